Context: an optimization exercise on an open-source flow, tuned for small area, a short achievable clock period and few clock cycles. The choices shown serve that exercise and are no tape-out recipe. At most, simulation tests tie the RTL to the original design; equivalence was not proved. Order is by start time. A run may have started before the one above it ended, and the first run may already hold edits. Some runs may be left out. An edit can pass the tests and still lose a function that they never use. Only the layout flow was run in runs 2 to 6, 10 to 16, 22, 23, 33, 34, 37, 38, 46 and 48; the RTL was not checked for function there. The clock cells of runs 28 to 56 come from the design's own scripts or RTL, not from TritonCTS. No driver is modelled on the clock port, so clock power and skew are understated where the tree is cut down; a real chip needs a root buffer or a tree.

==> flow/design.v <==
module SORT_IP #(parameter IP_WIDTH = 8) (
           IN_character, IN_weight,
           OUT_character
       );
input [IP_WIDTH*4-1:0]  IN_character;   
input [IP_WIDTH*5-1:0]  IN_weight;      
output  [IP_WIDTH*4-1:0] OUT_character;  
reg [4:0] w_temp;
reg [4:0] c_temp;
wire [3:0]  character_temp [IP_WIDTH - 1 : 0 ];   
wire [4:0]  weight_temp    [IP_WIDTH - 1 : 0 ];   
reg [3:0]  character [IP_WIDTH - 1 : 0 ];   
reg [4:0]  weight    [IP_WIDTH - 1 : 0 ];   
genvar  gen_i;
generate
    for( gen_i = 0 ; gen_i < IP_WIDTH ; gen_i =  gen_i + 1) begin
        assign weight_temp[gen_i] =    IN_weight[ (gen_i*5) + 4 : (gen_i * 5)];
        assign character_temp[gen_i] = IN_character[ (gen_i*4) + 3 : (gen_i * 4)];
    end
endgenerate
integer  i , j ;
always@(*) begin
    for( i = 0 ; i < IP_WIDTH ; i =  i + 1) begin
        weight[i] =  weight_temp[i];
        character[i] = character_temp[i];
    end
    for( i = 0 ; i < IP_WIDTH ; i =  i + 1) begin
        for( j = IP_WIDTH - 1 ; j > i  ; j =  j - 1) begin
            if(weight[j] < weight[j - 1]) begin
                c_temp = character[j];
                character[j] = character[j - 1];
                character[j - 1] =  c_temp ;
                w_temp = weight[j];
                weight[j] = weight[j - 1];
                weight[j - 1] =  w_temp ;
            end
        end
    end
end
generate
    for( gen_i = 0 ; gen_i < IP_WIDTH ; gen_i =  gen_i + 1) begin
        assign OUT_character[(gen_i*4) + 3: (gen_i*4)] =  character[gen_i];
    end
endgenerate
endmodule
module HT_TOP(
           clk,
           rst_n,
           in_valid,
           in_weight,
           out_mode,
           out_valid,
           out_code
       );
input clk, rst_n, in_valid, out_mode;
input [2:0] in_weight;
output reg out_valid, out_code;
reg  [31 : 0]sort_c_in ;
reg  [39 : 0]sort_w    ;
wire [31 : 0]sort_c_out ;
SORT_IP #(.IP_WIDTH(8)) SORT(.IN_character(sort_c_in), .IN_weight(sort_w), .OUT_character(sort_c_out));
reg [3:0]state;
reg [2:0] counter ;
reg mode;
parameter Output_I = 6,
          Output_L = 7,
          Output_O = 8,
          Output_V = 9,
          Output_E = 10,
          Output_C = 11,
          Output_A = 13,
          Output_B = 14;
reg [2:0] test_number[7:0] ;  
reg [4:0] group_weight[7:0] ;  
reg [7:0] group_member[7:0] ;  
reg [3:0] group_number      ;
reg [6:0] HC [7:0]     ;  
reg [2:0] HC_long[7:0] ;  
reg [7:0]check ;  
reg [3:0]last ;
reg [3:0]second_last;
reg [3:0]weight_last ;
reg [3:0]weight_second_last;
always@(*) begin
    case(group_number)
        default: begin
            second_last =  test_number[( 8 - group_number) ];
            last        =  test_number[( 7 - group_number) ];
            weight_second_last =  ( 8 - group_number) ;
            weight_last =   ( 7 - group_number) ;
        end
    endcase
end
wire [4:0] new_weight ;
assign new_weight = group_weight[ weight_second_last] + group_weight[ weight_last];
integer  i;
always@(posedge clk or negedge rst_n) begin
    if(!rst_n) begin
        out_valid <= 0 ;
        out_code  <= 0 ;
        state <= 0;
        counter <= 0;
    end
    else begin
        case(state)
            0: begin
                group_number <= 7;
                for( i = 7 ; i >= 0 ; i = i - 1) begin
                    HC[i] <= 1;
                    HC_long[i] <= 0;
                    group_weight[i] <= 0;  
                end
                check <= 8'b01111111;
                group_member[7] <= 8'b10000000;
                group_member[6] <= 8'b01000000;
                group_member[5] <= 8'b00100000;
                group_member[4] <= 8'b00010000;
                group_member[3] <= 8'b00001000;
                group_member[2] <= 8'b00000100;
                group_member[1] <= 8'b00000010;
                group_member[0] <= 8'b00000001;
                if(in_valid) begin
                    mode <= out_mode;
                    group_weight[7] <= in_weight;
                    test_number[7] <= 7;
                    counter <= 6;
                    state <= state + 1;
                end
            end
            1: begin
                if(in_weight > group_weight [4] || check[4] ) begin
                    if(in_weight > group_weight [6] || check[6]) begin
                        if(in_weight > group_weight [7] ) begin
                            group_weight[7] <= in_weight;
                            test_number[7] <= counter ;
                            for(i = 7 ; i > 0 ; i = i - 1) begin
                                group_weight[i - 1] <= group_weight[i];
                                test_number[i - 1] <= test_number[i];
                                check[i - 1] <= check[i] ;
                            end
                        end
                        else begin
                            group_weight[6] <= in_weight;
                            test_number[6] <= counter ;
                            check[6] <= 0;
                            for(i = 6 ; i > 0 ; i = i - 1) begin
                                group_weight[i - 1] <= group_weight[i];
                                test_number[i - 1] <= test_number[i];
                                check[i - 1] <= check[i] ;
                            end
                        end
                    end
                    else begin
                        if(in_weight > group_weight [5] || check[5]) begin
                            group_weight[5] <= in_weight;
                            test_number[5] <= counter;
                            check[5] <= 0;
                            for(i = 5 ; i > 0 ; i = i - 1) begin
                                group_weight[i - 1] <= group_weight[i];
                                test_number[i - 1] <= test_number[i];
                                check[i - 1] <= check[i] ;
                            end
                        end
                        else begin
                            group_weight[4] <= in_weight;
                            test_number[4] <= counter;
                            check[4] <= 0;
                            for(i = 4 ; i > 0 ; i = i - 1) begin
                                group_weight[i - 1] <= group_weight[i];
                                test_number[i - 1] <= test_number[i];
                                check[i - 1] <= check[i] ;
                            end
                        end
                    end
                end
                else begin
                    if(in_weight > group_weight [2] || check[2]) begin
                        if(in_weight > group_weight [3] || check[3]) begin
                            group_weight[3] <= in_weight;
                            test_number[3] <= counter;
                            check[3] <= 0;
                            for(i = 3 ; i > 0 ; i = i - 1) begin
                                group_weight[i - 1] <= group_weight[i];
                                test_number[i - 1] <= test_number[i];
                                check[i - 1] <= check[i] ;
                            end
                        end
                        else begin
                            group_weight[2] <= in_weight;
                            test_number[2] <= counter;
                            check[2] <= 0;
                            for(i = 2 ; i > 0 ; i = i - 1) begin
                                group_weight[i - 1] <= group_weight[i];
                                test_number[i - 1] <= test_number[i];
                                check[i - 1] <= check[i] ;
                            end
                        end
                    end
                    else begin
                        if(in_weight > group_weight [1] || check[1]) begin
                            group_weight[1] <= in_weight;
                            test_number[1] <= counter;
                            check[1] <= 0;
                            for(i = 1 ; i > 0 ; i = i - 1) begin
                                group_weight[i - 1] <= group_weight[i];
                                test_number[i - 1] <= test_number[i];
                                check[i - 1] <= check[i] ;
                            end
                        end
                        else begin
                            group_weight[0] <= in_weight;
                            test_number[0] <= counter;
                            check[0] <= 0;
                        end
                    end
                end
                if(counter == 0) begin
                    state <= state + 1;
                end
                else
                    counter <= counter - 1;
            end
            2: begin   
                for(i = 0 ; i < 8; i = i + 1) begin
                    if(group_member[last][i]) begin   
                        HC[i] <= {HC[i][6:0],1'b1 };
                        HC_long[i] <= HC_long[i] + 1;
                    end
                    if(group_member[second_last][i]) begin   
                        HC[i] <= {HC[i][6:0],1'b0 };
                        HC_long[i] <= HC_long[i] + 1;
                    end
                end
                group_number <= group_number - 1;
                group_member[ second_last ] <= group_member[ last] | group_member[ second_last];
                if(new_weight > group_weight [4]) begin
                    if(new_weight > group_weight [6]) begin
                        if(new_weight > group_weight [7]) begin
                            group_weight[7] <= new_weight;
                            test_number[7] <= second_last ;
                            for(i = 7 ; i > 0 ; i = i - 1) begin
                                group_weight[i - 1] <= group_weight[i];
                                test_number[i - 1] <= test_number[i];
                            end
                        end
                        else begin
                            group_weight[6] <= new_weight;
                            test_number[6] <= second_last ;
                            for(i = 6 ; i > 0 ; i = i - 1) begin
                                group_weight[i - 1] <= group_weight[i];
                                test_number[i - 1] <= test_number[i];
                            end
                        end
                    end
                    else begin
                        if(new_weight > group_weight [5]) begin
                            group_weight[5] <= new_weight;
                            test_number[5] <= second_last;
                            for(i = 5 ; i > 0 ; i = i - 1) begin
                                group_weight[i - 1] <= group_weight[i];
                                test_number[i - 1] <= test_number[i];
                            end
                        end
                        else begin
                            group_weight[4] <= new_weight;
                            test_number[4] <= second_last;
                            for(i = 4 ; i > 0 ; i = i - 1) begin
                                group_weight[i - 1] <= group_weight[i];
                                test_number[i - 1] <= test_number[i];
                            end
                        end
                    end
                end
                else begin
                    if(new_weight > group_weight [2]) begin
                        if(new_weight > group_weight [3]) begin
                            group_weight[3] <= new_weight;
                            test_number[3] <= second_last;
                            for(i = 3 ; i > 0 ; i = i - 1) begin
                                group_weight[i - 1] <= group_weight[i];
                                test_number[i - 1] <= test_number[i];
                            end
                        end
                        else begin
                            group_weight[2] <= new_weight;
                            test_number[2] <= second_last;
                            for(i = 2 ; i > 0 ; i = i - 1) begin
                                group_weight[i - 1] <= group_weight[i];
                                test_number[i - 1] <= test_number[i];
                            end
                        end
                    end
                    else begin
                        if(new_weight > group_weight [1]) begin
                            group_weight[1] <= new_weight;
                            test_number[1] <= second_last;
                            for(i = 1 ; i > 0 ; i = i - 1) begin
                                group_weight[i - 1] <= group_weight[i];
                                test_number[i - 1] <= test_number[i];
                            end
                        end
                        else begin
                            group_weight[0] <= new_weight;
                            test_number[0] <= second_last;
                        end
                    end
                end
                if(group_number == 1)
                    state <=  Output_I;
            end
            Output_I: begin  
                out_valid  <= 1 ;
                out_code <= HC[3][0];
                HC[3] <= ( HC[3] >> 1);
                if(HC_long[3] == 1) begin
                    if(mode == 0)  
                        state <=  state + 1;
                    else  
                        state <= Output_C;
                end
                else begin
                    HC_long[3] <= HC_long[3] - 1;
                end
            end
            Output_L: begin  
                out_code <= HC[2][0];
                HC[2] <= ( HC[2] >> 1);
                if(HC_long[2] == 1) begin
                    if(mode == 0)  
                        state <= state + 1;
                    else  
                        state <= Output_A;
                end
                else
                    HC_long[2] <= HC_long[2] - 1;
            end
            Output_O: begin 
                out_code <= HC[1][0];
                HC[1] <= ( HC[1] >> 1);
                if(HC_long[1] == 1)
                    state <= state + 1;
                else
                    HC_long[1] <= HC_long[1] - 1;
            end
            Output_V: begin  
                out_code <= HC[0][0];
                HC[0] <= ( HC[0] >> 1);
                if(HC_long[0] == 1)
                    state <= state + 1;
                else
                    HC_long[0] <= HC_long[0] - 1;
            end
            Output_E: begin  
                out_code <= HC[4][0];
                HC[4] <= ( HC[4] >> 1);
                if(HC_long[4] == 1)
                    state <= 15;
                else
                    HC_long[4] <= HC_long[4] - 1;
            end
            Output_C: begin  
                out_code <= HC[5][0];
                HC[5] <= ( HC[5] >> 1);
                if(HC_long[5] == 1)
                    state <= Output_L;
                else
                    HC_long[5] <= HC_long[5] - 1;
            end
            Output_A: begin  
                out_code <= HC[7][0];
                HC[7] <= ( HC[7] >> 1);
                if(HC_long[7] == 1)
                    state <= state + 1;
                else
                    HC_long[7] <= HC_long[7] - 1;
            end
            Output_B: begin  
                out_code <= HC[6][0];
                HC[6] <= ( HC[6] >> 1);
                if(HC_long[6] == 1)
                    state <= state + 1;
                else
                    HC_long[6] <= HC_long[6] - 1;
            end
            15: begin
                out_valid <= 0;
                out_code  <= 0;
                state <= 0;
            end
        endcase
    end
end
endmodule  
==> flow/run.sh <==
#!/bin/bash
# synth_recipe.tcl (not shown) runs the flow's synth.tcl, then flattens the netlist and writes it again
# the make line also repeats each setting of config.mk as NAME=value (left out here)
make -C /OpenROAD-flow-scripts/flow DESIGN_CONFIG=/design/flow/config.mk WORK_HOME=/design/flow/orfs CLKGATE_MAP_FILE= SYNTH_SCRIPT=/design/flow/synth_recipe.tcl finish
==> flow/config.mk <==
export PLATFORM = sky130hd
export DESIGN_NAME = HT_TOP
export DESIGN_NICKNAME = HT_TOP
export VERILOG_FILES = /design/flow/design.v
export SDC_FILE = /design/flow/constraint.sdc
export NUM_CORES = 4
export LEC_CHECK = 0
export CAP_MARGIN = 20
export CORE_MARGIN = 2
export CORE_UTILIZATION = 40
export SLEW_MARGIN = 20
==> flow/constraint.sdc <==
create_clock -name core_clock -period 6.0 [get_ports {clk}]
set_input_delay 1.2000 -clock core_clock [delete_from_list [all_inputs] [get_ports {clk}]]
set_output_delay 1.2000 -clock core_clock [all_outputs]
set_load 0.01 [all_outputs]
==> summary.txt, run 1 <==
Status
  • Status: timing/DRC/antenna clean

Die
  • Die Wd: 194 um
  • Initial Util: 40.7%
  • Die height: around 200 um
  • Core area: between 0.03 and 0.04 mm^2
  • Area of the die: roughly 0.038 mm^2
  • Row count: between 60 and 70
  • Top Ports: 9

Placement
  • Placed wire-length estimate: around 32000 um
  • IO Port Bufs: 8
  • GPL Wtd Cong: ~0.95

Clock tree
  • Clk pin slew, worst setup/hold paths: 0.06 ns
  • CTS root buf: clkbuf_16
  • CTS tree: yes
  • Post-CTS setup buffers: 0
  • Clk sinks: 228
  • Worst skew pair latency: 0.56 ns
  • TritonCTS Buffers: 27
  • H-tree depth: 1
  • Hold Buf Count CTS: 0
  • Max Buffers Root-to-Sink: 3

STA
  • Setup TNS Final: 0 ns
  • Max Slew Vio Count: 0
  • Final setup viols: 0
  • Slew @ Worst Pin: 0.989 ns
  • Slew margin rel.: between 30 and 40%
  • RSZ-0062 raised after global routing: false
  • Post-Route Skew: 0.0141 ns
  • Fmax: approximately 0.17 GHz
  • Hold Vio Cnt, Final: 0
  • Min Tclk post-route: approximately 5.7 ns
  • Final critical-path share of the clock period: a little over nine tenths

Logic synthesis
  • Post-synthesis async set-or-reset flop share: approximately 3.9%
  • Register area share after synthesis: 47.0%
  • #FFs+latches synth: 228
  • Netlist cell types: 70
  • Most used DFF post-synth: edfxtp_1
  • Synth Instances: 1400
  • Top cell type's share of synthesized area: roughly 45%
  • Yosys warns: 9
  • Synth area leaders: edfxtp_1 45%, ha_1 8.4%, mux2i_1 3.9%
  • Synth area leader: edfxtp_1
  • Synth Area per Inst: around 10 um^2
  • Mapped cell area: 0.0145 mm^2
  • Number of synthesized flops with an enable pin: 219

Critical path
  • Startpoint Class: flip-flop
  • Reg2reg path depth: 19
  • Crit end category: flip-flop
  • FF-to-FF End: group_weight[0][1]
  • Crit Path Category: flip-flop to flip-flop
  • R2R setup slack: ~0.27 ns
  • Worst r2r src: group_number[0]
  • Worst Path Arrival: slightly above 6 ns
  • Crit-path max FO: 9
  • Critical Path RT: 6.30 ns

Hold path
  • Hold Path Sink: HC[7][5]
  • Hold Path Origin: HC[7][6]
  • Worst hold stages: 1
  • Hold/Removal Path Class: flip-flop to flip-flop

Final layout
  • FF/Latch Area: between 0.006 and 0.007 mm^2
  • Area occupied by multi-input gates: 0.00704 mm^2
  • Layout area overhead: 11.6%
  • ANT cells: 0
  • Fill cells: approximately 3400
  • Layout cells sized above 1: 10.1%
  • Nets: roughly 1500

Global route
  • Initial antenna violation count: 1
  • First-pass GRT wire length: a little under 70000 um
  • GRT Overall Usage: 22.9%
  • Largest net degree at the start of global routing: 51
  • Number of global-route vias before repair: approximately 12000
  • GRT overflow: 0

Routing
  • Iter 0 DRT Violations: 1110
  • Antenna-violating nets left: 0
  • Vias after detailed routing: 11800
  • Routed wire length: 44300 um
  • Vias per std cell: approximately 6.3
  • Avg WL per Cell: 23.4 um
  • Drc violations: 0
  • DRT Pass-1 Iters: 5

Job
  • Maxcap violations: 0
-- cell usage after synthesis (all sizes together), types with 30 or more instances --
cell,n
nor2,101
o21ai,76
ha,97
and3,30
clkbuf,50
a22o,55
a21oi,95
o22ai,43
nand2,99
buf,35
mux2i,56
inv,82
edfxtp,219
-- critical path: stages (launching register included) --
cell and delay [ns]:
edfxtp_1 0.42, inv_1 0.11, ha_1 0.24, ha_1 0.20, or3_4 0.42, or3_1 0.50
nor2_1 0.13, a41oi_1 0.05, ha_1 0.24, fa_1 0.43, xor2_2 0.58, buf_4 0.29
ha_1 0.27, o21a_1 0.12, o21a_1 0.16, o21a_1 0.16, o22ai_1 0.14, and2_0 0.38
o22ai_1 0.22, a221o_1 0.40
-- layer usage --
metal	GRT usage [%]	part of all wire [%]	up-vias
met1	32.5	44	5814
met3	6.00	11	64
li1	-	-	5409
met4	6.03	2.0	0
met2	34.8	44	542
met5	0	0	-
-- worst max path at each step --
stage | from | end | slack (ns) | cells after the start
global placement | group_number[0] | group_weight[3][1] | 0.15 | 19
finish | group_number[0] | group_weight[0][1] | 0.27 | 19
detailed placement | group_number[0] | group_weight[0][1] | 0.08 | 19
floorplan | group_number[0] | group_weight[3][0] | 0.22 | 22
CTS | group_number[0] | group_weight[0][1] | 0.08 | 19
global route | group_number[0] | group_weight[0][1] | 0.009 | 19
-- cells by family after synthesis --
kind of cell,synth area share [%]
muxes,5.04
adders and majority gates,8.52
buffers and inverters,4.71
DFF,47.0
AOI/OAI and AO/OA,22.0
and+or+nand+nor,12.4
xor gates and xnor gates,0.363
-- layout by cell type, fill, tap and decap left out, drive strengths merged, types with 15 or more instances in the layout --
master / netlist / routed
a22oi: 26 / 26
o21a: 21 / 21
inv: 82 / 84
o22ai: 43 / 43
nor2: 101 / 101
ha: 97 / 97
and3: 30 / 30
a21oi: 95 / 95
nand3: 28 / 28
mux2i: 56 / 56
a22o: 55 / 55
edfxtp: 219 / 219
buf: 35 / 56
and2: 20 / 20
mux2: 15 / 15
nor2b: 21 / 21
a221oi: 15 / 15
o21ai: 76 / 76
nand2: 99 / 99
o22a: 16 / 16
nor3: 21 / 21
clkbuf: 50 / 31
-- registers in the layout (all words and copies together), names as in the netlist --
signal and flops:
HC 56, counter 3, mode 1, group_member 64, state 4, test_number 24, out_code 1, HC_long 24
out_valid 1, group_weight 40, group_number 4, check 6
-- metrics by stage --
| step | cells | util [%] | hold WS [ns] | area (um^2) | worst slack (ns) |
|---|---|---|---|---|---|
| after global placement | 1839 | 42.7 | 0.516 | 15200 | 0.151 |
| after CTS | 1889 | 45.3 | 0.530 | 16100 | 0.0765 |
| after global routing | 1890 | 45.4 | 0.550 | 16100 | 0.00907 |
| after detailed placement | 1839 | 42.7 | 0.521 | 15200 | 0.0771 |
| final | 1890 | 45.4 | 0.544 | 16100 | 0.267 |
| after floorplan | 1400 | - | 0.506 | 14500 | 0.222 |
-- repair_timing --
item,4_1_cts,5_1_grt
setup endpoints to repair,0,21
hold endpoints to repair,0,0
gates resized for setup,0,3
-- final cells by class --
class,instances,share of cell area (%)
Timing Repair Buffer,64,3.10
Tap cell,461,3.57
Multi-Input combinational cell,1002,43.6
Inverter,85,1.98
Clock buffer,31,4.28
Clock inverter,19,1.38
Sequential cell,228,42.1
Testbench counts, summed over its fixed seeds: cycles 17,669.
Power of run 1 is not shown: the default activity estimate is doubtful for this run.
==> run 2, diff against run 1 <==
==> flow/design.v (replaced) <==
module HT_TOP(
    input clk,
    input rst_n,
    input in_valid,
    input [2:0] in_weight,
    input out_mode,
    output reg out_valid,
    output reg out_code
);
localparam IDLE = 2'd0, IN = 2'd1, MERGE = 2'd2, OUT = 2'd3;
reg [1:0] phase;
reg [2:0] cnt;
reg [2:0] cur;
reg       mode;
reg [5:0] w [0:7];
reg [4:0] m [0:7];
reg [5:0] S;               
reg [7:0] cr [0:4];        
wire in_phase = (phase != MERGE);
wire [2:0] k = (phase == IN) ? cnt : 3'd0;    
wire md = (phase == IN) ? mode : out_mode;
reg [4:0] leaf_m;
always @(*) begin
    leaf_m = 5'd0;
    if (!md) begin
        case (k)
            3'd4: leaf_m = 5'b00001;
            3'd5: leaf_m = 5'b00010;
            3'd6: leaf_m = 5'b00100;
            3'd7: leaf_m = 5'b01000;
            3'd3: leaf_m = 5'b10000;
            default: leaf_m = 5'd0;
        endcase
    end else begin
        case (k)
            3'd4: leaf_m = 5'b00001;
            3'd2: leaf_m = 5'b00010;
            3'd5: leaf_m = 5'b00100;
            3'd0: leaf_m = 5'b01000;
            3'd1: leaf_m = 5'b10000;
            default: leaf_m = 5'd0;
        endcase
    end
end
wire [5:0] x = {3'd0, in_weight};
wire [9:0] st, c;
genvar g;
generate
    for (g = 0; g < 8; g = g + 1) begin : cmp
        assign st[g] = (k > 7 - g) && (w[g] >= x);
        assign c[g]  = (w[g] >= S);
    end
endgenerate
assign st[9:8] = 2'b11;
assign c[9:8]  = 2'b11;
wire [5:0] nw = in_phase ? x : S;
wire [4:0] nm = in_phase ? leaf_m : (m[0] | m[1]);
wire [5:0] wx [0:9];
wire [4:0] mx [0:9];
generate
    for (g = 0; g < 8; g = g + 1) begin : ext
        assign wx[g] = w[g];
        assign mx[g] = m[g];
    end
endgenerate
assign wx[8] = 6'h3f; assign wx[9] = 6'h3f;
assign mx[8] = 5'd0;  assign mx[9] = 5'd0;
integer i;
always @(posedge clk) begin
    for (i = 0; i < 8; i = i + 1) begin
        if (in_phase) begin
            if (st[i]) begin
                w[i] <= wx[i];  m[i] <= mx[i];
            end else if (st[i+1]) begin
                w[i] <= nw;     m[i] <= nm;
            end else begin
                w[i] <= wx[i+1]; m[i] <= mx[i+1];
            end
        end else begin
            if (i > 0 && c[i+1]) begin
                w[i] <= wx[i+1]; m[i] <= mx[i+1];
            end else if (c[i+2]) begin
                w[i] <= nw;      m[i] <= nm;
            end else begin
                w[i] <= wx[i+2]; m[i] <= mx[i+2];
            end
        end
    end
    if (in_phase)
        S <= st[2] ? (x + w[1]) : (w[1] + w[2]);
    else
        S <= c[3] ? (S + w[2]) : (w[2] + w[3]);
end
wire root = (phase == MERGE) && (cnt == 3'd6);
integer j;
always @(posedge clk) begin
    for (j = 0; j < 5; j = j + 1) begin
        if (phase == IDLE || phase == IN)
            cr[j] <= 8'd1;
        else if (phase == MERGE) begin
            if ((m[0][j] | m[1][j]) && !(root && j == 0))
                cr[j] <= {cr[j][6:0], m[0][j]};
        end else if (cur == j)
            cr[j] <= {1'b0, cr[j][7:1]};
    end
end
wire [7:0] ccur = cr[cur];
wire last = (ccur[7:1] == 7'd1);
always @(posedge clk or negedge rst_n) begin
    if (!rst_n) begin
        phase <= IDLE;
        out_valid <= 1'b0;
        out_code <= 1'b0;
    end else begin
        case (phase)
            IDLE: begin
                out_valid <= 1'b0;
                if (in_valid) phase <= IN;
            end
            IN: begin
                if (cnt == 3'd7) phase <= MERGE;
            end
            MERGE: begin
                if (root) begin
                    phase <= OUT;
                    out_valid <= 1'b1;
                    out_code <= m[0][0];
                end
            end
            OUT: begin
                out_code <= ccur[0];
                if (last && cur == 3'd4) phase <= IDLE;
            end
        endcase
    end
end
always @(posedge clk) begin
    case (phase)
        IDLE: begin
            cnt <= 3'd1;
            mode <= out_mode;
        end
        IN: cnt <= cnt + 3'd1;
        MERGE: begin
            cnt <= cnt + 3'd1;
            cur <= (cr[0] == 8'd1) ? 3'd1 : 3'd0;
        end
        OUT: if (last) cur <= cur + 3'd1;
    endcase
end
endmodule
==> run 2 against run 1 <==
Still clean on timing, DRC and antenna. Routed wire length is 48% lower. Critical path depth down 4. Sequential share of layout area fell by 7.7 points. Non-clock buffer count down 41. Maximum frequency up 33%. Flip-flop and latch count decreased by 89. Clock skew decreased by 0.0021 ns. Setup slack improved by 1.4 ns. Area after synthesis shrank 34%. Hold slack got worse by 0.038 ns. Die area decreased by 34%. Synthesized cell count down 27%.
==> summary.txt, run 2 <==
Final layout
  • Nets: about 1100
  • Largest reg by FF count: w
  • Layout cells sized above 1: 6.50%
  • Top flop regs: w (42), cr (40), m (40)
  • Most frequent cells in the layout: 102 x nor2_1, 94 x mux2i_1, 79 x ha_1
  • ANT cells: 0
  • Max reg flops: 42
  • Fill cells: 2291
  • Most common cell after layout, fill and taps aside: nor2_1
  • Post-route cell area: 0.0104 mm^2
  • Layout area overhead: 9.76%

Critical path
  • Slowest cell delay on critical path: approximately 0.45 ns
  • Crit end category: flip-flop
  • Crit Path Category: input port to flip-flop
  • Crit-path max FO: 10
  • Worst r2r src: S[5]
  • CP max-delay cell: clkdlybuf4s50_1
  • Setup crit end: S[5]
  • FF-to-FF End: S[5]
  • CP startpoint: in_weight[1]
  • CP delay by family, top: compound AO/OA/AOI/OAI gates
  • CP Cell Sequence: clkdlybuf4s50_1 -> buf_4 -> inv_1 -> ha_1 -> a21boi_0 -> o21ai_0 -> a21o_1 -> mux2_2 -> ha_1 -> a21o_1 -> a21oi_1 -> o21bai_1 -> a21oi_1 -> xnor2_1 -> mux2i_1
  • Worst path buffer plus inverter count: 3
  • Reg2reg path depth: 12
  • Number of cells on the critical path: 15
  • R2R setup slack: 1.95 ns
  • Startpoint Class: input port
  • Critical Path RT: 6.30 ns
  • Worst Path Arrival: 4.60 ns

Routing
  • Routed wire length: 23200 um
  • Iter 0 DRT Violations: 557
  • Drc violations: 0
  • DRT Pass-1 Iters: 5
  • Antenna-violating nets left: 0
  • Avg WL per Cell: 17.4 um
  • Vias after detailed routing: 7434
  • Vias per std cell: 5.57

Logic synthesis
  • Netlist cell types: 68
  • Top cell type's share of synthesized area: 24.7%
  • Register area share after synthesis: 37.8%
  • Synth area leaders: edfxtp_1 25%, dfxtp_1 12%, ha_1 11%
  • Mapped cell area: 0.00949 mm^2
  • Synth Instances: 1025
  • Most used DFF post-synth: edfxtp_1
  • Number of synthesized flops with an enable pin: 78
  • Top-count cell post-synth: nor2_1
  • Synth area leader: edfxtp_1
  • Synth Area per Inst: 9.26 um^2
  • Yosys warns: 4
  • Post-synthesis async set-or-reset flop share: roughly 2.9%
  • #FFs+latches synth: 139
  • Synth top cells by count: 102 x nor2_1, 94 x mux2i_1, 80 x ha_1, 78 x edfxtp_1, 77 x a21oi_1

Clock tree
  • CTS root buf: clkbuf_16
  • Clk sinks: about 140
  • CTS tree: yes
  • Cts repair resizes: 0
  • Post-CTS setup buffers: 0
  • H-tree depth: 4
  • Max Buffers Root-to-Sink: 2
  • Worst skew pair latency: approximately 0.44 ns
  • Hold Buf Count CTS: 0
  • TritonCTS Buffers: 17
  • Clk pin slew, worst setup/hold paths: 0.06 ns

Global route
  • GRT overflow: 0
  • First-pass GRT wire length: ~38000 um
  • Number of global-route vias before repair: 7167
  • Largest net degree at the start of global routing: 54
  • Initial antenna violation count: 0
  • GRT Overall Usage: 19.4%

Die
  • Die Wd: 158 um
  • Core area: around 0.023 mm^2
  • Row count: 56
  • Area of the die: 0.0250 mm^2
  • Top Ports: 9
  • Initial Util: 40.5%
  • Die height: 158 um

Hold path
  • Hold/Removal Path Class: flip-flop to flip-flop

STA
  • Max Slew Vio Count: 0
  • Final critical-path share of the clock period: 71.7%
  • Slew margin rel.: about a third
  • Fmax: roughly 0.23 GHz
  • Setup TNS Final: 0 ns
  • Min Tclk post-route: between 4 and 5 ns
  • Worst Setup Slack, final: 1.70 ns
  • Post-Route Skew: 0.0120 ns
  • Hold Vio Cnt, Final: 0
  • RSZ-0062 raised after global routing: false
  • Final setup viols: 0
  • Slew @ Worst Pin: 1.02 ns

Placement
  • Post-Place Cell Area: 0.00983 mm^2
  • Dpl ws: 1.27 ns
  • IO Port Bufs: 8
  • Placed wire-length estimate: about 17000 um
  • GPL Wtd Cong: 0.808

Status
  • Status: timing/DRC/antenna clean

Job
  • Maxcap violations: 0
[run 2: cell types whose count changed after synthesis, sizes merged, moves of 30 or more]
cell,change
a211oi,+30
a22o,-52
dfxtp,+57
edfxtp,-141
inv,-33
mux2i,+38
o22ai,-37
[run 2: worst reg2reg max path: cells and delay by family (launching register included)]
family	cells	cell delay, ns
multiplexers	2	0.52
buffers and inverters	1	0.28
flip-flops	1	0.50
AND/OR/NAND/NOR	1	0.19
adder cells (fa/ha/maj)	2	0.63
AO/OA/AOI/OAI	4	1.48
XOR/XNOR	2	0.33
[run 2: worst min path at each step]
stage               slack (ns)  depth (start not counted)  endpoint      from
floorplan                 0.44                          2  cr[0][7]  cr[0][7]
global placement          0.48                          2   m[7][0]   m[7][0]
detailed placement        0.49                          2  cr[0][7]  cr[0][7]
CTS                       0.50                          2  cr[0][7]  cr[0][7]
global route              0.52                          2  cr[0][7]  cr[0][7]
finish                    0.51                          2   w[7][3]   w[7][3]
[run 2: cell type report]
cell class / count / area, um^2 / share of cell area [%]
flip-flops and latches: 139 / 3580 / 34.4
well taps: 319 / 399 / 3.83
inverters: 49 / 184 / 1.77
clock buffers: 18 / 429 / 4.12
repair buffers: 23 / 193 / 1.85
clock inverters: 14 / 156 / 1.50
multi-input cells: 772 / 5470 / 52.5
[run 2: routing by layer]
metal,part of all wire [%],global-route usage (%),vias to the layer above
met5,0,0,-
li1,-,-,3748
met2,48,32.6,149
met4,1.6,5.92,0
met1,47,25.8,3514
met3,3.2,3.04,23
[run 2: cell families after synthesis]
| kind of cell | share of synthesized area (%) |
|---|---|
| adders and majority gates | 11.0 |
| DFF | 37.8 |
| and+or+nand+nor | 12.9 |
| buffers and inverters | 4.88 |
| xor gates and xnor gates | 0.923 |
| muxes | 11.6 |
| AOI/OAI and AO/OA | 21.0 |
| other | 0.0395 |
[run 2: stage by stage]
stage | instances | hold slack, ns | util [%]
global route | 1334 | 0.523 | 44.5
detailed placement | 1302 | 0.492 | 42.0
CTS | 1334 | 0.503 | 44.5
global placement | 1302 | 0.477 | 42.0
finish | 1334 | 0.506 | 44.5
floorplan | 1029 | 0.444 | -
Power of run 2 is not shown: the default activity estimate is doubtful for this run.
==> run 3, diff against run 2 <==
--- a/flow/config.mk
+++ b/flow/config.mk
@@ -7,2 +7,3 @@
 export LEC_CHECK = 0
+export ABC_CLOCK_PERIOD_IN_PS = 2000
 export CAP_MARGIN = 20
@@ -10,2 +11,3 @@
 export CORE_UTILIZATION = 40
+export SETUP_SLACK_MARGIN = 3.6
 export SLEW_MARGIN = 20
==> run 3 against run 2 <==
Synthesized cell count unchanged. Clock-buffer cell count rose by 1. Cell count is 7.1% higher. Setup slack better by 1.1 ns. Still clean. Hold slack got worse by 0.024 ns. Sequential share of layout area down 5.6 points. Die area did not move. Register-to-register slack improved by 0.90 ns. Critical path depth unchanged.
==> summary.txt, run 3 <==
Routing
  • Routed wire length: 27700 um
  • DRT Pass-1 Iters: 6
  • Vias after detailed routing: 8307
  • Vias per std cell: a little under 6
  • Avg WL per Cell: 19.4 um
  • Drc violations: 0
  • Antenna-violating nets left: 0
  • Iter 0 DRT Violations: about 650

STA
  • Slew margin rel.: approximately 50%
  • Min Tclk post-route: about 3.2 ns
  • RSZ-0062 raised after global routing: true
  • Final critical-path share of the clock period: 53.2%
  • Setup TNS Final: 0 ns
  • Fmax: around 0.31 GHz
  • Hold Vio Cnt, Final: 0
  • Final setup viols: 0
  • Post-Route Skew: 0.0167 ns
  • Max Slew Vio Count: 0
  • Slew @ Worst Pin: 0.745 ns

Logic synthesis
  • Synth top cells by count: 102 x nor2_1, 94 x mux2i_1, 80 x ha_1, 78 x edfxtp_1, 77 x a21oi_1
  • Post-synthesis async set-or-reset flop share: 2.88%
  • Most used DFF post-synth: edfxtp_1
  • Synth Area per Inst: 9.26 um^2
  • Mapped cell area: approximately 0.0095 mm^2
  • Synth area leaders: edfxtp_1 25%, dfxtp_1 12%, ha_1 11%
  • Register area share after synthesis: 37.8%
  • Netlist cell types: 68
  • Number of synthesized flops with an enable pin: 78
  • Yosys warns: 4
  • Synth area leader: edfxtp_1
  • #FFs+latches synth: 139
  • Synth Instances: 1025
  • Top cell type's share of synthesized area: about a quarter
  • Top-count cell post-synth: nor2_1

Global route
  • First-pass GRT wire length: 41500 um
  • Largest net degree at the start of global routing: 49
  • GRT Overall Usage: a little over a fifth
  • GRT overflow: 0
  • Number of global-route vias before repair: about 7700
  • Initial antenna violation count: 0

Final layout
  • #MultiIn Comb: between 700 and 800
  • Layout area overhead: 31.8%
  • Largest reg by FF count: w
  • Inverters: 50
  • Seq cells: between 100 and 150
  • Non-CTS buffers: 110
  • Clk_buf instances: 19
  • Most frequent cells in the layout: 91 x nor2_1, 91 x mux2i_1, 78 x edfxtp_1
  • Fraction of area in registers: 28.8%
  • Area occupied by multi-input gates: 0.00653 mm^2
  • Nets: 1186
  • ANT cells: 0
  • Post-route cell area: 0.0125 mm^2
  • Fraction of area in multi-input gates: 52.2%
  • ClkCell Share: 4.65%
  • Layout cells sized above 1: between 20% and 30%
  • FF/Latch Area: 0.00360 mm^2
  • Fill cells: 2082
  • Top flop regs: w (42), cr (40), m (40)
  • Max reg flops: 42
  • Non-clock buffers, area share: 9.46%
  • Top class by area: multi-input combinational cells

Clock tree
  • Hold Buf Count CTS: 0
  • TritonCTS Buffers: 17
  • Worst skew pair latency: 0.43 ns
  • Clk pin slew, worst setup/hold paths: 0.07 ns
  • CTS tree: yes
  • CTS root buf: clkbuf_16
  • H-tree depth: 4
  • Max Buffers Root-to-Sink: 2
  • Clk sinks: 139

Critical path
  • Crit end category: flip-flop
  • Startpoint Class: input port
  • Crit-path max FO: 5
  • Critical Path RT: between 6 and 7 ns
  • Worst Path Arrival: 3.49 ns
  • Crit Path Category: input port to flip-flop

Status
  • Status: timing/DRC/antenna clean

Hold path
  • Hold/Removal Path Class: flip-flop to flip-flop

Die
  • Initial Util: 40.5%
  • # Taps: 319
  • Die Wd: 158 um
  • Top Ports: 9
  • Row count: 56
  • Area of the die: 0.0250 mm^2
  • Core area: around 0.023 mm^2
  • Die height: around 160 um

Job
  • Maxcap violations: 0

Placement
  • Post-Place Cell Area: approximately 0.010 mm^2
  • IO Port Bufs: 8
  • GPL Wtd Cong: ~0.78
  • Placed wire-length estimate: about 17000 um
[run 3: cell counts after synthesis]
Identical to the previous run, type by type.
[run 3: per-stage QoR]
step / setup slack [ns] / instances / utilization [%] / hold slack [ns]
finish: 2.81 / 1429 / 53.4 / 0.481
global route: 2.68 / 1429 / 53.4 / 0.512
CTS: 2.81 / 1384 / 49.5 / 0.479
detailed placement: 1.49 / 1301 / 42.6 / 0.468
global placement: 1.50 / 1301 / 42.6 / 0.459
floorplan: 2.43 / 1029 / - / 0.444
[run 3: logic make-up (layout without fill, tap and decap cells)]
logic type                 count (synthesis)  count (layout)  share of synthesized area [%]
adders and majority gates                 82              82                           11.0
buffers and inverters                    118             192                           4.88
DFF                                      139             139                           37.8
other                                      1               5                         0.0395
muxes                                    108             108                           11.6
and+or+nand+nor                          269             272                           12.9
xor gates and xnor gates                  10              10                          0.923
AOI/OAI and AO/OA                        298             302                           21.0
[run 3: per-layer routing]
| metal | vias up | share of wire, % | GRT usage, % |
|---|---|---|---|
| met5 | - | 0 | 0 |
| met4 | 0 | 3.7 | 7.08 |
| met3 | 73 | 4.4 | 3.18 |
| met2 | 271 | 50 | 37.7 |
| met1 | 3995 | 42 | 26.6 |
| li1 | 3968 | - | - |
[run 3: repair_timing]
item | in CTS | in global routing
pin swaps | 41 | 70
gates resized for setup | 149 | 112
setup endpoints to repair | 194 | 180
setup buffers | 42 | 43
cloned | 9 | 2
[run 3: critical path, stage by stage]
cell	delay [ns]
buf_6	0.09
buf_6	0.12
ha_4	0.25
inv_2	0.03
a21boi_2	0.10
o21ai_1	0.06
a21o_2	0.26
mux2_4	0.32
ha_4	0.17
fa_2	0.37
a21oi_2	0.14
nor2_1	0.05
nor2_1	0.13
xor2_1	0.15
o21ai_1	0.06
[run 3: final timing paths]
check	depth (start not counted)	endpoint	slack (ns)	from
setup / recovery	15	S[4]	2.81	in_weight[0]
hold / removal	2	cr[0][7]	0.48	cr[0][7]
setup reg to reg	12	S[5]	2.85	S[3]
hold reg to reg	2	cr[0][7]	0.48	cr[0][7]
max in group asynchronous	1	out_code	4.85	rst_n
min in group asynchronous	1	phase[0]	0.98	rst_n
Power of run 3 is not shown: the default activity estimate is doubtful for this run.
==> run 4, diff against run 3 <==
--- a/flow/config.mk
+++ b/flow/config.mk
@@ -7,3 +7,2 @@
 export LEC_CHECK = 0
-export ABC_CLOCK_PERIOD_IN_PS = 2000
 export CAP_MARGIN = 20
==> run 4 against run 3 <==
Non-clock buffer count is the same. Design area is the same. Critical endpoint unchanged. Area after synthesis is the same. Hold slack is the same. Die area is the same. Core utilization is the same. Routed wire length is the same. Critical path type unchanged. Global-route usage is the same. Register-to-register slack is essentially flat. Clock skew is the same. Synthesized cell count is the same.
==> summary.txt, run 4 <==
Die
  • Top Ports: 9
  • Initial Util: 40.5%
  • Die height: roughly 160 um
  • Core area: 0.0234 mm^2
  • Area of the die: around 0.025 mm^2
  • Die Wd: 158 um
  • Row count: 56

Logic synthesis
  • Simple-gate share of the synthesized area: 12.9%
  • Synth Area in XOR/XNOR: less than 1%
  • Register area share after synthesis: 37.8%
  • Top cell type's share of synthesized area: roughly a quarter
  • Synth Instances: 1025
  • Adder-cell share of the synthesized area: between 10% and 20%
  • Synth area leader: edfxtp_1
  • Largest family of logic cells by synthesized area: compound AO/OA/AOI/OAI gates
  • Netlist cell types: 68
  • Most used DFF post-synth: edfxtp_1
  • Post-synthesis async set-or-reset flop share: 2.88%
  • Synth area leaders: edfxtp_1 25%, dfxtp_1 12%, ha_1 11%
  • Synth Area per Inst: 9.26 um^2
  • Top-count cell post-synth: nor2_1
  • Synth top cells by count: 102 x nor2_1, 94 x mux2i_1, 80 x ha_1, 78 x edfxtp_1, 77 x a21oi_1
  • Fraction of synthesized area in multiplexers: 11.6%
  • #FFs+latches synth: 139
  • Post-synthesis compound-gate area fraction: 21.0%
  • Yosys warns: 4
  • Mapped cell area: 0.00949 mm^2
  • Number of synthesized flops with an enable pin: 78

Final layout
  • Max reg flops: 42
  • Largest reg by FF count: w
  • Layout area overhead: 31.8%
  • Nets: 1186
  • ANT cells: 0
  • Layout cells sized above 1: approximately 28%
  • Top flop regs: w (42), cr (40), m (40)
  • Most frequent cells in the layout: 91 x nor2_1, 91 x mux2i_1, 78 x edfxtp_1
  • Fill cells: between 2000 and 2500

Clock tree
  • TritonCTS Buffers: 17
  • H-tree depth: 4
  • CTS tree: yes
  • CTS root buf: clkbuf_16
  • Worst skew pair latency: ~0.43 ns
  • Clk sinks: 139
  • Max Buffers Root-to-Sink: 2
  • Clk pin slew, worst setup/hold paths: 0.07 ns

Global route
  • GRT overflow: 0
  • Number of global-route vias before repair: 7669
  • Met1 GRT Util: approximately a quarter
  • Met2 Usage GRT: 37.7%
  • Largest net degree at the start of global routing: between 40 and 50
  • Gr busiest metal: met2
  • Grt met3 use: 3.18%
  • First-pass GRT wire length: 41500 um
  • GRT Overall Usage: 21.4%
  • Initial antenna violation count: 0

Critical path
  • Worst path buffer plus inverter count: 3
  • Crit Path Category: input port to flip-flop
  • Critical Path RT: about 6.3 ns
  • CP max-delay cell: fa_2
  • CP startpoint: in_weight[0]
  • CP delay by family, top: adder cells
  • Number of cells on the critical path: 15
  • Slowest cell delay on critical path: around 0.37 ns
  • Startpoint Class: input port
  • R2R setup slack: 2.85 ns
  • Crit-path max FO: 5
  • Crit end category: flip-flop
  • Worst Path Arrival: about 3.5 ns
  • Worst r2r src: S[3]
  • Reg2reg path depth: 12
  • FF-to-FF End: S[5]
  • CP Cell Sequence: buf_6 -> buf_6 -> ha_4 -> inv_2 -> a21boi_2 -> o21ai_1 -> a21o_2 -> mux2_4 -> ha_4 -> fa_2 -> a21oi_2 -> nor2_1 -> nor2_1 -> xor2_1 -> o21ai_1
  • Setup crit end: S[4]

Routing
  • DRT Pass-1 Iters: 6
  • Drc violations: 0
  • Met3 WL: about 1200 um
  • Routed wl met2: 13900 um
  • Avg WL per Cell: 19.4 um
  • Top metal layer carrying routed signals: met4
  • Iter 0 DRT Violations: 654
  • Vias per std cell: a little under 6
  • WL met1: 11600 um
  • Vias after detailed routing: 8307
  • Routed wire length: 27700 um
  • Antenna-violating nets left: 0

STA
  • Final setup viols: 0
  • Fmax: between 0.3 and 0.4 GHz
  • Final critical-path share of the clock period: a little over half
  • Worst Setup Slack, final: 2.81 ns
  • RSZ-0062 raised after global routing: true
  • Max Slew Vio Count: 0
  • Slew @ Worst Pin: about 0.74 ns
  • Setup TNS Final: 0 ns
  • Slew margin rel.: 49.9%
  • Post-Route Skew: 0.0167 ns
  • Min Tclk post-route: 3.19 ns
  • Hold Vio Cnt, Final: 0

Status
  • Status: timing/DRC/antenna clean

Placement
  • Dpl ws: 1.49 ns
  • GPL Wtd Cong: 0.785
  • IO Port Bufs: 8
  • Placed wire-length estimate: between 15000 and 20000 um

Hold path
  • Hold/Removal Path Class: flip-flop to flip-flop

Job
  • Maxcap violations: 0
## run 4: cell counts in the layout (fill, tap and decap cells not counted)
Identical to the previous run, type by type.
## run 4: worst min-delay path by stage
| stage | from | to | slack, ns | depth (start not counted) |
|---|---|---|---|---|
| 2_1_floorplan | cr[0][7] | cr[0][7] | 0.44 | 2 |
| 3_3_place_gp | cr[0][7] | cr[0][7] | 0.46 | 2 |
| 3_5_place_dp | cr[0][7] | cr[0][7] | 0.47 | 2 |
| 4_1_cts | cr[0][7] | cr[0][7] | 0.48 | 2 |
| 5_1_grt | m[7][0] | m[7][0] | 0.51 | 2 |
| 6_report | cr[0][7] | cr[0][7] | 0.48 | 2 |
## run 4: cell type report
cell class	instances	area, um^2	share of cell area, %
multi-input combinational	779	6530	52.2
timing repair inverter	1	6.26	0.0500
inverter	49	210	1.68
clock buffer	19	464	3.71
sequential	139	3600	28.8
clock inverter	13	118	0.940
timing repair buffer	110	1180	9.46
tap	319	399	3.19
## run 4: worst reg2reg max path: cells and delay by family (launching register included)
family                   cells  cell delay (ns)
flip-flops                   1             0.40
AO/OA/AOI/OAI                4             0.77
AND/OR/NAND/NOR              1             0.21
multiplexers                 2             0.46
XOR/XNOR                     2             0.35
buffers and inverters        1             0.15
adder cells (fa/ha/maj)      2             0.70
## run 4: through the flow
stage | instances | util [%] | hold slack, ns | area, um^2
2_1_floorplan | 1029 | - | 0.444 | 9740
3_3_place_gp | 1301 | 42.6 | 0.459 | 9960
3_5_place_dp | 1301 | 42.6 | 0.468 | 9960
4_1_cts | 1384 | 49.5 | 0.479 | 11600
5_1_grt | 1429 | 53.4 | 0.512 | 12500
6_report | 1429 | 53.4 | 0.481 | 12500
## run 4: repair_timing
item,CTS,global route
gates resized for setup,149,112
gates cloned,9,2
setup endpoints to repair,194,180
setup buffers,42,43
hold buffers,0,0
pin swaps,41,70
## run 4: kinds of logic after synthesis
logic type	after synthesis
AOI/OAI and AO/OA	298
and+or+nand+nor	269
muxes	108
DFF	139
xor gates and xnor gates	10
adders and majority gates	82
other	1
buffers and inverters	118
Power of run 4 is not shown: the default activity estimate is doubtful for this run.
==> run 5, diff against run 4 <==
--- a/flow/design.v
+++ b/flow/design.v
@@ -9,2 +9,42 @@
 );
+function [3:0] add3(input [2:0] a, input [2:0] b);
+    reg [2:0] g, p; reg [3:0] c;
+    begin
+        g = a & b; p = a ^ b;
+        c[0] = 1'b0;
+        c[1] = g[0];
+        c[2] = g[1] | (p[1] & g[0]);
+        c[3] = g[2] | (p[2] & g[1]) | (p[2] & p[1] & g[0]);
+        add3 = {c[3], p ^ c[2:0]};
+    end
+endfunction
+function [5:0] add6(input [5:0] a, input [5:0] b);
+    reg [5:0] g, p, c;
+    begin
+        g = a & b; p = a ^ b;
+        c[0] = 1'b0;
+        c[1] = g[0];
+        c[2] = g[1] | (p[1] & g[0]);
+        c[3] = g[2] | (p[2] & g[1]) | (p[2] & p[1] & g[0]);
+        c[4] = g[3] | (p[3] & g[2]) | (p[3] & p[2] & g[1]) | (p[3] & p[2] & p[1] & g[0]);
+        c[5] = g[4] | (p[4] & g[3]) | (p[4] & p[3] & g[2]) | (p[4] & p[3] & p[2] & g[1])
+             | (p[4] & p[3] & p[2] & p[1] & g[0]);
+        add6 = p ^ c;
+    end
+endfunction
+function ge3(input [2:0] a, input [2:0] b);
+    reg [2:0] gt, lt;
+    begin
+        gt = a & ~b; lt = ~a & b;
+        ge3 = ~(lt[2] | (~gt[2] & (lt[1] | (~gt[1] & lt[0]))));
+    end
+endfunction
+function ge6(input [5:0] a, input [5:0] b);
+    reg [5:0] gt, lt;
+    begin
+        gt = a & ~b; lt = ~a & b;
+        ge6 = ~(lt[5] | (~gt[5] & (lt[4] | (~gt[4] & (lt[3] | (~gt[3] &
+              (lt[2] | (~gt[2] & (lt[1] | (~gt[1] & lt[0]))))))))));
+    end
+endfunction
 localparam IDLE = 2'd0, IN = 2'd1, MERGE = 2'd2, OUT = 2'd3;
@@ -49,4 +89,4 @@
     for (g = 0; g < 8; g = g + 1) begin : cmp
-        assign st[g] = (k > 7 - g) && (w[g] >= x);
-        assign c[g]  = (w[g] >= S);
+        assign st[g] = (k > 7 - g) && ge3(w[g][2:0], in_weight);
+        assign c[g]  = ge6(w[g], S);
     end
@@ -67,2 +107,6 @@
 assign mx[8] = 5'd0;  assign mx[9] = 5'd0;
+wire [3:0] s_in_a = add3(in_weight, w[1][2:0]);
+wire [3:0] s_in_b = add3(w[1][2:0], w[2][2:0]);
+wire [5:0] s_m_a = add6(S, w[2]);
+wire [5:0] s_m_b = add6(w[2], w[3]);
 integer i;
@@ -89,5 +133,5 @@
     if (in_phase)
-        S <= st[2] ? (x + w[1]) : (w[1] + w[2]);
+        S <= st[2] ? {2'd0, s_in_a} : {2'd0, s_in_b};
     else
-        S <= c[3] ? (S + w[2]) : (w[2] + w[3]);
+        S <= c[3] ? s_m_a : s_m_b;
 end
--- a/flow/config.mk
+++ b/flow/config.mk
@@ -9,4 +9,4 @@
 export CORE_MARGIN = 2
-export CORE_UTILIZATION = 40
-export SETUP_SLACK_MARGIN = 3.6
+export CORE_UTILIZATION = 65
+export SETUP_SLACK_MARGIN = 4.0
 export SLEW_MARGIN = 20
==> run 5 against run 4 <==
The run now fails in global routing. Synthesized cell count down 0.98%. Area after synthesis down 3.7%.
==> summary.txt, run 5 <==
Status
  • Status: did not finish
  • Stopping stage: global routing
  • Log Error: [ERROR GRT-0232] Routing congestion too high. Check the congestion heatmap in the GUI.

Clock tree
  • Hold Buf Count CTS: 0
  • Max Buffers Root-to-Sink: 2
  • TritonCTS Buffers: 17
  • H-tree depth: 4
  • Clk sinks: 136
  • CTS root buf: clkbuf_16

Global route
  • GRT overflow: 486
  • GRT Overall Usage: 90.7%
  • Largest net degree at the start of global routing: 60

Placement
  • Dpl ws: 1.92 ns
  • Placed wire-length estimate: 16900 um
  • GPL Wtd Cong: roughly 0.91
  • IO Port Bufs: 8

Logic synthesis
  • Number of synthesized flops with an enable pin: 75
  • Most used DFF post-synth: edfxtp_1
  • #FFs+latches synth: 136
  • Netlist cell types: between 70 and 80
  • Top-count cell post-synth: nor2_1
  • Top cell type's share of synthesized area: 24.6%
  • Synth area leader: edfxtp_1
  • Register area share after synthesis: 38.2%
  • Yosys warns: 4
  • Synth Instances: ~1000
  • Synth top cells by count: 124 x nor2_1, 82 x mux2i_1, 79 x a21oi_1, 75 x edfxtp_1, 67 x nand2_1
  • Synth area leaders: edfxtp_1 25%, dfxtp_1 12%, mux2i_1 9.0%
  • Mapped cell area: 0.00914 mm^2
  • Post-synthesis async set-or-reset flop share: 2.94%
  • Synth Area per Inst: 9.00 um^2

Die
  • Die Wd: between 100 and 150 um
  • Die height: 123 um
  • Row count: 43
  • Initial Util: 66.1%
  • Top Ports: 9

STA
  • Worst EP post-GRT repair: m[6][2]$_DFFE_PP_/D
  • Worst_ep kind: sequential cell input
-- run 5: worst max path at each step --
stage	end	slack [ns]	cells past startpoint	from
2_1_floorplan	m[6][0]	3.11	9	in_weight[1]
3_3_place_gp	m[3][1]	2.06	8	in_weight[1]
3_5_place_dp	m[3][1]	1.92	8	in_weight[1]
4_1_cts	phase[1]	3.46	7	cr[2][7]
-- run 5: repair_timing --
action | CTS
setup buffers | 126
gates resized for setup | 287
pin swaps | 59
cloned | 12
setup endpoints to repair | 196
-- run 5: cell families after synthesis --
logic type	synth area share, %
compound gates	20.6
xor+xnor	1.15
fa+ha+maj	7.72
buf+inv	5.68
flops	38.2
mux	11.9
other cells	0.0410
simple gates	14.7
-- run 5: metal layers --
layer	GRT overflow	track usage, %
met4	164	99.6
met2	301	107
met3	8	74.4
met1	11	87.1
met5	2	43.8
-- run 5: stage by stage --
step | std cells | cell area, um^2 | hold WS, ns | utilization (%)
after detailed placement | 1151 | 9580 | 0.462 | 69.3
after global placement | 1151 | 9580 | 0.454 | 69.3
after CTS | 1321 | 12400 | 0.467 | 89.6
after floorplan | 1019 | 9590 | 0.438 | -
==> run 6, diff against run 5 <==
--- a/flow/config.mk
+++ b/flow/config.mk
@@ -9,4 +9,4 @@
 export CORE_MARGIN = 2
-export CORE_UTILIZATION = 65
-export SETUP_SLACK_MARGIN = 4.0
+export CORE_UTILIZATION = 40
+export SETUP_SLACK_MARGIN = 3.6
 export SLEW_MARGIN = 20
==> run 6 against run 5 <==
The run now finishes clean. Synthesized cell count is the same. Area after synthesis is the same.
==> summary.txt, run 6 <==
Routing
  • Drc violations: 0
  • DRT Pass-1 Iters: 6
  • Vias per std cell: 5.69
  • Iter 0 DRT Violations: approximately 660
  • Avg WL per Cell: 18.8 um
  • Vias after detailed routing: roughly 8000
  • Antenna-violating nets left: 0
  • Routed wire length: 25900 um

Critical path
  • CP max-delay cell: o21ai_4
  • Critical Path RT: 6.18 ns
  • Crit Path Category: input port to flip-flop
  • Slowest cell delay on critical path: approximately 0.27 ns
  • Crit-path max FO: 8
  • CP Cell Sequence: buf_12 -> clkinv_8 -> buf_4 -> o21ai_4 -> a31oi_2 -> o21ai_4 -> nor3_1 -> a31o_2 -> a311o_1
  • Most used cell, CP: o21ai_4
  • Startpoint Class: input port
  • Worst Path Arrival: roughly 2.7 ns
  • Crit end category: flip-flop

STA
  • Min Tclk post-route: roughly 2.5 ns
  • Slew margin rel.: 53.7%
  • Hold Vio Cnt, Final: 0
  • Worst Setup Slack, final: 3.49 ns
  • Final critical-path share of the clock period: between 40% and 50%
  • Post-Route Skew: 0.0185 ns
  • Setup TNS Final: 0 ns
  • RSZ-0062 raised after global routing: true
  • Max Slew Vio Count: 0
  • Fmax: roughly 0.4 GHz
  • Final setup viols: 0
  • Slew @ Worst Pin: 0.688 ns

Global route
  • GRT Overall Usage: 21.2%
  • GRT overflow: 0
  • Number of global-route vias before repair: 7300
  • Initial antenna violation count: 0
  • First-pass GRT wire length: 40300 um
  • Largest net degree at the start of global routing: 54

Final layout
  • Most common cell after layout, fill and taps aside: nor2_1
  • Post-route cell area: about 0.012 mm^2
  • Area occupied by multi-input gates: 0.00592 mm^2
  • Layout area overhead: 27.0%
  • FF/Latch Area: 0.00351 mm^2
  • Fill cells: ~2000
  • Top flop regs: cr (40), m (40), w (39)
  • Most frequent cells in the layout: 114 x nor2_1, 81 x mux2i_1, 75 x edfxtp_1
  • Nets: 1136
  • ANT cells: 0
  • Layout cells sized above 1: 27.0%

Logic synthesis
  • Post-synthesis async set-or-reset flop share: 2.94%
  • Netlist cell types: between 70 and 80
  • Most used DFF post-synth: edfxtp_1
  • Synth Area per Inst: ~9.0 um^2
  • Synth area leader: edfxtp_1
  • Top cell type's share of synthesized area: 24.6%
  • Synth area leaders: edfxtp_1 25%, dfxtp_1 12%, mux2i_1 9.0%
  • Synth Instances: about 1000
  • Top-count cell post-synth: nor2_1
  • Register area share after synthesis: approximately two fifths
  • Number of synthesized flops with an enable pin: 75
  • Synth top cells by count: 124 x nor2_1, 82 x mux2i_1, 79 x a21oi_1, 75 x edfxtp_1, 67 x nand2_1
  • #FFs+latches synth: 136
  • Yosys warns: 4
  • Mapped cell area: between 0.009 and 0.01 mm^2

Die
  • Area of the die: 0.0241 mm^2
  • Initial Util: 40.6%
  • Core area: 0.0225 mm^2
  • Top Ports: 9
  • Die Wd: 155 um
  • Die height: about 160 um
  • Row count: between 50 and 60

Clock tree
  • Clk sinks: approximately 140
  • TritonCTS Buffers: 17
  • Clk pin slew, worst setup/hold paths: around 0.06 ns
  • CTS tree: yes
  • Max Buffers Root-to-Sink: 2
  • H-tree depth: 4
  • CTS root buf: clkbuf_16
  • Hold Buf Count CTS: 0
  • Worst skew pair latency: 0.43 ns

Job
  • Maxcap violations: 0

Hold path
  • Hold/Removal Path Class: flip-flop to flip-flop

Status
  • Status: timing/DRC/antenna clean

Placement
  • Post-Place Cell Area: 0.00964 mm^2
  • Dpl ws: roughly 2.0 ns
  • GPL Wtd Cong: 0.792
  • Placed wire-length estimate: 16700 um
  • IO Port Bufs: 8
[run 6: metrics by stage]
| step | util (%) | cells | hold slack (ns) |
|---|---|---|---|
| after CTS | 48.9 | 1347 | 0.467 |
| after global placement | 42.8 | 1260 | 0.453 |
| after detailed placement | 42.8 | 1260 | 0.461 |
| after floorplan | - | 1019 | 0.438 |
| final | 51.6 | 1378 | 0.462 |
| after global routing | 51.6 | 1378 | 0.504 |
[run 6: worst paths after layout]
path	start	to	slack, ns	cells past startpoint
setup / recovery	in_weight[0]	m[3][1]	3.49	9
hold / removal	m[7][1]	m[7][1]	0.46	2
setup reg to reg	w[4][0]	w[2][1]	3.52	9
hold reg to reg	m[7][1]	m[7][1]	0.46	2
max in group asynchronous	rst_n	phase[0]	4.85	1
min in group asynchronous	rst_n	out_code	0.97	1
[run 6: logic make-up after synthesis]
family                   count (synthesis)  synth area share, %
other                                    1               0.0410
XOR/XNOR                                12                 1.15
multiplexers                           105                 11.9
AO/OA/AOI/OAI                          282                 20.6
flip-flops                             136                 38.2
buffers and inverters                  129                 5.68
AND/OR/NAND/NOR                        295                 14.7
adder cells (fa/ha/maj)                 55                 7.72
[run 6: worst max-delay path: cells and delay by family]
family / cells / cell delay (ns)
AO/OA/AOI/OAI: 5 / 1.04
buffers and inverters: 3 / 0.34
AND/OR/NAND/NOR: 1 / 0.10
[run 6: timing repair]
action / in CTS / in global routing
setup endpoints to repair: 190 / 65
gates cloned: 1 / 1
pin swaps: 23 / 33
buffers inserted: 54 / 30
resized for setup: 110 / 87
[run 6: cell type report]
cell class	instances	share of cell area, %
well taps	285	3.07
clock buffers	17	3.67
clock inverters	15	1.21
repair buffers	103	8.14
inverters	66	2.55
flip-flops and latches	136	30.3
multi-input cells	755	51.0
repair inverters	1	0.0647
[run 6: metal layers]
layer	GRT usage [%]	up-vias	part of all wire [%]
met1	28.8	3806	45
met2	35.1	187	49
met5	0	-	0
met4	6.00	0	1.8
li1	-	3823	-
met3	3.40	26	3.9
Power of run 6 is not shown: the default activity estimate is doubtful for this run.
==> run 7, diff against run 6 <==
--- a/flow/design.v
+++ b/flow/design.v
@@ -57,3 +57,5 @@
 reg [5:0] S;               
-reg [7:0] cr [0:4];        
+reg [6:0] cr [0:4];        
+reg [4:0] rootbit;         
+reg       rb;              
 wire in_phase = (phase != MERGE);
@@ -137,3 +139,3 @@
 end
-wire root = (phase == MERGE) && (cnt == 3'd6);
+wire fuse = (phase == MERGE) && (cnt == 3'd5);
 integer j;
@@ -142,12 +144,16 @@
         if (phase == IDLE || phase == IN)
-            cr[j] <= 8'd1;
+            cr[j] <= 7'd1;
         else if (phase == MERGE) begin
-            if ((m[0][j] | m[1][j]) && !(root && j == 0))
-                cr[j] <= {cr[j][6:0], m[0][j]};
-        end else if (cur == j)
-            cr[j] <= {1'b0, cr[j][7:1]};
-    end
-end
-wire [7:0] ccur = cr[cur];
-wire last = (ccur[7:1] == 7'd1);
+            if (m[0][j] | m[1][j])
+                cr[j] <= {cr[j][5:0], m[0][j]};
+            if (fuse)
+                rootbit[j] <= ~((m[0][j] | m[1][j]) ^ c[2]);
+        end else if (cur == j && !rb)
+            cr[j] <= {1'b0, cr[j][6:1]};
+    end
+end
+wire [6:0] ccur = cr[cur];
+wire cempty = (ccur == 7'd1);
+wire last = (ccur[6:1] == 6'd1);
+wire empty0 = (cr[0] == 7'd1) && !(m[0][0] | m[1][0]);
 always @(posedge clk or negedge rst_n) begin
@@ -167,6 +173,6 @@
             MERGE: begin
-                if (root) begin
+                if (fuse) begin
                     phase <= OUT;
                     out_valid <= 1'b1;
-                    out_code <= m[0][0];
+                    out_code <= ~((m[0][0] | m[1][0]) ^ c[2]);
                 end
@@ -174,4 +180,4 @@
             OUT: begin
-                out_code <= ccur[0];
-                if (last && cur == 3'd4) phase <= IDLE;
+                out_code <= rb ? rootbit[cur] : ccur[0];
+                if ((rb ? cempty : last) && cur == 3'd4) phase <= IDLE;
             end
@@ -189,5 +195,12 @@
             cnt <= cnt + 3'd1;
-            cur <= (cr[0] == 8'd1) ? 3'd1 : 3'd0;
-        end
-        OUT: if (last) cur <= cur + 3'd1;
+            cur <= empty0 ? 3'd1 : 3'd0;
+            rb <= empty0;
+        end
+        OUT: begin
+            if (rb ? cempty : last) begin
+                cur <= cur + 3'd1;
+                rb <= 1'b1;
+            end else
+                rb <= 1'b0;
+        end
     endcase
--- a/flow/config.mk
+++ b/flow/config.mk
@@ -9,4 +9,4 @@
 export CORE_MARGIN = 2
-export CORE_UTILIZATION = 40
-export SETUP_SLACK_MARGIN = 3.6
+export CORE_UTILIZATION = 50
+export SETUP_SLACK_MARGIN = 3.9
 export SLEW_MARGIN = 20
==> run 7 against run 6 <==
Still clean. Critical endpoint is now m[6][4]. Die area decreased by 20%. Non-clock buffer count grew 84. Design area up 14%. Synthesized cell count down 5.0%. Routed wire length increased by 23%.
==> summary.txt, run 7 <==
Status
  • Status: timing/DRC/antenna clean

Critical path
  • Slowest cell delay on critical path: 0.35 ns
  • Crit Path Category: input port to flip-flop
  • Critical Path RT: between 6 and 7 ns
  • Most used cell, CP: maj3_2
  • CP max-delay cell: maj3_2
  • Worst Path Arrival: 2.70 ns
  • Crit end category: flip-flop
  • Crit-path max FO: 5
  • CP Cell Sequence: buf_12 -> clkinv_4 -> nor2_2 -> maj3_2 -> maj3_2 -> nor3_4 -> a21oi_4 -> mux2_4
  • Startpoint Class: input port

Logic synthesis
  • Synth area leaders: edfxtp_1 27%, dfxtp_1 11%, mux2i_1 9.2%
  • Register area share after synthesis: 39.2%
  • Synth top cells by count: 118 x nor2_1, 84 x mux2i_1, 81 x edfxtp_1, 80 x a21oi_1
  • Netlist cell types: 89
  • Post-synthesis async set-or-reset flop share: 2.92%
  • Number of synthesized flops with an enable pin: 81
  • Synth area leader: edfxtp_1
  • Top cell type's share of synthesized area: a little over a quarter
  • Most used DFF post-synth: edfxtp_1
  • Synth Area per Inst: between 9 and 10 um^2
  • Mapped cell area: 0.00912 mm^2
  • Top-count cell post-synth: nor2_1
  • Synth Instances: 964
  • Yosys warns: 4
  • #FFs+latches synth: 137

Clock tree
  • TritonCTS Buffers: 17
  • Max Buffers Root-to-Sink: 2
  • Worst skew pair latency: 0.44 ns
  • Hold Buf Count CTS: 0
  • CTS tree: yes
  • CTS root buf: clkbuf_16
  • Clk pin slew, worst setup/hold paths: around 0.07 ns
  • H-tree depth: 4
  • Clk sinks: 137

Routing
  • Vias per std cell: 6.39
  • DRT Pass-1 Iters: 6
  • Iter 0 DRT Violations: a little under 1000
  • Drc violations: 0
  • Avg WL per Cell: 23.3 um
  • Antenna-violating nets left: 0
  • Vias after detailed routing: roughly 9000
  • Routed wire length: 32000 um

Final layout
  • Layout Utilization: 74.1%
  • Most frequent cells in the layout: 109 x buf_4, 95 x nor2_1, 81 x edfxtp_1
  • Layout area overhead: 45.4%
  • Fill cells: 1185
  • Layout cells sized above 1: 42.5%
  • ANT cells: 0
  • Largest reg by FF count: m
  • Most common cell after layout, fill and taps aside: buf_4
  • Top flop regs: m (40), w (39), cr (35)
  • Nets: 1185
  • Max reg flops: 40

Global route
  • First-pass GRT wire length: 46200 um
  • GRT overflow: 0
  • Initial antenna violation count: 0
  • Largest net degree at the start of global routing: 33
  • Number of global-route vias before repair: 8195
  • GRT Overall Usage: 30.6%

Die
  • Area of the die: 0.0193 mm^2
  • Initial Util: between 50 and 60%
  • Die height: 139 um
  • Die Wd: 139 um
  • Row count: 49
  • Core area: 0.0179 mm^2
  • Top Ports: 9

Job
  • Maxcap violations: 0

STA
  • Setup TNS Final: 0 ns
  • Final critical-path share of the clock period: 41.7%
  • RSZ-0062 raised after global routing: true
  • Min Tclk post-route: approximately 2.5 ns
  • Slew @ Worst Pin: 0.921 ns
  • Post-Route Skew: 0.00973 ns
  • Max Slew Vio Count: 0
  • Final setup viols: 0
  • Fmax: 0.399 GHz
  • Slew margin rel.: a little under two fifths
  • Hold Vio Cnt, Final: 0

Placement
  • IO Port Bufs: 8
  • Placed wire-length estimate: 18000 um
  • GPL Wtd Cong: around 0.90

Hold path
  • Hold/Removal Path Class: flip-flop to flip-flop
run 7: stage by stage:
step	std cells	instance area, um^2	hold slack (ns)	setup slack (ns)
6_report	1371	13300	0.493	3.50
5_1_grt	1371	13300	0.502	3.48
4_1_cts	1314	12200	0.490	3.52
3_5_place_dp	1157	9590	0.473	1.64
3_3_place_gp	1157	9590	0.468	1.68
2_1_floorplan	968	9510	0.452	2.95
run 7: area by class of cell:
cell class                 instances  area [um^2]  area share, %
clock buffer                      19          475           3.58
clock inverter                    13          120          0.905
inverter                          63          313           2.36
multi-input combinational        722         6500           49.0
sequential                       137         3600           27.1
tap                              229          287           2.16
timing repair buffer             187         1960           14.8
timing repair inverter             1         8.76         0.0660
run 7: final timing paths:
| check | start | end | depth (start not counted) | slack [ns] |
|---|---|---|---|---|
| worst max-delay path | in_weight[0] | m[6][4] | 8 | 3.50 |
| worst min-delay path | m[7][3] | m[7][3] | 1 | 0.49 |
| worst max register to register | w[3][2] | m[1][2] | 7 | 3.58 |
| worst min register to register | m[7][3] | m[7][3] | 1 | 0.49 |
| max in group asynchronous | rst_n | phase[1] | 1 | 4.81 |
| min in group asynchronous | rst_n | phase[0] | 1 | 0.98 |
run 7: kinds of logic after synthesis:
logic type	share of synthesized area, %
buf+inv	5.43
mux	11.9
fa+ha+maj	8.38
other cells	0.0411
simple gates	14.7
xor+xnor	1.34
compound gates	19.1
flops	39.2
run 7: critical path, delay by kind of cell:
kind	cells	cell delay, ns
muxes	1	0.31
buffers and inverters	2	0.15
adders and majority gates	2	0.64
AOI/OAI and AO/OA	1	0.11
and+or+nand+nor	2	0.28
run 7: timing repair:
| action | CTS | global route |
|---|---|---|
| pin swaps | 48 | 73 |
| setup buffers | 115 | 52 |
| gates resized for setup | 227 | 142 |
| setup endpoints to repair | 203 | 191 |
| gates cloned | 10 | 5 |
run 7: routing by layer:
metal  part of all wire, %  GRT usage (%)
met1                    43           42.3
met5                     0              0
met2                    46           46.7
met3                   7.7           6.91
met4                   3.0           12.2
Testbench counts for the RTL of run 7, summed over its fixed seeds: cycles 16,645.
Power of run 7 is not shown: the default activity estimate is doubtful for this run.
==> run 8, diff against run 7 <==
--- a/flow/config.mk
+++ b/flow/config.mk
@@ -9,4 +9,4 @@
 export CORE_MARGIN = 2
-export CORE_UTILIZATION = 50
-export SETUP_SLACK_MARGIN = 3.9
+export CORE_UTILIZATION = 40
+export SETUP_SLACK_MARGIN = 3.6
 export SLEW_MARGIN = 20
==> run 8 against run 7 <==
Still clean. Global-route usage is 8.1 points lower. Die area up 24%. Via count is 10% lower. First-iteration DRC count is 49% lower. Non-clock buffer count is 60 lower. Sequential share of layout area grew 3.3 points. Critical path depth unchanged. Design area shrank 11%. Register-to-register slack improved by 0.02 ns. Cell count fell by 0.73%. Setup slack gained 0.015 ns. Flip-flop and latch count unchanged. Largest cell class unchanged.
==> summary.txt, run 8 <==
Placement
  • Dpl ws: 1.87 ns
  • GPL Wtd Cong: 0.843
  • IO Port Bufs: 8
  • Placed wire-length estimate: around 17000 um

Job
  • Maxcap violations: 0

Clock tree
  • CTS root buf: clkbuf_16
  • CTS tree: yes
  • H-tree depth: 4
  • Clk pin slew, worst setup/hold paths: roughly 0.06 ns
  • Max Buffers Root-to-Sink: 2
  • Worst skew pair latency: about 0.44 ns
  • Clk sinks: ~140
  • TritonCTS Buffers: 17

Die
  • Top Ports: 9
  • Area of the die: 0.0240 mm^2
  • Die height: between 150 and 200 um
  • Core area: 0.0225 mm^2
  • Row count: 55
  • Initial Util: 40.5%
  • Die Wd: about 160 um

Global route
  • Met2 Usage GRT: a little under two fifths
  • GRT Overall Usage: 22.5%
  • GRT overflow: 0
  • First-pass GRT wire length: 41500 um
  • Gr busiest metal: met2
  • Largest net degree at the start of global routing: approximately 50
  • Initial antenna violation count: 0
  • Number of global-route vias before repair: 7385
  • Grt met3 use: ~4.8%
  • Met1 GRT Util: 28.5%

Logic synthesis
  • Yosys warns: 4
  • Netlist cell types: 89
  • Synth area leader: edfxtp_1
  • Most used DFF post-synth: edfxtp_1
  • Synth top cells by count: 118 x nor2_1, 84 x mux2i_1, 81 x edfxtp_1, 80 x a21oi_1
  • Register area share after synthesis: 39.2%
  • Synth Instances: 964
  • Number of synthesized flops with an enable pin: 81
  • Post-synthesis async set-or-reset flop share: 2.92%
  • Synth area leaders: edfxtp_1 27%, dfxtp_1 11%, mux2i_1 9.2%
  • #FFs+latches synth: ~140
  • Top cell type's share of synthesized area: 26.7%
  • Mapped cell area: about 0.009 mm^2
  • Synth Area per Inst: 9.46 um^2
  • Top-count cell post-synth: nor2_1

Status
  • Status: timing/DRC/antenna clean

Critical path
  • FF-to-FF End: w[2][4]
  • Startpoint Class: input port
  • Critical Path RT: around 6.2 ns
  • Worst Path Arrival: 2.68 ns
  • Reg2reg path depth: 8
  • Crit-path max FO: 6
  • R2R setup slack: 3.60 ns
  • Crit Path Category: input port to flip-flop
  • Crit end category: flip-flop
  • Worst r2r src: phase[1]

STA
  • Setup TNS Final: 0 ns
  • Fmax: between 0.4 and 0.5 GHz
  • Max Slew Vio Count: 0
  • Post-Route Skew: about 0.019 ns
  • Final critical-path share of the clock period: 41.5%
  • Slew margin rel.: 49.3%
  • Min Tclk post-route: 2.49 ns
  • RSZ-0062 raised after global routing: true
  • Final setup viols: 0
  • Hold Vio Cnt, Final: 0
  • Worst Setup Slack, final: about 3.5 ns
  • Slew @ Worst Pin: between 0.7 and 0.8 ns

Final layout
  • Most frequent cells in the layout: 97 x nor2_1, 95 x buf_4, 81 x edfxtp_1
  • Largest reg by FF count: m
  • Max reg flops: 40
  • ANT cells: 0
  • Top flop regs: m (40), w (39), cr (35)
  • Layout area overhead: 29.5%
  • Layout cells sized above 1: 30.0%
  • Fill cells: approximately 2000
  • Nets: 1119
  • Most common cell after layout, fill and taps aside: nor2_1

Hold path
  • Hold Path Origin: m[7][2]
  • Worst hold stages: 1
  • Hold Path Sink: m[7][2]
  • Hold/Removal Path Class: flip-flop to flip-flop

Routing
  • Drc violations: 0
  • Met3 WL: roughly 1900 um
  • Vias per std cell: 5.79
  • Routed wire length: 28100 um
  • Vias after detailed routing: 7883
  • Routed wl met2: 13600 um
  • Top metal layer carrying routed signals: met4
  • Iter 0 DRT Violations: 511
  • Antenna-violating nets left: 0
  • DRT Pass-1 Iters: 5
  • WL met1: ~12000 um
  • Avg WL per Cell: 20.6 um
run 8: cell types whose count changed in the layout (fill, tap and decap cells not counted), moves of 7 or more:
cell     previous run  this run
a21oi_1            51        69
a21oi_2            21         9
a21oi_4            10         3
buf_4             109        95
buf_6              45         9
ha_4               12         4
o21ai_0            11        22
o21ai_2            13         2
run 8: critical path, cell delays in order:
cell and delay (ns):
buf_12 0.12, clkinv_8 0.05, nor2_2 0.03, maj3_2 0.29
maj3_2 0.34, nor3_4 0.21, a21oi_4 0.11, mux2_4 0.32
run 8: how the worst max path moves through the flow:
stage | start | end | cells after the start
final | in_weight[0] | m[6][4] | 8
after global routing | in_weight[0] | m[6][0] | 8
after CTS | in_weight[0] | m[6][4] | 8
after detailed placement | in_weight[0] | m[1][3] | 8
after global placement | in_weight[1] | m[1][3] | 8
after floorplan | in_weight[0] | m[6][4] | 8
run 8: kinds of logic after synthesis:
family / after synthesis / share of synthesized area [%]
compound gates: 251 / 19.1
xor+xnor: 14 / 1.34
fa+ha+maj: 60 / 8.38
buf+inv: 115 / 5.43
flops: 137 / 39.2
mux: 105 / 11.9
other cells: 1 / 0.0411
simple gates: 281 / 14.7
run 8: final cells by class:
| class | count | area (um^2) | area share, % |
|---|---|---|---|
| Multi-Input combinational cell | 717 | 5740 | 48.6 |
| Tap cell | 285 | 357 | 3.02 |
| Inverter | 63 | 309 | 2.62 |
| Clock inverter | 11 | 93.8 | 0.794 |
| Clock buffer | 21 | 514 | 4.35 |
| Sequential cell | 137 | 3600 | 30.4 |
| Timing Repair Buffer | 127 | 1210 | 10.2 |
run 8: repair_timing:
action / CTS / global route
setup endpoints to repair: 195 / 88
pin swaps: 13 / 23
gates resized for setup: 108 / 67
setup buffers: 45 / 66
gates cloned: 1 / 3
hold buffers: 0 / 0
hold endpoints to repair: 0 / 0
run 8: metrics by stage:
step	instance area [um^2]	std cells	hold WS [ns]	util (%)
6_report	11800	1361	0.488	52.5
5_1_grt	11800	1361	0.496	52.5
4_1_cts	11000	1292	0.488	48.7
3_5_place_dp	9630	1214	0.470	42.8
3_3_place_gp	9630	1214	0.468	42.8
2_1_floorplan	9450	968	0.452	-
Power of run 8 is not shown: the default activity estimate is doubtful for this run.
==> run 9, diff against run 8 <==
--- a/flow/config.mk
+++ b/flow/config.mk
@@ -10,3 +10,3 @@
 export CORE_UTILIZATION = 40
-export SETUP_SLACK_MARGIN = 3.6
+export SETUP_SLACK_MARGIN = 3.3
 export SLEW_MARGIN = 20
==> run 9 against run 8 <==
Still clean. Design area fell by 11%. Clock-buffer cell count did not move. Maximum frequency fell by 7.8%. First-iteration DRC count fell by 8.8%. Critical path type unchanged.
==> summary.txt, run 9 <==
Final layout
  • Most frequent cells in the layout: 110 x nor2_1, 82 x mux2i_1, 81 x edfxtp_1
  • Layout area overhead: 15.7%
  • Post-route non-filler standard cell count: between 1000 and 1500
  • Max reg flops: 40
  • Largest reg by FF count: m
  • Nets: approximately 1000
  • Top flop regs: m (40), w (39), cr (35)
  • Post-route cell area: roughly 0.011 mm^2
  • Most common cell after layout, fill and taps aside: nor2_1
  • ANT cells: 0
  • Fill cells: 2123
  • Layout cells sized above 1: 18.6%

Die
  • Top Ports: 9
  • Die Wd: about 160 um
  • Row count: 55
  • Die height: 155 um
  • Area of the die: 0.0240 mm^2
  • Initial Util: 40.5%
  • Core area: 0.0225 mm^2

Placement
  • IO Port Bufs: 8
  • GPL Wtd Cong: 0.865
  • Post-Place Cell Area: 0.00950 mm^2
  • Placed Instances: 1213
  • Placed wire-length estimate: 17200 um
  • Dpl ws: 1.72 ns

Critical path
  • CP delay by family, top: buffers and inverters
  • Crit Path Category: input port to flip-flop
  • Number of cells on the critical path: 9
  • Critical Path RT: 6.17 ns
  • FF-to-FF End: w[3][1]
  • Worst path buffer plus inverter count: 2
  • Crit end category: flip-flop
  • Reg2reg path depth: 7
  • Slowest cell delay on critical path: 0.37 ns
  • Crit-path max FO: 12
  • Startpoint Class: input port
  • Worst r2r src: phase[0]
  • CP Cell Sequence: buf_2 -> nand2b_1 -> maj3_1 -> a21oi_2 -> a2111oi_4 -> buf_4 -> mux2_4 -> o22ai_1 -> a21oi_1
  • CP max-delay cell: maj3_1
  • Worst Path Arrival: 2.87 ns
  • R2R setup slack: 3.37 ns

Global route
  • Largest net degree at the start of global routing: 52
  • Initial antenna violation count: 0
  • GRT Overall Usage: roughly 22%
  • Number of global-route vias before repair: 7177
  • GRT overflow: 0
  • First-pass GRT wire length: 40300 um

Clock tree
  • Clk sinks: 137
  • TritonCTS Buffers: 17
  • Max Buffers Root-to-Sink: 2
  • Hold Buf Count CTS: 0
  • Worst skew pair latency: 0.43 ns
  • H-tree depth: 4
  • CTS root buf: clkbuf_16
  • Clk pin slew, worst setup/hold paths: 0.06 ns
  • CTS tree: yes

Routing
  • Vias per std cell: 5.80
  • Routed wire length: between 20000 and 30000 um
  • Drc violations: 0
  • Iter 0 DRT Violations: around 470
  • DRT Pass-1 Iters: 6
  • Avg WL per Cell: 19.9 um
  • Antenna-violating nets left: 0
  • Vias after detailed routing: 7404

Logic synthesis
  • Post-synthesis async set-or-reset flop share: 2.92%
  • Synth area leaders: edfxtp_1 27%, dfxtp_1 11%, mux2i_1 9.2%
  • Most used DFF post-synth: edfxtp_1
  • Top cell type's share of synthesized area: between 20% and 30%
  • Synth Area per Inst: ~9.5 um^2
  • Number of synthesized flops with an enable pin: 81
  • Netlist cell types: 89
  • Top-count cell post-synth: nor2_1
  • #FFs+latches synth: 137
  • Synth top cells by count: 118 x nor2_1, 84 x mux2i_1, 81 x edfxtp_1, 80 x a21oi_1
  • Register area share after synthesis: 39.2%
  • Synth area leader: edfxtp_1
  • Yosys warns: 4
  • Mapped cell area: about 0.0091 mm^2
  • Synth Instances: ~960

STA
  • Min Tclk post-route: 2.70 ns
  • Max Slew Vio Count: 0
  • Setup TNS Final: 0 ns
  • Hold Vio Cnt, Final: 0
  • Worst Setup Slack, final: 3.30 ns
  • Final critical-path share of the clock period: 45.0%
  • Slew margin rel.: 46.9%
  • Final setup viols: 0
  • RSZ-0062 raised after global routing: true
  • Slew @ Worst Pin: 0.791 ns
  • Fmax: 0.370 GHz
  • Post-Route Skew: 0.0168 ns

Status
  • Status: timing/DRC/antenna clean

Hold path
  • Hold Path Origin: m[7][2]
  • Hold Path Sink: m[7][2]
  • Worst hold stages: 1
  • Hold/Removal Path Class: flip-flop to flip-flop

Job
  • Maxcap violations: 0
[run 9: changes by cell type in the layout (fill, tap and decap cells not counted), sizes merged]
| cell | previous run | this run |
|---|---|---|
| clkinvlp | 1 | 0 |
| bufinv | 0 | 1 |
| buf | 119 | 38 |
| dlygate4sd2 | 3 | 0 |
| clkinv | 7 | 8 |
| clkdlybuf4s50 | 2 | 5 |
| clkbuf | 24 | 21 |
| inv | 66 | 65 |
[run 9: repair_timing]
action / CTS / global route
pin swaps: 4 / 3
cloned: 1 / 0
gates resized for setup: 52 / 17
hold endpoints to repair: 0 / 0
setup buffers: 16 / 15
setup endpoints to repair: 185 / 51
[run 9: logic make-up (layout without fill, tap and decap cells)]
family / Yosys count / in the layout / synth area share (%)
and+or+nand+nor: 281 / 281 / 14.7
AOI/OAI and AO/OA: 251 / 251 / 19.1
DFF: 137 / 137 / 39.2
buffers and inverters: 115 / 138 / 5.43
muxes: 105 / 105 / 11.9
adders and majority gates: 60 / 61 / 8.38
xor gates and xnor gates: 14 / 14 / 1.34
other: 1 / 5 / 0.0411
[run 9: area by class of cell]
cell class	instances	area (um^2)	area share (%)
multi-input cells	717	5350	50.7
flip-flops and latches	137	3580	33.9
clock buffers	21	493	4.67
repair buffers	43	409	3.88
well taps	285	357	3.38
inverters	63	258	2.44
clock inverters	11	105	0.996
[run 9: through the flow]
step / utilization, % / hold WS [ns]
after floorplan: - / 0.449
after global placement: 42.2 / 0.465
after detailed placement: 42.2 / 0.466
after CTS: 46.1 / 0.485
after global routing: 46.9 / 0.500
final: 46.9 / 0.483
[run 9: per-layer routing]
layer	up-vias	routed length [um]	track usage (%)
met1	3585	11200	28.1
met4	0	690	8.25
li1	3555	-	-
met3	45	1350	3.79
met5	-	0	0
met2	219	12200	35.7
[run 9: how the worst max path moves through the flow]
stage                            start      end
after detailed placement  in_weight[0]  m[5][4]
after floorplan           in_weight[0]  m[6][4]
after global placement    in_weight[0]  m[5][4]
final                     in_weight[0]  m[1][3]
after CTS                      w[5][0]  m[3][0]
after global routing          phase[0]  w[3][0]
Power of run 9 is not shown: the default activity estimate is doubtful for this run.
==> run 10, diff against run 9 <==
--- a/flow/design.v
+++ b/flow/design.v
@@ -60,3 +60,4 @@
 reg       rb;              
-wire in_phase = (phase != MERGE);
+reg in_phase;               
+reg [7:0] valid;            
 wire [2:0] k = (phase == IN) ? cnt : 3'd0;    
@@ -91,3 +92,3 @@
     for (g = 0; g < 8; g = g + 1) begin : cmp
-        assign st[g] = (k > 7 - g) && ge3(w[g][2:0], in_weight);
+        assign st[g] = valid[g] && ge3(w[g][2:0], in_weight);
         assign c[g]  = ge6(w[g], S);
@@ -186,3 +187,14 @@
 end
+always @(posedge clk or negedge rst_n) begin
+    if (!rst_n)
+        in_phase <= 1'b1;
+    else
+        in_phase <= !((phase == IN && cnt == 3'd7) || (phase == MERGE && !fuse));
+end
 always @(posedge clk) begin
+    case (phase)
+        IDLE: valid <= in_valid ? 8'h80 : 8'h00;
+        IN: valid <= {1'b1, valid[7:1]};
+        default: valid <= 8'h00;
+    endcase
     case (phase)
--- a/flow/config.mk
+++ b/flow/config.mk
@@ -10,3 +10,3 @@
 export CORE_UTILIZATION = 40
-export SETUP_SLACK_MARGIN = 3.3
+export SETUP_SLACK_MARGIN = 3.6
 export SLEW_MARGIN = 20
==> run 10 against run 9 <==
Maximum frequency up 7.4%. Register-to-register slack better by 0.27 ns. Hold slack better by 0.0054 ns. Setup slack better by 0.19 ns. Sequential share of layout area down 2.4 points. Still clean on timing, DRC and antenna. Clock skew down 0.0039 ns. Critical path type unchanged. Routed wire length up 12%. Via count up 14%. Critical path depth down 1.
==> summary.txt, run 10 <==
Logic synthesis
  • Top-count cell post-synth: mux2i_1
  • Top cell type's share of synthesized area: 25.3%
  • Yosys warns: 4
  • Number of synthesized flops with an enable pin: 84
  • Synth area leader: edfxtp_1
  • Synth top cells by count: 109 x mux2i_1, 105 x nor2_1, 87 x nand2_1, 84 x edfxtp_1, 76 x o21ai_0
  • Mapped cell area: 0.00995 mm^2
  • Synth Area per Inst: 9.22 um^2
  • Synth area leaders: edfxtp_1 25%, dfxtp_1 12%, mux2i_1 11%
  • Most used DFF post-synth: edfxtp_1
  • Register area share after synthesis: between 30% and 40%
  • #FFs+latches synth: between 100 and 150
  • Synth Instances: 1080
  • Netlist cell types: between 70 and 80
  • Post-synthesis async set-or-reset flop share: under 10%

Clock tree
  • CTS root buf: clkbuf_16
  • H-tree depth: 4
  • Clk sinks: 149
  • Clk pin slew, worst setup/hold paths: 0.07 ns
  • Worst skew pair latency: 0.43 ns
  • TritonCTS Buffers: 17
  • CTS tree: yes
  • Max Buffers Root-to-Sink: 2

Final layout
  • Layout cells sized above 1: 23.6%
  • Max reg flops: 42
  • Largest reg by FF count: w
  • ANT cells: 0
  • Nets: 1195
  • Most common cell after layout, fill and taps aside: mux2i_1
  • Post-route non-filler standard cell count: 1476
  • Layout area overhead: 23.5%
  • Most frequent cells in the layout: 108 x mux2i_1, 101 x nor2_1, 84 x edfxtp_1
  • Top flop regs: w (42), m (40), cr (35)

Critical path
  • Crit-path max FO: 8
  • Crit end category: flip-flop
  • Worst Path Arrival: 2.68 ns
  • Crit Path Category: input port to flip-flop
  • Startpoint Class: input port
  • Critical Path RT: between 6 and 7 ns

Placement
  • GPL Wtd Cong: 0.834
  • IO Port Bufs: 8
  • Placed Instances: approximately 1400
  • Placed wire-length estimate: 17500 um

Die
  • Die Wd: 162 um
  • Area of the die: 0.0262 mm^2
  • Initial Util: 40.8%
  • Top Ports: 9
  • Row count: 57
  • Core area: around 0.024 mm^2
  • Die height: 162 um

Routing
  • Routed wire length: 28400 um
  • Vias per std cell: roughly 5.7
  • Iter 0 DRT Violations: approximately 570
  • Antenna-violating nets left: 0
  • Vias after detailed routing: approximately 8400
  • Drc violations: 0
  • DRT Pass-1 Iters: 5
  • Avg WL per Cell: 19.2 um

Global route
  • First-pass GRT wire length: 44900 um
  • Met2 Usage GRT: a little over a third
  • GRT overflow: 0
  • Initial antenna violation count: 0
  • Number of global-route vias before repair: around 8000
  • GRT Overall Usage: a little over a fifth
  • Largest net degree at the start of global routing: 55
  • Met1 GRT Util: slightly below 30%
  • Gr busiest metal: met2
  • Grt met3 use: 3.12%

STA
  • Slew @ Worst Pin: 0.969 ns
  • Final setup viols: 0
  • Hold Vio Cnt, Final: 0
  • Post-Route Skew: 0.0129 ns
  • RSZ-0062 raised after global routing: true
  • Final critical-path share of the clock period: 41.9%
  • Fmax: 0.398 GHz
  • Setup TNS Final: 0 ns
  • Slew margin rel.: a little over a third
  • Min Tclk post-route: 2.51 ns
  • Max Slew Vio Count: 0

Status
  • Status: timing/DRC/antenna clean

Job
  • Maxcap violations: 0

Hold path
  • Hold/Removal Path Class: flip-flop to flip-flop
run 10: logic make-up (layout without fill, tap and decap cells):
logic type	Yosys count	in the layout	synth area share, %
compound gates	269	269	17.4
xor+xnor	14	14	1.23
fa+ha+maj	57	57	7.28
buf+inv	132	202	5.33
flops	149	149	38.7
mux	146	146	15.3
simple gates	313	315	14.8
run 10: worst max-delay path, stage by stage:
cell and delay (ns):
buf_12 0.12, nor2b_4 0.12, maj3_2 0.32, a21oi_4 0.21, buf_6 0.16, mux2_4 0.29
a22oi_1 0.15, o21ai_1 0.10
run 10: per-layer routing:
metal | wire (um) | share of wire (%)
met1 | 12800 | 45
met2 | 13500 | 47
met3 | 1510 | 5.3
met4 | 581 | 2.0
met5 | 0 | 0
run 10: what timing repair did:
item,in CTS,in global routing
gates cloned,3,3
setup buffers,54,28
endpoints found under the hold margin,0,0
setup endpoints to repair,189,85
hold buffers,0,0
pin swaps,17,24
gates resized for setup,121,48
run 10: through the flow:
step	util [%]	hold slack, ns	setup slack (ns)	area [um^2]
after floorplan	-	0.435	3.27	10200
after global routing	50.4	0.504	3.48	12300
after detailed placement	42.7	0.473	1.74	10400
after global placement	42.7	0.471	1.77	10400
final	50.4	0.489	3.49	12300
after CTS	48.5	0.486	3.49	11800
run 10: layout make-up:
cell class / count / area, um^2
fillers: 2207 / 12100
multi-input cells: 801 / 6130
flip-flops and latches: 149 / 3870
repair buffers: 106 / 1060
clock buffers: 22 / 497
well taps: 324 / 405
inverters: 63 / 258
clock inverters: 10 / 65.1
repair inverters: 1 / 7.51
run 10: final timing paths:
check | startpoint | depth (start not counted) | slack, ns | end
hold / removal | w[7][4] | 2 | 0.49 | w[7][4]
min in group asynchronous | rst_n | 1 | 1.02 | out_code
setup / recovery | in_weight[0] | 8 | 3.49 | m[3][2]
max in group asynchronous | rst_n | 1 | 4.69 | in_phase
hold reg to reg | w[7][4] | 2 | 0.49 | w[7][4]
setup reg to reg | w[4][4] | 6 | 3.64 | m[3][1]
Power of run 10 is not shown: the default activity estimate is doubtful for this run.
==> run 11, diff against run 10 <==
--- a/flow/design.v
+++ b/flow/design.v
@@ -114,23 +114,21 @@
 wire [5:0] s_m_b = add6(w[2], w[3]);
-integer i;
+wire [7:0] selA, selB;
+wire [10:0] dA [0:7];
+wire [10:0] dB [0:7];
+wire [10:0] dN = {nm, nw};
+generate
+    for (g = 0; g < 8; g = g + 1) begin : upd
+        assign selA[g] = in_phase ? st[g] : (g > 0 ? c[g+1] : 1'b0);
+        assign selB[g] = in_phase ? st[g+1] : c[g+2];
+        assign dA[g] = in_phase ? {mx[g], wx[g]} : {mx[g+1], wx[g+1]};
+        assign dB[g] = in_phase ? {mx[g+1], wx[g+1]} : {mx[g+2], wx[g+2]};
+        wire [10:0] nxt = ({11{selA[g]}} & dA[g]) | ({11{~selA[g] & selB[g]}} & dN)
+                        | ({11{~selB[g]}} & dB[g]);
+        always @(posedge clk) begin
+            w[g] <= nxt[5:0];
+            m[g] <= nxt[10:6];
+        end
+    end
+endgenerate
 always @(posedge clk) begin
-    for (i = 0; i < 8; i = i + 1) begin
-        if (in_phase) begin
-            if (st[i]) begin
-                w[i] <= wx[i];  m[i] <= mx[i];
-            end else if (st[i+1]) begin
-                w[i] <= nw;     m[i] <= nm;
-            end else begin
-                w[i] <= wx[i+1]; m[i] <= mx[i+1];
-            end
-        end else begin
-            if (i > 0 && c[i+1]) begin
-                w[i] <= wx[i+1]; m[i] <= mx[i+1];
-            end else if (c[i+2]) begin
-                w[i] <= nw;      m[i] <= nm;
-            end else begin
-                w[i] <= wx[i+2]; m[i] <= mx[i+2];
-            end
-        end
-    end
     if (in_phase)
==> run 11 against run 10 <==
Non-clock buffer count decreased by 12. Die area decreased by 12%. Global-route usage increased by 0.87 points. Clock-buffer cell count decreased by 3. Still clean. Critical endpoint is now m[1][2]. Core utilization increased by 1.6 points. Largest cell class unchanged. Design area decreased by 8.3%.
==> summary.txt, run 11 <==
Status
  • Status: timing/DRC/antenna clean

Global route
  • GRT Overall Usage: 22.5%
  • Met1 GRT Util: 33.2%
  • First-pass GRT wire length: 41900 um
  • Gr busiest metal: met2
  • Largest net degree at the start of global routing: 72
  • GRT overflow: 0
  • Met2 Usage GRT: between 30% and 40%
  • Number of global-route vias before repair: 7364
  • Grt met3 use: 4.08%
  • Initial antenna violation count: 0

Die
  • Core area: 0.0217 mm^2
  • Die height: 152 um
  • Row count: 54
  • Top Ports: 9
  • Initial Util: 40.4%
  • Area of the die: 0.0231 mm^2
  • Die Wd: 152 um

Routing
  • Avg WL per Cell: 20.5 um
  • Antenna-violating nets left: 0
  • DRT Pass-1 Iters: 9
  • Vias per std cell: between 5 and 6
  • Drc violations: 0
  • Routed wire length: approximately 28000 um
  • Vias after detailed routing: 8042
  • Iter 0 DRT Violations: 865

Clock tree
  • CTS tree: yes
  • CTS root buf: clkbuf_16
  • Clk sinks: ~150
  • TritonCTS Buffers: 17
  • Hold Buf Count CTS: 0
  • Clk pin slew, worst setup/hold paths: 0.07 ns
  • Max Buffers Root-to-Sink: 2
  • H-tree depth: 4
  • Worst skew pair latency: 0.44 ns

Critical path
  • CP Cell Sequence: buf_12 -> inv_12 -> maj3_2 -> maj3_2 -> and3_4 -> or3_4 -> buf_12 -> o221ai_4
  • CP delay by family, top: simple AND/OR/NAND/NOR gates
  • FF-to-FF End: w[2][3]
  • Critical Path RT: between 6 and 7 ns
  • Reg2reg path depth: 8
  • R2R setup slack: 3.52 ns
  • Startpoint Class: input port
  • Crit-path max FO: 8
  • Worst r2r src: in_phase
  • CP max-delay cell: or3_4
  • Slowest cell delay on critical path: 0.46 ns
  • Crit end category: flip-flop
  • Crit Path Category: input port to flip-flop
  • Worst path buffer plus inverter count: 3
  • Worst Path Arrival: 2.94 ns

Logic synthesis
  • Netlist cell types: 73
  • Top cell type's share of synthesized area: 29.9%
  • Synth top cells by count: 131 x dfxtp_1, 88 x nor2_1, 77 x nand2_1, 73 x o21ai_0, 68 x mux2i_1
  • Synth area leaders: dfxtp_1 30%, mux2i_1 7.8%, ha_1 6.4%
  • Number of synthesized flops with an enable pin: 13
  • #FFs+latches synth: between 100 and 150
  • Mapped cell area: roughly 0.0088 mm^2
  • Synth area leader: dfxtp_1
  • Register area share after synthesis: 35.8%
  • Top-count cell post-synth: dfxtp_1
  • Most used DFF post-synth: dfxtp_1
  • Post-synthesis async set-or-reset flop share: 3.36%
  • Synth Area per Inst: 8.85 um^2
  • Yosys warns: 4
  • Synth Instances: 991

Final layout
  • Max reg flops: 42
  • Top flop regs: w (42), m (40), cr (35)
  • Most common cell after layout, fill and taps aside: dfxtp_1
  • Largest reg by FF count: w
  • Area occupied by multi-input gates: between 0.005 and 0.006 mm^2
  • Post-route non-filler standard cell count: 1349
  • Nets: 1112
  • Most frequent cells in the layout: 123 x dfxtp_1, 83 x nor2_1, 72 x nand2_1
  • ANT cells: 0
  • FF/Latch Area: 0.00316 mm^2
  • Layout cells sized above 1: between 20% and 30%
  • Fill cells: roughly 1900
  • Layout area overhead: 28.5%

STA
  • Hold Vio Cnt, Final: 0
  • Slew @ Worst Pin: 1.33 ns
  • Slew margin rel.: 10.3%
  • WHS: 0.472 ns
  • Setup TNS Final: 0 ns
  • Max Slew Vio Count: 0
  • Post-Route Skew: 0.0155 ns
  • Final critical-path share of the clock period: ~43%
  • RSZ-0062 raised after global routing: true
  • Fmax: 0.387 GHz
  • Min Tclk post-route: 2.59 ns
  • Final setup viols: 0

Hold path
  • Worst hold stages: 1
  • Hold Path Origin: valid[1]
  • Hold/Removal Path Class: flip-flop to flip-flop
  • Hold Path Sink: valid[0]

Placement
  • Placed wire-length estimate: 17000 um
  • IO Port Bufs: 8
  • Placed Instances: 1229
  • GPL Wtd Cong: about 0.85

Job
  • Maxcap violations: 0
## run 11: cell count changes after synthesis, sizes merged, moves of 17 or more
| cell | before | now |
|---|---|---|
| o22a | 0 | 19 |
| nor2 | 106 | 89 |
| a222oi | 0 | 20 |
| dfxtp | 60 | 131 |
| nor2b | 31 | 11 |
| edfxtp | 84 | 13 |
| mux2i | 109 | 68 |
## run 11: layout make-up
cell class                 count  area share (%)
timing repair buffer          94            8.75
sequential                   149            28.0
timing repair inverter         1          0.0666
clock buffer                  19            3.93
tap                          280            3.11
inverter                      52            1.94
clock inverter                13            1.49
multi-input combinational    741            52.7
## run 11: routing by layer
metal  routed length, um  up-vias
met1               13000     3870
li1                    -     3788
met2               12100      328
met4                 671        0
met5                   0        -
met3                1890       56
## run 11: worst register-to-register path: stages (launching register included)
cell and delay, ns:
dfstp_4 0.67, clkinv_2 0.14, buf_4 0.24, nand2_2 0.24, a221o_1 0.30, o211ai_1 0.17, buf_4 0.20, or3_1 0.30
o211ai_1 0.10
## run 11: how the worst max path moves through the flow
stage	from	to	slack [ns]	depth (start not counted)
after floorplan	in_weight[0]	m[1][2]	3.19	8
after CTS	in_weight[1]	m[1][1]	3.42	8
after global placement	in_weight[0]	w[3][4]	1.86	8
after global routing	in_weight[0]	w[5][0]	3.35	9
final	in_weight[1]	m[1][2]	3.41	8
after detailed placement	in_weight[2]	m[6][1]	1.89	8
## run 11: cells by family after synthesis
| group | Yosys count | synth area share, % |
|---|---|---|
| xor+xnor | 17 | 1.70 |
| buf+inv | 108 | 4.89 |
| fa+ha+maj | 68 | 9.55 |
| compound gates | 291 | 22.6 |
| flops | 149 | 35.8 |
| simple gates | 265 | 14.3 |
| mux | 93 | 11.1 |
## run 11: per-stage QoR
step	cell area, um^2	util [%]	setup WS (ns)
global route	11300	52.0	3.35
detailed placement	9170	42.3	1.89
CTS	10700	49.4	3.42
global placement	9170	42.3	1.86
floorplan	9020	-	3.19
finish	11300	52.0	3.41
## run 11: repair_timing
action                                  in CTS  in global routing
buffers inserted                            56                 22
cloned                                       7                  3
gates resized for setup                    113                 85
endpoints found under the setup margin     121                109
pin swaps                                   37                 57
Power of run 11 is not shown: the default activity estimate is doubtful for this run.
==> run 12, diff against run 11 <==
--- a/flow/config.mk
+++ b/flow/config.mk
@@ -10,3 +10,3 @@
 export CORE_UTILIZATION = 40
-export SETUP_SLACK_MARGIN = 3.6
+export SETUP_SLACK_MARGIN = 3.3
 export SLEW_MARGIN = 20
==> run 12 against run 11 <==
Area after synthesis stayed put. Clock-buffer cell count is 3 higher. Flip-flop and latch count stayed put. Setup slack worse by 0.12 ns.
==> summary.txt, run 12 <==
Critical path
  • Crit-path max FO: 8
  • CP delay by family, top: simple AND/OR/NAND/NOR gates
  • Critical Path RT: 6.25 ns
  • Slowest cell delay on critical path: 0.48 ns
  • Most used cell, CP: maj3_2
  • Worst Path Arrival: 2.95 ns
  • FF-to-FF End: w[4][1]
  • Reg2reg path depth: 9
  • Startpoint Class: input port
  • R2R setup slack: 3.42 ns
  • Worst r2r src: w[6][0]
  • Crit Path Category: input port to flip-flop
  • Worst path buffer plus inverter count: 2
  • Crit end category: flip-flop
  • CP Cell Sequence: buf_8 -> inv_12 -> maj3_2 -> maj3_2 -> and3_4 -> or3_4 -> nand2_8 -> o221ai_1
  • CP max-delay cell: or3_4

Hold path
  • Hold Path Sink: w[7][5]
  • Hold Path Origin: w[7][5]
  • Hold/Removal Path Class: flip-flop to flip-flop
  • Worst hold stages: 2

Die
  • Area of the die: between 0.02 and 0.025 mm^2
  • Core area: 0.0217 mm^2
  • Row count: 54
  • Top Ports: 9
  • Die Wd: 152 um
  • Die height: 152 um
  • Initial Util: 40.4%

STA
  • Final critical-path share of the clock period: a little under half
  • Fmax: 0.370 GHz
  • Slew margin rel.: 24.2%
  • Slew @ Worst Pin: 1.12 ns
  • RSZ-0062 raised after global routing: true
  • Setup TNS Final: 0 ns
  • Post-Route Skew: 0.0131 ns
  • Min Tclk post-route: between 2 and 3 ns
  • Final setup viols: 0
  • Max Slew Vio Count: 0
  • Hold Vio Cnt, Final: 0

Clock tree
  • CTS root buf: clkbuf_16
  • Clk sinks: approximately 150
  • Worst skew pair latency: 0.43 ns
  • TritonCTS Buffers: 17
  • CTS tree: yes
  • Clk pin slew, worst setup/hold paths: 0.06 ns
  • Max Buffers Root-to-Sink: 2
  • H-tree depth: 4

Logic synthesis
  • Post-synthesis async set-or-reset flop share: 3.36%
  • Synth area leaders: dfxtp_1 30%, mux2i_1 7.8%, ha_1 6.4%
  • Number of synthesized flops with an enable pin: 13
  • Most used DFF post-synth: dfxtp_1
  • Yosys warns: 4
  • Mapped cell area: 0.00877 mm^2
  • Register area share after synthesis: a little over a third
  • Synth top cells by count: 131 x dfxtp_1, 88 x nor2_1, 77 x nand2_1, 73 x o21ai_0, 68 x mux2i_1
  • Synth area leader: dfxtp_1
  • Synth Area per Inst: 8.85 um^2
  • #FFs+latches synth: 149
  • Top-count cell post-synth: dfxtp_1
  • Synth Instances: between 900 and 1000
  • Netlist cell types: 73
  • Top cell type's share of synthesized area: 29.9%

Global route
  • GRT overflow: 0
  • Initial antenna violation count: 0
  • GRT Overall Usage: 20.9%
  • Largest net degree at the start of global routing: 67
  • Number of global-route vias before repair: 6940
  • First-pass GRT wire length: 39000 um

Final layout
  • Top flop regs: w (42), m (40), cr (35)
  • Most frequent cells in the layout: 127 x dfxtp_1, 88 x nor2_1, 75 x nand2_1
  • Nets: between 1000 and 1500
  • Layout cells sized above 1: 15.5%
  • ANT cells: 0
  • Max reg flops: 42
  • Largest reg by FF count: w
  • Most common cell after layout, fill and taps aside: dfxtp_1
  • Layout area overhead: 14.9%
  • Layout Utilization: 46.5%

Routing
  • Avg WL per Cell: 19.3 um
  • Antenna-violating nets left: 0
  • Drc violations: 0
  • DRT Pass-1 Iters: 8
  • Vias per std cell: 5.82
  • Routed wire length: 25000 um
  • Vias after detailed routing: 7528
  • Iter 0 DRT Violations: approximately 760

Placement
  • IO Port Bufs: 8
  • GPL Wtd Cong: between 0.8 and 0.9
  • Placed wire-length estimate: 17000 um

Status
  • Status: timing/DRC/antenna clean

Job
  • Maxcap violations: 0
[run 12: cell type report]
class,instances,area (um^2)
flip-flops and latches,149,3150
clock buffers,22,495
inverters,52,220
multi-input cells,735,5390
repair buffers,46,392
fillers,2066,11600
clock inverters,10,86.3
well taps,280,350
[run 12: logic make-up (layout without fill, tap and decap cells)]
logic type	after synthesis	in the layout	share of synthesized area (%)
mux	93	93	11.1
flops	149	149	35.8
fa+ha+maj	68	68	9.55
xor+xnor	17	17	1.70
buf+inv	108	130	4.89
simple gates	265	266	14.3
compound gates	291	291	22.6
[run 12: routing by layer]
metal	up-vias	GRT usage [%]	wire length, um
met2	228	32.5	11200
met1	3616	30.3	12100
met3	37	2.80	1190
li1	3647	-	-
met5	-	0	0
met4	0	6.36	447
[run 12: worst min-delay path, cell delays in order, from the launching register on]
cell and delay [ns]:
dfxtp_1 0.33, nand2_1 0.06, nand2_1 0.04
[run 12: timing repair]
action	in CTS	in global routing
endpoints found under the hold margin	0	0
endpoints found under the setup margin	105	61
setup buffers	19	10
cloned	0	1
pin swaps	4	8
gates resized for setup	38	23
hold buffers	0	0
[run 12: worst max path at each step]
stage                     cells past startpoint  slack [ns]         start      end
after CTS                                     8        3.26          S[4]  w[5][0]
after global placement                        9        2.02  in_weight[0]  w[3][2]
after floorplan                               8        3.19  in_weight[0]  m[1][2]
after global routing                          8        3.27  in_weight[1]  m[1][2]
after detailed placement                      9        2.03  in_weight[0]  w[3][2]
final                                         8        3.30  in_weight[1]  m[1][2]
[run 12: stage by stage]
| step | instances | hold WS (ns) | cell area, um^2 | worst slack, ns |
|---|---|---|---|---|
| 2_1_floorplan | 991 | 0.428 | 8850 | 3.19 |
| 3_3_place_gp | 1232 | 0.453 | 9110 | 2.02 |
| 3_5_place_dp | 1232 | 0.462 | 9110 | 2.03 |
| 4_1_cts | 1283 | 0.472 | 9910 | 3.26 |
| 5_1_grt | 1294 | 0.514 | 10100 | 3.27 |
| 6_report | 1294 | 0.476 | 10100 | 3.30 |
Power of run 12 is not shown: the default activity estimate is doubtful for this run.
==> run 13, diff against run 12 <==
--- a/flow/design.v
+++ b/flow/design.v
@@ -49,2 +49,15 @@
 endfunction
+reg       iv;               
+reg [2:0] iw;               
+reg       om;               
+always @(posedge clk or negedge rst_n) begin
+    if (!rst_n)
+        iv <= 1'b0;
+    else
+        iv <= in_valid;
+end
+always @(posedge clk) begin
+    iw <= in_weight;
+    om <= out_mode;
+end
 localparam IDLE = 2'd0, IN = 2'd1, MERGE = 2'd2, OUT = 2'd3;
@@ -61,5 +74,4 @@
 reg in_phase;               
-reg [7:0] valid;            
 wire [2:0] k = (phase == IN) ? cnt : 3'd0;    
-wire md = (phase == IN) ? mode : out_mode;
+wire md = (phase == IN) ? mode : om;
 reg [4:0] leaf_m;
@@ -87,3 +99,3 @@
 end
-wire [5:0] x = {3'd0, in_weight};
+wire [5:0] x = {3'd0, iw};
 wire [9:0] st, c;
@@ -92,3 +104,3 @@
     for (g = 0; g < 8; g = g + 1) begin : cmp
-        assign st[g] = valid[g] && ge3(w[g][2:0], in_weight);
+        assign st[g] = (k > 7 - g) && ge3(w[g][2:0], iw);
         assign c[g]  = ge6(w[g], S);
@@ -110,3 +122,3 @@
 assign mx[8] = 5'd0;  assign mx[9] = 5'd0;
-wire [3:0] s_in_a = add3(in_weight, w[1][2:0]);
+wire [3:0] s_in_a = add3(iw, w[1][2:0]);
 wire [3:0] s_in_b = add3(w[1][2:0], w[2][2:0]);
@@ -166,3 +178,3 @@
                 out_valid <= 1'b0;
-                if (in_valid) phase <= IN;
+                if (iv) phase <= IN;
             end
@@ -193,10 +205,5 @@
     case (phase)
-        IDLE: valid <= in_valid ? 8'h80 : 8'h00;
-        IN: valid <= {1'b1, valid[7:1]};
-        default: valid <= 8'h00;
-    endcase
-    case (phase)
         IDLE: begin
             cnt <= 3'd1;
-            mode <= out_mode;
+            mode <= om;
         end
--- a/flow/config.mk
+++ b/flow/config.mk
@@ -10,3 +10,3 @@
 export CORE_UTILIZATION = 40
-export SETUP_SLACK_MARGIN = 3.3
+export SETUP_SLACK_MARGIN = 3.6
 export SLEW_MARGIN = 20
==> run 13 against run 12 <==
Cell count grew 1.8%. Via count grew 1.3%. Setup slack gained 0.35 ns. Area after synthesis shrank 0.41%. First-iteration DRC count shrank 2.1%. Non-clock buffer count grew 14. Maximum frequency grew 15%. Synthesized cell count grew 0.30%. Core utilization grew 1.2 points. Design area grew 2.2%. Sequential share of layout area shrank 1.6 points. Highest routed layer unchanged. Critical endpoint is now w[1][0].
==> summary.txt, run 13 <==
Final layout
  • Post-route non-filler standard cell count: 1317
  • Layout cells sized above 1: between 15 and 20%
  • ANT cells: 0
  • Layout area overhead: 18.0%
  • Max reg flops: 40
  • Most common cell after layout, fill and taps aside: dfxtp_1
  • Nets: 1080
  • Top flop regs: m (40), w (39), cr (35)
  • Most frequent cells in the layout: 112 x dfxtp_1, 96 x nor2_1, 77 x nand2_1
  • Largest reg by FF count: m

STA
  • Hold Vio Cnt, Final: 0
  • Min Tclk post-route: 2.35 ns
  • Slew @ Worst Pin: 0.852 ns
  • Final setup viols: 0
  • Fmax: about 0.43 GHz
  • Max Slew Vio Count: 0
  • Final critical-path share of the clock period: 39.2%
  • Setup TNS Final: 0 ns
  • Post-Route Skew: 0.0106 ns
  • Slew margin rel.: 43.2%
  • RSZ-0062 raised after global routing: true

Clock tree
  • Clk sinks: 143
  • CTS root buf: clkbuf_16
  • TritonCTS Buffers: 17
  • CTS tree: yes
  • Clk pin slew, worst setup/hold paths: around 0.07 ns
  • Max Buffers Root-to-Sink: 2
  • Worst skew pair latency: 0.43 ns
  • H-tree depth: 4
  • Hold Buf Count CTS: 0

Global route
  • Number of global-route vias before repair: 7071
  • First-pass GRT wire length: 40200 um
  • GRT Overall Usage: 22.5%
  • GRT overflow: 0
  • Initial antenna violation count: 0
  • Largest net degree at the start of global routing: 60

Placement
  • IO Port Bufs: 8
  • GPL Wtd Cong: 0.840
  • Placed wire-length estimate: around 17000 um
  • Placed Instances: 1242

Logic synthesis
  • Synth area leaders: dfxtp_1 28%, mux2i_1 8.7%, ha_1 6.4%
  • Synth Instances: 994
  • Register area share after synthesis: 34.6%
  • Top cell type's share of synthesized area: 28.4%
  • Yosys warns: 4
  • Most used DFF post-synth: dfxtp_1
  • #FFs+latches synth: 143
  • Synth top cells by count: 124 x dfxtp_1, 102 x nor2_1, 78 x nand2_1, 76 x mux2i_1, 62 x o21ai_0
  • Netlist cell types: 81
  • Number of synthesized flops with an enable pin: 13
  • Mapped cell area: 0.00873 mm^2
  • Top-count cell post-synth: dfxtp_1
  • Synth area leader: dfxtp_1
  • Post-synthesis async set-or-reset flop share: 4.20%
  • Synth Area per Inst: 8.78 um^2

Routing
  • Iter 0 DRT Violations: ~740
  • Drc violations: 0
  • Routed wire length: 25800 um
  • DRT Pass-1 Iters: 5
  • Antenna-violating nets left: 0
  • Vias per std cell: between 5 and 6
  • Avg WL per Cell: 19.6 um
  • Vias after detailed routing: 7625

Die
  • Area of the die: 0.0230 mm^2
  • Core area: 0.0216 mm^2
  • Die Wd: around 150 um
  • Row count: 54
  • Initial Util: approximately 40%
  • Die height: roughly 150 um
  • Top Ports: 9

Status
  • Status: timing/DRC/antenna clean

Critical path
  • Crit end category: flip-flop
  • Startpoint Class: flip-flop
  • Crit-path max FO: 59
  • Worst Path Arrival: 2.67 ns
  • Crit Path Category: flip-flop to flip-flop
  • Critical Path RT: 6.32 ns
  • R2R setup slack: 3.65 ns

Hold path
  • Hold/Removal Path Class: flip-flop to flip-flop

Job
  • Maxcap violations: 0
[run 13: area by class of cell]
class	count	area [um^2]
clock buffer	21	482
clock inverter	11	93.8
fill	2061	11300
inverter	55	221
multi-input combinational	747	5550
sequential	143	3050
tap	280	350
timing repair buffer	60	553
[run 13: logic make-up after synthesis]
logic type                 synth area share [%]
AOI/OAI and AO/OA                          23.8
DFF                                        34.6
buffers and inverters                      4.94
xor gates and xnor gates                   1.71
adders and majority gates                  9.00
and+or+nand+nor                            13.7
muxes                                      12.2
[run 13: worst paths after layout]
check / end / cells after the start / from
min: cr[3][6] / 2 / cr[3][6]
min in group asynchronous: out_code / 1 / rst_n
min reg2reg: cr[3][6] / 2 / cr[3][6]
max: w[1][0] / 5 / in_phase
max reg2reg: w[1][0] / 5 / in_phase
max in group asynchronous: in_phase / 1 / rst_n
[run 13: through the flow]
| step | area [um^2] | worst slack (ns) | util (%) | hold slack [ns] |
|---|---|---|---|---|
| after global placement | 9050 | 2.52 | 41.9 | 0.455 |
| final | 10300 | 3.65 | 47.7 | 0.470 |
| after CTS | 9950 | 3.60 | 46.0 | 0.481 |
| after floorplan | 8740 | 3.69 | - | 0.427 |
| after detailed placement | 9050 | 2.47 | 41.9 | 0.472 |
| after global routing | 10300 | 3.57 | 47.7 | 0.490 |
[run 13: timing repair]
action / in CTS / in global routing
resized for setup: 53 / 44
setup buffers: 16 / 23
pin swaps: 6 / 10
cloned: 2 / 2
setup endpoints to repair: 103 / 81
[run 13: worst max-delay path: stages (launching register included)]
cell and delay [ns]:
dfstp_4 0.68, buf_4 0.16, clkbuf_8 0.45, mux2i_1 0.54, nor3_1 0.12, a221o_1 0.27
[run 13: routing by layer]
metal / GRT usage [%] / vias to the layer above / wire, um
met5: 0 / - / 0
met4: 5.93 / 0 / 447
met3: 3.92 / 43 / 1430
met2: 34.8 / 250 / 11600
met1: 32.4 / 3620 / 12400
li1: - / 3712 / -
Power of run 13 is not shown: the default activity estimate is doubtful for this run.
==> run 14, diff against run 13 <==
--- a/flow/config.mk
+++ b/flow/config.mk
@@ -10,3 +10,3 @@
 export CORE_UTILIZATION = 40
-export SETUP_SLACK_MARGIN = 3.6
+export SETUP_SLACK_MARGIN = 3.3
 export SLEW_MARGIN = 20
==> run 14 against run 13 <==
Cell count down 3.0%. Critical path depth up 2. Clock-buffer cell count down 3. Still clean. Core utilization down 2.5 points. Maximum frequency down 9.2%. Hold slack worse by 0.0060 ns. Routed wire length down 6.9%. Largest cell class unchanged. Design area down 5.2%. Register-to-register slack worse by 0.24 ns. Setup slack worse by 0.24 ns.
==> summary.txt, run 14 <==
Critical path
  • Slowest cell delay on critical path: about 0.82 ns
  • Critical Path RT: 6.33 ns
  • Startpoint Class: flip-flop
  • Worst Path Arrival: between 2 and 3 ns
  • Crit Path Category: flip-flop to flip-flop
  • CP max-delay cell: dfstp_4
  • CP Cell Sequence: nand3_1 -> a211oi_1 -> nand2_2 -> o211ai_1 -> buf_4 -> nand3_4 -> o221ai_1
  • Crit-path max FO: 26
  • Crit end category: flip-flop

Final layout
  • Layout Utilization: 45.2%
  • Layout area overhead: 11.8%
  • Most common cell after layout, fill and taps aside: dfxtp_1
  • Most frequent cells in the layout: 118 x dfxtp_1, 99 x nor2_1, 77 x nand2_1
  • Post-route non-filler standard cell count: around 1300
  • Top flop regs: m (40), w (39), cr (35)
  • Fill cells: 2147
  • Max reg flops: 40
  • Layout cells sized above 1: approximately an eighth
  • Nets: 1040
  • Largest reg by FF count: m
  • Post-route cell area: 0.00976 mm^2
  • Area occupied by multi-input gates: 0.00539 mm^2
  • FF/Latch Area: about 0.0030 mm^2
  • ANT cells: 0

Logic synthesis
  • Synth area leader: dfxtp_1
  • Top-count cell post-synth: dfxtp_1
  • Synth top cells by count: 124 x dfxtp_1, 102 x nor2_1, 78 x nand2_1, 76 x mux2i_1, 62 x o21ai_0
  • Top cell type's share of synthesized area: 28.4%
  • Synth Instances: between 900 and 1000
  • Netlist cell types: 81
  • Synth Area per Inst: 8.78 um^2
  • Mapped cell area: 0.00873 mm^2
  • Register area share after synthesis: 34.6%
  • Yosys warns: 4
  • Number of synthesized flops with an enable pin: 13
  • Most used DFF post-synth: dfxtp_1
  • #FFs+latches synth: 143
  • Synth area leaders: dfxtp_1 28%, mux2i_1 8.7%, ha_1 6.4%
  • Post-synthesis async set-or-reset flop share: 4.20%

STA
  • Post-Route Skew: 0.0119 ns
  • RSZ-0062 raised after global routing: false
  • Hold Vio Cnt, Final: 0
  • Final setup viols: 0
  • Slew @ Worst Pin: roughly 0.95 ns
  • Min Tclk post-route: around 2.6 ns
  • Final critical-path share of the clock period: approximately 43%
  • Max Slew Vio Count: 0
  • Fmax: 0.386 GHz
  • Setup TNS Final: 0 ns
  • Slew margin rel.: a little over a third

Placement
  • IO Port Bufs: 8
  • Placed Instances: about 1200
  • Post-Place Cell Area: between 0.009 and 0.01 mm^2
  • Placed wire-length estimate: 17000 um
  • GPL Wtd Cong: 0.880

Global route
  • First-pass GRT wire length: 38800 um
  • GRT Overall Usage: 21.6%
  • Initial antenna violation count: 0
  • Number of global-route vias before repair: 6960
  • GRT overflow: 0
  • Largest net degree at the start of global routing: 54

Routing
  • Antenna-violating nets left: 0
  • Avg WL per Cell: between 15 and 20 um
  • DRT Pass-1 Iters: 6
  • Vias after detailed routing: about 7500
  • Drc violations: 0
  • Vias per std cell: 5.84
  • Routed wire length: ~24000 um
  • Iter 0 DRT Violations: 683

Clock tree
  • Worst skew pair latency: 0.43 ns
  • CTS tree: yes
  • Clk pin slew, worst setup/hold paths: roughly 0.070 ns
  • H-tree depth: 4
  • TritonCTS Buffers: 17
  • Max Buffers Root-to-Sink: 2
  • CTS root buf: clkbuf_16
  • Hold Buf Count CTS: 0
  • Clk sinks: 143

Die
  • Core area: 0.0216 mm^2
  • Die height: around 150 um
  • Initial Util: 40.4%
  • Row count: 54
  • Top Ports: 9
  • Area of the die: roughly 0.023 mm^2
  • Die Wd: 152 um

Job
  • Maxcap violations: 0

Status
  • Status: timing/DRC/antenna clean

Hold path
  • Hold/Removal Path Class: flip-flop to flip-flop
## run 14: critical path: cells and delay by family, from the launching register on
family | cells | cell delay, ns
flops | 1 | 0.82
buf+inv | 1 | 0.17
compound gates | 3 | 0.76
simple gates | 3 | 0.73
## run 14: cell families (layout without fill, tap and decap cells)
family | Yosys count | after routing | share of synthesized area [%]
AO/OA/AOI/OAI | 295 | 295 | 23.8
AND/OR/NAND/NOR | 267 | 267 | 13.7
flip-flops | 143 | 143 | 34.6
buffers and inverters | 107 | 110 | 4.94
multiplexers | 102 | 102 | 12.2
adder cells (fa/ha/maj) | 63 | 63 | 9.00
XOR/XNOR | 17 | 17 | 1.71
## run 14: final cells by class
cell class | count | area share, %
clock buffer | 18 | 4.50
timing repair buffer | 23 | 2.18
clock inverter | 14 | 1.28
multi-input combinational | 744 | 55.2
inverter | 55 | 2.18
sequential | 143 | 31.1
tap | 280 | 3.59
## run 14: repair_timing
item | CTS | global route
buffers inserted | 2 | 0
pin swaps | 2 | 0
setup endpoints to repair | 65 | 70
resized for setup | 14 | 29
## run 14: through the flow
stage          worst slack (ns)  hold WS, ns
3_5_place_dp               2.93        0.458
4_1_cts                    3.29        0.468
6_report                   3.41        0.464
3_3_place_gp               2.92        0.456
2_1_floorplan              3.49        0.427
5_1_grt                    3.30        0.498
## run 14: path summary, 6_finish.rpt
check                           startpoint         to  slack [ns]  cells past startpoint
worst max-delay path              in_phase    w[2][1]        3.41                      7
worst min-delay path              cr[3][6]   cr[3][6]        0.46                      2
worst max register to register    in_phase    w[2][1]        3.41                      7
worst min register to register    cr[3][6]   cr[3][6]        0.46                      2
max in group asynchronous            rst_n   in_phase        4.70                      1
min in group asynchronous            rst_n  out_valid        1.02                      1
## run 14: per-layer routing
layer  track usage (%)  wire length (um)
met5                 0                 0
met1              30.2             11500
met4              7.31               409
met2              33.7             10800
met3              3.65              1340
Power of run 14 is not shown: the default activity estimate is doubtful for this run.
==> run 15, diff against run 14 <==
--- a/flow/design.v
+++ b/flow/design.v
@@ -50,3 +50,2 @@
 reg       iv;               
-reg [2:0] iw;               
 reg       om;               
@@ -59,3 +58,2 @@
 always @(posedge clk) begin
-    iw <= in_weight;
     om <= out_mode;
@@ -69,3 +67,3 @@
 reg [4:0] m [0:7];
-reg [5:0] S;               
+reg [5:0] Y;               
 reg [6:0] cr [0:4];        
@@ -99,3 +97,2 @@
 end
-wire [5:0] x = {3'd0, iw};
 wire [9:0] st, c;
@@ -104,4 +101,4 @@
     for (g = 0; g < 8; g = g + 1) begin : cmp
-        assign st[g] = (k > 7 - g) && ge3(w[g][2:0], iw);
-        assign c[g]  = ge6(w[g], S);
+        assign c[g]  = ge6(w[g], Y);
+        assign st[g] = (k > 7 - g) && c[g];
     end
@@ -110,3 +107,3 @@
 assign c[9:8]  = 2'b11;
-wire [5:0] nw = in_phase ? x : S;
+wire [5:0] nw = Y;
 wire [4:0] nm = in_phase ? leaf_m : (m[0] | m[1]);
@@ -122,6 +119,8 @@
 assign mx[8] = 5'd0;  assign mx[9] = 5'd0;
-wire [3:0] s_in_a = add3(iw, w[1][2:0]);
+wire [3:0] s_in_a = add3(Y[2:0], w[1][2:0]);
 wire [3:0] s_in_b = add3(w[1][2:0], w[2][2:0]);
-wire [5:0] s_m_a = add6(S, w[2]);
+wire [5:0] s_m_a = add6(Y, w[2]);
 wire [5:0] s_m_b = add6(w[2], w[3]);
+wire [5:0] s_next = in_phase ? (st[2] ? {2'd0, s_in_a} : {2'd0, s_in_b})
+                             : (c[3] ? s_m_a : s_m_b);
 wire [7:0] selA, selB;
@@ -144,9 +143,6 @@
 endgenerate
-always @(posedge clk) begin
-    if (in_phase)
-        S <= st[2] ? {2'd0, s_in_a} : {2'd0, s_in_b};
-    else
-        S <= c[3] ? s_m_a : s_m_b;
-end
+always @(posedge clk)
+    Y <= ip_next ? {3'd0, in_weight} : s_next;
 wire fuse = (phase == MERGE) && (cnt == 3'd5);
+wire ip_next = !((phase == IN && cnt == 3'd7) || (phase == MERGE && !fuse));
 integer j;
@@ -201,3 +197,3 @@
     else
-        in_phase <= !((phase == IN && cnt == 3'd7) || (phase == MERGE && !fuse));
+        in_phase <= ip_next;
 end
--- a/flow/config.mk
+++ b/flow/config.mk
@@ -10,3 +10,3 @@
 export CORE_UTILIZATION = 40
-export SETUP_SLACK_MARGIN = 3.3
+export SETUP_SLACK_MARGIN = 3.9
 export SLEW_MARGIN = 20
==> run 15 against run 14 <==
Hold slack worse by 0.0017 ns. Largest cell class unchanged. Flip-flop and latch count stayed put. Via count is 8.1% higher.
==> summary.txt, run 15 <==
Status
  • Status: timing/DRC/antenna clean

Clock tree
  • Clk sinks: around 140
  • CTS tree: yes
  • Worst skew pair latency: roughly 0.44 ns
  • H-tree depth: 4
  • Clk pin slew, worst setup/hold paths: 0.06 ns
  • Max Buffers Root-to-Sink: 2
  • CTS root buf: clkbuf_16
  • TritonCTS Buffers: 17

Critical path
  • Worst Path Arrival: 2.84 ns
  • Crit-path max FO: 5
  • Crit Path Category: flip-flop to flip-flop
  • Startpoint Class: flip-flop
  • Crit end category: flip-flop
  • R2R setup slack: 3.48 ns
  • Critical Path RT: 6.32 ns

Logic synthesis
  • Register area share after synthesis: a little over a third
  • Mapped cell area: 0.00840 mm^2
  • Fraction of synthesized area in multiplexers: 12.3%
  • Largest family of logic cells by synthesized area: compound AO/OA/AOI/OAI gates
  • Synth Area per Inst: 8.95 um^2
  • Netlist cell types: 74
  • Synth area leaders: dfxtp_1 30%, mux2i_1 10%, ha_1 6.7%
  • Number of synthesized flops with an enable pin: 13
  • Top cell type's share of synthesized area: 29.6%
  • Post-synthesis compound-gate area fraction: a little over a fifth
  • Yosys warns: 4
  • Simple-gate share of the synthesized area: 14.2%
  • Synth Area in XOR/XNOR: 1.77%
  • Most used DFF post-synth: dfxtp_1
  • Top-count cell post-synth: dfxtp_1
  • Adder-cell share of the synthesized area: 8.63%
  • Synth Instances: 938
  • #FFs+latches synth: 143
  • Synth area leader: dfxtp_1
  • Synth top cells by count: 124 x dfxtp_1, 88 x mux2i_1, 85 x nor2_1, 62 x nand2_1, 53 x nand3_1
  • Post-synthesis async set-or-reset flop share: under 10%

Global route
  • GRT Overall Usage: approximately a quarter
  • Initial antenna violation count: 0
  • First-pass GRT wire length: roughly 41000 um
  • GRT overflow: 0
  • Number of global-route vias before repair: roughly 7500
  • Largest net degree at the start of global routing: 54

Routing
  • DRT Pass-1 Iters: 8
  • Drc violations: 0
  • Vias per std cell: 6.04
  • Antenna-violating nets left: 0
  • Avg WL per Cell: 21.7 um
  • Vias after detailed routing: 8064
  • Routed wire length: between 20000 and 30000 um
  • Iter 0 DRT Violations: 845

Die
  • Initial Util: about two fifths
  • Area of the die: 0.0222 mm^2
  • Row count: 53
  • Die Wd: 149 um
  • Core area: ~0.021 mm^2
  • Die height: 149 um
  • Top Ports: 9

Final layout
  • Largest reg by FF count: w
  • Nets: 1104
  • Layout area overhead: 43.4%
  • Max reg flops: 42
  • Most frequent cells in the layout: 114 x dfxtp_1, 87 x mux2i_1, 74 x buf_4
  • Post-route cell area: 0.0120 mm^2
  • ANT cells: 0
  • Post-route non-filler standard cell count: 1335
  • Layout cells sized above 1: 41.2%
  • Most common cell after layout, fill and taps aside: dfxtp_1
  • Top flop regs: w (42), m (40), cr (35)

STA
  • Fmax: around 0.40 GHz
  • Setup TNS Final: 0 ns
  • Max Slew Vio Count: 0
  • Final setup viols: 0
  • Final critical-path share of the clock period: 42.0%
  • Min Tclk post-route: between 2 and 3 ns
  • RSZ-0062 raised after global routing: true
  • WHS: 0.463 ns
  • Slew @ Worst Pin: 0.852 ns
  • Slew margin rel.: 43.2%
  • Post-Route Skew: 0.0158 ns
  • Hold Vio Cnt, Final: 0

Hold path
  • Hold/Removal Path Class: flip-flop to flip-flop

Placement
  • Placed wire-length estimate: 14900 um
  • IO Port Bufs: 8
  • Placed Instances: 1156
  • Post-Place Cell Area: 0.00886 mm^2
  • GPL Wtd Cong: ~0.77

Job
  • Maxcap violations: 0
-- run 15: changes by cell type after synthesis, moves of 17 or more --
cell      before  now
a221o_1       20    1
o21ai_0       62   32
nand3_1       21   53
nor2_1       102   85
o221ai_1      15   33
-- run 15: final cells by class --
type	count	area (um^2)
repair inverters	1	11.3
well taps	275	344
clock inverters	8	78.8
fillers	1721	8780
inverters	48	210
flip-flops and latches	143	3060
clock buffers	23	509
repair buffers	140	1440
multi-input cells	697	6400
-- run 15: path summary, 6_finish.rpt --
| path | to | start | depth (start not counted) |
|---|---|---|---|
| worst min-delay path | mode | om | 0 |
| worst max-delay path | phase[1] | cur[0] | 9 |
| min in group asynchronous | iv | rst_n | 1 |
| worst max register to register | phase[1] | cur[0] | 9 |
| max in group asynchronous | in_phase | rst_n | 1 |
| worst min register to register | mode | om | 0 |
-- run 15: worst max-delay path, stage by stage, from the launching register on --
cell and delay [ns]:
edfxtp_1 0.47, ha_2 0.24, ha_4 0.16, a32o_1 0.21, a21oi_2 0.12, nand3_1 0.08, o21a_1 0.12, o41a_1 0.37
a211o_1 0.33, mux2_4 0.30
-- run 15: per-stage QoR --
| stage | setup slack [ns] | util, % |
|---|---|---|
| after floorplan | 3.62 | - |
| after global placement | 2.77 | 42.6 |
| after detailed placement | 2.67 | 42.6 |
| after CTS | 3.50 | 53.1 |
| after global routing | 3.40 | 57.8 |
| final | 3.48 | 57.8 |
-- run 15: kinds of logic after synthesis --
family / count (synthesis)
simple gates: 257
compound gates: 246
flops: 143
buf+inv: 118
mux: 100
fa+ha+maj: 57
xor+xnor: 17
-- run 15: layer usage --
metal / global-route usage, % / part of all wire (%) / wire (um)
met3: 4.65 / 5.2 / 1500
met4: 8.33 / 3.9 / 1140
met5: 0 / 0 / 0
met2: 38.0 / 47 / 13700
met1: 31.5 / 44 / 12700
-- run 15: what timing repair did --
item,CTS,global route
setup endpoints to repair,131,116
hold buffers,0,0
cloned,16,9
pin swaps,50,93
buffers inserted,98,25
gates resized for setup,149,159
Power of run 15 is not shown: the default activity estimate is doubtful for this run.
==> run 16, diff against run 15 <==
--- a/flow/config.mk
+++ b/flow/config.mk
@@ -10,3 +10,3 @@
 export CORE_UTILIZATION = 40
-export SETUP_SLACK_MARGIN = 3.9
+export SETUP_SLACK_MARGIN = 3.6
 export SLEW_MARGIN = 20
==> run 16 against run 15 <==
Still clean on timing, DRC and antenna. Clock skew down 0.0080 ns. Clock-buffer cell count stayed put. Sequential share of layout area is 5.1 points higher. Global-route usage shrank 1.9 points. Register-to-register slack worse by 0.06 ns. Non-clock buffer count is 85 lower. Synthesized cell count unchanged. Critical endpoint unchanged.
==> summary.txt, run 16 <==
Status
  • Status: timing/DRC/antenna clean

Final layout
  • Nets: roughly 1000
  • ANT cells: 0
  • Most common cell after layout, fill and taps aside: dfxtp_1
  • Max reg flops: 42
  • Layout area overhead: 19.2%
  • Largest reg by FF count: w
  • Most frequent cells in the layout: 117 x dfxtp_1, 87 x mux2i_1, 83 x nor2_1
  • Layout cells sized above 1: 17.8%
  • Top flop regs: w (42), m (40), cr (35)

Routing
  • DRT Pass-1 Iters: 5
  • Antenna-violating nets left: 0
  • Vias after detailed routing: 7291
  • Vias per std cell: just under 6
  • Drc violations: 0
  • Iter 0 DRT Violations: a little over 700
  • Routed wire length: 23900 um
  • Avg WL per Cell: 19.3 um

Placement
  • IO Port Bufs: 8
  • Placed wire-length estimate: 15200 um
  • GPL Wtd Cong: 0.832

Logic synthesis
  • Synth Area in XOR/XNOR: under 10%
  • Adder-cell share of the synthesized area: 8.63%
  • Synth area leaders: dfxtp_1 30%, mux2i_1 10%, ha_1 6.7%
  • Mapped cell area: 0.00840 mm^2
  • Register area share after synthesis: 36.0%
  • #FFs+latches synth: 143
  • Fraction of synthesized area in multiplexers: 12.3%
  • Synth area leader: dfxtp_1
  • Most used DFF post-synth: dfxtp_1
  • Top-count cell post-synth: dfxtp_1
  • Post-synthesis async set-or-reset flop share: 4.20%
  • Post-synthesis compound-gate area fraction: between 20% and 30%
  • Netlist cell types: 74
  • Largest family of logic cells by synthesized area: compound AO/OA/AOI/OAI gates
  • Synth top cells by count: 124 x dfxtp_1, 88 x mux2i_1, 85 x nor2_1, 62 x nand2_1, 53 x nand3_1
  • Synth Instances: 938
  • Top cell type's share of synthesized area: 29.6%
  • Number of synthesized flops with an enable pin: 13
  • Yosys warns: 4
  • Simple-gate share of the synthesized area: 14.2%
  • Synth Area per Inst: 8.95 um^2

Critical path
  • Critical Path RT: about 6.3 ns
  • Startpoint Class: flip-flop
  • Crit-path max FO: 5
  • Crit Path Category: flip-flop to flip-flop
  • Worst Path Arrival: ~2.9 ns
  • Crit end category: flip-flop

STA
  • Min Tclk post-route: 2.58 ns
  • Setup TNS Final: 0 ns
  • Fmax: 0.388 GHz
  • Slew @ Worst Pin: slightly above 0.8 ns
  • Final setup viols: 0
  • Post-Route Skew: 0.00779 ns
  • Max Slew Vio Count: 0
  • Final critical-path share of the clock period: 43.0%
  • RSZ-0062 raised after global routing: true
  • Hold Vio Cnt, Final: 0
  • Slew margin rel.: about 45%

Die
  • Die height: approximately 150 um
  • Area of the die: 0.0222 mm^2
  • Die Wd: 149 um
  • Top Ports: 9
  • Core area: roughly 0.021 mm^2
  • Initial Util: 40.3%
  • Row count: 53

Clock tree
  • Clk sinks: 143
  • CTS tree: yes
  • H-tree depth: 4
  • CTS root buf: clkbuf_16
  • Worst skew pair latency: 0.42 ns
  • Max Buffers Root-to-Sink: 2
  • Clk pin slew, worst setup/hold paths: approximately 0.060 ns
  • TritonCTS Buffers: 17

Job
  • Maxcap violations: 0

Global route
  • GRT Overall Usage: 21.7%
  • First-pass GRT wire length: 38000 um
  • Number of global-route vias before repair: 6963
  • GRT overflow: 0
  • Largest net degree at the start of global routing: 54
  • Initial antenna violation count: 0

Hold path
  • Hold/Removal Path Class: flip-flop to flip-flop
-- run 16: cell counts after synthesis --
Identical to the previous run, type by type.
-- run 16: per-layer routing --
layer	global-route usage (%)	share of wire (%)	routed length (um)
met3	4.13	4.8	1160
met2	35.1	47	11200
met4	7.90	2.7	647
met1	29.0	46	11000
met5	0	0	0
-- run 16: through the flow --
stage / setup WS [ns] / cell area (um^2) / hold WS (ns) / std cells / util (%)
6_report: 3.42 / 10000 / 0.475 / 1238 / 48.1
5_1_grt: 3.34 / 10000 / 0.490 / 1238 / 48.1
4_1_cts: 3.44 / 9750 / 0.473 / 1221 / 46.8
3_5_place_dp: 2.50 / 8590 / 0.465 / 1158 / 41.3
3_3_place_gp: 2.50 / 8590 / 0.462 / 1158 / 41.3
2_1_floorplan: 3.59 / 8420 / 0.409 / 938 / -
-- run 16: worst paths after layout --
path / from / end / slack (ns) / depth (start not counted)
worst max-delay path: cur[0] / phase[1] / 3.42 / 8
worst min-delay path: m[7][1] / m[7][1] / 0.47 / 2
worst max register to register: cur[0] / phase[1] / 3.42 / 8
worst min register to register: m[7][1] / m[7][1] / 0.47 / 2
max in group asynchronous: rst_n / in_phase / 4.63 / 1
min in group asynchronous: rst_n / out_valid / 1.06 / 1
-- run 16: layout make-up --
type	instances	area [um^2]
clock inverters	9	81.3
flip-flops and latches	143	3050
multi-input cells	685	5300
clock buffers	23	490
repair buffers	55	567
well taps	275	344
inverters	48	188
fillers	1891	10800
-- run 16: critical path: stages, from the launching register on --
cell and delay [ns]:
edfxtp_1 0.53, inv_2 0.18, ha_4 0.18, nand2_1 0.14, o21a_1 0.18, a31o_1 0.19
o41a_1 0.44, a211o_1 0.31, mux2_4 0.31
-- run 16: repair_timing --
item / in CTS / in global routing
gates resized for setup: 65 / 23
setup buffers: 23 / 14
gates cloned: 8 / 3
setup endpoints to repair: 106 / 95
hold buffers: 0 / 0
pin swaps: 10 / 9
-- run 16: cell families after synthesis --
logic type               after synthesis
AND/OR/NAND/NOR                      257
AO/OA/AOI/OAI                        246
flip-flops                           143
buffers and inverters                118
multiplexers                         100
adder cells (fa/ha/maj)               57
XOR/XNOR                              17
Power of run 16 is not shown: the default activity estimate is doubtful for this run.
==> run 17, diff against run 16 <==
--- a/flow/design.v
+++ b/flow/design.v
@@ -63,3 +63,3 @@
 reg [2:0] cnt;
-reg [2:0] cur;
+reg [4:0] coh;             
 reg       mode;
@@ -157,3 +157,3 @@
                 rootbit[j] <= ~((m[0][j] | m[1][j]) ^ c[2]);
-        end else if (cur == j && !rb)
+        end else if (coh[j] && !rb)
             cr[j] <= {1'b0, cr[j][6:1]};
@@ -161,5 +161,13 @@
 end
-wire [6:0] ccur = cr[cur];
-wire cempty = (ccur == 7'd1);
-wire last = (ccur[6:1] == 6'd1);
+reg [4:0] emp, lst, top;
+always @(*) begin
+    for (j = 0; j < 5; j = j + 1) begin
+        emp[j] = (cr[j] == 7'd1);
+        lst[j] = (cr[j][6:1] == 6'd1);
+        top[j] = cr[j][0];
+    end
+end
+wire cempty = |(coh & emp);
+wire last = |(coh & lst);
+wire adv = rb ? cempty : last;       
 wire empty0 = (cr[0] == 7'd1) && !(m[0][0] | m[1][0]);
@@ -187,4 +195,4 @@
             OUT: begin
-                out_code <= rb ? rootbit[cur] : ccur[0];
-                if ((rb ? cempty : last) && cur == 3'd4) phase <= IDLE;
+                out_code <= |(coh & (rb ? rootbit : top));
+                if (adv && coh[4]) phase <= IDLE;
             end
@@ -208,3 +216,3 @@
             cnt <= cnt + 3'd1;
-            cur <= empty0 ? 3'd1 : 3'd0;
+            coh <= empty0 ? 5'b00010 : 5'b00001;
             rb <= empty0;
@@ -212,4 +220,4 @@
         OUT: begin
-            if (rb ? cempty : last) begin
-                cur <= cur + 3'd1;
+            if (adv) begin
+                coh <= {coh[3:0], 1'b0};
                 rb <= 1'b1;
==> run 17 against run 16 <==
Maximum frequency grew 8.4%. Hold slack gained 0.038 ns. First-iteration DRC count is 1.3% lower. Die area grew 11%. Clock skew increased by 0.0040 ns. Non-clock buffer count grew 4. Critical path type unchanged. Clock-buffer cell count decreased by 5. Largest cell class unchanged. Core utilization shrank 0.75 points. Flip-flop and latch count rose by 2. Routed wire length increased by 12%. Synthesized cell count increased by 10%. Register-to-register slack improved by 0.20 ns. Still clean on timing, DRC and antenna.
==> summary.txt, run 17 <==
Status
  • Status: timing/DRC/antenna clean

Placement
  • Placed wire-length estimate: 17800 um
  • GPL Wtd Cong: between 0.9 and 1
  • Dpl ws: 2.44 ns
  • IO Port Bufs: 8

Routing
  • DRT Pass-1 Iters: 5
  • Vias after detailed routing: between 8000 and 9000
  • Avg WL per Cell: 19.6 um
  • Routed wire length: around 27000 um
  • Antenna-violating nets left: 0
  • Vias per std cell: 5.92
  • Drc violations: 0
  • Iter 0 DRT Violations: 695

Logic synthesis
  • Top-count cell post-synth: dfxtp_1
  • Netlist cell types: 91
  • Register area share after synthesis: between 30% and 40%
  • Synth area leader: dfxtp_1
  • Post-synthesis async set-or-reset flop share: 4.14%
  • Synth area leaders: dfxtp_1 27%, mux2_2 5.9%, mux2i_1 5.6%
  • Synth Instances: 1035
  • Synth top cells by count: 124 x dfxtp_1, 68 x o21ai_0, 65 x nor2_1, 58 x nand2_1, 55 x inv_1
  • Yosys warns: 4
  • Number of synthesized flops with an enable pin: 15
  • Most used DFF post-synth: dfxtp_1
  • Top cell type's share of synthesized area: 26.6%
  • Mapped cell area: 0.00933 mm^2
  • Synth Area per Inst: 9.02 um^2
  • #FFs+latches synth: 145

Job
  • Maxcap violations: 0

Critical path
  • Critical Path RT: 6.32 ns
  • Crit end category: flip-flop
  • Startpoint Class: flip-flop
  • Crit-path max FO: 15
  • Worst Path Arrival: 2.70 ns
  • Crit Path Category: flip-flop to flip-flop

Clock tree
  • Clk sinks: 145
  • CTS tree: yes
  • CTS root buf: clkbuf_16
  • H-tree depth: 4
  • Clk pin slew, worst setup/hold paths: 0.07 ns
  • Worst skew pair latency: 0.43 ns
  • TritonCTS Buffers: 17
  • Hold Buf Count CTS: 0
  • Post-CTS setup buffers: 19
  • Cts repair resizes: 54
  • Max Buffers Root-to-Sink: 2

Final layout
  • Nets: 1086
  • Most frequent cells in the layout: 118 x dfxtp_1, 66 x o21ai_0, 63 x nor2_1
  • ANT cells: 0
  • Layout cells sized above 1: roughly a fifth
  • Most common cell after layout, fill and taps aside: dfxtp_1
  • Layout area overhead: 15.5%
  • Top flop regs: w (42), m (40), cr (35)
  • Largest reg by FF count: w
  • Max reg flops: 42
  • Fill cells: 2138

STA
  • Min Tclk post-route: approximately 2.4 ns
  • Max Slew Vio Count: 0
  • Worst Setup Slack, final: 3.62 ns
  • Fmax: 0.420 GHz
  • RSZ-0062 raised after global routing: true
  • Setup TNS Final: 0 ns
  • Final setup viols: 0
  • Post-Route Skew: 0.0117 ns
  • Slew @ Worst Pin: 0.810 ns
  • Hold Vio Cnt, Final: 0
  • Slew margin rel.: a little under half
  • Final critical-path share of the clock period: roughly two fifths

Die
  • Die Wd: 157 um
  • Top Ports: 9
  • Die height: 157 um
  • Row count: 55
  • Initial Util: 41.0%
  • Area of the die: about 0.025 mm^2
  • Core area: 0.0228 mm^2

Hold path
  • Hold/Removal Path Class: flip-flop to flip-flop

Global route
  • Number of global-route vias before repair: 7661
  • GRT overflow: 0
  • Initial antenna violation count: 0
  • Largest net degree at the start of global routing: 81
  • First-pass GRT wire length: 42700 um
  • GRT Overall Usage: 22.0%
run 17: cell count changes after synthesis, sizes merged, moves of 13 or more:
cell	change
mux2	+38
mux2i	-36
inv	+13
o21ai	+29
a211oi	+17
o311ai	+43
o221ai	-18
nand4	+14
nor2	-19
a22oi	-22
a21oi	-26
run 17: cells by family after synthesis:
| family | after synthesis | synth area share [%] |
|---|---|---|
| flops | 145 | 33.0 |
| compound gates | 303 | 25.7 |
| fa+ha+maj | 45 | 6.34 |
| xor+xnor | 15 | 1.41 |
| simple gates | 287 | 15.5 |
| buf+inv | 139 | 6.45 |
| mux | 101 | 11.5 |
run 17: final timing paths:
check / from / end / slack (ns) / cells after the start
worst max register to register: Y[1] / w[1][0] / 3.62 / 9
max in group asynchronous: rst_n / in_phase / 4.68 / 1
worst min register to register: cr[1][6] / cr[1][6] / 0.51 / 2
worst max-delay path: Y[1] / w[1][0] / 3.62 / 9
worst min-delay path: cr[1][6] / cr[1][6] / 0.51 / 2
min in group asynchronous: rst_n / out_valid / 1.03 / 1
run 17: worst max-delay path, stage by stage (launching register included):
cell and delay (ns):
dfxtp_4 0.38, inv_4 0.11, ha_1 0.21, nand2b_1 0.14
a221o_1 0.35, a21oi_4 0.19, o21ai_4 0.14, or2_4 0.34
buf_12 0.15, o311ai_1 0.27
run 17: through the flow:
stage	hold slack, ns	utilization, %	instance area [um^2]	instances
2_1_floorplan	0.408	-	9340	1035
3_3_place_gp	0.432	41.9	9540	1291
3_5_place_dp	0.428	41.9	9540	1291
4_1_cts	0.474	46.0	10500	1343
5_1_grt	0.523	47.3	10800	1361
6_report	0.513	47.3	10800	1361
run 17: per-layer routing:
metal | GRT usage, % | routed length [um] | vias to the layer above | share of wire, %
met5 | 0 | 0 | - | 0
met4 | 6.47 | 395 | 0 | 1.5
met3 | 3.93 | 1320 | 31 | 4.9
met2 | 32.8 | 12000 | 228 | 45
met1 | 32.1 | 13100 | 3917 | 49
li1 | - | - | 3884 | -
run 17: area by class of cell:
type	count	area, um^2	share of cell area [%]
tap	313	392	3.63
inverter	60	235	2.18
clock buffer	18	439	4.07
multi-input combinational	752	5940	55.1
timing repair buffer	59	564	5.23
sequential	145	3110	28.8
clock inverter	14	105	0.974
Testbench counts for the RTL of run 17, summed over its fixed seeds: cycles 17,157.
Power of run 17 is not shown: the default activity estimate is doubtful for this run.
==> run 18, diff against run 17 <==
--- a/flow/config.mk
+++ b/flow/config.mk
@@ -7,2 +7,3 @@
 export LEC_CHECK = 0
+export ABC_AREA = 1
 export CAP_MARGIN = 20
==> run 18 against run 17 <==
Non-clock buffer count is 37 lower. Synthesized cell count is 32% higher. Sequential share of layout area is 2.2 points higher. Critical endpoint is now out_valid.
==> summary.txt, run 18 <==
Logic synthesis
  • Synth area leaders: dfxtp_1 28%, nand2_1 18%, nand3_1 8.8%
  • Adder-cell share of the synthesized area: 6.46%
  • Fraction of synthesized area in multiplexers: 0%
  • #FFs+latches synth: 145
  • Post-synthesis async set-or-reset flop share: around 4.1%
  • Synth Area per Inst: between 6 and 7 um^2
  • Yosys warns: 4
  • Number of synthesized flops with an enable pin: 15
  • Most used DFF post-synth: dfxtp_1
  • Largest family of logic cells by synthesized area: simple AND/OR/NAND/NOR gates
  • Synth top cells by count: 430 x nand2_1, 166 x inv_1, 158 x nand3_1, 124 x dfxtp_1, 120 x o21ai_0
  • Netlist cell types: 44
  • Synth Instances: roughly 1400
  • Synth area leader: dfxtp_1
  • Top cell type's share of synthesized area: 27.6%
  • Mapped cell area: 0.00899 mm^2
  • Register area share after synthesis: between 30% and 40%
  • Top-count cell post-synth: nand2_1
  • Post-synthesis compound-gate area fraction: 13.8%
  • Simple-gate share of the synthesized area: between 30 and 40%
  • Synth Area in XOR/XNOR: 0.974%

STA
  • Final critical-path share of the clock period: 38.2%
  • Setup TNS Final: 0 ns
  • Post-Route Skew: about 0.011 ns
  • Max Slew Vio Count: 0
  • Final setup viols: 0
  • Min Tclk post-route: between 2 and 2.5 ns
  • Slew margin rel.: 62.3%
  • Fmax: 0.436 GHz
  • Hold Vio Cnt, Final: 0
  • RSZ-0062 raised after global routing: true
  • Worst Setup Slack, final: 3.71 ns
  • Slew @ Worst Pin: 0.560 ns

Placement
  • Post-Place Cell Area: 0.00911 mm^2
  • IO Port Bufs: 8
  • GPL Wtd Cong: around 0.85
  • Dpl ws: 2.79 ns
  • Placed wire-length estimate: around 17000 um

Final layout
  • Top flop regs: w (42), m (40), cr (35)
  • Post-route cell area: between 0.009 and 0.01 mm^2
  • Layout cells sized above 1: 8.15%
  • Most frequent cells in the layout: 428 x nand2_1, 161 x inv_1, 157 x nand3_1
  • Largest reg by FF count: w
  • Nets: 1387
  • Max reg flops: 42
  • ANT cells: 0
  • Layout Utilization: between 40% and 50%
  • Most common cell after layout, fill and taps aside: nand2_1
  • Layout area overhead: 10.9%

Routing
  • Drc violations: 0
  • Vias per std cell: 5.33
  • Antenna-violating nets left: 0
  • Routed wire length: between 20000 and 30000 um
  • DRT Pass-1 Iters: 5
  • Avg WL per Cell: 15.5 um
  • WL met1: 12600 um
  • Routed wl met2: 10900 um
  • Iter 0 DRT Violations: around 750
  • Top metal layer carrying routed signals: met4
  • Vias after detailed routing: around 8700
  • Met3 WL: ~1400 um

Job
  • Maxcap violations: 0

Clock tree
  • Clk sinks: 145
  • Worst skew pair latency: 0.44 ns
  • H-tree depth: 4
  • Max Buffers Root-to-Sink: 2
  • Clk pin slew, worst setup/hold paths: 0.06 ns
  • Hold Buf Count CTS: 0
  • CTS root buf: clkbuf_16
  • TritonCTS Buffers: 17
  • CTS tree: yes

Die
  • Die Wd: 154 um
  • Row count: 54
  • Die height: 154 um
  • Core area: 0.0220 mm^2
  • Initial Util: 41.0%
  • Area of the die: 0.0237 mm^2
  • Top Ports: 9

Critical path
  • CP max-delay cell: dfrtp_1
  • Crit Path Category: flip-flop to primary output
  • Worst path buffer plus inverter count: 1
  • Critical Path RT: 4.80 ns
  • Worst Path Arrival: 1.09 ns
  • CP Cell Sequence: dlygate4sd2_1
  • Startpoint Class: flip-flop
  • Crit end category: primary output
  • Crit-path max FO: 2
  • CP delay by family, top: flip-flops
  • Slowest cell delay on critical path: between 0.3 and 0.4 ns

Global route
  • GRT Overall Usage: 21.9%
  • GRT overflow: 0
  • Largest net degree at the start of global routing: between 40 and 50
  • First-pass GRT wire length: 42100 um
  • Number of global-route vias before repair: 8071
  • Initial antenna violation count: 0

Hold path
  • Hold/Removal Path Class: flip-flop to flip-flop

Status
  • Status: timing/DRC/antenna clean
==> run 18: changes by cell type in the layout (fill, tap and decap cells not counted), moves of 19 or more <==
cell / change
mux2_2: -49
a21oi_1: +19
o21ai_0: +54
a31oi_1: +19
buf_4: -35
o221ai_1: -25
mux2i_1: -51
nand3_1: +108
nand2b_1: -23
inv_1: +106
o311ai_1: -27
nand2_1: +372
a211oi_1: -29
nor2_1: -24
==> run 18: area by class of cell <==
| cell class | count | area [um^2] |
|---|---|---|
| repair buffers | 22 | 259 |
| flip-flops and latches | 145 | 3090 |
| clock inverters | 15 | 124 |
| fillers | 2283 | 12000 |
| clock buffers | 17 | 425 |
| inverters | 184 | 718 |
| multi-input cells | 966 | 5000 |
| well taps | 280 | 350 |
==> run 18: timing repair <==
| action | in CTS | in global routing |
|---|---|---|
| setup buffers | 4 | 0 |
| setup endpoints to repair | 103 | 104 |
| resized for setup | 30 | 30 |
| pin swaps | 0 | 1 |
| gates cloned | 1 | 2 |
==> run 18: stage by stage <==
stage | std cells | hold slack (ns)
CTS | 1627 | 0.441
detailed placement | 1590 | 0.426
floorplan | 1364 | 0.408
global route | 1629 | 0.449
finish | 1629 | 0.440
global placement | 1590 | 0.426
==> run 18: worst paths after layout <==
check,start,to,slack (ns),depth (start not counted)
max in group asynchronous,rst_n,in_phase,4.69,1
min in group asynchronous,rst_n,iv,1.03,1
worst min register to register,om,mode,0.44,0
worst max register to register,phase[1],m[5][3],3.71,11
worst max-delay path,out_valid,out_valid,3.71,1
worst min-delay path,om,mode,0.44,0
==> run 18: per-layer routing <==
layer / up-vias / global-route usage [%]
met4: 0 / 5.43
met1: 4027 / 32.4
li1: 4373 / -
met2: 248 / 33.6
met5: - / 0
met3: 30 / 2.73
==> run 18: logic make-up after synthesis <==
kind of cell	after synthesis
AO/OA/AOI/OAI	228
XOR/XNOR	10
adder cells (fa/ha/maj)	44
buffers and inverters	255
AND/OR/NAND/NOR	682
flip-flops	145
Power of run 18 is not shown: the default activity estimate is doubtful for this run.
==> run 19, diff against run 18 <==
--- a/flow/config.mk
+++ b/flow/config.mk
@@ -11,3 +11,3 @@
 export CORE_UTILIZATION = 40
-export SETUP_SLACK_MARGIN = 3.6
+export SETUP_SLACK_MARGIN = 3.85
 export SLEW_MARGIN = 20
==> run 19 against run 18 <==
Setup slack improved by 0.14 ns. Cell count increased by 2.0%. Hold slack about the same. Die area unchanged. Register-to-register slack improved by 0.15 ns. Area after synthesis unchanged. Critical path depth unchanged. Critical endpoint unchanged. Clock skew about the same. Clock-buffer cell count unchanged. Maximum frequency increased by 6.7%. Flip-flop and latch count unchanged. First-iteration DRC count increased by 0.53%.
==> summary.txt, run 19 <==
Logic synthesis
  • Number of synthesized flops with an enable pin: 15
  • Synth Instances: between 1000 and 1500
  • Synth area leaders: dfxtp_1 28%, nand2_1 18%, nand3_1 8.8%
  • Top-count cell post-synth: nand2_1
  • Top cell type's share of synthesized area: 27.6%
  • Post-synthesis async set-or-reset flop share: 4.14%
  • Yosys warns: 4
  • Most used DFF post-synth: dfxtp_1
  • Synth area leader: dfxtp_1
  • Mapped cell area: 0.00899 mm^2
  • Register area share after synthesis: approximately a third
  • #FFs+latches synth: about 150
  • Synth top cells by count: 430 x nand2_1, 166 x inv_1, 158 x nand3_1, 124 x dfxtp_1, 120 x o21ai_0
  • Netlist cell types: 44
  • Synth Area per Inst: 6.59 um^2

Routing
  • Antenna-violating nets left: 0
  • Vias after detailed routing: 8865
  • Iter 0 DRT Violations: ~760
  • Avg WL per Cell: 15.8 um
  • Vias per std cell: 5.33
  • Drc violations: 0
  • Routed wire length: 26200 um
  • DRT Pass-1 Iters: 5

STA
  • RSZ-0062 raised after global routing: true
  • Setup TNS Final: 0 ns
  • Max Slew Vio Count: 0
  • Post-Route Skew: 0.0108 ns
  • Min Tclk post-route: roughly 2.1 ns
  • Final setup viols: 0
  • Fmax: 0.465 GHz
  • Hold Vio Cnt, Final: 0
  • Slew @ Worst Pin: 0.516 ns
  • Slew margin rel.: 65.6%
  • Final critical-path share of the clock period: 35.8%

Clock tree
  • Clk sinks: 145
  • Max Buffers Root-to-Sink: 2
  • H-tree depth: 4
  • CTS root buf: clkbuf_16
  • Worst skew pair latency: 0.44 ns
  • Hold Buf Count CTS: 0
  • TritonCTS Buffers: 17
  • CTS tree: yes
  • Clk pin slew, worst setup/hold paths: 0.06 ns

Final layout
  • Largest reg by FF count: w
  • Top flop regs: w (42), m (40), cr (35)
  • Max reg flops: 42
  • Most frequent cells in the layout: 425 x nand2_1, 159 x inv_1, 152 x nand3_1
  • ANT cells: 0
  • Layout cells sized above 1: 11.9%
  • Nets: 1420
  • Most common cell after layout, fill and taps aside: nand2_1
  • Layout area overhead: 16.4%

Global route
  • Number of global-route vias before repair: 8241
  • GRT overflow: 0
  • Largest net degree at the start of global routing: 46
  • GRT Overall Usage: 22.4%
  • First-pass GRT wire length: 43000 um
  • Initial antenna violation count: 0

Critical path
  • Worst Path Arrival: around 0.95 ns
  • CP delay by family, top: flip-flops
  • Crit-path max FO: 2
  • FF-to-FF End: m[5][4]
  • CP max-delay cell: dfrtp_1
  • R2R setup slack: roughly 3.9 ns
  • Worst path buffer plus inverter count: 1
  • Critical Path RT: 4.80 ns
  • Crit Path Category: flip-flop to primary output
  • Crit end category: primary output
  • Startpoint Class: flip-flop
  • Slowest cell delay on critical path: 0.38 ns
  • Worst r2r src: phase[1]
  • CP Cell Sequence: buf_2
  • Reg2reg path depth: 11

Placement
  • Placed wire-length estimate: 16700 um
  • IO Port Bufs: 8
  • GPL Wtd Cong: 0.846

Hold path
  • Hold Path Sink: mode
  • Hold/Removal Path Class: flip-flop to flip-flop
  • Worst hold stages: 0
  • Hold Path Origin: om

Die
  • Core area: 0.0220 mm^2
  • Row count: 54
  • Top Ports: 9
  • Die Wd: between 150 and 200 um
  • Area of the die: ~0.024 mm^2
  • Initial Util: 41.0%
  • Die height: approximately 150 um

Status
  • Status: timing/DRC/antenna clean

Job
  • Maxcap violations: 0
-- run 19: layer usage --
| metal | global-route usage [%] | routed length, um | vias to the layer above |
|---|---|---|---|
| li1 | - | - | 4454 |
| met1 | 32.9 | 12900 | 4132 |
| met2 | 34.6 | 11600 | 255 |
| met3 | 2.90 | 1400 | 24 |
| met4 | 5.96 | 314 | 0 |
| met5 | 0 | 0 | - |
-- run 19: area by class of cell --
type | count | area (um^2)
timing repair buffer | 48 | 507
tap | 280 | 350
fill | 2241 | 11500
inverter | 184 | 742
timing repair inverter | 1 | 8.76
multi-input combinational | 972 | 5220
clock buffer | 17 | 425
clock inverter | 15 | 124
sequential | 145 | 3100
-- run 19: timing repair --
action | 4_1_cts | 5_1_grt
setup buffers | 17 | 12
endpoints found under the setup margin | 137 | 116
resized for setup | 71 | 41
gates cloned | 6 | 5
pin swaps | 5 | 6
-- run 19: worst max-delay path by stage --
stage | startpoint | cells past startpoint | slack (ns) | endpoint
2_1_floorplan | Y[1] | 19 | 3.98 | m[1][1]
3_5_place_dp | in_phase | 6 | 2.79 | m[2][2]
6_report | out_valid | 1 | 3.85 | out_valid
3_3_place_gp | in_phase | 7 | 2.82 | m[5][1]
4_1_cts | out_valid | 1 | 3.84 | out_valid
5_1_grt | in_phase | 9 | 3.78 | w[3][1]
-- run 19: kinds of logic after synthesis --
| group | count (synthesis) | synth area share [%] |
|---|---|---|
| adders and majority gates | 44 | 6.46 |
| AOI/OAI and AO/OA | 228 | 13.8 |
| xor gates and xnor gates | 10 | 0.974 |
| and+or+nand+nor | 682 | 32.4 |
| DFF | 145 | 34.3 |
| buffers and inverters | 255 | 12.1 |
-- run 19: through the flow --
stage	std cells	hold WS (ns)	cell area [um^2]	util [%]	setup slack (ns)
floorplan	1364	0.408	8990	-	3.98
global placement	1590	0.426	9110	41.5	2.82
detailed placement	1590	0.426	9110	41.5	2.79
CTS	1645	0.441	10100	46.2	3.84
global route	1662	0.449	10500	47.7	3.78
finish	1662	0.441	10500	47.7	3.85
Power of run 19 is not shown: the default activity estimate is doubtful for this run.
==> run 20, diff against run 19 <==
--- a/flow/config.mk
+++ b/flow/config.mk
@@ -11,3 +11,4 @@
 export CORE_UTILIZATION = 40
-export SETUP_SLACK_MARGIN = 3.85
+export PLACE_DENSITY = 0.8
+export SETUP_SLACK_MARGIN = 3.6
 export SLEW_MARGIN = 20
==> run 20 against run 19 <==
First-iteration DRC count increased by 38%. Design area fell by 4.5%. Core utilization fell by 2.2 points. Non-clock buffer count down 23.
==> summary.txt, run 20 <==
Logic synthesis
  • Synth area leaders: dfxtp_1 28%, nand2_1 18%, nand3_1 8.8%
  • Synth top cells by count: 430 x nand2_1, 166 x inv_1, 158 x nand3_1, 124 x dfxtp_1, 120 x o21ai_0
  • Netlist cell types: 44
  • Number of synthesized flops with an enable pin: 15
  • Synth Area per Inst: 6.59 um^2
  • Synth area leader: dfxtp_1
  • Synth Instances: about 1400
  • Post-synthesis async set-or-reset flop share: 4.14%
  • Register area share after synthesis: 34.3%
  • Yosys warns: 4
  • #FFs+latches synth: 145
  • Top cell type's share of synthesized area: 27.6%
  • Top-count cell post-synth: nand2_1
  • Most used DFF post-synth: dfxtp_1
  • Mapped cell area: 0.00899 mm^2

STA
  • RSZ-0062 raised after global routing: true
  • Min Tclk post-route: 2.33 ns
  • Post-Route Skew: 0.00829 ns
  • Fmax: between 0.4 and 0.5 GHz
  • WHS: 0.472 ns
  • Slew @ Worst Pin: 0.770 ns
  • Final setup viols: 0
  • Hold Vio Cnt, Final: 0
  • Max Slew Vio Count: 0
  • Worst Setup Slack, final: 3.67 ns
  • Slew margin rel.: roughly 48%
  • Final critical-path share of the clock period: roughly 39%
  • Setup TNS Final: 0 ns

Global route
  • Number of global-route vias before repair: just over 8000
  • Largest net degree at the start of global routing: 67
  • Initial antenna violation count: 0
  • GRT overflow: 0
  • GRT Overall Usage: around a fifth
  • First-pass GRT wire length: approximately 40000 um

Routing
  • Iter 0 DRT Violations: 1041
  • Antenna-violating nets left: 0
  • Drc violations: 0
  • Vias after detailed routing: 8808
  • Routed wire length: 23700 um
  • DRT Pass-1 Iters: 6
  • Vias per std cell: 5.40
  • Avg WL per Cell: 14.5 um

Critical path
  • Critical Path RT: 6.32 ns
  • Worst Path Arrival: 2.64 ns
  • Crit Path Category: flip-flop to flip-flop
  • Crit end category: flip-flop
  • Crit-path max FO: 11
  • Startpoint Class: flip-flop

Die
  • Die height: between 150 and 200 um
  • Initial Util: 41.0%
  • Core area: 0.0220 mm^2
  • Area of the die: 0.0237 mm^2
  • Top Ports: 9
  • Die Wd: around 150 um
  • Row count: 54

Final layout
  • Largest reg by FF count: w
  • Fill cells: 2118
  • Most frequent cells in the layout: 429 x nand2_1, 163 x inv_1, 157 x nand3_1
  • ANT cells: 0
  • Nets: 1390
  • Top flop regs: w (42), m (40), cr (35)
  • Layout Utilization: 45.5%
  • Max reg flops: 42
  • Layout cells sized above 1: 7.84%
  • Most common cell after layout, fill and taps aside: nand2_1
  • Layout area overhead: 11.2%

Clock tree
  • Clk sinks: 145
  • CTS tree: yes
  • TritonCTS Buffers: 17
  • Hold Buf Count CTS: 0
  • CTS root buf: clkbuf_16
  • Clk pin slew, worst setup/hold paths: 0.06 ns
  • Worst skew pair latency: 0.43 ns
  • H-tree depth: 4
  • Max Buffers Root-to-Sink: 2

Placement
  • IO Port Bufs: 8
  • Placed wire-length estimate: about 15000 um
  • GPL Wtd Cong: 0.885
  • Dpl ws: 2.84 ns

Hold path
  • Hold/Removal Path Class: flip-flop to flip-flop

Job
  • Maxcap violations: 0

Status
  • Status: timing/DRC/antenna clean
run 20: path summary, 6_finish.rpt:
check                      cells after the start  startpoint       end  slack, ns
min in group asynchronous                      1       rst_n  phase[1]       1.02
hold reg to reg                                0          om      mode       0.47
setup / recovery                              11    phase[1]   w[5][5]       3.67
max in group asynchronous                      1       rst_n  in_phase       4.69
hold / removal                                 0          om      mode       0.47
setup reg to reg                              11    phase[1]   w[5][5]       3.67
run 20: area by class of cell:
cell class | instances | area, um^2 | share of cell area [%]
Multi-Input combinational cell | 966 | 4970 | 49.7
Sequential cell | 145 | 3100 | 31.0
Inverter | 184 | 713 | 7.13
Clock buffer | 20 | 468 | 4.68
Tap cell | 280 | 350 | 3.50
Timing Repair Buffer | 25 | 269 | 2.69
Clock inverter | 12 | 129 | 1.29
run 20: logic make-up (layout without fill, tap and decap cells):
family / after synthesis / after routing / synth area share, %
AOI/OAI and AO/OA: 228 / 228 / 13.8
xor gates and xnor gates: 10 / 10 / 0.974
adders and majority gates: 44 / 44 / 6.46
buffers and inverters: 255 / 241 / 12.1
DFF: 145 / 145 / 34.3
and+or+nand+nor: 682 / 684 / 32.4
run 20: metrics by stage:
stage	cells	cell area, um^2
finish	1632	10000
global route	1632	10000
CTS	1622	9830
detailed placement	1588	9090
global placement	1588	9090
floorplan	1364	8990
run 20: metal layers:
layer  vias to the layer above  track usage (%)  routed length, um
met5                         -                0                  0
met4                         0             8.37                631
met3                        58             3.41               1640
met2                       352             32.1              10900
met1                      4015             26.1              10500
li1                       4383                -                  -
run 20: worst max-delay path, stage by stage, from the launching register on:
cell and delay (ns):
dfrtp_1 0.44, inv_1 0.11, ha_2 0.26, nand2_1 0.16, nand2_1 0.18, nand2_1 0.19, nand3b_1 0.34, buf_4 0.25
nand3_1 0.08, nand2_1 0.06, inv_1 0.06, nand2_1 0.07
run 20: repair_timing:
action,4_1_cts,5_1_grt
cloned,0,2
buffers inserted,2,8
endpoints found under the setup margin,106,107
resized for setup,29,22
pin swaps,0,1
Power of run 20 is not shown: the default activity estimate is doubtful for this run.
==> run 21, diff against run 20 <==
--- a/flow/design.v
+++ b/flow/design.v
@@ -50,3 +50,2 @@
 reg       iv;               
-reg       om;               
 always @(posedge clk or negedge rst_n) begin
@@ -58,3 +57,2 @@
 always @(posedge clk) begin
-    om <= out_mode;
 end
@@ -62,5 +60,4 @@
 reg [1:0] phase;
-reg [2:0] cnt;
+reg [2:0] cnt;             
 reg [4:0] coh;             
-reg       mode;
 reg [5:0] w [0:7];
@@ -72,4 +69,4 @@
 reg in_phase;               
-wire [2:0] k = (phase == IN) ? cnt : 3'd0;    
-wire md = (phase == IN) ? mode : om;
+wire [2:0] k = cnt;         
+wire md = mode;
 reg [4:0] leaf_m;
@@ -207,11 +204,17 @@
 end
+always @(posedge clk or negedge rst_n) begin
+    if (!rst_n)
+        cnt <= 3'd0;
+    else if ((phase == IDLE && iv) || phase == IN || (phase == MERGE && !fuse))
+        cnt <= cnt + 3'd1;
+    else if (fuse)
+        cnt <= 3'd0;
+end
+reg mode;
+always @(posedge clk)
+    if (in_valid && !iv)
+        mode <= out_mode;
 always @(posedge clk) begin
     case (phase)
-        IDLE: begin
-            cnt <= 3'd1;
-            mode <= om;
-        end
-        IN: cnt <= cnt + 3'd1;
         MERGE: begin
-            cnt <= cnt + 3'd1;
             coh <= empty0 ? 5'b00010 : 5'b00001;
--- a/flow/config.mk
+++ b/flow/config.mk
@@ -11,3 +11,2 @@
 export CORE_UTILIZATION = 40
-export PLACE_DENSITY = 0.8
 export SETUP_SLACK_MARGIN = 3.6
==> run 21 against run 20 <==
First-iteration DRC count down 21%. Highest routed layer unchanged. Hold slack worse by 0.0027 ns. Global-route usage grew 2.7 points. Non-clock buffer count is 1 lower. Flip-flop and latch count increased by 5. Critical path type is now flip-flop to primary output. Design area is 3.5% higher. Still clean.
==> summary.txt, run 21 <==
Clock tree
  • Worst skew pair latency: 0.43 ns
  • H-tree depth: 4
  • Clk pin slew, worst setup/hold paths: approximately 0.070 ns
  • Clk sinks: 150
  • Max Buffers Root-to-Sink: 2
  • CTS root buf: clkbuf_16
  • TritonCTS Buffers: 17
  • Hold Buf Count CTS: 0
  • CTS tree: yes

Critical path
  • Crit end category: primary output
  • Worst r2r src: in_phase
  • CP Cell Sequence: dlygate4sd2_1
  • FF-to-FF End: w[2][1]
  • Worst Path Arrival: 1.12 ns
  • CP max-delay cell: dfrtp_1
  • Number of cells on the critical path: 1
  • Reg2reg path depth: 8
  • CP delay by family, top: flip-flops
  • Crit Path Category: flip-flop to primary output
  • Startpoint Class: flip-flop
  • Crit-path max FO: 2
  • Worst path buffer plus inverter count: 1
  • R2R setup slack: 3.75 ns
  • Slowest cell delay on critical path: 0.40 ns
  • Critical Path RT: 4.80 ns

Logic synthesis
  • Synth area leaders: dfxtp_1 28%, nand2_1 17%, nand3_1 10%
  • Top cell type's share of synthesized area: 27.6%
  • Post-synthesis async set-or-reset flop share: 6.00%
  • Most used DFF post-synth: dfxtp_1
  • Synth Instances: 1397
  • Netlist cell types: 53
  • Synth top cells by count: 436 x nand2_1, 196 x nand3_1, 151 x inv_1, 129 x dfxtp_1, 106 x o21ai_0
  • Mapped cell area: slightly above 0.009 mm^2
  • Number of synthesized flops with an enable pin: 12
  • #FFs+latches synth: 150
  • Top-count cell post-synth: nand2_1
  • Synth Area per Inst: 6.69 um^2
  • Register area share after synthesis: 33.9%
  • Synth area leader: dfxtp_1
  • Yosys warns: 4

Die
  • Die Wd: 157 um
  • Top Ports: 9
  • Area of the die: 0.0246 mm^2
  • Die height: 157 um
  • Row count: 55
  • Core area: 0.0228 mm^2
  • Initial Util: between 40% and 50%

Placement
  • GPL Wtd Cong: 0.837
  • Placed wire-length estimate: 17500 um
  • Post-Place Cell Area: 0.00944 mm^2
  • IO Port Bufs: 8
  • Placed Instances: 1654

STA
  • Max Slew Vio Count: 0
  • Min Tclk post-route: roughly 2.3 ns
  • Slew margin rel.: 39.9%
  • Hold Vio Cnt, Final: 0
  • WHS: around 0.47 ns
  • Fmax: between 0.4 and 0.5 GHz
  • Slew @ Worst Pin: 0.902 ns
  • Setup TNS Final: 0 ns
  • RSZ-0062 raised after global routing: true
  • Final critical-path share of the clock period: 38.7%
  • Post-Route Skew: between 0.01 and 0.015 ns
  • Final setup viols: 0

Hold path
  • Hold Path Origin: cr[0][0]
  • Worst hold stages: 2
  • Hold Path Sink: cr[0][1]
  • Hold/Removal Path Class: flip-flop to flip-flop

Routing
  • Antenna-violating nets left: 0
  • Avg WL per Cell: 15.9 um
  • Routed wire length: 27000 um
  • Vias per std cell: 5.31
  • Iter 0 DRT Violations: 818
  • Vias after detailed routing: 9030
  • Drc violations: 0
  • DRT Pass-1 Iters: 5

Final layout
  • Post-route non-filler standard cell count: around 1700
  • Top flop regs: w (48), m (40), cr (35)
  • Most frequent cells in the layout: 433 x nand2_1, 194 x nand3_1, 148 x inv_1
  • Max reg flops: 48
  • Largest reg by FF count: w
  • ANT cells: 0
  • Most common cell after layout, fill and taps aside: nand2_1
  • Layout area overhead: 10.6%
  • Nets: 1426
  • Fill cells: 2317
  • Layout cells sized above 1: 8.23%
  • FF/Latch Area: between 0.003 and 0.004 mm^2
  • Area occupied by multi-input gates: around 0.0052 mm^2
  • Post-route cell area: 0.0103 mm^2

Global route
  • First-pass GRT wire length: 44500 um
  • Largest net degree at the start of global routing: 70
  • GRT overflow: 0
  • GRT Overall Usage: 22.5%
  • Number of global-route vias before repair: 8405
  • Initial antenna violation count: 0

Job
  • Maxcap violations: 0

Status
  • Status: timing/DRC/antenna clean
==> run 21: cell count changes after synthesis, moves of 5 or more <==
cell,delta
buf_2,-7
nand3_1,+38
o21ai_0,-14
buf_6,+8
nand2_2,-6
inv_1,-15
nand2_1,+6
a21oi_1,-10
dfxtp_1,+5
nand2_4,+5
nor2_1,+10
==> run 21: logic make-up after synthesis <==
kind of cell / Yosys count / synth area share [%]
XOR/XNOR: 9 / 0.843
AO/OA/AOI/OAI: 211 / 12.7
flip-flops: 150 / 33.9
adder cells (fa/ha/maj): 46 / 6.47
buffers and inverters: 241 / 11.6
AND/OR/NAND/NOR: 740 / 34.4
==> run 21: repair_timing <==
item | 4_1_cts | 5_1_grt
buffers inserted | 4 | 5
pin swaps | 3 | 1
gates cloned | 3 | 1
gates resized for setup | 21 | 24
setup endpoints to repair | 100 | 93
==> run 21: cell type report <==
cell class,count,share of cell area (%)
multi-input cells,1010,50.4
inverters,170,6.42
clock buffers,20,4.63
flip-flops and latches,150,30.8
clock inverters,12,1.57
well taps,313,3.79
repair buffers,24,2.37
==> run 21: per-stage QoR <==
step | worst slack, ns | utilization [%]
finish | 3.68 | 45.4
floorplan | 4.00 | -
detailed placement | 2.58 | 41.5
CTS | 3.62 | 44.9
global route | 3.59 | 45.4
global placement | 2.62 | 41.5
==> run 21: worst max-delay path by stage <==
stage	start	end	slack [ns]
6_report	out_code	out_code	3.68
5_1_grt	cnt[1]	Y[0]	3.59
4_1_cts	in_phase	m[4][2]	3.62
3_5_place_dp	in_phase	w[4][2]	2.58
3_3_place_gp	in_phase	w[4][2]	2.62
2_1_floorplan	Y[1]	m[2][0]	4.00
==> run 21: metal layers <==
metal	global-route usage, %	vias up	share of wire (%)
met5	0	-	0
met4	6.77	0	1.6
met3	4.16	29	6.1
met2	34.6	262	44
met1	32.1	4200	48
li1	-	4539	-
Testbench counts for the RTL of run 21, summed over its fixed seeds: cycles 17,157.
Power of run 21 is not shown: the default activity estimate is doubtful for this run.
==> run 22, diff against run 21 <==
--- a/flow/design.v
+++ b/flow/design.v
@@ -34,9 +34,2 @@
 endfunction
-function ge3(input [2:0] a, input [2:0] b);
-    reg [2:0] gt, lt;
-    begin
-        gt = a & ~b; lt = ~a & b;
-        ge3 = ~(lt[2] | (~gt[2] & (lt[1] | (~gt[1] & lt[0]))));
-    end
-endfunction
 function ge6(input [5:0] a, input [5:0] b);
@@ -49,15 +42,8 @@
 endfunction
-reg       iv;               
-always @(posedge clk or negedge rst_n) begin
-    if (!rst_n)
-        iv <= 1'b0;
-    else
-        iv <= in_valid;
-end
-always @(posedge clk) begin
-end
 localparam IDLE = 2'd0, IN = 2'd1, MERGE = 2'd2, OUT = 2'd3;
 reg [1:0] phase;
+reg       in_phase;        
 reg [2:0] cnt;             
-reg [4:0] coh;             
+reg       iv;              
+reg       mode;            
 reg [5:0] w [0:7];
@@ -68,5 +54,12 @@
 reg       rb;              
-reg in_phase;               
-wire [2:0] k = cnt;         
-wire md = mode;
+reg [4:0] coh;             
+always @(posedge clk or negedge rst_n) begin
+    if (!rst_n)
+        iv <= 1'b0;
+    else
+        iv <= in_valid;
+end
+always @(posedge clk)
+    if (in_valid && !iv)
+        mode <= out_mode;
 reg [4:0] leaf_m;
@@ -74,4 +67,4 @@
     leaf_m = 5'd0;
-    if (!md) begin
-        case (k)
+    if (!mode) begin
+        case (cnt)
             3'd4: leaf_m = 5'b00001;
@@ -84,3 +77,3 @@
     end else begin
-        case (k)
+        case (cnt)
             3'd4: leaf_m = 5'b00001;
@@ -94,3 +87,4 @@
 end
-wire [9:0] st, c;
+wire [2:0] nv = in_phase ? cnt : 3'd6 - cnt;
+wire [7:0] st;
 genvar g;
@@ -98,38 +92,32 @@
     for (g = 0; g < 8; g = g + 1) begin : cmp
-        assign c[g]  = ge6(w[g], Y);
-        assign st[g] = (k > 7 - g) && c[g];
+        assign st[g] = (g < nv) && ge6(w[g], Y);
     end
 endgenerate
-assign st[9:8] = 2'b11;
-assign c[9:8]  = 2'b11;
-wire [5:0] nw = Y;
-wire [4:0] nm = in_phase ? leaf_m : (m[0] | m[1]);
-wire [5:0] wx [0:9];
-wire [4:0] mx [0:9];
-generate
-    for (g = 0; g < 8; g = g + 1) begin : ext
-        assign wx[g] = w[g];
-        assign mx[g] = m[g];
-    end
-endgenerate
-assign wx[8] = 6'h3f; assign wx[9] = 6'h3f;
-assign mx[8] = 5'd0;  assign mx[9] = 5'd0;
-wire [3:0] s_in_a = add3(Y[2:0], w[1][2:0]);
-wire [3:0] s_in_b = add3(w[1][2:0], w[2][2:0]);
-wire [5:0] s_m_a = add6(Y, w[2]);
-wire [5:0] s_m_b = add6(w[2], w[3]);
-wire [5:0] s_next = in_phase ? (st[2] ? {2'd0, s_in_a} : {2'd0, s_in_b})
-                             : (c[3] ? s_m_a : s_m_b);
-wire [7:0] selA, selB;
-wire [10:0] dA [0:7];
-wire [10:0] dB [0:7];
-wire [10:0] dN = {nm, nw};
+reg [4:0] mA, mB;          
+reg [5:0] wC, wD;          
+reg       sD;              
+always @(*) begin
+    case (cnt)
+        3'd0: begin mA = m[7]; mB = m[6]; wC = w[5]; wD = w[4]; sD = st[4]; end
+        3'd1: begin mA = m[6]; mB = m[5]; wC = w[4]; wD = w[3]; sD = st[3]; end
+        3'd2: begin mA = m[5]; mB = m[4]; wC = w[3]; wD = w[2]; sD = st[2]; end
+        3'd3: begin mA = m[4]; mB = m[3]; wC = w[2]; wD = w[1]; sD = st[1]; end
+        3'd4: begin mA = m[3]; mB = m[2]; wC = w[1]; wD = w[0]; sD = st[0]; end
+        default: begin mA = m[2]; mB = m[1]; wC = w[0]; wD = w[0]; sD = st[0]; end
+    endcase
+end
+wire [4:0] mAB = mA | mB;
+wire [10:0] dN = {in_phase ? leaf_m : mAB, Y};
 generate
     for (g = 0; g < 8; g = g + 1) begin : upd
-        assign selA[g] = in_phase ? st[g] : (g > 0 ? c[g+1] : 1'b0);
-        assign selB[g] = in_phase ? st[g+1] : c[g+2];
-        assign dA[g] = in_phase ? {mx[g], wx[g]} : {mx[g+1], wx[g+1]};
-        assign dB[g] = in_phase ? {mx[g+1], wx[g+1]} : {mx[g+2], wx[g+2]};
-        wire [10:0] nxt = ({11{selA[g]}} & dA[g]) | ({11{~selA[g] & selB[g]}} & dN)
-                        | ({11{~selB[g]}} & dB[g]);
+        wire up = (g == 0) ? 1'b1 : st[g-1];
+        wire [10:0] cur = {m[g], w[g]};
+        wire [10:0] abv;
+        if (g == 0) begin : top
+            assign abv = cur;
+        end else begin : rest
+            assign abv = {m[g-1], w[g-1]};
+        end
+        wire [10:0] nxt = ({11{st[g]}} & cur) | ({11{~st[g] & up}} & dN)
+                        | ({11{~up}} & abv);
         always @(posedge clk) begin
@@ -140,6 +128,12 @@
 endgenerate
+wire [3:0] s_in_a = add3(Y[2:0], w[6][2:0]);
+wire [3:0] s_in_b = add3(w[6][2:0], w[5][2:0]);
+wire [5:0] s_m_a = add6(Y, wC);
+wire [5:0] s_m_b = add6(wC, wD);
+wire [5:0] s_next = in_phase ? (st[5] ? {2'd0, s_in_a} : {2'd0, s_in_b})
+                             : (sD ? s_m_a : s_m_b);
+wire fuse = (phase == MERGE) && (cnt == 3'd5);
+wire ip_next = !((phase == IN && cnt == 3'd7) || (phase == MERGE && !fuse));
 always @(posedge clk)
     Y <= ip_next ? {3'd0, in_weight} : s_next;
-wire fuse = (phase == MERGE) && (cnt == 3'd5);
-wire ip_next = !((phase == IN && cnt == 3'd7) || (phase == MERGE && !fuse));
 integer j;
@@ -150,6 +144,6 @@
         else if (phase == MERGE) begin
-            if (m[0][j] | m[1][j])
-                cr[j] <= {cr[j][5:0], m[0][j]};
+            if (mAB[j])
+                cr[j] <= {cr[j][5:0], mA[j]};
             if (fuse)
-                rootbit[j] <= ~((m[0][j] | m[1][j]) ^ c[2]);
+                rootbit[j] <= ~(mAB[j] ^ st[0]);
         end else if (coh[j] && !rb)
@@ -169,3 +163,3 @@
 wire adv = rb ? cempty : last;       
-wire empty0 = (cr[0] == 7'd1) && !(m[0][0] | m[1][0]);
+wire empty0 = (cr[0] == 7'd1) && !mAB[0];
 always @(posedge clk or negedge rst_n) begin
@@ -188,3 +182,3 @@
                     out_valid <= 1'b1;
-                    out_code <= ~((m[0][0] | m[1][0]) ^ c[2]);
+                    out_code <= ~(mAB[0] ^ st[0]);
                 end
@@ -212,6 +206,2 @@
 end
-reg mode;
-always @(posedge clk)
-    if (in_valid && !iv)
-        mode <= out_mode;
 always @(posedge clk) begin
@@ -229,2 +219,3 @@
         end
+        default: ;
     endcase
--- a/flow/config.mk
+++ b/flow/config.mk
@@ -11,3 +11,3 @@
 export CORE_UTILIZATION = 40
-export SETUP_SLACK_MARGIN = 3.6
+export SETUP_SLACK_MARGIN = 3.85
 export SLEW_MARGIN = 20
==> run 22 against run 21 <==
Still clean on timing, DRC and antenna. Flip-flop and latch count down 6. Sequential share of layout area down 3.7 points. Register-to-register slack worse by 0.78 ns. Routed wire length up 8.2%. Die area down 7.6%. Cell count down 6.8%. Via count down 3.0%. Area after synthesis down 7.7%. Setup slack worse by 0.71 ns. Maximum frequency down 23%. Global-route usage up 2.4 points.
==> summary.txt, run 22 <==
Clock tree
  • Clk sinks: 144
  • Worst skew pair latency: roughly 0.44 ns
  • Clk pin slew, worst setup/hold paths: approximately 0.070 ns
  • CTS tree: yes
  • TritonCTS Buffers: 17
  • Max Buffers Root-to-Sink: 2
  • CTS root buf: clkbuf_16
  • Hold Buf Count CTS: 0
  • H-tree depth: 4

Status
  • Status: timing/DRC/antenna clean

Logic synthesis
  • Most used DFF post-synth: dfxtp_1
  • Synth Area per Inst: 7.24 um^2
  • Post-synthesis async set-or-reset flop share: between 6 and 7%
  • Simple-gate share of the synthesized area: roughly a quarter
  • Largest family of logic cells by synthesized area: simple AND/OR/NAND/NOR gates
  • Synth Instances: 1191
  • Register area share after synthesis: 36.6%
  • Post-synthesis compound-gate area fraction: 20.3%
  • Yosys warns: 4
  • Number of synthesized flops with an enable pin: 23
  • Mapped cell area: roughly 0.0086 mm^2
  • Adder-cell share of the synthesized area: 5.57%
  • #FFs+latches synth: 144
  • Synth Area in XOR/XNOR: 1.52%
  • Top-count cell post-synth: nand2_1
  • Fraction of synthesized area in multiplexers: 0.116%
  • Netlist cell types: 56
  • Synth top cells by count: 312 x nand2_1, 138 x inv_1, 120 x nor2_1, 112 x dfxtp_1, 66 x o21ai_0
  • Top cell type's share of synthesized area: 26.0%
  • Synth area leader: dfxtp_1
  • Synth area leaders: dfxtp_1 26%, nand2_1 14%, edfxtp_1 8.0%

Routing
  • Vias after detailed routing: 8762
  • Drc violations: 0
  • Avg WL per Cell: between 15 and 20 um
  • Routed wire length: 29200 um
  • Vias per std cell: between 5 and 6
  • DRT Pass-1 Iters: 9
  • Antenna-violating nets left: 0
  • Iter 0 DRT Violations: between 600 and 700

Final layout
  • Max reg flops: 36
  • Nets: approximately 1300
  • Largest reg by FF count: w
  • Most common cell after layout, fill and taps aside: nand2_1
  • Post-route cell area: about 0.012 mm^2
  • Fill cells: 1890
  • Layout cells sized above 1: around 28%
  • ANT cells: 0
  • Top flop regs: w (36), cr (35), m (35)
  • Most frequent cells in the layout: 282 x nand2_1, 119 x inv_1, 109 x dfxtp_1
  • Layout area overhead: 35.6%

Global route
  • Initial antenna violation count: 0
  • First-pass GRT wire length: 43800 um
  • GRT Overall Usage: 24.9%
  • GRT overflow: 0
  • Number of global-route vias before repair: ~8300
  • Largest net degree at the start of global routing: 54

Critical path
  • Worst Path Arrival: 3.36 ns
  • CP Cell Sequence: ha_4 -> ha_4 -> inv_8 -> nand4_4 -> nor2_4 -> inv_6 -> o21ai_4 -> inv_2 -> ha_4 -> a21o_1 -> a21oi_2 -> buf_4 -> buf_4 -> buf_4 -> buf_4 -> xor2_1 -> o211ai_1 -> nand2_1
  • CP startpoint: cnt[0]
  • Crit-path max FO: 8
  • Crit Path Category: flip-flop to flip-flop
  • Worst r2r src: cnt[0]
  • Critical Path RT: 6.33 ns
  • CP max-delay cell: dfrtp_2
  • Startpoint Class: flip-flop
  • R2R setup slack: about 3.0 ns
  • Slowest cell delay on critical path: 0.47 ns
  • Crit end category: flip-flop
  • Reg2reg path depth: 18
  • Most used cell, CP: buf_4
  • FF-to-FF End: Y[3]
  • Setup crit end: Y[3]

Die
  • Row count: 53
  • Core area: between 0.02 and 0.025 mm^2
  • Area of the die: approximately 0.023 mm^2
  • Top Ports: 9
  • Initial Util: about two fifths
  • Die height: 151 um
  • Die Wd: 151 um

Placement
  • GPL Wtd Cong: 0.904
  • Post-Place Cell Area: ~0.0089 mm^2
  • IO Port Bufs: 8
  • Placed wire-length estimate: between 15000 and 20000 um

STA
  • Final critical-path share of the clock period: between 50% and 60%
  • Setup TNS Final: 0 ns
  • Hold Vio Cnt, Final: 0
  • Slew margin rel.: 49.1%
  • Final setup viols: 0
  • Fmax: between 0.3 and 0.4 GHz
  • Max Slew Vio Count: 0
  • RSZ-0062 raised after global routing: true
  • Slew @ Worst Pin: around 0.76 ns
  • Post-Route Skew: 0.0128 ns
  • Min Tclk post-route: between 3 and 4 ns

Hold path
  • Hold/Removal Path Class: flip-flop to flip-flop
  • Hold Path Sink: m[1][4]
  • Worst hold stages: 2

Job
  • Maxcap violations: 0
-- run 22: changes by cell type in the layout (fill, tap and decap cells not counted), moves of 17 or more --
cell / change
nor2_1: +52
o21ai_0: -69
o221ai_1: +21
nand2_1: -151
buf_6: +22
o21ai_2: +27
o22ai_1: +24
a31oi_1: -19
inv_1: -29
nand3_1: -141
nand2_4: +17
o211ai_1: +18
buf_4: +75
ha_1: -22
-- run 22: kinds of logic after synthesis --
family	count (synthesis)
AO/OA/AOI/OAI	257
XOR/XNOR	15
adder cells (fa/ha/maj)	36
buffers and inverters	205
flip-flops	144
multiplexers	1
AND/OR/NAND/NOR	533
-- run 22: final cells by class --
class                           instances  area [um^2]  share of cell area (%)
Clock buffer                           19          454                    3.88
Clock inverter                         13          174                    1.49
Inverter                              149          667                    5.70
Multi-Input combinational cell        852         5630                    48.1
Sequential cell                       144         3170                    27.1
Tap cell                              275          344                    2.94
Timing Repair Buffer                  131         1260                    10.8
Timing Repair inverter                  1         5.00                  0.0428
-- run 22: per-layer routing --
metal | track usage (%) | vias up | wire length, um
li1 | - | 4216 | -
met5 | 0 | - | 0
met3 | 4.10 | 104 | 1610
met2 | 41.3 | 326 | 14000
met4 | 15.0 | 0 | 1520
met1 | 30.3 | 4116 | 12100
-- run 22: metrics by stage --
stage | hold WS (ns) | cells | setup WS, ns | utilization, %
6_report | 0.465 | 1584 | 2.97 | 55.5
4_1_cts | 0.470 | 1544 | 3.07 | 51.3
3_5_place_dp | 0.454 | 1425 | 2.16 | 42.4
3_3_place_gp | 0.440 | 1425 | 2.22 | 42.4
2_1_floorplan | 0.403 | 1191 | 3.19 | -
5_1_grt | 0.479 | 1584 | 2.80 | 55.5
-- run 22: critical path, delay by kind of cell (launching register included) --
kind | cells | cell delay, ns
compound gates | 4 | 0.52
xor+xnor | 1 | 0.13
fa+ha+maj | 3 | 0.64
buf+inv | 7 | 0.73
flops | 1 | 0.47
simple gates | 3 | 0.42
-- run 22: timing repair --
action,CTS,global route
setup endpoints to repair,151,145
setup buffers,81,33
pin swaps,35,68
gates resized for setup,142,147
gates cloned,6,7
Power of run 22 is not shown: default switching activity piles up to over one toggle a cycle in this logic, so the estimate is an artifact.
==> run 23, diff against run 22 <==
--- a/flow/design.v
+++ b/flow/design.v
@@ -87,3 +87,2 @@
 end
-wire [2:0] nv = in_phase ? cnt : 3'd6 - cnt;
 wire [7:0] st;
@@ -92,5 +91,6 @@
     for (g = 0; g < 8; g = g + 1) begin : cmp
-        assign st[g] = (g < nv) && ge6(w[g], Y);
+        assign st[g] = (in_phase ? (cnt > g) : (cnt < 6 - g)) && ge6(w[g], Y);
     end
 endgenerate
+wire [5:0] t1 = {cnt == 3'd5, cnt == 3'd4, cnt == 3'd3, cnt == 3'd2, cnt == 3'd1, cnt == 3'd0};
 reg [4:0] mA, mB;          
@@ -98,11 +98,14 @@
 reg       sD;              
+integer q;
 always @(*) begin
-    case (cnt)
-        3'd0: begin mA = m[7]; mB = m[6]; wC = w[5]; wD = w[4]; sD = st[4]; end
-        3'd1: begin mA = m[6]; mB = m[5]; wC = w[4]; wD = w[3]; sD = st[3]; end
-        3'd2: begin mA = m[5]; mB = m[4]; wC = w[3]; wD = w[2]; sD = st[2]; end
-        3'd3: begin mA = m[4]; mB = m[3]; wC = w[2]; wD = w[1]; sD = st[1]; end
-        3'd4: begin mA = m[3]; mB = m[2]; wC = w[1]; wD = w[0]; sD = st[0]; end
-        default: begin mA = m[2]; mB = m[1]; wC = w[0]; wD = w[0]; sD = st[0]; end
-    endcase
+    mA = 5'd0; mB = 5'd0; wC = 6'd0; wD = 6'd0; sD = 1'b0;
+    for (q = 0; q < 6; q = q + 1) begin
+        mA = mA | ({5{t1[q]}} & m[7-q]);
+        mB = mB | ({5{t1[q]}} & m[6-q]);
+        if (q < 5) begin
+            wC = wC | ({6{t1[q]}} & w[5-q]);
+            wD = wD | ({6{t1[q]}} & w[4-q]);
+            sD = sD | (t1[q] & st[4-q]);
+        end
+    end
 end
==> run 23 against run 22 <==
Still clean. Synthesized cell count up 0.92%. Die area rose by 1.0%. Core utilization increased by 1.2 points. Non-clock buffer count grew 32. Setup slack better by 0.17 ns. Clock skew rose by 0.0026 ns. Hold slack better by 0.0035 ns. Critical path depth is 3 lower. First-iteration DRC count rose by 88%. Sequential share of layout area down 0.19 points. Via count grew 8.7%. Global-route usage grew 0.81 points. Critical path type unchanged.
==> summary.txt, run 23 <==
Critical path
  • Critical Path RT: 6.36 ns
  • Worst Path Arrival: ~3.2 ns
  • Crit end category: flip-flop
  • Worst path buffer plus inverter count: 3
  • Slowest cell delay on critical path: 0.47 ns
  • Startpoint Class: flip-flop
  • CP delay by family, top: compound AO/OA/AOI/OAI gates
  • Crit Path Category: flip-flop to flip-flop
  • Crit-path max FO: 6
  • CP Cell Sequence: ha_4 -> ha_4 -> inv_8 -> buf_4 -> o22ai_1 -> a21oi_1 -> o211ai_1 -> ha_1 -> nand2_1 -> inv_2 -> or2_4 -> a21oi_2 -> xnor2_1 -> o21ai_1 -> a21oi_1
  • CP max-delay cell: dfrtp_2

Logic synthesis
  • Top-count cell post-synth: nand2_1
  • Simple-gate share of the synthesized area: roughly a quarter
  • Largest family of logic cells by synthesized area: simple AND/OR/NAND/NOR gates
  • Netlist cell types: 55
  • #FFs+latches synth: 150
  • Top cell type's share of synthesized area: 27.1%
  • Adder-cell share of the synthesized area: 5.37%
  • Fraction of synthesized area in multiplexers: 0%
  • Synth Instances: 1202
  • Number of synthesized flops with an enable pin: 23
  • Synth area leaders: dfxtp_1 27%, nand2_1 16%, edfxtp_1 7.9%
  • Synth Area per Inst: 7.26 um^2
  • Synth area leader: dfxtp_1
  • Post-synthesis compound-gate area fraction: 21.0%
  • Mapped cell area: 0.00872 mm^2
  • Synth Area in XOR/XNOR: 1.31%
  • Synth top cells by count: 363 x nand2_1, 138 x inv_1, 118 x dfxtp_1, 60 x nand3_1, 57 x nor2_1
  • Post-synthesis async set-or-reset flop share: 6.00%
  • Yosys warns: 4
  • Most used DFF post-synth: dfxtp_1
  • Register area share after synthesis: between 30% and 40%

Placement
  • Dpl ws: 2.45 ns
  • GPL Wtd Cong: 0.941
  • IO Port Bufs: 8
  • Placed Instances: 1444
  • Placed wire-length estimate: about 19000 um

Routing
  • Routed wire length: 31500 um
  • Vias per std cell: 5.83
  • Vias after detailed routing: 9526
  • Antenna-violating nets left: 0
  • Iter 0 DRT Violations: 1188
  • Drc violations: 0
  • Avg WL per Cell: about 19 um
  • DRT Pass-1 Iters: 5

Status
  • Status: timing/DRC/antenna clean

Clock tree
  • TritonCTS Buffers: 17
  • Clk pin slew, worst setup/hold paths: approximately 0.07 ns
  • Max Buffers Root-to-Sink: 2
  • CTS root buf: clkbuf_16
  • Worst skew pair latency: 0.44 ns
  • CTS tree: yes
  • H-tree depth: 4
  • Clk sinks: 150

Die
  • Top Ports: 9
  • Row count: between 50 and 60
  • Die height: 152 um
  • Core area: 0.0216 mm^2
  • Die Wd: 152 um
  • Initial Util: between 40% and 50%
  • Area of the die: approximately 0.023 mm^2

STA
  • Setup TNS Final: 0 ns
  • Fmax: 0.350 GHz
  • Final setup viols: 0
  • Slew margin rel.: 58.9%
  • Min Tclk post-route: 2.86 ns
  • Worst Setup Slack, final: around 3.1 ns
  • Hold Vio Cnt, Final: 0
  • Final critical-path share of the clock period: 47.7%
  • Max Slew Vio Count: 0
  • Slew @ Worst Pin: a little over 0.6 ns
  • Post-Route Skew: 0.0154 ns
  • RSZ-0062 raised after global routing: true

Global route
  • First-pass GRT wire length: 45400 um
  • GRT Overall Usage: between 20% and 30%
  • Number of global-route vias before repair: 8094
  • GRT overflow: 0
  • Initial antenna violation count: 0
  • Largest net degree at the start of global routing: 36

Final layout
  • Post-route non-filler standard cell count: 1635
  • Top flop regs: w (42), cr (35), m (35)
  • Largest reg by FF count: w
  • Nets: 1384
  • Most frequent cells in the layout: 309 x nand2_1, 114 x inv_1, 113 x dfxtp_1
  • ANT cells: 0
  • Layout cells sized above 1: between 30 and 40%
  • Most common cell after layout, fill and taps aside: nand2_1
  • Layout Utilization: 56.6%
  • Max reg flops: 42
  • Layout area overhead: 40.4%

Job
  • Maxcap violations: 0

Hold path
  • Hold/Removal Path Class: flip-flop to flip-flop
==> run 23: cell count changes in the layout (fill, tap and decap cells not counted), sizes merged, moves of 14 or more <==
cell,before,now
o211ai,25,39
inv,138,153
buf,124,156
nand2,333,379
nor2,128,60
a31oi,8,23
==> run 23: layer usage <==
metal / GRT usage (%) / up-vias / part of all wire (%) / wire length (um)
li1: - / 4382 / - / -
met1: 37.8 / 4480 / 44 / 13800
met2: 37.3 / 549 / 43 / 13500
met3: 5.36 / 115 / 9.0 / 2830
met4: 8.43 / 0 / 4.1 / 1300
met5: 0 / - / 0 / 0
==> run 23: area by class of cell <==
| cell class | count | area (um^2) |
|---|---|---|
| fill | 1852 | 9370 |
| multi-input combinational | 853 | 5770 |
| sequential | 150 | 3290 |
| timing repair buffer | 163 | 1550 |
| inverter | 154 | 693 |
| clock buffer | 21 | 482 |
| tap | 280 | 350 |
| clock inverter | 11 | 85.1 |
| timing repair inverter | 3 | 23.8 |
==> run 23: worst reg2reg max path: stages, from the launching register on <==
cell      delay, ns
dfrtp_2        0.47
ha_4           0.19
ha_4           0.19
inv_8          0.09
buf_4          0.13
o22ai_1        0.07
a21oi_1        0.28
o211ai_1       0.17
ha_1           0.35
nand2_1        0.08
inv_2          0.04
or2_4          0.25
a21oi_2        0.14
xnor2_1        0.13
o21ai_1        0.08
a21oi_1        0.12
==> run 23: metrics by stage <==
stage	hold WS, ns	cell area (um^2)
2_1_floorplan	0.435	8820
3_3_place_gp	0.446	9000
3_5_place_dp	0.450	9000
4_1_cts	0.466	10800
5_1_grt	0.482	12200
6_report	0.468	12200
==> run 23: path summary, 6_finish.rpt <==
kind                                start        to  slack, ns  cells past startpoint
min in group asynchronous           rst_n  out_code       1.13                      1
worst min-delay path            flip-flop   m[1][4]       0.47                      2
max in group asynchronous           rst_n    cnt[1]       4.46                      1
worst max-delay path               cnt[0]      Y[5]       3.14                     15
worst min register to register  flip-flop   m[1][4]       0.47                      2
worst max register to register     cnt[0]      Y[5]       3.14                     15
==> run 23: timing repair <==
item,4_1_cts,5_1_grt
endpoints found under the setup margin,157,148
resized for setup,146,232
setup buffers,88,61
pin swaps,35,63
gates cloned,6,4
hold buffers,0,0
Power of run 23 is left out for the same reason.
==> run 24, diff against run 23 <==
==> flow/design.v: back to that of run 17 <==
--- a/flow/config.mk
+++ b/flow/config.mk
@@ -11,3 +11,5 @@
 export CORE_UTILIZATION = 40
-export SETUP_SLACK_MARGIN = 3.85
+export CTS_CLUSTER_DIAMETER = 60
+export CTS_CLUSTER_SIZE = 40
+export SETUP_SLACK_MARGIN = 3.95
 export SLEW_MARGIN = 20
==> run 24 against run 23 <==
Global-route usage is 2.9 points lower. Register-to-register slack improved by 0.84 ns. Via count fell by 4.6%. Sequential share of layout area increased by 1.2 points. Critical endpoint is now out_code. Cell count increased by 3.5%. Still clean on timing, DRC and antenna.
==> summary.txt, run 24 <==
Clock tree
  • Hold Buf Count CTS: 0
  • Max Buffers Root-to-Sink: 2
  • CTS tree: yes
  • CTS root buf: clkbuf_16
  • Clk sinks: 145
  • TritonCTS Buffers: 17
  • Worst skew pair latency: 0.44 ns
  • H-tree depth: 4
  • Clk pin slew, worst setup/hold paths: 0.06 ns

Routing
  • Antenna-violating nets left: 0
  • Routed wire length: 27700 um
  • DRT Pass-1 Iters: 5
  • Iter 0 DRT Violations: about 860
  • Avg WL per Cell: ~16 um
  • Drc violations: 0
  • Vias per std cell: 5.37
  • Vias after detailed routing: 9088

Global route
  • First-pass GRT wire length: 43600 um
  • Largest net degree at the start of global routing: 46
  • GRT Overall Usage: a little under a quarter
  • Initial antenna violation count: 1
  • Number of global-route vias before repair: around 8300
  • GRT overflow: 0

Critical path
  • Crit Path Category: flip-flop to primary output
  • CP max-delay cell: dfrtp_1
  • CP Cell Sequence: buf_2
  • Critical Path RT: 4.80 ns
  • Worst path buffer plus inverter count: 1
  • CP delay by family, top: flip-flops
  • Crit end category: primary output
  • Startpoint Class: flip-flop
  • Crit-path max FO: 2
  • Slowest cell delay on critical path: 0.39 ns
  • Worst Path Arrival: 0.96 ns

Final layout
  • Largest reg by FF count: w
  • Fill cells: 2152
  • Most frequent cells in the layout: 419 x nand2_1, 153 x inv_1, 145 x nand3_1
  • ANT cells: 0
  • Max reg flops: 42
  • Top flop regs: w (42), m (40), cr (35)
  • Most common cell after layout, fill and taps aside: nand2_1
  • Nets: about 1500
  • Layout cells sized above 1: 15.9%
  • Layout area overhead: 23.0%

Logic synthesis
  • Synth Instances: between 1000 and 1500
  • Mapped cell area: 0.00899 mm^2
  • Top-count cell post-synth: nand2_1
  • Synth Area per Inst: 6.59 um^2
  • Top cell type's share of synthesized area: 27.6%
  • Synth top cells by count: 430 x nand2_1, 166 x inv_1, 158 x nand3_1, 124 x dfxtp_1, 120 x o21ai_0
  • Synth area leaders: dfxtp_1 28%, nand2_1 18%, nand3_1 8.8%
  • Register area share after synthesis: between 30% and 40%
  • Netlist cell types: 44
  • Number of synthesized flops with an enable pin: 15
  • #FFs+latches synth: 145
  • Synth area leader: dfxtp_1
  • Post-synthesis async set-or-reset flop share: 4.14%
  • Yosys warns: 4
  • Most used DFF post-synth: dfxtp_1

STA
  • Setup TNS Final: 0 ns
  • Post-Route Skew: 0.0103 ns
  • Slew margin rel.: 65.1%
  • Hold Vio Cnt, Final: 0
  • Final critical-path share of the clock period: 36.0%
  • Fmax: roughly 0.46 GHz
  • Min Tclk post-route: 2.16 ns
  • Slew @ Worst Pin: 0.524 ns
  • Max Slew Vio Count: 0
  • Final setup viols: 0
  • RSZ-0062 raised after global routing: true

Die
  • Initial Util: 41.0%
  • Die height: 154 um
  • Top Ports: 9
  • Core area: ~0.022 mm^2
  • Area of the die: 0.0237 mm^2
  • Row count: 54
  • Die Wd: 154 um

Job
  • Maxcap violations: 0

Placement
  • GPL Wtd Cong: 0.846
  • Placed wire-length estimate: 16700 um
  • IO Port Bufs: 8

Hold path
  • Hold/Removal Path Class: flip-flop to flip-flop

Status
  • Status: timing/DRC/antenna clean
==> run 24: changes by cell type after synthesis, moves of 28 or more <==
cell,change
inv_1,+28
nand2_1,+67
nand3_1,+98
o211ai_1,-28
o21ai_0,+72
o221ai_1,-37
==> run 24: final cells by class <==
type,count,area (um^2),area share [%]
inverter,184,762,6.89
timing repair buffer,73,838,7.58
timing repair inverter,2,20.0,0.181
tap,280,350,3.17
sequential,145,3110,28.1
clock buffer,17,425,3.85
multi-input combinational,976,5430,49.1
clock inverter,15,124,1.12
==> run 24: timing repair <==
action | CTS | global route
gates resized for setup | 83 | 97
pin swaps | 6 | 14
setup buffers | 18 | 33
cloned | 9 | 10
endpoints found under the setup margin | 142 | 133
==> run 24: per-layer routing <==
| layer | part of all wire, % | GRT usage [%] |
|---|---|---|
| met5 | 0.043 | 0 |
| met4 | 1.2 | 5.87 |
| met3 | 5.2 | 2.85 |
| met2 | 45 | 35.6 |
| met1 | 48 | 33.2 |
==> run 24: logic make-up after synthesis <==
group                    Yosys count  share of synthesized area [%]
AO/OA/AOI/OAI                    228                           13.8
XOR/XNOR                          10                          0.974
adder cells (fa/ha/maj)           44                           6.46
buffers and inverters            255                           12.1
flip-flops                       145                           34.3
AND/OR/NAND/NOR                  682                           32.4
==> run 24: per-stage QoR <==
step	hold slack, ns	cells	setup WS, ns	utilization (%)	instance area [um^2]
after global placement	0.426	1590	2.82	41.5	9110
after global routing	0.452	1692	3.81	50.4	11100
after detailed placement	0.426	1590	2.79	41.5	9110
after CTS	0.441	1649	3.84	46.6	10200
final	0.446	1692	3.84	50.4	11100
after floorplan	0.408	1364	3.98	-	8990
==> run 24: final timing paths <==
path	startpoint	endpoint	slack (ns)	depth (start not counted)
max	out_code	out_code	3.84	1
min	om	mode	0.45	0
max reg2reg	Y[3]	m[2][2]	3.98	14
min reg2reg	om	mode	0.45	0
max in group asynchronous	rst_n	in_phase	4.67	1
min in group asynchronous	rst_n	iv	1.04	1
Testbench counts for the RTL of run 24, summed over its fixed seeds: cycles 17,157.
Power of run 24 is not shown: the default activity estimate is doubtful for this run.
==> run 25, diff against run 24 <==
--- a/flow/config.mk
+++ b/flow/config.mk
@@ -11,4 +11,3 @@
 export CORE_UTILIZATION = 40
-export CTS_CLUSTER_DIAMETER = 60
-export CTS_CLUSTER_SIZE = 40
+export CTS_BUF_LIST = sky130_fd_sc_hd__clkbuf_8
 export SETUP_SLACK_MARGIN = 3.95
==> run 25 against run 24 <==
Synthesized cell count stayed put. Maximum frequency decreased by 0.72%. Core utilization is 0.11 points lower. Critical endpoint is now out_valid. Clock-buffer cell count unchanged. Largest cell class unchanged. Sequential share of layout area is essentially flat. Setup slack got worse by 0.016 ns. Routed wire length is 0.19% higher. Flip-flop and latch count did not move.
==> summary.txt, run 25 <==
Logic synthesis
  • Top cell type's share of synthesized area: between 20% and 30%
  • Synth Area per Inst: 6.59 um^2
  • Top-count cell post-synth: nand2_1
  • Register area share after synthesis: 34.3%
  • Yosys warns: 4
  • Most used DFF post-synth: dfxtp_1
  • Number of synthesized flops with an enable pin: 15
  • Post-synthesis async set-or-reset flop share: 4.14%
  • Synth area leader: dfxtp_1
  • Netlist cell types: 44
  • Synth Instances: 1364
  • #FFs+latches synth: ~150
  • Mapped cell area: 0.00899 mm^2
  • Synth area leaders: dfxtp_1 28%, nand2_1 18%, nand3_1 8.8%
  • Synth top cells by count: 430 x nand2_1, 166 x inv_1, 158 x nand3_1, 124 x dfxtp_1, 120 x o21ai_0

STA
  • Slew @ Worst Pin: 0.549 ns
  • Final setup viols: 0
  • WHS: roughly 0.45 ns
  • Fmax: 0.459 GHz
  • Final critical-path share of the clock period: a little over a third
  • Min Tclk post-route: 2.18 ns
  • Slew margin rel.: a little under two thirds
  • Hold Vio Cnt, Final: 0
  • Setup TNS Final: 0 ns
  • Max Slew Vio Count: 0
  • RSZ-0062 raised after global routing: true
  • Post-Route Skew: 0.0173 ns

Final layout
  • Most frequent cells in the layout: 407 x nand2_1, 152 x inv_1, 135 x nand3_1
  • Post-route non-filler standard cell count: 1693
  • Layout cells sized above 1: 17.6%
  • Most common cell after layout, fill and taps aside: nand2_1
  • Max reg flops: 42
  • Layout area overhead: 22.7%
  • ANT cells: 0
  • Top flop regs: w (42), m (40), cr (35)
  • Nets: 1451
  • Largest reg by FF count: w

Status
  • Status: timing/DRC/antenna clean

Placement
  • Placed Instances: 1590
  • GPL Wtd Cong: 0.846
  • IO Port Bufs: 8
  • Placed wire-length estimate: 16700 um

Routing
  • Iter 0 DRT Violations: 747
  • DRT Pass-1 Iters: 6
  • Vias after detailed routing: around 9000
  • Antenna-violating nets left: 0
  • Vias per std cell: 5.39
  • Drc violations: 0
  • Avg WL per Cell: 16.4 um
  • Routed wire length: about 28000 um

Die
  • Die Wd: roughly 150 um
  • Core area: 0.0220 mm^2
  • Top Ports: 9
  • Initial Util: approximately 41%
  • Area of the die: 0.0237 mm^2
  • Die height: 154 um
  • Row count: between 50 and 60

Critical path
  • CP max-delay cell: dfrtp_1
  • CP Cell Sequence: buf_2
  • Critical Path RT: 4.80 ns
  • Crit Path Category: flip-flop to primary output
  • Slowest cell delay on critical path: 0.39 ns
  • R2R setup slack: slightly below 4 ns
  • Crit end category: primary output
  • Worst Path Arrival: 0.98 ns
  • Startpoint Class: flip-flop
  • Crit-path max FO: 2
  • CP startpoint: out_valid
  • Worst r2r src: phase[1]
  • Worst path buffer plus inverter count: 1
  • CP delay by family, top: flip-flops

Global route
  • GRT overflow: 0
  • Initial antenna violation count: 0
  • Number of global-route vias before repair: between 8000 and 9000
  • GRT Overall Usage: between 20 and 25%
  • First-pass GRT wire length: 43600 um
  • Largest net degree at the start of global routing: 46

Hold path
  • Hold/Removal Path Class: flip-flop to flip-flop
  • Hold Path Origin: om

Job
  • Maxcap violations: 0

Clock tree
  • TritonCTS Buffers: 17
  • Hold Buf Count CTS: 0
  • Worst skew pair latency: ~0.46 ns
  • CTS tree: yes
  • Clk sinks: 145
  • Max Buffers Root-to-Sink: 2
  • CTS root buf: clkbuf_8
  • H-tree depth: 4
  • Clk pin slew, worst setup/hold paths: 0.09 ns
run 25: changes by cell type in the layout (fill, tap and decap cells not counted), sizes merged:
cell / previous run / this run
nand4: 21 / 22
clkinv: 7 / 8
clkbuf: 20 / 19
run 25: path summary, 6_finish.rpt:
kind / to / cells after the start
max reg2reg: cr[4][3] / 9
max in group asynchronous: in_phase / 1
max: out_valid / 1
min in group asynchronous: iv / 1
min: mode / 0
min reg2reg: mode / 0
run 25: layer usage:
| layer | routed length, um | GRT usage (%) | part of all wire [%] | vias to the layer above |
|---|---|---|---|---|
| li1 | - | - | - | 4536 |
| met5 | 0 | 0 | 0 | - |
| met1 | 13400 | 33.6 | 48 | 4287 |
| met2 | 12400 | 35.1 | 45 | 270 |
| met4 | 395 | 5.47 | 1.4 | 0 |
| met3 | 1570 | 3.04 | 5.7 | 38 |
run 25: repair_timing:
action,4_1_cts,5_1_grt
cloned,11,10
pin swaps,9,36
buffers inserted,23,27
gates resized for setup,89,138
setup endpoints to repair,142,121
run 25: final cells by class:
| cell class | instances | area [um^2] |
|---|---|---|
| repair buffers | 72 | 841 |
| inverters | 184 | 776 |
| repair inverters | 3 | 31.3 |
| flip-flops and latches | 145 | 3110 |
| fillers | 2170 | 10900 |
| clock buffers | 17 | 234 |
| clock inverters | 15 | 124 |
| well taps | 280 | 350 |
| multi-input cells | 977 | 5570 |
run 25: cell families (layout without fill, tap and decap cells):
group | after synthesis | count (layout) | synth area share, %
DFF | 145 | 145 | 34.3
and+or+nand+nor | 682 | 695 | 32.4
xor gates and xnor gates | 10 | 10 | 0.974
buffers and inverters | 255 | 291 | 12.1
adders and majority gates | 44 | 44 | 6.46
AOI/OAI and AO/OA | 228 | 228 | 13.8
run 25: stage by stage:
step,setup WS (ns),instance area [um^2],utilization [%]
after floorplan,3.98,8990,-
after global placement,2.82,9110,41.5
after detailed placement,2.79,9110,41.5
after CTS,3.80,10100,46.2
after global routing,3.78,11000,50.2
final,3.82,11000,50.2
Power of run 25 is not shown: the default activity estimate is doubtful for this run.
==> run 26, diff against run 25 <==
--- a/flow/config.mk
+++ b/flow/config.mk
@@ -10,5 +10,4 @@
 export CORE_MARGIN = 2
-export CORE_UTILIZATION = 40
-export CTS_BUF_LIST = sky130_fd_sc_hd__clkbuf_8
-export SETUP_SLACK_MARGIN = 3.95
+export CORE_UTILIZATION = 50
+export SETUP_SLACK_MARGIN = 3.85
 export SLEW_MARGIN = 20
==> run 26 against run 25 <==
Synthesized cell count did not move. Via count fell by 3.8%. Non-clock buffer count fell by 21. Critical path depth did not move. Hold slack improved by 0.016 ns. Register-to-register slack got worse by 0.09 ns. Clock-buffer cell count rose by 3. Global-route usage rose by 3.5 points. Design area fell by 4.5%. Die area fell by 20%. Flip-flop and latch count did not move. Critical endpoint is now out_code. Highest routed layer unchanged.
==> summary.txt, run 26 <==
Status
  • Status: timing/DRC/antenna clean

STA
  • RSZ-0062 raised after global routing: true
  • Min Tclk post-route: 2.15 ns
  • Fmax: 0.465 GHz
  • Slew @ Worst Pin: between 0.4 and 0.5 ns
  • Slew margin rel.: between 60% and 70%
  • Post-Route Skew: 0.00966 ns
  • Max Slew Vio Count: 0
  • Setup TNS Final: 0 ns
  • Final setup viols: 0
  • Final critical-path share of the clock period: 35.8%
  • Hold Vio Cnt, Final: 0

Critical path
  • CP delay by family, top: flip-flops
  • Crit Path Category: flip-flop to primary output
  • Worst path buffer plus inverter count: 1
  • Crit-path max FO: 2
  • Startpoint Class: flip-flop
  • CP Cell Sequence: buf_2
  • Reg2reg path depth: 11
  • CP max-delay cell: dfrtp_1
  • Slowest cell delay on critical path: 0.38 ns
  • Critical Path RT: around 4.8 ns
  • Crit end category: primary output
  • Worst r2r src: phase[1]
  • R2R setup slack: 3.86 ns
  • Worst Path Arrival: 0.95 ns
  • FF-to-FF End: w[5][2]

Logic synthesis
  • Netlist cell types: 44
  • Synth Instances: 1364
  • Synth Area per Inst: 6.59 um^2
  • Synth area leader: dfxtp_1
  • Top cell type's share of synthesized area: 27.6%
  • Synth top cells by count: 430 x nand2_1, 166 x inv_1, 158 x nand3_1, 124 x dfxtp_1, 120 x o21ai_0
  • Register area share after synthesis: 34.3%
  • Post-synthesis async set-or-reset flop share: 4.14%
  • #FFs+latches synth: roughly 150
  • Synth area leaders: dfxtp_1 28%, nand2_1 18%, nand3_1 8.8%
  • Number of synthesized flops with an enable pin: 15
  • Most used DFF post-synth: dfxtp_1
  • Yosys warns: 4
  • Mapped cell area: 0.00899 mm^2
  • Top-count cell post-synth: nand2_1

Routing
  • Vias after detailed routing: 8783
  • Antenna-violating nets left: 0
  • Iter 0 DRT Violations: 599
  • Routed wire length: 26200 um
  • Vias per std cell: 5.44
  • Avg WL per Cell: 16.2 um
  • Drc violations: 0
  • DRT Pass-1 Iters: 5

Global route
  • GRT overflow: 0
  • Largest net degree at the start of global routing: 96
  • GRT Overall Usage: 26.3%
  • First-pass GRT wire length: between 40000 and 50000 um
  • Initial antenna violation count: 0
  • Number of global-route vias before repair: 7958

Die
  • Row count: 49
  • Die height: 138 um
  • Die Wd: 138 um
  • Area of the die: about 0.019 mm^2
  • Top Ports: 9
  • Initial Util: 50.6%
  • Core area: between 0.015 and 0.02 mm^2

Final layout
  • Max reg flops: 42
  • ANT cells: 0
  • Post-route cell area: 0.0105 mm^2
  • Layout cells sized above 1: 11.5%
  • Most common cell after layout, fill and taps aside: nand2_1
  • Fill cells: 1696
  • Nets: approximately 1400
  • Layout area overhead: 17.1%
  • Post-route non-filler standard cell count: 1616
  • Largest reg by FF count: w
  • Top flop regs: w (42), m (40), cr (35)
  • Most frequent cells in the layout: 425 x nand2_1, 162 x inv_1, 153 x nand3_1

Clock tree
  • Max Buffers Root-to-Sink: 2
  • Clk sinks: 145
  • Worst skew pair latency: 0.43 ns
  • TritonCTS Buffers: 17
  • Hold Buf Count CTS: 0
  • H-tree depth: 4
  • CTS tree: yes
  • CTS root buf: clkbuf_16
  • Clk pin slew, worst setup/hold paths: approximately 0.060 ns

Job
  • Maxcap violations: 0

Hold path
  • Hold Path Sink: mode
  • Worst hold stages: 0
  • Hold/Removal Path Class: flip-flop to flip-flop
  • Hold Path Origin: om

Placement
  • Placed wire-length estimate: 16700 um
  • IO Port Bufs: 8
  • Placed Instances: 1538
  • Post-Place Cell Area: 0.00904 mm^2
  • GPL Wtd Cong: roughly 0.85
## run 26: final cells by class
type                            count  area, um^2  share of cell area (%)
Clock buffer                       20         468                    4.44
Inverter                          184         743                    7.06
Timing Repair Buffer               51         583                    5.54
Timing Repair inverter              1        8.76                  0.0832
Tap cell                          229         287                    2.72
Multi-Input combinational cell    974        5160                    49.0
Clock inverter                     12         179                    1.70
Sequential cell                   145        3100                    29.4
## run 26: worst max path at each step
| stage | slack [ns] | cells after the start | end | from |
|---|---|---|---|---|
| 2_1_floorplan | 3.98 | 19 | m[1][1] | Y[1] |
| 3_3_place_gp | 2.97 | 15 | w[1][1] | w[2][1] |
| 3_5_place_dp | 2.96 | 15 | w[1][4] | w[2][1] |
| 4_1_cts | 3.84 | 13 | m[5][1] | phase[1] |
| 5_1_grt | 3.71 | 12 | w[6][3] | phase[1] |
| 6_report | 3.85 | 1 | out_code | out_code |
## run 26: kinds of logic after synthesis
| kind of cell | share of synthesized area [%] |
|---|---|
| fa+ha+maj | 6.46 |
| buf+inv | 12.1 |
| xor+xnor | 0.974 |
| simple gates | 32.4 |
| flops | 34.3 |
| compound gates | 13.8 |
## run 26: through the flow
stage               util, %  worst slack [ns]  hold slack, ns
floorplan                 -              3.98           0.408
global placement       50.8              2.97           0.437
detailed placement     50.8              2.96           0.428
CTS                    56.7              3.84           0.470
global route           59.2              3.71           0.483
finish                 59.2              3.85           0.469
## run 26: routing by layer
layer / wire length (um) / vias up / global-route usage (%)
met2: 11700 / 245 / 41.2
met3: 1400 / 32 / 4.36
met4: 399 / 0 / 5.42
met1: 12700 / 4052 / 38.4
met5: 0 / - / 0
li1: - / 4454 / -
## run 26: repair_timing
| item | 4_1_cts | 5_1_grt |
|---|---|---|
| gates resized for setup | 59 | 40 |
| setup endpoints to repair | 139 | 117 |
| cloned | 5 | 11 |
| setup buffers | 13 | 17 |
| pin swaps | 4 | 4 |
Power of run 26 is not shown: the default activity estimate is doubtful for this run.
==> run 27, diff against run 26 <==
--- a/flow/config.mk
+++ b/flow/config.mk
@@ -10,4 +10,4 @@
 export CORE_MARGIN = 2
-export CORE_UTILIZATION = 50
-export SETUP_SLACK_MARGIN = 3.85
+export CORE_UTILIZATION = 40
+export SETUP_SLACK_MARGIN = 3.75
 export SLEW_MARGIN = 20
==> run 27 against run 26 <==
Still clean. Setup slack lost 0.0081 ns. Area after synthesis is the same. Synthesized cell count is the same. Clock skew is essentially flat. Critical path type is now flip-flop to flip-flop. Critical endpoint is now w[6][2]. Largest cell class unchanged. Highest routed layer unchanged.
==> summary.txt, run 27 <==
Status
  • Status: timing/DRC/antenna clean

Routing
  • Vias per std cell: 5.33
  • Antenna-violating nets left: 0
  • Drc violations: 0
  • Routed wire length: 25600 um
  • Avg WL per Cell: 15.5 um
  • DRT Pass-1 Iters: 5
  • Vias after detailed routing: approximately 8800
  • Iter 0 DRT Violations: 772

Logic synthesis
  • Most used DFF post-synth: dfxtp_1
  • Largest family of logic cells by synthesized area: simple AND/OR/NAND/NOR gates
  • Top cell type's share of synthesized area: 27.6%
  • Synth area leader: dfxtp_1
  • Synth area leaders: dfxtp_1 28%, nand2_1 18%, nand3_1 8.8%
  • Post-synthesis async set-or-reset flop share: 4.14%
  • Yosys warns: 4
  • Simple-gate share of the synthesized area: 32.4%
  • Netlist cell types: 44
  • Synth Area in XOR/XNOR: 0.974%
  • #FFs+latches synth: 145
  • Adder-cell share of the synthesized area: 6.46%
  • Synth Instances: roughly 1400
  • Register area share after synthesis: 34.3%
  • Fraction of synthesized area in multiplexers: 0%
  • Number of synthesized flops with an enable pin: 15
  • Top-count cell post-synth: nand2_1
  • Synth Area per Inst: 6.59 um^2
  • Mapped cell area: between 0.008 and 0.009 mm^2
  • Synth top cells by count: 430 x nand2_1, 166 x inv_1, 158 x nand3_1, 124 x dfxtp_1, 120 x o21ai_0
  • Post-synthesis compound-gate area fraction: between 10 and 15%

Hold path
  • Hold/Removal Path Class: flip-flop to flip-flop

Global route
  • GRT overflow: 0
  • Number of global-route vias before repair: a little over 8000
  • GRT Overall Usage: between 20 and 25%
  • First-pass GRT wire length: 42400 um
  • Largest net degree at the start of global routing: between 40 and 50
  • Initial antenna violation count: 0

Placement
  • GPL Wtd Cong: 0.846
  • Placed wire-length estimate: 16700 um
  • Post-Place Cell Area: 0.00911 mm^2
  • IO Port Bufs: 8

Critical path
  • Most used cell, CP: nand2_1
  • Crit Path Category: flip-flop to flip-flop
  • CP max-delay cell: dfrtp_2
  • Worst r2r src: phase[1]
  • CP delay by family, top: simple AND/OR/NAND/NOR gates
  • Setup crit end: w[6][2]
  • Reg2reg path depth: 12
  • Slowest cell delay on critical path: about 0.45 ns
  • CP Cell Sequence: inv_1 -> ha_4 -> nand2_1 -> nand2_1 -> nand2_2 -> nand3b_1 -> nand2_4 -> buf_12 -> nand2_1 -> nand2_1 -> inv_1 -> nand2_1
  • Critical Path RT: about 6.4 ns
  • Worst Path Arrival: 2.54 ns
  • Crit-path max FO: 7
  • R2R setup slack: 3.84 ns
  • Crit end category: flip-flop
  • FF-to-FF End: w[6][2]
  • CP startpoint: phase[1]
  • Startpoint Class: flip-flop
  • Number of cells on the critical path: 12
  • Worst path buffer plus inverter count: 3

STA
  • Slew margin rel.: 66.9%
  • Post-Route Skew: 0.00925 ns
  • Hold Vio Cnt, Final: 0
  • Max Slew Vio Count: 0
  • Final critical-path share of the clock period: 35.9%
  • Slew @ Worst Pin: 0.497 ns
  • Min Tclk post-route: roughly 2.2 ns
  • RSZ-0062 raised after global routing: true
  • Final setup viols: 0
  • Fmax: around 0.46 GHz
  • Setup TNS Final: 0 ns

Die
  • Area of the die: 0.0237 mm^2
  • Core area: 0.0220 mm^2
  • Row count: 54
  • Die height: approximately 150 um
  • Top Ports: 9
  • Initial Util: 41.0%
  • Die Wd: 154 um

Final layout
  • Area occupied by multi-input gates: 0.00510 mm^2
  • Nets: 1405
  • FF/Latch Area: about 0.0031 mm^2
  • Top flop regs: w (42), m (40), cr (35)
  • Layout cells sized above 1: 9.80%
  • ANT cells: 0
  • Most common cell after layout, fill and taps aside: nand2_1
  • Layout area overhead: 13.4%
  • Layout Utilization: roughly 46%
  • Most frequent cells in the layout: 426 x nand2_1, 161 x inv_1, 156 x nand3_1
  • Max reg flops: 42
  • Post-route cell area: about 0.010 mm^2
  • Fill cells: 2270
  • Largest reg by FF count: w

Clock tree
  • H-tree depth: 4
  • Worst skew pair latency: 0.43 ns
  • CTS tree: yes
  • TritonCTS Buffers: 17
  • Clk pin slew, worst setup/hold paths: 0.07 ns
  • Clk sinks: between 100 and 150
  • Max Buffers Root-to-Sink: 2
  • CTS root buf: clkbuf_16

Job
  • Maxcap violations: 0
run 27: cell counts after synthesis:
No cell type changed its count.
run 27: metal layers:
metal	GRT usage, %	up-vias	wire length (um)
met3	2.79	25	1140
met4	5.65	0	331
met5	0	-	0
met2	33.9	224	11300
li1	-	4415	-
met1	32.6	4109	12800
run 27: cell type report:
class | instances | area share (%)
Clock buffer | 17 | 4.17
Clock inverter | 15 | 1.21
Inverter | 184 | 7.12
Multi-Input combinational cell | 970 | 50.0
Sequential cell | 145 | 30.3
Tap cell | 280 | 3.44
Timing Repair Buffer | 36 | 3.74
run 27: what timing repair did:
item	in CTS	in global routing
cloned	3	4
endpoints found under the setup margin	124	110
hold buffers	0	0
pin swaps	3	4
endpoints found under the hold margin	0	0
gates resized for setup	53	31
buffers inserted	6	12
run 27: worst min-delay path by stage:
stage,startpoint,end,slack (ns),depth (start not counted)
final,om,mode,0.44,0
after detailed placement,om,mode,0.43,0
after CTS,om,mode,0.44,0
after global routing,om,mode,0.45,0
after floorplan,om,mode,0.41,0
after global placement,om,mode,0.43,0
run 27: per-stage QoR:
step,worst slack [ns],instances,hold WS (ns)
2_1_floorplan,3.98,1364,0.408
3_3_place_gp,2.82,1590,0.426
3_5_place_dp,2.79,1590,0.426
4_1_cts,3.75,1631,0.441
5_1_grt,3.73,1647,0.449
6_report,3.84,1647,0.441
run 27: logic make-up after synthesis:
family | count (synthesis)
simple gates | 682
buf+inv | 255
compound gates | 228
flops | 145
fa+ha+maj | 44
xor+xnor | 10
run 27: worst reg2reg max path: stages, from the launching register on:
cell and delay, ns:
dfrtp_2 0.45, inv_1 0.14, ha_4 0.20, nand2_1 0.15
nand2_1 0.18, nand2_2 0.13, nand3b_1 0.32, nand2_4 0.20
buf_12 0.13, nand2_1 0.06, nand2_1 0.08, inv_1 0.04
nand2_1 0.04
Power of run 27 is not shown: the default activity estimate is doubtful for this run.
==> run 28, diff against run 27 <==
==> flow/flow/run.sh (new file) <==
#!/bin/bash
# Own flow: the standard layout, with a hook after CTS that replaces the
# clock tree by four clkbuf_16 fed by the clock port (flow/reclk.tcl).
set -euo pipefail
W=$(pwd)
export FLOW_FLOW_DIR="$W/flow"
export POST_CTS_TCL="$W/flow/post_cts.tcl"
bash standard.sh finish > "$W/standard_flow.log" 2>&1
==> flow/flow/post_cts.tcl (new file) <==
# POST_CTS hook (see run.sh): rebuild the clock tree one buffer deep, then
# legalize and repair as ORFS's CTS step does.
source $::env(FLOW_FLOW_DIR)/reclk.tcl
my_reclock
detailed_placement
estimate_parasitics -placement
repair_timing_helper
detailed_placement
check_placement -verbose
==> flow/flow/reclk.tcl (new file) <==
proc my_reclock {} {
  set block [ord::get_db_block]
  set clkport_net [$block findNet clk]
  set recs {}
  foreach p [all_registers -clock_pins] {
    set it [sta::sta_to_db_pin $p]
    set loc [[$it getInst] getLocation]
    lappend recs [list $it [lindex $loc 0] [lindex $loc 1]]
  }
  # four groups of equal size
  set byx [lsort -integer -index 1 $recs]
  set n [llength $byx]
  set h [expr {$n / 2}]
  set halves [list [lrange $byx 0 [expr {$h - 1}]] [lrange $byx $h end]]
  set groups {}
  foreach half $halves {
    set byy [lsort -integer -index 2 $half]
    set m [llength $byy]
    set k [expr {$m / 2}]
    lappend groups [lrange $byy 0 [expr {$k - 1}]] [lrange $byy $k end]
  }
  # the old tree: its nets
  set oldnets {}
  foreach dnet [$block getNets] {
    if {[string match "clknet_*" [$dnet getName]]} { lappend oldnets $dnet }
  }
  # new buffers and nets; move the clock pins to them. Each quarter has a
  # root buffer on the clock port feeding two leaf buffers, each leaf feeding
  # half of the quarter's clock pins.
  set master [[ord::get_db] findMaster sky130_fd_sc_hd__clkbuf_16]
  $clkport_net setSigType CLOCK
  set q 0
  foreach grp $groups {
    set rnet [odb::dbNet_create $block "bclk_rnet$q"]
    $rnet setSigType CLOCK
    set rbuf [odb::dbInst_create $block $master "bclk_rbuf$q"]
    [$rbuf findITerm A] connect $clkport_net
    [$rbuf findITerm X] connect $rnet
    set byx [lsort -integer -index 1 $grp]
    set c [llength $byx]
    set k [expr {$c / 2}]
    set rx 0; set ry 0
    set l 0
    foreach sub [list [lrange $byx 0 [expr {$k - 1}]] [lrange $byx $k end]] {
      set cnet [odb::dbNet_create $block "bclk_net${q}_$l"]
      $cnet setSigType CLOCK
      set buf [odb::dbInst_create $block $master "bclk_buf${q}_$l"]
      [$buf findITerm A] connect $rnet
      [$buf findITerm X] connect $cnet
      set sx 0; set sy 0
      foreach r $sub {
        set it [lindex $r 0]
        if {[$it getNet] ne "NULL"} { $it disconnect }
        $it connect $cnet
        set sx [expr {$sx + [lindex $r 1]}]; set sy [expr {$sy + [lindex $r 2]}]
      }
      set cs [llength $sub]
      set bx [expr {$sx / $cs}]; set by [expr {$sy / $cs}]
      $buf setLocation $bx $by
      $buf setPlacementStatus PLACED
      set rx [expr {$rx + $bx}]; set ry [expr {$ry + $by}]
      puts "my_reclock: bclk_buf${q}_$l drives $cs clock pins"
      incr l
    }
    $rbuf setLocation [expr {$rx / 2}] [expr {$ry / 2}]
    $rbuf setPlacementStatus PLACED
    incr q
  }
  # remove what is left of the old tree: its buffers, dummy loads and nets
  set dead {}
  foreach it [$clkport_net getITerms] {
    set inst [$it getInst]
    if {![string match "bclk_*" [$inst getName]]} { lappend dead $inst }
  }
  foreach dnet $oldnets {
    foreach it [$dnet getITerms] { lappend dead [$it getInst] }
  }
  set names {}
  foreach inst $dead {
    set nm [$inst getName]
    if {[lsearch -exact $names $nm] < 0} { lappend names $nm }
  }
  foreach nm $names {
    set inst [$block findInst $nm]
    puts "my_reclock: removing $nm ([[$inst getMaster] getName])"
    foreach it [$inst getITerms] {
      if {[$it getNet] ne "NULL"} { $it disconnect }
    }
    odb::dbInst_destroy $inst
  }
  foreach dnet $oldnets { odb::dbNet_destroy $dnet }
}
==> flow/standard.sh (new file) <==
#!/bin/bash
# synth_recipe.tcl (not shown) runs the flow's synth.tcl, then flattens the netlist and writes it again
# the make line also repeats each setting of config.mk as NAME=value (left out here)
make -C /OpenROAD-flow-scripts/flow DESIGN_CONFIG=/design/flow/config.mk WORK_HOME=/design/flow/orfs CLKGATE_MAP_FILE= SYNTH_SCRIPT=/design/flow/synth_recipe.tcl "${@:-finish}"
--- a/flow/config.mk
+++ b/flow/config.mk
@@ -11,3 +11,3 @@
 export CORE_UTILIZATION = 40
-export SETUP_SLACK_MARGIN = 3.75
+export SETUP_SLACK_MARGIN = 4.0
 export SLEW_MARGIN = 20
removed: flow/run.sh
==> run 28 against run 27 <==
Still clean. Cell count up 2.1%. Die area unchanged. First-iteration DRC count grew 4.4%. Synthesized cell count unchanged. Setup slack improved by 0.12 ns. Design area grew 8.3%. Sequential share of layout area down 2.2 points. Register-to-register slack improved by 0.12 ns. Critical path depth rose by 6. Clock skew grew 0.0062 ns. Largest cell class unchanged. Highest routed layer unchanged.
==> summary.txt, run 28 <==
Status
  • Status: timing/DRC/antenna clean

Logic synthesis
  • #FFs+latches synth: 145
  • Register area share after synthesis: 34.3%
  • Most used DFF post-synth: dfxtp_1
  • Synth area leader: dfxtp_1
  • Top-count cell post-synth: nand2_1
  • Number of synthesized flops with an enable pin: 15
  • Synth area leaders: dfxtp_1 28%, nand2_1 18%, nand3_1 8.8%
  • Synth Instances: 1364
  • Yosys warns: 4
  • Netlist cell types: 44
  • Synth top cells by count: 430 x nand2_1, 166 x inv_1, 158 x nand3_1, 124 x dfxtp_1, 120 x o21ai_0
  • Synth Area per Inst: 6.59 um^2
  • Mapped cell area: 0.00899 mm^2
  • Post-synthesis async set-or-reset flop share: 4.14%
  • Top cell type's share of synthesized area: 27.6%

Die
  • Row count: 54
  • Initial Util: 41.0%
  • Area of the die: approximately 0.024 mm^2
  • Die Wd: about 150 um
  • Top Ports: 9
  • Core area: between 0.02 and 0.025 mm^2
  • Die height: 154 um

Routing
  • Vias per std cell: 5.44
  • DRT Pass-1 Iters: 5
  • Antenna-violating nets left: 0
  • Drc violations: 0
  • Routed wire length: 27900 um
  • Vias after detailed routing: 9145
  • Iter 0 DRT Violations: just over 800
  • Avg WL per Cell: roughly 17 um

Clock tree
  • Clk pin slew, worst setup/hold paths: 0.08 ns
  • Worst skew pair latency: 0.28 ns
  • Clk sinks: 145

STA
  • Post-Route Skew: between 0.015 and 0.02 ns
  • Final setup viols: 0
  • Slew @ Worst Pin: 0.640 ns
  • RSZ-0062 raised after global routing: true
  • Hold Vio Cnt, Final: 0
  • Final critical-path share of the clock period: 33.9%
  • Fmax: 0.491 GHz
  • Setup TNS Final: 0 ns
  • Min Tclk post-route: approximately 2.0 ns
  • Max Slew Vio Count: 0
  • Slew margin rel.: 56.9%

Final layout
  • Layout area overhead: 22.7%
  • ANT cells: 0
  • Layout Utilization: 50.3%
  • Most frequent cells in the layout: 407 x nand2_1, 149 x inv_1, 131 x nand3_1
  • Top flop regs: w (42), m (40), cr (35)
  • Layout cells sized above 1: 17.3%
  • Fill cells: around 2100
  • Max reg flops: 42
  • Largest reg by FF count: w
  • Most common cell after layout, fill and taps aside: nand2_1
  • Nets: 1454

Global route
  • GRT overflow: 0
  • First-pass GRT wire length: approximately 43000 um
  • GRT Overall Usage: approximately 22%
  • Largest net degree at the start of global routing: 83
  • Initial antenna violation count: 0
  • Number of global-route vias before repair: just over 8000

Critical path
  • Critical Path RT: 6.23 ns
  • Crit Path Category: flip-flop to flip-flop
  • CP delay by family, top: simple AND/OR/NAND/NOR gates
  • Crit-path max FO: 8
  • CP Cell Sequence: buf_12 -> inv_12 -> ha_4 -> inv_2 -> nand2_1 -> nand2_1 -> nand2_1 -> nand2_1 -> nand2_1 -> nand2_1 -> nand2_1 -> nand2_2 -> nand2_4 -> nand4_4 -> clkbuf_16 -> nand2_4 -> nand3_1 -> nand2_1
  • Worst Path Arrival: 2.26 ns
  • CP max-delay cell: dfxtp_2
  • Slowest cell delay on critical path: 0.34 ns
  • Worst path buffer plus inverter count: 4
  • Crit end category: flip-flop
  • Most used cell, CP: nand2_1
  • Startpoint Class: flip-flop

Hold path
  • Hold/Removal Path Class: flip-flop to flip-flop

Placement
  • GPL Wtd Cong: 0.824
  • IO Port Bufs: 8
  • Placed wire-length estimate: 16400 um

Job
  • Maxcap violations: 0
[run 28: worst paths after layout]
path / from / to / slack, ns / depth (start not counted)
worst max-delay path: Y[1] / w[1][4] / 3.96 / 18
worst min register to register: om / mode / 0.45 / 0
worst min-delay path: om / mode / 0.45 / 0
worst max register to register: Y[1] / w[1][4] / 3.96 / 18
min in group asynchronous: rst_n / iv / 1.17 / 1
max in group asynchronous: rst_n / in_phase / 4.54 / 1
[run 28: per-stage QoR]
step / cell area (um^2) / hold slack, ns / worst slack [ns] / std cells
5_1_grt: 11000 / 0.462 / 3.87 / 1681
3_3_place_gp: 9100 / 0.424 / 2.87 / 1589
6_report: 11000 / 0.446 / 3.96 / 1681
3_5_place_dp: 9100 / 0.425 / 2.87 / 1589
2_1_floorplan: 8990 / 0.408 / 4.02 / 1364
[run 28: logic make-up (layout without fill, tap and decap cells)]
| group | Yosys count | after routing | share of synthesized area [%] |
|---|---|---|---|
| AOI/OAI and AO/OA | 228 | 228 | 13.8 |
| xor gates and xnor gates | 10 | 10 | 0.974 |
| adders and majority gates | 44 | 44 | 6.46 |
| buffers and inverters | 255 | 276 | 12.1 |
| DFF | 145 | 145 | 34.3 |
| and+or+nand+nor | 682 | 698 | 32.4 |
[run 28: cell type report]
cell class | instances | area (um^2) | share of cell area [%]
Inverter | 184 | 777 | 7.04
Tap cell | 280 | 350 | 3.17
Sequential cell | 145 | 3100 | 28.1
Timing Repair Buffer | 78 | 845 | 7.65
Timing Repair inverter | 2 | 20.0 | 0.181
Multi-Input combinational cell | 980 | 5640 | 51.1
Buffer | 12 | 300 | 2.72
[run 28: per-layer routing]
metal  vias to the layer above  track usage [%]  wire [um]  part of all wire (%)
li1                       4522                -          -                     -
met1                      4278             31.9      13000                    47
met2                       312             35.0      12800                    46
met3                        33             3.30       1730                   6.2
met4                         0             5.16        398                   1.4
met5                         -                0          0                     0
Power of run 28 is not shown: the default activity estimate is doubtful for this run.
==> run 29, diff against run 28 <==
--- a/flow/design.v
+++ b/flow/design.v
@@ -50,3 +50,2 @@
 reg       iv;               
-reg       om;               
 always @(posedge clk or negedge rst_n) begin
@@ -58,3 +57,2 @@
 always @(posedge clk) begin
-    om <= out_mode;
 end
@@ -62,5 +60,4 @@
 reg [1:0] phase;
-reg [2:0] cnt;
+reg [2:0] cnt;             
 reg [4:0] coh;             
-reg       mode;
 reg [5:0] w [0:7];
@@ -72,4 +69,4 @@
 reg in_phase;               
-wire [2:0] k = (phase == IN) ? cnt : 3'd0;    
-wire md = (phase == IN) ? mode : om;
+wire [2:0] k = cnt;         
+wire md = mode;
 reg [4:0] leaf_m;
@@ -207,11 +204,17 @@
 end
+always @(posedge clk or negedge rst_n) begin
+    if (!rst_n)
+        cnt <= 3'd0;
+    else if ((phase == IDLE && iv) || phase == IN || (phase == MERGE && !fuse))
+        cnt <= cnt + 3'd1;
+    else if (fuse)
+        cnt <= 3'd0;
+end
+reg mode;
+always @(posedge clk)
+    if (in_valid && !iv)
+        mode <= out_mode;
 always @(posedge clk) begin
     case (phase)
-        IDLE: begin
-            cnt <= 3'd1;
-            mode <= om;
-        end
-        IN: cnt <= cnt + 3'd1;
         MERGE: begin
-            cnt <= cnt + 3'd1;
             coh <= empty0 ? 5'b00010 : 5'b00001;
==> run 29 against run 28 <==
Synthesized cell count rose by 2.4%. Setup slack worse by 0.0034 ns. Critical path depth decreased by 17. Flip-flop and latch count up 5. Die area up 3.9%. Largest cell class unchanged.
==> summary.txt, run 29 <==
Status
  • Status: timing/DRC/antenna clean

Clock tree
  • Clk pin slew, worst setup/hold paths: 0.09 ns
  • Worst skew pair latency: around 0.28 ns
  • Clk sinks: 150

Logic synthesis
  • Mapped cell area: 0.00935 mm^2
  • Top-count cell post-synth: nand2_1
  • Post-synthesis async set-or-reset flop share: 6.00%
  • Synth Area per Inst: 6.69 um^2
  • Synth area leader: dfxtp_1
  • Number of synthesized flops with an enable pin: 12
  • Yosys warns: 4
  • Most used DFF post-synth: dfxtp_1
  • Register area share after synthesis: 33.9%
  • Netlist cell types: 53
  • Top cell type's share of synthesized area: 27.6%
  • #FFs+latches synth: 150
  • Synth Instances: 1397
  • Synth area leaders: dfxtp_1 28%, nand2_1 17%, nand3_1 10%
  • Synth top cells by count: 436 x nand2_1, 196 x nand3_1, 151 x inv_1, 129 x dfxtp_1, 106 x o21ai_0

Final layout
  • Max reg flops: 48
  • Layout cells sized above 1: 16.1%
  • Largest reg by FF count: w
  • Top flop regs: w (48), m (40), cr (35)
  • Fill cells: 2216
  • Nets: 1487
  • ANT cells: 0
  • Most common cell after layout, fill and taps aside: nand2_1
  • Layout area overhead: 21.2%
  • Most frequent cells in the layout: 419 x nand2_1, 184 x nand3_1, 138 x inv_1
  • Post-route non-filler standard cell count: 1745

Routing
  • Met3 WL: between 1500 and 2000 um
  • Routed wire length: 30300 um
  • Avg WL per Cell: 17.3 um
  • Drc violations: 0
  • Routed wl met2: 13800 um
  • Antenna-violating nets left: 0
  • Vias after detailed routing: 9581
  • DRT Pass-1 Iters: 6
  • WL met1: between 10000 and 15000 um
  • Vias per std cell: 5.49
  • Iter 0 DRT Violations: slightly below 800
  • Top metal layer carrying routed signals: met4

Die
  • Die height: ~160 um
  • Core area: 0.0228 mm^2
  • Row count: 55
  • Top Ports: 9
  • Area of the die: 0.0246 mm^2
  • Initial Util: 41.1%
  • Die Wd: ~160 um

Global route
  • GRT Overall Usage: 23.3%
  • GRT overflow: 0
  • First-pass GRT wire length: 46400 um
  • Largest net degree at the start of global routing: 70
  • Initial antenna violation count: 0
  • Number of global-route vias before repair: 8734

Critical path
  • CP max-delay cell: dfrtp_1
  • CP delay by family, top: flip-flops
  • Worst path buffer plus inverter count: 1
  • CP Cell Sequence: buf_2
  • Crit Path Category: flip-flop to primary output
  • Crit-path max FO: 2
  • Startpoint Class: flip-flop
  • Slowest cell delay on critical path: 0.41 ns
  • Worst Path Arrival: ~0.84 ns
  • Crit end category: primary output
  • Critical Path RT: between 4 and 5 ns

Placement
  • Placed Instances: 1655
  • GPL Wtd Cong: 0.858
  • IO Port Bufs: 8
  • Placed wire-length estimate: 17700 um

STA
  • Final setup viols: 0
  • Slew @ Worst Pin: ~0.74 ns
  • Final critical-path share of the clock period: 34.0%
  • Hold Vio Cnt, Final: 0
  • Setup TNS Final: 0 ns
  • RSZ-0062 raised after global routing: true
  • Max Slew Vio Count: 0
  • Fmax: a little under 0.5 GHz
  • Post-Route Skew: 0.0123 ns
  • Min Tclk post-route: about 2.0 ns
  • Slew margin rel.: 50.5%

Job
  • Maxcap violations: 0

Hold path
  • Hold/Removal Path Class: flip-flop to flip-flop
## run 29: changes by cell type after synthesis, moves of 4 or more
cell / before / now
buf_6: 5 / 13
a21oi_1: 36 / 26
o21ai_0: 120 / 106
o211ai_1: 11 / 7
inv_1: 166 / 151
nand2_1: 430 / 436
nand3_1: 158 / 196
buf_2: 24 / 17
o22ai_1: 18 / 14
dfxtp_1: 124 / 129
nor2_1: 43 / 53
nand2_4: 1 / 6
nand2_2: 13 / 7
## run 29: metrics by stage
| stage | util [%] | area, um^2 | hold slack, ns | worst slack (ns) |
|---|---|---|---|---|
| 2_1_floorplan | - | 9350 | 0.443 | 4.04 |
| 3_3_place_gp | 41.5 | 9450 | 0.462 | 2.61 |
| 3_5_place_dp | 41.5 | 9450 | 0.465 | 2.62 |
| 5_1_grt | 49.8 | 11300 | 0.485 | 3.88 |
| 6_report | 49.8 | 11300 | 0.468 | 3.96 |
## run 29: final timing paths
check,start,endpoint,slack (ns),cells after the start
max reg2reg,Y[1],m[1][0],4.00,13
max in group asynchronous,rst_n,in_phase,4.46,1
min reg2reg,cr[0][0],cr[0][1],0.47,2
max,out_code,out_code,3.96,1
min in group asynchronous,rst_n,out_valid,1.21,1
min,cr[0][0],cr[0][1],0.47,2
## run 29: layout make-up
cell class | count | area (um^2) | share of cell area [%]
inverter | 170 | 739 | 6.52
tap | 313 | 392 | 3.45
timing repair buffer | 83 | 1000 | 8.84
sequential | 150 | 3200 | 28.2
multi-input combinational | 1014 | 5670 | 50.0
timing repair inverter | 3 | 36.3 | 0.320
buffer | 12 | 300 | 2.65
## run 29: logic make-up after synthesis
family	Yosys count	synth area share [%]
adders and majority gates	46	6.47
DFF	150	33.9
and+or+nand+nor	740	34.4
AOI/OAI and AO/OA	211	12.7
buffers and inverters	241	11.6
xor gates and xnor gates	9	0.843
## run 29: tightest hold or removal path, delay by kind of cell, from the launching register on
kind	cells	cell delay [ns]
AO/OA/AOI/OAI	1	0.07
AND/OR/NAND/NOR	1	0.05
flip-flops	1	0.32
## run 29: layer usage
metal  up-vias  global-route usage [%]
li1       4672                       -
met1      4539                    32.5
met2       325                    37.7
met3        45                    2.75
met4         0                    7.03
met5         -                       0
Testbench counts for the RTL of run 29, summed over its fixed seeds: cycles 17,157.
Power of run 29 is not shown: the default activity estimate is doubtful for this run.
==> run 30, diff against run 29 <==
--- a/flow/design.v
+++ b/flow/design.v
@@ -50,2 +50,3 @@
 reg       iv;               
+reg       om;               
 always @(posedge clk or negedge rst_n) begin
@@ -57,2 +58,3 @@
 always @(posedge clk) begin
+    om <= out_mode;
 end
@@ -60,4 +62,5 @@
 reg [1:0] phase;
-reg [2:0] cnt;             
+reg [2:0] cnt;
 reg [4:0] coh;             
+reg       mode;
 reg [5:0] w [0:7];
@@ -69,4 +72,4 @@
 reg in_phase;               
-wire [2:0] k = cnt;         
-wire md = mode;
+wire [2:0] k = (phase == IN) ? cnt : 3'd0;    
+wire md = (phase == IN) ? mode : om;
 reg [4:0] leaf_m;
@@ -204,17 +207,11 @@
 end
-always @(posedge clk or negedge rst_n) begin
-    if (!rst_n)
-        cnt <= 3'd0;
-    else if ((phase == IDLE && iv) || phase == IN || (phase == MERGE && !fuse))
-        cnt <= cnt + 3'd1;
-    else if (fuse)
-        cnt <= 3'd0;
-end
-reg mode;
-always @(posedge clk)
-    if (in_valid && !iv)
-        mode <= out_mode;
 always @(posedge clk) begin
     case (phase)
+        IDLE: begin
+            cnt <= 3'd1;
+            mode <= om;
+        end
+        IN: cnt <= cnt + 3'd1;
         MERGE: begin
+            cnt <= cnt + 3'd1;
             coh <= empty0 ? 5'b00010 : 5'b00001;
--- a/flow/config.mk
+++ b/flow/config.mk
@@ -11,3 +11,3 @@
 export CORE_UTILIZATION = 40
-export SETUP_SLACK_MARGIN = 4.0
+export SETUP_SLACK_MARGIN = 3.9
 export SLEW_MARGIN = 20
==> run 30 against run 29 <==
Die area fell by 3.7%. Sequential share of layout area increased by 1.6 points. First-iteration DRC count increased by 9.2%. Flip-flop and latch count is 5 lower. Highest routed layer is now met5. Via count shrank 7.4%. Largest cell class unchanged.
==> summary.txt, run 30 <==
Routing
  • Iter 0 DRT Violations: 840
  • Routed wire length: ~27000 um
  • Drc violations: 0
  • DRT Pass-1 Iters: 6
  • Avg WL per Cell: approximately 16 um
  • Antenna-violating nets left: 0
  • Vias after detailed routing: around 8900
  • Vias per std cell: roughly 5.4

STA
  • Worst Setup Slack, final: 3.94 ns
  • Slew @ Worst Pin: just over 0.5 ns
  • Final setup viols: 0
  • Slew margin rel.: between 60% and 70%
  • Setup TNS Final: 0 ns
  • Min Tclk post-route: 2.06 ns
  • Fmax: 0.485 GHz
  • RSZ-0062 raised after global routing: true
  • Hold Vio Cnt, Final: 0
  • Max Slew Vio Count: 0
  • Post-Route Skew: 0.0147 ns
  • Final critical-path share of the clock period: 34.4%

Critical path
  • Worst r2r src: phase[1]
  • Crit Path Category: flip-flop to flip-flop
  • R2R setup slack: 3.94 ns
  • Crit end category: flip-flop
  • FF-to-FF End: m[2][0]
  • Reg2reg path depth: 11
  • Startpoint Class: flip-flop
  • Critical Path RT: around 6.2 ns
  • Crit-path max FO: 7
  • Worst Path Arrival: approximately 2.2 ns
  • Setup crit end: m[2][0]
  • CP startpoint: phase[1]

Final layout
  • Fill cells: 2230
  • Top flop regs: w (42), m (40), cr (35)
  • Most frequent cells in the layout: 420 x nand2_1, 157 x inv_1, 151 x nand3_1
  • Max reg flops: 42
  • Nets: roughly 1400
  • ANT cells: 0
  • Layout area overhead: 15.8%
  • Layout cells sized above 1: 12.2%
  • Most common cell after layout, fill and taps aside: nand2_1
  • Largest reg by FF count: w

Logic synthesis
  • Synth Instances: approximately 1400
  • Synth area leader: dfxtp_1
  • Register area share after synthesis: between 30% and 40%
  • Synth top cells by count: 430 x nand2_1, 166 x inv_1, 158 x nand3_1, 124 x dfxtp_1, 120 x o21ai_0
  • Number of synthesized flops with an enable pin: 15
  • Synth area leaders: dfxtp_1 28%, nand2_1 18%, nand3_1 8.8%
  • Post-synthesis async set-or-reset flop share: 4.14%
  • Yosys warns: 4
  • Mapped cell area: 0.00899 mm^2
  • #FFs+latches synth: 145
  • Netlist cell types: 44
  • Top-count cell post-synth: nand2_1
  • Most used DFF post-synth: dfxtp_1
  • Top cell type's share of synthesized area: 27.6%
  • Synth Area per Inst: 6.59 um^2

Die
  • Area of the die: 0.0237 mm^2
  • Core area: 0.0220 mm^2
  • Die height: 154 um
  • Initial Util: 41.0%
  • Die Wd: 154 um
  • Row count: between 50 and 60
  • Top Ports: 9

Clock tree
  • Clk pin slew, worst setup/hold paths: 0.09 ns
  • Clk sinks: about 150
  • Worst skew pair latency: 0.28 ns

Placement
  • IO Port Bufs: 8
  • Dpl ws: 2.79 ns
  • Placed wire-length estimate: 16700 um
  • GPL Wtd Cong: 0.846

Global route
  • GRT overflow: 0
  • GRT Overall Usage: 22.4%
  • Initial antenna violation count: 1
  • Number of global-route vias before repair: 8249
  • First-pass GRT wire length: approximately 43000 um
  • Largest net degree at the start of global routing: 46

Hold path
  • Hold/Removal Path Class: flip-flop to flip-flop
  • Worst hold stages: 0

Status
  • Status: timing/DRC/antenna clean

Job
  • Maxcap violations: 0
-- run 30: final cells by class --
cell class | instances | area, um^2 | area share, %
tap | 280 | 350 | 3.36
timing repair buffer | 59 | 637 | 6.11
inverter | 184 | 748 | 7.18
multi-input combinational | 973 | 5270 | 50.6
timing repair inverter | 1 | 8.76 | 0.0841
sequential | 145 | 3110 | 29.8
buffer | 12 | 300 | 2.88
-- run 30: critical path, stage by stage (launching register included) --
cell     delay (ns)
dfrtp_2        0.46
inv_1          0.14
ha_4           0.20
nand2_2        0.12
nor2_2         0.15
nand2_2        0.13
and2_1         0.17
nand2_2        0.15
nand2_8        0.10
buf_4          0.17
nand4_1        0.08
nand3_1        0.08
-- run 30: metrics by stage --
stage / utilization, % / std cells / instance area [um^2] / hold WS, ns
finish: 47.4 / 1654 / 10400 / 0.445
floorplan: - / 1364 / 8990 / 0.408
global placement: 41.5 / 1590 / 9110 / 0.426
global route: 47.4 / 1654 / 10400 / 0.454
detailed placement: 41.5 / 1590 / 9110 / 0.426
-- run 30: worst min path at each step --
stage           end  from  slack, ns
2_1_floorplan  mode    om       0.41
3_3_place_gp   mode    om       0.43
3_5_place_dp   mode    om       0.43
5_1_grt        mode    om       0.45
6_report       mode    om       0.44
-- run 30: kinds of logic (layout without fill, tap and decap cells) --
| family | count (synthesis) | after routing | synth area share [%] |
|---|---|---|---|
| flops | 145 | 145 | 34.3 |
| fa+ha+maj | 44 | 44 | 6.46 |
| buf+inv | 255 | 256 | 12.1 |
| simple gates | 682 | 691 | 32.4 |
| compound gates | 228 | 228 | 13.8 |
| xor+xnor | 10 | 10 | 0.974 |
-- run 30: routing by layer --
layer  track usage, %  vias up  part of all wire (%)
met3             2.34       22                   5.1
li1                 -     4458                     -
met4             5.03        2                   1.2
met5                0        -                 0.045
met2             35.3      230                    44
met1             32.9     4160                    49
Testbench counts for the RTL of run 30, summed over its fixed seeds: cycles 17,157.
Power of run 30 is not shown: the default activity estimate is doubtful for this run.
==> run 31, diff against run 30 <==
--- a/flow/design.v
+++ b/flow/design.v
@@ -50,3 +50,2 @@
 reg       iv;               
-reg       om;               
 always @(posedge clk or negedge rst_n) begin
@@ -58,3 +57,2 @@
 always @(posedge clk) begin
-    om <= out_mode;
 end
@@ -62,5 +60,4 @@
 reg [1:0] phase;
-reg [2:0] cnt;
+reg [2:0] cnt;             
 reg [4:0] coh;             
-reg       mode;
 reg [5:0] w [0:7];
@@ -72,4 +69,4 @@
 reg in_phase;               
-wire [2:0] k = (phase == IN) ? cnt : 3'd0;    
-wire md = (phase == IN) ? mode : om;
+wire [2:0] k = cnt;         
+wire md = mode;
 reg [4:0] leaf_m;
@@ -207,11 +204,17 @@
 end
+always @(posedge clk or negedge rst_n) begin
+    if (!rst_n)
+        cnt <= 3'd0;
+    else if ((phase == IDLE && iv) || phase == IN || (phase == MERGE && !fuse))
+        cnt <= cnt + 3'd1;
+    else if (fuse)
+        cnt <= 3'd0;
+end
+reg mode;
+always @(posedge clk)
+    if (in_valid && !iv)
+        mode <= out_mode;
 always @(posedge clk) begin
     case (phase)
-        IDLE: begin
-            cnt <= 3'd1;
-            mode <= om;
-        end
-        IN: cnt <= cnt + 3'd1;
         MERGE: begin
-            cnt <= cnt + 3'd1;
             coh <= empty0 ? 5'b00010 : 5'b00001;
==> run 31 against run 30 <==
Design area rose by 1.4%. Sequential share of layout area increased by 0.45 points. Via count increased by 3.3%. Largest cell class unchanged. Cell count up 3.4%. Synthesized cell count grew 2.4%. Maximum frequency rose by 1.9%. Still clean.
==> summary.txt, run 31 <==
Status
  • Status: timing/DRC/antenna clean

Logic synthesis
  • Register area share after synthesis: 33.9%
  • Synth top cells by count: 436 x nand2_1, 196 x nand3_1, 151 x inv_1, 129 x dfxtp_1, 106 x o21ai_0
  • Netlist cell types: 53
  • Yosys warns: 4
  • Post-synthesis async set-or-reset flop share: 6.00%
  • Synth Area per Inst: 6.69 um^2
  • #FFs+latches synth: 150
  • Synth area leader: dfxtp_1
  • Top cell type's share of synthesized area: between 20% and 30%
  • Number of synthesized flops with an enable pin: 12
  • Mapped cell area: 0.00935 mm^2
  • Top-count cell post-synth: nand2_1
  • Synth Instances: 1397
  • Most used DFF post-synth: dfxtp_1
  • Synth area leaders: dfxtp_1 28%, nand2_1 17%, nand3_1 10%

Critical path
  • Crit-path max FO: 2
  • Crit Path Category: flip-flop to primary output
  • Critical Path RT: about 4.8 ns
  • Worst path buffer plus inverter count: 1
  • Crit end category: primary output
  • R2R setup slack: 3.98 ns
  • Slowest cell delay on critical path: 0.40 ns
  • Worst Path Arrival: 0.83 ns
  • CP delay by family, top: flip-flops
  • CP max-delay cell: dfrtp_1
  • CP Cell Sequence: buf_2
  • Startpoint Class: flip-flop

STA
  • Final critical-path share of the clock period: about a third
  • Setup TNS Final: 0 ns
  • Worst Setup Slack, final: between 3 and 4 ns
  • RSZ-0062 raised after global routing: true
  • Final setup viols: 0
  • Post-Route Skew: around 0.015 ns
  • WHS: 0.472 ns
  • Slew margin rel.: 51.1%
  • Fmax: 0.494 GHz
  • Hold Vio Cnt, Final: 0
  • Min Tclk post-route: approximately 2 ns
  • Max Slew Vio Count: 0
  • Slew @ Worst Pin: 0.729 ns

Routing
  • Drc violations: 0
  • Routed wire length: about 28000 um
  • Vias after detailed routing: 9162
  • DRT Pass-1 Iters: 5
  • Vias per std cell: between 5 and 6
  • Antenna-violating nets left: 0
  • Avg WL per Cell: 16.1 um
  • Iter 0 DRT Violations: 883

Die
  • Core area: 0.0228 mm^2
  • Row count: 55
  • Die Wd: 157 um
  • Initial Util: 41.1%
  • Top Ports: 9
  • Area of the die: between 0.02 and 0.025 mm^2
  • Die height: 157 um

Clock tree
  • Clk sinks: 150
  • Worst skew pair latency: just under 0.3 ns
  • Clk pin slew, worst setup/hold paths: 0.08 ns

Final layout
  • Nets: ~1500
  • Max reg flops: 48
  • Largest reg by FF count: w
  • Top flop regs: w (48), m (40), cr (35)
  • Layout cells sized above 1: 11.1%
  • Layout area overhead: 12.9%
  • Most frequent cells in the layout: 432 x nand2_1, 193 x nand3_1, 145 x inv_1
  • Fill cells: 2271
  • Layout Utilization: 46.3%
  • Most common cell after layout, fill and taps aside: nand2_1
  • ANT cells: 0

Job
  • Maxcap violations: 0

Placement
  • GPL Wtd Cong: 0.837
  • Placed wire-length estimate: 17500 um
  • Dpl ws: 2.58 ns
  • IO Port Bufs: 8

Global route
  • GRT Overall Usage: 22.5%
  • Largest net degree at the start of global routing: 70
  • First-pass GRT wire length: about 45000 um
  • GRT overflow: 0
  • Number of global-route vias before repair: 8458
  • Initial antenna violation count: 0

Hold path
  • Hold/Removal Path Class: flip-flop to flip-flop
## run 31: worst paths after layout
kind	endpoint	cells past startpoint	from
max	out_code	1	out_code
min	cr[0][1]	2	cr[0][0]
max reg2reg	Y[1]	10	cnt[0]
min reg2reg	cr[0][1]	2	cr[0][0]
max in group asynchronous	in_phase	1	rst_n
min in group asynchronous	phase[1]	1	rst_n
## run 31: layout make-up
| class | count | area [um^2] | area share, % |
|---|---|---|---|
| timing repair buffer | 51 | 518 | 4.91 |
| buffer | 12 | 300 | 2.84 |
| tap | 313 | 392 | 3.71 |
| sequential | 150 | 3200 | 30.3 |
| inverter | 170 | 692 | 6.55 |
| multi-input combinational | 1014 | 5460 | 51.7 |
## run 31: per-layer routing
metal | vias to the layer above | track usage (%) | share of wire, %
li1 | 4582 | - | -
met1 | 4267 | 32.1 | 48
met2 | 276 | 34.8 | 44
met3 | 37 | 3.41 | 6.1
met4 | 0 | 6.99 | 2.2
met5 | - | 0 | 0
## run 31: kinds of logic after synthesis
group                    share of synthesized area (%)
flip-flops                                        33.9
AO/OA/AOI/OAI                                     12.7
buffers and inverters                             11.6
adder cells (fa/ha/maj)                           6.47
AND/OR/NAND/NOR                                   34.4
XOR/XNOR                                         0.843
## run 31: through the flow
step | instance area (um^2) | std cells
final | 10600 | 1710
after floorplan | 9350 | 1397
after detailed placement | 9440 | 1654
after global placement | 9440 | 1654
after global routing | 10600 | 1710
Testbench counts for the RTL of run 31, summed over its fixed seeds: cycles 17,157.
Power of run 31 is not shown: the default activity estimate is doubtful for this run.
==> run 32, diff against run 31 <==
--- a/flow/config.mk
+++ b/flow/config.mk
@@ -11,3 +11,3 @@
 export CORE_UTILIZATION = 40
-export SETUP_SLACK_MARGIN = 3.9
+export SETUP_SLACK_MARGIN = 3.8
 export SLEW_MARGIN = 20
==> run 32 against run 31 <==
Flip-flop and latch count did not move. Via count fell by 0.74%. First-iteration DRC count fell by 8.5%. Sequential share of layout area rose by 0.41 points. Critical path type is now flip-flop to flip-flop. Maximum frequency fell by 2.5%. Synthesized cell count did not move.
==> summary.txt, run 32 <==
Critical path
  • CP Cell Sequence: inv_2 -> buf_12 -> a21oi_4 -> and2_1 -> nand3b_2 -> nand2_8 -> inv_4 -> nand2_1 -> nand3_1
  • Crit end category: flip-flop
  • CP max-delay cell: dfstp_4
  • Startpoint Class: flip-flop
  • Critical Path RT: 6.18 ns
  • Crit-path max FO: slightly below 70
  • Crit Path Category: flip-flop to flip-flop
  • Worst Path Arrival: 2.26 ns
  • Slowest cell delay on critical path: 0.64 ns

Global route
  • First-pass GRT wire length: 44900 um
  • Number of global-route vias before repair: 8428
  • Initial antenna violation count: 0
  • GRT Overall Usage: 22.4%
  • Largest net degree at the start of global routing: 70
  • GRT overflow: 0

Routing
  • Antenna-violating nets left: 0
  • Iter 0 DRT Violations: 808
  • Routed wire length: 27400 um
  • DRT Pass-1 Iters: 5
  • Drc violations: 0
  • Vias after detailed routing: 9094
  • Vias per std cell: 5.33
  • Avg WL per Cell: between 15 and 20 um

Logic synthesis
  • Synth Area per Inst: 6.69 um^2
  • Top cell type's share of synthesized area: 27.6%
  • Most used DFF post-synth: dfxtp_1
  • Top-count cell post-synth: nand2_1
  • Synth Instances: 1397
  • #FFs+latches synth: 150
  • Synth area leader: dfxtp_1
  • Synth area leaders: dfxtp_1 28%, nand2_1 17%, nand3_1 10%
  • Post-synthesis async set-or-reset flop share: 6.00%
  • Register area share after synthesis: 33.9%
  • Netlist cell types: 53
  • Mapped cell area: 0.00935 mm^2
  • Yosys warns: 4
  • Number of synthesized flops with an enable pin: 12
  • Synth top cells by count: 436 x nand2_1, 196 x nand3_1, 151 x inv_1, 129 x dfxtp_1, 106 x o21ai_0

Die
  • Row count: 55
  • Initial Util: 41.1%
  • Area of the die: 0.0246 mm^2
  • Die height: ~160 um
  • Core area: ~0.023 mm^2
  • Top Ports: 9
  • Die Wd: 157 um

Final layout
  • Layout cells sized above 1: 9.98%
  • Most frequent cells in the layout: 433 x nand2_1, 194 x nand3_1, 146 x inv_1
  • Top flop regs: w (48), m (40), cr (35)
  • Layout area overhead: 11.2%
  • Largest reg by FF count: w
  • ANT cells: 0
  • Max reg flops: between 40 and 50
  • Nets: 1448
  • Fill cells: about 2300
  • Most common cell after layout, fill and taps aside: nand2_1

STA
  • Setup TNS Final: 0 ns
  • Final setup viols: 0
  • Slew @ Worst Pin: 0.731 ns
  • Max Slew Vio Count: 0
  • Fmax: 0.481 GHz
  • RSZ-0062 raised after global routing: false
  • Min Tclk post-route: approximately 2.1 ns
  • Slew margin rel.: between 50 and 60%
  • Post-Route Skew: 0.0128 ns
  • Hold Vio Cnt, Final: 0
  • Final critical-path share of the clock period: between 30% and 40%

Placement
  • GPL Wtd Cong: roughly 0.84
  • Placed wire-length estimate: ~18000 um
  • IO Port Bufs: 8

Status
  • Status: timing/DRC/antenna clean

Clock tree
  • Worst skew pair latency: 0.29 ns
  • Clk sinks: 150
  • Clk pin slew, worst setup/hold paths: approximately 0.090 ns

Hold path
  • Hold/Removal Path Class: flip-flop to flip-flop

Job
  • Maxcap violations: 0
run 32: cell types whose count changed in the layout (fill, tap and decap cells not counted), moves of 2 or more:
cell / previous run / this run
inv_4: 7 / 5
dfxtp_4: 5 / 3
nor2_4: 4 / 2
buf_6: 6 / 3
o21ai_0: 103 / 105
run 32: final cells by class:
type	instances	area (um^2)	area share, %
flip-flops and latches	150	3190	30.7
well taps	313	392	3.77
inverters	170	674	6.49
plain buffers	12	300	2.89
repair buffers	47	469	4.51
multi-input cells	1014	5370	51.7
run 32: logic make-up (layout without fill, tap and decap cells):
kind of cell,Yosys count,after routing,synth area share (%)
AO/OA/AOI/OAI,211,211,12.7
XOR/XNOR,9,9,0.843
adder cells (fa/ha/maj),46,46,6.47
buffers and inverters,241,229,11.6
flip-flops,150,150,33.9
AND/OR/NAND/NOR,740,748,34.4
run 32: layer usage:
metal	vias to the layer above	global-route usage (%)	wire length, um
li1	4565	-	-
met1	4217	32.4	13200
met2	279	34.7	12000
met3	33	3.11	1660
met4	0	6.64	567
met5	-	0	0
run 32: final timing paths:
kind / to / slack (ns) / startpoint / depth (start not counted)
max in group asynchronous: in_phase / 4.43 / rst_n / 1
hold reg to reg: cr[0][1] / 0.47 / cr[0][0] / 2
setup / recovery: w[3][2] / 3.92 / in_phase / 9
hold / removal: cr[0][1] / 0.47 / cr[0][0] / 2
min in group asynchronous: phase[1] / 1.22 / rst_n / 1
setup reg to reg: w[3][2] / 3.92 / in_phase / 9
run 32: worst max-delay path: cells and delay by family (launching register included):
family	cells	cell delay [ns]
simple gates	5	0.74
flops	1	0.64
buf+inv	3	0.39
compound gates	1	0.18
run 32: through the flow:
stage          std cells  util (%)  setup WS, ns  hold slack, ns  instance area, um^2
5_1_grt             1706      45.6          3.80           0.499                10400
3_3_place_gp        1654      41.5          2.62           0.458                 9440
6_report            1706      45.6          3.92           0.472                10400
2_1_floorplan       1397         -          4.00           0.443                 9350
3_5_place_dp        1654      41.5          2.58           0.461                 9440
Power of run 32 is not shown: the default activity estimate is doubtful for this run.
==> run 33, diff against run 32 <==
--- a/flow/design.v
+++ b/flow/design.v
@@ -68,3 +68,4 @@
 reg       rb;              
-reg in_phase;               
+reg merging;                
+wire in_phase = !merging;
 wire [2:0] k = cnt;         
@@ -200,5 +201,5 @@
     if (!rst_n)
-        in_phase <= 1'b1;
+        merging <= 1'b0;
     else
-        in_phase <= ip_next;
+        merging <= !ip_next;
 end
--- a/flow/config.mk
+++ b/flow/config.mk
@@ -11,3 +11,3 @@
 export CORE_UTILIZATION = 40
-export SETUP_SLACK_MARGIN = 3.8
+export SETUP_SLACK_MARGIN = 3.9
 export SLEW_MARGIN = 20
==> run 33 against run 32 <==
Still clean on timing, DRC and antenna. Core utilization rose by 2.4 points. Via count up 2.5%. Cell count increased by 5.6%. Flip-flop and latch count unchanged. Area after synthesis increased by 0.78%. Maximum frequency shrank 2.2%. Routed wire length increased by 1.7%.
==> summary.txt, run 33 <==
Routing
  • Vias per std cell: 5.17
  • DRT Pass-1 Iters: 5
  • Drc violations: 0
  • Avg WL per Cell: roughly 15 um
  • Vias after detailed routing: around 9300
  • Antenna-violating nets left: 0
  • Routed wire length: 27900 um
  • Iter 0 DRT Violations: 717

Placement
  • Placed wire-length estimate: 17800 um
  • IO Port Bufs: 8
  • GPL Wtd Cong: 0.850

Clock tree
  • Clk sinks: 150
  • Clk pin slew, worst setup/hold paths: 0.09 ns
  • Worst skew pair latency: approximately 0.28 ns

Logic synthesis
  • Post-synthesis async set-or-reset flop share: 6.00%
  • Synth area leaders: dfxtp_1 27%, nand2_1 21%, nand3_1 9.0%
  • Netlist cell types: 42
  • Synth area leader: dfxtp_1
  • Mapped cell area: 0.00943 mm^2
  • Yosys warns: 4
  • Most used DFF post-synth: dfxtp_1
  • Synth Instances: 1452
  • Top-count cell post-synth: nand2_1
  • Register area share after synthesis: 33.6%
  • Synth top cells by count: 530 x nand2_1, 170 x nand3_1, 141 x inv_1, 129 x dfxtp_1, 88 x o21ai_0
  • #FFs+latches synth: 150
  • Number of synthesized flops with an enable pin: 12
  • Synth Area per Inst: approximately 6.5 um^2
  • Top cell type's share of synthesized area: 27.4%

STA
  • Hold Vio Cnt, Final: 0
  • Max Slew Vio Count: 0
  • Slew @ Worst Pin: 0.699 ns
  • Slew margin rel.: 53.1%
  • Fmax: between 0.4 and 0.5 GHz
  • Setup TNS Final: 0 ns
  • RSZ-0062 raised after global routing: true
  • Post-Route Skew: 0.00844 ns
  • Final setup viols: 0
  • Final critical-path share of the clock period: approximately 35%
  • Min Tclk post-route: 2.12 ns

Global route
  • GRT overflow: 0
  • GRT Overall Usage: 21.7%
  • Initial antenna violation count: 0
  • Number of global-route vias before repair: 8467
  • First-pass GRT wire length: between 40000 and 50000 um
  • Largest net degree at the start of global routing: 55

Die
  • Row count: 56
  • Initial Util: roughly two fifths
  • Die height: 158 um
  • Die Wd: 158 um
  • Area of the die: ~0.025 mm^2
  • Core area: 0.0233 mm^2
  • Top Ports: 9

Job
  • Maxcap violations: 0

Critical path
  • Startpoint Class: flip-flop
  • CP Cell Sequence: buf_12 -> buf_4 -> clkinvlp_4 -> ha_1 -> inv_1 -> a21oi_1 -> o21ai_1 -> o21ai_1 -> o21ai_1 -> nand3_1 -> nand2_4 -> nand2_4 -> nand2_1 -> nand2_1 -> inv_1 -> nand2_1
  • Worst Path Arrival: 2.31 ns
  • Slowest cell delay on critical path: 0.35 ns
  • Worst path buffer plus inverter count: 5
  • Critical Path RT: 6.19 ns
  • Crit end category: flip-flop
  • CP max-delay cell: dfxtp_2
  • CP delay by family, top: simple AND/OR/NAND/NOR gates
  • Crit Path Category: flip-flop to flip-flop
  • Crit-path max FO: 12

Final layout
  • Most frequent cells in the layout: 505 x nand2_1, 152 x nand3_1, 132 x inv_1
  • Layout Utilization: 48.1%
  • Area occupied by multi-input gates: 0.00582 mm^2
  • Largest reg by FF count: w
  • Nets: 1537
  • Most common cell after layout, fill and taps aside: nand2_1
  • Top flop regs: w (48), m (40), cr (35)
  • Layout area overhead: 19.0%
  • ANT cells: 0
  • Fill cells: 2367
  • FF/Latch Area: 0.00319 mm^2
  • Max reg flops: 48
  • Layout cells sized above 1: 14.8%

Status
  • Status: timing/DRC/antenna clean

Hold path
  • Hold/Removal Path Class: flip-flop to flip-flop
[run 33: cell types whose count changed after synthesis, moves of 6 or more]
cell / change
clkbuf_1: +6
clkinv_1: +11
inv_1: -10
nand2_1: +94
nand3_1: -26
nor2_1: +7
o21ai_0: -18
[run 33: stage by stage]
stage	setup WS (ns)	hold WS (ns)	std cells	area, um^2
6_report	3.88	0.474	1801	11200
5_1_grt	3.74	0.500	1801	11200
3_5_place_dp	2.48	0.466	1714	9580
3_3_place_gp	2.49	0.454	1714	9580
2_1_floorplan	3.99	0.439	1452	9430
[run 33: cell families (layout without fill, tap and decap cells)]
logic type,Yosys count,after routing,synth area share (%)
flops,150,150,33.6
buf+inv,241,262,10.9
fa+ha+maj,46,46,6.43
compound gates,194,194,11.5
simple gates,808,817,36.3
xor+xnor,13,13,1.21
[run 33: routing by layer]
metal	up-vias	part of all wire [%]	track usage (%)
met4	0	2.6	6.80
met2	231	47	36.0
met3	41	4.4	2.34
li1	4758	-	-
met1	4290	46	29.8
met5	-	0	0
[run 33: cell type report]
class                           instances  share of cell area, %
Buffer                                 12                   2.68
Inverter                              167                   6.03
Multi-Input combinational cell       1070                   51.8
Sequential cell                       150                   28.4
Tap cell                              319                   3.56
Timing Repair Buffer                   77                   7.07
Timing Repair inverter                  6                  0.424
[run 33: path summary, 6_finish.rpt]
kind / start / end / slack [ns] / cells after the start
min in group asynchronous: rst_n / out_valid / 1.21 / 1
max in group asynchronous: rst_n / merging / 4.45 / 1
min: m[7][1] / m[7][1] / 0.47 / 2
max: Y[1] / w[1][4] / 3.88 / 16
min reg2reg: m[7][1] / m[7][1] / 0.47 / 2
max reg2reg: Y[1] / w[1][4] / 3.88 / 16
[run 33: worst reg2reg max path, cell delays in order (launching register included)]
cell,delay (ns)
dfxtp_2,0.35
buf_12,0.11
buf_4,0.11
clkinvlp_4,0.12
ha_1,0.22
inv_1,0.05
a21oi_1,0.05
o21ai_1,0.18
o21ai_1,0.10
o21ai_1,0.08
nand3_1,0.13
nand2_4,0.15
nand2_4,0.14
nand2_1,0.09
nand2_1,0.05
inv_1,0.05
nand2_1,0.04
Power of run 33 is not shown: the default activity estimate is doubtful for this run.
==> run 34, diff against run 33 <==
--- a/flow/config.mk
+++ b/flow/config.mk
@@ -11,3 +11,3 @@
 export CORE_UTILIZATION = 40
-export SETUP_SLACK_MARGIN = 3.9
+export SETUP_SLACK_MARGIN = 3.98
 export SLEW_MARGIN = 20
==> run 34 against run 33 <==
Flip-flop and latch count stayed put. First-iteration DRC count is 14% higher. Largest cell class unchanged. Sequential share of layout area is 1.6 points lower. Synthesized cell count stayed put. Critical path type unchanged. Still clean. Cell count is 1.7% higher. Design area is 6.1% higher. Via count is 3.9% higher.
==> summary.txt, run 34 <==
Status
  • Status: timing/DRC/antenna clean

STA
  • Final critical-path share of the clock period: 36.1%
  • Post-Route Skew: 0.00837 ns
  • Max Slew Vio Count: 0
  • Fmax: 0.462 GHz
  • Slew margin rel.: 50.7%
  • Hold Vio Cnt, Final: 0
  • Final setup viols: 0
  • Min Tclk post-route: 2.17 ns
  • Slew @ Worst Pin: 0.734 ns
  • Setup TNS Final: 0 ns
  • RSZ-0062 raised after global routing: true

Critical path
  • Startpoint Class: flip-flop
  • CP Cell Sequence: buf_12 -> clkinvlp_4 -> buf_4 -> buf_6 -> o22ai_2 -> nand3_1 -> nand3_1 -> nand2_1 -> nand2_1 -> nand2_2 -> nand2_4 -> buf_4 -> clkbuf_16 -> nand3_1 -> nand2_1 -> inv_1 -> nand2_1
  • Number of cells on the critical path: 17
  • CP delay by family, top: buffers and inverters
  • Crit-path max FO: 5
  • CP max-delay cell: dfxtp_2
  • Slowest cell delay on critical path: 0.35 ns
  • Most used cell, CP: nand2_1
  • Critical Path RT: 6.23 ns
  • R2R setup slack: 3.83 ns
  • Reg2reg path depth: 17
  • Crit end category: flip-flop
  • Crit Path Category: flip-flop to flip-flop
  • Worst Path Arrival: roughly 2.4 ns
  • Worst path buffer plus inverter count: 7

Die
  • Top Ports: 9
  • Initial Util: 40.4%
  • Row count: 56
  • Area of the die: 0.0248 mm^2
  • Core area: about 0.023 mm^2
  • Die height: 158 um
  • Die Wd: roughly 160 um

Global route
  • GRT Overall Usage: 22.8%
  • Number of global-route vias before repair: 8809
  • Largest net degree at the start of global routing: 55
  • Initial antenna violation count: 0
  • GRT overflow: 0
  • First-pass GRT wire length: ~46000 um

Final layout
  • Top flop regs: w (48), m (40), cr (35)
  • Layout cells sized above 1: between 15 and 20%
  • Largest reg by FF count: w
  • Max reg flops: 48
  • Nets: between 1500 and 2000
  • ANT cells: 0
  • Layout area overhead: 26.3%
  • Post-route cell area: ~0.012 mm^2
  • Most frequent cells in the layout: 491 x nand2_1, 142 x nand3_1, 128 x inv_1
  • Most common cell after layout, fill and taps aside: nand2_1

Clock tree
  • Clk sinks: 150
  • Worst skew pair latency: 0.28 ns
  • Clk pin slew, worst setup/hold paths: 0.09 ns

Logic synthesis
  • Top-count cell post-synth: nand2_1
  • Synth Instances: 1452
  • Most used DFF post-synth: dfxtp_1
  • Synth Area per Inst: between 6 and 7 um^2
  • Yosys warns: 4
  • Netlist cell types: 42
  • Synth area leaders: dfxtp_1 27%, nand2_1 21%, nand3_1 9.0%
  • Synth top cells by count: 530 x nand2_1, 170 x nand3_1, 141 x inv_1, 129 x dfxtp_1, 88 x o21ai_0
  • #FFs+latches synth: 150
  • Top cell type's share of synthesized area: 27.4%
  • Mapped cell area: 0.00943 mm^2
  • Synth area leader: dfxtp_1
  • Post-synthesis async set-or-reset flop share: 6.00%
  • Number of synthesized flops with an enable pin: 12
  • Register area share after synthesis: 33.6%

Routing
  • Antenna-violating nets left: 0
  • Drc violations: 0
  • Vias per std cell: 5.29
  • Routed wire length: 30000 um
  • DRT Pass-1 Iters: 5
  • Iter 0 DRT Violations: 816
  • Avg WL per Cell: roughly 16 um
  • Vias after detailed routing: just under 10000

Placement
  • Placed wire-length estimate: 17800 um
  • GPL Wtd Cong: 0.850
  • IO Port Bufs: 8
  • Post-Place Cell Area: 0.00958 mm^2

Hold path
  • Hold/Removal Path Class: flip-flop to flip-flop
  • Worst hold stages: 2

Job
  • Maxcap violations: 0
run 34: worst paths after layout:
check / startpoint / endpoint
setup / recovery: Y[1] / m[5][3]
hold / removal: m[7][1] / m[7][1]
setup reg to reg: Y[1] / m[5][3]
hold reg to reg: m[7][1] / m[7][1]
max in group asynchronous: rst_n / merging
min in group asynchronous: rst_n / out_valid
run 34: logic make-up after synthesis:
family,Yosys count,synth area share (%)
XOR/XNOR,13,1.21
adder cells (fa/ha/maj),46,6.43
flip-flops,150,33.6
AO/OA/AOI/OAI,194,11.5
AND/OR/NAND/NOR,808,36.3
buffers and inverters,241,10.9
run 34: final cells by class:
| cell class | instances | area (um^2) |
|---|---|---|
| Multi-Input combinational cell | 1076 | 6100 |
| Fill cell | 2295 | 11400 |
| Tap cell | 319 | 399 |
| Inverter | 167 | 691 |
| Timing Repair inverter | 7 | 58.8 |
| Timing Repair Buffer | 100 | 1160 |
| Buffer | 12 | 300 |
| Sequential cell | 150 | 3190 |
run 34: stage by stage:
stage | hold slack, ns | setup slack [ns] | util [%] | std cells
floorplan | 0.439 | 3.99 | - | 1452
global placement | 0.454 | 2.49 | 41.1 | 1714
detailed placement | 0.466 | 2.48 | 41.1 | 1714
global route | 0.499 | 3.71 | 51.0 | 1831
finish | 0.474 | 3.83 | 51.0 | 1831
run 34: metal layers:
layer  vias up  global-route usage [%]  share of wire [%]
met5         -                       0                  0
met4         0                    8.05                3.0
met3        63                    3.19                4.7
met2       275                    37.7                 48
met1      4512                    30.4                 44
li1       4832                       -                  -
run 34: worst register-to-register path, cell delays in order (launching register included):
cell        delay [ns]
dfxtp_2           0.35
buf_12            0.11
clkinvlp_4        0.17
buf_4             0.18
buf_6             0.10
o22ai_2           0.12
nand3_1           0.09
nand3_1           0.08
nand2_1           0.06
nand2_1           0.07
nand2_2           0.11
nand2_4           0.17
buf_4             0.14
clkbuf_16         0.13
nand3_1           0.06
nand2_1           0.07
inv_1             0.04
nand2_1           0.06
Power of run 34 is not shown: the default activity estimate is doubtful for this run.
==> run 35, diff against run 34 <==
--- a/flow/design.v
+++ b/flow/design.v
@@ -68,4 +68,3 @@
 reg       rb;              
-reg merging;                
-wire in_phase = !merging;
+reg in_phase;               
 wire [2:0] k = cnt;         
@@ -201,5 +200,5 @@
     if (!rst_n)
-        merging <= 1'b0;
+        in_phase <= 1'b1;
     else
-        merging <= !ip_next;
+        in_phase <= ip_next;
 end
--- a/flow/config.mk
+++ b/flow/config.mk
@@ -10,4 +10,4 @@
 export CORE_MARGIN = 2
-export CORE_UTILIZATION = 40
-export SETUP_SLACK_MARGIN = 3.98
+export CORE_UTILIZATION = 45
+export SETUP_SLACK_MARGIN = 3.9
 export SLEW_MARGIN = 20
==> run 35 against run 34 <==
Maximum frequency up 6.6%. Synthesized cell count down 3.8%. Flip-flop and latch count unchanged. Area after synthesis down 0.77%. Cell count down 8.8%. Setup slack improved by 0.13 ns. Clock skew up 0.0048 ns.
==> summary.txt, run 35 <==
Logic synthesis
  • Top-count cell post-synth: nand2_1
  • Top cell type's share of synthesized area: 27.6%
  • Synth area leaders: dfxtp_1 28%, nand2_1 17%, nand3_1 10%
  • Register area share after synthesis: 33.9%
  • Yosys warns: 4
  • Synth Instances: between 1000 and 1500
  • Post-synthesis async set-or-reset flop share: 6.00%
  • #FFs+latches synth: 150
  • Most used DFF post-synth: dfxtp_1
  • Synth Area per Inst: 6.69 um^2
  • Synth area leader: dfxtp_1
  • Synth top cells by count: 436 x nand2_1, 196 x nand3_1, 151 x inv_1, 129 x dfxtp_1, 106 x o21ai_0
  • Number of synthesized flops with an enable pin: 12
  • Netlist cell types: 53
  • Mapped cell area: slightly above 0.009 mm^2

Job
  • Maxcap violations: 0

Clock tree
  • Clk pin slew, worst setup/hold paths: approximately 0.08 ns
  • Clk sinks: 150
  • Worst skew pair latency: 0.28 ns

Final layout
  • Largest reg by FF count: w
  • Top flop regs: w (48), m (40), cr (35)
  • Layout cells sized above 1: between 10% and 20%
  • Layout area overhead: 12.0%
  • Most frequent cells in the layout: 432 x nand2_1, 193 x nand3_1, 144 x inv_1
  • ANT cells: 0
  • Nets: approximately 1500
  • Most common cell after layout, fill and taps aside: nand2_1
  • Max reg flops: between 40 and 50

Die
  • Initial Util: 46.1%
  • Top Ports: 9
  • Area of the die: 0.0220 mm^2
  • Die height: 148 um
  • Core area: 0.0203 mm^2
  • Die Wd: between 100 and 150 um
  • Row count: 52

Routing
  • Vias after detailed routing: slightly above 9000
  • DRT Pass-1 Iters: 5
  • Drc violations: 0
  • Antenna-violating nets left: 0
  • Avg WL per Cell: 16.4 um
  • Routed wire length: 27300 um
  • Vias per std cell: 5.49
  • Iter 0 DRT Violations: 883

Global route
  • Number of global-route vias before repair: 8450
  • Initial antenna violation count: 0
  • Largest net degree at the start of global routing: 88
  • GRT overflow: 0
  • GRT Overall Usage: 24.7%
  • First-pass GRT wire length: 44200 um

Critical path
  • Reg2reg path depth: 8
  • Slowest cell delay on critical path: roughly 0.4 ns
  • Crit-path max FO: 2
  • Startpoint Class: flip-flop
  • CP Cell Sequence: buf_2
  • Worst Path Arrival: 0.83 ns
  • R2R setup slack: ~4.0 ns
  • Worst r2r src: cnt[2]
  • Crit Path Category: flip-flop to primary output
  • CP delay by family, top: flip-flops
  • Crit end category: primary output
  • FF-to-FF End: w[2][1]
  • CP max-delay cell: dfrtp_1
  • Critical Path RT: 4.80 ns
  • Worst path buffer plus inverter count: 1

Hold path
  • Worst hold stages: 2
  • Hold Path Origin: cr[0][0]
  • Hold/Removal Path Class: flip-flop to flip-flop
  • Hold Path Sink: cr[0][1]

STA
  • RSZ-0062 raised after global routing: true
  • Fmax: 0.492 GHz
  • Hold Vio Cnt, Final: 0
  • Final setup viols: 0
  • Max Slew Vio Count: 0
  • WHS: 0.483 ns
  • Setup TNS Final: 0 ns
  • Slew @ Worst Pin: between 0.6 and 0.7 ns
  • Slew margin rel.: 53.7%
  • Final critical-path share of the clock period: 33.9%
  • Post-Route Skew: 0.0132 ns
  • Min Tclk post-route: between 2 and 2.5 ns

Placement
  • GPL Wtd Cong: approximately 0.83
  • IO Port Bufs: 8
  • Placed wire-length estimate: 18000 um

Status
  • Status: timing/DRC/antenna clean
## run 35: cell count changes after synthesis, sizes merged, moves of 5 or more
cell / before / now
nand2: 545 / 450
nand3: 173 / 198
o21ai: 103 / 119
inv: 152 / 166
clkinv: 15 / 4
nor2: 62 / 54
clkbuf: 30 / 24
o211ai: 12 / 7
## run 35: kinds of logic after synthesis
group	after synthesis	synth area share [%]
adder cells (fa/ha/maj)	46	6.47
XOR/XNOR	9	0.843
AO/OA/AOI/OAI	211	12.7
AND/OR/NAND/NOR	740	34.4
flip-flops	150	33.9
buffers and inverters	241	11.6
## run 35: how the worst max path moves through the flow
stage               cells past startpoint      from  slack [ns]  endpoint
finish                                  1  out_code        3.97  out_code
detailed placement                     16      Y[1]        2.69   w[1][0]
global placement                       16      Y[1]        2.74   w[1][2]
global route                           10  in_phase        3.87   w[0][5]
floorplan                              16      Y[1]        4.00   m[2][0]
## run 35: cell type report
| class | instances | area [um^2] |
|---|---|---|
| Buffer | 12 | 300 |
| Fill cell | 2063 | 9830 |
| Inverter | 170 | 702 |
| Multi-Input combinational cell | 1013 | 5410 |
| Sequential cell | 150 | 3200 |
| Tap cell | 270 | 338 |
| Timing Repair Buffer | 54 | 514 |
| Timing Repair inverter | 1 | 7.51 |
## run 35: metal layers
metal	vias to the layer above	routed length (um)	global-route usage (%)
met1	4271	13000	35.9
met2	282	12300	38.9
li1	4577	-	-
met4	0	468	6.90
met3	32	1540	2.67
met5	-	0	0
## run 35: per-stage QoR
step	util, %	cell area (um^2)	std cells	setup WS, ns
final	51.6	10500	1670	3.97
after global routing	51.6	10500	1670	3.87
after detailed placement	46.2	9380	1610	2.69
after global placement	46.2	9380	1610	2.74
after floorplan	-	9350	1397	4.00
Testbench counts for the RTL of run 35, summed over its fixed seeds: cycles 17,157.
Power of run 35 is not shown: the default activity estimate is doubtful for this run.
==> run 36, diff against run 35 <==
--- a/flow/config.mk
+++ b/flow/config.mk
@@ -10,4 +10,5 @@
 export CORE_MARGIN = 2
-export CORE_UTILIZATION = 45
+export CORE_UTILIZATION = 40
 export SETUP_SLACK_MARGIN = 3.9
 export SLEW_MARGIN = 20
+export TNS_END_PERCENT = 20
==> run 36 against run 35 <==
Global-route usage is 2.2 points lower. Hold slack worse by 0.011 ns. Register-to-register slack worse by 0.06 ns. Clock skew is 0.0016 ns lower. Largest cell class unchanged. First-iteration DRC count decreased by 0.11%. Maximum frequency decreased by 2.1%. Design area is 1.3% higher. Routed wire length grew 1.9%. Die area is 12% higher.
==> summary.txt, run 36 <==
Critical path
  • Slowest cell delay on critical path: 0.64 ns
  • Most used cell, CP: nand3_1
  • Startpoint Class: flip-flop
  • Reg2reg path depth: 8
  • Critical Path RT: 6.17 ns
  • Setup crit end: w[2][3]
  • R2R setup slack: 3.93 ns
  • Number of cells on the critical path: 8
  • Worst r2r src: in_phase
  • Worst path buffer plus inverter count: 3
  • CP delay by family, top: simple AND/OR/NAND/NOR gates
  • CP Cell Sequence: inv_2 -> buf_12 -> nor3_1 -> nand3_1 -> nand2_4 -> inv_4 -> nand2_1 -> nand3_1
  • Crit-path max FO: 69
  • Crit end category: flip-flop
  • CP startpoint: in_phase
  • FF-to-FF End: w[2][3]
  • Crit Path Category: flip-flop to flip-flop
  • CP max-delay cell: dfstp_4
  • Worst Path Arrival: 2.25 ns

Final layout
  • Fill cells: 2291
  • Layout cells sized above 1: between 10% and 20%
  • Top flop regs: w (48), m (40), cr (35)
  • Layout area overhead: 13.4%
  • Area occupied by multi-input gates: 0.00546 mm^2
  • ANT cells: 0
  • Largest reg by FF count: w
  • FF/Latch Area: 0.00320 mm^2
  • Most frequent cells in the layout: 432 x nand2_1, 189 x nand3_1, 146 x inv_1
  • Max reg flops: 48
  • Most common cell after layout, fill and taps aside: nand2_1
  • Nets: about 1500

Logic synthesis
  • Synth area leader: dfxtp_1
  • Synth Instances: 1397
  • Post-synthesis async set-or-reset flop share: 6.00%
  • Synth top cells by count: 436 x nand2_1, 196 x nand3_1, 151 x inv_1, 129 x dfxtp_1, 106 x o21ai_0
  • Top-count cell post-synth: nand2_1
  • Mapped cell area: 0.00935 mm^2
  • Top cell type's share of synthesized area: 27.6%
  • Register area share after synthesis: 33.9%
  • Synth area leaders: dfxtp_1 28%, nand2_1 17%, nand3_1 10%
  • Most used DFF post-synth: dfxtp_1
  • #FFs+latches synth: 150
  • Yosys warns: 4
  • Synth Area per Inst: 6.69 um^2
  • Number of synthesized flops with an enable pin: 12
  • Netlist cell types: 53

Die
  • Core area: 0.0228 mm^2
  • Area of the die: 0.0246 mm^2
  • Die height: 157 um
  • Top Ports: 9
  • Initial Util: about two fifths
  • Die Wd: 157 um
  • Row count: 55

Global route
  • Initial antenna violation count: 0
  • First-pass GRT wire length: 45000 um
  • Largest net degree at the start of global routing: 70
  • GRT overflow: 0
  • Number of global-route vias before repair: 8455
  • GRT Overall Usage: roughly 22%

STA
  • Fmax: 0.482 GHz
  • Final critical-path share of the clock period: 34.6%
  • Setup TNS Final: 0 ns
  • Final setup viols: 0
  • Slew margin rel.: 50.7%
  • Max Slew Vio Count: 0
  • RSZ-0062 raised after global routing: true
  • Post-Route Skew: 0.0115 ns
  • Min Tclk post-route: 2.07 ns
  • Slew @ Worst Pin: 0.735 ns
  • Hold Vio Cnt, Final: 0

Clock tree
  • Worst skew pair latency: 0.29 ns
  • Clk pin slew, worst setup/hold paths: roughly 0.080 ns
  • Clk sinks: 150

Placement
  • Placed wire-length estimate: 17500 um
  • GPL Wtd Cong: ~0.84
  • IO Port Bufs: 8

Routing
  • Iter 0 DRT Violations: 882
  • Avg WL per Cell: 16.2 um
  • Routed wire length: 27900 um
  • Antenna-violating nets left: 0
  • Vias per std cell: around 5.4
  • Drc violations: 0
  • Vias after detailed routing: 9200
  • DRT Pass-1 Iters: 7

Status
  • Status: timing/DRC/antenna clean

Job
  • Maxcap violations: 0

Hold path
  • Hold/Removal Path Class: flip-flop to flip-flop
-- run 36: cell counts after synthesis --
No cell type changed its count.
-- run 36: kinds of logic after synthesis --
kind of cell / after synthesis / synth area share, %
AO/OA/AOI/OAI: 211 / 12.7
XOR/XNOR: 9 / 0.843
adder cells (fa/ha/maj): 46 / 6.47
AND/OR/NAND/NOR: 740 / 34.4
buffers and inverters: 241 / 11.6
flip-flops: 150 / 33.9
-- run 36: worst reg2reg max path: cells and delay by family, from the launching register on --
kind / cells / cell delay, ns
and+or+nand+nor: 5 / 0.91
DFF: 1 / 0.64
buffers and inverters: 3 / 0.42
-- run 36: per-layer routing --
layer  vias to the layer above  track usage (%)  wire length [um]
met3                        35             3.19              1720
met5                         -                0                 0
met4                         0             7.08               615
met1                      4275             32.4             13400
met2                       295             34.7             12200
li1                       4595                -                 -
-- run 36: worst min-delay path by stage --
stage	from	end	slack, ns	cells past startpoint
global route	cr[3][0]	cr[3][1]	0.50	2
detailed placement	cr[0][0]	cr[0][1]	0.46	2
finish	cr[0][0]	cr[0][1]	0.47	2
floorplan	w[0][0]	w[0][0]	0.44	2
global placement	cr[0][0]	cr[0][1]	0.46	2
-- run 36: through the flow --
step                      cell area (um^2)  hold slack [ns]  setup slack [ns]  util (%)  cells
after global routing                 10600            0.499              3.83      46.6   1717
after detailed placement              9440            0.461              2.58      41.5   1654
final                                10600            0.472              3.93      46.6   1717
after floorplan                       9350            0.443              4.00         -   1397
after global placement                9440            0.458              2.62      41.5   1654
-- run 36: layout make-up --
| class | count | area share [%] |
|---|---|---|
| buffer | 12 | 2.83 |
| inverter | 170 | 6.56 |
| multi-input combinational | 1015 | 51.5 |
| sequential | 150 | 30.1 |
| tap | 313 | 3.69 |
| timing repair buffer | 57 | 5.28 |
Power of run 36 is not shown: the default activity estimate is doubtful for this run.
==> run 37, diff against run 36 <==
--- a/flow/design.v
+++ b/flow/design.v
@@ -68,3 +68,4 @@
 reg       rb;              
-reg in_phase;               
+reg merging;                
+wire in_phase = !merging;
 wire [2:0] k = cnt;         
@@ -94,2 +95,4 @@
 end
+wire [7:0] valid = {|k, k[2] | k[1], k[2] | (k[1] & k[0]), k[2],
+                    k[2] & (k[1] | k[0]), k[2] & k[1], &k, 1'b0};
 wire [9:0] st, c;
@@ -99,3 +102,3 @@
         assign c[g]  = ge6(w[g], Y);
-        assign st[g] = (k > 7 - g) && c[g];
+        assign st[g] = valid[g] && c[g];
     end
@@ -200,5 +203,5 @@
     if (!rst_n)
-        in_phase <= 1'b1;
+        merging <= 1'b0;
     else
-        in_phase <= ip_next;
+        merging <= !ip_next;
 end
--- a/flow/config.mk
+++ b/flow/config.mk
@@ -13,2 +13 @@
 export SLEW_MARGIN = 20
-export TNS_END_PERCENT = 20
==> run 37 against run 36 <==
Global-route usage decreased by 2.8 points. Sequential share of layout area rose by 0.25 points. Hold slack improved by 0.0082 ns. Area after synthesis is 5.1% lower. Synthesized cell count fell by 3.8%. Critical path depth grew 9. Maximum frequency fell by 1.0%. Cell count down 5.4%. Setup slack got worse by 0.021 ns. Register-to-register slack got worse by 0.02 ns. Design area down 4.6%. Core utilization fell by 0.18 points. Critical path type unchanged.
==> summary.txt, run 37 <==
STA
  • WHS: 0.480 ns
  • Final setup viols: 0
  • Final critical-path share of the clock period: 34.9%
  • Post-Route Skew: 0.0129 ns
  • Slew margin rel.: 61.1%
  • Hold Vio Cnt, Final: 0
  • Max Slew Vio Count: 0
  • Min Tclk post-route: 2.10 ns
  • Setup TNS Final: 0 ns
  • RSZ-0062 raised after global routing: true
  • Fmax: 0.477 GHz
  • Slew @ Worst Pin: 0.579 ns

Critical path
  • Slowest cell delay on critical path: 0.39 ns
  • Crit-path max FO: 6
  • Worst r2r src: w[2][1]
  • CP max-delay cell: dfxtp_4
  • CP Cell Sequence: clkinvlp_4 -> ha_4 -> inv_2 -> nand2_1 -> nand2_1 -> nand2_1 -> nand2_1 -> nand2_1 -> nand2_1 -> nand2_2 -> nand2_4 -> nand3_4 -> nand2_8 -> clkinvlp_4 -> clkbuf_16 -> nand3_2 -> nand2_1
  • Crit Path Category: flip-flop to flip-flop
  • R2R setup slack: 3.90 ns
  • Reg2reg path depth: 17
  • Crit end category: flip-flop
  • Worst Path Arrival: 2.27 ns
  • CP delay by family, top: simple AND/OR/NAND/NOR gates
  • Most used cell, CP: nand2_1
  • Worst path buffer plus inverter count: 4
  • Number of cells on the critical path: 17
  • FF-to-FF End: m[1][1]
  • Startpoint Class: flip-flop
  • Critical Path RT: 6.17 ns

Logic synthesis
  • Adder-cell share of the synthesized area: 6.96%
  • Synth Area per Inst: 6.61 um^2
  • Register area share after synthesis: 34.3%
  • Mapped cell area: around 0.0089 mm^2
  • Synth area leaders: dfxtp_1 28%, nand2_1 19%, nand3_1 8.7%
  • #FFs+latches synth: 144
  • Top-count cell post-synth: nand2_1
  • Synth area leader: dfxtp_1
  • Post-synthesis compound-gate area fraction: around 13%
  • Fraction of synthesized area in multiplexers: 0%
  • Synth top cells by count: 457 x nand2_1, 154 x nand3_1, 144 x inv_1, 123 x dfxtp_1, 94 x o21ai_0
  • Top cell type's share of synthesized area: 27.7%
  • Post-synthesis async set-or-reset flop share: 6.25%
  • Simple-gate share of the synthesized area: 33.9%
  • Largest family of logic cells by synthesized area: simple AND/OR/NAND/NOR gates
  • Synth Instances: between 1000 and 1500
  • Synth Area in XOR/XNOR: 1.09%
  • Yosys warns: 4
  • Most used DFF post-synth: dfxtp_1
  • Netlist cell types: 44
  • Number of synthesized flops with an enable pin: 12

Routing
  • Antenna-violating nets left: 0
  • Drc violations: 0
  • DRT Pass-1 Iters: 5
  • Vias per std cell: roughly 5.2
  • Vias after detailed routing: 8479
  • Iter 0 DRT Violations: ~770
  • Avg WL per Cell: 15.0 um
  • Routed wire length: 24300 um

Clock tree
  • Worst skew pair latency: 0.28 ns
  • Clk pin slew, worst setup/hold paths: 0.08 ns
  • Clk sinks: about 140

Hold path
  • Hold Path Origin: m[7][0]
  • Hold/Removal Path Class: flip-flop to flip-flop
  • Hold Path Sink: m[7][0]
  • Worst hold stages: 2

Final layout
  • Top flop regs: w (42), m (40), cr (35)
  • Most common cell after layout, fill and taps aside: nand2_1
  • Fill cells: 2201
  • Layout area overhead: 14.0%
  • Layout Utilization: 46.4%
  • Max reg flops: 42
  • Nets: 1400
  • Layout cells sized above 1: roughly a tenth
  • ANT cells: 0
  • Most frequent cells in the layout: 449 x nand2_1, 143 x nand3_1, 136 x inv_1
  • Post-route cell area: 0.0101 mm^2
  • Largest reg by FF count: w

Die
  • Die height: 153 um
  • Area of the die: 0.0234 mm^2
  • Initial Util: 40.7%
  • Die Wd: 153 um
  • Core area: 0.0218 mm^2
  • Row count: 54
  • Top Ports: 9

Global route
  • Largest net degree at the start of global routing: 69
  • GRT Overall Usage: 19.7%
  • Number of global-route vias before repair: 7530
  • Initial antenna violation count: 0
  • GRT overflow: 0
  • First-pass GRT wire length: just under 40000 um

Placement
  • Post-Place Cell Area: approximately 0.009 mm^2
  • Placed wire-length estimate: 15600 um
  • IO Port Bufs: 8
  • GPL Wtd Cong: 0.802

Status
  • Status: timing/DRC/antenna clean

Job
  • Maxcap violations: 0
[run 37: cells by family after synthesis]
group	Yosys count
flops	144
xor+xnor	11
compound gates	203
fa+ha+maj	47
simple gates	715
buf+inv	224
[run 37: worst max-delay path by stage]
stage | startpoint | endpoint
floorplan | Y[1] | m[2][0]
global placement | Y[1] | w[1][1]
detailed placement | Y[1] | m[0][4]
global route | w[2][1] | w[1][4]
finish | w[2][1] | m[1][1]
[run 37: worst register-to-register path, stage by stage, from the launching register on]
cell and delay, ns:
dfxtp_4 0.39, clkinvlp_4 0.14, ha_4 0.19, inv_2 0.04, nand2_1 0.05, nand2_1 0.05, nand2_1 0.06, nand2_1 0.05
nand2_1 0.04, nand2_1 0.06, nand2_2 0.06, nand2_4 0.15, nand3_4 0.12, nand2_8 0.15, clkinvlp_4 0.13, clkbuf_16 0.18
nand3_2 0.07, nand2_1 0.05
[run 37: metrics by stage]
| step | cells | setup WS, ns |
|---|---|---|
| 2_1_floorplan | 1344 | 4.05 |
| 3_3_place_gp | 1573 | 3.10 |
| 3_5_place_dp | 1573 | 3.03 |
| 5_1_grt | 1624 | 3.75 |
| 6_report | 1624 | 3.90 |
[run 37: metal layers]
metal  track usage (%)  part of all wire [%]
met3              2.24                   4.4
met5                 0                     0
met1              29.8                    50
met4              3.62                  0.98
met2              30.5                    45
[run 37: layout make-up]
| class | instances | area, um^2 | area share, % |
|---|---|---|---|
| Buffer | 12 | 300 | 2.97 |
| Timing Repair Buffer | 46 | 502 | 4.96 |
| Inverter | 158 | 676 | 6.67 |
| Tap cell | 280 | 350 | 3.46 |
| Timing Repair inverter | 2 | 15.0 | 0.148 |
| Sequential cell | 144 | 3080 | 30.4 |
| Multi-Input combinational cell | 982 | 5200 | 51.4 |
Power of run 37 is not shown: the default activity estimate is doubtful for this run.
==> run 38, diff against run 37 <==
--- a/flow/design.v
+++ b/flow/design.v
@@ -68,4 +68,3 @@
 reg       rb;              
-reg merging;                
-wire in_phase = !merging;
+reg in_phase;               
 wire [2:0] k = cnt;         
@@ -203,5 +202,5 @@
     if (!rst_n)
-        merging <= 1'b0;
+        in_phase <= 1'b1;
     else
-        merging <= !ip_next;
+        in_phase <= ip_next;
 end
==> run 38 against run 37 <==
Global-route usage increased by 1.4 points. Routed wire length increased by 8.3%. Hold slack about the same. Register-to-register slack about the same. Sequential share of layout area decreased by 1.4 points. Cell count increased by 2.6%. Maximum frequency decreased by 0.21%. Critical path depth decreased by 1. Via count increased by 4.2%. Core utilization increased by 1.8 points. Die area increased by 1.7%. Still clean on timing, DRC and antenna.
==> summary.txt, run 38 <==
STA
  • Final setup viols: 0
  • Slew @ Worst Pin: 0.697 ns
  • WHS: ~0.48 ns
  • Post-Route Skew: between 0.01 and 0.015 ns
  • Final critical-path share of the clock period: 35.0%
  • Slew margin rel.: roughly 53%
  • RSZ-0062 raised after global routing: true
  • Hold Vio Cnt, Final: 0
  • Setup TNS Final: 0 ns
  • Fmax: 0.476 GHz
  • Max Slew Vio Count: 0
  • Worst Setup Slack, final: a little under 4 ns
  • Min Tclk post-route: 2.10 ns

Routing
  • Iter 0 DRT Violations: 587
  • Routed wire length: approximately 26000 um
  • Avg WL per Cell: 15.8 um
  • Vias after detailed routing: roughly 8800
  • Antenna-violating nets left: 0
  • Drc violations: 0
  • Vias per std cell: 5.30
  • DRT Pass-1 Iters: 5

Final layout
  • Most common cell after layout, fill and taps aside: nand2_1
  • ANT cells: 0
  • Nets: between 1000 and 1500
  • Top flop regs: w (42), m (40), cr (35)
  • Post-route non-filler standard cell count: 1667
  • Max reg flops: 42
  • Layout area overhead: 17.4%
  • Largest reg by FF count: w
  • Most frequent cells in the layout: 415 x nand2_1, 162 x inv_1, 141 x nand3_1
  • Layout cells sized above 1: between 10% and 20%
  • Layout Utilization: 48.2%
  • Fill cells: 2257
  • Post-route cell area: 0.0106 mm^2

Placement
  • Post-Place Cell Area: 0.00916 mm^2
  • Dpl ws: 3.02 ns
  • IO Port Bufs: 8
  • GPL Wtd Cong: roughly 0.86
  • Placed wire-length estimate: 16500 um
  • Placed Instances: 1600

Logic synthesis
  • Register area share after synthesis: 33.7%
  • Number of synthesized flops with an enable pin: 12
  • Synth top cells by count: 435 x nand2_1, 172 x inv_1, 160 x nand3_1, 123 x dfxtp_1, 111 x o21ai_0
  • Mapped cell area: roughly 0.0090 mm^2
  • Most used DFF post-synth: dfxtp_1
  • Netlist cell types: between 40 and 50
  • Top-count cell post-synth: nand2_1
  • Synth area leader: dfxtp_1
  • Synth Instances: 1370
  • Post-synthesis async set-or-reset flop share: 6.25%
  • Synth area leaders: dfxtp_1 27%, nand2_1 18%, nand3_1 8.9%
  • Synth Area per Inst: 6.60 um^2
  • Top cell type's share of synthesized area: 27.2%
  • Yosys warns: 4
  • #FFs+latches synth: 144

Critical path
  • Startpoint Class: flip-flop
  • Crit-path max FO: 7
  • Critical Path RT: 6.18 ns
  • Crit Path Category: flip-flop to flip-flop
  • CP startpoint: w[2][1]
  • Worst r2r src: w[2][1]
  • Crit end category: flip-flop
  • Worst Path Arrival: 2.28 ns

Global route
  • GRT overflow: 0
  • Largest net degree at the start of global routing: 53
  • Number of global-route vias before repair: roughly 8000
  • Initial antenna violation count: 0
  • First-pass GRT wire length: 41300 um
  • GRT Overall Usage: 21.1%

Die
  • Row count: between 50 and 60
  • Initial Util: approximately 41%
  • Core area: 0.0220 mm^2
  • Area of the die: roughly 0.024 mm^2
  • Die height: 154 um
  • Top Ports: 9
  • Die Wd: 154 um

Status
  • Status: timing/DRC/antenna clean

Clock tree
  • Clk sinks: 144
  • Worst skew pair latency: roughly 0.28 ns
  • Clk pin slew, worst setup/hold paths: about 0.09 ns

Job
  • Maxcap violations: 0

Hold path
  • Hold Path Origin: cr[3][6]
  • Hold/Removal Path Class: flip-flop to flip-flop
run 38: changes by cell type in the layout (fill, tap and decap cells not counted), moves of 3 or more:
cell,delta
nand2_2,+7
inv_4,+3
inv_2,+5
buf_4,+15
nand2_8,+4
a21oi_1,-6
nand3_2,+3
o21ai_0,+17
nand3_4,+6
nand2_1,-34
nor2_1,-11
o211ai_1,+3
inv_1,+26
run 38: layer usage:
| metal | up-vias | share of wire (%) | global-route usage [%] |
|---|---|---|---|
| met5 | - | 0 | 0 |
| met4 | 0 | 1.7 | 5.60 |
| met3 | 30 | 4.8 | 2.94 |
| met2 | 208 | 45 | 32.8 |
| met1 | 4117 | 49 | 30.7 |
| li1 | 4484 | - | - |
run 38: cells by family after synthesis:
| kind of cell | Yosys count | share of synthesized area, % |
|---|---|---|
| adder cells (fa/ha/maj) | 47 | 6.84 |
| AO/OA/AOI/OAI | 222 | 13.7 |
| buffers and inverters | 256 | 12.1 |
| AND/OR/NAND/NOR | 690 | 32.5 |
| XOR/XNOR | 11 | 1.07 |
| flip-flops | 144 | 33.7 |
run 38: area by class of cell:
type	count	area (um^2)	area share [%]
Sequential cell	144	3070	28.9
Multi-Input combinational cell	978	5470	51.5
Inverter	188	762	7.18
Buffer	12	300	2.83
Timing Repair inverter	4	31.3	0.295
Timing Repair Buffer	61	629	5.93
Tap cell	280	350	3.30
run 38: worst max-delay path, cell delays in order (launching register included):
cell and delay [ns]:
dfxtp_4 0.43, clkinvlp_4 0.15, ha_4 0.18, inv_2 0.04, nand2_2 0.05, nand2_2 0.06, nand2_1 0.04, nand2_1 0.05
nand2_1 0.05, nand2_1 0.07, nand2_2 0.09, nand2_8 0.11, nand3_4 0.10, nand2_8 0.16, clkinvlp_4 0.22, nand3_2 0.13
nand2_1 0.05
run 38: final timing paths:
path	endpoint	slack, ns	cells past startpoint
min in group asynchronous	phase[0]	1.21	1
min	cr[3][6]	0.48	2
max	m[1][1]	3.90	16
max in group asynchronous	in_phase	4.46	1
min reg2reg	cr[3][6]	0.48	2
max reg2reg	m[1][1]	3.90	16
Power of run 38 is not shown: the default activity estimate is doubtful for this run.
==> run 39, diff against run 38 <==
--- a/flow/design.v
+++ b/flow/design.v
@@ -43,6 +43,11 @@
     reg [5:0] gt, lt;
+    reg l54, g54, l32, g32, l10;
     begin
         gt = a & ~b; lt = ~a & b;
-        ge6 = ~(lt[5] | (~gt[5] & (lt[4] | (~gt[4] & (lt[3] | (~gt[3] &
-              (lt[2] | (~gt[2] & (lt[1] | (~gt[1] & lt[0]))))))))));
+        l54 = lt[5] | (~gt[5] & lt[4]);
+        g54 = gt[5] | (~lt[5] & gt[4]);
+        l32 = lt[3] | (~gt[3] & lt[2]);
+        g32 = gt[3] | (~lt[3] & gt[2]);
+        l10 = lt[1] | (~gt[1] & lt[0]);
+        ge6 = ~(l54 | (~g54 & (l32 | (~g32 & l10))));
     end
@@ -68,3 +73,4 @@
 reg       rb;              
-reg in_phase;               
+reg merging;                
+wire in_phase = !merging;
 wire [2:0] k = cnt;         
@@ -202,5 +208,5 @@
     if (!rst_n)
-        in_phase <= 1'b1;
+        merging <= 1'b0;
     else
-        in_phase <= ip_next;
+        merging <= !ip_next;
 end
--- a/flow/config.mk
+++ b/flow/config.mk
@@ -11,3 +11,3 @@
 export CORE_UTILIZATION = 40
-export SETUP_SLACK_MARGIN = 3.9
+export SETUP_SLACK_MARGIN = 3.97
 export SLEW_MARGIN = 20
==> run 39 against run 38 <==
Core utilization decreased by 1.1 points. Via count grew 2.2%. Clock skew fell by 0.0012 ns. Critical path depth shrank 15. Maximum frequency up 4.5%. Sequential share of layout area fell by 0.068 points. Setup slack gained 0.091 ns.
==> summary.txt, run 39 <==
Die
  • Die height: between 150 and 200 um
  • Initial Util: around two fifths
  • Area of the die: around 0.024 mm^2
  • Die Wd: 155 um
  • Core area: 0.0226 mm^2
  • Row count: between 50 and 60
  • Top Ports: 9

Logic synthesis
  • Synth area leader: dfxtp_1
  • Number of synthesized flops with an enable pin: 12
  • Post-synthesis async set-or-reset flop share: 6.25%
  • Mapped cell area: 0.00917 mm^2
  • Simple-gate share of the synthesized area: 36.7%
  • Synth Area per Inst: about 6.4 um^2
  • Netlist cell types: 39
  • Synth Instances: 1443
  • Register area share after synthesis: approximately a third
  • Synth Area in XOR/XNOR: about 1.1%
  • #FFs+latches synth: 144
  • Top cell type's share of synthesized area: 26.9%
  • Fraction of synthesized area in multiplexers: 0%
  • Synth top cells by count: 558 x nand2_1, 151 x inv_1, 151 x nand3_1, 123 x dfxtp_1, 97 x o21ai_0
  • Largest family of logic cells by synthesized area: simple AND/OR/NAND/NOR gates
  • Yosys warns: 4
  • Adder-cell share of the synthesized area: 6.74%
  • Top-count cell post-synth: nand2_1
  • Synth area leaders: dfxtp_1 27%, nand2_1 23%, nand3_1 8.2%
  • Post-synthesis compound-gate area fraction: around 11%
  • Most used DFF post-synth: dfxtp_1

Global route
  • Number of global-route vias before repair: 8101
  • First-pass GRT wire length: 42000 um
  • Initial antenna violation count: 0
  • GRT overflow: 0
  • GRT Overall Usage: 21.1%
  • Largest net degree at the start of global routing: 67

Placement
  • GPL Wtd Cong: 0.902
  • Placed Instances: 1685
  • Placed wire-length estimate: 17200 um
  • Post-Place Cell Area: approximately 0.0093 mm^2
  • IO Port Bufs: 8
  • Dpl ws: 2.91 ns

STA
  • Max Slew Vio Count: 0
  • Final setup viols: 0
  • Post-Route Skew: approximately 0.01 ns
  • Worst Setup Slack, final: 3.99 ns
  • Slew margin rel.: 69.3%
  • Slew @ Worst Pin: 0.461 ns
  • RSZ-0062 raised after global routing: true
  • Setup TNS Final: 0 ns
  • Final critical-path share of the clock period: between 30% and 40%
  • Min Tclk post-route: between 2 and 2.5 ns
  • Hold Vio Cnt, Final: 0
  • Fmax: 0.498 GHz

Critical path
  • CP delay by family, top: flip-flops
  • Worst path buffer plus inverter count: 1
  • CP Cell Sequence: buf_2
  • Worst r2r src: Y[4]
  • Crit end category: primary output
  • CP max-delay cell: dfrtp_1
  • Crit Path Category: flip-flop to primary output
  • Critical Path RT: 4.80 ns
  • Worst Path Arrival: 0.81 ns
  • CP startpoint: out_code
  • R2R setup slack: 4.01 ns
  • Slowest cell delay on critical path: approximately 0.39 ns
  • Startpoint Class: flip-flop
  • Crit-path max FO: 2

Routing
  • Antenna-violating nets left: 0
  • Iter 0 DRT Violations: 710
  • Avg WL per Cell: 15.2 um
  • DRT Pass-1 Iters: 5
  • Drc violations: 0
  • Vias after detailed routing: approximately 9000
  • Routed wire length: 26600 um
  • Vias per std cell: between 5 and 6

Final layout
  • Largest reg by FF count: w
  • ANT cells: 0
  • Post-route non-filler standard cell count: roughly 1700
  • Layout area overhead: 16.0%
  • Fill cells: 2292
  • Most frequent cells in the layout: 551 x nand2_1, 147 x inv_1, 146 x nand3_1
  • Layout cells sized above 1: a little over a tenth
  • Nets: 1520
  • Post-route cell area: 0.0106 mm^2
  • Most common cell after layout, fill and taps aside: nand2_1
  • Max reg flops: between 40 and 50
  • Top flop regs: w (42), m (40), cr (35)

Clock tree
  • Clk pin slew, worst setup/hold paths: approximately 0.08 ns
  • Clk sinks: between 100 and 150
  • Worst skew pair latency: 0.28 ns

Hold path
  • Hold Path Origin: cr[0][6]
  • Hold/Removal Path Class: flip-flop to flip-flop

Status
  • Status: timing/DRC/antenna clean

Job
  • Maxcap violations: 0
[run 39: cell types whose count changed after synthesis, moves of 7 or more]
| cell | change |
|---|---|
| clkinv_1 | +11 |
| nor2_1 | +11 |
| nand2_1 | +123 |
| inv_1 | -21 |
| nand3_1 | -9 |
| o22ai_1 | -7 |
| o21ai_0 | -14 |
[run 39: logic make-up (layout without fill, tap and decap cells)]
family,Yosys count,in the layout
and+or+nand+nor,813,819
buffers and inverters,239,254
AOI/OAI and AO/OA,188,188
DFF,144,144
adders and majority gates,47,47
xor gates and xnor gates,12,12
[run 39: tightest hold or removal path: cells and delay by family, from the launching register on]
kind / cells / cell delay (ns)
AND/OR/NAND/NOR: 1 / 0.07
flip-flops: 1 / 0.32
AO/OA/AOI/OAI: 1 / 0.05
[run 39: metal layers]
metal	routed length (um)	global-route usage, %	part of all wire, %	up-vias
met5	0	0	0	-
met1	13000	30.9	49	4141
met2	11800	32.8	44	239
li1	-	-	-	4637
met4	231	4.28	0.87	0
met3	1680	3.31	6.3	15
[run 39: path summary, 6_finish.rpt]
| kind | endpoint | cells past startpoint |
|---|---|---|
| setup / recovery | out_code | 1 |
| hold / removal | cr[0][6] | 2 |
| setup reg to reg | w[1][1] | 11 |
| hold reg to reg | cr[0][6] | 2 |
| max in group asynchronous | merging | 1 |
| min in group asynchronous | cnt[1] | 1 |
[run 39: final cells by class]
class	instances	area, um^2	area share, %
Buffer	12	300	2.82
Inverter	177	709	6.67
Multi-Input combinational cell	1066	5510	51.8
Sequential cell	144	3070	28.9
Tap cell	285	357	3.35
Timing Repair Buffer	64	681	6.40
Timing Repair inverter	1	3.75	0.0353
[run 39: per-stage QoR]
| step | util (%) | hold slack (ns) |
|---|---|---|
| final | 47.1 | 0.481 |
| after global routing | 47.1 | 0.506 |
| after detailed placement | 41.4 | 0.472 |
| after global placement | 41.4 | 0.468 |
| after floorplan | - | 0.448 |
Testbench counts for the RTL of run 39, summed over its fixed seeds: cycles 17,157.
Power of run 39 is not shown: the default activity estimate is doubtful for this run.
==> run 40, diff against run 39 <==
--- a/flow/config.mk
+++ b/flow/config.mk
@@ -11,3 +11,3 @@
 export CORE_UTILIZATION = 40
-export SETUP_SLACK_MARGIN = 3.97
+export SETUP_SLACK_MARGIN = 3.9
 export SLEW_MARGIN = 20
==> run 40 against run 39 <==
Cell count is 0.80% lower. Routed wire length is 3.3% lower. Highest routed layer unchanged. Setup slack worse by 0.011 ns. Design area is 2.5% lower. Critical path depth is 9 higher. Via count is 1.0% lower. Die area stayed put. Core utilization is 1.2 points lower. Hold slack better by 0.0010 ns.
==> summary.txt, run 40 <==
Status
  • Status: timing/DRC/antenna clean

Critical path
  • Worst r2r src: phase[0]
  • Slowest cell delay on critical path: 0.40 ns
  • Critical Path RT: 6.16 ns
  • CP max-delay cell: dfrtp_1
  • Crit Path Category: flip-flop to flip-flop
  • Worst Path Arrival: between 2 and 2.5 ns
  • Crit-path max FO: 30
  • CP Cell Sequence: inv_1 -> ha_1 -> buf_12 -> clkinvlp_4 -> buf_12 -> nor2_1 -> a21oi_2 -> clkinv_2 -> o21ai_0 -> a31oi_1
  • Most used cell, CP: buf_12
  • Startpoint Class: flip-flop
  • FF-to-FF End: cr[3][1]
  • R2R setup slack: 3.98 ns
  • Reg2reg path depth: 10
  • Crit end category: flip-flop

Final layout
  • Most frequent cells in the layout: 552 x nand2_1, 147 x inv_1, 146 x nand3_1
  • Top flop regs: w (42), m (40), cr (35)
  • Layout area overhead: 13.1%
  • ANT cells: 0
  • Max reg flops: 42
  • Layout cells sized above 1: 9.52%
  • Most common cell after layout, fill and taps aside: nand2_1
  • Largest reg by FF count: w
  • Nets: 1506

Global route
  • GRT overflow: 0
  • First-pass GRT wire length: 41700 um
  • Initial antenna violation count: 0
  • Largest net degree at the start of global routing: 67
  • GRT Overall Usage: 21.0%
  • Number of global-route vias before repair: 8037

Logic synthesis
  • Top-count cell post-synth: nand2_1
  • Number of synthesized flops with an enable pin: 12
  • Post-synthesis async set-or-reset flop share: under 10%
  • Yosys warns: 4
  • Synth top cells by count: 558 x nand2_1, 151 x inv_1, 151 x nand3_1, 123 x dfxtp_1, 97 x o21ai_0
  • #FFs+latches synth: approximately 140
  • Mapped cell area: 0.00917 mm^2
  • Netlist cell types: 39
  • Synth area leader: dfxtp_1
  • Synth area leaders: dfxtp_1 27%, nand2_1 23%, nand3_1 8.2%
  • Top cell type's share of synthesized area: 26.9%
  • Synth Instances: ~1400
  • Synth Area per Inst: 6.35 um^2
  • Most used DFF post-synth: dfxtp_1
  • Register area share after synthesis: 33.2%

Placement
  • Placed wire-length estimate: between 15000 and 20000 um
  • Dpl ws: 2.91 ns
  • GPL Wtd Cong: 0.902
  • IO Port Bufs: 8

Die
  • Core area: about 0.023 mm^2
  • Die Wd: 155 um
  • Area of the die: 0.0241 mm^2
  • Initial Util: 40.6%
  • Row count: 55
  • Die height: approximately 160 um
  • Top Ports: 9

Hold path
  • Hold Path Sink: cr[0][6]
  • Worst hold stages: 2
  • Hold Path Origin: cr[0][6]
  • Hold/Removal Path Class: flip-flop to flip-flop

STA
  • Final setup viols: 0
  • Hold Vio Cnt, Final: 0
  • Post-Route Skew: 0.0108 ns
  • Slew margin rel.: 69.9%
  • Setup TNS Final: 0 ns
  • Final critical-path share of the clock period: between 30% and 40%
  • Min Tclk post-route: about 2.0 ns
  • Worst Setup Slack, final: roughly 4 ns
  • RSZ-0062 raised after global routing: true
  • WHS: 0.482 ns
  • Max Slew Vio Count: 0
  • Slew @ Worst Pin: between 0.4 and 0.5 ns
  • Fmax: 0.495 GHz

Routing
  • Drc violations: 0
  • Iter 0 DRT Violations: 650
  • Avg WL per Cell: 14.8 um
  • DRT Pass-1 Iters: 5
  • Vias after detailed routing: between 8000 and 9000
  • Routed wire length: between 20000 and 30000 um
  • Vias per std cell: 5.15
  • Antenna-violating nets left: 0

Clock tree
  • Worst skew pair latency: around 0.28 ns
  • Clk sinks: 144
  • Clk pin slew, worst setup/hold paths: 0.08 ns

Job
  • Maxcap violations: 0
## run 40: cell count changes in the layout (fill, tap and decap cells not counted), moves of 3 or more
cell       delta
buf_4        -11
clkbuf_16     -4
ha_1          +3
nand2_8       -3
o21ai_0       +3
## run 40: cell families after synthesis
group,synth area share [%]
buffers and inverters,11.0
adders and majority gates,6.74
AOI/OAI and AO/OA,11.1
DFF,33.2
and+or+nand+nor,36.7
xor gates and xnor gates,1.15
## run 40: layout make-up
class / instances / area, um^2
sequential: 144 / 3060
multi-input combinational: 1067 / 5460
fill: 2332 / 12200
timing repair buffer: 48 / 479
buffer: 12 / 300
inverter: 177 / 699
timing repair inverter: 2 / 7.51
tap: 285 / 357
## run 40: worst max path at each step
stage                        start  endpoint  slack, ns  cells after the start
after global placement        Y[1]   w[1][1]       3.00                     11
after floorplan               Y[1]   w[2][2]       3.99                     13
after detailed placement      Y[1]   m[1][1]       2.91                     11
after global routing      phase[0]  cr[3][2]       3.84                     10
final                     phase[0]  cr[3][1]       3.98                     10
## run 40: worst max-delay path, delay by kind of cell (launching register included)
kind                     cells  cell delay, ns
flip-flops                   1            0.40
adder cells (fa/ha/maj)      1            0.23
buffers and inverters        5            0.67
AO/OA/AOI/OAI                3            0.50
AND/OR/NAND/NOR              1            0.08
## run 40: per-layer routing
layer	up-vias	track usage, %	part of all wire, %
met5	-	0	0
met4	0	4.15	1.0
met3	19	2.92	5.4
met2	204	32.6	44
met1	4110	31.0	49
li1	4609	-	-
## run 40: metrics by stage
stage	util, %	instance area [um^2]	cells
after global routing	45.9	10400	1735
after floorplan	-	9170	1443
after detailed placement	41.4	9350	1685
after global placement	41.4	9350	1685
final	45.9	10400	1735
Power of run 40 is not shown: the default activity estimate is doubtful for this run.
==> run 41, diff against run 40 <==
--- a/flow/config.mk
+++ b/flow/config.mk
@@ -7,3 +7,2 @@
 export LEC_CHECK = 0
-export ABC_AREA = 1
 export CAP_MARGIN = 20
==> run 41 against run 40 <==
First-iteration DRC count is 18% lower. Global-route usage is 2.3 points higher. Cell count is 26% lower. Flip-flop and latch count stayed put. Via count is 15% lower. Hold slack better by 0.028 ns. Critical path type unchanged. Critical endpoint is now m[3][2]. Highest routed layer unchanged.
==> summary.txt, run 41 <==
Critical path
  • Slowest cell delay on critical path: 0.47 ns
  • Crit end category: flip-flop
  • Crit Path Category: flip-flop to flip-flop
  • CP max-delay cell: dfxtp_1
  • Worst path buffer plus inverter count: 4
  • CP Cell Sequence: nor2b_4 -> a211oi_2 -> o41ai_2 -> buf_4 -> maj3_2 -> a2bb2oi_4 -> buf_6 -> buf_6 -> buf_16 -> a22oi_2 -> o21ai_1
  • Critical Path RT: just over 6 ns
  • Most used cell, CP: buf_6
  • Crit-path max FO: 7
  • Startpoint Class: flip-flop
  • Worst Path Arrival: 2.52 ns
  • CP delay by family, top: compound AO/OA/AOI/OAI gates

Logic synthesis
  • Post-synthesis async set-or-reset flop share: 6.25%
  • #FFs+latches synth: 144
  • Most used DFF post-synth: dfxtp_1
  • Synth Instances: a little over 900
  • Synth area leader: dfxtp_1
  • Mapped cell area: 0.00868 mm^2
  • Top-count cell post-synth: dfxtp_1
  • Number of synthesized flops with an enable pin: 12
  • Register area share after synthesis: 35.1%
  • Yosys warns: 4
  • Synth area leaders: dfxtp_1 28%, mux2i_1 8.6%, ha_1 6.2%
  • Synth top cells by count: 123 x dfxtp_1, 81 x nor2_1, 75 x mux2i_1, 70 x nand2_1, 60 x inv_1
  • Netlist cell types: 80
  • Synth Area per Inst: 9.43 um^2
  • Top cell type's share of synthesized area: between 20% and 30%

Routing
  • DRT Pass-1 Iters: 5
  • Antenna-violating nets left: 0
  • Iter 0 DRT Violations: 536
  • Vias after detailed routing: between 7000 and 8000
  • Routed wire length: roughly 26000 um
  • Vias per std cell: 5.89
  • Drc violations: 0
  • Avg WL per Cell: a little over 20 um

Hold path
  • Hold/Removal Path Class: flip-flop to flip-flop

STA
  • Setup TNS Final: 0 ns
  • Max Slew Vio Count: 0
  • RSZ-0062 raised after global routing: true
  • Slew @ Worst Pin: 0.611 ns
  • Final setup viols: 0
  • Final critical-path share of the clock period: just under 40%
  • Post-Route Skew: ~0.0095 ns
  • Hold Vio Cnt, Final: 0
  • WHS: ~0.51 ns
  • Fmax: around 0.42 GHz
  • Min Tclk post-route: 2.37 ns
  • Worst Setup Slack, final: 3.63 ns
  • Slew margin rel.: between 50% and 60%

Clock tree
  • Clk sinks: about 140
  • Worst skew pair latency: about 0.28 ns
  • Clk pin slew, worst setup/hold paths: 0.08 ns

Final layout
  • Fill cells: 1768
  • Largest reg by FF count: w
  • FF/Latch Area: 0.00310 mm^2
  • Layout area overhead: 31.9%
  • Max reg flops: 42
  • Most common cell after layout, fill and taps aside: dfxtp_1
  • Layout cells sized above 1: between 30% and 40%
  • Most frequent cells in the layout: 107 x dfxtp_1, 73 x mux2i_1, 71 x nor2_1
  • Top flop regs: w (42), m (40), cr (35)
  • Area occupied by multi-input gates: 0.00609 mm^2
  • ANT cells: 0
  • Post-route cell area: around 0.011 mm^2
  • Nets: 1073

Global route
  • Number of global-route vias before repair: 7549
  • GRT overflow: 0
  • Initial antenna violation count: 0
  • GRT Overall Usage: 23.3%
  • Largest net degree at the start of global routing: 42
  • First-pass GRT wire length: 41500 um

Status
  • Status: timing/DRC/antenna clean

Job
  • Maxcap violations: 0

Placement
  • Placed wire-length estimate: ~16000 um
  • Post-Place Cell Area: 0.00899 mm^2
  • Dpl ws: 2.46 ns
  • GPL Wtd Cong: 0.860
  • IO Port Bufs: 8

Die
  • Area of the die: 0.0229 mm^2
  • Top Ports: 9
  • Initial Util: 41.1%
  • Die height: 151 um
  • Row count: between 50 and 60
  • Die Wd: 151 um
  • Core area: 0.0212 mm^2
==> run 41: cell count changes after synthesis, sizes merged, moves of 20 or more <==
| cell | change |
|---|---|
| nand2 | -497 |
| nand3 | -151 |
| inv | -100 |
| o21ai | -76 |
| mux2i | +75 |
| o221ai | +38 |
| mux2 | +30 |
| a211oi | +27 |
| a31oi | -25 |
| a22oi | +22 |
| nand2b | +20 |
==> run 41: metal layers <==
| layer | track usage [%] | vias up | wire length (um) |
|---|---|---|---|
| li1 | - | 3613 | - |
| met1 | 29.6 | 3677 | 11300 |
| met2 | 39.8 | 256 | 12900 |
| met3 | 3.28 | 61 | 1370 |
| met4 | 9.02 | 0 | 902 |
| met5 | 0 | - | 0 |
==> run 41: through the flow <==
step | instances | utilization [%]
after floorplan | 921 | -
after global placement | 1157 | 42.5
after detailed placement | 1157 | 42.5
after global routing | 1292 | 54.2
final | 1292 | 54.2
==> run 41: cell families after synthesis <==
| group | count (synthesis) | synth area share [%] |
|---|---|---|
| adder cells (fa/ha/maj) | 58 | 8.40 |
| flip-flops | 144 | 35.1 |
| multiplexers | 105 | 12.5 |
| buffers and inverters | 118 | 5.96 |
| AND/OR/NAND/NOR | 235 | 12.7 |
| AO/OA/AOI/OAI | 246 | 23.8 |
| XOR/XNOR | 15 | 1.51 |
==> run 41: cell type report <==
type / count / share of cell area [%]
multi-input combinational: 664 / 53.2
sequential: 144 / 27.1
timing repair buffer: 133 / 11.8
tap: 275 / 3.00
buffer: 12 / 2.62
inverter: 63 / 2.33
timing repair inverter: 1 / 0.0546
==> run 41: final timing paths <==
| path | slack, ns | depth (start not counted) | end | from |
|---|---|---|---|---|
| max in group asynchronous | 4.47 | 1 | merging | rst_n |
| hold reg to reg | 0.51 | 1 | m[6][3] | m[7][3] |
| min in group asynchronous | 1.21 | 1 | cnt[0] | rst_n |
| setup reg to reg | 3.63 | 11 | m[3][2] | w[5][2] |
| hold / removal | 0.51 | 1 | m[6][3] | m[7][3] |
| setup / recovery | 3.63 | 11 | m[3][2] | w[5][2] |
Power of run 41 is not shown: the default activity estimate is doubtful for this run.
==> run 42, diff against run 41 <==
--- a/flow/flow/reclk.tcl
+++ b/flow/flow/reclk.tcl
@@ -29,3 +29,3 @@
   # half of the quarter's clock pins.
-  set master [[ord::get_db] findMaster sky130_fd_sc_hd__clkbuf_16]
+  set master [[ord::get_db] findMaster sky130_fd_sc_hd__buf_12]
   $clkport_net setSigType CLOCK
--- a/flow/config.mk
+++ b/flow/config.mk
@@ -7,2 +7,3 @@
 export LEC_CHECK = 0
+export ABC_AREA = 1
 export CAP_MARGIN = 20
==> run 42 against run 41 <==
Still clean on timing, DRC and antenna. Sequential share of layout area increased by 2.7 points. Setup slack better by 0.35 ns. Global-route usage fell by 2.3 points. Clock skew rose by 0.0027 ns. Register-to-register slack better by 0.35 ns. Flip-flop and latch count stayed put. Cell count grew 34%. Largest cell class unchanged.
==> summary.txt, run 42 <==
Final layout
  • FF/Latch Area: 0.00306 mm^2
  • Area occupied by multi-input gates: around 0.0054 mm^2
  • ANT cells: 0
  • Nets: 1505
  • Most frequent cells in the layout: 552 x nand2_1, 148 x nand3_1, 147 x inv_1
  • Post-route cell area: between 0.01 and 0.015 mm^2
  • Fill cells: 2339
  • Largest reg by FF count: w
  • Max reg flops: 42
  • Layout Utilization: 45.6%
  • Most common cell after layout, fill and taps aside: nand2_1
  • Layout area overhead: 12.3%
  • Top flop regs: w (42), m (40), cr (35)
  • Layout cells sized above 1: 9.32%

STA
  • Final setup viols: 0
  • Max Slew Vio Count: 0
  • Slew margin rel.: 69.6%
  • Slew @ Worst Pin: 0.455 ns
  • Fmax: 0.496 GHz
  • Final critical-path share of the clock period: approximately a third
  • Min Tclk post-route: 2.02 ns
  • RSZ-0062 raised after global routing: true
  • Hold Vio Cnt, Final: 0
  • Setup TNS Final: 0 ns
  • Post-Route Skew: around 0.012 ns
  • WHS: slightly below 0.5 ns

Placement
  • Post-Place Cell Area: 0.00935 mm^2
  • IO Port Bufs: 8
  • GPL Wtd Cong: 0.902
  • Placed wire-length estimate: 17200 um

Die
  • Die Wd: roughly 160 um
  • Initial Util: 40.6%
  • Row count: 55
  • Top Ports: 9
  • Area of the die: 0.0241 mm^2
  • Die height: roughly 160 um
  • Core area: 0.0226 mm^2

Logic synthesis
  • Synth Area in XOR/XNOR: about 1.1%
  • Yosys warns: 4
  • Largest family of logic cells by synthesized area: simple AND/OR/NAND/NOR gates
  • Synth area leaders: dfxtp_1 27%, nand2_1 23%, nand3_1 8.2%
  • Top-count cell post-synth: nand2_1
  • Mapped cell area: approximately 0.0092 mm^2
  • Most used DFF post-synth: dfxtp_1
  • Synth Area per Inst: 6.35 um^2
  • Adder-cell share of the synthesized area: 6.74%
  • Post-synthesis compound-gate area fraction: 11.1%
  • Register area share after synthesis: between 30% and 40%
  • Number of synthesized flops with an enable pin: 12
  • #FFs+latches synth: ~140
  • Synth Instances: ~1400
  • Synth top cells by count: 558 x nand2_1, 151 x inv_1, 151 x nand3_1, 123 x dfxtp_1, 97 x o21ai_0
  • Synth area leader: dfxtp_1
  • Post-synthesis async set-or-reset flop share: 6.25%
  • Simple-gate share of the synthesized area: 36.7%
  • Fraction of synthesized area in multiplexers: 0%
  • Netlist cell types: 39
  • Top cell type's share of synthesized area: between 20% and 30%

Global route
  • Gr busiest metal: met2
  • Largest net degree at the start of global routing: 67
  • GRT Overall Usage: between 20% and 30%
  • Number of global-route vias before repair: between 8000 and 9000
  • Met2 Usage GRT: roughly 33%
  • First-pass GRT wire length: 41800 um
  • Grt met3 use: 2.95%
  • GRT overflow: 0
  • Initial antenna violation count: 0
  • Met1 GRT Util: 31.0%

Routing
  • Routed wire length: ~26000 um
  • Vias per std cell: 5.15
  • Antenna-violating nets left: 0
  • Avg WL per Cell: 14.8 um
  • Iter 0 DRT Violations: 655
  • Drc violations: 0
  • Vias after detailed routing: 8928
  • DRT Pass-1 Iters: 5

Critical path
  • CP delay by family, top: simple AND/OR/NAND/NOR gates
  • Worst path buffer plus inverter count: 3
  • Critical Path RT: 6.18 ns
  • Most used cell, CP: nand2_1
  • Slowest cell delay on critical path: 0.34 ns
  • Worst Path Arrival: 2.20 ns
  • CP Cell Sequence: buf_6 -> inv_4 -> ha_1 -> a21oi_1 -> nand2_1 -> nand2_1 -> nand2_4 -> nand3_2 -> nand2_4 -> buf_4 -> nor2_4 -> nand2_1 -> nand2_1
  • Crit end category: flip-flop
  • CP max-delay cell: dfxtp_1
  • Crit Path Category: flip-flop to flip-flop
  • Startpoint Class: flip-flop
  • Crit-path max FO: 14

Clock tree
  • Clk sinks: 144
  • Clk pin slew, worst setup/hold paths: 0.09 ns
  • Worst skew pair latency: 0.23 ns

Hold path
  • Hold/Removal Path Class: flip-flop to flip-flop

Job
  • Maxcap violations: 0

Status
  • Status: timing/DRC/antenna clean
run 42: area by class of cell:
cell class	count	area share, %
Multi-Input combinational cell	1066	52.9
Buffer	12	2.33
Timing Repair inverter	2	0.0729
Timing Repair Buffer	48	4.66
Tap cell	285	3.46
Sequential cell	144	29.8
Inverter	177	6.79
run 42: cell families (layout without fill, tap and decap cells):
family | after synthesis | in the layout
xor gates and xnor gates | 12 | 12
AOI/OAI and AO/OA | 188 | 188
buffers and inverters | 239 | 239
adders and majority gates | 47 | 47
DFF | 144 | 144
and+or+nand+nor | 813 | 819
run 42: metal layers:
layer	part of all wire, %	vias up	wire (um)
li1	-	4608	-
met1	49	4079	12500
met2	44	220	11300
met3	5.8	21	1500
met4	1.1	0	291
met5	0	-	0
run 42: worst paths after layout:
| kind | start | to | slack [ns] | cells after the start |
|---|---|---|---|---|
| hold / removal | cr[0][6] | cr[0][6] | 0.48 | 2 |
| min in group asynchronous | rst_n | cnt[2] | 1.27 | 1 |
| setup / recovery | Y[3] | w[1][0] | 3.98 | 13 |
| setup reg to reg | Y[3] | w[1][0] | 3.98 | 13 |
| max in group asynchronous | rst_n | merging | 4.40 | 1 |
| hold reg to reg | cr[0][6] | cr[0][6] | 0.48 | 2 |
run 42: worst min-delay path: stages (launching register included):
cell	delay, ns
dfxtp_1	0.32
nand2_1	0.06
a21oi_1	0.05
run 42: stage by stage:
| stage | instances | worst slack [ns] |
|---|---|---|
| finish | 1734 | 3.98 |
| global route | 1734 | 3.84 |
| detailed placement | 1685 | 2.91 |
| global placement | 1685 | 3.00 |
| floorplan | 1443 | 3.99 |
Power of run 42 is not shown: the default activity estimate is doubtful for this run.
==> run 43, diff against run 42 <==
--- a/flow/config.mk
+++ b/flow/config.mk
@@ -11,3 +11,3 @@
 export CORE_UTILIZATION = 40
-export SETUP_SLACK_MARGIN = 3.9
+export SETUP_SLACK_MARGIN = 4.0
 export SLEW_MARGIN = 20
==> run 43 against run 42 <==
Still clean. Synthesized cell count did not move. Die area unchanged. Critical path depth fell by 12. Routed wire length rose by 3.4%. Flip-flop and latch count stayed put. Maximum frequency grew 3.0%. Global-route usage grew 0.16 points. Design area rose by 3.7%. Hold slack worse by 0.0050 ns. Largest cell class unchanged.
==> summary.txt, run 43 <==
Status
  • Status: timing/DRC/antenna clean

Die
  • Die Wd: about 160 um
  • Area of the die: 0.0241 mm^2
  • Top Ports: 9
  • Initial Util: 40.6%
  • Die height: roughly 160 um
  • Core area: 0.0226 mm^2
  • Row count: 55

Routing
  • Vias per std cell: 5.11
  • DRT Pass-1 Iters: 5
  • Iter 0 DRT Violations: 687
  • Top metal layer carrying routed signals: met4
  • Avg WL per Cell: 15.0 um
  • Drc violations: 0
  • Antenna-violating nets left: 0
  • WL met1: 12800 um
  • Routed wire length: 26500 um
  • Vias after detailed routing: 9022
  • Met3 WL: about 1500 um
  • Routed wl met2: 11700 um

Placement
  • IO Port Bufs: 8
  • Placed wire-length estimate: 17100 um
  • GPL Wtd Cong: between 0.8 and 0.9

STA
  • Fmax: around 0.5 GHz
  • Slew margin rel.: 64.8%
  • Final setup viols: 0
  • Setup TNS Final: 0 ns
  • Max Slew Vio Count: 0
  • Hold Vio Cnt, Final: 0
  • Slew @ Worst Pin: 0.526 ns
  • Final critical-path share of the clock period: 32.6%
  • Min Tclk post-route: 1.96 ns
  • Post-Route Skew: 0.0155 ns
  • RSZ-0062 raised after global routing: true

Critical path
  • Crit-path max FO: 2
  • Reg2reg path depth: 10
  • Worst Path Arrival: between 0.7 and 0.8 ns
  • Crit end category: primary output
  • Crit Path Category: flip-flop to primary output
  • CP max-delay cell: dfrtp_1
  • CP delay by family, top: flip-flops
  • Startpoint Class: flip-flop
  • Slowest cell delay on critical path: 0.38 ns
  • FF-to-FF End: cr[4][1]
  • Critical Path RT: 4.80 ns
  • Number of cells on the critical path: 1
  • Worst path buffer plus inverter count: 1
  • CP Cell Sequence: buf_2
  • Setup crit end: out_valid
  • Worst r2r src: phase[0]
  • R2R setup slack: 4.05 ns
  • CP startpoint: out_valid

Logic synthesis
  • Top cell type's share of synthesized area: 26.9%
  • Synth top cells by count: 558 x nand2_1, 151 x inv_1, 151 x nand3_1, 123 x dfxtp_1, 97 x o21ai_0
  • Post-synthesis async set-or-reset flop share: under 10%
  • Top-count cell post-synth: nand2_1
  • Mapped cell area: 0.00917 mm^2
  • Number of synthesized flops with an enable pin: 12
  • Synth Area per Inst: 6.35 um^2
  • Yosys warns: 4
  • Register area share after synthesis: 33.2%
  • Synth Instances: between 1000 and 1500
  • Synth area leader: dfxtp_1
  • Most used DFF post-synth: dfxtp_1
  • #FFs+latches synth: 144
  • Netlist cell types: 39
  • Synth area leaders: dfxtp_1 27%, nand2_1 23%, nand3_1 8.2%

Final layout
  • Nets: 1535
  • Most frequent cells in the layout: 552 x nand2_1, 147 x nand3_1, 142 x inv_1
  • Layout area overhead: 16.5%
  • Largest reg by FF count: w
  • Most common cell after layout, fill and taps aside: nand2_1
  • Area occupied by multi-input gates: 0.00554 mm^2
  • Layout cells sized above 1: ~13%
  • Fill cells: 2283
  • Top flop regs: w (42), m (40), cr (35)
  • ANT cells: 0
  • Max reg flops: 42
  • Layout Utilization: 47.3%
  • FF/Latch Area: 0.00309 mm^2

Global route
  • GRT overflow: 0
  • Initial antenna violation count: 0
  • GRT Overall Usage: between 20% and 30%
  • Number of global-route vias before repair: roughly 8000
  • First-pass GRT wire length: 41800 um
  • Largest net degree at the start of global routing: 67

Clock tree
  • Worst skew pair latency: 0.23 ns
  • Clk pin slew, worst setup/hold paths: 0.09 ns
  • Clk sinks: 144

Job
  • Maxcap violations: 0

Hold path
  • Hold/Removal Path Class: flip-flop to flip-flop
run 43: cell counts after synthesis:
No cell type changed its count.
run 43: cell type report:
| type | instances | share of cell area (%) |
|---|---|---|
| well taps | 285 | 3.34 |
| plain buffers | 12 | 2.25 |
| flip-flops and latches | 144 | 28.9 |
| repair inverters | 2 | 0.117 |
| repair buffers | 78 | 6.83 |
| multi-input cells | 1066 | 51.9 |
| inverters | 177 | 6.67 |
run 43: cells by family (layout without fill, tap and decap cells):
group | after synthesis | in the layout | share of synthesized area, %
and+or+nand+nor | 813 | 819 | 36.7
buffers and inverters | 239 | 269 | 11.0
xor gates and xnor gates | 12 | 12 | 1.15
DFF | 144 | 144 | 33.2
adders and majority gates | 47 | 47 | 6.74
AOI/OAI and AO/OA | 188 | 188 | 11.1
run 43: per-layer routing:
metal	vias to the layer above	global-route usage [%]
met2	238	33.3
met1	4082	30.2
met3	34	3.45
met4	0	5.42
met5	-	0
li1	4668	-
run 43: stage by stage:
step / worst slack, ns / cell area, um^2 / instances / hold slack, ns
floorplan: 4.08 / 9170 / 1443 / 0.448
global placement: 3.21 / 9320 / 1681 / 0.467
detailed placement: 3.14 / 9320 / 1681 / 0.470
global route: 3.96 / 10700 / 1764 / 0.494
finish: 4.04 / 10700 / 1764 / 0.477
run 43: worst min path at each step:
stage                         from        to  slack [ns]  cells after the start
after floorplan            m[7][2]   m[7][2]        0.45                      2
after global placement    cr[4][6]  cr[4][6]        0.47                      2
after detailed placement  cr[0][6]  cr[0][6]        0.47                      2
after global routing      cr[4][6]  cr[4][6]        0.49                      2
final                     cr[1][6]  cr[1][6]        0.48                      2
Power of run 43 is not shown: the default activity estimate is doubtful for this run.
==> run 44, diff against run 43 <==
--- a/flow/config.mk
+++ b/flow/config.mk
@@ -11,3 +11,3 @@
 export CORE_UTILIZATION = 40
-export SETUP_SLACK_MARGIN = 4.0
+export SETUP_SLACK_MARGIN = 4.1
 export SLEW_MARGIN = 20
==> run 44 against run 43 <==
Synthesized cell count unchanged. Design area rose by 8.6%. Critical endpoint is now m[1][0]. Critical path type is now flip-flop to flip-flop. Still clean on timing, DRC and antenna. Area after synthesis stayed put. Setup slack got worse by 0.053 ns. Critical path depth is 13 higher. Via count up 4.2%.
==> summary.txt, run 44 <==
Status
  • Status: timing/DRC/antenna clean

Critical path
  • Most used cell, CP: nand2_2
  • Critical Path RT: 6.17 ns
  • CP delay by family, top: simple AND/OR/NAND/NOR gates
  • FF-to-FF End: m[1][0]
  • Slowest cell delay on critical path: 0.42 ns
  • R2R setup slack: 3.99 ns
  • Crit Path Category: flip-flop to flip-flop
  • CP max-delay cell: dfxtp_4
  • Crit-path max FO: 7
  • Worst Path Arrival: 2.18 ns
  • Worst r2r src: Y[1]
  • Worst path buffer plus inverter count: 4
  • Startpoint Class: flip-flop
  • CP Cell Sequence: clkinvlp_4 -> buf_6 -> ha_4 -> o21bai_4 -> nand3_2 -> nand3_2 -> nand2_2 -> nand2_2 -> nand2_4 -> nor2_4 -> buf_6 -> buf_12 -> nand2_2 -> nand2_1
  • Crit end category: flip-flop
  • Reg2reg path depth: 14

Global route
  • GRT overflow: 0
  • Initial antenna violation count: 0
  • GRT Overall Usage: a little under a quarter
  • Largest net degree at the start of global routing: 73
  • Number of global-route vias before repair: 8607
  • First-pass GRT wire length: roughly 44000 um

Die
  • Top Ports: 9
  • Area of the die: 0.0241 mm^2
  • Die height: 155 um
  • Row count: 55
  • Core area: 0.0226 mm^2
  • Initial Util: 40.6%
  • Die Wd: 155 um

Final layout
  • Fill cells: roughly 2200
  • Layout cells sized above 1: 19.4%
  • Top flop regs: w (42), m (40), cr (35)
  • Max reg flops: 42
  • Area occupied by multi-input gates: 0.00581 mm^2
  • Nets: 1594
  • ANT cells: 0
  • FF/Latch Area: a little over 0.003 mm^2
  • Most frequent cells in the layout: 533 x nand2_1, 142 x nand3_1, 138 x inv_1
  • Most common cell after layout, fill and taps aside: nand2_1
  • Layout area overhead: 26.5%
  • Largest reg by FF count: w

Logic synthesis
  • #FFs+latches synth: 144
  • Register area share after synthesis: 33.2%
  • Yosys warns: 4
  • Synth area leader: dfxtp_1
  • Number of synthesized flops with an enable pin: 12
  • Synth Instances: approximately 1400
  • Synth Area per Inst: 6.35 um^2
  • Netlist cell types: 39
  • Post-synthesis async set-or-reset flop share: 6.25%
  • Top cell type's share of synthesized area: a little over a quarter
  • Most used DFF post-synth: dfxtp_1
  • Synth area leaders: dfxtp_1 27%, nand2_1 23%, nand3_1 8.2%
  • Mapped cell area: 0.00917 mm^2
  • Top-count cell post-synth: nand2_1
  • Synth top cells by count: 558 x nand2_1, 151 x inv_1, 151 x nand3_1, 123 x dfxtp_1, 97 x o21ai_0

Hold path
  • Hold/Removal Path Class: flip-flop to flip-flop
  • Hold Path Origin: m[7][0]
  • Worst hold stages: 2
  • Hold Path Sink: m[7][0]

Routing
  • Vias after detailed routing: about 9400
  • Routed wire length: 28400 um
  • Drc violations: 0
  • Vias per std cell: roughly 5.2
  • DRT Pass-1 Iters: 5
  • Avg WL per Cell: 15.6 um
  • Antenna-violating nets left: 0
  • Iter 0 DRT Violations: a little under 800

STA
  • Setup TNS Final: 0 ns
  • Slew @ Worst Pin: 0.558 ns
  • Min Tclk post-route: 2.01 ns
  • Post-Route Skew: roughly 0.0085 ns
  • Max Slew Vio Count: 0
  • Slew margin rel.: between 60% and 70%
  • Hold Vio Cnt, Final: 0
  • Final setup viols: 0
  • Fmax: approximately 0.50 GHz
  • Final critical-path share of the clock period: 33.5%
  • RSZ-0062 raised after global routing: true

Job
  • Maxcap violations: 0

Clock tree
  • Clk pin slew, worst setup/hold paths: about 0.09 ns
  • Clk sinks: 144
  • Worst skew pair latency: around 0.23 ns

Placement
  • IO Port Bufs: 8
  • Placed wire-length estimate: 17300 um
  • GPL Wtd Cong: around 0.86
## run 44: cell counts after synthesis
Identical to the previous run, type by type.
## run 44: worst max-delay path by stage
stage / cells after the start / endpoint / slack, ns / startpoint
floorplan: 6 / rootbit[0] / 4.11 / phase[0]
global placement: 9 / w[2][0] / 3.04 / merging
detailed placement: 9 / w[2][1] / 2.95 / merging
global route: 14 / m[1][0] / 3.91 / Y[1]
finish: 14 / m[1][0] / 3.99 / Y[1]
## run 44: per-layer routing
metal	share of wire, %	GRT usage [%]	up-vias
met5	0	0	-
met2	47	37.2	249
met1	47	31.8	4320
met4	1.7	6.03	0
li1	-	-	4802
met3	4.5	2.56	34
## run 44: layout make-up
type                    count  area share (%)
multi-input cells        1069            50.1
flip-flops and latches    144            26.7
repair buffers            132            11.5
inverters                 177            6.45
well taps                 285            3.08
plain buffers              12            2.07
repair inverters            4           0.140
## run 44: kinds of logic after synthesis
kind of cell / after synthesis / synth area share, %
AO/OA/AOI/OAI: 188 / 11.1
AND/OR/NAND/NOR: 813 / 36.7
adder cells (fa/ha/maj): 47 / 6.74
buffers and inverters: 239 / 11.0
XOR/XNOR: 12 / 1.15
flip-flops: 144 / 33.2
## run 44: worst reg2reg max path, delay by kind of cell, from the launching register on
family,cells,cell delay (ns)
simple gates,8,0.69
compound gates,1,0.12
flops,1,0.42
fa+ha+maj,1,0.15
buf+inv,4,0.57
## run 44: per-stage QoR
stage / setup slack (ns) / std cells / hold slack, ns / area (um^2) / util (%)
6_report: 3.99 / 1823 / 0.478 / 11600 / 51.4
3_3_place_gp: 3.04 / 1680 / 0.466 / 9320 / 41.3
3_5_place_dp: 2.95 / 1680 / 0.470 / 9320 / 41.3
2_1_floorplan: 4.11 / 1443 / 0.448 / 9180 / -
5_1_grt: 3.91 / 1823 / 0.505 / 11600 / 51.4
Power of run 44 is not shown: the default activity estimate is doubtful for this run.
==> run 45, diff against run 44 <==
--- a/flow/design.v
+++ b/flow/design.v
@@ -131,4 +131,2 @@
 wire [7:0] selA, selB;
-wire [10:0] dA [0:7];
-wire [10:0] dB [0:7];
 wire [10:0] dN = {nm, nw};
@@ -138,6 +136,8 @@
         assign selB[g] = in_phase ? st[g+1] : c[g+2];
-        assign dA[g] = in_phase ? {mx[g], wx[g]} : {mx[g+1], wx[g+1]};
-        assign dB[g] = in_phase ? {mx[g+1], wx[g+1]} : {mx[g+2], wx[g+2]};
-        wire [10:0] nxt = ({11{selA[g]}} & dA[g]) | ({11{~selA[g] & selB[g]}} & dN)
-                        | ({11{~selB[g]}} & dB[g]);
+        wire s0 = in_phase & selA[g];
+        wire s1 = in_phase ? ~selB[g] : selA[g];
+        wire s2 = ~in_phase & ~selB[g];
+        wire sn = ~selA[g] & selB[g];
+        wire [10:0] nxt = ({11{s0}} & {mx[g], wx[g]}) | ({11{s1}} & {mx[g+1], wx[g+1]})
+                        | ({11{s2}} & {mx[g+2], wx[g+2]}) | ({11{sn}} & dN);
         always @(posedge clk) begin
--- a/flow/config.mk
+++ b/flow/config.mk
@@ -11,3 +11,3 @@
 export CORE_UTILIZATION = 40
-export SETUP_SLACK_MARGIN = 4.1
+export SETUP_SLACK_MARGIN = 3.9
 export SLEW_MARGIN = 20
==> run 45 against run 44 <==
Still clean on timing, DRC and antenna. Largest cell class unchanged. Sequential share of layout area up 4.0 points. Via count down 6.8%. Die area fell by 0.48%.
==> summary.txt, run 45 <==
Hold path
  • Hold Path Origin: cr[0][0]
  • Worst hold stages: 2
  • Hold/Removal Path Class: flip-flop to flip-flop
  • Hold Path Sink: cr[0][1]

Logic synthesis
  • Register area share after synthesis: 33.4%
  • Simple-gate share of the synthesized area: 38.7%
  • Synth Area per Inst: around 6.6 um^2
  • Largest family of logic cells by synthesized area: simple AND/OR/NAND/NOR gates
  • Synth area leaders: dfxtp_1 27%, nand2_1 15%, nand3_1 11%
  • Post-synthesis async set-or-reset flop share: about 6.3%
  • Netlist cell types: 44
  • Top-count cell post-synth: nand2_1
  • Yosys warns: 4
  • Fraction of synthesized area in multiplexers: 0%
  • Post-synthesis compound-gate area fraction: a little over 9%
  • Mapped cell area: 0.00912 mm^2
  • Adder-cell share of the synthesized area: 6.78%
  • Top cell type's share of synthesized area: 27.0%
  • Synth top cells by count: 354 x nand2_1, 207 x nand3_1, 158 x nor2_1, 145 x inv_1, 123 x dfxtp_1
  • Synth area leader: dfxtp_1
  • Most used DFF post-synth: dfxtp_1
  • Synth Area in XOR/XNOR: under 10%
  • Synth Instances: ~1400
  • #FFs+latches synth: around 140
  • Number of synthesized flops with an enable pin: 12

Die
  • Initial Util: between 40% and 50%
  • Die Wd: 155 um
  • Die height: 155 um
  • Row count: 55
  • Area of the die: 0.0240 mm^2
  • Top Ports: 9
  • Core area: 0.0225 mm^2

Routing
  • DRT Pass-1 Iters: 7
  • Routed wire length: roughly 25000 um
  • Vias per std cell: 5.31
  • Avg WL per Cell: about 15 um
  • Iter 0 DRT Violations: 596
  • Antenna-violating nets left: 0
  • Drc violations: 0
  • Vias after detailed routing: 8763

STA
  • Final critical-path share of the clock period: 33.4%
  • Slew @ Worst Pin: around 0.59 ns
  • Worst Setup Slack, final: 4.00 ns
  • RSZ-0062 raised after global routing: true
  • Fmax: 0.499 GHz
  • Hold Vio Cnt, Final: 0
  • Final setup viols: 0
  • Slew margin rel.: between 60 and 70%
  • WHS: 0.468 ns
  • Max Slew Vio Count: 0
  • Post-Route Skew: 0.0163 ns
  • Min Tclk post-route: roughly 2 ns
  • Setup TNS Final: 0 ns

Clock tree
  • Clk pin slew, worst setup/hold paths: 0.09 ns
  • Worst skew pair latency: around 0.23 ns
  • Clk sinks: 144

Critical path
  • Crit Path Category: flip-flop to flip-flop
  • FF-to-FF End: w[2][0]
  • Worst r2r src: Y[5]
  • Crit end category: flip-flop
  • Critical Path RT: about 6 ns
  • R2R setup slack: 4.00 ns
  • Startpoint Class: flip-flop
  • CP startpoint: Y[5]
  • Worst Path Arrival: 2.13 ns
  • Crit-path max FO: 20
  • Reg2reg path depth: 11

Job
  • Maxcap violations: 0

Final layout
  • Largest reg by FF count: w
  • Layout cells sized above 1: 9.97%
  • Most common cell after layout, fill and taps aside: nand2_1
  • Layout area overhead: 9.96%
  • ANT cells: 0
  • Max reg flops: between 40 and 50
  • Most frequent cells in the layout: 342 x nand2_1, 203 x nand3_1, 153 x nor2_1
  • Nets: ~1400
  • Top flop regs: w (42), m (40), cr (35)

Global route
  • Number of global-route vias before repair: 7941
  • Largest net degree at the start of global routing: 73
  • First-pass GRT wire length: 41900 um
  • GRT overflow: 0
  • GRT Overall Usage: a little over a fifth
  • Initial antenna violation count: 0

Status
  • Status: timing/DRC/antenna clean

Placement
  • IO Port Bufs: 8
  • Placed wire-length estimate: about 18000 um
  • GPL Wtd Cong: approximately 0.84
  • Dpl ws: 3.21 ns
## run 45: cell count changes after synthesis, sizes merged, moves of 6 or more
| cell | previous run | this run |
|---|---|---|
| buf | 43 | 49 |
| clkbuf | 19 | 11 |
| clkinv | 15 | 4 |
| nand2 | 567 | 371 |
| nand3 | 157 | 212 |
| nand3b | 0 | 12 |
| nand4 | 10 | 26 |
| nor2 | 68 | 165 |
| o21ai | 109 | 76 |
## run 45: logic make-up (layout without fill, tap and decap cells)
group,Yosys count,in the layout
compound gates,152,152
buf+inv,225,210
xor+xnor,13,13
simple gates,798,798
flops,144,144
fa+ha+maj,47,47
## run 45: critical path, stage by stage (launching register included)
cell	delay, ns
dfxtp_4	0.46
inv_2	0.14
nor2_2	0.20
nor3_2	0.06
nor2_2	0.13
nand2_4	0.10
nand2_4	0.20
nand2_1	0.14
nand2_1	0.09
inv_1	0.17
nand2_1	0.11
nand3b_1	0.08
## run 45: area by class of cell
type                            instances  area [um^2]
Timing Repair inverter                  1         7.51
Multi-Input combinational cell       1010         5380
Tap cell                              285          357
Buffer                                 12          240
Inverter                              165          651
Timing Repair Buffer                   32          322
Sequential cell                       144         3070
Fill cell                            2304        12500
## run 45: stage by stage
step,instances,utilization (%),cell area (um^2)
after floorplan,1379,-,9120
after global placement,1620,41.3,9280
after detailed placement,1620,41.3,9280
after global routing,1649,44.6,10000
final,1649,44.6,10000
## run 45: routing by layer
| metal | up-vias | GRT usage, % | wire, um | share of wire, % |
|---|---|---|---|---|
| met2 | 202 | 34.6 | 11600 | 46 |
| met3 | 29 | 2.12 | 1050 | 4.1 |
| li1 | 4451 | - | - | - |
| met5 | - | 0 | 0 | 0 |
| met4 | 0 | 4.98 | 403 | 1.6 |
| met1 | 4081 | 30.4 | 12300 | 49 |
## run 45: worst max path at each step
stage	to	slack, ns	depth (start not counted)
after floorplan	w[2][1]	4.12	14
after global placement	Y[5]	3.26	12
after detailed placement	Y[5]	3.21	12
final	w[2][0]	4.00	11
after global routing	w[2][0]	3.86	11
Testbench counts for the RTL of run 45, summed over its fixed seeds: cycles 17,157.
Power of run 45 is not shown: the default activity estimate is doubtful for this run.
==> run 46, diff against run 45 <==
--- a/flow/design.v
+++ b/flow/design.v
@@ -153,15 +153,18 @@
 integer j;
-always @(posedge clk) begin
-    for (j = 0; j < 5; j = j + 1) begin
-        if (phase == IDLE || phase == IN)
-            cr[j] <= 7'd1;
-        else if (phase == MERGE) begin
-            if (m[0][j] | m[1][j])
-                cr[j] <= {cr[j][5:0], m[0][j]};
-            if (fuse)
-                rootbit[j] <= ~((m[0][j] | m[1][j]) ^ c[2]);
-        end else if (coh[j] && !rb)
-            cr[j] <= {1'b0, cr[j][6:1]};
-    end
-end
+always @(posedge clk)
+    for (j = 0; j < 5; j = j + 1)
+        if (fuse)
+            rootbit[j] <= ~((m[0][j] | m[1][j]) ^ c[2]);
+wire clr = (phase == IDLE || phase == IN);
+generate
+    for (g = 0; g < 5; g = g + 1) begin : stk
+        wire push = (phase == MERGE) && (m[0][g] | m[1][g]);
+        wire pop = (phase == OUT) && coh[g] && !rb;
+        wire keep = !clr && !push && !pop;
+        wire [6:0] nxt = ({7{clr}} & 7'd1) | ({7{push}} & {cr[g][5:0], m[0][g]})
+                       | ({7{pop}} & {1'b0, cr[g][6:1]}) | ({7{keep}} & cr[g]);
+        always @(posedge clk)
+            cr[g] <= nxt;
+    end
+endgenerate
 reg [4:0] emp, lst, top;
--- a/flow/config.mk
+++ b/flow/config.mk
@@ -11,3 +11,3 @@
 export CORE_UTILIZATION = 40
-export SETUP_SLACK_MARGIN = 3.9
+export SETUP_SLACK_MARGIN = 4.0
 export SLEW_MARGIN = 20
==> run 46 against run 45 <==
Still clean. Maximum frequency rose by 0.98%. First-iteration DRC count rose by 30%. Design area rose by 4.1%. Setup slack improved by 0.019 ns. Clock skew fell by 0.0063 ns. Via count rose by 1.7%. Hold slack barely moved. Flip-flop and latch count did not move. Area after synthesis fell by 2.5%. Register-to-register slack improved by 0.02 ns. Critical endpoint is now w[1][3].
==> summary.txt, run 46 <==
Critical path
  • Startpoint Class: flip-flop
  • Crit end category: flip-flop
  • Worst Path Arrival: approximately 2.1 ns
  • Crit Path Category: flip-flop to flip-flop
  • Critical Path RT: between 6 and 7 ns
  • Crit-path max FO: 5

STA
  • Setup TNS Final: 0 ns
  • Final critical-path share of the clock period: 33.0%
  • Slew @ Worst Pin: about 0.55 ns
  • Final setup viols: 0
  • RSZ-0062 raised after global routing: true
  • Hold Vio Cnt, Final: 0
  • Post-Route Skew: 0.0100 ns
  • Min Tclk post-route: a little under 2 ns
  • Worst Setup Slack, final: 4.02 ns
  • Fmax: 0.504 GHz
  • Slew margin rel.: 63.5%
  • Max Slew Vio Count: 0

Die
  • Die height: 153 um
  • Die Wd: 153 um
  • Initial Util: about two fifths
  • Core area: 0.0218 mm^2
  • Area of the die: between 0.02 and 0.025 mm^2
  • Top Ports: 9
  • Row count: 54

Final layout
  • Layout area overhead: 17.4%
  • Most frequent cells in the layout: 289 x nand2_1, 229 x nand3_1, 163 x inv_1
  • Area occupied by multi-input gates: 0.00542 mm^2
  • Layout cells sized above 1: between 10% and 20%
  • Fill cells: 2192
  • Max reg flops: 42
  • Top flop regs: w (42), m (40), cr (35)
  • FF/Latch Area: around 0.0031 mm^2
  • Largest reg by FF count: w
  • Nets: ~1400
  • ANT cells: 0
  • Most common cell after layout, fill and taps aside: nand2_1

Status
  • Status: timing/DRC/antenna clean

Global route
  • Largest net degree at the start of global routing: 76
  • GRT overflow: 0
  • Number of global-route vias before repair: 8169
  • First-pass GRT wire length: 42500 um
  • Initial antenna violation count: 0
  • GRT Overall Usage: 22.0%

Placement
  • Placed wire-length estimate: about 18000 um
  • IO Port Bufs: 8
  • GPL Wtd Cong: 0.839
  • Dpl ws: 3.13 ns

Routing
  • Iter 0 DRT Violations: between 700 and 800
  • Drc violations: 0
  • DRT Pass-1 Iters: 5
  • Routed wire length: around 27000 um
  • Vias after detailed routing: 8913
  • Vias per std cell: 5.41
  • Antenna-violating nets left: 0
  • Avg WL per Cell: 16.2 um

Logic synthesis
  • Top cell type's share of synthesized area: about 28%
  • Register area share after synthesis: 34.3%
  • Synth top cells by count: 322 x nand2_1, 242 x nand3_1, 178 x inv_1, 146 x nor2_1, 123 x dfxtp_1
  • Most used DFF post-synth: dfxtp_1
  • Synth Instances: 1332
  • Yosys warns: 4
  • Post-synthesis async set-or-reset flop share: between 6 and 7%
  • Synth area leader: dfxtp_1
  • Synth area leaders: dfxtp_1 28%, nand3_1 14%, nand2_1 14%
  • Netlist cell types: 40
  • Synth Area per Inst: 6.68 um^2
  • Mapped cell area: 0.00889 mm^2
  • #FFs+latches synth: 144
  • Top-count cell post-synth: nand2_1
  • Number of synthesized flops with an enable pin: 12

Clock tree
  • Clk sinks: 144
  • Clk pin slew, worst setup/hold paths: 0.09 ns
  • Worst skew pair latency: ~0.23 ns

Job
  • Maxcap violations: 0

Hold path
  • Hold/Removal Path Class: flip-flop to flip-flop
## run 46: logic make-up (layout without fill, tap and decap cells)
group                    Yosys count  after routing  synth area share (%)
adder cells (fa/ha/maj)           47             47                  6.95
buffers and inverters            240            270                  11.2
flip-flops                       144            144                  34.3
AO/OA/AOI/OAI                    110            110                  7.74
AND/OR/NAND/NOR                  779            783                  38.7
XOR/XNOR                          12             12                  1.18
## run 46: final cells by class
cell class / instances / area share, %
multi-input combinational: 952 / 51.9
sequential: 144 / 29.3
inverter: 185 / 7.13
timing repair buffer: 68 / 5.69
tap: 280 / 3.35
buffer: 12 / 2.30
timing repair inverter: 5 / 0.335
## run 46: worst paths after layout
| check | start | endpoint | slack [ns] | cells after the start |
|---|---|---|---|---|
| max | w[2][3] | w[1][3] | 4.02 | 12 |
| min | cr[0][4] | cr[0][4] | 0.47 | 2 |
| max reg2reg | w[2][3] | w[1][3] | 4.02 | 12 |
| min reg2reg | cr[0][4] | cr[0][4] | 0.47 | 2 |
| max in group asynchronous | rst_n | cnt[1] | 4.38 | 1 |
| min in group asynchronous | rst_n | out_code | 1.29 | 1 |
## run 46: per-layer routing
metal | GRT usage (%) | vias up | part of all wire (%)
li1 | - | 4445 | -
met1 | 31.3 | 4183 | 48
met2 | 35.4 | 255 | 46
met3 | 2.24 | 30 | 4.4
met4 | 6.61 | 0 | 1.6
met5 | 0 | - | 0
## run 46: through the flow
step           std cells  area [um^2]  hold slack (ns)  util [%]
2_1_floorplan       1332         8900            0.436         -
5_1_grt             1646        10400            0.496      47.9
6_report            1646        10400            0.469      47.9
3_5_place_dp        1573         9090            0.452      41.7
3_3_place_gp        1573         9090            0.447      41.7
## run 46: critical path, cell delays in order (launching register included)
cell	delay, ns
dfxtp_1	0.47
inv_1	0.12
ha_1	0.22
a21oi_2	0.13
nand2_2	0.08
nand2_4	0.11
nand4_1	0.14
buf_6	0.19
buf_6	0.12
nand2_4	0.07
nor2_2	0.04
nor2_1	0.12
nand2_1	0.06
Power of run 46 is not shown: the default activity estimate is doubtful for this run.
==> run 47, diff against run 46 <==
--- a/flow/design.v
+++ b/flow/design.v
@@ -153,18 +153,15 @@
 integer j;
-always @(posedge clk)
-    for (j = 0; j < 5; j = j + 1)
-        if (fuse)
-            rootbit[j] <= ~((m[0][j] | m[1][j]) ^ c[2]);
-wire clr = (phase == IDLE || phase == IN);
-generate
-    for (g = 0; g < 5; g = g + 1) begin : stk
-        wire push = (phase == MERGE) && (m[0][g] | m[1][g]);
-        wire pop = (phase == OUT) && coh[g] && !rb;
-        wire keep = !clr && !push && !pop;
-        wire [6:0] nxt = ({7{clr}} & 7'd1) | ({7{push}} & {cr[g][5:0], m[0][g]})
-                       | ({7{pop}} & {1'b0, cr[g][6:1]}) | ({7{keep}} & cr[g]);
-        always @(posedge clk)
-            cr[g] <= nxt;
-    end
-endgenerate
+always @(posedge clk) begin
+    for (j = 0; j < 5; j = j + 1) begin
+        if (phase == IDLE || phase == IN)
+            cr[j] <= 7'd1;
+        else if (phase == MERGE) begin
+            if (m[0][j] | m[1][j])
+                cr[j] <= {cr[j][5:0], m[0][j]};
+            if (fuse)
+                rootbit[j] <= ~((m[0][j] | m[1][j]) ^ c[2]);
+        end else if (coh[j] && !rb)
+            cr[j] <= {1'b0, cr[j][6:1]};
+    end
+end
 reg [4:0] emp, lst, top;
==> run 47 against run 46 <==
Design area shrank 1.2%. Die area grew 2.5%. Clock skew grew 0.0053 ns. Hold slack is essentially flat. Maximum frequency grew 1.6%. Synthesized cell count grew 3.5%. Area after synthesis grew 2.6%. Core utilization shrank 2.0 points. Setup slack gained 0.032 ns. Register-to-register slack gained 0.08 ns. Via count shrank 1.2%. Global-route usage shrank 0.54 points.
==> summary.txt, run 47 <==
Final layout
  • ANT cells: 0
  • Layout cells sized above 1: about an eighth
  • Fill cells: around 2300
  • Most common cell after layout, fill and taps aside: nand2_1
  • Max reg flops: 42
  • Nets: 1441
  • FF/Latch Area: 0.00307 mm^2
  • Largest reg by FF count: w
  • Layout area overhead: 13.1%
  • Top flop regs: w (42), m (40), cr (35)
  • Area occupied by multi-input gates: 0.00543 mm^2
  • Most frequent cells in the layout: 341 x nand2_1, 204 x nand3_1, 153 x nor2_1

Critical path
  • Worst Path Arrival: about 0.75 ns
  • R2R setup slack: 4.10 ns
  • Startpoint Class: flip-flop
  • Crit end category: primary output
  • FF-to-FF End: m[3][4]
  • Crit-path max FO: 2
  • CP max-delay cell: dfrtp_1
  • Worst r2r src: Y[5]
  • Slowest cell delay on critical path: 0.38 ns
  • CP Cell Sequence: buf_2
  • Reg2reg path depth: 8
  • Crit Path Category: flip-flop to primary output
  • Worst path buffer plus inverter count: 1
  • Critical Path RT: 4.80 ns
  • CP delay by family, top: flip-flops
  • Number of cells on the critical path: 1

Logic synthesis
  • Synth top cells by count: 354 x nand2_1, 207 x nand3_1, 158 x nor2_1, 145 x inv_1, 123 x dfxtp_1
  • Top cell type's share of synthesized area: 27.0%
  • Synth Area per Inst: 6.62 um^2
  • Synth area leaders: dfxtp_1 27%, nand2_1 15%, nand3_1 11%
  • Mapped cell area: between 0.009 and 0.01 mm^2
  • Synth area leader: dfxtp_1
  • Netlist cell types: 44
  • Yosys warns: 4
  • Register area share after synthesis: 33.4%
  • Synth Instances: 1379
  • Most used DFF post-synth: dfxtp_1
  • Number of synthesized flops with an enable pin: 12
  • Top-count cell post-synth: nand2_1
  • Post-synthesis async set-or-reset flop share: 6.25%
  • #FFs+latches synth: 144

Routing
  • Vias after detailed routing: 8807
  • DRT Pass-1 Iters: 5
  • Vias per std cell: 5.27
  • Avg WL per Cell: ~15 um
  • Drc violations: 0
  • Routed wire length: between 20000 and 30000 um
  • Iter 0 DRT Violations: 647
  • Antenna-violating nets left: 0

STA
  • Max Slew Vio Count: 0
  • Min Tclk post-route: 1.95 ns
  • Final critical-path share of the clock period: 32.5%
  • RSZ-0062 raised after global routing: true
  • Setup TNS Final: 0 ns
  • Slew @ Worst Pin: about 0.64 ns
  • Final setup viols: 0
  • Worst Setup Slack, final: just over 4 ns
  • Post-Route Skew: 0.0153 ns
  • Hold Vio Cnt, Final: 0
  • Fmax: between 0.5 and 0.6 GHz
  • Slew margin rel.: a little under three fifths

Placement
  • GPL Wtd Cong: 0.842
  • IO Port Bufs: 8
  • Placed wire-length estimate: 18300 um
  • Dpl ws: 3.21 ns

Die
  • Area of the die: between 0.02 and 0.025 mm^2
  • Die height: 155 um
  • Top Ports: 9
  • Die Wd: approximately 160 um
  • Initial Util: around 41%
  • Core area: roughly 0.023 mm^2
  • Row count: 55

Job
  • Maxcap violations: 0

Global route
  • Initial antenna violation count: 0
  • Number of global-route vias before repair: 7967
  • GRT Overall Usage: 21.5%
  • Largest net degree at the start of global routing: 73
  • GRT overflow: 0
  • First-pass GRT wire length: about 42000 um

Clock tree
  • Clk sinks: 144
  • Clk pin slew, worst setup/hold paths: 0.09 ns
  • Worst skew pair latency: 0.23 ns

Hold path
  • Hold Path Origin: cr[0][0]
  • Hold/Removal Path Class: flip-flop to flip-flop
  • Hold Path Sink: cr[0][1]
  • Worst hold stages: 2

Status
  • Status: timing/DRC/antenna clean
run 47: worst max path at each step:
stage | startpoint | to | slack [ns]
5_1_grt | Y[2] | w[3][4] | 3.99
3_5_place_dp | phase[0] | Y[5] | 3.21
2_1_floorplan | Y[1] | w[2][1] | 4.12
3_3_place_gp | phase[0] | Y[5] | 3.26
6_report | out_code | out_code | 4.05
run 47: routing by layer:
layer  routed length [um]  global-route usage (%)  vias to the layer above
met5                    0                       0                        -
met4                  386                    4.76                        0
met3                 1110                    2.23                       31
met2                12000                    35.2                      215
met1                12400                    30.6                     4071
li1                     -                       -                     4490
run 47: layout make-up:
| type | instances | share of cell area, % |
|---|---|---|
| buffer | 12 | 2.33 |
| inverter | 165 | 6.38 |
| multi-input combinational | 1010 | 52.6 |
| sequential | 144 | 29.8 |
| tap | 285 | 3.46 |
| timing repair buffer | 53 | 5.39 |
| timing repair inverter | 1 | 0.0728 |
run 47: per-stage QoR:
stage	instances	util, %	hold slack (ns)	instance area [um^2]
3_3_place_gp	1620	41.3	0.455	9280
3_5_place_dp	1620	41.3	0.465	9280
5_1_grt	1670	45.8	0.494	10300
6_report	1670	45.8	0.469	10300
2_1_floorplan	1379	-	0.441	9120
run 47: kinds of logic after synthesis:
family	Yosys count	share of synthesized area, %
AND/OR/NAND/NOR	798	38.7
XOR/XNOR	13	1.25
adder cells (fa/ha/maj)	47	6.78
buffers and inverters	225	10.5
AO/OA/AOI/OAI	152	9.30
flip-flops	144	33.4
Testbench counts for the RTL of run 47, summed over its fixed seeds: cycles 17,157.
Power of run 47 is not shown: the default activity estimate is doubtful for this run.
==> run 48, diff against run 47 <==
--- a/flow/design.v
+++ b/flow/design.v
@@ -153,15 +153,18 @@
 integer j;
-always @(posedge clk) begin
-    for (j = 0; j < 5; j = j + 1) begin
-        if (phase == IDLE || phase == IN)
-            cr[j] <= 7'd1;
-        else if (phase == MERGE) begin
-            if (m[0][j] | m[1][j])
-                cr[j] <= {cr[j][5:0], m[0][j]};
-            if (fuse)
-                rootbit[j] <= ~((m[0][j] | m[1][j]) ^ c[2]);
-        end else if (coh[j] && !rb)
-            cr[j] <= {1'b0, cr[j][6:1]};
-    end
-end
+always @(posedge clk)
+    for (j = 0; j < 5; j = j + 1)
+        if (fuse)
+            rootbit[j] <= ~((m[0][j] | m[1][j]) ^ c[2]);
+wire clr = (phase == IDLE || phase == IN);
+generate
+    for (g = 0; g < 5; g = g + 1) begin : stk
+        wire push = (phase == MERGE) && (m[0][g] | m[1][g]);
+        wire pop = (phase == OUT) && coh[g] && !rb;
+        wire keep = !clr && !push && !pop;
+        wire [6:0] nxt = ({7{clr}} & 7'd1) | ({7{push}} & {cr[g][5:0], m[0][g]})
+                       | ({7{pop}} & {1'b0, cr[g][6:1]}) | ({7{keep}} & cr[g]);
+        always @(posedge clk)
+            cr[g] <= nxt;
+    end
+endgenerate
 reg [4:0] emp, lst, top;
--- a/flow/config.mk
+++ b/flow/config.mk
@@ -11,3 +11,3 @@
 export CORE_UTILIZATION = 40
-export SETUP_SLACK_MARGIN = 4.0
+export SETUP_SLACK_MARGIN = 3.9
 export SLEW_MARGIN = 20
==> run 48 against run 47 <==
Critical endpoint is now w[1][0]. Still clean on timing, DRC and antenna. Sequential share of layout area rose by 0.080 points. Core utilization up 1.1 points. Setup slack worse by 0.044 ns. Register-to-register slack got worse by 0.09 ns. Via count rose by 0.20%. Hold slack got worse by 0.0018 ns. Die area is 2.4% lower. Global-route usage grew 0.59 points. First-iteration DRC count rose by 20%.
==> summary.txt, run 48 <==
Die
  • Top Ports: 9
  • Initial Util: around two fifths
  • Die Wd: ~150 um
  • Die height: 153 um
  • Row count: 54
  • Area of the die: approximately 0.023 mm^2
  • Core area: 0.0218 mm^2

STA
  • Max Slew Vio Count: 0
  • Slew margin rel.: 60.7%
  • Hold Vio Cnt, Final: 0
  • RSZ-0062 raised after global routing: true
  • Slew @ Worst Pin: 0.589 ns
  • Post-Route Skew: 0.0133 ns
  • Final setup viols: 0
  • Setup TNS Final: 0 ns
  • Final critical-path share of the clock period: 33.2%
  • Fmax: 0.501 GHz
  • Min Tclk post-route: 1.99 ns

Global route
  • Largest net degree at the start of global routing: slightly below 80
  • Initial antenna violation count: 0
  • Number of global-route vias before repair: roughly 8000
  • GRT Overall Usage: between 20% and 30%
  • GRT overflow: 0
  • First-pass GRT wire length: between 40000 and 50000 um

Routing
  • Iter 0 DRT Violations: slightly below 800
  • Avg WL per Cell: 16.3 um
  • Drc violations: 0
  • Vias after detailed routing: 8825
  • Routed wire length: about 27000 um
  • DRT Pass-1 Iters: 6
  • Vias per std cell: 5.39
  • Antenna-violating nets left: 0

Final layout
  • Most common cell after layout, fill and taps aside: nand2_1
  • Max reg flops: 42
  • ANT cells: 0
  • Top flop regs: w (42), m (40), cr (35)
  • Post-route non-filler standard cell count: 1638
  • Nets: 1414
  • Layout area overhead: 15.1%
  • Layout cells sized above 1: 12.6%
  • Largest reg by FF count: w
  • Most frequent cells in the layout: 290 x nand2_1, 239 x nand3_1, 167 x inv_1

Logic synthesis
  • Register area share after synthesis: 34.3%
  • Synth area leaders: dfxtp_1 28%, nand3_1 14%, nand2_1 14%
  • Post-synthesis async set-or-reset flop share: 6.25%
  • Synth top cells by count: 322 x nand2_1, 242 x nand3_1, 178 x inv_1, 146 x nor2_1, 123 x dfxtp_1
  • Mapped cell area: 0.00889 mm^2
  • Simple-gate share of the synthesized area: 38.7%
  • Top cell type's share of synthesized area: between 20% and 30%
  • Top-count cell post-synth: nand2_1
  • #FFs+latches synth: 144
  • Netlist cell types: 40
  • Synth area leader: dfxtp_1
  • Adder-cell share of the synthesized area: 6.95%
  • Largest family of logic cells by synthesized area: simple AND/OR/NAND/NOR gates
  • Number of synthesized flops with an enable pin: 12
  • Synth Area per Inst: around 6.7 um^2
  • Fraction of synthesized area in multiplexers: 0%
  • Synth Instances: 1332
  • Post-synthesis compound-gate area fraction: slightly below 8%
  • Yosys warns: 4
  • Synth Area in XOR/XNOR: 1.18%
  • Most used DFF post-synth: dfxtp_1

Status
  • Status: timing/DRC/antenna clean

Critical path
  • Critical Path RT: just over 6 ns
  • Worst Path Arrival: 2.12 ns
  • Crit-path max FO: 7
  • Crit Path Category: flip-flop to flip-flop
  • Startpoint Class: flip-flop
  • Crit end category: flip-flop

Placement
  • GPL Wtd Cong: between 0.8 and 0.9
  • Placed wire-length estimate: 18200 um
  • IO Port Bufs: 8
  • Placed Instances: 1573

Hold path
  • Hold/Removal Path Class: flip-flop to flip-flop

Clock tree
  • Clk pin slew, worst setup/hold paths: approximately 0.080 ns
  • Worst skew pair latency: approximately 0.23 ns
  • Clk sinks: 144

Job
  • Maxcap violations: 0
## run 48: through the flow
stage	cell area (um^2)	worst slack (ns)	utilization (%)	hold WS (ns)
floorplan	8890	3.99	-	0.436
global placement	9090	2.68	41.7	0.446
detailed placement	9090	2.58	41.7	0.451
global route	10200	3.82	46.9	0.500
finish	10200	4.01	46.9	0.467
## run 48: final cells by class
type                    instances  area (um^2)
multi-input cells             949         5230
repair buffers                 66          603
plain buffers                  12          240
fillers                      2244        11600
inverters                     185          741
flip-flops and latches        144         3060
repair inverters                2         15.0
well taps                     280          350
## run 48: critical path, cell delays in order (launching register included)
cell	delay (ns)
dfxtp_2	0.35
buf_12	0.10
clkinvlp_4	0.21
buf_6	0.21
ha_4	0.15
inv_2	0.03
nand2_1	0.04
nand2_1	0.06
nand2_1	0.05
nand2_1	0.06
nand2_2	0.05
nand2_2	0.09
nand2_4	0.08
nand3_4	0.10
buf_12	0.12
nor2_1	0.04
nor2_1	0.09
nand2_1	0.05
## run 48: worst paths after layout
kind | slack (ns) | endpoint | cells past startpoint | start
worst max-delay path | 4.01 | w[1][0] | 17 | Y[1]
min in group asynchronous | 1.28 | phase[0] | 1 | rst_n
worst max register to register | 4.01 | w[1][0] | 17 | Y[1]
worst min-delay path | 0.47 | cr[1][1] | 2 | cr[1][1]
worst min register to register | 0.47 | cr[1][1] | 2 | cr[1][1]
max in group asynchronous | 4.40 | merging | 1 | rst_n
## run 48: metal layers
metal  vias up  GRT usage, %  wire, um
met2       317          34.2     12100
met3        30          3.03      1550
met4         0          6.22       457
met1      4048          32.1     12600
met5         -             0         0
li1       4430             -         -
## run 48: cell families after synthesis
kind of cell             count (synthesis)
adder cells (fa/ha/maj)                 47
AND/OR/NAND/NOR                        779
flip-flops                             144
buffers and inverters                  240
XOR/XNOR                                12
AO/OA/AOI/OAI                          110
Power of run 48 is not shown: the default activity estimate is doubtful for this run.
==> run 49, diff against run 48 <==
--- a/flow/design.v
+++ b/flow/design.v
@@ -153,18 +153,15 @@
 integer j;
-always @(posedge clk)
-    for (j = 0; j < 5; j = j + 1)
-        if (fuse)
-            rootbit[j] <= ~((m[0][j] | m[1][j]) ^ c[2]);
-wire clr = (phase == IDLE || phase == IN);
-generate
-    for (g = 0; g < 5; g = g + 1) begin : stk
-        wire push = (phase == MERGE) && (m[0][g] | m[1][g]);
-        wire pop = (phase == OUT) && coh[g] && !rb;
-        wire keep = !clr && !push && !pop;
-        wire [6:0] nxt = ({7{clr}} & 7'd1) | ({7{push}} & {cr[g][5:0], m[0][g]})
-                       | ({7{pop}} & {1'b0, cr[g][6:1]}) | ({7{keep}} & cr[g]);
-        always @(posedge clk)
-            cr[g] <= nxt;
-    end
-endgenerate
+always @(posedge clk) begin
+    for (j = 0; j < 5; j = j + 1) begin
+        if (phase == IDLE || phase == IN)
+            cr[j] <= 7'd1;
+        else if (phase == MERGE) begin
+            if (m[0][j] | m[1][j])
+                cr[j] <= {cr[j][5:0], m[0][j]};
+            if (fuse)
+                rootbit[j] <= ~((m[0][j] | m[1][j]) ^ c[2]);
+        end else if (coh[j] && !rb)
+            cr[j] <= {1'b0, cr[j][6:1]};
+    end
+end
 reg [4:0] emp, lst, top;
--- a/flow/config.mk
+++ b/flow/config.mk
@@ -11,3 +11,3 @@
 export CORE_UTILIZATION = 40
-export SETUP_SLACK_MARGIN = 3.9
+export SETUP_SLACK_MARGIN = 4.05
 export SLEW_MARGIN = 20
==> run 49 against run 48 <==
Critical path type is now flip-flop to primary output. Flip-flop and latch count stayed put. Largest cell class unchanged. Hold slack worse by 0.0022 ns. Design area is 2.4% higher. First-iteration DRC count is 11% lower.
==> summary.txt, run 49 <==
Global route
  • Number of global-route vias before repair: 8026
  • First-pass GRT wire length: 42600 um
  • Largest net degree at the start of global routing: 73
  • Initial antenna violation count: 0
  • GRT Overall Usage: 21.7%
  • GRT overflow: 0

Clock tree
  • Worst skew pair latency: 0.24 ns
  • Clk sinks: 144
  • Clk pin slew, worst setup/hold paths: 0.09 ns

Die
  • Top Ports: 9
  • Row count: 55
  • Initial Util: 40.5%
  • Die height: 155 um
  • Area of the die: between 0.02 and 0.025 mm^2
  • Core area: 0.0225 mm^2
  • Die Wd: 155 um

Routing
  • Antenna-violating nets left: 0
  • Iter 0 DRT Violations: 687
  • Top metal layer carrying routed signals: met4
  • Vias per std cell: approximately 5.3
  • Met3 WL: 1370 um
  • WL met1: 12200 um
  • Avg WL per Cell: 15.6 um
  • Routed wire length: ~26000 um
  • DRT Pass-1 Iters: 5
  • Vias after detailed routing: 8853
  • Routed wl met2: 12100 um
  • Drc violations: 0

Final layout
  • Nets: 1450
  • Layout cells sized above 1: 13.5%
  • Top flop regs: w (42), m (40), cr (35)
  • Max reg flops: 42
  • Most common cell after layout, fill and taps aside: nand2_1
  • Most frequent cells in the layout: 340 x nand2_1, 203 x nand3_1, 150 x nor2_1
  • Layout area overhead: 14.9%
  • Post-route non-filler standard cell count: around 1700
  • ANT cells: 0
  • Largest reg by FF count: w

Critical path
  • Worst Path Arrival: between 0.7 and 0.8 ns
  • Slowest cell delay on critical path: about 0.40 ns
  • Crit Path Category: flip-flop to primary output
  • CP Cell Sequence: buf_6
  • CP delay by family, top: flip-flops
  • Crit end category: primary output
  • Crit-path max FO: 2
  • Worst path buffer plus inverter count: 1
  • Critical Path RT: approximately 4.8 ns
  • CP max-delay cell: dfrtp_1
  • Startpoint Class: flip-flop

Logic synthesis
  • Number of synthesized flops with an enable pin: 12
  • Synth Area per Inst: 6.62 um^2
  • Top-count cell post-synth: nand2_1
  • Post-synthesis async set-or-reset flop share: approximately 6.3%
  • Yosys warns: 4
  • Top cell type's share of synthesized area: 27.0%
  • Synth Instances: between 1000 and 1500
  • #FFs+latches synth: 144
  • Mapped cell area: 0.00912 mm^2
  • Netlist cell types: 44
  • Synth top cells by count: 354 x nand2_1, 207 x nand3_1, 158 x nor2_1, 145 x inv_1, 123 x dfxtp_1
  • Synth area leader: dfxtp_1
  • Most used DFF post-synth: dfxtp_1
  • Synth area leaders: dfxtp_1 27%, nand2_1 15%, nand3_1 11%
  • Register area share after synthesis: roughly 33%

Placement
  • Placed Instances: 1620
  • Placed wire-length estimate: roughly 18000 um
  • GPL Wtd Cong: 0.842
  • IO Port Bufs: 8

STA
  • Post-Route Skew: 0.0181 ns
  • Slew margin rel.: 55.6%
  • RSZ-0062 raised after global routing: true
  • Final setup viols: 0
  • Final critical-path share of the clock period: 32.5%
  • Setup TNS Final: 0 ns
  • Hold Vio Cnt, Final: 0
  • Max Slew Vio Count: 0
  • Slew @ Worst Pin: 0.663 ns
  • Fmax: 0.513 GHz
  • Min Tclk post-route: 1.95 ns

Job
  • Maxcap violations: 0

Hold path
  • Hold/Removal Path Class: flip-flop to flip-flop

Status
  • Status: timing/DRC/antenna clean
[run 49: changes by cell type after synthesis, sizes merged, moves of 6 or more]
cell | previous run | this run
nand4 | 41 | 26
o211ai | 2 | 8
nor2 | 150 | 165
o221ai | 25 | 0
nand3 | 245 | 212
o21ai | 38 | 76
nand3b | 0 | 12
a31oi | 0 | 25
inv | 184 | 161
nand2 | 328 | 371
[run 49: final cells by class]
cell class / instances / area, um^2
tap: 285 / 357
multi-input combinational: 1012 / 5520
fill: 2256 / 12000
timing repair inverter: 1 / 7.51
buffer: 12 / 240
sequential: 144 / 3080
timing repair buffer: 60 / 593
inverter: 165 / 688
[run 49: cells by family after synthesis]
family | count (synthesis) | synth area share [%]
and+or+nand+nor | 798 | 38.7
buffers and inverters | 225 | 10.5
AOI/OAI and AO/OA | 152 | 9.30
DFF | 144 | 33.4
adders and majority gates | 47 | 6.78
xor gates and xnor gates | 13 | 1.25
[run 49: metal layers]
| metal | GRT usage (%) | up-vias |
|---|---|---|
| met1 | 30.8 | 4069 |
| met2 | 35.3 | 238 |
| li1 | - | 4512 |
| met4 | 5.47 | 0 |
| met5 | 0 | - |
| met3 | 2.26 | 34 |
[run 49: path summary, 6_finish.rpt]
| path | from | to | slack [ns] | cells after the start |
|---|---|---|---|---|
| worst max register to register | Y[0] | w[1][5] | 4.13 | 13 |
| worst max-delay path | out_code | out_code | 4.05 | 1 |
| worst min-delay path | cr[0][0] | cr[0][1] | 0.47 | 2 |
| worst min register to register | cr[0][0] | cr[0][1] | 0.47 | 2 |
| max in group asynchronous | rst_n | merging | 4.39 | 1 |
| min in group asynchronous | rst_n | phase[0] | 1.28 | 1 |
[run 49: stage by stage]
step	util [%]	setup slack, ns	area (um^2)	hold slack, ns
floorplan	-	4.12	9120	0.441
global placement	41.3	3.26	9280	0.455
detailed placement	41.3	3.21	9280	0.465
global route	46.6	4.00	10500	0.492
finish	46.6	4.05	10500	0.465
Testbench counts for the RTL of run 49, summed over its fixed seeds: cycles 17,157.
Power of run 49 is not shown: the default activity estimate is doubtful for this run.
==> run 50, diff against run 49 <==
--- a/flow/config.mk
+++ b/flow/config.mk
@@ -11,3 +11,4 @@
 export CORE_UTILIZATION = 40
-export SETUP_SLACK_MARGIN = 4.05
+export PLACE_DENSITY = 0.7
+export SETUP_SLACK_MARGIN = 4.0
 export SLEW_MARGIN = 20
==> run 50 against run 49 <==
Design area is 2.6% lower. Sequential share of layout area grew 0.79 points. Die area did not move. Register-to-register slack worse by 0.03 ns. Core utilization decreased by 1.2 points. Synthesized cell count did not move. Largest cell class unchanged. Still clean. Hold slack improved by 0.014 ns. Routed wire length down 4.9%. Critical path depth unchanged. Clock skew fell by 0.0092 ns. Via count fell by 0.59%.
==> summary.txt, run 50 <==
STA
  • Final critical-path share of the clock period: 32.9%
  • Setup TNS Final: 0 ns
  • Slew @ Worst Pin: 0.586 ns
  • Max Slew Vio Count: 0
  • RSZ-0062 raised after global routing: true
  • Worst Setup Slack, final: 4.03 ns
  • Min Tclk post-route: 1.97 ns
  • Slew margin rel.: approximately 61%
  • WHS: 0.479 ns
  • Final setup viols: 0
  • Post-Route Skew: ~0.0089 ns
  • Hold Vio Cnt, Final: 0
  • Fmax: 0.507 GHz

Routing
  • Vias per std cell: between 5 and 6
  • DRT Pass-1 Iters: 5
  • Drc violations: 0
  • Avg WL per Cell: 14.9 um
  • Vias after detailed routing: between 8000 and 9000
  • Antenna-violating nets left: 0
  • Routed wire length: 24900 um
  • Iter 0 DRT Violations: 802

Placement
  • Dpl ws: approximately 3 ns
  • IO Port Bufs: 8
  • Placed wire-length estimate: approximately 18000 um
  • GPL Wtd Cong: 0.859

Die
  • Row count: 55
  • Die height: 155 um
  • Top Ports: 9
  • Die Wd: 155 um
  • Core area: 0.0225 mm^2
  • Initial Util: 40.5%
  • Area of the die: ~0.024 mm^2

Critical path
  • CP startpoint: out_code
  • Crit end category: primary output
  • Slowest cell delay on critical path: 0.40 ns
  • Crit-path max FO: 2
  • Worst r2r src: phase[0]
  • Worst Path Arrival: 0.77 ns
  • Crit Path Category: flip-flop to primary output
  • CP Cell Sequence: buf_2
  • CP max-delay cell: dfrtp_1
  • Startpoint Class: flip-flop
  • CP delay by family, top: flip-flops
  • Worst path buffer plus inverter count: 1
  • Critical Path RT: around 4.8 ns

Logic synthesis
  • Synth top cells by count: 354 x nand2_1, 207 x nand3_1, 158 x nor2_1, 145 x inv_1, 123 x dfxtp_1
  • Synth area leader: dfxtp_1
  • Post-synthesis async set-or-reset flop share: 6.25%
  • #FFs+latches synth: ~140
  • Most used DFF post-synth: dfxtp_1
  • Mapped cell area: 0.00912 mm^2
  • Yosys warns: 4
  • Top-count cell post-synth: nand2_1
  • Top cell type's share of synthesized area: 27.0%
  • Synth Instances: 1379
  • Register area share after synthesis: 33.4%
  • Synth area leaders: dfxtp_1 27%, nand2_1 15%, nand3_1 11%
  • Synth Area per Inst: 6.62 um^2
  • Netlist cell types: 44
  • Number of synthesized flops with an enable pin: 12

Final layout
  • Most frequent cells in the layout: 340 x nand2_1, 204 x nand3_1, 152 x nor2_1
  • Max reg flops: 42
  • Most common cell after layout, fill and taps aside: nand2_1
  • Largest reg by FF count: w
  • ANT cells: 0
  • Top flop regs: w (42), m (40), cr (35)
  • Nets: approximately 1400
  • Layout area overhead: 11.9%
  • Layout cells sized above 1: 12.0%

Clock tree
  • Worst skew pair latency: between 0.2 and 0.25 ns
  • Clk sinks: 144
  • Clk pin slew, worst setup/hold paths: 0.08 ns

Hold path
  • Hold Path Origin: m[7][1]
  • Hold/Removal Path Class: flip-flop to flip-flop

Global route
  • Largest net degree at the start of global routing: 74
  • Initial antenna violation count: 0
  • GRT Overall Usage: between 20 and 25%
  • GRT overflow: 0
  • Number of global-route vias before repair: 8115
  • First-pass GRT wire length: 41000 um

Status
  • Status: timing/DRC/antenna clean

Job
  • Maxcap violations: 0
[run 50: changes by cell type in the layout (fill, tap and decap cells not counted), sizes merged]
cell,delta
buf,-15
clkinvlp,-2
inv,+2
clkinv,+1
nor2,-1
[run 50: per-stage QoR]
stage          cell area [um^2]  utilization (%)  std cells
2_1_floorplan              9120                -       1379
6_report                  10200             45.4       1664
3_3_place_gp               9280             41.2       1619
5_1_grt                   10200             45.4       1664
3_5_place_dp               9280             41.2       1619
[run 50: kinds of logic after synthesis]
| logic type | share of synthesized area [%] |
|---|---|
| simple gates | 38.7 |
| compound gates | 9.30 |
| buf+inv | 10.5 |
| xor+xnor | 1.25 |
| fa+ha+maj | 6.78 |
| flops | 33.4 |
[run 50: final timing paths]
kind / cells after the start / slack (ns) / end
max: 1 / 4.03 / out_code
min: 2 / 0.48 / m[7][1]
max reg2reg: 12 / 4.10 / Y[4]
min reg2reg: 2 / 0.48 / m[7][1]
max in group asynchronous: 1 / 4.42 / cnt[1]
min in group asynchronous: 1 / 1.27 / out_valid
[run 50: layout make-up]
class                   instances  area [um^2]
fillers                      2256        12300
repair buffers                 45          434
repair inverters                2         11.3
well taps                     285          357
flip-flops and latches        144         3080
inverters                     165          667
multi-input cells            1011         5420
plain buffers                  12          240
[run 50: per-layer routing]
metal | routed length, um | GRT usage, %
met1 | 11200 | 27.5
met2 | 12000 | 35.4
met3 | 1190 | 2.40
met4 | 435 | 5.51
met5 | 0 | 0
Power of run 50 is not shown: the default activity estimate is doubtful for this run.
==> run 51, diff against run 50 <==
--- a/flow/config.mk
+++ b/flow/config.mk
@@ -10,4 +10,3 @@
 export CORE_MARGIN = 2
-export CORE_UTILIZATION = 40
-export PLACE_DENSITY = 0.7
+export CORE_UTILIZATION = 45
 export SETUP_SLACK_MARGIN = 4.0
==> run 51 against run 50 <==
Area after synthesis unchanged. Critical path type unchanged. Setup slack improved by 0.0095 ns. Cell count increased by 0.42%. Critical endpoint unchanged. Via count rose by 2.5%. Flip-flop and latch count unchanged. Critical path depth did not move. Core utilization grew 6.5 points. Routed wire length is 12% higher. Design area increased by 1.8%. Die area decreased by 11%. Hold slack worse by 0.0028 ns. Global-route usage grew 5.0 points.
==> summary.txt, run 51 <==
Critical path
  • Crit Path Category: flip-flop to primary output
  • Crit end category: primary output
  • Crit-path max FO: 2
  • FF-to-FF End: w[2][3]
  • Startpoint Class: flip-flop
  • Worst r2r src: Y[2]
  • Critical Path RT: 4.80 ns
  • CP max-delay cell: dfrtp_1
  • Setup crit end: out_code
  • Reg2reg path depth: 13
  • CP delay by family, top: flip-flops
  • Number of cells on the critical path: 1
  • CP Cell Sequence: buf_2
  • CP startpoint: out_code
  • Worst path buffer plus inverter count: 1
  • Slowest cell delay on critical path: approximately 0.40 ns
  • R2R setup slack: a little over 4 ns
  • Worst Path Arrival: 0.76 ns

Hold path
  • Hold/Removal Path Class: flip-flop to flip-flop

Logic synthesis
  • Synth area leader: dfxtp_1
  • Synth area leaders: dfxtp_1 27%, nand2_1 15%, nand3_1 11%
  • Top cell type's share of synthesized area: 27.0%
  • Post-synthesis async set-or-reset flop share: around 6.3%
  • Adder-cell share of the synthesized area: 6.78%
  • Mapped cell area: 0.00912 mm^2
  • Netlist cell types: 44
  • Synth Area in XOR/XNOR: 1.25%
  • Synth top cells by count: 354 x nand2_1, 207 x nand3_1, 158 x nor2_1, 145 x inv_1, 123 x dfxtp_1
  • Most used DFF post-synth: dfxtp_1
  • Largest family of logic cells by synthesized area: simple AND/OR/NAND/NOR gates
  • Simple-gate share of the synthesized area: 38.7%
  • Post-synthesis compound-gate area fraction: a little under a tenth
  • #FFs+latches synth: 144
  • Number of synthesized flops with an enable pin: 12
  • Yosys warns: 4
  • Synth Instances: 1379
  • Synth Area per Inst: 6.62 um^2
  • Register area share after synthesis: approximately a third
  • Top-count cell post-synth: nand2_1
  • Fraction of synthesized area in multiplexers: 0%

Routing
  • Iter 0 DRT Violations: 752
  • Top metal layer carrying routed signals: met4
  • Routed wire length: 27800 um
  • Vias per std cell: 5.40
  • Routed wl met2: 12600 um
  • DRT Pass-1 Iters: 5
  • Met3 WL: 1720 um
  • Avg WL per Cell: 16.6 um
  • Drc violations: 0
  • Vias after detailed routing: about 9000
  • Antenna-violating nets left: 0
  • WL met1: 13100 um

Final layout
  • Post-route cell area: a little over 0.01 mm^2
  • Most frequent cells in the layout: 339 x nand2_1, 205 x nand3_1, 150 x nor2_1
  • Fill cells: 2104
  • Most common cell after layout, fill and taps aside: nand2_1
  • Max reg flops: between 40 and 50
  • Area occupied by multi-input gates: 0.00539 mm^2
  • ANT cells: 0
  • Largest reg by FF count: w
  • Layout Utilization: approximately half
  • Layout area overhead: 13.9%
  • Top flop regs: w (42), m (40), cr (35)
  • Layout cells sized above 1: 13.8%
  • FF/Latch Area: 0.00308 mm^2
  • Nets: 1457

Status
  • Status: timing/DRC/antenna clean

STA
  • Fmax: 0.509 GHz
  • Hold Vio Cnt, Final: 0
  • Post-Route Skew: 0.0150 ns
  • Setup TNS Final: 0 ns
  • Max Slew Vio Count: 0
  • Final setup viols: 0
  • Min Tclk post-route: 1.96 ns
  • Final critical-path share of the clock period: between 30% and 40%
  • Slew @ Worst Pin: about 0.55 ns
  • RSZ-0062 raised after global routing: true
  • Slew margin rel.: between 60 and 70%

Job
  • Maxcap violations: 0

Die
  • Initial Util: 45.5%
  • Die Wd: 146 um
  • Area of the die: 0.0214 mm^2
  • Die height: roughly 150 um
  • Top Ports: 9
  • Row count: 52
  • Core area: 0.0200 mm^2

Global route
  • GRT overflow: 0
  • Number of global-route vias before repair: 8408
  • GRT Overall Usage: 25.6%
  • First-pass GRT wire length: 44800 um
  • Largest net degree at the start of global routing: 50
  • Initial antenna violation count: 0

Clock tree
  • Clk pin slew, worst setup/hold paths: 0.08 ns
  • Clk sinks: 144
  • Worst skew pair latency: around 0.23 ns

Placement
  • Placed wire-length estimate: 18800 um
  • GPL Wtd Cong: ~0.85
  • Post-Place Cell Area: 0.00925 mm^2
  • IO Port Bufs: 8
[run 51: cell type report]
type | instances | share of cell area, %
Sequential cell | 144 | 29.6
Timing Repair Buffer | 66 | 6.35
Multi-Input combinational cell | 1011 | 51.8
Timing Repair inverter | 3 | 0.193
Buffer | 12 | 2.31
Tap cell | 270 | 3.25
Inverter | 165 | 6.44
[run 51: routing by layer]
layer | up-vias | global-route usage, %
li1 | 4517 | -
met1 | 4182 | 37.4
met2 | 300 | 40.8
met3 | 25 | 2.84
met4 | 0 | 5.78
met5 | - | 0
[run 51: logic make-up (layout without fill, tap and decap cells)]
family,after synthesis,count (layout)
AND/OR/NAND/NOR,798,799
buffers and inverters,225,246
AO/OA/AOI/OAI,152,152
flip-flops,144,144
adder cells (fa/ha/maj),47,47
XOR/XNOR,13,13
[run 51: how the worst min path moves through the flow]
stage               startpoint  endpoint  slack (ns)  depth (start not counted)
floorplan              m[7][0]   m[7][0]        0.44                          2
global placement       m[7][3]   m[7][3]        0.46                          2
detailed placement     m[7][3]   m[7][3]        0.47                          2
global route           m[7][0]   m[7][0]        0.50                          2
finish                cr[1][6]  cr[1][6]        0.48                          2
[run 51: per-stage QoR]
| stage | hold slack [ns] | instances | setup WS [ns] |
|---|---|---|---|
| 2_1_floorplan | 0.441 | 1379 | 4.12 |
| 3_3_place_gp | 0.459 | 1603 | 3.32 |
| 3_5_place_dp | 0.467 | 1603 | 3.28 |
| 5_1_grt | 0.499 | 1671 | 3.96 |
| 6_report | 0.476 | 1671 | 4.04 |
Power of run 51 is not shown: the default activity estimate is doubtful for this run.
==> run 52, diff against run 51 <==
--- a/flow/design.v
+++ b/flow/design.v
@@ -68,3 +68,3 @@
 reg [5:0] w [0:7];
-reg [4:0] m [0:7];
+reg [2:0] m [0:7];         
 reg [5:0] Y;               
@@ -77,25 +77,9 @@
 wire md = mode;
-reg [4:0] leaf_m;
-always @(*) begin
-    leaf_m = 5'd0;
-    if (!md) begin
-        case (k)
-            3'd4: leaf_m = 5'b00001;
-            3'd5: leaf_m = 5'b00010;
-            3'd6: leaf_m = 5'b00100;
-            3'd7: leaf_m = 5'b01000;
-            3'd3: leaf_m = 5'b10000;
-            default: leaf_m = 5'd0;
-        endcase
-    end else begin
-        case (k)
-            3'd4: leaf_m = 5'b00001;
-            3'd2: leaf_m = 5'b00010;
-            3'd5: leaf_m = 5'b00100;
-            3'd0: leaf_m = 5'b01000;
-            3'd1: leaf_m = 5'b10000;
-            default: leaf_m = 5'd0;
-        endcase
-    end
-end
+reg [2:0] label [0:4];
+wire [2:0] lab0 [0:4];
+assign lab0[0] = 3'd4;
+assign lab0[1] = md ? 3'd2 : 3'd5;
+assign lab0[2] = md ? 3'd5 : 3'd6;
+assign lab0[3] = md ? 3'd0 : 3'd7;
+assign lab0[4] = md ? 3'd1 : 3'd3;
 wire [7:0] valid = {|k, k[2] | k[1], k[2] | (k[1] & k[0]), k[2],
@@ -113,5 +97,5 @@
 wire [5:0] nw = Y;
-wire [4:0] nm = in_phase ? leaf_m : (m[0] | m[1]);
+wire [2:0] nm = in_phase ? k : m[1];
 wire [5:0] wx [0:9];
-wire [4:0] mx [0:9];
+wire [2:0] mx [0:9];
 generate
@@ -123,3 +107,3 @@
 assign wx[8] = 6'h3f; assign wx[9] = 6'h3f;
-assign mx[8] = 5'd0;  assign mx[9] = 5'd0;
+assign mx[8] = 3'd0;  assign mx[9] = 3'd0;
 wire [3:0] s_in_a = add3(Y[2:0], w[1][2:0]);
@@ -131,3 +115,3 @@
 wire [7:0] selA, selB;
-wire [10:0] dN = {nm, nw};
+wire [8:0] dN = {nm, nw};
 generate
@@ -140,7 +124,7 @@
         wire sn = ~selA[g] & selB[g];
-        wire [10:0] nxt = ({11{s0}} & {mx[g], wx[g]}) | ({11{s1}} & {mx[g+1], wx[g+1]})
-                        | ({11{s2}} & {mx[g+2], wx[g+2]}) | ({11{sn}} & dN);
+        wire [8:0] nxt = ({9{s0}} & {mx[g], wx[g]}) | ({9{s1}} & {mx[g+1], wx[g+1]})
+                       | ({9{s2}} & {mx[g+2], wx[g+2]}) | ({9{sn}} & dN);
         always @(posedge clk) begin
             w[g] <= nxt[5:0];
-            m[g] <= nxt[10:6];
+            m[g] <= nxt[8:6];
         end
@@ -150,2 +134,15 @@
     Y <= ip_next ? {3'd0, in_weight} : s_next;
+reg [4:0] in0, in1;
+integer jj;
+always @(*)
+    for (jj = 0; jj < 5; jj = jj + 1) begin
+        in0[jj] = (label[jj] == m[0]);
+        in1[jj] = (label[jj] == m[1]);
+    end
+always @(posedge clk)
+    for (jj = 0; jj < 5; jj = jj + 1)
+        if (in_phase)
+            label[jj] <= lab0[jj];
+        else if (in0[jj] | in1[jj])
+            label[jj] <= m[1];
 wire fuse = (phase == MERGE) && (cnt == 3'd5);
@@ -158,6 +155,6 @@
         else if (phase == MERGE) begin
-            if (m[0][j] | m[1][j])
-                cr[j] <= {cr[j][5:0], m[0][j]};
+            if (in0[j] | in1[j])
+                cr[j] <= {cr[j][5:0], in0[j]};
             if (fuse)
-                rootbit[j] <= ~((m[0][j] | m[1][j]) ^ c[2]);
+                rootbit[j] <= ~((in0[j] | in1[j]) ^ c[2]);
         end else if (coh[j] && !rb)
@@ -177,3 +174,3 @@
 wire adv = rb ? cempty : last;       
-wire empty0 = (cr[0] == 7'd1) && !(m[0][0] | m[1][0]);
+wire empty0 = (cr[0] == 7'd1) && !(in0[0] | in1[0]);
 always @(posedge clk or negedge rst_n) begin
@@ -196,3 +193,3 @@
                     out_valid <= 1'b1;
-                    out_code <= ~((m[0][0] | m[1][0]) ^ c[2]);
+                    out_code <= ~((in0[0] | in1[0]) ^ c[2]);
                 end
--- a/flow/config.mk
+++ b/flow/config.mk
@@ -10,4 +10,4 @@
 export CORE_MARGIN = 2
-export CORE_UTILIZATION = 45
-export SETUP_SLACK_MARGIN = 4.0
+export CORE_UTILIZATION = 40
+export SETUP_SLACK_MARGIN = 3.95
 export SLEW_MARGIN = 20
==> run 52 against run 51 <==
Hold slack improved by 0.0012 ns. Clock skew decreased by 0.0022 ns. Still clean on timing, DRC and antenna. Via count decreased by 6.3%. Area after synthesis decreased by 1.3%. Register-to-register slack got worse by 0.06 ns. Synthesized cell count decreased by 6.3%. Highest routed layer unchanged. Cell count decreased by 5.0%. Critical endpoint is now w[7][1].
==> summary.txt, run 52 <==
Status
  • Status: timing/DRC/antenna clean

Final layout
  • Largest reg by FF count: w
  • Most common cell after layout, fill and taps aside: nand2_1
  • Layout cells sized above 1: ~11%
  • ANT cells: 0
  • Top flop regs: w (42), cr (35), m (24)
  • Most frequent cells in the layout: 313 x nand2_1, 178 x nand3_1, 129 x inv_1
  • Nets: 1361
  • Max reg flops: 42
  • Layout area overhead: 12.1%

STA
  • Slew @ Worst Pin: 0.746 ns
  • Min Tclk post-route: about 2.0 ns
  • RSZ-0062 raised after global routing: true
  • Final critical-path share of the clock period: between 30 and 40%
  • Setup TNS Final: 0 ns
  • Final setup viols: 0
  • Fmax: 0.506 GHz
  • Max Slew Vio Count: 0
  • Post-Route Skew: 0.0127 ns
  • Slew margin rel.: about half
  • Hold Vio Cnt, Final: 0

Critical path
  • Crit end category: flip-flop
  • Crit-path max FO: 16
  • Critical Path RT: 6.11 ns
  • Crit Path Category: flip-flop to flip-flop
  • Startpoint Class: flip-flop
  • Worst Path Arrival: 2.09 ns

Logic synthesis
  • Synth area leaders: dfxtp_1 24%, nand2_1 13%, nand3_1 10%
  • Number of synthesized flops with an enable pin: 24
  • Register area share after synthesis: 35.0%
  • Synth top cells by count: 320 x nand2_1, 184 x nand3_1, 134 x inv_1, 130 x nor2_1, 110 x dfxtp_1
  • Top cell type's share of synthesized area: around 24%
  • Synth Instances: 1292
  • Mapped cell area: 0.00901 mm^2
  • Yosys warns: 5
  • Synth Area per Inst: approximately 7.0 um^2
  • Most used DFF post-synth: dfxtp_1
  • Top-count cell post-synth: nand2_1
  • Synth area leader: dfxtp_1
  • Post-synthesis async set-or-reset flop share: under 10%
  • Netlist cell types: 45
  • #FFs+latches synth: 143

Die
  • Top Ports: 9
  • Area of the die: approximately 0.024 mm^2
  • Row count: 54
  • Core area: 0.0220 mm^2
  • Initial Util: 41.0%
  • Die height: 154 um
  • Die Wd: 154 um

Placement
  • GPL Wtd Cong: 0.864
  • IO Port Bufs: 8
  • Placed wire-length estimate: 17600 um

Routing
  • Iter 0 DRT Violations: 591
  • Routed wire length: 25300 um
  • DRT Pass-1 Iters: 5
  • Avg WL per Cell: 15.9 um
  • Vias after detailed routing: 8457
  • Drc violations: 0
  • Vias per std cell: 5.33
  • Antenna-violating nets left: 0

Global route
  • Largest net degree at the start of global routing: 44
  • Number of global-route vias before repair: 7930
  • First-pass GRT wire length: 41300 um
  • Initial antenna violation count: 0
  • GRT Overall Usage: between 20% and 30%
  • GRT overflow: 0

Hold path
  • Hold/Removal Path Class: flip-flop to flip-flop

Clock tree
  • Clk pin slew, worst setup/hold paths: 0.08 ns
  • Worst skew pair latency: between 0.2 and 0.25 ns
  • Clk sinks: 143

Job
  • Maxcap violations: 0
==> run 52: changes by cell type in the layout (fill, tap and decap cells not counted), moves of 12 or more <==
cell      previous run  this run
xnor2_1              7        35
nand3_1            205       178
nand2_1            339       313
nor2_1             150       126
o21ai_0             51        70
dfxtp_1            112        97
buf_4               45        31
edfxtp_1            12        24
nand3b_1            12         0
o21ai_1             21         9
==> run 52: worst paths after layout <==
path | slack [ns] | end | from | depth (start not counted)
max | 4.02 | w[7][1] | cnt[0] | 7
min | 0.48 | cr[2][1] | cr[2][0] | 2
min reg2reg | 0.48 | cr[2][1] | cr[2][0] | 2
min in group asynchronous | 1.27 | cnt[1] | rst_n | 1
max reg2reg | 4.02 | w[7][1] | cnt[0] | 7
max in group asynchronous | 4.41 | merging | rst_n | 1
==> run 52: logic make-up after synthesis <==
family	share of synthesized area, %
AO/OA/AOI/OAI	10.5
XOR/XNOR	4.18
adder cells (fa/ha/maj)	6.59
buffers and inverters	8.99
flip-flops	35.0
AND/OR/NAND/NOR	34.7
==> run 52: area by class of cell <==
cell class | count | area (um^2)
Timing Repair Buffer | 46 | 453
Inverter | 145 | 577
Tap cell | 280 | 350
Fill cell | 2211 | 11900
Buffer | 12 | 240
Multi-Input combinational cell | 959 | 5290
Timing Repair inverter | 2 | 10.0
Sequential cell | 143 | 3180
==> run 52: worst max-delay path: stages (launching register included) <==
cell	delay, ns
dfrtp_1	0.41
inv_1	0.21
ha_1	0.32
nand2_1	0.16
nand3_1	0.14
nand2_2	0.23
inv_1	0.29
a21oi_1	0.10
==> run 52: stage by stage <==
step	utilization [%]	cells	setup WS, ns	hold slack, ns	instance area (um^2)
2_1_floorplan	-	1292	4.01	0.442	9010
3_3_place_gp	42.0	1537	3.18	0.461	9220
3_5_place_dp	42.0	1537	3.13	0.466	9220
5_1_grt	46.0	1587	3.90	0.497	10100
6_report	46.0	1587	4.02	0.477	10100
==> run 52: layer usage <==
| layer | global-route usage, % | part of all wire (%) | up-vias |
|---|---|---|---|
| met1 | 29.8 | 48 | 3986 |
| li1 | - | - | 4275 |
| met3 | 2.82 | 4.3 | 26 |
| met5 | 0 | 0 | - |
| met2 | 34.5 | 46 | 170 |
| met4 | 6.32 | 1.9 | 0 |
Testbench counts for the RTL of run 52, summed over its fixed seeds: cycles 17,157.
Power of run 52 is not shown: the default activity estimate is doubtful for this run.
==> run 53, diff against run 52 <==
--- a/flow/config.mk
+++ b/flow/config.mk
@@ -11,3 +11,3 @@
 export CORE_UTILIZATION = 40
-export SETUP_SLACK_MARGIN = 3.95
+export SETUP_SLACK_MARGIN = 4.0
 export SLEW_MARGIN = 20
==> run 53 against run 52 <==
Die area did not move. Highest routed layer unchanged. Flip-flop and latch count is the same. Setup slack gained 0.0023 ns. First-iteration DRC count is 5.8% lower.
==> summary.txt, run 53 <==
Global route
  • Initial antenna violation count: 0
  • GRT overflow: 0
  • GRT Overall Usage: 21.3%
  • Largest net degree at the start of global routing: 44
  • Number of global-route vias before repair: around 8000
  • First-pass GRT wire length: around 41000 um

Final layout
  • Layout cells sized above 1: between 10% and 20%
  • Nets: 1360
  • Most frequent cells in the layout: 311 x nand2_1, 183 x nand3_1, 126 x inv_1, 126 x nor2_1, 96 x dfxtp_1
  • Max reg flops: 42
  • Most common cell after layout, fill and taps aside: nand2_1
  • Fill cells: 2206
  • Top flop regs: w (42), cr (35), m (24)
  • Area occupied by multi-input gates: 0.00529 mm^2
  • FF/Latch Area: 0.00318 mm^2
  • Layout Utilization: roughly 46%
  • Largest reg by FF count: w
  • Post-route cell area: 0.0101 mm^2
  • Layout area overhead: 12.0%
  • ANT cells: 0

STA
  • RSZ-0062 raised after global routing: true
  • Post-Route Skew: 0.0154 ns
  • Slew margin rel.: a little over half
  • Hold Vio Cnt, Final: 0
  • Slew @ Worst Pin: 0.705 ns
  • Final setup viols: 0
  • Fmax: 0.506 GHz
  • Max Slew Vio Count: 0
  • Final critical-path share of the clock period: 32.9%
  • Min Tclk post-route: between 1.5 and 2 ns
  • Setup TNS Final: 0 ns

Logic synthesis
  • Top cell type's share of synthesized area: between 20 and 25%
  • Synth Instances: 1292
  • #FFs+latches synth: 143
  • Number of synthesized flops with an enable pin: 24
  • Top-count cell post-synth: nand2_1
  • Synth top cells by count: 320 x nand2_1, 184 x nand3_1, 134 x inv_1, 130 x nor2_1, 110 x dfxtp_1
  • Adder-cell share of the synthesized area: between 6 and 7%
  • Synth area leaders: dfxtp_1 24%, nand2_1 13%, nand3_1 10%
  • Most used DFF post-synth: dfxtp_1
  • Synth Area per Inst: around 7.0 um^2
  • Synth area leader: dfxtp_1
  • Yosys warns: 5
  • Post-synthesis async set-or-reset flop share: 6.29%
  • Largest family of logic cells by synthesized area: simple AND/OR/NAND/NOR gates
  • Register area share after synthesis: 35.0%
  • Mapped cell area: 0.00901 mm^2
  • Simple-gate share of the synthesized area: 34.7%
  • Fraction of synthesized area in multiplexers: 0%
  • Netlist cell types: 45
  • Post-synthesis compound-gate area fraction: 10.5%
  • Synth Area in XOR/XNOR: 4.18%

Hold path
  • Worst hold stages: 2
  • Hold/Removal Path Class: flip-flop to flip-flop

Critical path
  • Setup crit end: out_code
  • CP Cell Sequence: buf_2
  • Crit end category: primary output
  • Worst Path Arrival: 0.78 ns
  • FF-to-FF End: w[5][3]
  • Crit-path max FO: 2
  • Slowest cell delay on critical path: 0.41 ns
  • CP max-delay cell: dfrtp_1
  • Crit Path Category: flip-flop to primary output
  • Worst r2r src: Y[0]
  • Worst path buffer plus inverter count: 1
  • Reg2reg path depth: 11
  • Startpoint Class: flip-flop
  • Critical Path RT: 4.80 ns
  • CP delay by family, top: flip-flops
  • R2R setup slack: 4.06 ns
  • CP startpoint: out_code
  • Number of cells on the critical path: 1

Clock tree
  • Clk pin slew, worst setup/hold paths: 0.08 ns
  • Clk sinks: 143
  • Worst skew pair latency: 0.23 ns

Status
  • Status: timing/DRC/antenna clean

Die
  • Die height: 154 um
  • Row count: 54
  • Core area: 0.0220 mm^2
  • Die Wd: between 150 and 200 um
  • Top Ports: 9
  • Initial Util: between 40% and 50%
  • Area of the die: 0.0237 mm^2

Routing
  • Drc violations: 0
  • Vias after detailed routing: 8435
  • DRT Pass-1 Iters: 6
  • Iter 0 DRT Violations: ~560
  • Routed wire length: 25300 um
  • Vias per std cell: around 5.3
  • Avg WL per Cell: ~16 um
  • Antenna-violating nets left: 0

Placement
  • IO Port Bufs: 8
  • Post-Place Cell Area: about 0.0092 mm^2
  • Placed wire-length estimate: 17600 um
  • GPL Wtd Cong: about 0.86

Job
  • Maxcap violations: 0
run 53: cell counts after synthesis:
Identical to the previous run, type by type.
run 53: layout make-up:
type / instances / share of cell area, %
timing repair inverter: 1 / 0.0496
sequential: 143 / 31.5
inverter: 145 / 5.83
multi-input combinational: 960 / 52.5
tap: 280 / 3.47
buffer: 12 / 2.38
timing repair buffer: 45 / 4.24
run 53: per-layer routing:
layer / vias up / track usage, % / wire length [um]
li1: 4276 / - / -
met1: 3969 / 29.6 / 12000
met2: 161 / 34.3 / 11600
met3: 29 / 2.99 / 1210
met4: 0 / 6.90 / 497
met5: - / 0 / 0
run 53: cells by family after synthesis:
group           Yosys count
compound gates          166
simple gates            702
xor+xnor                 43
flops                   143
buf+inv                 193
fa+ha+maj                45
run 53: how the worst min path moves through the flow:
stage                   from       end  slack [ns]
floorplan            m[2][0]   m[0][0]        0.44
global placement    cr[0][0]  cr[0][1]        0.46
detailed placement  cr[0][0]  cr[0][1]        0.47
global route        cr[4][0]  cr[4][1]        0.50
finish              cr[0][0]  cr[0][1]        0.47
run 53: metrics by stage:
step                      instances  setup slack [ns]  hold WS, ns
after floorplan                1292              4.01        0.442
after global placement         1537              3.18        0.461
after detailed placement       1537              3.13        0.466
after global routing           1586              3.92        0.497
final                          1586              4.02        0.475
Power of run 53 is not shown: the default activity estimate is doubtful for this run.
==> run 54, diff against run 53 <==
--- a/flow/design.v
+++ b/flow/design.v
@@ -150,15 +150,18 @@
 integer j;
-always @(posedge clk) begin
-    for (j = 0; j < 5; j = j + 1) begin
-        if (phase == IDLE || phase == IN)
-            cr[j] <= 7'd1;
-        else if (phase == MERGE) begin
-            if (in0[j] | in1[j])
-                cr[j] <= {cr[j][5:0], in0[j]};
-            if (fuse)
-                rootbit[j] <= ~((in0[j] | in1[j]) ^ c[2]);
-        end else if (coh[j] && !rb)
-            cr[j] <= {1'b0, cr[j][6:1]};
-    end
-end
+always @(posedge clk)
+    for (j = 0; j < 5; j = j + 1)
+        if (fuse)
+            rootbit[j] <= ~((in0[j] | in1[j]) ^ c[2]);
+wire clr = (phase == IDLE || phase == IN);
+generate
+    for (g = 0; g < 5; g = g + 1) begin : stk
+        wire push = (phase == MERGE) && (in0[g] | in1[g]);
+        wire pop = (phase == OUT) && coh[g] && !rb;
+        wire keep = !clr && !push && !pop;
+        wire [6:0] nxt = ({7{clr}} & 7'd1) | ({7{push}} & {cr[g][5:0], in0[g]})
+                       | ({7{pop}} & {1'b0, cr[g][6:1]}) | ({7{keep}} & cr[g]);
+        always @(posedge clk)
+            cr[g] <= nxt;
+    end
+endgenerate
 reg [4:0] emp, lst, top;
==> run 54 against run 53 <==
Design area barely moved. Area after synthesis hardly changed. Critical path type unchanged. Global-route usage is 0.47 points higher.
==> summary.txt, run 54 <==
Status
  • Status: timing/DRC/antenna clean

Critical path
  • CP Cell Sequence: buf_2
  • Crit-path max FO: 2
  • CP max-delay cell: dfrtp_1
  • Crit Path Category: flip-flop to primary output
  • Worst Path Arrival: 0.78 ns
  • Startpoint Class: flip-flop
  • CP delay by family, top: flip-flops
  • Crit end category: primary output
  • R2R setup slack: 4.07 ns
  • Worst path buffer plus inverter count: 1
  • Critical Path RT: 4.80 ns
  • Slowest cell delay on critical path: 0.41 ns

Routing
  • Drc violations: 0
  • Antenna-violating nets left: 0
  • DRT Pass-1 Iters: 6
  • Vias after detailed routing: 8411
  • Iter 0 DRT Violations: ~700
  • Vias per std cell: between 5 and 6
  • Routed wire length: 26200 um
  • Avg WL per Cell: 16.7 um

Global route
  • First-pass GRT wire length: 42000 um
  • GRT overflow: 0
  • Initial antenna violation count: 0
  • Largest net degree at the start of global routing: 78
  • Number of global-route vias before repair: about 8100
  • GRT Overall Usage: 21.8%

STA
  • Worst Setup Slack, final: 4.02 ns
  • Fmax: 0.506 GHz
  • Slew margin rel.: 51.0%
  • Max Slew Vio Count: 0
  • Slew @ Worst Pin: 0.730 ns
  • Setup TNS Final: 0 ns
  • Hold Vio Cnt, Final: 0
  • Min Tclk post-route: 1.98 ns
  • Final critical-path share of the clock period: between 30% and 40%
  • Post-Route Skew: 0.0169 ns
  • Final setup viols: 0
  • RSZ-0062 raised after global routing: true
  • WHS: 0.478 ns

Logic synthesis
  • Synth Instances: roughly 1300
  • Synth area leaders: dfxtp_1 24%, nand2_1 13%, nand3_1 12%
  • Yosys warns: 5
  • Top cell type's share of synthesized area: 24.5%
  • Register area share after synthesis: around a third
  • Number of synthesized flops with an enable pin: 24
  • Netlist cell types: 46
  • Mapped cell area: about 0.0090 mm^2
  • Most used DFF post-synth: dfxtp_1
  • Synth top cells by count: 300 x nand2_1, 211 x nand3_1, 151 x inv_1, 119 x nor2_1, 110 x dfxtp_1
  • Post-synthesis async set-or-reset flop share: 6.29%
  • Top-count cell post-synth: nand2_1
  • Synth area leader: dfxtp_1
  • #FFs+latches synth: 143
  • Synth Area per Inst: approximately 7 um^2

Placement
  • IO Port Bufs: 8
  • Dpl ws: 3.38 ns
  • Post-Place Cell Area: 0.00920 mm^2
  • Placed wire-length estimate: 18300 um
  • GPL Wtd Cong: 0.871

Die
  • Core area: ~0.022 mm^2
  • Top Ports: 9
  • Die Wd: 154 um
  • Area of the die: 0.0237 mm^2
  • Row count: 54
  • Initial Util: 41.0%
  • Die height: 154 um

Final layout
  • Fill cells: between 2000 and 2500
  • Nets: approximately 1300
  • Max reg flops: 42
  • Most frequent cells in the layout: 291 x nand2_1, 204 x nand3_1, 146 x inv_1
  • Layout area overhead: 12.0%
  • Top flop regs: w (42), cr (35), m (24)
  • ANT cells: 0
  • Largest reg by FF count: w
  • Most common cell after layout, fill and taps aside: nand2_1
  • Post-route cell area: 0.0101 mm^2
  • Layout cells sized above 1: 12.8%

Hold path
  • Hold/Removal Path Class: flip-flop to flip-flop

Job
  • Maxcap violations: 0

Clock tree
  • Worst skew pair latency: about 0.23 ns
  • Clk sinks: 143
  • Clk pin slew, worst setup/hold paths: 0.08 ns
-- run 54: cell count changes after synthesis, sizes merged, moves of 10 or more --
cell,delta
nand3b,+10
nand3,+27
inv,+24
o221ai,+12
nand2,-15
o21ai,-30
a31oi,-24
-- run 54: kinds of logic after synthesis --
logic type	after synthesis	share of synthesized area, %
and+or+nand+nor	716	36.3
buffers and inverters	204	10.1
DFF	143	35.0
AOI/OAI and AO/OA	120	8.07
adders and majority gates	45	6.59
xor gates and xnor gates	41	3.99
-- run 54: metrics by stage --
step,util [%],std cells
2_1_floorplan,-,1269
3_3_place_gp,41.9,1525
3_5_place_dp,41.9,1525
5_1_grt,45.9,1574
6_report,45.9,1574
-- run 54: area by class of cell --
cell class	instances	area, um^2	area share (%)
Timing Repair inverter	1	6.26	0.0620
Inverter	168	686	6.80
Multi-Input combinational cell	923	5200	51.6
Sequential cell	143	3180	31.5
Timing Repair Buffer	47	420	4.17
Tap cell	280	350	3.47
Buffer	12	240	2.38
-- run 54: worst paths after layout --
kind / start / end / depth (start not counted)
max in group asynchronous: rst_n / merging / 1
min reg2reg: cr[2][5] / cr[2][4] / 2
min: cr[2][5] / cr[2][4] / 2
min in group asynchronous: rst_n / cnt[2] / 1
max: out_code / out_code / 1
max reg2reg: Y[1] / m[1][2] / 14
-- run 54: routing by layer --
layer / part of all wire (%) / track usage [%] / up-vias
met5: 0 / 0 / -
met4: 2.5 / 6.76 / 0
met3: 4.6 / 2.09 / 41
met2: 48 / 37.7 / 219
met1: 45 / 28.7 / 3939
li1: - / - / 4212
Testbench counts for the RTL of run 54, summed over its fixed seeds: cycles 17,157.
Power of run 54 is not shown: the default activity estimate is doubtful for this run.
==> run 55, diff against run 54 <==
--- a/flow/design.v
+++ b/flow/design.v
@@ -127,3 +127,3 @@
         always @(posedge clk) begin
-            w[g] <= nxt[5:0];
+            w[g] <= (g < 2) ? {1'b0, nxt[4:0]} : nxt[5:0];
             m[g] <= nxt[8:6];
==> run 55 against run 54 <==
Maximum frequency is 1.0% lower. Routed wire length fell by 4.5%. Still clean. Critical path depth up 10. Area after synthesis decreased by 1.0%. Highest routed layer unchanged. Global-route usage shrank 0.57 points. Design area is 1.6% lower. Hold slack lost 0.018 ns. First-iteration DRC count shrank 12%. Flip-flop and latch count fell by 1.
==> summary.txt, run 55 <==
Status
  • Status: timing/DRC/antenna clean

Routing
  • Met3 WL: 1360 um
  • DRT Pass-1 Iters: 5
  • Drc violations: 0
  • Routed wire length: around 25000 um
  • Vias per std cell: 5.38
  • WL met1: roughly 11000 um
  • Avg WL per Cell: roughly 16 um
  • Vias after detailed routing: 8341
  • Routed wl met2: 12200 um
  • Antenna-violating nets left: 0
  • Top metal layer carrying routed signals: met4
  • Iter 0 DRT Violations: 614

Final layout
  • Max reg flops: 41
  • Largest reg by FF count: w
  • Most frequent cells in the layout: 294 x nand2_1, 193 x nand3_1, 139 x inv_1
  • Layout cells sized above 1: 12.5%
  • Nets: 1325
  • Top flop regs: w (41), cr (35), m (24)
  • ANT cells: 0
  • Most common cell after layout, fill and taps aside: nand2_1
  • Layout area overhead: 11.4%
  • Fill cells: around 2200

STA
  • Slew margin rel.: between 50% and 60%
  • Min Tclk post-route: 2.00 ns
  • Max Slew Vio Count: 0
  • Final critical-path share of the clock period: 33.3%
  • WHS: 0.461 ns
  • RSZ-0062 raised after global routing: true
  • Fmax: 0.501 GHz
  • Hold Vio Cnt, Final: 0
  • Setup TNS Final: 0 ns
  • Final setup viols: 0
  • Post-Route Skew: between 0.015 and 0.02 ns
  • Slew @ Worst Pin: 0.660 ns

Critical path
  • Crit-path max FO: 8
  • CP Cell Sequence: buf_6 -> ha_2 -> inv_1 -> a21oi_2 -> nand2_2 -> nand4_1 -> buf_6 -> clkinvlp_4 -> nand2_1 -> nand2_1 -> nand3b_1
  • Reg2reg path depth: 11
  • Worst Path Arrival: 2.11 ns
  • Critical Path RT: 6.11 ns
  • Worst r2r src: Y[5]
  • CP delay by family, top: simple AND/OR/NAND/NOR gates
  • CP max-delay cell: dfxtp_1
  • R2R setup slack: 4.00 ns
  • Startpoint Class: flip-flop
  • FF-to-FF End: w[2][3]
  • Crit end category: flip-flop
  • Worst path buffer plus inverter count: 4
  • Slowest cell delay on critical path: 0.40 ns
  • Crit Path Category: flip-flop to flip-flop

Hold path
  • Worst hold stages: 2
  • Hold Path Sink: cr[2][4]
  • Hold/Removal Path Class: flip-flop to flip-flop
  • Hold Path Origin: cr[2][5]

Die
  • Area of the die: about 0.023 mm^2
  • Core area: 0.0218 mm^2
  • Row count: 54
  • Top Ports: 9
  • Initial Util: between 40% and 50%
  • Die Wd: 153 um
  • Die height: 153 um

Logic synthesis
  • Most used DFF post-synth: dfxtp_1
  • Synth Area per Inst: 7.10 um^2
  • Top cell type's share of synthesized area: 24.5%
  • Number of synthesized flops with an enable pin: 24
  • Synth area leader: dfxtp_1
  • #FFs+latches synth: 142
  • Top-count cell post-synth: nand2_1
  • Register area share after synthesis: 35.1%
  • Mapped cell area: 0.00891 mm^2
  • Synth Instances: 1255
  • Post-synthesis async set-or-reset flop share: 6.34%
  • Synth top cells by count: 305 x nand2_1, 195 x nand3_1, 145 x inv_1, 118 x nor2_1, 109 x dfxtp_1
  • Synth area leaders: dfxtp_1 24%, nand2_1 13%, nand3_1 11%
  • Yosys warns: 5
  • Netlist cell types: 48

Clock tree
  • Worst skew pair latency: 0.23 ns
  • Clk sinks: 142
  • Clk pin slew, worst setup/hold paths: around 0.080 ns

Placement
  • Placed wire-length estimate: 17700 um
  • GPL Wtd Cong: 0.885
  • IO Port Bufs: 8

Global route
  • Number of global-route vias before repair: about 8000
  • First-pass GRT wire length: 41000 um
  • Initial antenna violation count: 0
  • Largest net degree at the start of global routing: 67
  • GRT overflow: 0
  • GRT Overall Usage: 21.2%

Job
  • Maxcap violations: 0
-- run 55: cell count changes after synthesis, sizes merged, moves of 2 or more --
cell	delta
nand3b	+2
o21ai	-3
buf	+5
nor3	-2
o221ai	+3
clkinv	+2
nand3	-15
inv	-7
nor2	+5
o211ai	-3
clkbuf	-3
-- run 55: per-stage QoR --
stage / util [%] / cell area, um^2 / setup slack [ns] / instances
floorplan: - / 8910 / 4.03 / 1255
global placement: 41.7 / 9110 / 3.19 / 1508
detailed placement: 41.7 / 9110 / 3.07 / 1508
global route: 45.5 / 9930 / 3.94 / 1551
finish: 45.5 / 9930 / 4.00 / 1551
-- run 55: how the worst max path moves through the flow --
| stage | to | slack, ns | depth (start not counted) | from |
|---|---|---|---|---|
| final | w[2][3] | 4.00 | 11 | Y[5] |
| after global routing | w[2][3] | 3.94 | 11 | Y[5] |
| after detailed placement | m[1][2] | 3.07 | 14 | Y[1] |
| after global placement | m[1][0] | 3.19 | 14 | Y[1] |
| after floorplan | m[1][0] | 4.03 | 14 | Y[1] |
-- run 55: per-layer routing --
layer	track usage, %	vias up
met5	0	-
li1	-	4137
met1	27.0	3916
met4	7.72	0
met3	2.30	47
met2	37.1	241
-- run 55: area by class of cell --
type                       instances  area [um^2]  area share, %
tap                              280          350           3.53
inverter                         163          664           6.69
buffer                            12          240           2.42
timing repair buffer              40          359           3.62
multi-input combinational        913         5140           51.8
timing repair inverter             1         7.51         0.0756
sequential                       142         3160           31.8
-- run 55: kinds of logic (layout without fill, tap and decap cells) --
family                     Yosys count  in the layout  synth area share [%]
AOI/OAI and AO/OA                  121            121                  8.34
xor gates and xnor gates            41             41                  4.03
DFF                                142            142                  35.1
and+or+nand+nor                    705            706                  36.0
buffers and inverters              201            216                  9.88
adders and majority gates           45             45                  6.65
-- run 55: worst reg2reg max path, delay by kind of cell, from the launching register on --
family	cells	cell delay, ns
flops	1	0.40
simple gates	5	0.58
buf+inv	4	0.55
compound gates	1	0.15
fa+ha+maj	1	0.22
Testbench counts for the RTL of run 55, summed over its fixed seeds: cycles 17,157.
Power of run 55 is not shown: the default activity estimate is doubtful for this run.
==> run 56, diff against run 55 <==
--- a/flow/config.mk
+++ b/flow/config.mk
@@ -11,2 +11,3 @@
 export CORE_UTILIZATION = 40
+export PLACE_DENSITY = 0.7
 export SETUP_SLACK_MARGIN = 4.0
==> run 56 against run 55 <==
Largest cell class unchanged. Still clean on timing, DRC and antenna. Register-to-register slack gained 0.05 ns. Die area is the same. Design area shrank 0.25%. Maximum frequency shrank 0.41%. Flip-flop and latch count is the same. Setup slack lost 0.0083 ns. Global-route usage shrank 1.2 points.
==> summary.txt, run 56 <==
Logic synthesis
  • Synth top cells by count: 305 x nand2_1, 195 x nand3_1, 145 x inv_1, 118 x nor2_1, 109 x dfxtp_1
  • Post-synthesis compound-gate area fraction: 8.34%
  • Yosys warns: 5
  • Largest family of logic cells by synthesized area: simple AND/OR/NAND/NOR gates
  • Adder-cell share of the synthesized area: 6.65%
  • Synth Area per Inst: 7.10 um^2
  • Post-synthesis async set-or-reset flop share: 6.34%
  • Mapped cell area: 0.00891 mm^2
  • Synth Area in XOR/XNOR: 4.03%
  • Simple-gate share of the synthesized area: 36.0%
  • Netlist cell types: 48
  • Number of synthesized flops with an enable pin: 24
  • Most used DFF post-synth: dfxtp_1
  • Fraction of synthesized area in multiplexers: 0%
  • Top cell type's share of synthesized area: 24.5%
  • Top-count cell post-synth: nand2_1
  • Synth area leader: dfxtp_1
  • Synth area leaders: dfxtp_1 24%, nand2_1 13%, nand3_1 11%
  • Synth Instances: 1255
  • Register area share after synthesis: between 30% and 40%
  • #FFs+latches synth: 142

Critical path
  • Crit Path Category: flip-flop to primary output
  • Critical Path RT: 4.80 ns
  • Startpoint Class: flip-flop
  • Crit-path max FO: 2
  • Reg2reg path depth: 12
  • Crit end category: primary output
  • Worst path buffer plus inverter count: 1
  • FF-to-FF End: w[5][3]
  • Worst r2r src: Y[1]
  • CP max-delay cell: dfrtp_1
  • R2R setup slack: 4.05 ns
  • Slowest cell delay on critical path: 0.42 ns
  • CP startpoint: out_code
  • Worst Path Arrival: 0.81 ns
  • CP delay by family, top: flip-flops
  • CP Cell Sequence: buf_2

Global route
  • First-pass GRT wire length: 39400 um
  • GRT Overall Usage: 20.0%
  • Largest net degree at the start of global routing: 44
  • GRT overflow: 0
  • Number of global-route vias before repair: 7860
  • Initial antenna violation count: 0

Placement
  • Placed Instances: approximately 1500
  • GPL Wtd Cong: roughly 0.86
  • Dpl ws: 3.09 ns
  • Placed wire-length estimate: 16800 um
  • IO Port Bufs: 8

Hold path
  • Worst hold stages: 2
  • Hold Path Sink: cr[2][2]
  • Hold/Removal Path Class: flip-flop to flip-flop
  • Hold Path Origin: cr[2][3]

STA
  • Worst Setup Slack, final: 3.99 ns
  • Final critical-path share of the clock period: 33.4%
  • RSZ-0062 raised after global routing: true
  • Slew @ Worst Pin: 0.849 ns
  • Setup TNS Final: 0 ns
  • Final setup viols: 0
  • Slew margin rel.: a little over two fifths
  • Post-Route Skew: 0.0146 ns
  • Fmax: 0.499 GHz
  • Max Slew Vio Count: 0
  • Min Tclk post-route: between 2 and 2.5 ns
  • Hold Vio Cnt, Final: 0

Die
  • Die height: approximately 150 um
  • Row count: 54
  • Top Ports: 9
  • Initial Util: 40.8%
  • Core area: 0.0218 mm^2
  • Die Wd: 153 um
  • Area of the die: ~0.023 mm^2

Routing
  • Vias after detailed routing: 8416
  • Iter 0 DRT Violations: 629
  • Drc violations: 0
  • Vias per std cell: 5.42
  • Routed wire length: between 20000 and 25000 um
  • Antenna-violating nets left: 0
  • DRT Pass-1 Iters: 7
  • Avg WL per Cell: around 16 um

Final layout
  • Area occupied by multi-input gates: 0.00511 mm^2
  • Post-route non-filler standard cell count: 1552
  • Fill cells: 2136
  • ANT cells: 0
  • Layout cells sized above 1: 11.8%
  • Nets: 1326
  • Layout area overhead: 11.1%
  • Top flop regs: w (41), cr (35), m (24)
  • Largest reg by FF count: w
  • Most common cell after layout, fill and taps aside: nand2_1
  • Max reg flops: 41
  • FF/Latch Area: 0.00316 mm^2
  • Most frequent cells in the layout: 299 x nand2_1, 191 x nand3_1, 140 x inv_1

Status
  • Status: timing/DRC/antenna clean

Job
  • Maxcap violations: 0

Clock tree
  • Clk pin slew, worst setup/hold paths: 0.08 ns
  • Worst skew pair latency: 0.23 ns
  • Clk sinks: 142
## run 56: changes by cell type in the layout (fill, tap and decap cells not counted), moves of 2 or more
cell | previous run | this run
nand2_4 | 15 | 12
ha_1 | 37 | 39
nand2_1 | 294 | 299
clkinvlp_4 | 5 | 2
nand3_1 | 193 | 191
nor2_1 | 110 | 112
nand2_2 | 15 | 11
nand3_2 | 4 | 6
buf_4 | 26 | 29
ha_2 | 3 | 1
## run 56: how the worst max path moves through the flow
stage,slack (ns),end,cells past startpoint
after floorplan,4.03,m[1][0],14
final,3.99,out_code,1
after global routing,3.96,w[1][4],13
after detailed placement,3.09,w[1][2],14
after global placement,3.23,m[1][0],14
## run 56: cell type report
type | instances | area share (%)
plain buffers | 12 | 2.43
inverters | 163 | 6.66
multi-input cells | 912 | 51.6
flip-flops and latches | 142 | 31.9
well taps | 280 | 3.54
repair buffers | 43 | 3.89
## run 56: cell families (layout without fill, tap and decap cells)
family          Yosys count  in the layout
fa+ha+maj                45             45
simple gates            705            705
flops                   142            142
buf+inv                 201            218
compound gates          121            121
xor+xnor                 41             41
## run 56: metrics by stage
step                      hold slack [ns]  area (um^2)  util, %
after floorplan                     0.436         8910        -
after global placement              0.447         9100     41.7
after detailed placement            0.454         9100     41.7
after global routing                0.497         9900     45.4
final                               0.470         9900     45.4
## run 56: per-layer routing
metal,wire (um),share of wire [%],track usage (%)
met1,10500,43,25.7
met2,11600,48,34.0
met3,1380,5.7,3.03
met4,764,3.1,7.58
met5,0,0,0
Power of run 56 is not shown: the default activity estimate is doubtful for this run.

## static timing again, ports no longer ideal
Ports are ideal in the flow. The routed layouts listed here were re-timed in OpenROAD.
Step 1, drivers: a clkbuf_16 drives clk and a buf_2 each remaining input, both assumed.
Step 2, shift: input delay + t, output delay - t, t = (earliest + latest rising clock arrival at the registers) / 2. This alone moves slack from input paths to output paths.
a / b / c = ideal ports / drivers / drivers and shift; a / b = the first two.
run | t (ns) | slack for setup (ns) | hold slack, ns
run 1 | 0.600 | 0.267 / 0.267 / 0.267 | 0.544 / 0.544 / 0.544
run 2 | 0.475 | 1.696 / 1.711 / 1.235 | 0.506 / 0.506 / 0.506
run 3 | 0.475 | 2.810 / 2.828 / 2.353 | 0.481 / 0.481 / 0.481
run 4 | 0.475 | 2.810 / 2.828 / 2.353 | 0.481 / 0.481 / 0.481
run 6 | 0.473 | 3.491 / 3.478 / 3.005 | 0.462 / 0.462 / 0.462
run 7 | 0.484 | 3.496 / 3.436 / 2.952 | 0.493 / 0.493 / 0.493
run 8 | 0.478 | 3.511 / 3.460 / 2.982 | 0.488 / 0.488 / 0.488
run 9 | 0.472 | 3.300 / 3.305 / 2.834 | 0.483 / 0.483 / 0.483
run 10 | 0.475 | 3.486 / 3.490 / 3.016 | 0.489 / 0.489 / 0.489
run 11 | 0.478 | 3.414 / 3.396 / 2.918 | 0.472 / 0.472 / 0.472
run 12 | 0.467 | 3.299 / 3.295 / 2.828 | 0.476 / 0.476 / 0.476
run 13 | 0.475 | 3.649 / 3.633 / 3.649 | 0.470 / 0.470 / 0.470
run 14 | 0.466 | 3.411 / 3.411 / 3.411 | 0.464 / 0.464 / 0.464
run 15 | 0.478 | 3.479 / 3.479 / 3.479 | 0.463 / 0.463 / 0.463
run 16 | 0.462 | 3.422 / 3.422 / 3.422 | 0.475 / 0.475 / 0.475
run 17 | 0.469 | 3.621 / 3.621 / 3.621 | 0.513 / 0.513 / 0.513
run 18 | 0.476 | 3.707 / 3.661 / 3.712 | 0.440 / 0.440 / 0.440
run 19 | 0.478 | 3.851 / 3.805 / 3.860 | 0.441 / 0.441 / 0.441
run 20 | 0.475 | 3.672 / 3.658 / 3.672 | 0.472 / 0.472 / 0.472
run 21 | 0.466 | 3.678 / 3.636 / 3.749 | 0.469 / 0.469 / 0.469
run 22 | 0.482 | 2.970 / 2.970 / 2.970 | 0.465 / 0.465 / 0.465
run 23 | 0.476 | 3.139 / 3.139 / 3.139 | 0.468 / 0.468 / 0.468
run 24 | 0.476 | 3.839 / 3.793 / 3.859 | 0.446 / 0.446 / 0.446
run 25 | 0.495 | 3.823 / 3.779 / 3.868 | 0.452 / 0.452 / 0.452
run 26 | 0.468 | 3.852 / 3.810 / 3.856 | 0.469 / 0.469 / 0.469
run 27 | 0.475 | 3.844 / 3.803 / 3.844 | 0.441 / 0.441 / 0.441
run 28 | 0.377 | 3.963 / 3.904 / 3.867 | 0.446 / 0.446 / 0.446
run 29 | 0.372 | 3.960 / 3.866 / 3.821 | 0.468 / 0.468 / 0.468
run 30 | 0.374 | 3.937 / 3.896 / 3.857 | 0.445 / 0.445 / 0.445
run 31 | 0.373 | 3.975 / 3.882 / 3.804 | 0.472 / 0.472 / 0.472
run 32 | 0.373 | 3.923 / 3.882 / 3.808 | 0.472 / 0.472 / 0.472
run 33 | 0.376 | 3.877 / 3.875 / 3.877 | 0.474 / 0.474 / 0.474
run 34 | 0.376 | 3.835 / 3.835 / 3.835 | 0.474 / 0.474 / 0.474
run 35 | 0.371 | 3.969 / 3.873 / 3.798 | 0.483 / 0.483 / 0.483
run 36 | 0.373 | 3.926 / 3.873 / 3.805 | 0.472 / 0.472 / 0.472
run 37 | 0.368 | 3.904 / 3.896 / 3.887 | 0.480 / 0.480 / 0.480
run 38 | 0.370 | 3.900 / 3.900 / 3.886 | 0.480 / 0.480 / 0.480
run 39 | 0.370 | 3.991 / 3.895 / 3.884 | 0.481 / 0.481 / 0.481
run 40 | 0.370 | 3.980 / 3.897 / 3.880 | 0.482 / 0.482 / 0.482
run 41 | 0.369 | 3.629 / 3.629 / 3.629 | 0.510 / 0.510 / 0.510
run 42 | 0.325 | 3.984 / 3.942 / 3.880 | 0.482 / 0.482 / 0.482
run 43 | 0.326 | 4.042 / 3.943 / 3.891 | 0.477 / 0.477 / 0.477
run 44 | 0.328 | 3.990 / 3.948 / 3.881 | 0.478 / 0.478 / 0.478
run 45 | 0.324 | 3.998 / 3.949 / 3.876 | 0.468 / 0.468 / 0.468
run 46 | 0.322 | 4.017 / 3.950 / 3.891 | 0.469 / 0.469 / 0.469
run 47 | 0.325 | 4.049 / 3.951 / 3.873 | 0.469 / 0.469 / 0.469
run 48 | 0.324 | 4.005 / 3.933 / 3.894 | 0.467 / 0.467 / 0.467
run 49 | 0.326 | 4.051 / 3.953 / 3.874 | 0.465 / 0.465 / 0.465
run 50 | 0.325 | 4.026 / 3.925 / 3.894 | 0.479 / 0.479 / 0.479
run 51 | 0.325 | 4.036 / 3.936 / 3.900 | 0.476 / 0.476 / 0.476
run 52 | 0.322 | 4.022 / 3.930 / 4.022 | 0.477 / 0.477 / 0.477
run 53 | 0.322 | 4.025 / 3.926 / 3.929 | 0.475 / 0.475 / 0.475
run 54 | 0.323 | 4.023 / 3.926 / 3.867 | 0.478 / 0.478 / 0.478
run 55 | 0.320 | 4.003 / 3.964 / 3.889 | 0.461 / 0.461 / 0.461
run 56 | 0.321 | 3.995 / 3.902 / 3.860 | 0.470 / 0.470 / 0.470
After both steps setup and hold are still met in every run listed. The setup slack of run 7, which loses most, moves by -0.060 ns with the drivers and by -0.544 ns with both steps.
